Source: an optimization exercise on an open RTL-to-GDS flow (aim: small area and a short achievable clock period). Production flows keep margins and buffers that such runs may drop.
Where RTL was checked, it was by simulation tests only, not by an equivalence proof against the original.
The runs stand in the order in which they began. Some may have run side by side, so a run need not build on the results above it, and the first need not be the original design.
Some runs may be left out. An edit can pass the tests and still lose a function that they never use.
For runs 2 to 12, 20, 22, 26, 28 and 30, only the layout was checked, not whether the RTL still works.
Power is estimated from default activity; no workload was simulated.

[design/flow/design.v]
module moving_avg_filter #(
	parameter WIDTH = 16,
	parameter N     = 16
)(
	input                         clk,
	input                         rst_n,
	input                         in_valid,
	input      signed [WIDTH-1:0] in_sample,
	output reg                    out_valid,
	output reg signed [WIDTH-1:0] out_sample
);
	localparam SHIFT = 4;
	localparam SUM_WIDTH = WIDTH + SHIFT;
	reg signed [WIDTH-1:0] window [0:N-1];
	reg [SHIFT-1:0] ptr;
	reg [SHIFT:0]   count;  
	reg signed [SUM_WIDTH-1:0] sum;
	wire signed [WIDTH-1:0]     old_sample = window[ptr];
	wire signed [SUM_WIDTH-1:0] next_sum   = sum + $signed({{(SUM_WIDTH-WIDTH){in_sample[WIDTH-1]}}, in_sample})
		                                         - $signed({{(SUM_WIDTH-WIDTH){old_sample[WIDTH-1]}}, old_sample});
	integer i;
	always @(posedge clk or negedge rst_n) begin
		if (!rst_n) begin
			for (i = 0; i < N; i = i + 1) begin
				window[i] <= {WIDTH{1'b0}};
			end
			ptr        <= {SHIFT{1'b0}};
			count      <= {(SHIFT+1){1'b0}};
			sum        <= {SUM_WIDTH{1'b0}};
			out_valid  <= 1'b0;
			out_sample <= {WIDTH{1'b0}};
		end else begin
			out_valid <= 1'b0;  
			if (in_valid) begin
				sum <= next_sum;
				window[ptr] <= in_sample;
				ptr <= ptr == N-1 ? {SHIFT{1'b0}} : ptr + 1'b1;
				count <= count < N ? count + 1'b1 : count;
				out_sample <= $signed(next_sum >>> SHIFT);
				out_valid <= count >= (N-1);
			end
		end
	end
endmodule
module moving_avg_top #(
    parameter FILTER_TYPE =  0,     
    parameter WIDTH       = 16,
    parameter N           = 16,
    parameter SHIFT       =  4,
    parameter DO_ROUND    =  0,
    parameter K           =  3
)(
    input                     clk,
    input                     rst_n,
    input                     in_valid,
    input  signed [WIDTH-1:0] in_sample,
    output                    out_valid,
    output signed [WIDTH-1:0] out_sample
);
    wire                     out_valid_w;
    wire signed [WIDTH-1:0]  out_sample_w;
    generate
        if (FILTER_TYPE == 0) begin : gen_win_buffer
            moving_avg_filter #(
                .WIDTH (WIDTH),
                .N     (N)
            ) u_filter (
                .clk        (clk),
                .rst_n      (rst_n),
                .in_valid   (in_valid),
                .in_sample  (in_sample),
                .out_valid  (out_valid_w),
                .out_sample (out_sample_w)
            );
        end else begin : gen_default
            moving_avg_filter #(
                .WIDTH (WIDTH),
                .N     (N)
            ) u_filter (
                .clk        (clk),
                .rst_n      (rst_n),
                .in_valid   (in_valid),
                .in_sample  (in_sample),
                .out_valid  (out_valid_w),
                .out_sample (out_sample_w)
            );
        end
    endgenerate
    assign out_valid  = out_valid_w;
    assign out_sample = out_sample_w;
endmodule
[design/flow/run.sh]
#!/bin/bash
# synth_recipe.tcl (not shown) runs the flow's synth.tcl, then flattens the netlist and writes it again
# the make line also repeats each setting of config.mk as NAME=value (left out here)
make -C /OpenROAD-flow-scripts/flow DESIGN_CONFIG=/design/flow/config.mk WORK_HOME=/design/flow/orfs CLKGATE_MAP_FILE= SYNTH_SCRIPT=/design/flow/synth_recipe.tcl finish
[design/flow/config.mk]
export PLATFORM = sky130hd
export DESIGN_NAME = moving_avg_top
export DESIGN_NICKNAME = moving_avg_top
export VERILOG_FILES = /design/flow/design.v
export SDC_FILE = /design/flow/constraint.sdc
export NUM_CORES = 4
export LEC_CHECK = 0
export CAP_MARGIN = 20
export CORE_MARGIN = 2
export CORE_UTILIZATION = 40
export SLEW_MARGIN = 20
[design/flow/constraint.sdc]
create_clock -name core_clock -period 4.8 [get_ports {clk}]
set_input_delay 0.9600 -clock core_clock [delete_from_list [all_inputs] [get_ports {clk}]]
set_output_delay 0.9600 -clock core_clock [all_outputs]
set_load 0.01 [all_outputs]
==> out/metrics.sh, run 1 <==
RUN_STATUS='no timing/DRC/antenna violations'
INITIAL_UTILIZATION=0.403
SYNTH_ENABLE_FLOP_CELLS=0
DRT_PASS1_ITERATIONS=5
MET2_LENGTH_MM=19.2
PERIOD_SHARE=0.956
VIAS=9956
ASYNC_FLOP_SHARE=1.00
DRIVE_ABOVE_1_SHARE=0.349
HOLD_SLACK_NS=0.383
ANTENNA_VIOLATING_NETS_LEFT=0
DRT-INITIAL-DRC-COUNT=733
CTS.SINK_COUNT=286
NUMCTSBUFFERS=31
LAYOUTNONFILLERINSTCOUNT=1709
DP.FINAL_HPWL_MM=27.1
CORE-AREA_UM2=35300
SYNTHESIS.AREA_UM2=14200
GRT_OVERFLOW_TOTAL=0
CLOCK_LATENCY_NS=0.57
ROUTE.DETAILED.VIAS_PER_INST=5.83
GRT_ANTENNA_BEFORE_REPAIR=0
NUM_ANTENNA_CELLS=0
TIMING.FINAL.HOLD_VIOLATIONS=0
FINALCOREUTILIZATION=0.469
FIRST_GLOBAL_VIAS=10200
TRACK_USAGE=0.228
NUMBER_OF_FILL_CELLS_IN_THE_LAYOUT=3170
FINAL_SETUP_VIOLATIONS=0
POSTSYNTHREGISTERBITS=286
DIEAREA_UM2=37100
CRITICAL_PATH.MAX_FANOUT=9
YOSYS_MOST_USED_DFF='sky130_fd_sc_hd__dfrtp_1'
ROOT_BUFFER='sky130_fd_sc_hd__clkbuf_16'
PERIOD_MINUS_SLACK_NS=4.59
SKEW_NS=0.0103
GRT_START_MAX_NET_PINS=100
MAX_SLEW_MARGIN=0.229
CTS.CLK_SLEW.WORST_PATHS_NS=0.06
SYNTH_ADDER_AREA_SHARE=0.0505
MOST_AREA_HUNGRY_CELL_TYPE_IN_THE_YOSYS_NETLIST='sky130_fd_sc_hd__dfrtp_1'
CP-START-KIND='flop'
SYNTHDISTINCTLIBCELLS=70
IOPINCOUNT=36
NUMPORTBUFFERS=35
WORSTHOLDPATHTYPE='input pin to asynchronous set/reset pin'
ROUTEDLENGTHMET1_MM=18.1
MAX_FREQ_MHz=218
DP.CELLS=1649
YOSYS_WARNINGS=2
SYN_NETS=1233
NUMBER_OF_NETS_AT_THE_END_OF_THE_FLOW=1288
SYNTHTOPCELLSBYAREA='sky130_fd_sc_hd__dfrtp_1, sky130_fd_sc_hd__mux2_2, sky130_fd_sc_hd__fa_1'
ARRIVAL_TIME_REPORTED_FOR_THE_CRITICAL_PATH_ENDPOINT_NS=5.05
GRT_PASS1_WL_MM=63.4
DRT-TOTAL-WL_MM=41.1
WORST_SLEW_PIN_SLEW_NS=1.15
MAX-CLOCK-PATH-BUFFERS=3
ROUTABILITY_CONGESTION_ESTIMATE=0.835
ROUTE.TOP_LAYER_USED='met4'
DIE_W_UM=193
CRITICAL_PATH_CLASS='flop to flop'
FLOORPLAN.ROWS=69
CRIT_REQUIRED_NS=5.26
DRC=0
DOMINANT_COMBINATIONAL_CELL_FAMILY_BY_AREA_AFTER_SYNTHESIS='multiplexers'
SYNTH_SEQUENTIAL_AREA_RATIO=0.503
SYNTHXORXNORAREAFRAC=0.0117
SYNTH_COMPOUND_GATE_AREA_SHARE=0.117
TRITONCTS='yes'
POST-SYNTH-TOP-AREA-FRACTION=0.503
WL_PER_CELL_UM=24.1
DRV.MAX_CAP_VIOLATION_COUNT=0
MET3ROUTEDLENGTH_MM=2.80
SYNTH_SIMPLE_GATE_AREA_FRAC=0.0622
POST_SYNTH.CELL_AREA_AVG_UM2=12.2
CLOCK_TREE.HTREE_LEVEL_COUNT=1
CELL_COUNT_AFTER_SYNTHESIS=1168
POST_SYNTH_MUX_AREA_SHARE=0.215
CP-END-KIND='flop'
SYN_TO_FINAL_GROWTH_PCT=16.4
FF_LATCH_AREA_UM2=7160
TIMING_MAX_TRANSITION_VIOLATIONS_FINAL=0
DIE_Y_UM=193
MULTI_INPUT_COMB_AREA_UM2=6570
## metrics by stage
stage / cell area (µm²) / setup TNS, ns / setup WS [ns]
after floorplan: 14200 / 0 / 0.382
after CTS: 16500 / 0 / 0.120
after global placement: 15400 / 0 / 0.223
after global routing: 16500 / -0.0688 / -0.0452
final: 16500 / 0 / 0.212
after detailed placement: 15400 / 0 / 0.132
## final timing paths
kind                                                        start                                endpoint  slack (ns)  cells past startpoint
max                                gen_win_buffer.u_filter.ptr[0]         gen_win_buffer.u_filter.sum[16]        0.21                     17
min                                                         rst_n   gen_win_buffer.u_filter.window[15][0]        0.38                      1
max reg2reg                        gen_win_buffer.u_filter.ptr[0]         gen_win_buffer.u_filter.sum[16]        0.21                     17
min reg2reg                gen_win_buffer.u_filter.window[13][15]  gen_win_buffer.u_filter.window[13][15]        0.48                      2
max in group asynchronous                                   rst_n   gen_win_buffer.u_filter.window[2][10]        3.32                      2
min in group core_clock    gen_win_buffer.u_filter.window[13][15]  gen_win_buffer.u_filter.window[13][15]        0.48                      2
## Yosys cell counts, types with 3 or more instances
cell type	number
sky130_fd_sc_hd__nor2_1	26
sky130_fd_sc_hd__mux2_2	254
sky130_fd_sc_hd__and3_1	14
sky130_fd_sc_hd__inv_1	28
sky130_fd_sc_hd__o31ai_1	3
sky130_fd_sc_hd__dfrtp_1	286
sky130_fd_sc_hd__a32oi_1	15
sky130_fd_sc_hd__a22o_1	8
sky130_fd_sc_hd__a21o_1	6
sky130_fd_sc_hd__o21a_1	3
sky130_fd_sc_hd__xor2_1	5
sky130_fd_sc_hd__ha_1	27
sky130_fd_sc_hd__fa_1	19
sky130_fd_sc_hd__nand2_1	76
sky130_fd_sc_hd__xnor2_1	14
sky130_fd_sc_hd__nand3_2	4
sky130_fd_sc_hd__nand4_1	13
sky130_fd_sc_hd__a32o_1	4
sky130_fd_sc_hd__a21oi_1	39
sky130_fd_sc_hd__a22oi_1	30
sky130_fd_sc_hd__a222oi_1	16
sky130_fd_sc_hd__and2_1	3
sky130_fd_sc_hd__nand3_1	18
sky130_fd_sc_hd__nor3_2	3
sky130_fd_sc_hd__o21ai_0	68
sky130_fd_sc_hd__a221oi_1	11
sky130_fd_sc_hd__nor2b_1	7
sky130_fd_sc_hd__clkbuf_1	54
sky130_fd_sc_hd__a211oi_1	3
sky130_fd_sc_hd__mux2i_1	15
sky130_fd_sc_hd__buf_2	26
sky130_fd_sc_hd__buf_4	17
## metal layers
layer,up-vias,track usage
met5,-,0
met4,0,0.0643
met3,65,0.0336
met2,339,0.367
met1,5163,0.321
li1,4389,-
## final cells by class
type / instances / area share
tap: 461 / 0.0349
multi-input combinational: 753 / 0.397
timing repair buffer: 121 / 0.0625
inverter: 30 / 0.00680
clock buffer: 43 / 0.0544
sequential: 286 / 0.433
clock inverter: 15 / 0.0116
## sequential cells by signal (all words and copies together) (netlist names)
| signal | count |
|---|---|
| gen_win_buffer.u_filter.ptr | 4 |
| gen_win_buffer.u_filter.sum | 20 |
| gen_win_buffer.u_filter.out_valid | 1 |
| gen_win_buffer.u_filter.count | 5 |
| gen_win_buffer.u_filter.window | 256 |
## layout by cell type, fill, tap and decap left out, types with 4 or more instances in the layout
| cell | Yosys | routed |
|---|---|---|
| sky130_fd_sc_hd__dfrtp_1 | 286 | 284 |
| sky130_fd_sc_hd__mux2_2 | 254 | 254 |
| sky130_fd_sc_hd__nor2b_1 | 7 | 7 |
| sky130_fd_sc_hd__ha_2 | 0 | 4 |
| sky130_fd_sc_hd__ha_1 | 27 | 23 |
| sky130_fd_sc_hd__nand4_1 | 13 | 13 |
| sky130_fd_sc_hd__nand3_2 | 4 | 4 |
| sky130_fd_sc_hd__nand2_1 | 76 | 76 |
| sky130_fd_sc_hd__a21o_1 | 6 | 6 |
| sky130_fd_sc_hd__a32o_1 | 4 | 4 |
| sky130_fd_sc_hd__and3_1 | 14 | 12 |
| sky130_fd_sc_hd__a22o_1 | 8 | 8 |
| sky130_fd_sc_hd__nand3_1 | 18 | 18 |
| sky130_fd_sc_hd__xnor2_1 | 14 | 14 |
| sky130_fd_sc_hd__clkbuf_1 | 54 | 4 |
| sky130_fd_sc_hd__o21ai_0 | 68 | 68 |
| sky130_fd_sc_hd__xor2_1 | 5 | 5 |
| sky130_fd_sc_hd__a22oi_1 | 30 | 30 |
| sky130_fd_sc_hd__a21oi_1 | 39 | 38 |
| sky130_fd_sc_hd__clkbuf_16 | 0 | 31 |
| sky130_fd_sc_hd__a221oi_1 | 11 | 10 |
| sky130_fd_sc_hd__clkinvlp_4 | 0 | 4 |
| sky130_fd_sc_hd__a222oi_1 | 16 | 16 |
| sky130_fd_sc_hd__inv_1 | 28 | 27 |
| sky130_fd_sc_hd__mux2i_1 | 15 | 14 |
| sky130_fd_sc_hd__buf_4 | 17 | 83 |
| sky130_fd_sc_hd__clkbuf_8 | 0 | 8 |
| sky130_fd_sc_hd__nor2_2 | 2 | 4 |
| sky130_fd_sc_hd__a32oi_1 | 15 | 15 |
| sky130_fd_sc_hd__clkdlybuf4s50_1 | 0 | 33 |
| sky130_fd_sc_hd__clkinv_2 | 0 | 5 |
| sky130_fd_sc_hd__fa_1 | 19 | 19 |
| sky130_fd_sc_hd__nor2_1 | 26 | 24 |
| sky130_fd_sc_hd__bufinv_16 | 0 | 4 |
## critical path: stages (launching register included)
cell and delay (ns):
sky130_fd_sc_hd__dfrtp_1 0.41, sky130_fd_sc_hd__inv_1 0.12, sky130_fd_sc_hd__ha_2 0.25, sky130_fd_sc_hd__buf_4 0.22
sky130_fd_sc_hd__a22oi_1 0.24, sky130_fd_sc_hd__a21oi_1 0.10, sky130_fd_sc_hd__a221o_1 0.27, sky130_fd_sc_hd__a221oi_1 0.24
sky130_fd_sc_hd__nand4_1 0.19, sky130_fd_sc_hd__o21ai_0 0.18, sky130_fd_sc_hd__fa_1 0.48, sky130_fd_sc_hd__ha_1 0.39
sky130_fd_sc_hd__o21a_1 0.19, sky130_fd_sc_hd__nand4_1 0.10, sky130_fd_sc_hd__o221a_2 0.32, sky130_fd_sc_hd__o21a_4 0.22
sky130_fd_sc_hd__or4_1 0.47, sky130_fd_sc_hd__o311ai_1 0.09
## logic make-up after synthesis
family,count (synthesis)
simple gates,180
flops,286
xor+xnor,19
mux,271
buf+inv,129
fa+ha+maj,46
compound gates,237
## timing repair
item,CTS,global route
endpoints found under the setup margin,0,9
hold buffers,0,0
setup buffers,0,2
resized for setup,0,20
Power of run 1 is not shown: the default activity estimate is doubtful for this run.
==> run 2: changes to the inputs <==
--- a/design/flow/design.v
+++ b/design/flow/design.v
@@ -9,3 +9,3 @@
 	output reg                    out_valid,
-	output reg signed [WIDTH-1:0] out_sample
+	output     signed [WIDTH-1:0] out_sample
 );
@@ -14,28 +14,28 @@
 	reg signed [WIDTH-1:0] window [0:N-1];
-	reg [SHIFT-1:0] ptr;
-	reg [SHIFT:0]   count;  
+	reg [SHIFT-1:0] count;    
+	reg             full;     
 	reg signed [SUM_WIDTH-1:0] sum;
-	wire signed [WIDTH-1:0]     old_sample = window[ptr];
-	wire signed [SUM_WIDTH-1:0] next_sum   = sum + $signed({{(SUM_WIDTH-WIDTH){in_sample[WIDTH-1]}}, in_sample})
-		                                         - $signed({{(SUM_WIDTH-WIDTH){old_sample[WIDTH-1]}}, old_sample});
+	wire signed [WIDTH-1:0] old_sample = full ? window[N-1] : {WIDTH{1'b0}};
+	wire signed [SUM_WIDTH-1:0] next_sum = sum + in_sample - old_sample;
 	integer i;
+	always @(posedge clk) begin
+		if (in_valid) begin
+			window[0] <= in_sample;
+			for (i = 1; i < N; i = i + 1)
+				window[i] <= window[i-1];
+		end
+	end
 	always @(posedge clk or negedge rst_n) begin
 		if (!rst_n) begin
-			for (i = 0; i < N; i = i + 1) begin
-				window[i] <= {WIDTH{1'b0}};
-			end
-			ptr        <= {SHIFT{1'b0}};
-			count      <= {(SHIFT+1){1'b0}};
-			sum        <= {SUM_WIDTH{1'b0}};
-			out_valid  <= 1'b0;
-			out_sample <= {WIDTH{1'b0}};
+			count     <= {SHIFT{1'b0}};
+			full      <= 1'b0;
+			sum       <= {SUM_WIDTH{1'b0}};
+			out_valid <= 1'b0;
 		end else begin
-			out_valid <= 1'b0;  
+			out_valid <= 1'b0;
 			if (in_valid) begin
-				sum <= next_sum;
-				window[ptr] <= in_sample;
-				ptr <= ptr == N-1 ? {SHIFT{1'b0}} : ptr + 1'b1;
-				count <= count < N ? count + 1'b1 : count;
-				out_sample <= $signed(next_sum >>> SHIFT);
-				out_valid <= count >= (N-1);
+				sum       <= next_sum;
+				count     <= count + 1'b1;
+				if (&count) full <= 1'b1;
+				out_valid <= full | (&count);
 			end
@@ -43,2 +43,3 @@
 	end
+	assign out_sample = sum[SUM_WIDTH-1:SHIFT];
 endmodule
==> run 2 against run 1 <==
- still clean on timing, DRC and antenna
- utilization grew 0.068 points
- sequential cell count fell by 4
- synthesized cell count decreased by 48%
- die area decreased by 25%
- sequential share of layout area up 25 points
- via count shrank 52%
- critical path depth decreased by 6
- fmax up 27%
- final area shrank 26%
- clock skew increased by 0.0053 ns
- cell count down 41%
- setup slack better by 0.97 ns
==> out/metrics.sh, run 2 <==
GRT_ANTENNA_BEFORE_REPAIR=0  # unchanged
MAX_FREQ_MHz=276  # +27%
WORST_SLEW_PIN_SLEW_NS=0.838  # -0.316 ns
FINAL_SETUP_VIOLATIONS=0  # unchanged
R2R.WORST_PATH.CELLS=10  # -7
CRITICAL_PATH.MAX_FANOUT=4  # -5
SYNTHTOPCELLSBYAREA='sky130_fd_sc_hd__edfxtp_1, sky130_fd_sc_hd__dfrtp_1, sky130_fd_sc_hd__fa_1'
WORST-PATH-STAGES=11  # -6
PRE_CTS_SLACK_NS=0.598  # +0.466 ns
CTS.CLK_SLEW.WORST_PATHS_NS=0.07  # about the same
NUM_ANTENNA_CELLS=0  # unchanged
YOSYS_WARNINGS=2  # unchanged
CLOCK_TREE.HTREE_LEVEL_COUNT=1  # unchanged
LARGEST_REGISTERS='gen_win_buffer.u_filter.window x256, gen_win_buffer.u_filter.sum x20, gen_win_buffer.u_filter.count x4'
DRT-INITIAL-DRC-COUNT=334  # -54%
DIE_W_UM=167  # -13%
ROUTABILITY_CONGESTION_ESTIMATE=0.777  # -6.9%
SYNTHDISTINCTLIBCELLS=48  # -31%
GRT_START_MAX_NET_PINS=123  # +23%
DRIVE_ABOVE_1_SHARE=0.0910  # -0.258
MAX_FLOP_REGISTER='gen_win_buffer.u_filter.window'
TRITONCTS='yes'
SYN_TO_FINAL_GROWTH_PCT=15.4
RUN_STATUS='no timing/DRC/antenna violations'
CRITICAL_PATH_TOP_DELAY_CELL='sky130_fd_sc_hd__fa_1'
NUMCTSBUFFERS=29  # -6.5%
FIRST_GLOBAL_VIAS=4944  # -51%
SYNTH_SEQUENTIAL_AREA_RATIO=0.787  # +0.284
SYNTHMOSTINSTANTIATEDCELL='sky130_fd_sc_hd__edfxtp_1'
CORE-AREA_UM2=26100  # -26%
CLOCK_LATENCY_NS=0.54  # -0.03 ns
DRT-TOTAL-WL_MM=16.0  # -61%
INITIAL_UTILIZATION=0.407  # +0.00387
ANTENNA_VIOLATING_NETS_LEFT=0  # unchanged
FLOORPLAN.ROWS=59  # -14%
TIMING.FINAL.HOLD_VIOLATIONS=0  # unchanged
NUMPORTBUFFERS=35  # unchanged
VIAS=4821  # -52%
SYNTHESIS.AREA_UM2=10600  # -25%
ROUTE.DETAILED.VIAS_PER_INST=4.80  # -18%
DIE_Y_UM=167  # -13%
SYN_NETS=662  # -46%
NUMBER_OF_NETS_AT_THE_END_OF_THE_FLOW=707  # -45%
CP-START-KIND='input pin'
R2R-START='gen_win_buffer.u_filter.full'
POST-SYNTH-TOP-AREA-FRACTION=0.726  # +0.222
FINAL_CRITICAL_PATH_SETUP_SLACK_NS=1.18  # +0.971 ns
MAX-CLOCK-PATH-BUFFERS=3  # unchanged
WORST_PATH_LARGEST_CELL_DELAY_NS=0.53  # +0.05 ns
YS_TOP_CELLS_BY_COUNT='sky130_fd_sc_hd__edfxtp_1, sky130_fd_sc_hd__inv_1, sky130_fd_sc_hd__dfrtp_1'
DRT_PASS1_ITERATIONS=4  # -1
DRV.MAX_CAP_VIOLATION_COUNT=0  # unchanged
PERIOD_SHARE=0.754  # -0.202
POSTCTSSETUPBUFFERS=0  # unchanged
MOST_AREA_HUNGRY_CELL_TYPE_IN_THE_YOSYS_NETLIST='sky130_fd_sc_hd__edfxtp_1'
FLIP_FLOP_COUNT_OF_THE_LARGEST_REGISTER_ALL_COPIES_AND_WORDS_ADDED=256  # unchanged
ARRIVAL_TIME_REPORTED_FOR_THE_CRITICAL_PATH_ENDPOINT_NS=4.08  # -0.97 ns
MULTI_INPUT_COMB_AREA_UM2=1810  # -72%
TIMING.CRITICAL_PATH.FROM='in_sample[1]'
LAYOUT_COMMONEST_CELL='sky130_fd_sc_hd__edfxtp_1'
ASYNC_FLOP_SHARE=0.0922  # -0.908
LAYOUT.CELLS.MOST_COMMON_LIST='sky130_fd_sc_hd__edfxtp_1, sky130_fd_sc_hd__inv_1, sky130_fd_sc_hd__clkdlybuf4s50_1'
TIMING_MAX_TRANSITION_VIOLATIONS_FINAL=0  # unchanged
GRT_OVERFLOW_TOTAL=0  # unchanged
MAX_SLEW_MARGIN=0.441  # +0.212
DIEAREA_UM2=27800  # -25%
CTS_RESIZED=0  # unchanged
POST_CTS_HOLD_BUFFER_COUNT=0  # unchanged
TIMING.CRITICAL_PATH.MAX_DELAY_FAMILY='compound AO/OA/AOI/OAI gates'
SKEW_NS=0.0156  # +0.00531 ns
NUMBER_OF_FILL_CELLS_IN_THE_LAYOUT=2200  # -31%
run 2: changes by cell type after synthesis, moves of 51 or more:
cell                       delta
sky130_fd_sc_hd__nand2_1     -56
sky130_fd_sc_hd__o21ai_0     -51
sky130_fd_sc_hd__dfrtp_1    -260
sky130_fd_sc_hd__inv_1       +51
sky130_fd_sc_hd__mux2_2     -251
sky130_fd_sc_hd__edfxtp_1   +256
run 2: power by group through the flow:
| stage | registers (mW) | logic [mW] | clock network [mW] |
|---|---|---|---|
| after floorplan | 3.08 | 2.03 | 0 |
| after global placement | 3.15 | 2.59 | 0 |
| after detailed placement | 3.15 | 2.64 | 0 |
| after CTS | 3.11 | 2.66 | 2.33 |
| after global routing | 3.13 | 2.99 | 2.42 |
| final | 3.10 | 2.63 | 2.25 |
run 2: stage by stage:
stage,cell area [µm²],hold WS (ns),cells,total power [mW],util
after floorplan,10600,0.400,602,5.11,-
final,12200,0.413,1005,7.98,0.469
after global placement,11300,0.404,951,5.74,0.432
after detailed placement,11300,0.405,951,5.79,0.432
after CTS,12200,0.415,1005,8.10,0.469
after global routing,12200,0.424,1005,8.54,0.469
run 2: path summary, 6_finish.rpt:
path                                                          end
setup / recovery                  gen_win_buffer.u_filter.sum[18]
hold / removal             gen_win_buffer.u_filter.window[10][12]
setup reg to reg                  gen_win_buffer.u_filter.sum[18]
hold reg to reg            gen_win_buffer.u_filter.window[10][12]
max in group asynchronous          gen_win_buffer.u_filter.sum[4]
min in group asynchronous        gen_win_buffer.u_filter.count[1]
run 2: per-layer routing:
layer / GRT usage / share of wire / wire length (µm) / vias up
met5: 0 / 0 / 0 / -
met4: 0.0307 / 0.024 / 389 / 0
met3: 0.0299 / 0.047 / 753 / 31
met2: 0.181 / 0.45 / 7250 / 86
met1: 0.162 / 0.48 / 7610 / 2440
li1: - / - / - / 2264
run 2: layout make-up:
type,instances,area share
clock buffer,33,0.0614
clock inverter,21,0.0185
inverter,79,0.0242
multi-input combinational,217,0.148
sequential,282,0.682
tap,335,0.0343
timing repair buffer,38,0.0319
run 2: kinds of logic (layout without fill, tap and decap cells):
family,count (synthesis),after routing,synth area share
AOI/OAI and AO/OA,78,78,0.0501
xor gates and xnor gates,15,15,0.0124
adders and majority gates,41,41,0.0619
buffers and inverters,103,171,0.0423
DFF,282,282,0.787
muxes,11,11,0.0107
and+or+nand+nor,72,72,0.0357
==> run 3: changes to the inputs <==
--- a/design/flow/config.mk
+++ b/design/flow/config.mk
@@ -10,2 +10,3 @@
 export CORE_UTILIZATION = 40
+export SETUP_SLACK_MARGIN = 2.8
 export SLEW_MARGIN = 20
==> run 3 against run 2 <==
- sequential cell count unchanged
- still clean on timing, DRC and antenna
- register-to-register slack better by 0.48 ns
- global-route usage up 0.88 points
- critical path depth up 1
- cell count up 4.3%
==> out/metrics.sh, run 3 <==
DIE_Y_UM=167  # unchanged
YS_TOP_CELLS_BY_COUNT='sky130_fd_sc_hd__edfxtp_1, sky130_fd_sc_hd__inv_1, sky130_fd_sc_hd__dfrtp_1'
GRT_OVERFLOW_TOTAL=0  # unchanged
CP-START-KIND='input pin'
TIMING.CRITICAL_PATH.MAX_DELAY_FAMILY='adder cells'
POST-SYNTH-TOP-AREA-FRACTION=0.726  # unchanged
SYNTH_SEQUENTIAL_AREA_RATIO=0.787  # unchanged
CORE-AREA_UM2=26100  # unchanged
SYN_TO_FINAL_GROWTH_PCT=23.2
ARRIVAL_TIME_REPORTED_FOR_THE_CRITICAL_PATH_ENDPOINT_NS=3.40  # -0.68 ns
CRITICAL_PATH_TOP_DELAY_CELL='sky130_fd_sc_hd__fa_1'
INITIAL_UTILIZATION=0.407  # unchanged
SYN_NETS=662  # unchanged
GR-MAX-USAGE-LAYER='met2'
LAYOUT_COMMONEST_CELL='sky130_fd_sc_hd__edfxtp_1'
LAYOUT.CELLS.MOST_COMMON_LIST='sky130_fd_sc_hd__edfxtp_1, sky130_fd_sc_hd__inv_1, sky130_fd_sc_hd__buf_4'
DRT-TOTAL-WL_MM=17.0  # +6.5%
GLOBAL_ROUTE.USAGE.MET2=0.198  # +0.0163
WORST_SLEW_PIN_SLEW_NS=0.599  # -0.240 ns
ROUTABILITY_CONGESTION_ESTIMATE=0.830  # +6.8%
CLOCK_LATENCY_NS=0.53  # about the same
DRV.MAX_CAP_VIOLATION_COUNT=0  # unchanged
GRT_ANTENNA_BEFORE_REPAIR=0  # unchanged
FLOORPLAN.ROWS=59  # unchanged
FLIP_FLOP_COUNT_OF_THE_LARGEST_REGISTER_ALL_COPIES_AND_WORDS_ADDED=256  # unchanged
POSTSYNTHREGISTERBITS=282
MAX_FREQ_MHz=335  # +21%
WORSTHOLDPATHTYPE='flop to flop'
RUN_STATUS='no timing/DRC/antenna violations'
TIMING.FINAL.HOLD_VIOLATIONS=0  # unchanged
NUM_ANTENNA_CELLS=0  # unchanged
NUMBER_OF_FILL_CELLS_IN_THE_LAYOUT=2123  # -3.5%
GRT.MET1_USAGE=0.174  # +0.0119
GRT_UTIL_MET3=0.0264  # -0.00356
HOLD_SLACK_NS=0.415  # +0.00164 ns
CRITICAL_PATH.MAX_FANOUT=4  # unchanged
PERIOD_SHARE=0.621  # -0.132
MAX_SLEW_MARGIN=0.601  # +0.160
WORST_PATH_LARGEST_CELL_DELAY_NS=0.56  # +0.03 ns
DRT_PASS1_ITERATIONS=4  # unchanged
ANTENNA_VIOLATING_NETS_LEFT=0  # unchanged
DIE_W_UM=167  # unchanged
FINAL_SETUP_VIOLATIONS=0  # unchanged
MAX-CLOCK-PATH-BUFFERS=3  # unchanged
MAX_FLOP_REGISTER='gen_win_buffer.u_filter.window'
NUMCTSBUFFERS=28  # -3.4%
CTS.CLK_SLEW.WORST_PATHS_NS=0.06  # about the same
VIAS=5026  # +4.3%
ASYNC_FLOP_SHARE=0.0922  # unchanged
ROUTEDLENGTHMET1_MM=7.84  # +3.1%
NUMPORTBUFFERS=35  # unchanged
ROUTE.DETAILED.VIAS_PER_INST=4.80  # about the same
FIRST_GLOBAL_VIAS=5270  # +6.6%
POSTCTSSETUPBUFFERS=39  # +39
MOST_AREA_HUNGRY_CELL_TYPE_IN_THE_YOSYS_NETLIST='sky130_fd_sc_hd__edfxtp_1'
POST_CTS_HOLD_BUFFER_COUNT=0  # unchanged
TIMING_MAX_TRANSITION_VIOLATIONS_FINAL=0  # unchanged
ROUTE.TOP_LAYER_USED='met4'
NUMBER_OF_NETS_AT_THE_END_OF_THE_FLOW=751  # +6.2%
MET2_LENGTH_MM=8.02  # +11%
TRITONCTS='yes'
GRT_PASS1_WL_MM=27.9
SYNTHDISTINCTLIBCELLS=48  # unchanged
GRT_START_MAX_NET_PINS=118  # -4.1%
CLOCK_TREE.HTREE_LEVEL_COUNT=1  # unchanged
MET3ROUTEDLENGTH_UM=659  # -12%
SKEW_NS=0.00875  # -0.00688 ns
SYNTHESIS.AREA_UM2=10600  # unchanged
DIEAREA_UM2=27800  # unchanged
DRT-INITIAL-DRC-COUNT=357  # +6.9%
LARGEST_REGISTERS='gen_win_buffer.u_filter.window x256, gen_win_buffer.u_filter.sum x20, gen_win_buffer.u_filter.count x4'
run 3: cell count changes in the layout (fill, tap and decap cells not counted), sizes merged:
cell,previous run,this run
dlygate4sd2,0,12
clkinvlp,6,1
inv,81,78
buf,4,67
clkinv,9,8
bufinv,4,3
clkdlybuf4s15,0,1
clkdlybuf4s50,34,2
clkbuf,33,42
run 3: worst paths after layout:
| kind | cells after the start | from | slack (ns) | endpoint |
|---|---|---|---|---|
| setup / recovery | 12 | in_sample[15] | 1.82 | gen_win_buffer.u_filter.sum[19] |
| min in group asynchronous | 2 | rst_n | 0.82 | gen_win_buffer.u_filter.out_valid |
| setup reg to reg | 12 | gen_win_buffer.u_filter.full | 1.83 | gen_win_buffer.u_filter.sum[19] |
| hold reg to reg | 0 | gen_win_buffer.u_filter.window[0][2] | 0.42 | gen_win_buffer.u_filter.window[1][2] |
| max in group asynchronous | 2 | rst_n | 3.68 | gen_win_buffer.u_filter.full |
| hold / removal | 0 | gen_win_buffer.u_filter.window[0][2] | 0.42 | gen_win_buffer.u_filter.window[1][2] |
run 3: layout make-up:
type	count	area, µm²	share of cell area
multi-input combinational	217	2270	0.174
inverter	79	315	0.0242
clock inverter	11	128	0.00978
sequential	282	8340	0.639
timing repair buffer	83	795	0.0609
clock buffer	41	781	0.0598
tap	335	419	0.0321
run 3: stage by stage:
step	utilization	instances	instance area (µm²)	setup WS [ns]
2_1_floorplan	-	602	10900	1.68
3_3_place_gp	0.444	951	11600	0.953
3_5_place_dp	0.444	951	11600	0.880
4_1_cts	0.496	1042	12900	1.84
5_1_grt	0.501	1048	13000	1.72
6_report	0.501	1048	13000	1.82
run 3: logic make-up (layout without fill, tap and decap cells):
kind of cell    after synthesis  count (layout)  synth area share
buf+inv                     103             214            0.0423
fa+ha+maj                    41              41            0.0619
simple gates                 72              72            0.0357
flops                       282             282             0.787
xor+xnor                     15              15            0.0124
compound gates               78              78            0.0501
mux                          11              11            0.0107
run 3: worst reg2reg max path, cell delays in order, from the launching register on:
cell and delay (ns):
sky130_fd_sc_hd__dfrtp_4 0.53, sky130_fd_sc_hd__buf_12 0.16, sky130_fd_sc_hd__and2_1 0.14, sky130_fd_sc_hd__fa_1 0.49, sky130_fd_sc_hd__inv_2 0.05, sky130_fd_sc_hd__ha_4 0.29, sky130_fd_sc_hd__and3_4 0.22, sky130_fd_sc_hd__nand3_4 0.10
sky130_fd_sc_hd__buf_4 0.15, sky130_fd_sc_hd__nor2_1 0.13, sky130_fd_sc_hd__nor3_2 0.07, sky130_fd_sc_hd__mux2i_1 0.13, sky130_fd_sc_hd__a2111o_1 0.39
Power of run 3 is not shown: the default activity estimate is doubtful for this run.
==> run 4: changes to the inputs <==
--- a/design/flow/config.mk
+++ b/design/flow/config.mk
@@ -10,3 +10,3 @@
 export CORE_UTILIZATION = 40
-export SETUP_SLACK_MARGIN = 2.8
+export SETUP_SLACK_MARGIN = 2.5
 export SLEW_MARGIN = 20
==> run 4 against run 3 <==
- setup slack worse by 0.067 ns
- sequential share of layout area is 0.60 points lower
- sequential cell count stayed put
- utilization is 0.47 points higher
- wire length is 2.8% higher
- final area is 0.94% higher
- register-to-register slack worse by 0.08 ns
- cell count stayed put
- highest routed layer unchanged
==> out/metrics.sh, run 4 <==
CLOCK_LATENCY_NS=0.54  # about the same
SYN_TO_FINAL_GROWTH_PCT=24.3
MOST_AREA_HUNGRY_CELL_TYPE_IN_THE_YOSYS_NETLIST='sky130_fd_sc_hd__edfxtp_1'
RUN_STATUS='no timing/DRC/antenna violations'
SYNTHESIS.AREA_UM2=10600  # unchanged
FIRST_GLOBAL_VIAS=5287  # +0.32%
NUMBER_OF_FILL_CELLS_IN_THE_LAYOUT=2118  # -0.24%
RSZ0062_AT_GRT='true'
SYNTHDISTINCTLIBCELLS=48  # unchanged
YOSYS_WARNINGS=2
CRITICAL_PATH.MAX_FANOUT=7  # +3
PRE_CTS_SLACK_NS=0.851  # -0.0293 ns
ROUTE.DETAILED.VIAS_PER_INST=4.85  # +1.1%
FLOORPLAN.ROWS=59  # unchanged
LAYOUT_COMMONEST_CELL='sky130_fd_sc_hd__edfxtp_1'
TIMING.HOLD.WORST_PATH_DEPTH=0  # unchanged
ARRIVAL_TIME_REPORTED_FOR_THE_CRITICAL_PATH_ENDPOINT_NS=3.46  # +0.06 ns
VIAS=5081  # +1.1%
DRT-TOTAL-WL_MM=17.5  # +2.8%
DRT_PASS1_ITERATIONS=5  # +1
ROOT_BUFFER='sky130_fd_sc_hd__clkbuf_16'
R2R.WORST_PATH.CELLS=12  # unchanged
DIEAREA_UM2=27800  # unchanged
NUM_ANTENNA_CELLS=0  # unchanged
CLOCK_TREE.HTREE_LEVEL_COUNT=1  # unchanged
ASYNC_FLOP_SHARE=0.0922  # unchanged
FINAL_SETUP_VIOLATIONS=0  # unchanged
DIE_Y_UM=167  # unchanged
POST-SYNTH-TOP-AREA-FRACTION=0.726  # unchanged
CTS.CLK_SLEW.WORST_PATHS_NS=0.06  # about the same
SYN_NETS=662  # unchanged
MAX_FREQ_MHz=328  # -2.2%
GRT_PASS1_WL_MM=28.1  # +0.64%
MULTI_INPUT_COMB_AREA_UM2=2380  # +5.0%
DRV.MAX_CAP_VIOLATION_COUNT=0  # unchanged
MAX-CLOCK-PATH-BUFFERS=3  # unchanged
ROUTABILITY_CONGESTION_ESTIMATE=0.786  # -5.3%
NUMPORTBUFFERS=35  # unchanged
PERIOD_SHARE=0.635  # +0.0140
NUMCTSBUFFERS=28  # unchanged
SKEW_NS=0.0193  # +0.0106 ns
LAYOUT.CELLS.MOST_COMMON_LIST='sky130_fd_sc_hd__edfxtp_1, sky130_fd_sc_hd__inv_1, sky130_fd_sc_hd__buf_4'
DP.FINAL_HPWL_MM=9.94
FINAL_CRITICAL_PATH_SETUP_SLACK_NS=1.75  # -0.0674 ns
DIE_W_UM=167  # unchanged
DRT-INITIAL-DRC-COUNT=390  # +9.2%
PLACE_AREA_UM2=11600  # about the same
NUMBER_OF_NETS_AT_THE_END_OF_THE_FLOW=755  # +0.53%
GRT_ANTENNA_BEFORE_REPAIR=0  # unchanged
ANTENNA_VIOLATING_NETS_LEFT=0  # unchanged
POST_CTS_HOLD_BUFFER_COUNT=0  # unchanged
CORE-AREA_UM2=26100  # unchanged
WORSTHOLDPATHTYPE='flop to flop'
FF_LATCH_AREA_UM2=8340  # unchanged
MAX_SLEW_MARGIN=0.494  # -0.107
FLIP_FLOP_COUNT_OF_THE_LARGEST_REGISTER_ALL_COPIES_AND_WORDS_ADDED=256  # unchanged
TRITONCTS='yes'
DESIGN_AREA_UM2=13200  # +0.94%
MAX_FLOP_REGISTER='gen_win_buffer.u_filter.window'
YS_TOP_CELLS_BY_COUNT='sky130_fd_sc_hd__edfxtp_1, sky130_fd_sc_hd__inv_1, sky130_fd_sc_hd__dfrtp_1'
CP-START-KIND='flop'
SYNTH_SEQUENTIAL_AREA_RATIO=0.787  # unchanged
GRT_OVERFLOW_TOTAL=0  # unchanged
DRIVE_ABOVE_1_SHARE=0.285
LARGEST_REGISTERS='gen_win_buffer.u_filter.window x256, gen_win_buffer.u_filter.sum x20, gen_win_buffer.u_filter.count x4'
GRT_START_MAX_NET_PINS=113  # -4.2%
TIMING_MAX_TRANSITION_VIOLATIONS_FINAL=0  # unchanged
WORST_SLEW_PIN_SLEW_NS=0.759  # +0.161 ns
INITIAL_UTILIZATION=0.407  # unchanged
POSTSYNTHREGISTERBITS=282  # unchanged
TIMING.FINAL.HOLD_VIOLATIONS=0  # unchanged
## run 4: area by class of cell
cell class,count,area share
flip-flops and latches,282,0.633
clock inverters,15,0.0180
clock buffers,33,0.0546
well taps,335,0.0318
multi-input cells,217,0.181
inverters,79,0.0239
repair buffers,87,0.0574
## run 4: worst paths after layout
path                            slack (ns)                               endpoint                                   from
worst max register to register        1.75        gen_win_buffer.u_filter.sum[19]           gen_win_buffer.u_filter.full
max in group asynchronous             3.64           gen_win_buffer.u_filter.full                                  rst_n
min in group asynchronous             0.84        gen_win_buffer.u_filter.sum[12]                                  rst_n
worst min-delay path                  0.41  gen_win_buffer.u_filter.window[3][10]  gen_win_buffer.u_filter.window[2][10]
worst min register to register        0.41  gen_win_buffer.u_filter.window[3][10]  gen_win_buffer.u_filter.window[2][10]
worst max-delay path                  1.75        gen_win_buffer.u_filter.sum[19]           gen_win_buffer.u_filter.full
## run 4: per-layer routing
metal  vias to the layer above  wire length (µm)  track usage  share of wire
li1                       2348                 -            -              -
met1                      2575              7900        0.175           0.45
met2                       113              8220        0.198           0.47
met3                        45               839       0.0297          0.048
met4                         0               554       0.0412          0.032
met5                         -                 0            0              0
## run 4: through the flow
step,instances,util,hold slack [ns]
floorplan,602,-,0.400
global placement,953,0.444,0.402
detailed placement,953,0.444,0.405
CTS,1034,0.495,0.417
global route,1048,0.505,0.417
finish,1048,0.505,0.412
## run 4: logic make-up (layout without fill, tap and decap cells)
kind of cell	Yosys count	in the layout	synth area share
muxes	11	11	0.0107
and+or+nand+nor	72	72	0.0357
AOI/OAI and AO/OA	78	78	0.0501
xor gates and xnor gates	15	15	0.0124
buffers and inverters	103	214	0.0423
adders and majority gates	41	41	0.0619
DFF	282	282	0.787
## run 4: worst max-delay path: stages (launching register included)
cell,delay [ns]
sky130_fd_sc_hd__dfrtp_4,0.54
sky130_fd_sc_hd__buf_6,0.17
sky130_fd_sc_hd__buf_6,0.11
sky130_fd_sc_hd__and2_4,0.14
sky130_fd_sc_hd__fa_1,0.51
sky130_fd_sc_hd__inv_2,0.05
sky130_fd_sc_hd__ha_4,0.30
sky130_fd_sc_hd__and2_4,0.18
sky130_fd_sc_hd__nand2_2,0.07
sky130_fd_sc_hd__nor4_4,0.23
sky130_fd_sc_hd__nor3_2,0.10
sky130_fd_sc_hd__mux2i_1,0.13
sky130_fd_sc_hd__a2111o_1,0.40
## run 4: timing repair
item	in CTS	in global routing
resized for setup	91	35
pin swaps	52	40
setup buffers	33	14
cloned	0	0
setup endpoints to repair	36	20
Power of run 4 is not shown: the default activity estimate is doubtful for this run.
==> run 5: changes to the inputs <==
--- a/design/flow/design.v
+++ b/design/flow/design.v
@@ -17,4 +17,6 @@
 	reg signed [SUM_WIDTH-1:0] sum;
-	wire signed [WIDTH-1:0] old_sample = full ? window[N-1] : {WIDTH{1'b0}};
-	wire signed [SUM_WIDTH-1:0] next_sum = sum + in_sample - old_sample;
+	wire empty = ~full & (count == {SHIFT{1'b0}});
+	wire signed [SUM_WIDTH-1:0] base       = empty ? {SUM_WIDTH{1'b0}} : sum;
+	wire signed [WIDTH-1:0]     old_sample = full ? window[N-1] : {WIDTH{1'b0}};
+	wire signed [SUM_WIDTH-1:0] next_sum   = base + in_sample - old_sample;
 	integer i;
@@ -22,2 +24,3 @@
 		if (in_valid) begin
+			sum       <= next_sum;
 			window[0] <= in_sample;
@@ -31,3 +34,2 @@
 			full      <= 1'b0;
-			sum       <= {SUM_WIDTH{1'b0}};
 			out_valid <= 1'b0;
@@ -36,3 +38,2 @@
 			if (in_valid) begin
-				sum       <= next_sum;
 				count     <= count + 1'b1;
--- a/design/flow/config.mk
+++ b/design/flow/config.mk
@@ -10,3 +10,3 @@
 export CORE_UTILIZATION = 40
-export SETUP_SLACK_MARGIN = 2.5
+export SETUP_SLACK_MARGIN = 2.8
 export SLEW_MARGIN = 20
==> run 5 against run 4 <==
- via count decreased by 3.5%
- clock-buffer cell count did not move
- wire length down 1.8%
- first-iteration DRC count fell by 7.4%
- register-to-register slack barely moved
- non-clock buffer count is 6 higher
- sequential cell count stayed put
- synthesized area fell by 0.59%
- cell count down 1.8%
- sequential share of layout area about the same
- largest cell class unchanged
- highest routed layer unchanged
==> out/metrics.sh, run 5 <==
POSTSYNTHREGISTERBITS=282  # unchanged
RRSETUPSLACK_NS=1.76  # about the same
LAYOUT_COMMONEST_CELL='sky130_fd_sc_hd__edfxtp_1'
DIE_W_UM=166  # -0.29%
ROOT_BUFFER='sky130_fd_sc_hd__clkbuf_16'
CLOCK_LATENCY_NS=0.55  # about the same
SKEW_NS=0.00908  # -0.0102 ns
DIEAREA_UM2=27600  # -0.58%
YOSYS_WARNINGS=2  # unchanged
ARRIVAL_TIME_REPORTED_FOR_THE_CRITICAL_PATH_ENDPOINT_NS=3.33  # -0.13 ns
ANTENNA_VIOLATING_NETS_LEFT=0  # unchanged
MAX_FREQ_MHz=329  # +0.38%
LARGEST_REGISTERS='gen_win_buffer.u_filter.window x256, gen_win_buffer.u_filter.sum x20, gen_win_buffer.u_filter.count x4'
LAYOUTNONFILLERINSTCOUNT=1029  # -1.8%
NUMPORTBUFFERS=35  # unchanged
SYNTH_SEQUENTIAL_AREA_RATIO=0.801  # +0.0142
ASYNC_FLOP_SHARE=0.0213  # -0.0709
RUN_STATUS='no timing/DRC/antenna violations'
RSZ0062_AT_GRT='true'
INITIAL_UTILIZATION=0.405  # -0.00125
DP.FINAL_HPWL_MM=9.18  # -7.7%
CLOCK_TREE.HTREE_LEVEL_COUNT=1  # unchanged
PERIOD_SHARE=0.633  # -0.00243
FLIP_FLOP_COUNT_OF_THE_LARGEST_REGISTER_ALL_COPIES_AND_WORDS_ADDED=256  # unchanged
WORST_PATH_LARGEST_CELL_DELAY_NS=0.50  # -0.04 ns
TIMING_MAX_TRANSITION_VIOLATIONS_FINAL=0  # unchanged
GRT_START_MAX_NET_PINS=153  # +35%
YS_TOP_CELLS_BY_COUNT='sky130_fd_sc_hd__edfxtp_1, sky130_fd_sc_hd__inv_1, sky130_fd_sc_hd__nand2_1'
CORE-AREA_UM2=26000  # -0.28%
WHS_ENDPOINT='gen_win_buffer.u_filter.window[9][8]'
HOLD_PATH_STARTPOINT='gen_win_buffer.u_filter.window[8][8]'
DESIGN_AREA_UM2=13300  # +1.2%
ROUTABILITY_CONGESTION_ESTIMATE=0.869  # +10%
R2R.WORST_PATH.CELLS=13  # +1
WORST-PATH-BUF-INV=2  # -1
TIMING.FINAL.HOLD_VIOLATIONS=0  # unchanged
FIRST_GLOBAL_VIAS=5024  # -5.0%
DRT_PASS1_ITERATIONS=4  # -1
GRT_PASS1_WL_MM=27.4  # -2.4%
WORSTREG2REGEND='gen_win_buffer.u_filter.sum[14]'
TRITONCTS='yes'
PRE_CTS_SLACK_NS=0.922  # +0.0716 ns
NUMBER_OF_NETS_AT_THE_END_OF_THE_FLOW=732  # -3.0%
DRT-TOTAL-WL_MM=17.2  # -1.8%
FINAL_CRITICAL_PATH_SETUP_SLACK_NS=1.76  # +0.0116 ns
WORSTHOLDPATHTYPE='flop to flop'
SYN_NETS=631  # -4.7%
DRIVE_ABOVE_1_SHARE=0.339  # +0.0539
WORST_SLEW_PIN_SLEW_NS=0.866  # +0.106 ns
SYN_TO_FINAL_GROWTH_PCT=26.5
CRITICAL_PATH.MAX_FANOUT=5  # -2
POST-SYNTH-TOP-AREA-FRACTION=0.787  # +0.0613
TIMING.CRITICAL_PATH.MAX_DELAY_FAMILY='simple AND/OR/NAND/NOR gates'
DIE_Y_UM=166  # -0.29%
SYNTHESIS.AREA_UM2=10500  # -0.59%
CTS.CLK_SLEW.WORST_PATHS_NS=0.06  # about the same
CP-START-KIND='flop'
PLACE_AREA_UM2=11500  # -0.94%
NUM_ANTENNA_CELLS=0  # unchanged
LAYOUT.CELLS.MOST_COMMON_LIST='sky130_fd_sc_hd__edfxtp_1, sky130_fd_sc_hd__buf_4, sky130_fd_sc_hd__inv_1'
GRT_OVERFLOW_TOTAL=0  # unchanged
MAX_FLOP_REGISTER='gen_win_buffer.u_filter.window'
CRITICAL_PATH_TOP_DELAY_CELL='sky130_fd_sc_hd__dfrtp_4'
MAX_SLEW_MARGIN=0.423  # -0.0709
VIAS=4901  # -3.5%
PATH_CELLS='nor2_4 > buf_4 > nand3_4 > nand2_2 > fa_1 > inv_2 > ha_4 > a21o_1 > nand4_1 > a211oi_4 > nor2_2 > o21bai_1 > xnor2_1'
DRT-INITIAL-DRC-COUNT=361  # -7.4%
SYNTHDISTINCTLIBCELLS=48  # unchanged
POST_CTS_HOLD_BUFFER_COUNT=0  # unchanged
TIMING.HOLD.WORST_PATH_DEPTH=0  # unchanged
FLOORPLAN.ROWS=59  # unchanged
run 5: cell types whose count changed after synthesis, sizes merged, moves of 4 or more:
cell,previous run,this run
mux2i,8,0
o21ai,18,10
nand2,20,33
dfrtp,26,6
nand3,3,10
a21oi,12,17
xnor2,8,15
clkbuf,7,3
inv,79,59
buf,17,23
edfxtp,256,276
a21o,11,7
nor2,11,5
run 5: logic make-up after synthesis:
kind of cell    Yosys count  share of synthesized area
simple gates             84                     0.0413
compound gates           56                     0.0386
fa+ha+maj                42                     0.0634
xor+xnor                 21                     0.0175
flops                   282                      0.801
buf+inv                  85                     0.0380
run 5: stage by stage:
step | util | hold slack [ns]
2_1_floorplan | - | 0.400
3_3_place_gp | 0.441 | 0.403
3_5_place_dp | 0.441 | 0.405
4_1_cts | 0.506 | 0.409
5_1_grt | 0.513 | 0.422
6_report | 0.513 | 0.413
run 5: final cells by class:
cell class / instances / area (µm²)
clock buffer: 33 / 783
clock inverter: 22 / 244
fill: 2072 / 12700
inverter: 59 / 240
multi-input combinational: 205 / 2300
sequential: 282 / 8440
tap: 335 / 419
timing repair buffer: 93 / 898
run 5: how the worst max path moves through the flow:
stage | startpoint | to | slack, ns | cells after the start
after global placement | in_sample[6] | gen_win_buffer.u_filter.sum[11] | 1.03 | 11
after detailed placement | in_sample[10] | gen_win_buffer.u_filter.sum[19] | 0.92 | 11
after global routing | gen_win_buffer.u_filter.full | gen_win_buffer.u_filter.sum[11] | 1.66 | 14
final | gen_win_buffer.u_filter.full | gen_win_buffer.u_filter.sum[14] | 1.76 | 13
after floorplan | in_sample[6] | gen_win_buffer.u_filter.sum[11] | 1.74 | 11
after CTS | gen_win_buffer.u_filter.full | gen_win_buffer.u_filter.sum[16] | 1.81 | 15
run 5: metal layers:
layer | wire, µm | share of wire | vias to the layer above | global-route usage
li1 | - | - | 2283 | -
met1 | 8060 | 0.47 | 2487 | 0.176
met2 | 7920 | 0.46 | 89 | 0.192
met3 | 730 | 0.042 | 42 | 0.0248
met4 | 485 | 0.028 | 0 | 0.0454
met5 | 0 | 0 | - | 0
run 5: timing repair:
| action | CTS | global route |
|---|---|---|
| pin swaps | 43 | 15 |
| gates cloned | 2 | 0 |
| resized for setup | 166 | 24 |
| buffers inserted | 42 | 13 |
| setup endpoints to repair | 58 | 36 |
Power of run 5 is not shown: the default activity estimate is doubtful for this run.
==> run 6: changes to the inputs <==
--- a/design/flow/design.v
+++ b/design/flow/design.v
@@ -17,6 +17,4 @@
 	reg signed [SUM_WIDTH-1:0] sum;
-	wire empty = ~full & (count == {SHIFT{1'b0}});
-	wire signed [SUM_WIDTH-1:0] base       = empty ? {SUM_WIDTH{1'b0}} : sum;
-	wire signed [WIDTH-1:0]     old_sample = full ? window[N-1] : {WIDTH{1'b0}};
-	wire signed [SUM_WIDTH-1:0] next_sum   = base + in_sample - old_sample;
+	wire signed [WIDTH-1:0] old_sample = full ? window[N-1] : {WIDTH{1'b0}};
+	wire signed [SUM_WIDTH-1:0] next_sum = sum + in_sample - old_sample;
 	integer i;
@@ -24,3 +22,2 @@
 		if (in_valid) begin
-			sum       <= next_sum;
 			window[0] <= in_sample;
@@ -34,2 +31,3 @@
 			full      <= 1'b0;
+			sum       <= {SUM_WIDTH{1'b0}};
 			out_valid <= 1'b0;
@@ -38,2 +36,3 @@
 			if (in_valid) begin
+				sum       <= next_sum;
 				count     <= count + 1'b1;
--- a/design/flow/config.mk
+++ b/design/flow/config.mk
@@ -7,2 +7,3 @@
 export LEC_CHECK = 0
+export ABC_CLOCK_PERIOD_IN_PS = 1500
 export CAP_MARGIN = 20
==> run 6 against run 5 <==
- still clean on timing, DRC and antenna
- clock skew about the same
- sequential cell count unchanged
- global-route usage increased by 0.052 points
- worst hold slack improved by 0.0025 ns
- critical endpoint is now gen_win_buffer.u_filter.sum[19]
- highest routed layer unchanged
==> out/metrics.sh, run 6 <==
CRITICAL_PATH_TOP_DELAY_CELL='sky130_fd_sc_hd__fa_1'
NUM_ANTENNA_CELLS=0  # unchanged
SYNTH_SEQUENTIAL_AREA_RATIO=0.787  # -0.0142
CRITICAL_PATH.MAX_FANOUT=4  # -1
NUMBER_OF_NETS_AT_THE_END_OF_THE_FLOW=751  # +2.6%
CP-END-KIND='flop'
PERIOD_SHARE=0.621  # -0.0116
DP.FINAL_HPWL_MM=9.82  # +7.0%
FLIP_FLOP_COUNT_OF_THE_LARGEST_REGISTER_ALL_COPIES_AND_WORDS_ADDED=256  # unchanged
CRIT_REQUIRED_NS=5.22
DRT-TOTAL-WL_MM=17.0  # -0.96%
DRT-INITIAL-DRC-COUNT=357  # -1.1%
ARRIVAL_TIME_REPORTED_FOR_THE_CRITICAL_PATH_ENDPOINT_NS=3.40  # +0.07 ns
NUMPORTBUFFERS=35  # unchanged
CLOCK_TREE.HTREE_LEVEL_COUNT=1  # unchanged
CP-START-KIND='input pin'
WORST_SLEW_PIN_SLEW_NS=0.599  # -0.267 ns
WHS_ENDPOINT='gen_win_buffer.u_filter.window[1][2]'
SYN_TO_FINAL_GROWTH_PCT=23.2
GRT_PASS1_WL_MM=27.9  # +1.8%
GRT_START_MAX_NET_PINS=118  # -23%
TIMING_MAX_TRANSITION_VIOLATIONS_FINAL=0  # unchanged
ROUTABILITY_CONGESTION_ESTIMATE=0.830  # -4.4%
PATH_CELLS='buf_2 > clkinvlp_4 > fa_1 > inv_1 > ha_4 > and4_4 > nand3_4 > buf_4 > nor2_1 > nor3_2 > mux2i_1 > a2111o_1'
DIE_W_UM=167  # +0.29%
POSTSYNTHREGISTERBITS=282  # unchanged
TIMING.FINAL.HOLD_VIOLATIONS=0  # unchanged
WORST-PATH-BUF-INV=4  # +2
WORSTREG2REGEND='gen_win_buffer.u_filter.sum[19]'
RSZ0062_AT_GRT='true'
CELL_COUNT_AFTER_SYNTHESIS=602
FINAL.SETUP.TNS_NS=0
WORSTHOLDPATHTYPE='flop to flop'
SKEW_NS=0.00875  # -0.000334 ns
DRIVE_ABOVE_1_SHARE=0.275  # -0.0637
LAYOUT.CELLS.MOST_COMMON_LIST='sky130_fd_sc_hd__edfxtp_1, sky130_fd_sc_hd__inv_1, sky130_fd_sc_hd__buf_4'
FIRST_GLOBAL_VIAS=5270  # +4.9%
MAX_SLEW_MARGIN=0.601  # +0.178
MAX_FREQ_MHz=335  # +1.9%
YOSYS_WARNINGS=2  # unchanged
TIMING.HOLD.WORST_PATH_DEPTH=0  # unchanged
DIE_Y_UM=167  # +0.29%
ASYNC_FLOP_SHARE=0.0922  # +0.0709
DIEAREA_UM2=27800  # +0.58%
ROOT_BUFFER='sky130_fd_sc_hd__clkbuf_16'
HOLD_PATH_STARTPOINT='gen_win_buffer.u_filter.window[0][2]'
VIAS=5026  # +2.6%
INITIAL_UTILIZATION=0.407  # +0.00125
MAX_FLOP_REGISTER='gen_win_buffer.u_filter.window'
WORST_PATH_LARGEST_CELL_DELAY_NS=0.56  # +0.06 ns
POST-SYNTH-TOP-AREA-FRACTION=0.726  # -0.0613
DRT_PASS1_ITERATIONS=4  # unchanged
SYNTHDISTINCTLIBCELLS=48  # unchanged
LARGEST_REGISTERS='gen_win_buffer.u_filter.window x256, gen_win_buffer.u_filter.sum x20, gen_win_buffer.u_filter.count x4'
TIMING.CRITICAL_PATH.MAX_DELAY_FAMILY='adder cells'
CTS.CLK_SLEW.WORST_PATHS_NS=0.06  # about the same
CTS.SINK_COUNT=282
RRSETUPSLACK_NS=1.83  # +0.07 ns
LAYOUT_COMMONEST_CELL='sky130_fd_sc_hd__edfxtp_1'
CORE-AREA_UM2=26100  # +0.28%
TRITONCTS='yes'
FLOORPLAN.ROWS=59  # unchanged
R2R.WORST_PATH.CELLS=12  # -1
YS_TOP_CELLS_BY_COUNT='sky130_fd_sc_hd__edfxtp_1, sky130_fd_sc_hd__inv_1, sky130_fd_sc_hd__dfrtp_1'
RUN_STATUS='no timing/DRC/antenna violations'
CLOCK_LATENCY_NS=0.53  # -0.02 ns
NUMCTSBUFFERS=28
ANTENNA_VIOLATING_NETS_LEFT=0  # unchanged
SYN_NETS=662  # +4.9%
GRT_OVERFLOW_TOTAL=0  # unchanged
SYNTHESIS.AREA_UM2=10600  # +0.59%
run 6: kinds of logic (layout without fill, tap and decap cells):
kind of cell,after synthesis,in the layout,share of synthesized area
xor gates and xnor gates,15,15,0.0124
buffers and inverters,103,214,0.0423
AOI/OAI and AO/OA,78,78,0.0501
muxes,11,11,0.0107
adders and majority gates,41,41,0.0619
DFF,282,282,0.787
and+or+nand+nor,72,72,0.0357
run 6: worst reg2reg max path: cells and delay by family (launching register included):
| kind | cells | cell delay (ns) |
|---|---|---|
| flops | 1 | 0.53 |
| simple gates | 5 | 0.66 |
| mux | 1 | 0.13 |
| compound gates | 1 | 0.39 |
| fa+ha+maj | 2 | 0.78 |
| buf+inv | 3 | 0.36 |
run 6: worst max-delay path by stage:
stage,slack [ns],start,to,cells past startpoint
after floorplan,1.68,in_sample[15],gen_win_buffer.u_filter.sum[19],10
after global placement,0.95,in_sample[1],gen_win_buffer.u_filter.sum[18],11
after detailed placement,0.88,in_sample[15],gen_win_buffer.u_filter.sum[19],11
after CTS,1.84,gen_win_buffer.u_filter.full,gen_win_buffer.u_filter.sum[19],11
after global routing,1.72,gen_win_buffer.u_filter.full,gen_win_buffer.u_filter.sum[19],12
final,1.82,in_sample[15],gen_win_buffer.u_filter.sum[19],12
run 6: routing by layer:
| metal | vias up | GRT usage | part of all wire |
|---|---|---|---|
| met3 | 44 | 0.0264 | 0.039 |
| met5 | - | 0 | 0 |
| met4 | 0 | 0.0386 | 0.030 |
| met2 | 90 | 0.198 | 0.47 |
| li1 | 2355 | - | - |
| met1 | 2537 | 0.174 | 0.46 |
run 6: timing repair:
action                     CTS  global route
hold buffers                 0             0
gates resized for setup    150            17
buffers inserted            39             6
setup endpoints to repair   36           147
gates cloned                 0             0
pin swaps                   39            20
run 6: area by class of cell:
class                      count  area (µm²)
inverter                      79         315
tap                          335         419
timing repair buffer          83         795
sequential                   282        8340
clock buffer                  41         781
fill                        2123       13000
multi-input combinational    217        2270
clock inverter                11         128
run 6: per-stage QoR:
step / hold slack, ns / utilization / setup slack, ns / instance area (µm²) / cells
final: 0.415 / 0.501 / 1.82 / 13000 / 1048
after global routing: 0.422 / 0.501 / 1.72 / 13000 / 1048
after CTS: 0.415 / 0.496 / 1.84 / 12900 / 1042
after detailed placement: 0.405 / 0.444 / 0.880 / 11600 / 951
after global placement: 0.401 / 0.444 / 0.953 / 11600 / 951
after floorplan: 0.400 / - / 1.68 / 10900 / 602
Power of run 6 is not shown: the default activity estimate is doubtful for this run.
==> run 7: changes to the inputs <==
==> design/flow/flow/run.sh (new file) <==
#!/bin/bash
# Standard ORFS layout, with Yosys's full/half-adder cell extraction turned
# off (ADDER_MAP_FILE empty) so ABC maps the adders for speed itself.
set -euo pipefail
export ADDER_MAP_FILE=
bash standard.sh > flow_make.log 2>&1
==> design/flow/standard.sh (new file) <==
#!/bin/bash
# synth_recipe.tcl (not shown) runs the flow's synth.tcl, then flattens the netlist and writes it again
# the make line also repeats each setting of config.mk as NAME=value (left out here)
make -C /OpenROAD-flow-scripts/flow DESIGN_CONFIG=/design/flow/config.mk WORK_HOME=/design/flow/orfs CLKGATE_MAP_FILE= SYNTH_SCRIPT=/design/flow/synth_recipe.tcl "${@:-finish}"
--- a/design/flow/config.mk
+++ b/design/flow/config.mk
@@ -7,3 +7,2 @@
 export LEC_CHECK = 0
-export ABC_CLOCK_PERIOD_IN_PS = 1500
 export CAP_MARGIN = 20
removed: design/flow/run.sh
==> run 7 against run 6 <==
- synthesized area about the same
- cell count rose by 3.1%
- final area up 1.2%
- non-clock buffer count grew 30
- die area about the same
- global-route usage increased by 0.56 points
- critical endpoint is now gen_win_buffer.u_filter.sum[9]
- fmax fell by 7.0%
- utilization grew 0.61 points
- worst hold slack worse by 0.0097 ns
- register-to-register slack got worse by 0.23 ns
- clock-buffer cell count decreased by 3
==> out/metrics.sh, run 7 <==
CORE-AREA_UM2=26100  # unchanged
CELL_COUNT_AFTER_SYNTHESIS=613  # +1.8%
ANTENNA_VIOLATING_NETS_LEFT=0  # unchanged
SYNTH_SEQUENTIAL_AREA_RATIO=0.786  # about the same
CRITICAL_PATH_TOP_DELAY_CELL='sky130_fd_sc_hd__maj3_2'
CRIT_REQUIRED_NS=5.23  # about the same
WORST_SLEW_PIN_SLEW_NS=0.648  # +0.0498 ns
SKEW_NS=0.0187  # +0.00991 ns
CLOCK_TREE.HTREE_LEVEL_COUNT=1  # unchanged
WHS_ENDPOINT='gen_win_buffer.u_filter.window[10][11]'
DIE_W_UM=167  # about the same
WORSTREG2REGEND='gen_win_buffer.u_filter.sum[9]'
FLOORPLAN.ROWS=59  # unchanged
YS_TOP_CELLS_BY_COUNT='sky130_fd_sc_hd__edfxtp_1, sky130_fd_sc_hd__nand2_1, sky130_fd_sc_hd__xnor2_1'
RUN_STATUS='no timing/DRC/antenna violations'
DRIVE_ABOVE_1_SHARE=0.340  # +0.0656
POST-SYNTH-TOP-AREA-FRACTION=0.725  # about the same
ROOT_BUFFER='sky130_fd_sc_hd__clkbuf_16'
WORST_PATH_LARGEST_CELL_DELAY_NS=0.34  # -0.22 ns
NUM_ANTENNA_CELLS=0  # unchanged
NUMBER_OF_FILL_CELLS_IN_THE_LAYOUT=2090  # -1.6%
VIAS=5534  # +10%
TRITONCTS='yes'
MAX_SLEW_MARGIN=0.568  # -0.0332
MAX_FLOP_REGISTER='gen_win_buffer.u_filter.window'
RRSETUPSLACK_NS=1.60  # -0.23 ns
SYN_TO_FINAL_GROWTH_PCT=24.6
CP-START-KIND='input pin'
DRT-INITIAL-DRC-COUNT=663  # +86%
LAYOUT.CELLS.MOST_COMMON_LIST='sky130_fd_sc_hd__edfxtp_1, sky130_fd_sc_hd__buf_4, sky130_fd_sc_hd__nand2_1'
FIRST_GLOBAL_VIAS=5334  # +1.2%
POSTSYNTHREGISTERBITS=282  # unchanged
GRT_PASS1_WL_MM=28.9  # +3.7%
GLOBAL_ROUTE.USAGE.MET2=0.198  # +0.000539
DIE_Y_UM=167  # about the same
ASYNC_FLOP_SHARE=0.0922  # unchanged
SYN_NETS=632  # -4.5%
SYNTHESIS.AREA_UM2=10600  # about the same
ROUTABILITY_CONGESTION_ESTIMATE=0.848  # +2.1%
POST_CTS_HOLD_BUFFER_COUNT=0  # unchanged
GR-MAX-USAGE-LAYER='met2'
NUMBER_OF_NETS_AT_THE_END_OF_THE_FLOW=745  # -0.80%
CLOCK_LATENCY_NS=0.54  # about the same
DRT_PASS1_ITERATIONS=6  # +2
RSZ0062_AT_GRT='true'
LAYOUT_COMMONEST_CELL='sky130_fd_sc_hd__edfxtp_1'
DRT-TOTAL-WL_MM=19.3  # +13%
PERIOD_SHARE=0.668  # +0.0467
CTS.SINK_COUNT=282  # unchanged
NUMPORTBUFFERS=35  # unchanged
ARRIVAL_TIME_REPORTED_FOR_THE_CRITICAL_PATH_ENDPOINT_NS=3.63  # +0.23 ns
CP-END-KIND='flop'
MAX_FREQ_MHz=312  # -7.0%
CRITICAL_PATH.MAX_FANOUT=5  # +1
GRT_UTIL_MET3=0.0266  # +0.000238
HOLD_PATH_STARTPOINT='gen_win_buffer.u_filter.window[9][11]'
DP.FINAL_HPWL_MM=9.67  # -1.6%
TIMING_MAX_TRANSITION_VIOLATIONS_FINAL=0  # unchanged
NUMCTSBUFFERS=27  # -3.6%
GRT.MET1_USAGE=0.190  # +0.0157
FLIP_FLOP_COUNT_OF_THE_LARGEST_REGISTER_ALL_COPIES_AND_WORDS_ADDED=256  # unchanged
DIEAREA_UM2=27800  # about the same
PATH_CELLS='buf_2 > xnor2_2 > xnor2_2 > buf_4 > a21oi_1 > a211oi_2 > buf_4 > o2111ai_2 > nand4b_1 > buf_4 > o31ai_4 > maj3_2 > xor2_1 > mux2_2'
WORSTHOLDPATHTYPE='flop to flop'
LARGEST_REGISTERS='gen_win_buffer.u_filter.window x256, gen_win_buffer.u_filter.sum x20, gen_win_buffer.u_filter.count x4'
GRT_OVERFLOW_TOTAL=0  # unchanged
GRT_START_MAX_NET_PINS=119  # +0.85%
YOSYS_WARNINGS=2  # unchanged
TIMING.FINAL.HOLD_VIOLATIONS=0  # unchanged
TRACK_USAGE=0.130
CTS.CLK_SLEW.WORST_PATHS_NS=0.06  # about the same
run 7: cell types whose count changed after synthesis, sizes merged, moves of 17 or more:
cell	change
fa	-19
ha	-22
inv	-73
maj3	+18
nand2	+30
nor2	+17
xnor2	+47
run 7: worst max path at each step:
stage / startpoint / end / slack (ns) / depth (start not counted)
5_1_grt: gen_win_buffer.u_filter.full / gen_win_buffer.u_filter.sum[16] / 1.52 / 14
4_1_cts: gen_win_buffer.u_filter.full / gen_win_buffer.u_filter.sum[12] / 1.71 / 13
2_1_floorplan: in_sample[1] / gen_win_buffer.u_filter.sum[12] / 1.45 / 11
3_5_place_dp: in_sample[1] / gen_win_buffer.u_filter.sum[12] / 0.62 / 12
6_report: in_sample[6] / gen_win_buffer.u_filter.sum[9] / 1.59 / 14
3_3_place_gp: in_sample[1] / gen_win_buffer.u_filter.sum[12] / 0.68 / 12
run 7: metrics by stage:
| stage | area, µm² | hold WS (ns) | utilization | instances | setup slack, ns |
|---|---|---|---|---|---|
| after floorplan | 10600 | 0.400 | - | 613 | 1.45 |
| after global placement | 11300 | 0.403 | 0.433 | 958 | 0.678 |
| after detailed placement | 11300 | 0.405 | 0.433 | 958 | 0.624 |
| after CTS | 12800 | 0.408 | 0.493 | 1058 | 1.71 |
| after global routing | 13200 | 0.415 | 0.507 | 1081 | 1.52 |
| final | 13200 | 0.405 | 0.507 | 1081 | 1.59 |
run 7: worst max-delay path, delay by kind of cell:
kind	cells	cell delay, ns
xor gates and xnor gates	3	0.50
and+or+nand+nor	1	0.24
buffers and inverters	4	0.70
muxes	1	0.27
adders and majority gates	1	0.34
AOI/OAI and AO/OA	4	0.62
run 7: kinds of logic after synthesis:
kind of cell	after synthesis	synth area share
simple gates	110	0.0477
mux	7	0.00732
xor+xnor	69	0.0620
buf+inv	35	0.0195
flops	282	0.786
compound gates	92	0.0596
fa+ha+maj	18	0.0176
run 7: final cells by class:
class / instances / area (µm²) / area share
timing repair buffer: 113 / 1000 / 0.0757
clock buffer: 38 / 767 / 0.0581
multi-input combinational: 296 / 2480 / 0.188
tap: 335 / 419 / 0.0317
clock inverter: 11 / 163 / 0.0123
inverter: 6 / 22.5 / 0.00171
sequential: 282 / 8360 / 0.633
run 7: what timing repair did:
item,CTS,global route
pin swaps,39,43
setup buffers,51,23
resized for setup,180,57
hold endpoints to repair,0,0
endpoints found under the setup margin,38,34
run 7: metal layers:
layer  vias to the layer above  wire length, µm  part of all wire
li1                       2528                -                 -
met1                      2782             8590              0.44
met2                       175             9120              0.47
met3                        49             1040             0.054
met4                         0              565             0.029
met5                         -                0                 0
Power of run 7 is not shown: the default activity estimate is doubtful for this run.
==> run 8: changes to the inputs <==
--- a/design/flow/design.v
+++ b/design/flow/design.v
@@ -17,4 +17,6 @@
 	reg signed [SUM_WIDTH-1:0] sum;
-	wire signed [WIDTH-1:0] old_sample = full ? window[N-1] : {WIDTH{1'b0}};
-	wire signed [SUM_WIDTH-1:0] next_sum = sum + in_sample - old_sample;
+	wire empty = ~full & (count == {SHIFT{1'b0}});
+	wire signed [SUM_WIDTH-1:0] base       = empty ? {SUM_WIDTH{1'b0}} : sum;
+	wire signed [WIDTH-1:0]     old_sample = full ? window[N-1] : {WIDTH{1'b0}};
+	wire signed [SUM_WIDTH-1:0] next_sum   = base + in_sample - old_sample;
 	integer i;
@@ -22,2 +24,3 @@
 		if (in_valid) begin
+			sum       <= next_sum;
 			window[0] <= in_sample;
@@ -31,3 +34,2 @@
 			full      <= 1'b0;
-			sum       <= {SUM_WIDTH{1'b0}};
 			out_valid <= 1'b0;
@@ -36,3 +38,2 @@
 			if (in_valid) begin
-				sum       <= next_sum;
 				count     <= count + 1'b1;
--- a/design/flow/config.mk
+++ b/design/flow/config.mk
@@ -7,2 +7,3 @@
 export LEC_CHECK = 0
+export ABC_CLOCK_PERIOD_IN_PS = 1000
 export CAP_MARGIN = 20
==> run 8 against run 7 <==
- cell count rose by 15%
- fmax rose by 3.7%
- first-iteration DRC count fell by 23%
- critical path depth fell by 1
- still clean on timing, DRC and antenna
- non-clock buffer count rose by 11
- wire length rose by 13%
- clock-buffer cell count fell by 7
- setup slack improved by 0.11 ns
- clock skew fell by 0.0074 ns
- synthesized area rose by 7.9%
- final area rose by 7.7%
- synthesized cell count rose by 19%
==> out/metrics.sh, run 8 <==
SYNTHESIS.AREA_UM2=11400  # +7.9%
MAX_SLEW_MARGIN=0.526  # -0.0414
GRT_PASS1_WL_MM=34.5  # +19%
TRACK_USAGE=0.144  # +0.0136
DIE_W_UM=173  # +3.8%
ROOT_BUFFER='sky130_fd_sc_hd__clkbuf_16'
CORE-AREA_UM2=28000  # +7.5%
FINAL.SETUP.TNS_NS=0
HOLD_PATH_STARTPOINT='gen_win_buffer.u_filter.window[7][3]'
FLOORPLAN.ROWS=61  # +3.4%
CP-END-KIND='flop'
TIMING.CRITICAL_PATH.FROM='gen_win_buffer.u_filter.full'
DRT-TOTAL-WL_MM=21.8  # +13%
SYN_NETS=750  # +19%
DIE_Y_UM=173  # +3.8%
ASYNC_FLOP_SHARE=0.0213  # -0.0709
GRT_START_MAX_NET_PINS=94  # -21%
ARRIVAL_TIME_REPORTED_FOR_THE_CRITICAL_PATH_ENDPOINT_NS=3.40  # -0.23 ns
CRITICAL_PATH.MAX_FANOUT=6  # +1
SYN_TO_FINAL_GROWTH_PCT=24.3
LARGEST_REGISTERS='gen_win_buffer.u_filter.window x256, gen_win_buffer.u_filter.sum x20, gen_win_buffer.u_filter.count x4'
PATH_CELLS='or3_4 > buf_6 > nor2_4 > buf_6 > o32ai_4 > xnor2_2 > nand2_2 > buf_4 > a21oi_1 > o211a_1 > nor2_1 > o31ai_2 > xnor2_1'
WORST_PATH_LARGEST_CELL_DELAY_NS=0.48  # +0.14 ns
FLIP_FLOP_COUNT_OF_THE_LARGEST_REGISTER_ALL_COPIES_AND_WORDS_ADDED=256  # unchanged
YS_TOP_CELLS_BY_COUNT='sky130_fd_sc_hd__edfxtp_1, sky130_fd_sc_hd__nand2_1, sky130_fd_sc_hd__xnor2_1'
GRT_OVERFLOW_TOTAL=0  # unchanged
NUM_ANTENNA_CELLS=0  # unchanged
GRT_ANTENNA_BEFORE_REPAIR=0
POST-SYNTH-TOP-AREA-FRACTION=0.724  # about the same
CTS.CLK_SLEW.WORST_PATHS_NS=0.06  # about the same
LAYOUT.CELLS.MOST_COMMON_LIST='sky130_fd_sc_hd__edfxtp_1, sky130_fd_sc_hd__buf_4, sky130_fd_sc_hd__nand2_1'
CLOCK_TREE.HTREE_LEVEL_COUNT=1  # unchanged
ANTENNA_VIOLATING_NETS_LEFT=0  # unchanged
POST_CTS_HOLD_BUFFER_COUNT=0  # unchanged
TIMING_MAX_TRANSITION_VIOLATIONS_FINAL=0  # unchanged
FINAL_CRITICAL_PATH_SETUP_SLACK_NS=1.71  # +0.114 ns
DRT_PASS1_ITERATIONS=5  # -1
CRIT_REQUIRED_NS=5.11  # -0.12 ns
CLOCK_LATENCY_NS=0.55  # about the same
CELL_COUNT_AFTER_SYNTHESIS=731  # +19%
ROUTABILITY_CONGESTION_ESTIMATE=0.794  # -6.3%
NUMCTSBUFFERS=29  # +7.4%
DP.CELLS=1118  # +17%
FIRST_GLOBAL_VIAS=6259  # +17%
CRITICAL_PATH_TOP_DELAY_CELL='sky130_fd_sc_hd__or3_4'
MAX_FLOP_REGISTER='gen_win_buffer.u_filter.window'
SKEW_NS=0.0112  # -0.00741 ns
DP.FINAL_HPWL_MM=11.7  # +21%
RSZ0062_AT_GRT='true'
DRT-INITIAL-DRC-COUNT=508  # -23%
PRE_CTS_SLACK_NS=0.577  # -0.0467 ns
WORST_SLEW_PIN_SLEW_NS=0.693  # +0.0442 ns
GR-MAX-USAGE-LAYER='met1'
GRT.MET1_USAGE=0.212  # +0.0228
GLOBAL_ROUTE.USAGE.MET2=0.210  # +0.0118
RUN_STATUS='no timing/DRC/antenna violations'
TIMING.FINAL.HOLD_VIOLATIONS=0  # unchanged
TRITONCTS='yes'
GRT_UTIL_MET3=0.0301  # +0.00351
R2R-START='gen_win_buffer.u_filter.full'
DRIVE_ABOVE_1_SHARE=0.274  # -0.0669
PERIOD_SHARE=0.644  # -0.0238
CP-START-KIND='flop'
WORSTHOLDPATHTYPE='flop to flop'
CTS.SINK_COUNT=282  # unchanged
NUMPORTBUFFERS=35  # unchanged
PERIOD_MINUS_SLACK_NS=3.09
NUMBER_OF_NETS_AT_THE_END_OF_THE_FLOW=869  # +17%
TIMING.CRITICAL_PATH.MAX_DELAY_FAMILY='simple AND/OR/NAND/NOR gates'
DIEAREA_UM2=30000  # +7.7%
LAYOUT_COMMONEST_CELL='sky130_fd_sc_hd__edfxtp_1'
[run 8: cell types whose count changed in the layout (fill, tap and decap cells not counted), sizes merged, moves of 10 or more]
| cell | change |
|---|---|
| o21ai | +17 |
| nand3b | +15 |
| xnor2 | -11 |
| edfxtp | +20 |
| o211ai | +12 |
| dfrtp | -20 |
| nand2 | +12 |
| a21boi | +13 |
| and2 | +10 |
[run 8: per-layer routing]
metal	up-vias	share of wire	wire (µm)
li1	3023	-	-
met3	61	0.059	1290
met1	3168	0.46	10100
met4	0	0.037	810
met5	-	0	0
met2	184	0.44	9610
[run 8: path summary, 6_finish.rpt]
| path | end | slack, ns | depth (start not counted) |
|---|---|---|---|
| min in group asynchronous | gen_win_buffer.u_filter.count[2] | 0.65 | 1 |
| max | gen_win_buffer.u_filter.sum[12] | 1.71 | 13 |
| min | gen_win_buffer.u_filter.window[8][3] | 0.41 | 0 |
| min reg2reg | gen_win_buffer.u_filter.window[8][3] | 0.41 | 0 |
| max in group asynchronous | gen_win_buffer.u_filter.full | 3.92 | 1 |
| max reg2reg | gen_win_buffer.u_filter.sum[12] | 1.71 | 13 |
[run 8: final cells by class]
type                       instances  area [µm²]
tap                              378         473
fill                            2340       13800
multi-input combinational        399        3150
clock inverter                    20         171
clock buffer                      31         733
sequential                       282        8440
timing repair buffer             124        1210
inverter                          14        52.6
[run 8: through the flow]
stage	area (µm²)	util	hold slack, ns
4_1_cts	14100	0.502	0.405
2_1_floorplan	11600	-	0.400
3_5_place_dp	12200	0.436	0.405
6_report	14200	0.508	0.412
3_3_place_gp	12200	0.436	0.401
5_1_grt	14200	0.508	0.418
[run 8: kinds of logic after synthesis]
logic type / count (synthesis) / synth area share
flops: 282 / 0.737
mux: 1 / 0.000875
compound gates: 161 / 0.102
fa+ha+maj: 10 / 0.00897
buf+inv: 50 / 0.0255
simple gates: 160 / 0.0721
xor+xnor: 67 / 0.0536
[run 8: timing repair]
item                       CTS  global route
cloned                       3             0
resized for setup          190            19
setup endpoints to repair   36            87
pin swaps                   42            16
setup buffers               64            12
Power of run 8 is not shown: the default activity estimate is doubtful for this run.
==> run 9: changes to the inputs <==
--- a/design/flow/design.v
+++ b/design/flow/design.v
@@ -17,6 +17,4 @@
 	reg signed [SUM_WIDTH-1:0] sum;
-	wire empty = ~full & (count == {SHIFT{1'b0}});
-	wire signed [SUM_WIDTH-1:0] base       = empty ? {SUM_WIDTH{1'b0}} : sum;
-	wire signed [WIDTH-1:0]     old_sample = full ? window[N-1] : {WIDTH{1'b0}};
-	wire signed [SUM_WIDTH-1:0] next_sum   = base + in_sample - old_sample;
+	wire signed [WIDTH-1:0] old_sample = full ? window[N-1] : {WIDTH{1'b0}};
+	wire signed [SUM_WIDTH-1:0] next_sum = sum + in_sample - old_sample;
 	integer i;
@@ -24,3 +22,2 @@
 		if (in_valid) begin
-			sum       <= next_sum;
 			window[0] <= in_sample;
@@ -34,2 +31,3 @@
 			full      <= 1'b0;
+			sum       <= {SUM_WIDTH{1'b0}};
 			out_valid <= 1'b0;
@@ -38,2 +36,3 @@
 			if (in_valid) begin
+				sum       <= next_sum;
 				count     <= count + 1'b1;
==> run 9 against run 8 <==
- global-route usage shrank 1.4 points
- die area shrank 7.2%
- wire length shrank 12%
- worst hold slack lost 0.0070 ns
- final area shrank 7.2%
- still clean
- register-to-register slack lost 0.11 ns
- synthesized area shrank 7.3%
- sequential share of layout area grew 3.9 points
==> out/metrics.sh, run 9 <==
WORST_PATH_LARGEST_CELL_DELAY_NS=0.34  # -0.14 ns
CP-END-KIND='flop'
NUMCTSBUFFERS=27  # -6.9%
DRT-INITIAL-DRC-COUNT=663  # +31%
PERIOD_SHARE=0.668  # +0.0238
CLOCK_TREE.HTREE_LEVEL_COUNT=1  # unchanged
TIMING.CRITICAL_PATH.MAX_DELAY_FAMILY='buffers and inverters'
LARGEST_REGISTERS='gen_win_buffer.u_filter.window x256, gen_win_buffer.u_filter.sum x20, gen_win_buffer.u_filter.count x4'
TRITONCTS='yes'
PLACE_AREA_UM2=11300  # -7.5%
RUN_STATUS='no timing/DRC/antenna violations'
NUMPORTBUFFERS=35  # unchanged
TIMING_MAX_TRANSITION_VIOLATIONS_FINAL=0  # unchanged
GRT_OVERFLOW_TOTAL=0  # unchanged
DIE_W_UM=167  # -3.7%
YS_TOP_CELLS_BY_COUNT='sky130_fd_sc_hd__edfxtp_1, sky130_fd_sc_hd__nand2_1, sky130_fd_sc_hd__xnor2_1'
FIRST_GLOBAL_VIAS=5334  # -15%
SYNTH_ENABLE_FLOP_CELLS=256
SYN_TO_FINAL_GROWTH_PCT=24.6
CTS.SINK_COUNT=282  # unchanged
DIEAREA_UM2=27800  # -7.2%
POST_CTS_HOLD_BUFFER_COUNT=0  # unchanged
DRT_PASS1_ITERATIONS=6  # +1
SKEW_NS=0.0187  # +0.00741 ns
MAX_SLEW_MARGIN=0.568  # +0.0414
CLOCK_LATENCY_NS=0.54  # about the same
TIMING.FINAL.HOLD_VIOLATIONS=0  # unchanged
POST-SYNTH-TOP-AREA-FRACTION=0.725  # about the same
RSZ0062_AT_GRT='true'
SYNTHESIS.AREA_UM2=10600  # -7.3%
ANTENNA_VIOLATING_NETS_LEFT=0  # unchanged
POSTCTSSETUPBUFFERS=51  # -20%
SYN_NETS=632  # -16%
DP.FINAL_HPWL_MM=9.67  # -17%
CP-START-KIND='input pin'
ROOT_BUFFER='sky130_fd_sc_hd__clkbuf_16'
FLOORPLAN.ROWS=59  # -3.3%
FLIP_FLOP_COUNT_OF_THE_LARGEST_REGISTER_ALL_COPIES_AND_WORDS_ADDED=256  # unchanged
CRITICAL_PATH.MAX_FANOUT=5  # -1
CTS_RESIZED=180  # -5.3%
NUMBER_OF_FILL_CELLS_IN_THE_LAYOUT=2090  # -11%
LAYOUT.CELLS.MOST_COMMON_LIST='sky130_fd_sc_hd__edfxtp_1, sky130_fd_sc_hd__buf_4, sky130_fd_sc_hd__nand2_1'
PATH_CELLS='buf_2 > xnor2_2 > xnor2_2 > buf_4 > a21oi_1 > a211oi_2 > buf_4 > o2111ai_2 > nand4b_1 > buf_4 > o31ai_4 > maj3_2 > xor2_1 > mux2_2'
DRIVE_ABOVE_1_SHARE=0.340  # +0.0669
MULTI_INPUT_COMB_AREA_UM2=2480  # -21%
CELL_COUNT_AFTER_SYNTHESIS=613  # -16%
WORSTHOLDPATHTYPE='flop to flop'
GRT_PASS1_WL_MM=28.9  # -16%
MAX_FLOP_REGISTER='gen_win_buffer.u_filter.window'
ROUTABILITY_CONGESTION_ESTIMATE=0.848  # +6.8%
DESIGN_AREA_UM2=13200  # -7.2%
CRITICAL_PATH_TOP_DELAY_CELL='sky130_fd_sc_hd__maj3_2'
IOPINCOUNT=36
CORE-AREA_UM2=26100  # -7.0%
CTS.CLK_SLEW.WORST_PATHS_NS=0.06  # about the same
LAYOUT_COMMONEST_CELL='sky130_fd_sc_hd__edfxtp_1'
TRACK_USAGE=0.130  # -0.0136
FF_LATCH_AREA_UM2=8360  # -1.0%
DRT-TOTAL-WL_MM=19.3  # -12%
ARRIVAL_TIME_REPORTED_FOR_THE_CRITICAL_PATH_ENDPOINT_NS=3.63  # +0.23 ns
DIE_Y_UM=167  # -3.7%
CRIT_REQUIRED_NS=5.23  # +0.12 ns
NUMBER_OF_NETS_AT_THE_END_OF_THE_FLOW=745  # -14%
FINAL.SETUP.TNS_NS=0  # unchanged
GRT_ANTENNA_BEFORE_REPAIR=0  # unchanged
ASYNC_FLOP_SHARE=0.0922  # +0.0709
GRT_START_MAX_NET_PINS=119  # +27%
NUM_ANTENNA_CELLS=0  # unchanged
WORST_SLEW_PIN_SLEW_NS=0.648  # -0.0442 ns
FINALCOREUTILIZATION=0.507  # -0.00104
PERIOD_MINUS_SLACK_NS=3.21  # +0.114 ns
run 9: final cells by class:
class | instances | area share
sequential | 282 | 0.633
multi-input combinational | 296 | 0.188
timing repair buffer | 113 | 0.0757
clock buffer | 38 | 0.0581
tap | 335 | 0.0317
clock inverter | 11 | 0.0123
inverter | 6 | 0.00171
run 9: metrics by stage:
stage	std cells	setup slack, ns	hold slack (ns)
floorplan	613	1.45	0.400
global placement	958	0.678	0.403
detailed placement	958	0.624	0.405
CTS	1058	1.71	0.408
global route	1081	1.52	0.415
finish	1081	1.59	0.405
run 9: logic make-up (layout without fill, tap and decap cells):
kind of cell             count (synthesis)  after routing  synth area share
AND/OR/NAND/NOR                        110            110            0.0477
XOR/XNOR                                69             69            0.0620
buffers and inverters                   35            168            0.0195
flip-flops                             282            282             0.786
adder cells (fa/ha/maj)                 18             18            0.0176
AO/OA/AOI/OAI                           92             92            0.0596
multiplexers                             7              7           0.00732
run 9: path summary, 6_finish.rpt:
path,endpoint,cells past startpoint,from,slack (ns)
hold / removal,gen_win_buffer.u_filter.window[10][11],0,gen_win_buffer.u_filter.window[9][11],0.41
max in group asynchronous,gen_win_buffer.u_filter.full,2,rst_n,3.60
min in group asynchronous,gen_win_buffer.u_filter.sum[18],2,rst_n,0.85
setup / recovery,gen_win_buffer.u_filter.sum[9],14,in_sample[6],1.59
hold reg to reg,gen_win_buffer.u_filter.window[10][11],0,gen_win_buffer.u_filter.window[9][11],0.41
setup reg to reg,gen_win_buffer.u_filter.sum[9],13,gen_win_buffer.u_filter.full,1.60
run 9: worst register-to-register path, stage by stage (launching register included):
cell and delay, ns:
sky130_fd_sc_hd__dfrtp_4 0.54, sky130_fd_sc_hd__buf_8 0.17, sky130_fd_sc_hd__nand2_2 0.09, sky130_fd_sc_hd__maj3_2 0.29, sky130_fd_sc_hd__o21ai_1 0.11, sky130_fd_sc_hd__a211oi_2 0.28, sky130_fd_sc_hd__buf_4 0.21, sky130_fd_sc_hd__o2111ai_2 0.12
sky130_fd_sc_hd__nand4b_1 0.24, sky130_fd_sc_hd__buf_4 0.17, sky130_fd_sc_hd__o31ai_4 0.07, sky130_fd_sc_hd__maj3_2 0.34, sky130_fd_sc_hd__xor2_1 0.17, sky130_fd_sc_hd__mux2_2 0.27
run 9: per-layer routing:
metal,track usage,part of all wire
met1,0.190,0.44
met2,0.198,0.47
met3,0.0266,0.054
met4,0.0401,0.029
met5,0,0
Power of run 9 is not shown: the default activity estimate is doubtful for this run.
==> run 10: changes to the inputs <==
--- a/design/flow/design.v
+++ b/design/flow/design.v
@@ -1 +1,32 @@
+module mavg_csa #(parameter W = 20) (
+	input  [W-1:0] a,
+	input  [W-1:0] b,
+	input  [W-1:0] c,
+	input          cin,
+	output [W-1:0] g,
+	output [W-1:0] p
+);
+	wire [W-1:0] u = a ^ b;
+	wire [W-1:0] v = a & b;
+	wire [W-1:0] s = u ^ c;
+	wire [W-1:0] k = {(v[W-2:0] | (u[W-2:0] & c[W-2:0])), cin};
+	assign g = s & k;
+	assign p = s ^ k;
+endmodule
+module mavg_ks_level #(parameter W = 20, parameter D = 1) (
+	input  [W-1:0] gi,
+	input  [W-1:0] pi,
+	output [W-1:0] go,
+	output [W-1:0] po
+);
+	assign go = gi | (pi & {gi[W-1-D:0], {D{1'b0}}});
+	assign po = pi & {pi[W-1-D:0], {D{1'b1}}};
+endmodule
+module mavg_sum #(parameter W = 20) (
+	input  [W-1:0] p,
+	input  [W-1:0] g,
+	output [W-1:0] s
+);
+	assign s = p ^ {g[W-2:0], 1'b0};
+endmodule
 module moving_avg_filter #(
@@ -12,9 +43,20 @@
 	localparam SHIFT = 4;
-	localparam SUM_WIDTH = WIDTH + SHIFT;
-	reg signed [WIDTH-1:0] window [0:N-1];
+	localparam W = WIDTH + SHIFT;
+	reg [WIDTH-1:0] window [0:N-1];
 	reg [SHIFT-1:0] count;    
 	reg             full;     
-	reg signed [SUM_WIDTH-1:0] sum;
-	wire signed [WIDTH-1:0] old_sample = full ? window[N-1] : {WIDTH{1'b0}};
-	wire signed [SUM_WIDTH-1:0] next_sum = sum + in_sample - old_sample;
+	reg [W-1:0]     sum;
+	wire empty = ~full & (count == {SHIFT{1'b0}});
+	wire [W-1:0] a = empty ? {W{1'b0}} : sum;
+	wire [WIDTH-1:0] old = full ? window[N-1] : {WIDTH{1'b0}};
+	wire [W-1:0] b = ~{{SHIFT{old[WIDTH-1]}}, old};
+	wire [W-1:0] c = {{SHIFT{in_sample[WIDTH-1]}}, in_sample};
+	wire [W-1:0] g0, p0, g1, p1, g2, p2, g3, p3, g4, p4, g5, p5, next_sum;
+	mavg_csa      #(.W(W))         u_csa (.a(a), .b(b), .c(c), .cin(1'b1), .g(g0), .p(p0));
+	mavg_ks_level #(.W(W), .D(1))  u_ks1 (.gi(g0), .pi(p0), .go(g1), .po(p1));
+	mavg_ks_level #(.W(W), .D(2))  u_ks2 (.gi(g1), .pi(p1), .go(g2), .po(p2));
+	mavg_ks_level #(.W(W), .D(4))  u_ks3 (.gi(g2), .pi(p2), .go(g3), .po(p3));
+	mavg_ks_level #(.W(W), .D(8))  u_ks4 (.gi(g3), .pi(p3), .go(g4), .po(p4));
+	mavg_ks_level #(.W(W), .D(16)) u_ks5 (.gi(g4), .pi(p4), .go(g5), .po(p5));
+	mavg_sum      #(.W(W))         u_sum (.p(p0), .g(g5), .s(next_sum));
 	integer i;
@@ -22,2 +64,3 @@
 		if (in_valid) begin
+			sum       <= next_sum;
 			window[0] <= in_sample;
@@ -31,3 +74,2 @@
 			full      <= 1'b0;
-			sum       <= {SUM_WIDTH{1'b0}};
 			out_valid <= 1'b0;
@@ -36,3 +78,2 @@
 			if (in_valid) begin
-				sum       <= next_sum;
 				count     <= count + 1'b1;
@@ -43,3 +84,3 @@
 	end
-	assign out_sample = sum[SUM_WIDTH-1:SHIFT];
+	assign out_sample = sum[W-1:SHIFT];
 endmodule
==> design/flow/run.sh (new file) <==
#!/bin/bash
# synth_recipe.tcl (not shown) runs the flow's synth.tcl, then flattens the netlist and writes it again
# the make line also repeats each setting of config.mk as NAME=value (left out here)
make -C /OpenROAD-flow-scripts/flow DESIGN_CONFIG=/design/flow/config.mk WORK_HOME=/design/flow/orfs CLKGATE_MAP_FILE= SYNTH_SCRIPT=/design/flow/synth_recipe.tcl finish
--- a/design/flow/config.mk
+++ b/design/flow/config.mk
@@ -7,3 +7,2 @@
 export LEC_CHECK = 0
-export ABC_CLOCK_PERIOD_IN_PS = 1000
 export CAP_MARGIN = 20
@@ -13 +12,2 @@
 export SLEW_MARGIN = 20
+export SYNTH_HIERARCHICAL = 1
removed: design/flow/flow/run.sh
removed: design/flow/standard.sh
==> run 10 against run 9 <==
- cell count grew 1.2%
- critical path depth grew 1
- final area grew 0.68%
==> out/metrics.sh, run 10 <==
RUN_STATUS='no timing/DRC/antenna violations'
WORST_SLEW_PIN_SLEW_NS=0.594  # -0.0542 ns
WORSTHOLDPATHTYPE='flop to flop'
FLIP_FLOP_COUNT_OF_THE_LARGEST_REGISTER_ALL_COPIES_AND_WORDS_ADDED=256  # unchanged
IOPINCOUNT=36  # unchanged
ROUTE.DETAILED.VIAS_PER_INST=4.46
CP-END-KIND='flop'
TRITONCTS='yes'
DIE_W_UM=171  # +2.2%
MAX_SLEW_MARGIN=0.604  # +0.0361
NUMBER_OF_FILL_CELLS_IN_THE_LAYOUT=2264  # +8.3%
YOSYS_WARNINGS=8
MET3ROUTEDLENGTH_UM=659  # -36%
GRT_OVERFLOW_TOTAL=0  # unchanged
HOLD_SLACK_NS=0.412  # +0.00614 ns
DIEAREA_UM2=29100  # +4.5%
CP-START-KIND='flop'
DP.FINAL_HPWL_MM=10.2  # +5.1%
VIAS=4882
MULTI_INPUT_COMB_AREA_UM2=2220  # -10%
DIE_Y_UM=171  # +2.2%
SYNTHESIS.AREA_UM2=11100  # +4.6%
CRITICAL_PATH.MAX_FANOUT=19  # +14
DRT-INITIAL-DRC-COUNT=383  # -42%
FINAL.SETUP.TNS_NS=0  # unchanged
NUMCTSBUFFERS=30  # +11%
DRT_PASS1_ITERATIONS=8  # +2
TRACK_USAGE=0.122  # -0.00826
LAYOUT_COMMONEST_CELL='sky130_fd_sc_hd__edfxtp_1'
NUMBER_OF_NETS_AT_THE_END_OF_THE_FLOW=760  # +2.0%
WORST_PATH_LARGEST_CELL_DELAY_NS=0.42  # +0.08 ns
NUM_ANTENNA_CELLS=0  # unchanged
PATH_CELLS='buf_12 > nor4b_4 > buf_6 > clkbuf_16 > nor2b_1 > inv_1 > fa_1 > inv_2 > ha_4 > a21o_1 > a21o_1 > a21o_1 > a21o_1 > a21o_1 > xor2_1'
ROUTABILITY_CONGESTION_ESTIMATE=0.816  # -3.8%
MET2_LENGTH_MM=7.63  # -16%
SKEW_NS=0.0130  # -0.00561 ns
DRV.MAX_CAP_VIOLATION_COUNT=0
POST_SYNTH.CELL_AREA_AVG_UM2=17.2
MAX_FREQ_MHz=309
WL_PER_CELL_UM=15.7
NUMPORTBUFFERS=35  # unchanged
PERIOD_SHARE=0.674  # +0.00648
LARGEST_REGISTERS='gen_win_buffer.u_filter.window x256, gen_win_buffer.u_filter.sum x20, gen_win_buffer.u_filter.count x4'
CRITICAL_PATH_CLASS='flop to flop'
ANTENNA_VIOLATING_NETS_LEFT=0  # unchanged
ARRIVAL_TIME_REPORTED_FOR_THE_CRITICAL_PATH_ENDPOINT_NS=3.53  # -0.10 ns
CLOCK_LATENCY_NS=0.54  # about the same
INITIAL_UTILIZATION=0.409
CTS.SINK_COUNT=282  # unchanged
MAX-CLOCK-PATH-BUFFERS=3
CELL_COUNT_AFTER_SYNTHESIS=646  # +5.4%
FF_LATCH_AREA_UM2=8440  # +0.97%
TIMING.FINAL.HOLD_VIOLATIONS=0  # unchanged
FINAL_SETUP_VIOLATIONS=0
CORE-AREA_UM2=27100  # +4.0%
DRC=0
GRT_START_MAX_NET_PINS=112  # -5.9%
RSZ0062_AT_GRT='true'
CLOCK_TREE.HTREE_LEVEL_COUNT=1  # unchanged
ROOT_BUFFER='sky130_fd_sc_hd__clkbuf_16'
GRT_PASS1_WL_MM=27.7  # -4.1%
DRIVE_ABOVE_1_SHARE=0.245  # -0.0953
SYN_NETS=706  # +12%
CRITICAL_PATH_TOP_DELAY_CELL='sky130_fd_sc_hd__fa_1'
FIRST_GLOBAL_VIAS=5107  # -4.3%
LAYOUT.CELLS.MOST_COMMON_LIST='sky130_fd_sc_hd__edfxtp_1, sky130_fd_sc_hd__inv_1, sky130_fd_sc_hd__a21o_1'
CRITICAL_PATH.MOST_COMMON_CELL='sky130_fd_sc_hd__a21o_1'
ROUTEDLENGTHMET1_MM=8.49  # -1.1%
GRT_ANTENNA_BEFORE_REPAIR=0  # unchanged
CTS.CLK_SLEW.WORST_PATHS_NS=0.06  # about the same
TIMING_MAX_TRANSITION_VIOLATIONS_FINAL=0  # unchanged
ROUTE.TOP_LAYER_USED='met4'
FLOORPLAN.ROWS=60  # +1.7%
SYN_TO_FINAL_GROWTH_PCT=19.8
CRIT_REQUIRED_NS=5.09  # -0.14 ns
MAX_FLOP_REGISTER='gen_win_buffer.u_filter.window'
PERIOD_MINUS_SLACK_NS=3.24  # +0.0311 ns
DRT-TOTAL-WL_MM=17.2  # -11%
## run 10: cell count changes in the layout (fill, tap and decap cells not counted), sizes merged, moves of 32 or more
| cell | previous run | this run |
|---|---|---|
| and2 | 3 | 46 |
| nand2 | 50 | 18 |
| xnor2 | 55 | 2 |
| inv | 8 | 93 |
| buf | 99 | 55 |
| a21o | 4 | 64 |
## run 10: through the flow
stage	util	cell area, µm²	setup WS, ns	instances
finish	0.491	13300	1.56	1094
detailed placement	0.438	11900	1.01	1006
CTS	0.483	13100	1.53	1079
global route	0.491	13300	1.41	1094
global placement	0.438	11900	1.01	1006
floorplan	-	11400	1.83	646
## run 10: metal layers
metal,vias to the layer above,GRT usage
met5,-,0
met4,0,0.0323
met3,33,0.0254
met2,66,0.179
met1,2470,0.185
li1,2313,-
## run 10: final timing paths
kind | start | endpoint | slack, ns | cells past startpoint
max | gen_win_buffer.u_filter.full | gen_win_buffer.u_filter.sum[17] | 1.56 | 15
min | gen_win_buffer.u_filter.window[10][1] | gen_win_buffer.u_filter.window[11][1] | 0.41 | 0
max reg2reg | gen_win_buffer.u_filter.full | gen_win_buffer.u_filter.sum[17] | 1.56 | 15
min reg2reg | gen_win_buffer.u_filter.window[10][1] | gen_win_buffer.u_filter.window[11][1] | 0.41 | 0
max in group asynchronous | rst_n | gen_win_buffer.u_filter.count[3] | 3.93 | 1
min in group asynchronous | rst_n | gen_win_buffer.u_filter.count[1] | 0.66 | 1
## run 10: what timing repair did
action,CTS,global route
pin swaps,3,10
cloned,1,2
resized for setup,96,20
setup buffers,18,13
hold buffers,0,0
hold endpoints to repair,0,0
setup endpoints to repair,40,38
## run 10: area by class of cell
cell class	instances	share of cell area
repair buffers	74	0.0613
well taps	372	0.0350
clock buffers	38	0.0603
multi-input cells	220	0.167
flip-flops and latches	282	0.635
inverters	92	0.0275
clock inverters	16	0.0144
## run 10: worst max-delay path, delay by kind of cell (launching register included)
| kind | cells | cell delay (ns) |
|---|---|---|
| xor gates and xnor gates | 1 | 0.17 |
| adders and majority gates | 2 | 0.62 |
| AOI/OAI and AO/OA | 5 | 0.85 |
| and+or+nand+nor | 2 | 0.27 |
| buffers and inverters | 5 | 0.67 |
| DFF | 1 | 0.40 |
Power of run 10 is not shown: the default activity estimate is doubtful for this run.
==> run 11: changes to the inputs <==
--- a/design/flow/design.v
+++ b/design/flow/design.v
@@ -1,4 +1,13 @@
-module mavg_csa #(parameter W = 20) (
+module mavg_pre #(parameter W = 20) (
 	input  [W-1:0] a,
 	input  [W-1:0] b,
+	output [W-1:0] u,
+	output [W-1:0] v
+);
+	assign u = a ^ b;
+	assign v = a & b;
+endmodule
+module mavg_merge #(parameter W = 20) (
+	input  [W-1:0] u,
+	input  [W-1:0] v,
 	input  [W-1:0] c,
@@ -8,4 +17,2 @@
 );
-	wire [W-1:0] u = a ^ b;
-	wire [W-1:0] v = a & b;
 	wire [W-1:0] s = u ^ c;
@@ -44,3 +51,4 @@
 	localparam W = WIDTH + SHIFT;
-	reg [WIDTH-1:0] window [0:N-1];
+	reg [WIDTH-1:0] window [0:N-2];
+	reg [WIDTH-1:0] oldest;   
 	reg [SHIFT-1:0] count;    
@@ -48,9 +56,8 @@
 	reg [W-1:0]     sum;
-	wire empty = ~full & (count == {SHIFT{1'b0}});
-	wire [W-1:0] a = empty ? {W{1'b0}} : sum;
-	wire [WIDTH-1:0] old = full ? window[N-1] : {WIDTH{1'b0}};
-	wire [W-1:0] b = ~{{SHIFT{old[WIDTH-1]}}, old};
+	wire fills = full | (&count);   
+	wire [W-1:0] b = ~{{SHIFT{oldest[WIDTH-1]}}, oldest};
 	wire [W-1:0] c = {{SHIFT{in_sample[WIDTH-1]}}, in_sample};
-	wire [W-1:0] g0, p0, g1, p1, g2, p2, g3, p3, g4, p4, g5, p5, next_sum;
-	mavg_csa      #(.W(W))         u_csa (.a(a), .b(b), .c(c), .cin(1'b1), .g(g0), .p(p0));
+	wire [W-1:0] u, v, g0, p0, g1, p1, g2, p2, g3, p3, g4, p4, g5, p5, next_sum;
+	mavg_pre      #(.W(W))         u_pre (.a(sum), .b(b), .u(u), .v(v));
+	mavg_merge    #(.W(W))         u_mrg (.u(u), .v(v), .c(c), .cin(1'b1), .g(g0), .p(p0));
 	mavg_ks_level #(.W(W), .D(1))  u_ks1 (.gi(g0), .pi(p0), .go(g1), .po(p1));
@@ -64,5 +71,4 @@
 		if (in_valid) begin
-			sum       <= next_sum;
 			window[0] <= in_sample;
-			for (i = 1; i < N; i = i + 1)
+			for (i = 1; i < N-1; i = i + 1)
 				window[i] <= window[i-1];
@@ -72,2 +78,4 @@
 		if (!rst_n) begin
+			oldest    <= {WIDTH{1'b0}};
+			sum       <= {W{1'b0}};
 			count     <= {SHIFT{1'b0}};
@@ -78,5 +86,7 @@
 			if (in_valid) begin
+				oldest    <= fills ? window[N-2] : {WIDTH{1'b0}};
+				sum       <= next_sum;
 				count     <= count + 1'b1;
 				if (&count) full <= 1'b1;
-				out_valid <= full | (&count);
+				out_valid <= fills;
 			end
--- a/design/flow/config.mk
+++ b/design/flow/config.mk
@@ -10,3 +10,3 @@
 export CORE_UTILIZATION = 40
-export SETUP_SLACK_MARGIN = 2.8
+export SETUP_SLACK_MARGIN = 2.6
 export SLEW_MARGIN = 20
==> run 11 against run 10 <==
- first-iteration DRC count decreased by 40%
- final area increased by 3.6%
- critical path type unchanged
- sequential share of layout area shrank 3.5 points
- wire length grew 3.7%
- cell count fell by 1.7%
- synthesized cell count down 3.3%
- clock-buffer cell count rose by 2
==> out/metrics.sh, run 11 <==
FINAL.SETUP.TNS_NS=0  # unchanged
MAX_FREQ_MHz=365  # +18%
SKEW_NS=0.00879  # -0.00425 ns
PRE_CTS_SLACK_NS=1.15  # +0.141 ns
DIE_W_UM=171  # about the same
GRT_ANTENNA_BEFORE_REPAIR=0  # unchanged
CELL_COUNT_AFTER_SYNTHESIS=625  # -3.3%
CTS.CLK_SLEW.WORST_PATHS_NS=0.06  # about the same
DRT_PASS1_ITERATIONS=4  # -4
ROUTE.DETAILED.VIAS_PER_INST=4.67  # +4.7%
CRITICAL_PATH.MAX_FANOUT=4  # -15
DRT-INITIAL-DRC-COUNT=229  # -40%
TRACK_USAGE=0.125  # +0.00332
CLOCK_TREE.HTREE_LEVEL_COUNT=1  # unchanged
INITIAL_UTILIZATION=0.410  # about the same
WORST_SLEW_PIN_SLEW_NS=0.721  # +0.127 ns
MAX_SLEW_MARGIN=0.519  # -0.0845
CP-START-KIND='flop'
ROOT_BUFFER='sky130_fd_sc_hd__clkbuf_16'
PLACE_AREA_UM2=12000  # +1.3%
POST_CTS_HOLD_BUFFER_COUNT=0  # unchanged
PATH_CELLS='inv_4 > ha_4 > ha_1 > or2_4 > ha_4 > and2_4 > and2_1 > and2_1 > and2_1 > a21o_1 > xor2_1 > mux2_4'
VIAS=5021  # +2.8%
CRITICAL_PATH_CLASS='flop to flop'
GRT_START_MAX_NET_PINS=135  # +21%
DRIVE_ABOVE_1_SHARE=0.353  # +0.108
WORSTHOLDPATHTYPE='flop to flop'
MAX_FLOP_REGISTER='gen_win_buffer.u_filter.window'
ROUTABILITY_CONGESTION_ESTIMATE=0.799  # -2.1%
SYN_NETS=704  # -0.28%
FINAL_SETUP_VIOLATIONS=0  # unchanged
TRITONCTS='yes'
DRV.MAX_CAP_VIOLATION_COUNT=0  # unchanged
DRC=0  # unchanged
PERIOD_SHARE=0.571  # -0.103
WL_PER_CELL_UM=16.6  # +5.5%
LARGEST_REGISTERS='gen_win_buffer.u_filter.window x240, gen_win_buffer.u_filter.sum x20, gen_win_buffer.u_filter.oldest x16'
NUMPORTBUFFERS=35  # unchanged
FLIP_FLOP_COUNT_OF_THE_LARGEST_REGISTER_ALL_COPIES_AND_WORDS_ADDED=240  # -6.3%
WORST-PATH-BUF-INV=1  # -4
POST_SYNTH.CELL_AREA_AVG_UM2=17.8  # +3.4%
DP.FINAL_HPWL_MM=10.2  # +0.72%
CRITICAL_PATH_TOP_DELAY_CELL='sky130_fd_sc_hd__dfrtp_1'
TIMING.FINAL.HOLD_VIOLATIONS=0  # unchanged
LAYOUT.CELLS.MOST_COMMON_LIST='sky130_fd_sc_hd__edfxtp_1, sky130_fd_sc_hd__a21o_1, sky130_fd_sc_hd__ha_4'
DIE_Y_UM=171  # about the same
CLOCK_LATENCY_NS=0.54  # about the same
YOSYS_WARNINGS=8  # unchanged
CORE-AREA_UM2=27100  # unchanged
DP.CELLS=980  # -2.6%
LAYOUT_COMMONEST_CELL='sky130_fd_sc_hd__edfxtp_1'
FLOORPLAN.ROWS=60  # unchanged
MULTI_INPUT_COMB_AREA_UM2=3140  # +41%
MAX-CLOCK-PATH-BUFFERS=3  # unchanged
DIEAREA_UM2=29100  # about the same
SYN_TO_FINAL_GROWTH_PCT=24.1
DESIGN_AREA_UM2=13800  # +3.6%
ANTENNA_VIOLATING_NETS_LEFT=0  # unchanged
SYNTHESIS.AREA_UM2=11100  # about the same
RSZ0062_AT_GRT='true'
NUMBER_OF_FILL_CELLS_IN_THE_LAYOUT=2204  # -2.7%
TIMING_MAX_TRANSITION_VIOLATIONS_FINAL=0  # unchanged
IOPINCOUNT=36  # unchanged
TIMING.CRITICAL_PATH.MAX_DELAY_FAMILY='simple AND/OR/NAND/NOR gates'
RUN_STATUS='no timing/DRC/antenna violations'
NUMCTSBUFFERS=30  # unchanged
NUM_ANTENNA_CELLS=0  # unchanged
DRT-TOTAL-WL_MM=17.8  # +3.7%
CTS.SINK_COUNT=282  # unchanged
GRT_PASS1_WL_MM=28.8  # +3.7%
FINAL_CRITICAL_PATH_SETUP_SLACK_NS=2.06  # +0.495 ns
TIMING.CRITICAL_PATH.FROM='gen_win_buffer.u_filter.oldest[15]'
PERIOD_MINUS_SLACK_NS=2.74  # -0.495 ns
HOLD_PATH_STARTPOINT='gen_win_buffer.u_filter.window[5][1]'
NUMBER_OF_NETS_AT_THE_END_OF_THE_FLOW=758  # -0.26%
ARRIVAL_TIME_REPORTED_FOR_THE_CRITICAL_PATH_ENDPOINT_NS=3.16  # -0.37 ns
CP-END-KIND='flop'
FIRST_GLOBAL_VIAS=5357  # +4.9%
GRT_OVERFLOW_TOTAL=0  # unchanged
LAYOUTNONFILLERINSTCOUNT=1075  # -1.7%
CRITICAL_PATH.MOST_COMMON_CELL='sky130_fd_sc_hd__and2_1'
FF_LATCH_AREA_UM2=8260  # -2.1%
WORST_PATH_LARGEST_CELL_DELAY_NS=0.41  # about the same
CRIT_REQUIRED_NS=5.22  # +0.13 ns
R2R-START='gen_win_buffer.u_filter.oldest[15]'
## run 11: cell types whose count changed in the layout (fill, tap and decap cells not counted), moves of 13 or more
cell / delta
sky130_fd_sc_hd__nor2b_1: -13
sky130_fd_sc_hd__nand2_1: -17
sky130_fd_sc_hd__fa_1: -19
sky130_fd_sc_hd__clkdlybuf4s50_1: -17
sky130_fd_sc_hd__mux2i_1: +16
sky130_fd_sc_hd__dfrtp_1: +34
sky130_fd_sc_hd__edfxtp_1: -36
sky130_fd_sc_hd__or2_4: +16
sky130_fd_sc_hd__a21oi_1: +16
sky130_fd_sc_hd__ha_4: +27
sky130_fd_sc_hd__mux2_4: +17
sky130_fd_sc_hd__inv_1: -60
## run 11: routing by layer
| layer | track usage | vias up | share of wire |
|---|---|---|---|
| li1 | - | 2369 | - |
| met1 | 0.176 | 2549 | 0.48 |
| met2 | 0.198 | 77 | 0.47 |
| met3 | 0.0278 | 26 | 0.042 |
| met4 | 0.0323 | 0 | 0.017 |
| met5 | 0 | - | 0 |
## run 11: through the flow
step / utilization / hold slack (ns)
floorplan: - / 0.400
global placement: 0.443 / 0.405
detailed placement: 0.443 / 0.405
CTS: 0.501 / 0.409
global route: 0.508 / 0.418
finish: 0.508 / 0.409
## run 11: what timing repair did
item / 4_1_cts / 5_1_grt
resized for setup: 170 / 35
pin swaps: 32 / 19
hold endpoints to repair: 0 / 0
endpoints found under the setup margin: 35 / 32
buffers inserted: 28 / 11
## run 11: cell type report
class | instances | area share
clock inverter | 16 | 0.0180
clock buffer | 40 | 0.0617
tap | 372 | 0.0338
timing repair buffer | 77 | 0.0546
multi-input combinational | 272 | 0.228
inverter | 16 | 0.00454
sequential | 282 | 0.600
## run 11: path summary, 6_finish.rpt
check	endpoint	cells past startpoint	slack (ns)
min in group asynchronous	gen_win_buffer.u_filter.full	1	0.42
hold / removal	gen_win_buffer.u_filter.window[6][1]	0	0.41
max in group asynchronous	gen_win_buffer.u_filter.sum[6]	1	3.92
hold reg to reg	gen_win_buffer.u_filter.window[6][1]	0	0.41
setup / recovery	gen_win_buffer.u_filter.sum[19]	12	2.06
setup reg to reg	gen_win_buffer.u_filter.sum[19]	12	2.06
Power of run 11 is not shown: the default activity estimate is doubtful for this run.
==> run 12: changes to the inputs <==
==> design/flow/design.v: back to that of run 2 <==
--- a/design/flow/config.mk
+++ b/design/flow/config.mk
@@ -10,4 +10,6 @@
 export CORE_UTILIZATION = 40
-export SETUP_SLACK_MARGIN = 2.6
+export CTS_BUF_LIST = sky130_fd_sc_hd__clkbuf_16
+export CTS_CLUSTER_DIAMETER = 100
+export CTS_CLUSTER_SIZE = 24
+export SETUP_SLACK_MARGIN = 2.8
 export SLEW_MARGIN = 20
-export SYNTH_HIERARCHICAL = 1
==> run 12 against run 11 <==
- synthesized cell count decreased by 3.7%
- via count decreased by 1.6%
- utilization decreased by 2.4 points
- still clean on timing, DRC and antenna
- worst hold slack improved by 0.013 ns
- die area decreased by 4.5%
- clock skew increased by 0.0043 ns
- sequential cell count unchanged
- critical path depth unchanged
- fmax decreased by 8.6%
- clock-buffer cell count decreased by 25
==> out/metrics.sh, run 12 <==
PERIOD_SHARE=0.625  # +0.0540
YOSYS_WARNINGS=2  # -6
MAX_FLOP_REGISTER='gen_win_buffer.u_filter.window'
GRT_OVERFLOW_TOTAL=0  # unchanged
FINAL_SETUP_VIOLATIONS=0  # unchanged
CELL_COUNT_AFTER_SYNTHESIS=602  # -3.7%
RSZ0062_AT_GRT='true'
DRIVE_ABOVE_1_SHARE=0.265  # -0.0875
CLOCK_LATENCY_NS=0.50  # -0.04 ns
LAYOUT_COMMONEST_CELL='sky130_fd_sc_hd__edfxtp_1'
ANTENNA_VIOLATING_NETS_LEFT=0  # unchanged
POST_CTS_HOLD_BUFFER_COUNT=0  # unchanged
WL_PER_CELL_UM=16.5  # -0.53%
DRT-INITIAL-DRC-COUNT=463  # +100%
WORST_SLEW_PIN_SLEW_NS=0.590  # -0.131 ns
DRT_PASS1_ITERATIONS=4  # unchanged
CTS.SINK_COUNT=282  # unchanged
ROUTE.DETAILED.VIAS_PER_INST=4.84  # +3.7%
NUMCTSBUFFERS=15  # -50%
LARGEST_REGISTERS='gen_win_buffer.u_filter.window x256, gen_win_buffer.u_filter.sum x20, gen_win_buffer.u_filter.count x4'
DRT-TOTAL-WL_MM=16.8  # -5.5%
FINAL_CRITICAL_PATH_SETUP_SLACK_NS=1.80  # -0.259 ns
TRACK_USAGE=0.122  # -0.00311
RRSETUPSLACK_NS=1.80  # -0.26 ns
MAX_SLEW_MARGIN=0.607  # +0.0874
ROUTE.TOP_LAYER_USED='met4'
ROOT_BUFFER='sky130_fd_sc_hd__clkbuf_16'
POST_SYNTH.CELL_AREA_AVG_UM2=17.6  # -0.91%
ARRIVAL_TIME_REPORTED_FOR_THE_CRITICAL_PATH_ENDPOINT_NS=3.38  # +0.22 ns
CP-END-KIND='flop'
LAYOUTNONFILLERINSTCOUNT=1021  # -5.0%
INITIAL_UTILIZATION=0.407  # -0.00302
NUMBER_OF_NETS_AT_THE_END_OF_THE_FLOW=738  # -2.6%
MAX_FREQ_MHz=333  # -8.6%
NUMBER_OF_FILL_CELLS_IN_THE_LAYOUT=2159  # -2.0%
MET2_LENGTH_MM=8.07  # -2.6%
TIMING_MAX_TRANSITION_VIOLATIONS_FINAL=0  # unchanged
MET3ROUTEDLENGTH_UM=597  # -20%
NUMPORTBUFFERS=35  # unchanged
FLIP_FLOP_COUNT_OF_THE_LARGEST_REGISTER_ALL_COPIES_AND_WORDS_ADDED=256  # +6.7%
MAX-CLOCK-PATH-BUFFERS=3  # unchanged
DRC=0  # unchanged
RUN_STATUS='no timing/DRC/antenna violations'
PERIOD_MINUS_SLACK_NS=3.00  # +0.259 ns
CLOCK_TREE.HTREE_LEVEL_COUNT=1  # unchanged
DIE_Y_UM=167  # -2.3%
DRV.MAX_CAP_VIOLATION_COUNT=0  # unchanged
SYNTHESIS.AREA_UM2=10600  # -4.6%
IOPINCOUNT=36  # unchanged
VIAS=4943  # -1.6%
CP-START-KIND='input pin'
CTS.CLK_SLEW.WORST_PATHS_NS=0.09  # +0.03 ns
SYN_TO_FINAL_GROWTH_PCT=19.0
CRITICAL_PATH_CLASS='input pin to flop'
SYNTHDISTINCTLIBCELLS=48
DP.FINAL_HPWL_MM=9.82  # -4.0%
FLOORPLAN.ROWS=59  # -1.7%
WORSTHOLDPATHTYPE='flop to flop'
CRIT_REQUIRED_NS=5.18  # -0.04 ns
LAYOUT.CELLS.MOST_COMMON_LIST='sky130_fd_sc_hd__edfxtp_1, sky130_fd_sc_hd__inv_1, sky130_fd_sc_hd__buf_6'
CRITICAL_PATH.MAX_FANOUT=4  # unchanged
GRT_START_MAX_NET_PINS=118  # -13%
DIEAREA_UM2=27800  # -4.5%
ROUTABILITY_CONGESTION_ESTIMATE=0.830  # +3.9%
TRITONCTS='yes'
PRE_CTS_SLACK_NS=0.880  # -0.267 ns
FINALCOREUTILIZATION=0.484  # -0.0245
GRT_PASS1_WL_MM=27.3  # -5.0%
GRT_ANTENNA_BEFORE_REPAIR=0  # unchanged
FIRST_GLOBAL_VIAS=5100  # -4.8%
CORE-AREA_UM2=26100  # -3.8%
-- run 12: what timing repair did --
item / CTS / global route
setup buffers: 39 / 6
endpoints found under the setup margin: 36 / 153
resized for setup: 156 / 24
hold endpoints to repair: 0 / 0
pin swaps: 38 / 25
gates cloned: 0 / 0
-- run 12: final timing paths --
kind | to | depth (start not counted) | from
min in group asynchronous | gen_win_buffer.u_filter.out_valid | 2 | rst_n
worst min register to register | gen_win_buffer.u_filter.window[12][9] | 0 | gen_win_buffer.u_filter.window[11][9]
worst max register to register | gen_win_buffer.u_filter.sum[14] | 12 | gen_win_buffer.u_filter.full
worst min-delay path | gen_win_buffer.u_filter.window[12][9] | 0 | gen_win_buffer.u_filter.window[11][9]
worst max-delay path | gen_win_buffer.u_filter.sum[19] | 12 | in_sample[15]
max in group asynchronous | gen_win_buffer.u_filter.full | 2 | rst_n
-- run 12: cell type report --
class	instances	area (µm²)	area share
Tap cell	335	419	0.0332
Clock inverter	10	47.5	0.00377
Inverter	79	315	0.0250
Clock buffer	15	375	0.0298
Timing Repair Buffer	83	821	0.0651
Multi-Input combinational cell	217	2290	0.182
Sequential cell	282	8340	0.662
-- run 12: logic make-up after synthesis --
family	after synthesis	synth area share
flops	282	0.787
buf+inv	103	0.0423
compound gates	78	0.0501
simple gates	72	0.0357
fa+ha+maj	41	0.0619
xor+xnor	15	0.0124
mux	11	0.0107
-- run 12: stage by stage --
stage	cell area (µm²)	hold WS [ns]
detailed placement	11600	0.405
global route	12600	0.425
global placement	11600	0.401
CTS	12500	0.423
floorplan	10900	0.400
finish	12600	0.421
-- run 12: per-layer routing --
layer | track usage | up-vias
met5 | 0 | -
met4 | 0.0300 | 0
met3 | 0.0247 | 27
met2 | 0.196 | 75
met1 | 0.173 | 2529
li1 | - | 2312
-- run 12: critical path: stages --
cell and delay [ns]:
sky130_fd_sc_hd__buf_2 0.13, sky130_fd_sc_hd__clkinvlp_4 0.16, sky130_fd_sc_hd__fa_1 0.56, sky130_fd_sc_hd__inv_1 0.08
sky130_fd_sc_hd__ha_4 0.29, sky130_fd_sc_hd__and4_4 0.25, sky130_fd_sc_hd__nand3_4 0.10, sky130_fd_sc_hd__buf_4 0.16
sky130_fd_sc_hd__nor2_2 0.10, sky130_fd_sc_hd__nor3_2 0.07, sky130_fd_sc_hd__mux2i_1 0.12, sky130_fd_sc_hd__a2111o_1 0.39
Power of run 12 is not shown: the default activity estimate is doubtful for this run.
==> run 13: changes to the inputs <==
--- a/design/flow/design.v
+++ b/design/flow/design.v
@@ -1 +1,69 @@
+module mavg_pre #(parameter W = 20) (
+	input  [W-1:0] a,
+	input  [W-1:0] b,
+	output [W-1:0] u,
+	output [W-1:0] v
+);
+	assign u = ~(a ^ b);
+	assign v = a & ~b;
+endmodule
+module mavg_merge #(parameter W = 20) (
+	input  [W-1:0] u,
+	input  [W-1:0] v,
+	input  [W-1:0] c,
+	output [W-1:0] g,
+	output [W-1:0] p
+);
+	wire [W-1:0] s = u ^ c;
+	wire [W-1:0] k = {(v[W-2:0] | (u[W-2:0] & c[W-2:0])), 1'b1};
+	assign g = s & k;
+	assign p = s ^ k;
+endmodule
+module mavg_ks_inv #(parameter W = 20, parameter D = 1) (
+	input  [W-1:0] g,
+	input  [W-1:0] p,
+	output [W-1:0] gn,
+	output [W-1:0] pn
+);
+	genvar j;
+	generate
+		for (j = 0; j < W; j = j + 1) begin : b
+			if (j >= D) begin : op
+				assign gn[j] = ~(g[j] | (p[j] & g[j-D]));
+				assign pn[j] = ~(p[j] & p[j-D]);
+			end else begin : pass
+				assign gn[j] = ~g[j];
+				assign pn[j] = 1'b1;
+			end
+		end
+	endgenerate
+endmodule
+module mavg_ks_true #(parameter W = 20, parameter D = 1) (
+	input  [W-1:0] gn,
+	input  [W-1:0] pn,
+	output [W-1:0] g,
+	output [W-1:0] p
+);
+	genvar j;
+	generate
+		for (j = 0; j < W; j = j + 1) begin : b
+			if (j >= D) begin : op
+				assign g[j] = ~(gn[j] & (pn[j] | gn[j-D]));
+				assign p[j] = ~(pn[j] | pn[j-D]);
+			end else begin : pass
+				assign g[j] = ~gn[j];
+				assign p[j] = 1'b0;
+			end
+		end
+	endgenerate
+endmodule
+module mavg_sum #(parameter W = 20) (
+	input  [W-1:0] p,
+	input  [W-1:0] cn,
+	input  [W-1:0] hold,
+	input          en,
+	output [W-1:0] s
+);
+	assign s = en ? (p ^ ~{cn[W-2:0], 1'b1}) : hold;
+endmodule
 module moving_avg_filter #(
@@ -12,9 +80,20 @@
 	localparam SHIFT = 4;
-	localparam SUM_WIDTH = WIDTH + SHIFT;
-	reg signed [WIDTH-1:0] window [0:N-1];
+	localparam W = WIDTH + SHIFT;
+	reg [WIDTH-1:0] window [0:N-2];
+	reg [WIDTH-1:0] oldest;   
 	reg [SHIFT-1:0] count;    
 	reg             full;     
-	reg signed [SUM_WIDTH-1:0] sum;
-	wire signed [WIDTH-1:0] old_sample = full ? window[N-1] : {WIDTH{1'b0}};
-	wire signed [SUM_WIDTH-1:0] next_sum = sum + in_sample - old_sample;
+	reg [W-1:0]     sum;
+	wire fills = full | (&count);   
+	wire [W-1:0] b = {{SHIFT{oldest[WIDTH-1]}}, oldest};
+	wire [W-1:0] c = {{SHIFT{in_sample[WIDTH-1]}}, in_sample};
+	wire [W-1:0] u, v, g0, p0, gn1, pn1, g2, p2, gn3, pn3, g4, p4, gn5, pn5, next_sum;
+	mavg_pre               u_pre (.a(sum), .b(b), .u(u), .v(v));
+	mavg_merge             u_mrg (.u(u), .v(v), .c(c), .g(g0), .p(p0));
+	mavg_ks_inv  #(.D(1))  u_ks1 (.g(g0),   .p(p0),   .gn(gn1), .pn(pn1));
+	mavg_ks_true #(.D(2))  u_ks2 (.gn(gn1), .pn(pn1), .g(g2),   .p(p2));
+	mavg_ks_inv  #(.D(4))  u_ks3 (.g(g2),   .p(p2),   .gn(gn3), .pn(pn3));
+	mavg_ks_true #(.D(8))  u_ks4 (.gn(gn3), .pn(pn3), .g(g4),   .p(p4));
+	mavg_ks_inv  #(.D(16)) u_ks5 (.g(g4),   .p(p4),   .gn(gn5), .pn(pn5));
+	mavg_sum               u_sum (.p(p0), .cn(gn5), .hold(sum), .en(in_valid), .s(next_sum));
 	integer i;
@@ -23,3 +102,3 @@
 			window[0] <= in_sample;
-			for (i = 1; i < N; i = i + 1)
+			for (i = 1; i < N-1; i = i + 1)
 				window[i] <= window[i-1];
@@ -29,13 +108,15 @@
 		if (!rst_n) begin
+			oldest    <= {WIDTH{1'b0}};
+			sum       <= {W{1'b0}};
 			count     <= {SHIFT{1'b0}};
 			full      <= 1'b0;
-			sum       <= {SUM_WIDTH{1'b0}};
 			out_valid <= 1'b0;
 		end else begin
+			sum       <= next_sum;
 			out_valid <= 1'b0;
 			if (in_valid) begin
-				sum       <= next_sum;
+				oldest    <= fills ? window[N-2] : {WIDTH{1'b0}};
 				count     <= count + 1'b1;
 				if (&count) full <= 1'b1;
-				out_valid <= full | (&count);
+				out_valid <= fills;
 			end
@@ -43,3 +124,3 @@
 	end
-	assign out_sample = sum[SUM_WIDTH-1:SHIFT];
+	assign out_sample = sum[W-1:SHIFT];
 endmodule
--- a/design/flow/config.mk
+++ b/design/flow/config.mk
@@ -10,6 +10,4 @@
 export CORE_UTILIZATION = 40
-export CTS_BUF_LIST = sky130_fd_sc_hd__clkbuf_16
-export CTS_CLUSTER_DIAMETER = 100
-export CTS_CLUSTER_SIZE = 24
 export SETUP_SLACK_MARGIN = 2.8
 export SLEW_MARGIN = 20
+export SYNTH_HIERARCHICAL = 1
==> run 13 against run 12 <==
- still clean on timing, DRC and antenna
- clock-buffer cell count up 28
- setup slack better by 0.49 ns
- via count grew 4.6%
- clock skew shrank 0.0030 ns
- wire length is 8.6% higher
- synthesized cell count grew 4.2%
- fmax rose by 20%
- global-route usage rose by 0.78 points
==> out/metrics.sh, run 13 <==
RUN_STATUS='no timing/DRC/antenna violations'
CRITICAL_PATH_TOP_DELAY_CELL='sky130_fd_sc_hd__ha_4'
INITIAL_UTILIZATION=0.405  # -0.00191
LAYOUT.CELLS.MOST_COMMON_LIST='sky130_fd_sc_hd__edfxtp_1, sky130_fd_sc_hd__ha_4, sky130_fd_sc_hd__dfrtp_1'
ARRIVAL_TIME_REPORTED_FOR_THE_CRITICAL_PATH_ENDPOINT_NS=2.93  # -0.45 ns
PERIOD_SHARE=0.523  # -0.102
TIMING.FINAL.HOLD_VIOLATIONS=0
TIMING_MAX_TRANSITION_VIOLATIONS_FINAL=0  # unchanged
CTS.CLK_SLEW.WORST_PATHS_NS=0.06  # -0.03 ns
YOSYS_WARNINGS=8  # +6
CTS.SINK_COUNT=282  # unchanged
FLOORPLAN.ROWS=60  # +1.7%
GRT_START_MAX_NET_PINS=116  # -1.7%
POST_CTS_HOLD_BUFFER_COUNT=0  # unchanged
CRIT_REQUIRED_NS=5.22  # +0.04 ns
ROUTE.DETAILED.VIAS_PER_INST=4.80  # -0.77%
DIEAREA_UM2=28400  # +2.0%
MAX_FLOP_REGISTER='gen_win_buffer.u_filter.window'
CLOCK_LATENCY_NS=0.54  # +0.04 ns
DRT-TOTAL-WL_MM=18.3  # +8.6%
WORSTREG2REGEND='gen_win_buffer.u_filter.sum[18]'
CORE-AREA_UM2=26700  # +2.6%
SYNTHESIS.AREA_UM2=10800  # +2.1%
CELL_COUNT_AFTER_SYNTHESIS=627  # +4.2%
DIE_W_UM=168
DRC=0  # unchanged
DRV.MAX_CAP_VIOLATION_COUNT=0  # unchanged
NUMPORTBUFFERS=35  # unchanged
NUMBER_OF_NETS_AT_THE_END_OF_THE_FLOW=791  # +7.2%
POST_SYNTH.CELL_AREA_AVG_UM2=17.2  # -2.0%
FLIP_FLOP_COUNT_OF_THE_LARGEST_REGISTER_ALL_COPIES_AND_WORDS_ADDED=240  # -6.3%
ANTENNA_VIOLATING_NETS_LEFT=0  # unchanged
MAX_FREQ_MHz=398  # +20%
GRT_ANTENNA_BEFORE_REPAIR=0  # unchanged
PATH_CELLS='dlygate4sd2_1 > ha_1 > or2_4 > ha_4 > nand2_2 > nor2_4 > nand2_2 > o21ai_2 > a21oi_2 > xnor2_1 > mux2_4'
DIE_Y_UM=168  # +1.0%
CP-END-KIND='flop'
CP-ENDPOINT='gen_win_buffer.u_filter.sum[18]'
ROUTABILITY_CONGESTION_ESTIMATE=0.867  # +4.5%
SKEW_NS=0.0101
IOPINCOUNT=36  # unchanged
SYN_NETS=705
DRT-INITIAL-DRC-COUNT=329  # -29%
TIMING.CRITICAL_PATH.FROM='in_sample[14]'
CRITICAL_PATH.MAX_FANOUT=4  # unchanged
CRITICAL_PATH_CLASS='input pin to flop'
R2R-START='gen_win_buffer.u_filter.sum[4]'
WORST_PATH_LARGEST_CELL_DELAY_NS=0.31  # -0.25 ns
LARGEST_REGISTERS='gen_win_buffer.u_filter.window x240, gen_win_buffer.u_filter.sum x20, gen_win_buffer.u_filter.oldest x16'
DRT_PASS1_ITERATIONS=4  # unchanged
PERIOD_MINUS_SLACK_NS=2.51  # -0.491 ns
CP-START-KIND='input pin'
ROOT_BUFFER='sky130_fd_sc_hd__clkbuf_16'
DRIVE_ABOVE_1_SHARE=0.456  # +0.190
MAX-CLOCK-PATH-BUFFERS=3  # unchanged
RSZ0062_AT_GRT='true'
FINAL_SETUP_VIOLATIONS=0  # unchanged
NUM_ANTENNA_CELLS=0
VIAS=5169  # +4.6%
SYN_TO_FINAL_GROWTH_PCT=30.0
FINAL.SETUP.TNS_NS=0
GRT_PASS1_WL_MM=29.4  # +7.7%
CLOCK_TREE.HTREE_LEVEL_COUNT=1  # unchanged
LAYOUT_COMMONEST_CELL='sky130_fd_sc_hd__edfxtp_1'
NUMCTSBUFFERS=30  # +15
TRACK_USAGE=0.130  # +0.00783
R2R.WORST_PATH.CELLS=11  # -1
MAX_SLEW_MARGIN=0.509  # -0.0981
GRT_OVERFLOW_TOTAL=0  # unchanged
TIMING.HOLD.WORST_PATH_DEPTH=0  # unchanged
RRSETUPSLACK_NS=2.31  # +0.51 ns
CRITICAL_PATH.MOST_COMMON_CELL='sky130_fd_sc_hd__nand2_2'
TRITONCTS='yes'
WORST_SLEW_PIN_SLEW_NS=0.737  # +0.147 ns
DP.FINAL_HPWL_MM=10.5  # +6.8%
FIRST_GLOBAL_VIAS=5402  # +5.9%
WORSTHOLDPATHTYPE='flop to flop'
WL_PER_CELL_UM=17.0  # +3.1%
run 13: worst max-delay path, delay by kind of cell:
kind / cells / cell delay [ns]
AOI/OAI and AO/OA: 2 / 0.21
xor gates and xnor gates: 1 / 0.13
adders and majority gates: 2 / 0.52
buffers and inverters: 1 / 0.28
muxes: 1 / 0.26
and+or+nand+nor: 4 / 0.58
run 13: how the worst min path moves through the flow:
stage                                            end  slack (ns)                                  start
2_1_floorplan  gen_win_buffer.u_filter.window[10][0]        0.40   gen_win_buffer.u_filter.window[9][0]
3_3_place_gp   gen_win_buffer.u_filter.window[4][11]        0.41  gen_win_buffer.u_filter.window[3][11]
3_5_place_dp    gen_win_buffer.u_filter.window[3][6]        0.40   gen_win_buffer.u_filter.window[2][6]
4_1_cts        gen_win_buffer.u_filter.window[11][0]        0.42  gen_win_buffer.u_filter.window[10][0]
5_1_grt        gen_win_buffer.u_filter.window[3][13]        0.42  gen_win_buffer.u_filter.window[2][13]
6_report        gen_win_buffer.u_filter.window[7][2]        0.41   gen_win_buffer.u_filter.window[6][2]
run 13: cell type report:
cell class	count	area (µm²)
clock inverters	11	109
multi-input cells	270	3390
clock buffers	43	892
fillers	2116	12700
inverters	52	195
well taps	341	427
flip-flops and latches	282	8260
repair buffers	77	783
run 13: per-layer routing:
metal,up-vias,track usage,share of wire
met5,-,0,0
met4,0,0.0345,0.030
met3,42,0.0242,0.032
met2,79,0.207,0.47
met1,2603,0.185,0.47
li1,2445,-,-
run 13: metrics by stage:
stage	setup WS [ns]	hold slack, ns	util	cell area, µm²	cells
2_1_floorplan	2.20	0.400	-	11500	627
3_3_place_gp	1.42	0.405	0.453	12100	984
3_5_place_dp	1.37	0.405	0.453	12100	984
4_1_cts	2.32	0.418	0.517	13800	1067
5_1_grt	2.21	0.418	0.526	14100	1076
6_report	2.29	0.414	0.526	14100	1076
run 13: repair_timing:
item                       4_1_cts  5_1_grt
setup endpoints to repair       42       36
cloned                           0        0
gates resized for setup        233       55
buffers inserted                29        9
pin swaps                       58       51
Power of run 13 is not shown: the default activity estimate is doubtful for this run.
==> run 14: changes to the inputs <==
--- a/design/flow/config.mk
+++ b/design/flow/config.mk
@@ -10,2 +10,5 @@
 export CORE_UTILIZATION = 40
+export CTS_BUF_LIST = sky130_fd_sc_hd__clkbuf_16
+export CTS_CLUSTER_DIAMETER = 100
+export CTS_CLUSTER_SIZE = 24
 export SETUP_SLACK_MARGIN = 2.8
==> run 14 against run 13 <==
- still clean
- synthesized area unchanged
- utilization down 2.3 points
- critical path depth up 1
- critical path type is now flop to flop
- largest cell class unchanged
==> out/metrics.sh, run 14 <==
MULTI_INPUT_COMB_AREA_UM2=3380  # -0.41%
LAYOUT.CELLS.MOST_COMMON_LIST='sky130_fd_sc_hd__edfxtp_1, sky130_fd_sc_hd__ha_4, sky130_fd_sc_hd__dfrtp_1'
SYN_NETS=705  # unchanged
R2R-START='gen_win_buffer.u_filter.oldest[7]'
CTS.SINK_COUNT=282  # unchanged
GLOBAL_ROUTE.USAGE.MET2=0.200  # -0.00698
TRITONCTS='yes'
DRT-TOTAL-WL_MM=17.6  # -3.5%
CP-END-KIND='flop'
GRT_ANTENNA_BEFORE_REPAIR=0  # unchanged
RRSETUPSLACK_NS=2.31  # about the same
MAX-CLOCK-PATH-BUFFERS=3  # unchanged
IOPINCOUNT=36  # unchanged
DIE_W_UM=168  # unchanged
FLIP_FLOP_COUNT_OF_THE_LARGEST_REGISTER_ALL_COPIES_AND_WORDS_ADDED=240  # unchanged
WORSTREG2REGEND='gen_win_buffer.u_filter.sum[13]'
LAYOUT_COMMONEST_CELL='sky130_fd_sc_hd__edfxtp_1'
FIRST_GLOBAL_VIAS=5239  # -3.0%
R2R.WORST_PATH.CELLS=12  # +1
FF_LATCH_AREA_UM2=8260  # about the same
GRT_OVERFLOW_TOTAL=0  # unchanged
ARRIVAL_TIME_REPORTED_FOR_THE_CRITICAL_PATH_ENDPOINT_NS=2.87  # -0.06 ns
CELL_COUNT_AFTER_SYNTHESIS=627  # unchanged
CP-ENDPOINT='gen_win_buffer.u_filter.sum[13]'
GRT_PASS1_WL_MM=28.5  # -3.0%
INITIAL_UTILIZATION=0.405  # unchanged
TIMING_MAX_TRANSITION_VIOLATIONS_FINAL=0  # unchanged
MAX_FLOP_REGISTER='gen_win_buffer.u_filter.window'
FINAL.SETUP.TNS_NS=0  # unchanged
FLOORPLAN.ROWS=60  # unchanged
NUMCTSBUFFERS=15  # -50%
DRT-INITIAL-DRC-COUNT=312  # -5.2%
CRIT_REQUIRED_NS=5.18  # -0.04 ns
CORE-AREA_UM2=26700  # unchanged
TIMING.CRITICAL_PATH.FROM='gen_win_buffer.u_filter.oldest[7]'
SKEW_NS=0.0232  # +0.0131 ns
ROUTABILITY_CONGESTION_ESTIMATE=0.867  # unchanged
CRITICAL_PATH_CLASS='flop to flop'
DRV.MAX_CAP_VIOLATION_COUNT=0  # unchanged
VIAS=5034  # -2.6%
RUN_STATUS='no timing/DRC/antenna violations'
DRC=0  # unchanged
FINAL_SETUP_VIOLATIONS=0  # unchanged
CLOCK_LATENCY_NS=0.51  # -0.03 ns
CRITICAL_PATH.MAX_FANOUT=4  # unchanged
TRACK_USAGE=0.126  # -0.00400
MAX_FREQ_MHz=401  # +0.74%
SYN_TO_FINAL_GROWTH_PCT=24.3
PERIOD_SHARE=0.519  # -0.00386
WORSTHOLDPATHTYPE='flop to flop'
POST_CTS_HOLD_BUFFER_COUNT=0  # unchanged
GRT.MET1_USAGE=0.182  # -0.00292
NUMBER_OF_FILL_CELLS_IN_THE_LAYOUT=2140  # +1.1%
ROOT_BUFFER='sky130_fd_sc_hd__clkbuf_16'
WL_PER_CELL_UM=16.8  # -1.0%
NUMBER_OF_NETS_AT_THE_END_OF_THE_FLOW=778  # -1.6%
LARGEST_REGISTERS='gen_win_buffer.u_filter.window x240, gen_win_buffer.u_filter.sum x20, gen_win_buffer.u_filter.oldest x16'
MAX_SLEW_MARGIN=0.517  # +0.00857
TIMING.FINAL.HOLD_VIOLATIONS=0  # unchanged
NUMPORTBUFFERS=35  # unchanged
DRIVE_ABOVE_1_SHARE=0.425  # -0.0306
CP-START-KIND='flop'
POST_SYNTH.CELL_AREA_AVG_UM2=17.2  # unchanged
NUM_ANTENNA_CELLS=0  # unchanged
YOSYS_WARNINGS=8  # unchanged
GR-MAX-USAGE-LAYER='met2'
DIEAREA_UM2=28400  # unchanged
SYNTHESIS.AREA_UM2=10800  # unchanged
PERIOD_MINUS_SLACK_NS=2.49  # -0.0185 ns
DIE_Y_UM=168  # unchanged
GRT_UTIL_MET3=0.0233  # -0.000940
ROUTE.DETAILED.VIAS_PER_INST=4.80  # -0.11%
DRT_PASS1_ITERATIONS=4  # unchanged
DP.FINAL_HPWL_MM=10.5  # unchanged
ANTENNA_VIOLATING_NETS_LEFT=0  # unchanged
RSZ0062_AT_GRT='true'
CTS.CLK_SLEW.WORST_PATHS_NS=0.09  # +0.03 ns
GRT_START_MAX_NET_PINS=116  # unchanged
CLOCK_TREE.HTREE_LEVEL_COUNT=1  # unchanged
WORST_SLEW_PIN_SLEW_NS=0.724  # -0.0128 ns
[run 14: layout make-up]
cell class / instances / area share
clock buffers: 15 / 0.0279
clock inverters: 10 / 0.00335
inverters: 52 / 0.0145
multi-input cells: 270 / 0.252
flip-flops and latches: 282 / 0.615
well taps: 341 / 0.0317
repair buffers: 79 / 0.0563
[run 14: worst max-delay path: stages (launching register included)]
cell                      delay (ns)
sky130_fd_sc_hd__dfrtp_1        0.42
sky130_fd_sc_hd__inv_2          0.08
sky130_fd_sc_hd__ha_4           0.20
sky130_fd_sc_hd__ha_4           0.15
sky130_fd_sc_hd__or2_4          0.23
sky130_fd_sc_hd__ha_4           0.26
sky130_fd_sc_hd__a21oi_4        0.22
sky130_fd_sc_hd__o21ai_4        0.09
sky130_fd_sc_hd__a21oi_1        0.21
sky130_fd_sc_hd__o21ai_2        0.11
sky130_fd_sc_hd__inv_2          0.08
sky130_fd_sc_hd__xnor2_2        0.06
sky130_fd_sc_hd__mux2_4         0.25
[run 14: stage by stage]
step                area (µm²)  worst slack, ns  hold WS [ns]  utilization  cells
finish                   13400             2.31         0.415        0.503   1049
global route             13400             2.19         0.427        0.503   1049
detailed placement       12100             1.37         0.405        0.453    984
global placement         12100             1.42         0.405        0.453    984
floorplan                11500             2.20         0.400            -    627
CTS                      13200             2.32         0.421        0.495   1039
[run 14: metal layers]
layer	share of wire	wire length (µm)
met5	0	0
met4	0.015	265
met3	0.035	611
met2	0.47	8240
met1	0.48	8520
[run 14: worst min path at each step]
stage	start	endpoint	slack, ns	cells after the start
after global routing	gen_win_buffer.u_filter.window[5][6]	gen_win_buffer.u_filter.window[6][6]	0.43	0
after floorplan	gen_win_buffer.u_filter.window[9][0]	gen_win_buffer.u_filter.window[10][0]	0.40	0
after detailed placement	gen_win_buffer.u_filter.window[2][6]	gen_win_buffer.u_filter.window[3][6]	0.40	0
final	gen_win_buffer.u_filter.window[12][1]	gen_win_buffer.u_filter.window[13][1]	0.41	0
after global placement	gen_win_buffer.u_filter.window[3][11]	gen_win_buffer.u_filter.window[4][11]	0.41	0
after CTS	gen_win_buffer.u_filter.window[6][2]	gen_win_buffer.u_filter.window[7][2]	0.42	0
[run 14: repair_timing]
action                                 4_1_cts  5_1_grt
gates cloned                                 0        0
pin swaps                                   70       53
buffers inserted                            30       10
setup endpoints to repair                   59       37
resized for setup                          240       47
endpoints found under the hold margin        0        0
Power of run 14 is not shown: the default activity estimate is doubtful for this run.
==> run 15: changes to the inputs <==
--- a/design/flow/design.v
+++ b/design/flow/design.v
@@ -1,11 +1,23 @@
-module mavg_pre #(parameter W = 20) (
+module mavg_pre_u #(parameter W = 20) (
 	input  [W-1:0] a,
 	input  [W-1:0] b,
-	output [W-1:0] u,
+	output [W-1:0] u
+);
+	assign u = ~(a ^ b);
+endmodule
+module mavg_pre_v #(parameter W = 20) (
+	input  [W-1:0] a,
+	input  [W-1:0] b,
 	output [W-1:0] v
 );
-	assign u = ~(a ^ b);
 	assign v = a & ~b;
 endmodule
-module mavg_merge #(parameter W = 20) (
+module mavg_merge_s #(parameter W = 20) (
+	input  [W-1:0] u,
+	input  [W-1:0] c,
+	output [W-1:0] sn
+);
+	assign sn = ~(u ^ c);
+endmodule
+module mavg_merge_k #(parameter W = 20) (
 	input  [W-1:0] u,
@@ -13,9 +25,19 @@
 	input  [W-1:0] c,
-	output [W-1:0] g,
+	output [W-1:0] kn
+);
+	assign kn = {~(v[W-2:0] | (u[W-2:0] & c[W-2:0])), 1'b0};
+endmodule
+module mavg_prop #(parameter W = 20) (
+	input  [W-1:0] sn,
+	input  [W-1:0] kn,
 	output [W-1:0] p
 );
-	wire [W-1:0] s = u ^ c;
-	wire [W-1:0] k = {(v[W-2:0] | (u[W-2:0] & c[W-2:0])), 1'b1};
-	assign g = s & k;
-	assign p = s ^ k;
+	assign p = sn ^ kn;
+endmodule
+module mavg_gen #(parameter W = 20) (
+	input  [W-1:0] sn,
+	input  [W-1:0] kn,
+	output [W-1:0] g
+);
+	assign g = ~(sn | kn);
 endmodule
@@ -89,5 +111,9 @@
 	wire [W-1:0] c = {{SHIFT{in_sample[WIDTH-1]}}, in_sample};
-	wire [W-1:0] u, v, g0, p0, gn1, pn1, g2, p2, gn3, pn3, g4, p4, gn5, pn5, next_sum;
-	mavg_pre               u_pre (.a(sum), .b(b), .u(u), .v(v));
-	mavg_merge             u_mrg (.u(u), .v(v), .c(c), .g(g0), .p(p0));
+	wire [W-1:0] u, v, sn, kn, g0, p0, gn1, pn1, g2, p2, gn3, pn3, g4, p4, gn5, pn5, next_sum;
+	mavg_pre_u             u_pru (.a(sum), .b(b), .u(u));
+	mavg_pre_v             u_prv (.a(sum), .b(b), .v(v));
+	mavg_merge_s           u_mgs (.u(u), .c(c), .sn(sn));
+	mavg_merge_k           u_mgk (.u(u), .v(v), .c(c), .kn(kn));
+	mavg_prop              u_prp (.sn(sn), .kn(kn), .p(p0));
+	mavg_gen               u_gen (.sn(sn), .kn(kn), .g(g0));
 	mavg_ks_inv  #(.D(1))  u_ks1 (.g(g0),   .p(p0),   .gn(gn1), .pn(pn1));
==> run 15 against run 14 <==
- sequential cell count is the same
- first-iteration DRC count grew 24%
- register-to-register slack gained 0.08 ns
- setup slack improved by 0.060 ns
- cell count rose by 2.0%
- wire length up 3.8%
- clock-buffer cell count unchanged
==> out/metrics.sh, run 15 <==
FLOORPLAN.ROWS=60  # unchanged
VIAS=5244  # +4.2%
POST_CTS_HOLD_BUFFER_COUNT=0  # unchanged
DRV.MAX_CAP_VIOLATION_COUNT=0  # unchanged
WORST_PATH_LARGEST_CELL_DELAY_NS=0.28  # -0.14 ns
FINAL.SETUP.TNS_NS=0  # unchanged
CRITICAL_PATH_TOP_DELAY_CELL='sky130_fd_sc_hd__clkdlybuf4s15_2'
TIMING.CRITICAL_PATH.FROM='in_sample[5]'
NUMCTSBUFFERS=15  # unchanged
DP.FINAL_HPWL_MM=10.6  # +1.1%
GRT_PASS1_WL_MM=29.3  # +2.7%
WL_PER_CELL_UM=17.1  # +1.7%
POST_SYNTH.CELL_AREA_AVG_UM2=16.9  # -2.2%
DIE_W_UM=169  # +0.47%
DESIGN_AREA_UM2=13600  # +1.1%
WHS_ENDPOINT='gen_win_buffer.u_filter.window[2][7]'
CRITICAL_PATH_CLASS='input pin to flop'
ROUTE.DETAILED.VIAS_PER_INST=4.90  # +2.1%
WORST-PATH-BUF-INV=2  # unchanged
INITIAL_UTILIZATION=0.406  # +0.00160
RSZ0062_AT_GRT='true'
RUN_STATUS='no timing/DRC/antenna violations'
FLIP_FLOP_COUNT_OF_THE_LARGEST_REGISTER_ALL_COPIES_AND_WORDS_ADDED=240  # unchanged
DIEAREA_UM2=28600  # +0.93%
DRT-INITIAL-DRC-COUNT=386  # +24%
DRIVE_ABOVE_1_SHARE=0.443  # +0.0179
CLOCK_TREE.HTREE_LEVEL_COUNT=1  # unchanged
DP.CELLS=1003  # +1.9%
WORST_SLEW_PIN_SLEW_NS=0.748  # +0.0238 ns
SKEW_NS=0.0238  # +0.000567 ns
GRT_OVERFLOW_TOTAL=0  # unchanged
TIMING.CRITICAL_PATH.MAX_DELAY_FAMILY='XOR/XNOR gates'
ROOT_BUFFER='sky130_fd_sc_hd__clkbuf_16'
CLOCK_LATENCY_NS=0.50  # about the same
CP-END-KIND='flop'
ANTENNA_VIOLATING_NETS_LEFT=0  # unchanged
SYN_NETS=667  # -5.4%
GRT_ANTENNA_BEFORE_REPAIR=0  # unchanged
MAX_FREQ_MHz=411  # +2.5%
CORE-AREA_UM2=26900  # +0.56%
ARRIVAL_TIME_REPORTED_FOR_THE_CRITICAL_PATH_ENDPOINT_NS=2.82  # -0.05 ns
TIMING.HOLD.WORST_PATH_DEPTH=0  # unchanged
PLACE_AREA_UM2=12100  # +0.34%
MAX_SLEW_MARGIN=0.501  # -0.0159
CP-START-KIND='input pin'
TRITONCTS='yes'
FIRST_GLOBAL_VIAS=5319  # +1.5%
GRT_START_MAX_NET_PINS=108  # -6.9%
LARGEST_REGISTERS='gen_win_buffer.u_filter.window x240, gen_win_buffer.u_filter.sum x20, gen_win_buffer.u_filter.oldest x16'
WORSTHOLDPATHTYPE='flop to flop'
YOSYS_WARNINGS=8  # unchanged
MAX_FLOP_REGISTER='gen_win_buffer.u_filter.window'
NUM_ANTENNA_CELLS=0  # unchanged
ROUTABILITY_CONGESTION_ESTIMATE=0.858  # -1.0%
CRITICAL_PATH.MAX_FANOUT=4  # unchanged
TIMING.FINAL.HOLD_VIOLATIONS=0  # unchanged
WORSTREG2REGEND='gen_win_buffer.u_filter.sum[16]'
PERIOD_MINUS_SLACK_NS=2.43  # -0.0605 ns
MAX-CLOCK-PATH-BUFFERS=3  # unchanged
IOPINCOUNT=36  # unchanged
PATH_CELLS='clkdlybuf4s15_2 > xnor2_4 > xor2_4 > nand2_4 > nor2_2 > a21oi_1 > o21ai_1 > inv_1 > xnor2_1 > mux2_4'
NUMBER_OF_NETS_AT_THE_END_OF_THE_FLOW=740  # -4.9%
TIMING_MAX_TRANSITION_VIOLATIONS_FINAL=0  # unchanged
CTS.CLK_SLEW.WORST_PATHS_NS=0.10  # about the same
R2R-START='gen_win_buffer.u_filter.sum[3]'
SYN_TO_FINAL_GROWTH_PCT=24.5
CTS.SINK_COUNT=282  # unchanged
TRACK_USAGE=0.128  # +0.00180
HOLD_PATH_STARTPOINT='gen_win_buffer.u_filter.window[1][7]'
NUMBER_OF_FILL_CELLS_IN_THE_LAYOUT=2190  # +2.3%
NUMPORTBUFFERS=35  # unchanged
FINAL_SETUP_VIOLATIONS=0  # unchanged
PERIOD_SHARE=0.507  # -0.0126
CRIT_REQUIRED_NS=5.19  # about the same
LAYOUT.CELLS.MOST_COMMON_LIST='sky130_fd_sc_hd__edfxtp_1, sky130_fd_sc_hd__buf_4, sky130_fd_sc_hd__xnor2_4'
SYNTHESIS.AREA_UM2=10900  # +0.96%
DRT-TOTAL-WL_MM=18.3  # +3.8%
RRSETUPSLACK_NS=2.39  # +0.08 ns
DIE_Y_UM=169  # +0.47%
DRT_PASS1_ITERATIONS=5  # +1
CELL_COUNT_AFTER_SYNTHESIS=647  # +3.2%
DRC=0  # unchanged
LAYOUT_COMMONEST_CELL='sky130_fd_sc_hd__edfxtp_1'
R2R.WORST_PATH.CELLS=10  # -2
LAYOUTNONFILLERINSTCOUNT=1070  # +2.0%
run 15: timing repair:
| item | in CTS | in global routing |
|---|---|---|
| gates cloned | 0 | 0 |
| buffers inserted | 29 | 12 |
| resized for setup | 246 | 55 |
| endpoints found under the hold margin | 0 | 0 |
| endpoints found under the setup margin | 78 | 35 |
| pin swaps | 46 | 25 |
run 15: layout make-up:
cell class / count / area (µm²) / share of cell area
clock inverters: 11 / 47.5 / 0.00350
multi-input cells: 310 / 3630 / 0.267
flip-flops and latches: 282 / 8300 / 0.610
clock buffers: 15 / 375 / 0.0276
repair buffers: 80 / 698 / 0.0514
well taps: 341 / 427 / 0.0314
inverters: 31 / 116 / 0.00856
run 15: how the worst max path moves through the flow:
stage	cells past startpoint	end	slack [ns]
6_report	10	gen_win_buffer.u_filter.sum[16]	2.37
5_1_grt	10	gen_win_buffer.u_filter.sum[18]	2.28
4_1_cts	11	gen_win_buffer.u_filter.sum[14]	2.43
3_5_place_dp	10	gen_win_buffer.u_filter.sum[19]	1.07
3_3_place_gp	10	gen_win_buffer.u_filter.sum[19]	1.25
2_1_floorplan	9	gen_win_buffer.u_filter.sum[17]	2.43
run 15: per-stage QoR:
stage	util	setup WS, ns	hold slack [ns]
3_5_place_dp	0.452	1.07	0.405
2_1_floorplan	-	2.43	0.400
4_1_cts	0.494	2.43	0.408
3_3_place_gp	0.452	1.25	0.404
5_1_grt	0.506	2.28	0.410
6_report	0.506	2.37	0.410
run 15: layer usage:
layer | GRT usage | vias to the layer above | wire length, µm
li1 | - | 2453 | -
met1 | 0.182 | 2649 | 8390
met4 | 0.0260 | 0 | 374
met2 | 0.206 | 105 | 8750
met5 | 0 | - | 0
met3 | 0.0259 | 37 | 788
Power of run 15 is not shown: the default activity estimate is doubtful for this run.
==> run 16: changes to the inputs <==
--- a/design/flow/config.mk
+++ b/design/flow/config.mk
@@ -13,3 +13,3 @@
 export CTS_CLUSTER_SIZE = 24
-export SETUP_SLACK_MARGIN = 2.8
+export SETUP_SLACK_MARGIN = 2.5
 export SLEW_MARGIN = 20
==> run 16 against run 15 <==
- clock-buffer cell count rose by 2
- synthesized area did not move
- wire length rose by 3.1%
- utilization rose by 0.54 points
- synthesized cell count did not move
- setup slack improved by 0.034 ns
- cell count did not move
- clock skew fell by 0.0039 ns
- worst hold slack improved by 0.0016 ns
- critical path depth did not move
- sequential share of layout area fell by 0.65 points
- final area rose by 1.1%
==> out/metrics.sh, run 16 <==
RUN_STATUS='no timing/DRC/antenna violations'
ANTENNA_VIOLATING_NETS_LEFT=0  # unchanged
GRT_START_MAX_NET_PINS=96  # -11%
CP-START-KIND='input pin'
MAX_FREQ_MHz=417  # +1.4%
CRITICAL_PATH_CLASS='input pin to flop'
ROUTABILITY_CONGESTION_ESTIMATE=0.773  # -9.9%
RSZ0062_AT_GRT='true'
GRT_ANTENNA_BEFORE_REPAIR=0  # unchanged
DRT-TOTAL-WL_MM=18.9  # +3.1%
DIE_Y_UM=169  # unchanged
CRITICAL_PATH_TOP_DELAY_CELL='sky130_fd_sc_hd__clkdlybuf4s15_2'
WL_PER_CELL_UM=17.6  # +3.1%
GRT_OVERFLOW_TOTAL=0  # unchanged
PLACE_AREA_UM2=12200  # +0.11%
LARGEST_REGISTERS='gen_win_buffer.u_filter.window x240, gen_win_buffer.u_filter.sum x20, gen_win_buffer.u_filter.oldest x16'
ROOT_BUFFER='sky130_fd_sc_hd__clkbuf_16'
YOSYS_WARNINGS=8  # unchanged
PERIOD_SHARE=0.499  # -0.00715
NUMBER_OF_FILL_CELLS_IN_THE_LAYOUT=2212  # +1.0%
PERIOD_MINUS_SLACK_NS=2.40  # -0.0343 ns
TRACK_USAGE=0.132  # +0.00434
NUMBER_OF_NETS_AT_THE_END_OF_THE_FLOW=739  # -0.14%
FINAL_SETUP_VIOLATIONS=0  # unchanged
CRIT_REQUIRED_NS=5.19  # about the same
LAYOUT_COMMONEST_CELL='sky130_fd_sc_hd__edfxtp_1'
TIMING.CRITICAL_PATH.MAX_DELAY_FAMILY='simple AND/OR/NAND/NOR gates'
MAX_FLOP_REGISTER='gen_win_buffer.u_filter.window'
IOPINCOUNT=36  # unchanged
ARRIVAL_TIME_REPORTED_FOR_THE_CRITICAL_PATH_ENDPOINT_NS=2.79  # -0.03 ns
TIMING.FINAL.HOLD_VIOLATIONS=0  # unchanged
WORSTHOLDPATHTYPE='flop to flop'
CLOCK_LATENCY_NS=0.51  # about the same
WORST_SLEW_PIN_SLEW_NS=0.767  # +0.0194 ns
LAYOUT.CELLS.MOST_COMMON_LIST='sky130_fd_sc_hd__edfxtp_1, sky130_fd_sc_hd__buf_4, sky130_fd_sc_hd__inv_1'
TIMING_MAX_TRANSITION_VIOLATIONS_FINAL=0  # unchanged
SKEW_NS=0.0199  # -0.00390 ns
CP-END-KIND='flop'
SYN_TO_FINAL_GROWTH_PCT=25.8
SYNTHESIS.AREA_UM2=10900  # unchanged
CTS.CLK_SLEW.WORST_PATHS_NS=0.09  # about the same
DRC=0  # unchanged
PATH_CELLS='clkdlybuf4s15_2 > a21oi_4 > xor2_4 > nand2_2 > nor2_4 > nand2_1 > o21ai_1 > inv_1 > xnor2_1 > mux2_4'
DIE_W_UM=169  # unchanged
CELL_COUNT_AFTER_SYNTHESIS=647  # unchanged
FLOORPLAN.ROWS=60  # unchanged
WORST_PATH_LARGEST_CELL_DELAY_NS=0.27  # about the same
NUMPORTBUFFERS=35  # unchanged
DP.FINAL_HPWL_MM=11.5  # +8.6%
DRT-INITIAL-DRC-COUNT=298  # -23%
SYN_NETS=667  # unchanged
DIEAREA_UM2=28600  # unchanged
DRT_PASS1_ITERATIONS=4  # -1
POST_SYNTH.CELL_AREA_AVG_UM2=16.9  # unchanged
FINAL.SETUP.TNS_NS=0  # unchanged
WORST-PATH-BUF-INV=2  # unchanged
MAX_SLEW_MARGIN=0.488  # -0.0129
INITIAL_UTILIZATION=0.406  # unchanged
MAX-CLOCK-PATH-BUFFERS=3  # unchanged
TRITONCTS='yes'
NUM_ANTENNA_CELLS=0  # unchanged
DRIVE_ABOVE_1_SHARE=0.420  # -0.0233
DRV.MAX_CAP_VIOLATION_COUNT=0  # unchanged
GRT_PASS1_WL_MM=29.6  # +1.2%
CTS.SINK_COUNT=282  # unchanged
CLOCK_TREE.HTREE_LEVEL_COUNT=1  # unchanged
DESIGN_AREA_UM2=13700  # +1.1%
CRITICAL_PATH.MAX_FANOUT=4  # unchanged
CORE-AREA_UM2=26900  # unchanged
ROUTE.DETAILED.VIAS_PER_INST=4.81  # -1.9%
VIAS=5143  # -1.9%
FLIP_FLOP_COUNT_OF_THE_LARGEST_REGISTER_ALL_COPIES_AND_WORDS_ADDED=240  # unchanged
NUMCTSBUFFERS=16  # +1
FIRST_GLOBAL_VIAS=5145  # -3.3%
[run 16: path summary, 6_finish.rpt]
kind | slack, ns | startpoint | to | cells after the start
min in group asynchronous | 0.42 | rst_n | gen_win_buffer.u_filter.sum[15] | 1
setup / recovery | 2.40 | in_sample[7] | gen_win_buffer.u_filter.sum[9] | 10
hold / removal | 0.41 | gen_win_buffer.u_filter.window[7][3] | gen_win_buffer.u_filter.window[8][3] | 0
max in group asynchronous | 3.81 | rst_n | gen_win_buffer.u_filter.oldest[1] | 2
setup reg to reg | 2.41 | gen_win_buffer.u_filter.sum[6] | gen_win_buffer.u_filter.sum[18] | 10
hold reg to reg | 0.41 | gen_win_buffer.u_filter.window[7][3] | gen_win_buffer.u_filter.window[8][3] | 0
[run 16: final cells by class]
| type | instances | area [µm²] | share of cell area |
|---|---|---|---|
| flip-flops and latches | 282 | 8300 | 0.604 |
| multi-input cells | 310 | 3750 | 0.273 |
| repair buffers | 78 | 659 | 0.0480 |
| well taps | 341 | 427 | 0.0311 |
| clock buffers | 17 | 425 | 0.0310 |
| inverters | 31 | 119 | 0.00865 |
| clock inverters | 11 | 66.3 | 0.00483 |
[run 16: routing by layer]
| metal | up-vias | wire, µm | GRT usage |
|---|---|---|---|
| li1 | 2440 | - | - |
| met1 | 2623 | 8930 | 0.197 |
| met2 | 55 | 8880 | 0.202 |
| met3 | 25 | 636 | 0.0236 |
| met4 | 0 | 434 | 0.0327 |
| met5 | - | 0 | 0 |
[run 16: through the flow]
step / setup slack (ns) / utilization / hold WS (ns) / std cells
after floorplan: 2.43 / - / 0.400 / 647
after global placement: 1.21 / 0.451 / 0.401 / 1003
after detailed placement: 1.17 / 0.452 / 0.405 / 1004
after CTS: 2.25 / 0.486 / 0.409 / 1046
after global routing: 2.31 / 0.511 / 0.414 / 1070
final: 2.40 / 0.511 / 0.412 / 1070
[run 16: what timing repair did]
item | in CTS | in global routing
pin swaps | 13 | 56
resized for setup | 120 | 133
endpoints found under the setup margin | 36 | 19
hold buffers | 0 | 0
setup buffers | 14 | 24
Power of run 16 is not shown: the default activity estimate is doubtful for this run.
==> run 17: changes to the inputs <==
--- a/design/flow/config.mk
+++ b/design/flow/config.mk
@@ -13,3 +13,3 @@
 export CTS_CLUSTER_SIZE = 24
-export SETUP_SLACK_MARGIN = 2.5
+export SETUP_SLACK_MARGIN = 2.2
 export SLEW_MARGIN = 20
==> run 17 against run 16 <==
- clock-buffer cell count fell by 2
- sequential cell count did not move
- first-iteration DRC count rose by 17%
- fmax fell by 6.4%
- die area did not move
- utilization fell by 4.8 points
- sequential share of layout area rose by 6.0 points
- worst hold slack got worse by 0.0061 ns
- synthesized cell count did not move
- via count fell by 0.29%
- largest cell class unchanged
==> out/metrics.sh, run 17 <==
LAYOUTNONFILLERINSTCOUNT=1049  # -2.0%
R2R-START='gen_win_buffer.u_filter.oldest[15]'
NUMCTSBUFFERS=15  # -1
ROUTE.DETAILED.VIAS_PER_INST=4.89  # +1.7%
CP-START-KIND='flop'
RRSETUPSLACK_NS=2.32  # -0.09 ns
CP-END-KIND='primary output'
DRV.MAX_CAP_VIOLATION_COUNT=0  # unchanged
CRITICAL_PATH.MAX_FANOUT=3  # -1
HOLD_PATH_STARTPOINT='gen_win_buffer.u_filter.window[11][10]'
CRITICAL_PATH_CLASS='flop to primary output'
WORST-PATH-STAGES=1  # -9
LAYOUT_COMMONEST_CELL='sky130_fd_sc_hd__edfxtp_1'
DRC=0  # unchanged
ROUTABILITY_CONGESTION_ESTIMATE=0.898  # +16%
MAX_SLEW_MARGIN=0.402  # -0.0862
GRT_START_MAX_NET_PINS=112  # +17%
FIRST_GLOBAL_VIAS=5214  # +1.3%
INITIAL_UTILIZATION=0.406  # unchanged
DESIGN_AREA_UM2=12500  # -9.4%
MAX-CLOCK-PATH-BUFFERS=3  # unchanged
TIMING.FINAL.HOLD_VIOLATIONS=0  # unchanged
MAX_FREQ_MHz=391  # -6.4%
IOPINCOUNT=36  # unchanged
PERIOD_MINUS_SLACK_NS=2.56  # +0.163 ns
CTS.CLK_SLEW.WORST_PATHS_NS=0.10  # about the same
WHS_ENDPOINT='gen_win_buffer.u_filter.window[12][10]'
CRIT_REQUIRED_NS=3.84  # -1.35 ns
TRACK_USAGE=0.118  # -0.0136
ANTENNA_VIOLATING_NETS_LEFT=0  # unchanged
DIE_Y_UM=169  # unchanged
TIMING_MAX_TRANSITION_VIOLATIONS_FINAL=0  # unchanged
CRITICAL_PATH_TOP_DELAY_CELL='sky130_fd_sc_hd__clkdlybuf4s50_1'
NUMPORTBUFFERS=35  # unchanged
TIMING.HOLD.WORST_PATH_DEPTH=0  # unchanged
YOSYS_WARNINGS=8  # unchanged
LAYOUT.CELLS.MOST_COMMON_LIST='sky130_fd_sc_hd__edfxtp_1, sky130_fd_sc_hd__a21oi_1, sky130_fd_sc_hd__dfrtp_1'
DIEAREA_UM2=28600  # unchanged
ROOT_BUFFER='sky130_fd_sc_hd__clkbuf_16'
MAX_FLOP_REGISTER='gen_win_buffer.u_filter.window'
SYN_NETS=667  # unchanged
POST_SYNTH.CELL_AREA_AVG_UM2=16.9  # unchanged
FINAL.SETUP.TNS_NS=0  # unchanged
PLACE_AREA_UM2=11500  # -5.0%
FLIP_FLOP_COUNT_OF_THE_LARGEST_REGISTER_ALL_COPIES_AND_WORDS_ADDED=240  # unchanged
RSZ0062_AT_GRT='true'
PERIOD_SHARE=0.533  # +0.0339
DRIVE_ABOVE_1_SHARE=0.225  # -0.195
GRT_OVERFLOW_TOTAL=0  # unchanged
CORE-AREA_UM2=26900  # unchanged
DRT-TOTAL-WL_MM=17.1  # -9.6%
FLOORPLAN.ROWS=60  # unchanged
NUMBER_OF_NETS_AT_THE_END_OF_THE_FLOW=719  # -2.7%
WORST-PATH-BUF-INV=1  # -1
CTS.SINK_COUNT=282  # unchanged
WL_PER_CELL_UM=16.3  # -7.8%
SKEW_NS=0.0262  # +0.00630 ns
SYN_TO_FINAL_GROWTH_PCT=14.1
DP.CELLS=1002  # -0.20%
DP.FINAL_HPWL_MM=9.88  # -14%
NUM_ANTENNA_CELLS=0  # unchanged
GRT_PASS1_WL_MM=27.3  # -7.9%
DRT_PASS1_ITERATIONS=5  # +1
GRT_ANTENNA_BEFORE_REPAIR=0  # unchanged
WORST_PATH_LARGEST_CELL_DELAY_NS=0.59  # +0.32 ns
LARGEST_REGISTERS='gen_win_buffer.u_filter.window x240, gen_win_buffer.u_filter.sum x20, gen_win_buffer.u_filter.oldest x16'
DIE_W_UM=169  # unchanged
FINAL_SETUP_VIOLATIONS=0  # unchanged
VIAS=5128  # -0.29%
WORSTHOLDPATHTYPE='flop to flop'
PATH_CELLS='clkdlybuf4s50_1'
TIMING.CRITICAL_PATH.MAX_DELAY_FAMILY='buffers and inverters'
R2R.WORST_PATH.CELLS=10  # unchanged
RUN_STATUS='no timing/DRC/antenna violations'
DRT-INITIAL-DRC-COUNT=350  # +17%
CLOCK_TREE.HTREE_LEVEL_COUNT=1  # unchanged
ARRIVAL_TIME_REPORTED_FOR_THE_CRITICAL_PATH_ENDPOINT_NS=1.60  # -1.19 ns
CLOCK_LATENCY_NS=0.51  # about the same
WORST_SLEW_PIN_SLEW_NS=0.897  # +0.129 ns
TRITONCTS='yes'
WORSTREG2REGEND='gen_win_buffer.u_filter.sum[19]'
SYNTHESIS.AREA_UM2=10900  # unchanged
CELL_COUNT_AFTER_SYNTHESIS=647  # unchanged
[run 17: area by class of cell]
| type | count | area (µm²) |
|---|---|---|
| clock buffer | 15 | 375 |
| clock inverter | 11 | 48.8 |
| sequential | 282 | 8260 |
| inverter | 31 | 116 |
| multi-input combinational | 310 | 2680 |
| fill | 2312 | 14400 |
| timing repair buffer | 59 | 548 |
| tap | 341 | 427 |
[run 17: how the worst max path moves through the flow]
stage / start / slack (ns) / to
floorplan: in_sample[7] / 2.28 / gen_win_buffer.u_filter.sum[18]
global placement: in_sample[15] / 1.41 / gen_win_buffer.u_filter.sum[18]
detailed placement: in_sample[15] / 1.27 / gen_win_buffer.u_filter.sum[19]
CTS: in_sample[14] / 2.20 / gen_win_buffer.u_filter.sum[19]
global route: in_sample[7] / 2.15 / gen_win_buffer.u_filter.sum[18]
finish: gen_win_buffer.u_filter.sum[19] / 2.24 / out_sample[15]
[run 17: per-stage QoR]
stage / hold WS (ns) / util / worst slack (ns)
floorplan: 0.400 / - / 2.28
global placement: 0.404 / 0.430 / 1.41
detailed placement: 0.405 / 0.430 / 1.27
CTS: 0.401 / 0.457 / 2.20
global route: 0.412 / 0.463 / 2.15
finish: 0.406 / 0.463 / 2.24
[run 17: layer usage]
metal | vias up | track usage | wire length, µm
li1 | 2397 | - | -
met1 | 2575 | 0.173 | 8330
met3 | 42 | 0.0229 | 634
met2 | 114 | 0.181 | 7570
met4 | 0 | 0.0364 | 529
met5 | - | 0 | 0
[run 17: timing repair]
action | CTS | global route
pin swaps | 18 | 8
setup endpoints to repair | 17 | 12
buffers inserted | 19 | 2
hold buffers | 0 | 0
resized for setup | 44 | 26
Power of run 17 is not shown: the default activity estimate is doubtful for this run.
==> run 18: changes to the inputs <==
--- a/design/flow/config.mk
+++ b/design/flow/config.mk
@@ -13,3 +13,3 @@
 export CTS_CLUSTER_SIZE = 24
-export SETUP_SLACK_MARGIN = 2.2
+export SETUP_SLACK_MARGIN = 2.0
 export SLEW_MARGIN = 20
==> run 18 against run 17 <==
- worst hold slack lost 0.0011 ns
- non-clock buffer count shrank 9
- wire length shrank 0.56%
- critical path type is now input pin to flop
- highest routed layer unchanged
==> out/metrics.sh, run 18 <==
RUN_STATUS='no timing/DRC/antenna violations'
ROUTE.DETAILED.VIAS_PER_INST=4.85  # -0.77%
DRT-INITIAL-DRC-COUNT=396  # +13%
NUMCTSBUFFERS=15  # unchanged
ROOT_BUFFER='sky130_fd_sc_hd__clkbuf_16'
NUM_ANTENNA_CELLS=0  # unchanged
CP-START-KIND='input pin'
CORE-AREA_UM2=26900  # unchanged
POST_CTS_HOLD_BUFFER_COUNT=0  # unchanged
LARGEST_REGISTERS='gen_win_buffer.u_filter.window x240, gen_win_buffer.u_filter.sum x20, gen_win_buffer.u_filter.oldest x16'
PLACE_AREA_UM2=11500  # unchanged
FLOORPLAN.ROWS=60  # unchanged
YOSYS_WARNINGS=8  # unchanged
TRACK_USAGE=0.117  # -0.00165
WORSTHOLDPATHTYPE='flop to flop'
FIRST_GLOBAL_VIAS=5121  # -1.8%
DRT_PASS1_ITERATIONS=5  # unchanged
WORST_SLEW_PIN_SLEW_NS=0.901  # +0.00456 ns
SYN_NETS=667  # unchanged
PERIOD_SHARE=0.577  # +0.0433
HOLD_SLACK_NS=0.405  # -0.00110 ns
SYN_TO_FINAL_GROWTH_PCT=12.8
FLIP_FLOP_COUNT_OF_THE_LARGEST_REGISTER_ALL_COPIES_AND_WORDS_ADDED=240  # unchanged
DRC=0  # unchanged
DRV.MAX_CAP_VIOLATION_COUNT=0  # unchanged
TRITONCTS='yes'
MAX-CLOCK-PATH-BUFFERS=3  # unchanged
DESIGN_AREA_UM2=12300  # -1.1%
ROUTABILITY_CONGESTION_ESTIMATE=0.898  # unchanged
MAX_SLEW_MARGIN=0.399  # -0.00304
FF_LATCH_AREA_UM2=8260  # about the same
MAX_FLOP_REGISTER='gen_win_buffer.u_filter.window'
CRIT_REQUIRED_NS=5.20  # +1.36 ns
DIE_Y_UM=169  # unchanged
PERIOD_MINUS_SLACK_NS=2.77  # +0.208 ns
R2R.WORST_PATH.CELLS=10  # unchanged
LAYOUT.CELLS.MOST_COMMON_LIST='sky130_fd_sc_hd__edfxtp_1, sky130_fd_sc_hd__xnor2_1, sky130_fd_sc_hd__a21oi_1'
GRT_PASS1_WL_MM=26.9  # -1.4%
INITIAL_UTILIZATION=0.406  # unchanged
CTS.CLK_SLEW.WORST_PATHS_NS=0.10  # about the same
PATH_CELLS='clkdlybuf4s50_1 > xnor2_2 > xor2_1 > buf_4 > nand2_1 > nor2_2 > nand2_1 > o21ai_1 > inv_1 > xnor2_1 > mux2_4'
CELL_COUNT_AFTER_SYNTHESIS=647  # unchanged
DP.FINAL_HPWL_MM=9.88  # unchanged
CLOCK_TREE.HTREE_LEVEL_COUNT=1  # unchanged
NUMBER_OF_FILL_CELLS_IN_THE_LAYOUT=2344  # +1.4%
DRIVE_ABOVE_1_SHARE=0.199  # -0.0257
DRT-TOTAL-WL_MM=17.0  # -0.56%
GRT_START_MAX_NET_PINS=112  # unchanged
CLOCK_LATENCY_NS=0.51  # about the same
NUMBER_OF_NETS_AT_THE_END_OF_THE_FLOW=710  # -1.3%
CTS.SINK_COUNT=282  # unchanged
FINAL.SETUP.TNS_NS=0  # unchanged
FINALCOREUTILIZATION=0.458  # -0.00526
CRITICAL_PATH_CLASS='input pin to flop'
ANTENNA_VIOLATING_NETS_LEFT=0  # unchanged
GRT_ANTENNA_BEFORE_REPAIR=0  # unchanged
WORST_PATH_LARGEST_CELL_DELAY_NS=0.53  # -0.06 ns
CP-END-KIND='flop'
MULTI_INPUT_COMB_AREA_UM2=2580  # -3.5%
WL_PER_CELL_UM=16.3  # +0.30%
TIMING.HOLD.WORST_PATH_DEPTH=0  # unchanged
DIEAREA_UM2=28600  # unchanged
GRT_OVERFLOW_TOTAL=0  # unchanged
LAYOUT_COMMONEST_CELL='sky130_fd_sc_hd__edfxtp_1'
CRITICAL_PATH.MOST_COMMON_CELL='sky130_fd_sc_hd__nand2_1'
RSZ0062_AT_GRT='false'
FINAL_SETUP_VIOLATIONS=0  # unchanged
DIE_W_UM=169  # unchanged
POST_SYNTH.CELL_AREA_AVG_UM2=16.9  # unchanged
CRITICAL_PATH_TOP_DELAY_CELL='sky130_fd_sc_hd__clkdlybuf4s50_1'
NUMPORTBUFFERS=35  # unchanged
CRITICAL_PATH.MAX_FANOUT=4  # +1
TIMING.FINAL.HOLD_VIOLATIONS=0  # unchanged
SKEW_NS=0.0263  # +0.000117 ns
IOPINCOUNT=36  # unchanged
TIMING_MAX_TRANSITION_VIOLATIONS_FINAL=0  # unchanged
VIAS=5045  # -1.6%
MAX_FREQ_MHz=361  # -7.5%
SYNTHESIS.AREA_UM2=10900  # unchanged
ARRIVAL_TIME_REPORTED_FOR_THE_CRITICAL_PATH_ENDPOINT_NS=3.16  # +1.56 ns
==> run 18: critical path: cells and delay by family <==
kind            cells  cell delay [ns]
compound gates      1             0.20
xor+xnor            3             0.54
buf+inv             3             0.76
mux                 1             0.26
simple gates        3             0.44
==> run 18: timing repair <==
action                                  CTS  global route
pin swaps                                 8             8
setup buffers                             9             3
gates resized for setup                   4            46
endpoints found under the setup margin    9            16
==> run 18: final cells by class <==
class                      instances  share of cell area
multi-input combinational        310               0.210
sequential                       282               0.671
inverter                          31             0.00945
timing repair buffer              50              0.0408
clock inverter                    11             0.00396
tap                              341              0.0347
clock buffer                      15              0.0305
==> run 18: stage by stage <==
stage,cells,worst slack [ns]
CTS,1037,2.00
global route,1040,1.96
floorplan,647,2.28
finish,1040,2.03
detailed placement,1002,1.27
global placement,1002,1.41
==> run 18: per-layer routing <==
layer  vias to the layer above  part of all wire  track usage
li1                       2382                 -            -
met1                      2498              0.49        0.172
met2                       124              0.44        0.176
met3                        41             0.039       0.0229
met4                         0             0.031       0.0368
met5                         -                 0            0
==> run 18: path summary, 6_finish.rpt <==
check | startpoint | to | slack (ns)
worst max-delay path | in_sample[10] | gen_win_buffer.u_filter.sum[13] | 2.03
worst min-delay path | gen_win_buffer.u_filter.window[11][10] | gen_win_buffer.u_filter.window[12][10] | 0.40
worst max register to register | gen_win_buffer.u_filter.oldest[15] | gen_win_buffer.u_filter.sum[19] | 2.23
worst min register to register | gen_win_buffer.u_filter.window[11][10] | gen_win_buffer.u_filter.window[12][10] | 0.40
max in group asynchronous | rst_n | gen_win_buffer.u_filter.oldest[5] | 3.90
min in group asynchronous | rst_n | gen_win_buffer.u_filter.oldest[1] | 0.43
Power of run 18 is not shown: the default activity estimate is doubtful for this run.
==> run 19: changes to the inputs <==
--- a/design/flow/config.mk
+++ b/design/flow/config.mk
@@ -13,3 +13,3 @@
 export CTS_CLUSTER_SIZE = 24
-export SETUP_SLACK_MARGIN = 2.0
+export SETUP_SLACK_MARGIN = 2.3
 export SLEW_MARGIN = 20
==> run 19 against run 18 <==
- die area is the same
- via count is 0.32% higher
- sequential cell count stayed put
- cell count is 2.5% higher
- clock skew fell by 0.0076 ns
- non-clock buffer count increased by 25
- synthesized cell count unchanged
- sequential share of layout area down 2.3 points
- global-route usage increased by 0.23 points
- final area is 3.7% higher
- utilization up 1.7 points
- first-iteration DRC count shrank 15%
==> out/metrics.sh, run 19 <==
RUN_STATUS='no timing/DRC/antenna violations'
CP-START-KIND='input pin'
DESIGN_AREA_UM2=12800  # +3.7%
ROUTE.DETAILED.VIAS_PER_INST=4.75  # -2.1%
CRITICAL_PATH.MOST_COMMON_CELL='sky130_fd_sc_hd__o21ai_1'
PERIOD_MINUS_SLACK_NS=2.50  # -0.266 ns
WORSTHOLDPATHTYPE='flop to flop'
NUMCTSBUFFERS=15  # unchanged
RRSETUPSLACK_NS=2.38  # +0.15 ns
CLOCK_LATENCY_NS=0.50  # about the same
YOSYS_WARNINGS=8  # unchanged
FLOORPLAN.ROWS=60  # unchanged
GRT_OVERFLOW_TOTAL=0  # unchanged
LAYOUT.CELLS.MOST_COMMON_LIST='sky130_fd_sc_hd__edfxtp_1, sky130_fd_sc_hd__a21oi_1, sky130_fd_sc_hd__inv_1'
LARGEST_REGISTERS='gen_win_buffer.u_filter.window x240, gen_win_buffer.u_filter.sum x20, gen_win_buffer.u_filter.oldest x16'
CTS.SINK_COUNT=282  # unchanged
TRITONCTS='yes'
DRT_PASS1_ITERATIONS=4  # -1
DIEAREA_UM2=28600  # unchanged
VIAS=5061  # +0.32%
ANTENNA_VIOLATING_NETS_LEFT=0  # unchanged
MAX_SLEW_MARGIN=0.326  # -0.0729
FINALCOREUTILIZATION=0.475  # +0.0171
DIE_Y_UM=169  # unchanged
CLOCK_TREE.HTREE_LEVEL_COUNT=1  # unchanged
SYN_TO_FINAL_GROWTH_PCT=17.0
FINAL_SETUP_VIOLATIONS=0  # unchanged
CELL_COUNT_AFTER_SYNTHESIS=647  # unchanged
ROOT_BUFFER='sky130_fd_sc_hd__clkbuf_16'
CTS.CLK_SLEW.WORST_PATHS_NS=0.09  # about the same
WORST_SLEW_PIN_SLEW_NS=1.01  # +0.109 ns
SYNTHESIS.AREA_UM2=10900  # unchanged
SKEW_NS=0.0187  # -0.00759 ns
NUMBER_OF_FILL_CELLS_IN_THE_LAYOUT=2284  # -2.6%
PERIOD_SHARE=0.521  # -0.0554
MAX_FLOP_REGISTER='gen_win_buffer.u_filter.window'
DRC=0  # unchanged
CP-END-KIND='flop'
TRACK_USAGE=0.119  # +0.00233
CRITICAL_PATH_CLASS='input pin to flop'
DRT-TOTAL-WL_MM=16.9  # -0.25%
FINAL.SETUP.TNS_NS=0  # unchanged
LAYOUT_COMMONEST_CELL='sky130_fd_sc_hd__edfxtp_1'
GRT_START_MAX_NET_PINS=133  # +19%
INITIAL_UTILIZATION=0.406  # unchanged
DRT-INITIAL-DRC-COUNT=336  # -15%
SYN_NETS=667  # unchanged
DIE_W_UM=169  # unchanged
WL_PER_CELL_UM=15.9  # -2.7%
PATH_CELLS='dlygate4sd2_1 > xnor2_2 > xor2_2 > nand2_1 > o21ai_1 > a21oi_1 > o21ai_1 > inv_1 > xnor2_1 > mux2_4'
GRT_PASS1_WL_MM=27.2  # +0.92%
PLACE_AREA_UM2=11600  # +0.69%
FLIP_FLOP_COUNT_OF_THE_LARGEST_REGISTER_ALL_COPIES_AND_WORDS_ADDED=240  # unchanged
CRIT_REQUIRED_NS=5.18  # -0.02 ns
TIMING.FINAL.HOLD_VIOLATIONS=0  # unchanged
TIMING.CRITICAL_PATH.MAX_DELAY_FAMILY='XOR/XNOR gates'
CRITICAL_PATH.MAX_FANOUT=4  # unchanged
MAX-CLOCK-PATH-BUFFERS=3  # unchanged
DRV.MAX_CAP_VIOLATION_COUNT=0  # unchanged
POST_SYNTH.CELL_AREA_AVG_UM2=16.9  # unchanged
GRT_ANTENNA_BEFORE_REPAIR=1  # +1
RSZ0062_AT_GRT='true'
IOPINCOUNT=36  # unchanged
FIRST_GLOBAL_VIAS=5050  # -1.4%
TIMING_MAX_TRANSITION_VIOLATIONS_FINAL=0  # unchanged
MAX_FREQ_MHz=400  # +11%
NUMBER_OF_NETS_AT_THE_END_OF_THE_FLOW=735  # +3.5%
ARRIVAL_TIME_REPORTED_FOR_THE_CRITICAL_PATH_ENDPOINT_NS=2.89  # -0.27 ns
DRIVE_ABOVE_1_SHARE=0.297  # +0.0981
CORE-AREA_UM2=26900  # unchanged
ROUTABILITY_CONGESTION_ESTIMATE=0.843  # -6.2%
DP.FINAL_HPWL_MM=9.94  # +0.61%
WORST_PATH_LARGEST_CELL_DELAY_NS=0.32  # -0.21 ns
CRITICAL_PATH_TOP_DELAY_CELL='sky130_fd_sc_hd__dlygate4sd2_1'
WORST-PATH-BUF-INV=2  # -1
NUMPORTBUFFERS=35  # unchanged
[run 19: changes by cell type in the layout (fill, tap and decap cells not counted), sizes merged]
| cell | change |
|---|---|
| buf | +26 |
| clkdlybuf4s50 | -19 |
| dlygate4sd2 | +19 |
| dlymetal6s2s | -4 |
| clkbuf | +3 |
| clkinv | -1 |
| diode | +1 |
| inv | +1 |
[run 19: metal layers]
| layer | part of all wire | wire [µm] | global-route usage |
|---|---|---|---|
| met5 | 0 | 0 | 0 |
| met4 | 0.019 | 316 | 0.0353 |
| met3 | 0.036 | 615 | 0.0217 |
| met2 | 0.45 | 7670 | 0.178 |
| met1 | 0.49 | 8330 | 0.179 |
[run 19: layout make-up]
type	instances	area, µm²	share of cell area
sequential	282	8270	0.648
multi-input combinational	310	2890	0.226
timing repair buffer	75	637	0.0499
tap	341	427	0.0334
clock buffer	15	375	0.0294
inverter	31	116	0.00911
clock inverter	11	51.3	0.00402
antenna	1	2.50	0.000196
[run 19: path summary, 6_finish.rpt]
kind,endpoint,depth (start not counted),startpoint
worst max-delay path,gen_win_buffer.u_filter.sum[13],10,in_sample[3]
worst max register to register,gen_win_buffer.u_filter.sum[13],10,gen_win_buffer.u_filter.oldest[4]
worst min register to register,gen_win_buffer.u_filter.window[1][14],0,gen_win_buffer.u_filter.window[0][14]
max in group asynchronous,gen_win_buffer.u_filter.oldest[9],1,rst_n
min in group asynchronous,gen_win_buffer.u_filter.sum[15],1,rst_n
worst min-delay path,gen_win_buffer.u_filter.window[1][14],0,gen_win_buffer.u_filter.window[0][14]
[run 19: through the flow]
| stage | setup WS, ns | cells | hold WS, ns |
|---|---|---|---|
| 4_1_cts | 2.30 | 1049 | 0.410 |
| 6_report | 2.30 | 1066 | 0.405 |
| 5_1_grt | 2.22 | 1065 | 0.429 |
| 2_1_floorplan | 2.31 | 647 | 0.400 |
| 3_5_place_dp | 1.29 | 1003 | 0.405 |
| 3_3_place_gp | 1.43 | 1003 | 0.405 |
[run 19: repair_timing]
action / 4_1_cts / 5_1_grt
endpoints found under the setup margin: 28 / 22
resized for setup: 57 / 67
pin swaps: 31 / 15
endpoints found under the hold margin: 0 / 0
hold buffers: 0 / 0
setup buffers: 20 / 16
Power of run 19 is not shown: the default activity estimate is doubtful for this run.
==> run 20: changes to the inputs <==
--- a/design/flow/design.v
+++ b/design/flow/design.v
@@ -84,7 +84,13 @@
 	input  [W-1:0] cn,
-	input  [W-1:0] hold,
+	output [W-1:0] s
+);
+	assign s = p ^ ~{cn[W-2:0], 1'b1};
+endmodule
+module mavg_addend #(parameter W = 16) (
+	input  [W-1:0] x,
+	input  [W-1:0] o,
 	input          en,
-	output [W-1:0] s
-);
-	assign s = en ? (p ^ ~{cn[W-2:0], 1'b1}) : hold;
+	output [W-1:0] c
+);
+	assign c = en ? x : o;
 endmodule
@@ -110,3 +116,4 @@
 	wire [W-1:0] b = {{SHIFT{oldest[WIDTH-1]}}, oldest};
-	wire [W-1:0] c = {{SHIFT{in_sample[WIDTH-1]}}, in_sample};
+	wire [WIDTH-1:0] addend;
+	wire [W-1:0] c = {{SHIFT{addend[WIDTH-1]}}, addend};
 	wire [W-1:0] u, v, sn, kn, g0, p0, gn1, pn1, g2, p2, gn3, pn3, g4, p4, gn5, pn5, next_sum;
@@ -123,3 +130,4 @@
 	mavg_ks_inv  #(.D(16)) u_ks5 (.g(g4),   .p(p4),   .gn(gn5), .pn(pn5));
-	mavg_sum               u_sum (.p(p0), .cn(gn5), .hold(sum), .en(in_valid), .s(next_sum));
+	mavg_sum               u_sum (.p(p0), .cn(gn5), .s(next_sum));
+	mavg_addend            u_add (.x(in_sample), .o(oldest), .en(in_valid), .c(addend));
 	integer i;
--- a/design/flow/config.mk
+++ b/design/flow/config.mk
@@ -13,3 +13,3 @@
 export CTS_CLUSTER_SIZE = 24
-export SETUP_SLACK_MARGIN = 2.3
+export SETUP_SLACK_MARGIN = 2.2
 export SLEW_MARGIN = 20
==> run 20 against run 19 <==
- clock-buffer cell count is the same
- largest cell class unchanged
- synthesized area shrank 0.61%
- still clean
- utilization grew 1.4 points
==> out/metrics.sh, run 20 <==
RUN_STATUS='no timing/DRC/antenna violations'
NUM_ANTENNA_CELLS=0  # -1
NUMBER_OF_NETS_AT_THE_END_OF_THE_FLOW=720  # -2.0%
CLOCK_LATENCY_NS=0.48  # -0.02 ns
WORST_SLEW_PIN_SLEW_NS=0.753  # -0.258 ns
FLIP_FLOP_COUNT_OF_THE_LARGEST_REGISTER_ALL_COPIES_AND_WORDS_ADDED=240  # unchanged
CTS.CLK_SLEW.WORST_PATHS_NS=0.10  # about the same
CLOCK_TREE.HTREE_LEVEL_COUNT=1  # unchanged
LAYOUT_COMMONEST_CELL='sky130_fd_sc_hd__edfxtp_1'
FINAL.SETUP.TNS_NS=0  # unchanged
SYN_NETS=664  # -0.45%
ROUTE.DETAILED.VIAS_PER_INST=4.87  # +2.5%
TIMING.FINAL.HOLD_VIOLATIONS=0  # unchanged
GRT_OVERFLOW_TOTAL=0  # unchanged
DP.FINAL_HPWL_MM=10.6  # +6.5%
ROOT_BUFFER='sky130_fd_sc_hd__clkbuf_16'
TIMING_MAX_TRANSITION_VIOLATIONS_FINAL=0  # unchanged
GRT_PASS1_WL_MM=28.2  # +3.9%
YOSYS_WARNINGS=8  # unchanged
DRT-INITIAL-DRC-COUNT=308  # -8.3%
TRITONCTS='yes'
CP-END-KIND='flop'
GRT_START_MAX_NET_PINS=63  # -53%
SYN_TO_FINAL_GROWTH_PCT=20.9
HOLD_PATH_STARTPOINT='gen_win_buffer.u_filter.window[12][1]'
DRT-TOTAL-WL_MM=18.4  # +8.6%
DRT_PASS1_ITERATIONS=4  # unchanged
FINAL_SETUP_VIOLATIONS=0  # unchanged
DRV.MAX_CAP_VIOLATION_COUNT=0  # unchanged
DIE_W_UM=169  # -0.30%
FIRST_GLOBAL_VIAS=5188  # +2.7%
RSZ0062_AT_GRT='true'
SKEW_NS=0.0150  # -0.00373 ns
POST_CTS_HOLD_BUFFER_COUNT=0  # unchanged
CP-START-KIND='input pin'
TIMING.CRITICAL_PATH.FROM='in_sample[10]'
R2R-START='gen_win_buffer.u_filter.oldest[5]'
CRITICAL_PATH.MAX_FANOUT=4  # unchanged
SYNTHESIS.AREA_UM2=10900  # -0.61%
PLACE_AREA_UM2=11600  # -0.46%
TRACK_USAGE=0.126  # +0.00731
DRIVE_ABOVE_1_SHARE=0.298  # +0.00106
NUMPORTBUFFERS=35  # unchanged
DESIGN_AREA_UM2=13100  # +2.7%
CRITICAL_PATH_CLASS='input pin to flop'
GRT_ANTENNA_BEFORE_REPAIR=0  # -1
PERIOD_MINUS_SLACK_NS=2.59  # +0.0918 ns
LARGEST_REGISTERS='gen_win_buffer.u_filter.window x240, gen_win_buffer.u_filter.sum x20, gen_win_buffer.u_filter.oldest x16'
FINALCOREUTILIZATION=0.489  # +0.0143
MAX_FREQ_MHz=386  # -3.5%
VIAS=5106  # +0.89%
DIE_Y_UM=169  # -0.30%
POST_SYNTH.CELL_AREA_AVG_UM2=16.9  # -0.14%
MAX_FLOP_REGISTER='gen_win_buffer.u_filter.window'
MAX-CLOCK-PATH-BUFFERS=3  # unchanged
CORE-AREA_UM2=26800  # -0.28%
ARRIVAL_TIME_REPORTED_FOR_THE_CRITICAL_PATH_ENDPOINT_NS=2.97  # +0.08 ns
FLOORPLAN.ROWS=60  # unchanged
INITIAL_UTILIZATION=0.405  # -0.00134
CTS.SINK_COUNT=282  # unchanged
IOPINCOUNT=36  # unchanged
ANTENNA_VIOLATING_NETS_LEFT=0  # unchanged
WL_PER_CELL_UM=17.5  # +10%
ROUTABILITY_CONGESTION_ESTIMATE=0.802  # -4.9%
CELL_COUNT_AFTER_SYNTHESIS=644  # -0.46%
CRIT_REQUIRED_NS=5.17  # about the same
MAX_SLEW_MARGIN=0.498  # +0.172
NUMCTSBUFFERS=15  # unchanged
PERIOD_SHARE=0.540  # +0.0191
DIEAREA_UM2=28500  # -0.59%
WORSTHOLDPATHTYPE='flop to flop'
DRC=0  # unchanged
LAYOUT.CELLS.MOST_COMMON_LIST='sky130_fd_sc_hd__edfxtp_1, sky130_fd_sc_hd__dfrtp_1, sky130_fd_sc_hd__inv_1'
HOLD_SLACK_NS=0.406  # +0.000672 ns
-- run 20: changes by cell type in the layout (fill, tap and decap cells not counted), sizes merged --
cell           delta
mux2              -4
diode             -1
dlymetal6s2s      +6
bufbuf            +1
buf              -14
inv               -1
clkdlybuf4s50    +12
dlygate4sd2      -13
clkbuf            -3
-- run 20: per-stage QoR --
step           std cells  setup WS (ns)
6_report            1049           2.21
5_1_grt             1049           2.15
4_1_cts             1045           2.19
3_5_place_dp        1001           1.26
3_3_place_gp        1001           1.21
2_1_floorplan        644           2.02
-- run 20: area by class of cell --
class | instances | area (µm²)
clock buffer | 15 | 375
clock inverter | 10 | 42.5
fill | 2209 | 13700
inverter | 31 | 116
multi-input combinational | 306 | 3260
sequential | 282 | 8260
tap | 341 | 427
timing repair buffer | 64 | 638
-- run 20: final timing paths --
| path | slack [ns] | depth (start not counted) | endpoint |
|---|---|---|---|
| min reg2reg | 0.41 | 0 | gen_win_buffer.u_filter.window[13][1] |
| min in group asynchronous | 0.55 | 2 | gen_win_buffer.u_filter.oldest[14] |
| max in group asynchronous | 3.81 | 2 | gen_win_buffer.u_filter.oldest[15] |
| max | 2.21 | 10 | gen_win_buffer.u_filter.sum[19] |
| max reg2reg | 2.34 | 10 | gen_win_buffer.u_filter.sum[19] |
| min | 0.41 | 0 | gen_win_buffer.u_filter.window[13][1] |
-- run 20: worst max-delay path: stages --
cell and delay, ns:
sky130_fd_sc_hd__clkdlybuf4s50_1 0.43, sky130_fd_sc_hd__mux2_4 0.32, sky130_fd_sc_hd__xnor2_4 0.23, sky130_fd_sc_hd__xor2_4 0.32, sky130_fd_sc_hd__nand2_4 0.13, sky130_fd_sc_hd__nor2_4 0.16
sky130_fd_sc_hd__a21oi_1 0.11, sky130_fd_sc_hd__o21ai_2 0.13, sky130_fd_sc_hd__a21oi_2 0.07, sky130_fd_sc_hd__xnor2_1 0.12
-- run 20: timing repair --
| action | 4_1_cts | 5_1_grt |
|---|---|---|
| gates cloned | 1 | 1 |
| gates resized for setup | 85 | 77 |
| hold endpoints to repair | 0 | 0 |
| setup buffers | 18 | 3 |
| setup endpoints to repair | 18 | 15 |
| pin swaps | 19 | 41 |
-- run 20: layer usage --
layer,global-route usage,share of wire,up-vias
li1,-,-,2386
met1,0.188,0.49,2619
met2,0.195,0.46,73
met3,0.0203,0.031,28
met4,0.0330,0.018,0
met5,0,0,-
Power of run 20 is not shown: the default activity estimate is doubtful for this run.
==> run 21: changes to the inputs <==
--- a/design/flow/design.v
+++ b/design/flow/design.v
@@ -84,13 +84,7 @@
 	input  [W-1:0] cn,
+	input  [W-1:0] hold,
+	input          en,
 	output [W-1:0] s
 );
-	assign s = p ^ ~{cn[W-2:0], 1'b1};
-endmodule
-module mavg_addend #(parameter W = 16) (
-	input  [W-1:0] x,
-	input  [W-1:0] o,
-	input          en,
-	output [W-1:0] c
-);
-	assign c = en ? x : o;
+	assign s = en ? (p ^ ~{cn[W-2:0], 1'b1}) : hold;
 endmodule
@@ -116,4 +110,3 @@
 	wire [W-1:0] b = {{SHIFT{oldest[WIDTH-1]}}, oldest};
-	wire [WIDTH-1:0] addend;
-	wire [W-1:0] c = {{SHIFT{addend[WIDTH-1]}}, addend};
+	wire [W-1:0] c = {{SHIFT{in_sample[WIDTH-1]}}, in_sample};
 	wire [W-1:0] u, v, sn, kn, g0, p0, gn1, pn1, g2, p2, gn3, pn3, g4, p4, gn5, pn5, next_sum;
@@ -130,4 +123,3 @@
 	mavg_ks_inv  #(.D(16)) u_ks5 (.g(g4),   .p(p4),   .gn(gn5), .pn(pn5));
-	mavg_sum               u_sum (.p(p0), .cn(gn5), .s(next_sum));
-	mavg_addend            u_add (.x(in_sample), .o(oldest), .en(in_valid), .c(addend));
+	mavg_sum               u_sum (.p(p0), .cn(gn5), .hold(sum), .en(in_valid), .s(next_sum));
 	integer i;
==> design/flow/flow/run.sh (new file) <==
#!/bin/bash
# The standard layout (standard.sh, unchanged synthesis), except that the
# port buffers that global placement inserts are plain buf_2 cells instead of
# the delay buffers buffer_ports picks by default.
set -euo pipefail
export BUFFER_PORTS_ARGS="-buffer_cell sky130_fd_sc_hd__buf_2"
bash standard.sh > flow_make.log 2>&1
==> design/flow/standard.sh (new file) <==
#!/bin/bash
# synth_recipe.tcl (not shown) runs the flow's synth.tcl, then flattens the netlist and writes it again
# the make line also repeats each setting of config.mk as NAME=value (left out here)
make -C /OpenROAD-flow-scripts/flow DESIGN_CONFIG=/design/flow/config.mk WORK_HOME=/design/flow/orfs CLKGATE_MAP_FILE= SYNTH_SCRIPT=/design/flow/synth_recipe.tcl "${@:-finish}"
--- a/design/flow/config.mk
+++ b/design/flow/config.mk
@@ -13,3 +13,3 @@
 export CTS_CLUSTER_SIZE = 24
-export SETUP_SLACK_MARGIN = 2.2
+export SETUP_SLACK_MARGIN = 2.4
 export SLEW_MARGIN = 20
removed: design/flow/run.sh
==> run 21 against run 20 <==
- clock-buffer cell count unchanged
- via count down 0.80%
- synthesized cell count up 0.47%
- wire length down 5.1%
- clock skew about the same
- die area up 0.59%
- worst hold slack better by 0.0042 ns
- largest cell class unchanged
- fmax up 8.9%
- utilization up 0.33 points
- critical endpoint unchanged
==> out/metrics.sh, run 21 <==
YOSYS_WARNINGS=8  # unchanged
RSZ0062_AT_GRT='true'
DRC=0  # unchanged
CP-START-KIND='flop'
CLOCK_LATENCY_NS=0.48  # about the same
HOLD_SLACK_NS=0.410  # +0.00425 ns
CLOCK_TREE.HTREE_LEVEL_COUNT=1  # unchanged
GRT_OVERFLOW_TOTAL=0  # unchanged
POST_SYNTH.CELL_AREA_AVG_UM2=16.9  # +0.14%
DESIGN_AREA_UM2=13200  # +0.95%
LAYOUT_COMMONEST_CELL='sky130_fd_sc_hd__edfxtp_1'
DRT-INITIAL-DRC-COUNT=265  # -14%
TIMING.FINAL.HOLD_VIOLATIONS=0  # unchanged
WL_PER_CELL_UM=16.6  # -5.3%
GR-MAX-USAGE-LAYER='met2'
RUN_STATUS='no timing/DRC/antenna violations'
CTS.SINK_COUNT=282  # unchanged
DIE_Y_UM=169  # +0.30%
LAYOUT.CELLS.MOST_COMMON_LIST='sky130_fd_sc_hd__edfxtp_1, sky130_fd_sc_hd__inv_1, sky130_fd_sc_hd__a21oi_1'
TIMING.HOLD.WORST_PATH_DEPTH=0  # unchanged
FIRST_GLOBAL_VIAS=5035  # -2.9%
DIE_W_UM=169  # +0.30%
ROOT_BUFFER='sky130_fd_sc_hd__clkbuf_16'
R2R.WORST_PATH.CELLS=10  # unchanged
VIAS=5065  # -0.80%
FINAL_SETUP_VIOLATIONS=0  # unchanged
CELL_COUNT_AFTER_SYNTHESIS=647  # +0.47%
IOPINCOUNT=36  # unchanged
NUMCTSBUFFERS=15  # unchanged
DRIVE_ABOVE_1_SHARE=0.394  # +0.0963
TIMING_MAX_TRANSITION_VIOLATIONS_FINAL=0  # unchanged
SYN_TO_FINAL_GROWTH_PCT=21.3
FINAL.SETUP.TNS_NS=0  # unchanged
ROUTABILITY_CONGESTION_ESTIMATE=0.838  # +4.6%
CORE-AREA_UM2=26900  # +0.28%
GRT_PASS1_WL_MM=27.4  # -3.1%
PERIOD_MINUS_SLACK_NS=2.38  # -0.212 ns
SYN_NETS=667  # +0.45%
HOLD_PATH_STARTPOINT='gen_win_buffer.u_filter.window[13][10]'
WORSTHOLDPATHTYPE='flop to flop'
WORST_SLEW_PIN_SLEW_NS=0.860  # +0.107 ns
PLACE_AREA_UM2=11800  # +2.0%
TRITONCTS='yes'
CRITICAL_PATH_CLASS='flop to flop'
DIEAREA_UM2=28600  # +0.59%
FLOORPLAN.ROWS=60  # unchanged
CRITICAL_PATH.MAX_FANOUT=7  # +3
DRV.MAX_CAP_VIOLATION_COUNT=0  # unchanged
TRACK_USAGE=0.120  # -0.00685
LARGEST_REGISTERS='gen_win_buffer.u_filter.window x240, gen_win_buffer.u_filter.sum x20, gen_win_buffer.u_filter.oldest x16'
INITIAL_UTILIZATION=0.406  # +0.00134
GRT_ANTENNA_BEFORE_REPAIR=0  # unchanged
DRT-TOTAL-WL_MM=17.4  # -5.1%
CRIT_REQUIRED_NS=5.17  # about the same
MAX_SLEW_MARGIN=0.427  # -0.0713
DRT_PASS1_ITERATIONS=4  # unchanged
NUMPORTBUFFERS=35  # unchanged
WHS_ENDPOINT='gen_win_buffer.u_filter.window[14][10]'
RRSETUPSLACK_NS=2.42  # +0.08 ns
NUMBER_OF_NETS_AT_THE_END_OF_THE_FLOW=722  # +0.28%
SKEW_NS=0.0147  # -0.000228 ns
DP.CELLS=1003  # +0.20%
CTS.CLK_SLEW.WORST_PATHS_NS=0.10  # about the same
GRT.MET1_USAGE=0.172  # -0.0157
ROUTE.DETAILED.VIAS_PER_INST=4.82  # -0.99%
NUM_ANTENNA_CELLS=0  # unchanged
R2R-START='gen_win_buffer.u_filter.oldest[15]'
MAX-CLOCK-PATH-BUFFERS=3  # unchanged
SYNTHESIS.AREA_UM2=10900  # +0.61%
DP.FINAL_HPWL_MM=10.4  # -2.0%
MAX_FLOP_REGISTER='gen_win_buffer.u_filter.window'
WORSTREG2REGEND='gen_win_buffer.u_filter.sum[19]'
ANTENNA_VIOLATING_NETS_LEFT=0  # unchanged
LAYOUTNONFILLERINSTCOUNT=1051  # +0.19%
CP-END-KIND='flop'
PERIOD_SHARE=0.496  # -0.0442
ARRIVAL_TIME_REPORTED_FOR_THE_CRITICAL_PATH_ENDPOINT_NS=2.76  # -0.21 ns
FLIP_FLOP_COUNT_OF_THE_LARGEST_REGISTER_ALL_COPIES_AND_WORDS_ADDED=240  # unchanged
GRT_START_MAX_NET_PINS=107  # +70%
MAX_FREQ_MHz=420  # +8.9%
GRT_UTIL_MET3=0.0238  # +0.00345
GLOBAL_ROUTE.USAGE.MET2=0.190  # -0.00541
[run 21: how the worst max path moves through the flow]
stage	start	to	slack, ns	cells after the start
after floorplan	in_sample[15]	gen_win_buffer.u_filter.sum[19]	2.40	9
final	gen_win_buffer.u_filter.oldest[15]	gen_win_buffer.u_filter.sum[19]	2.42	10
after global placement	in_sample[1]	gen_win_buffer.u_filter.sum[15]	1.91	10
after detailed placement	in_sample[15]	gen_win_buffer.u_filter.sum[19]	1.88	10
after global routing	gen_win_buffer.u_filter.oldest[15]	gen_win_buffer.u_filter.sum[17]	2.31	10
after CTS	gen_win_buffer.u_filter.oldest[1]	gen_win_buffer.u_filter.sum[15]	2.39	10
[run 21: per-layer routing]
metal	wire [µm]	part of all wire
met5	0	0
met4	229	0.013
met3	633	0.036
met2	8330	0.48
met1	8240	0.47
[run 21: cell type report]
class                      instances  area, µm²
tap                              341        427
multi-input combinational        310       3570
inverter                          31        116
timing repair buffer              62        422
fill                            2224      13600
sequential                       282       8290
clock buffer                      15        375
clock inverter                    10       42.5
[run 21: critical path: stages, from the launching register on]
cell                      delay, ns
sky130_fd_sc_hd__dfrtp_4       0.60
sky130_fd_sc_hd__xnor2_4       0.19
sky130_fd_sc_hd__xnor2_2       0.25
sky130_fd_sc_hd__xor2_2        0.28
sky130_fd_sc_hd__nand2_2       0.13
sky130_fd_sc_hd__nor2_4        0.15
sky130_fd_sc_hd__nand2_2       0.08
sky130_fd_sc_hd__o21ai_2       0.15
sky130_fd_sc_hd__a21oi_2       0.05
sky130_fd_sc_hd__xnor2_1       0.12
sky130_fd_sc_hd__mux2_4        0.26
[run 21: what timing repair did]
item	4_1_cts	5_1_grt
hold buffers	0	0
pin swaps	13	46
setup buffers	5	18
setup endpoints to repair	15	15
gates resized for setup	38	115
[run 21: per-stage QoR]
stage / utilization / setup WS (ns)
6_report: 0.493 / 2.42
5_1_grt: 0.493 / 2.31
4_1_cts: 0.466 / 2.39
3_5_place_dp: 0.439 / 1.88
3_3_place_gp: 0.439 / 1.91
2_1_floorplan: - / 2.40
Power of run 21 is not shown: the default activity estimate is doubtful for this run.
==> run 22: changes to the inputs <==
--- a/design/flow/design.v
+++ b/design/flow/design.v
@@ -84,7 +84,13 @@
 	input  [W-1:0] cn,
-	input  [W-1:0] hold,
+	output [W-1:0] s
+);
+	assign s = p ^ ~{cn[W-2:0], 1'b1};
+endmodule
+module mavg_addend #(parameter W = 16) (
+	input  [W-1:0] x,
+	input  [W-1:0] o,
 	input          en,
-	output [W-1:0] s
-);
-	assign s = en ? (p ^ ~{cn[W-2:0], 1'b1}) : hold;
+	output [W-1:0] c
+);
+	assign c = en ? x : o;
 endmodule
@@ -110,3 +116,4 @@
 	wire [W-1:0] b = {{SHIFT{oldest[WIDTH-1]}}, oldest};
-	wire [W-1:0] c = {{SHIFT{in_sample[WIDTH-1]}}, in_sample};
+	wire [WIDTH-1:0] addend;
+	wire [W-1:0] c = {{SHIFT{addend[WIDTH-1]}}, addend};
 	wire [W-1:0] u, v, sn, kn, g0, p0, gn1, pn1, g2, p2, gn3, pn3, g4, p4, gn5, pn5, next_sum;
@@ -123,3 +130,4 @@
 	mavg_ks_inv  #(.D(16)) u_ks5 (.g(g4),   .p(p4),   .gn(gn5), .pn(pn5));
-	mavg_sum               u_sum (.p(p0), .cn(gn5), .hold(sum), .en(in_valid), .s(next_sum));
+	mavg_sum               u_sum (.p(p0), .cn(gn5), .s(next_sum));
+	mavg_addend            u_add (.x(in_sample), .o(oldest), .en(in_valid), .c(addend));
 	integer i;
--- a/design/flow/config.mk
+++ b/design/flow/config.mk
@@ -13,3 +13,3 @@
 export CTS_CLUSTER_SIZE = 24
-export SETUP_SLACK_MARGIN = 2.4
+export SETUP_SLACK_MARGIN = 2.2
 export SLEW_MARGIN = 20
==> run 22 against run 21 <==
- sequential share of layout area is 5.2 points higher
- final area decreased by 8.0%
- sequential cell count unchanged
- cell count shrank 1.5%
==> out/metrics.sh, run 22 <==
FF_LATCH_AREA_UM2=8260  # -0.36%
SKEW_NS=0.0297  # +0.0149 ns
HOLD_PATH_STARTPOINT='gen_win_buffer.u_filter.window[10][10]'
WORSTHOLDPATHTYPE='flop to flop'
DIEAREA_UM2=28500  # -0.59%
LARGEST_REGISTERS='gen_win_buffer.u_filter.window x240, gen_win_buffer.u_filter.sum x20, gen_win_buffer.u_filter.oldest x16'
SYNTHESIS.AREA_UM2=10900  # -0.61%
IOPINCOUNT=36  # unchanged
NUMPORTBUFFERS=35  # unchanged
DRT_PASS1_ITERATIONS=4  # unchanged
TIMING.FINAL.HOLD_VIOLATIONS=0  # unchanged
CORE-AREA_UM2=26800  # -0.28%
RUN_STATUS='no timing/DRC/antenna violations'
ARRIVAL_TIME_REPORTED_FOR_THE_CRITICAL_PATH_ENDPOINT_NS=2.89  # +0.13 ns
VIAS=4978  # -1.7%
TIMING_MAX_TRANSITION_VIOLATIONS_FINAL=0  # unchanged
CRIT_REQUIRED_NS=5.19  # +0.02 ns
GRT_START_MAX_NET_PINS=61  # -43%
ROOT_BUFFER='sky130_fd_sc_hd__clkbuf_16'
MULTI_INPUT_COMB_AREA_UM2=2580  # -28%
LAYOUT_COMMONEST_CELL='sky130_fd_sc_hd__edfxtp_1'
CRITICAL_PATH_CLASS='input pin to flop'
TIMING.HOLD.WORST_PATH_DEPTH=0  # unchanged
CELL_COUNT_AFTER_SYNTHESIS=644  # -0.46%
FINALCOREUTILIZATION=0.455  # -0.0381
GRT_PASS1_WL_MM=28.2  # +2.9%
NUMBER_OF_NETS_AT_THE_END_OF_THE_FLOW=705  # -2.4%
MAX-CLOCK-PATH-BUFFERS=3  # unchanged
DRC=0  # unchanged
TRITONCTS='yes'
TRACK_USAGE=0.127  # +0.00719
DIE_W_UM=169  # -0.30%
RRSETUPSLACK_NS=2.44  # +0.02 ns
DIE_Y_UM=169  # -0.30%
DP.CELLS=1001  # -0.20%
CTS.CLK_SLEW.WORST_PATHS_NS=0.10  # about the same
WL_PER_CELL_UM=17.3  # +4.0%
CRITICAL_PATH_TOP_DELAY_CELL='sky130_fd_sc_hd__mux2_4'
MAX_FLOP_REGISTER='gen_win_buffer.u_filter.window'
POST_SYNTH.CELL_AREA_AVG_UM2=16.9  # -0.14%
DP.FINAL_HPWL_MM=10.8  # +3.7%
NUM_ANTENNA_CELLS=0  # unchanged
ROUTABILITY_CONGESTION_ESTIMATE=0.819  # -2.3%
NUMCTSBUFFERS=15  # unchanged
ROUTE.DETAILED.VIAS_PER_INST=4.81  # -0.20%
PATH_CELLS='buf_16 > mux2_4 > xnor2_2 > xor2_2 > nand2_1 > nor2_2 > nand2_1 > o21ai_1 > inv_1 > xnor2_1'
FIRST_GLOBAL_VIAS=4999  # -0.71%
MAX_SLEW_MARGIN=0.499  # +0.0724
CLOCK_LATENCY_NS=0.51  # +0.03 ns
SYN_TO_FINAL_GROWTH_PCT=12.3
ANTENNA_VIOLATING_NETS_LEFT=0  # unchanged
GRT_ANTENNA_BEFORE_REPAIR=0  # unchanged
SYN_NETS=664  # -0.45%
WHS_ENDPOINT='gen_win_buffer.u_filter.window[11][10]'
WORST_PATH_LARGEST_CELL_DELAY_NS=0.35  # -0.25 ns
CLOCK_TREE.HTREE_LEVEL_COUNT=1  # unchanged
LAYOUTNONFILLERINSTCOUNT=1035  # -1.5%
CP-END-KIND='flop'
FLOORPLAN.ROWS=60  # unchanged
PERIOD_MINUS_SLACK_NS=2.50  # +0.117 ns
DRT-TOTAL-WL_MM=17.9  # +2.4%
WORST_SLEW_PIN_SLEW_NS=0.751  # -0.109 ns
R2R-START='gen_win_buffer.u_filter.oldest[15]'
FINAL_SETUP_VIOLATIONS=0  # unchanged
CP-START-KIND='input pin'
R2R.WORST_PATH.CELLS=9  # -1
INITIAL_UTILIZATION=0.405  # -0.00134
DRV.MAX_CAP_VIOLATION_COUNT=0  # unchanged
FLIP_FLOP_COUNT_OF_THE_LARGEST_REGISTER_ALL_COPIES_AND_WORDS_ADDED=240  # unchanged
CRITICAL_PATH.MOST_COMMON_CELL='sky130_fd_sc_hd__nand2_1'
GRT_OVERFLOW_TOTAL=0  # unchanged
YOSYS_WARNINGS=8  # unchanged
PERIOD_SHARE=0.521  # +0.0244
LAYOUT.CELLS.MOST_COMMON_LIST='sky130_fd_sc_hd__edfxtp_1, sky130_fd_sc_hd__a21oi_1, sky130_fd_sc_hd__xnor2_1'
CTS.SINK_COUNT=282  # unchanged
DRIVE_ABOVE_1_SHARE=0.251  # -0.144
RSZ0062_AT_GRT='true'
CRITICAL_PATH.MAX_FANOUT=24  # +17
WORSTREG2REGEND='gen_win_buffer.u_filter.sum[18]'
MAX_FREQ_MHz=400  # -4.7%
FINAL.SETUP.TNS_NS=0  # unchanged
DRT-INITIAL-DRC-COUNT=428  # +62%
NUMBER_OF_FILL_CELLS_IN_THE_LAYOUT=2285  # +2.7%
run 22: how the worst max path moves through the flow:
stage / startpoint / to
finish: in_valid / gen_win_buffer.u_filter.sum[13]
global route: in_valid / gen_win_buffer.u_filter.sum[16]
CTS: in_valid / gen_win_buffer.u_filter.sum[16]
detailed placement: in_valid / gen_win_buffer.u_filter.sum[14]
global placement: in_valid / gen_win_buffer.u_filter.sum[19]
floorplan: in_valid / gen_win_buffer.u_filter.sum[19]
run 22: metrics by stage:
step                      area, µm²  hold slack (ns)  worst slack (ns)
after floorplan               11000            0.400              2.02
after global placement        11400            0.401              1.15
after detailed placement      11400            0.405              1.17
after CTS                     12000            0.414              2.20
after global routing          12200            0.417              2.19
final                         12200            0.401              2.30
run 22: metal layers:
layer / global-route usage / wire length (µm)
met3: 0.0206 / 588
met2: 0.190 / 7990
met4: 0.0326 / 384
met5: 0 / 0
met1: 0.193 / 8900
run 22: repair_timing:
action	CTS	global route
gates cloned	2	0
hold buffers	0	0
pin swaps	2	6
setup buffers	2	4
endpoints found under the setup margin	18	15
resized for setup	4	29
run 22: area by class of cell:
type,count,share of cell area
well taps,341,0.0350
repair buffers,49,0.0290
clock inverters,11,0.00595
multi-input cells,306,0.212
inverters,31,0.00955
clock buffers,15,0.0308
flip-flops and latches,282,0.678
run 22: worst max-delay path, delay by kind of cell:
kind,cells,cell delay (ns)
multiplexers,1,0.35
AND/OR/NAND/NOR,3,0.44
XOR/XNOR,3,0.67
AO/OA/AOI/OAI,1,0.18
buffers and inverters,2,0.25
Power of run 22 is not shown: the default activity estimate is doubtful for this run.
==> run 23: changes to the inputs <==
--- a/design/flow/design.v
+++ b/design/flow/design.v
@@ -84,13 +84,7 @@
 	input  [W-1:0] cn,
+	input  [W-1:0] hold,
+	input          en,
 	output [W-1:0] s
 );
-	assign s = p ^ ~{cn[W-2:0], 1'b1};
-endmodule
-module mavg_addend #(parameter W = 16) (
-	input  [W-1:0] x,
-	input  [W-1:0] o,
-	input          en,
-	output [W-1:0] c
-);
-	assign c = en ? x : o;
+	assign s = en ? (p ^ ~{cn[W-2:0], 1'b1}) : hold;
 endmodule
@@ -116,4 +110,3 @@
 	wire [W-1:0] b = {{SHIFT{oldest[WIDTH-1]}}, oldest};
-	wire [WIDTH-1:0] addend;
-	wire [W-1:0] c = {{SHIFT{addend[WIDTH-1]}}, addend};
+	wire [W-1:0] c = {{SHIFT{in_sample[WIDTH-1]}}, in_sample};
 	wire [W-1:0] u, v, sn, kn, g0, p0, gn1, pn1, g2, p2, gn3, pn3, g4, p4, gn5, pn5, next_sum;
@@ -130,4 +123,3 @@
 	mavg_ks_inv  #(.D(16)) u_ks5 (.g(g4),   .p(p4),   .gn(gn5), .pn(pn5));
-	mavg_sum               u_sum (.p(p0), .cn(gn5), .s(next_sum));
-	mavg_addend            u_add (.x(in_sample), .o(oldest), .en(in_valid), .c(addend));
+	mavg_sum               u_sum (.p(p0), .cn(gn5), .hold(sum), .en(in_valid), .s(next_sum));
 	integer i;
==> run 23 against run 22 <==
- die area increased by 0.59%
- synthesized area increased by 0.61%
- still clean
- highest routed layer unchanged
- sequential share of layout area increased by 0.11 points
- register-to-register slack got worse by 0.11 ns
- first-iteration DRC count shrank 13%
==> out/metrics.sh, run 23 <==
LAYOUT_COMMONEST_CELL='sky130_fd_sc_hd__edfxtp_1'
NUM_ANTENNA_CELLS=0  # unchanged
DRT-INITIAL-DRC-COUNT=373  # -13%
GRT_OVERFLOW_TOTAL=0  # unchanged
HOLD_SLACK_NS=0.415  # +0.0137 ns
FF_LATCH_AREA_UM2=8260  # about the same
ANTENNA_VIOLATING_NETS_LEFT=0  # unchanged
NUMBER_OF_NETS_AT_THE_END_OF_THE_FLOW=706  # +0.14%
DIE_Y_UM=169  # +0.30%
FLOORPLAN.ROWS=60  # unchanged
WORST_PATH_LARGEST_CELL_DELAY_NS=0.58  # +0.23 ns
DRT_PASS1_ITERATIONS=4  # unchanged
IOPINCOUNT=36  # unchanged
ROUTABILITY_CONGESTION_ESTIMATE=0.833  # +1.7%
CLOCK_LATENCY_NS=0.50  # about the same
TIMING_MAX_TRANSITION_VIOLATIONS_FINAL=0  # unchanged
RRSETUPSLACK_NS=2.33  # -0.11 ns
MAX-CLOCK-PATH-BUFFERS=3  # unchanged
FINAL.SETUP.TNS_NS=0  # unchanged
GRT_ANTENNA_BEFORE_REPAIR=0  # unchanged
DP.CELLS=1004  # +0.30%
SYNTHESIS.AREA_UM2=10900  # +0.61%
RUN_STATUS='no timing/DRC/antenna violations'
POST_SYNTH.CELL_AREA_AVG_UM2=16.9  # +0.14%
RSZ0062_AT_GRT='false'
WL_PER_CELL_UM=16.6  # -4.0%
LARGEST_REGISTERS='gen_win_buffer.u_filter.window x240, gen_win_buffer.u_filter.sum x20, gen_win_buffer.u_filter.oldest x16'
ROUTE.DETAILED.VIAS_PER_INST=4.79  # -0.50%
POST_CTS_HOLD_BUFFER_COUNT=0  # unchanged
DRC=0  # unchanged
TRITONCTS='yes'
CRIT_REQUIRED_NS=5.20  # about the same
ARRIVAL_TIME_REPORTED_FOR_THE_CRITICAL_PATH_ENDPOINT_NS=2.86  # -0.03 ns
VIAS=4958  # -0.40%
CTS.SINK_COUNT=282  # unchanged
YOSYS_WARNINGS=8  # unchanged
SKEW_NS=0.0237  # -0.00600 ns
NUMCTSBUFFERS=15  # unchanged
CLOCK_TREE.HTREE_LEVEL_COUNT=1  # unchanged
SYN_TO_FINAL_GROWTH_PCT=11.5
CELL_COUNT_AFTER_SYNTHESIS=647  # +0.47%
CRITICAL_PATH_CLASS='flop to flop'
DRT-TOTAL-WL_MM=17.2  # -3.9%
DP.FINAL_HPWL_MM=10.3  # -4.2%
PATH_CELLS='clkbuf_2 > buf_4 > nor2b_4 > a21oi_2 > xor2_1 > nand2_1 > nor2_1 > nand2_1 > nor2_1 > a21oi_2 > xnor2_1 > mux2_4'
MAX_FREQ_MHz=405  # +1.3%
CRITICAL_PATH.MAX_FANOUT=6  # -75%
WORST_SLEW_PIN_SLEW_NS=0.888  # +0.137 ns
FLIP_FLOP_COUNT_OF_THE_LARGEST_REGISTER_ALL_COPIES_AND_WORDS_ADDED=240  # unchanged
NUMBER_OF_FILL_CELLS_IN_THE_LAYOUT=2341  # +2.5%
PERIOD_SHARE=0.514  # -0.00670
MAX_FLOP_REGISTER='gen_win_buffer.u_filter.window'
CRITICAL_PATH_TOP_DELAY_CELL='sky130_fd_sc_hd__dfrtp_4'
NUMPORTBUFFERS=35  # unchanged
DIE_W_UM=169  # +0.30%
DRIVE_ABOVE_1_SHARE=0.246  # -0.00468
LAYOUT.CELLS.MOST_COMMON_LIST='sky130_fd_sc_hd__edfxtp_1, sky130_fd_sc_hd__a21oi_1, sky130_fd_sc_hd__dfrtp_1'
WORSTHOLDPATHTYPE='flop to flop'
CP-START-KIND='flop'
GRT_START_MAX_NET_PINS=117  # +92%
MULTI_INPUT_COMB_AREA_UM2=2660  # +3.0%
GRT_PASS1_WL_MM=27.4  # -2.7%
INITIAL_UTILIZATION=0.406  # +0.00134
SYN_NETS=667  # +0.45%
CP-END-KIND='flop'
PERIOD_MINUS_SLACK_NS=2.47  # -0.0322 ns
FIRST_GLOBAL_VIAS=5111  # +2.2%
CORE-AREA_UM2=26900  # +0.28%
TRACK_USAGE=0.119  # -0.00755
ROOT_BUFFER='sky130_fd_sc_hd__clkbuf_16'
LAYOUTNONFILLERINSTCOUNT=1036  # +0.097%
DIEAREA_UM2=28600  # +0.59%
CTS.CLK_SLEW.WORST_PATHS_NS=0.09  # about the same
MAX_SLEW_MARGIN=0.408  # -0.0914
DRV.MAX_CAP_VIOLATION_COUNT=0  # unchanged
TIMING.FINAL.HOLD_VIOLATIONS=0  # unchanged
FINAL_SETUP_VIOLATIONS=0  # unchanged
[run 23: worst paths after layout]
kind                                                          to  depth (start not counted)                                   from
setup / recovery                 gen_win_buffer.u_filter.sum[19]                         12     gen_win_buffer.u_filter.oldest[15]
hold reg to reg            gen_win_buffer.u_filter.window[14][1]                          0  gen_win_buffer.u_filter.window[13][1]
min in group asynchronous      gen_win_buffer.u_filter.oldest[1]                          1                                  rst_n
hold / removal             gen_win_buffer.u_filter.window[14][1]                          0  gen_win_buffer.u_filter.window[13][1]
setup reg to reg                 gen_win_buffer.u_filter.sum[19]                         12     gen_win_buffer.u_filter.oldest[15]
max in group asynchronous     gen_win_buffer.u_filter.oldest[15]                          1                                  rst_n
[run 23: metrics by stage]
stage                     area, µm²  utilization  setup slack, ns
final                         12200        0.453             2.33
after global routing          12200        0.453             2.18
after CTS                     11800        0.441             2.20
after detailed placement      11400        0.424             1.77
after global placement        11400        0.424             1.76
after floorplan               10900            -             2.28
[run 23: critical path: cells and delay by family (launching register included)]
| family | cells | cell delay [ns] |
|---|---|---|
| multiplexers | 1 | 0.25 |
| AND/OR/NAND/NOR | 5 | 0.60 |
| buffers and inverters | 2 | 0.35 |
| flip-flops | 1 | 0.58 |
| AO/OA/AOI/OAI | 2 | 0.15 |
| XOR/XNOR | 2 | 0.44 |
[run 23: final cells by class]
cell class                      count  share of cell area
Clock buffer                       15              0.0308
Clock inverter                     11             0.00401
Inverter                           31             0.00956
Multi-Input combinational cell    310               0.219
Sequential cell                   282               0.679
Tap cell                          341              0.0351
Timing Repair Buffer               46              0.0230
[run 23: per-layer routing]
metal | track usage | wire (µm) | vias up
met1 | 0.184 | 8740 | 2503
met4 | 0.0338 | 448 | 0
met3 | 0.0208 | 502 | 24
met2 | 0.174 | 7460 | 60
met5 | 0 | 0 | -
li1 | - | - | 2371
[run 23: timing repair]
item | in CTS | in global routing
pin swaps | 1 | 3
resized for setup | 4 | 40
endpoints found under the setup margin | 5 | 11
buffers inserted | 1 | 5
Power of run 23 is not shown: the default activity estimate is doubtful for this run.
==> run 24: changes to the inputs <==
--- a/design/flow/config.mk
+++ b/design/flow/config.mk
@@ -13,3 +13,3 @@
 export CTS_CLUSTER_SIZE = 24
-export SETUP_SLACK_MARGIN = 2.2
+export SETUP_SLACK_MARGIN = 2.0
 export SLEW_MARGIN = 20
==> run 24 against run 23 <==
- synthesized area is the same
- via count shrank 1.4%
- critical path depth shrank 2
==> out/metrics.sh, run 24 <==
CTS.SINK_COUNT=282  # unchanged
CRITICAL_PATH_CLASS='flop to flop'
NUM_ANTENNA_CELLS=0  # unchanged
HOLD_PATH_STARTPOINT='gen_win_buffer.u_filter.window[13][1]'
DRC=0  # unchanged
FIRST_GLOBAL_VIAS=5089  # -0.43%
CLOCK_LATENCY_NS=0.50  # about the same
MAX-CLOCK-PATH-BUFFERS=3  # unchanged
WL_PER_CELL_UM=16.3  # -1.6%
PATH_CELLS='xnor2_1 > xnor2_1 > xor2_1 > nand2_1 > nor2_1 > nand2_1 > o21ai_1 > inv_1 > xnor2_1 > mux2_4'
FLOORPLAN.ROWS=60  # unchanged
MAX_FREQ_MHz=383  # -5.6%
CLOCK_TREE.HTREE_LEVEL_COUNT=1  # unchanged
R2R-START='gen_win_buffer.u_filter.oldest[9]'
WHS_ENDPOINT='gen_win_buffer.u_filter.window[14][1]'
DRV.MAX_CAP_VIOLATION_COUNT=0  # unchanged
POST_SYNTH.CELL_AREA_AVG_UM2=16.9  # unchanged
POST_CTS_HOLD_BUFFER_COUNT=0  # unchanged
TIMING.CRITICAL_PATH.MAX_DELAY_FAMILY='XOR/XNOR gates'
NUMBER_OF_NETS_AT_THE_END_OF_THE_FLOW=700  # -0.85%
RUN_STATUS='no timing/DRC/antenna violations'
TIMING.FINAL.HOLD_VIOLATIONS=0  # unchanged
POSTCTSSETUPBUFFERS=0  # -1
ROOT_BUFFER='sky130_fd_sc_hd__clkbuf_16'
DIE_W_UM=169  # unchanged
NUMCTSBUFFERS=15  # unchanged
NUMBER_OF_FILL_CELLS_IN_THE_LAYOUT=2361  # +0.85%
ROUTE.DETAILED.VIAS_PER_INST=4.75  # -0.78%
CORE-AREA_UM2=26900  # unchanged
DIE_Y_UM=169  # unchanged
WORST_SLEW_PIN_SLEW_NS=0.889  # +0.000258 ns
LAYOUTNONFILLERINSTCOUNT=1030  # -0.58%
MET2_LENGTH_MM=7.20  # -3.5%
ROUTE.TOP_LAYER_USED='met4'
DP.CELLS=1004  # unchanged
CELL_COUNT_AFTER_SYNTHESIS=647  # unchanged
SYNTHESIS.AREA_UM2=10900  # unchanged
SKEW_NS=0.0227  # -0.000941 ns
SYN_TO_FINAL_GROWTH_PCT=8.51
GRT_OVERFLOW_TOTAL=0  # unchanged
WORST-PATH-BUF-INV=1  # -1
DRT_PASS1_ITERATIONS=4  # unchanged
GRT_START_MAX_NET_PINS=117  # unchanged
NUMPORTBUFFERS=35  # unchanged
CTS.CLK_SLEW.WORST_PATHS_NS=0.10  # about the same
ANTENNA_VIOLATING_NETS_LEFT=0  # unchanged
CP-START-KIND='flop'
FINAL.SETUP.TNS_NS=0  # unchanged
CRITICAL_PATH_TOP_DELAY_CELL='sky130_fd_sc_hd__dfrtp_1'
TIMING_MAX_TRANSITION_VIOLATIONS_FINAL=0  # unchanged
INITIAL_UTILIZATION=0.406  # unchanged
DIEAREA_UM2=28600  # unchanged
LAYOUT.CELLS.MOST_COMMON_LIST='sky130_fd_sc_hd__edfxtp_1, sky130_fd_sc_hd__xnor2_1, sky130_fd_sc_hd__a21oi_1'
GRT_ANTENNA_BEFORE_REPAIR=0  # unchanged
CTS_RESIZED=0  # -4
TRITONCTS='yes'
CRITICAL_PATH.MAX_FANOUT=4  # -2
WORSTHOLDPATHTYPE='flop to flop'
R2R.WORST_PATH.CELLS=10  # -2
TIMING.HOLD.WORST_PATH_DEPTH=0  # unchanged
TRACK_USAGE=0.119  # -0.000331
CP-END-KIND='flop'
IOPINCOUNT=36  # unchanged
MAX_SLEW_MARGIN=0.408  # about the same
RSZ0062_AT_GRT='true'
DP.FINAL_HPWL_MM=10.3  # unchanged
PERIOD_MINUS_SLACK_NS=2.61  # +0.146 ns
CRITICAL_PATH.MOST_COMMON_CELL='sky130_fd_sc_hd__xnor2_1'
FLIP_FLOP_COUNT_OF_THE_LARGEST_REGISTER_ALL_COPIES_AND_WORDS_ADDED=240  # unchanged
GRT_PASS1_WL_MM=27.3  # -0.25%
LAYOUT_COMMONEST_CELL='sky130_fd_sc_hd__edfxtp_1'
DRT-INITIAL-DRC-COUNT=325  # -13%
DRT-TOTAL-WL_MM=16.8  # -2.1%
YOSYS_WARNINGS=8  # unchanged
CRIT_REQUIRED_NS=5.20  # about the same
ROUTABILITY_CONGESTION_ESTIMATE=0.833  # unchanged
RRSETUPSLACK_NS=2.19  # -0.15 ns
ARRIVAL_TIME_REPORTED_FOR_THE_CRITICAL_PATH_ENDPOINT_NS=3.01  # +0.15 ns
MAX_FLOP_REGISTER='gen_win_buffer.u_filter.window'
TIMING.CRITICAL_PATH.FROM='gen_win_buffer.u_filter.oldest[9]'
LARGEST_REGISTERS='gen_win_buffer.u_filter.window x240, gen_win_buffer.u_filter.sum x20, gen_win_buffer.u_filter.oldest x16'
ROUTEDLENGTHMET1_MM=8.63  # -1.3%
WORSTREG2REGEND='gen_win_buffer.u_filter.sum[16]'
MET3ROUTEDLENGTH_UM=513  # +2.2%
FINAL_SETUP_VIOLATIONS=0  # unchanged
DRIVE_ABOVE_1_SHARE=0.187  # -0.0588
WORST_PATH_LARGEST_CELL_DELAY_NS=0.45  # -0.13 ns
PERIOD_SHARE=0.544  # +0.0304
VIAS=4891  # -1.4%
SYN_NETS=667  # unchanged
==> run 24: final cells by class <==
| type | instances | area (µm²) | area share |
|---|---|---|---|
| Multi-Input combinational cell | 310 | 2380 | 0.201 |
| Tap cell | 341 | 427 | 0.0360 |
| Sequential cell | 282 | 8260 | 0.697 |
| Inverter | 31 | 116 | 0.00982 |
| Clock buffer | 15 | 375 | 0.0317 |
| Timing Repair Buffer | 40 | 238 | 0.0201 |
| Clock inverter | 11 | 48.8 | 0.00412 |
==> run 24: layer usage <==
layer  global-route usage  up-vias
li1                     -     2364
met5                    0        -
met2                0.173       60
met4               0.0327        0
met3               0.0208       24
met1                0.183     2443
==> run 24: how the worst max path moves through the flow <==
stage | to | slack [ns] | cells past startpoint
floorplan | gen_win_buffer.u_filter.sum[18] | 2.28 | 9
global placement | gen_win_buffer.u_filter.sum[9] | 1.76 | 10
detailed placement | gen_win_buffer.u_filter.sum[9] | 1.77 | 10
CTS | gen_win_buffer.u_filter.sum[16] | 2.00 | 10
global route | gen_win_buffer.u_filter.sum[17] | 1.99 | 10
finish | gen_win_buffer.u_filter.sum[16] | 2.19 | 10
==> run 24: per-stage QoR <==
stage / area, µm² / util / setup WS (ns) / hold WS [ns]
final: 11800 / 0.441 / 2.19 / 0.412
after global routing: 11800 / 0.441 / 1.99 / 0.430
after CTS: 11800 / 0.439 / 2.00 / 0.416
after detailed placement: 11400 / 0.424 / 1.77 / 0.405
after global placement: 11400 / 0.424 / 1.76 / 0.403
after floorplan: 10900 / - / 2.28 / 0.400
Power of run 24 is not shown: the default activity estimate is doubtful for this run.
==> run 25: changes to the inputs <==
--- a/design/flow/config.mk
+++ b/design/flow/config.mk
@@ -9,3 +9,3 @@
 export CORE_MARGIN = 2
-export CORE_UTILIZATION = 40
+export CORE_UTILIZATION = 60
 export CTS_BUF_LIST = sky130_fd_sc_hd__clkbuf_16
@@ -13,3 +13,3 @@
 export CTS_CLUSTER_SIZE = 24
-export SETUP_SLACK_MARGIN = 2.0
+export SETUP_SLACK_MARGIN = 2.2
 export SLEW_MARGIN = 20
==> run 25 against run 24 <==
- still clean
- clock-buffer cell count stayed put
- worst hold slack better by 0.0010 ns
- clock skew is 0.0049 ns lower
- synthesized area stayed put
- sequential cell count stayed put
- highest routed layer unchanged
==> out/metrics.sh, run 25 <==
CP-ENDPOINT='gen_win_buffer.u_filter.sum[14]'
CORE-AREA_UM2=17900  # -33%
CRITICAL_PATH_TOP_DELAY_CELL='sky130_fd_sc_hd__dfrtp_1'
FIRST_GLOBAL_VIAS=4827  # -5.1%
TRITONCTS='yes'
DIE_Y_UM=139  # -18%
MAX_SLEW_MARGIN=0.320  # -0.0880
CTS.SINK_COUNT=282  # unchanged
CP-END-KIND='flop'
MAX_FREQ_MHz=408  # +6.7%
POST_SYNTH.CELL_AREA_AVG_UM2=16.9  # unchanged
NUMBER_OF_NETS_AT_THE_END_OF_THE_FLOW=705  # +0.71%
TIMING.FINAL.HOLD_VIOLATIONS=0  # unchanged
FLOORPLAN.ROWS=49  # -18%
ROOT_BUFFER='sky130_fd_sc_hd__clkbuf_16'
NUMCTSBUFFERS=15  # unchanged
TIMING.HOLD.WORST_PATH_DEPTH=0  # unchanged
IOPINCOUNT=36  # unchanged
CLOCK_LATENCY_NS=0.48  # -0.02 ns
SKEW_NS=0.0178  # -0.00487 ns
DP.CELLS=891  # -11%
CTS.CLK_SLEW.WORST_PATHS_NS=0.09  # about the same
LAYOUT_COMMONEST_CELL='sky130_fd_sc_hd__edfxtp_1'
MAX-CLOCK-PATH-BUFFERS=3  # unchanged
DRT-TOTAL-WL_MM=15.9  # -5.5%
PERIOD_SHARE=0.510  # -0.0341
WORSTREG2REGEND='gen_win_buffer.u_filter.sum[14]'
RUN_STATUS='no timing/DRC/antenna violations'
R2R.WORST_PATH.CELLS=10  # unchanged
LAYOUTNONFILLERINSTCOUNT=922  # -10%
DRIVE_ABOVE_1_SHARE=0.250  # +0.0624
DRT-INITIAL-DRC-COUNT=296  # -8.9%
RSZ0062_AT_GRT='true'
CELL_COUNT_AFTER_SYNTHESIS=647  # unchanged
SYNTHESIS.AREA_UM2=10900  # unchanged
INITIAL_UTILIZATION=0.610  # +0.204
TRACK_USAGE=0.164  # +0.0451
DRT_PASS1_ITERATIONS=4  # unchanged
NUMBER_OF_FILL_CELLS_IN_THE_LAYOUT=1234  # -48%
ROUTABILITY_CONGESTION_ESTIMATE=0.837  # +0.40%
GRT_OVERFLOW_TOTAL=0  # unchanged
DRC=0  # unchanged
DP.FINAL_HPWL_MM=9.91  # -3.9%
POST_CTS_HOLD_BUFFER_COUNT=0  # unchanged
YOSYS_WARNINGS=8  # unchanged
LARGEST_REGISTERS='gen_win_buffer.u_filter.window x240, gen_win_buffer.u_filter.sum x20, gen_win_buffer.u_filter.oldest x16'
ARRIVAL_TIME_REPORTED_FOR_THE_CRITICAL_PATH_ENDPOINT_NS=2.82  # -0.19 ns
CRITICAL_PATH.MAX_FANOUT=4  # unchanged
LAYOUT.CELLS.MOST_COMMON_LIST='sky130_fd_sc_hd__edfxtp_1, sky130_fd_sc_hd__a21oi_1, sky130_fd_sc_hd__dfrtp_1'
GRT_START_MAX_NET_PINS=130  # +11%
R2R-START='gen_win_buffer.u_filter.oldest[12]'
ROUTE.DETAILED.VIAS_PER_INST=5.30  # +12%
CP-START-KIND='flop'
MAX_FLOP_REGISTER='gen_win_buffer.u_filter.window'
WORST_SLEW_PIN_SLEW_NS=1.02  # +0.132 ns
CRITICAL_PATH_CLASS='flop to flop'
WORSTHOLDPATHTYPE='flop to flop'
WL_PER_CELL_UM=17.2  # +5.6%
HOLD_PATH_STARTPOINT='gen_win_buffer.u_filter.window[6][1]'
ANTENNA_VIOLATING_NETS_LEFT=0  # unchanged
PERIOD_MINUS_SLACK_NS=2.45  # -0.163 ns
SYN_TO_FINAL_GROWTH_PCT=10.2
DIE_W_UM=139  # -18%
SYN_NETS=667  # unchanged
GRT_PASS1_WL_MM=25.2  # -7.8%
FINAL.SETUP.TNS_NS=0  # unchanged
TIMING.CRITICAL_PATH.FROM='gen_win_buffer.u_filter.oldest[12]'
NUMPORTBUFFERS=35  # unchanged
NUM_ANTENNA_CELLS=0  # unchanged
VIAS=4887  # -0.082%
FINAL_SETUP_VIOLATIONS=0  # unchanged
TIMING_MAX_TRANSITION_VIOLATIONS_FINAL=0  # unchanged
RRSETUPSLACK_NS=2.35  # +0.16 ns
DRV.MAX_CAP_VIOLATION_COUNT=0  # unchanged
CRIT_REQUIRED_NS=5.17  # -0.03 ns
WORST_PATH_LARGEST_CELL_DELAY_NS=0.45  # about the same
FLIP_FLOP_COUNT_OF_THE_LARGEST_REGISTER_ALL_COPIES_AND_WORDS_ADDED=240  # unchanged
GRT_ANTENNA_BEFORE_REPAIR=0  # unchanged
PATH_CELLS='xnor2_2 > xnor2_1 > xor2_1 > nand2_1 > nor2_1 > nand2_1 > o21ai_2 > inv_1 > xnor2_1 > mux2_4'
CLOCK_TREE.HTREE_LEVEL_COUNT=1  # unchanged
DIEAREA_UM2=19300  # -33%
==> run 25: stage by stage <==
stage	instance area [µm²]	setup slack, ns	utilization	hold WS (ns)
6_report	12000	2.35	0.672	0.413
5_1_grt	12000	2.16	0.672	0.424
4_1_cts	11700	2.20	0.654	0.416
3_5_place_dp	11200	1.59	0.628	0.405
3_3_place_gp	11200	1.57	0.628	0.402
2_1_floorplan	10900	2.28	-	0.400
==> run 25: repair_timing <==
action / 4_1_cts / 5_1_grt
gates resized for setup: 4 / 45
pin swaps: 2 / 10
setup endpoints to repair: 9 / 13
buffers inserted: 2 / 4
==> run 25: area by class of cell <==
cell class	instances	area [µm²]	area share
multi-input combinational	310	2670	0.222
clock inverter	10	42.5	0.00353
tap	229	287	0.0238
inverter	31	116	0.00967
clock buffer	15	375	0.0312
sequential	282	8260	0.686
timing repair buffer	45	288	0.0239
==> run 25: worst min-delay path by stage <==
stage / to / slack, ns
after floorplan: gen_win_buffer.u_filter.window[10][0] / 0.40
after global placement: gen_win_buffer.u_filter.window[6][1] / 0.40
after detailed placement: gen_win_buffer.u_filter.window[11][9] / 0.40
after CTS: gen_win_buffer.u_filter.window[13][12] / 0.42
after global routing: gen_win_buffer.u_filter.window[13][12] / 0.42
final: gen_win_buffer.u_filter.window[7][1] / 0.41
==> run 25: critical path, delay by kind of cell (launching register included) <==
kind                   cells  cell delay (ns)
AND/OR/NAND/NOR            3             0.48
AO/OA/AOI/OAI              1             0.19
multiplexers               1             0.26
buffers and inverters      1             0.07
XOR/XNOR                   4             0.88
flip-flops                 1             0.45
==> run 25: routing by layer <==
layer / GRT usage / up-vias / wire (µm) / part of all wire
met4: 0.0351 / 0 / 235 / 0.015
met3: 0.0245 / 22 / 484 / 0.031
met5: 0 / - / 0 / 0
met1: 0.253 / 2444 / 7750 / 0.49
met2: 0.255 / 60 / 7400 / 0.47
li1: - / 2361 / - / -
Power of run 25 is not shown: the default activity estimate is doubtful for this run.
==> run 26: changes to the inputs <==
--- a/design/flow/design.v
+++ b/design/flow/design.v
@@ -1,14 +1,16 @@
-module mavg_pre_u #(parameter W = 20) (
+module mavg_pre_u #(parameter W = 20, parameter B = 16) (
 	input  [W-1:0] a,
-	input  [W-1:0] b,
+	input  [B-1:0] bn,
+	input          bs,
 	output [W-1:0] u
 );
-	assign u = ~(a ^ b);
-endmodule
-module mavg_pre_v #(parameter W = 20) (
+	assign u = {~(a[W-1:B] ^ {(W-B){bs}}), a[B-1:0] ^ bn};
+endmodule
+module mavg_pre_v #(parameter W = 20, parameter B = 16) (
 	input  [W-1:0] a,
-	input  [W-1:0] b,
+	input  [B-1:0] bn,
+	input          bs,
 	output [W-1:0] v
 );
-	assign v = a & ~b;
+	assign v = {a[W-1:B] & ~{(W-B){bs}}, a[B-1:0] & bn};
 endmodule
@@ -81,10 +83,16 @@
 endmodule
-module mavg_sum #(parameter W = 20) (
+module mavg_sum_n #(parameter W = 20) (
 	input  [W-1:0] p,
 	input  [W-1:0] cn,
-	input  [W-1:0] hold,
+	output [W-1:0] sn
+);
+	assign sn = p ^ {cn[W-2:0], 1'b1};
+endmodule
+module mavg_hold #(parameter W = 20) (
+	input  [W-1:0] an,
+	input  [W-1:0] bn,
 	input          en,
-	output [W-1:0] s
-);
-	assign s = en ? (p ^ ~{cn[W-2:0], 1'b1}) : hold;
+	output [W-1:0] y
+);
+	assign y = ~(en ? an : bn);
 endmodule
@@ -104,3 +112,4 @@
 	reg [WIDTH-1:0] window [0:N-2];
-	reg [WIDTH-1:0] oldest;   
+	reg [WIDTH-1:0] oldest_n;
+	reg             oldest_sign;
 	reg [SHIFT-1:0] count;    
@@ -109,7 +118,7 @@
 	wire fills = full | (&count);   
-	wire [W-1:0] b = {{SHIFT{oldest[WIDTH-1]}}, oldest};
 	wire [W-1:0] c = {{SHIFT{in_sample[WIDTH-1]}}, in_sample};
+	wire [W-1:0] next_sum_n, sum_n;
 	wire [W-1:0] u, v, sn, kn, g0, p0, gn1, pn1, g2, p2, gn3, pn3, g4, p4, gn5, pn5, next_sum;
-	mavg_pre_u             u_pru (.a(sum), .b(b), .u(u));
-	mavg_pre_v             u_prv (.a(sum), .b(b), .v(v));
+	mavg_pre_u             u_pru (.a(sum), .bn(oldest_n), .bs(oldest_sign), .u(u));
+	mavg_pre_v             u_prv (.a(sum), .bn(oldest_n), .bs(oldest_sign), .v(v));
 	mavg_merge_s           u_mgs (.u(u), .c(c), .sn(sn));
@@ -123,3 +132,5 @@
 	mavg_ks_inv  #(.D(16)) u_ks5 (.g(g4),   .p(p4),   .gn(gn5), .pn(pn5));
-	mavg_sum               u_sum (.p(p0), .cn(gn5), .hold(sum), .en(in_valid), .s(next_sum));
+	mavg_sum_n             u_sum (.p(p0), .cn(gn5), .sn(next_sum_n));
+	mavg_hold              u_hld (.an(next_sum_n), .bn(sum_n), .en(in_valid), .y(next_sum));
+	assign sum_n = ~sum;
 	integer i;
@@ -134,3 +145,4 @@
 		if (!rst_n) begin
-			oldest    <= {WIDTH{1'b0}};
+			oldest_n      <= {WIDTH{1'b1}};
+			oldest_sign   <= 1'b0;
 			sum       <= {W{1'b0}};
@@ -143,3 +155,4 @@
 			if (in_valid) begin
-				oldest    <= fills ? window[N-2] : {WIDTH{1'b0}};
+				oldest_n      <= ~(fills ? window[N-2] : {WIDTH{1'b0}});
+				oldest_sign   <= fills & window[N-2][WIDTH-1];
 				count     <= count + 1'b1;
--- a/design/flow/config.mk
+++ b/design/flow/config.mk
@@ -9,3 +9,3 @@
 export CORE_MARGIN = 2
-export CORE_UTILIZATION = 60
+export CORE_UTILIZATION = 40
 export CTS_BUF_LIST = sky130_fd_sc_hd__clkbuf_16
==> run 26 against run 25 <==
- still clean
- synthesized cell count rose by 6.8%
- critical endpoint is now gen_win_buffer.u_filter.sum[12]
- register-to-register slack better by 0.02 ns
- critical path depth is the same
- clock skew is 0.0024 ns higher
- first-iteration DRC count shrank 6.4%
- global-route usage down 4.1 points
- setup slack improved by 0.025 ns
- sequential cell count is 1 higher
==> out/metrics.sh, run 26 <==
DRV.MAX_CAP_VIOLATION_COUNT=0  # unchanged
ARRIVAL_TIME_REPORTED_FOR_THE_CRITICAL_PATH_ENDPOINT_NS=2.80  # -0.02 ns
DIE_Y_UM=169  # +22%
DESIGN_AREA_UM2=12100  # +0.27%
PERIOD_MINUS_SLACK_NS=2.42  # -0.0247 ns
TIMING_MAX_TRANSITION_VIOLATIONS_FINAL=0  # unchanged
TIMING.FINAL.HOLD_VIOLATIONS=0  # unchanged
FINAL_CRITICAL_PATH_SETUP_SLACK_NS=2.38  # +0.0247 ns
NUMBER_OF_NETS_AT_THE_END_OF_THE_FLOW=747  # +6.0%
MAX_FLOP_REGISTER='gen_win_buffer.u_filter.window'
TIMING.HOLD.WORST_PATH_DEPTH=0  # unchanged
FINAL_SETUP_VIOLATIONS=0  # unchanged
CRITICAL_PATH_CLASS='flop to flop'
IOPINCOUNT=36  # unchanged
SYN_TO_FINAL_GROWTH_PCT=10.6
TRITONCTS='yes'
VIAS=5111  # +4.6%
DIE_W_UM=169  # +22%
WORST_SLEW_PIN_SLEW_NS=0.700  # -0.321 ns
TRACK_USAGE=0.123  # -0.0407
FIRST_GLOBAL_VIAS=5135  # +6.4%
PERIOD_SHARE=0.505  # -0.00515
NUM_ANTENNA_CELLS=0  # unchanged
CLOCK_TREE.HTREE_LEVEL_COUNT=1  # unchanged
CLOCK_LATENCY_NS=0.50  # +0.02 ns
GRT_START_MAX_NET_PINS=98  # -25%
FLIP_FLOP_COUNT_OF_THE_LARGEST_REGISTER_ALL_COPIES_AND_WORDS_ADDED=240  # unchanged
RUN_STATUS='no timing/DRC/antenna violations'
CRITICAL_PATH.MAX_FANOUT=3  # -1
FINALCOREUTILIZATION=0.449  # -0.223
DRIVE_ABOVE_1_SHARE=0.208  # -0.0418
SYN_NETS=711  # +6.6%
SKEW_NS=0.0203  # +0.00244 ns
FINAL.SETUP.TNS_NS=0  # unchanged
INITIAL_UTILIZATION=0.406  # -0.204
CRIT_REQUIRED_NS=5.17  # about the same
GRT_ANTENNA_BEFORE_REPAIR=0  # unchanged
PLACE_AREA_UM2=11400  # +0.91%
ROUTE.DETAILED.VIAS_PER_INST=4.75  # -10%
YOSYS_WARNINGS=8  # unchanged
GRT_PASS1_WL_MM=27.8  # +10%
CP-START-KIND='flop'
CTS.SINK_COUNT=283  # +0.35%
ANTENNA_VIOLATING_NETS_LEFT=0  # unchanged
PRE_CTS_SLACK_NS=1.79  # +0.201 ns
CORE-AREA_UM2=26900  # +50%
MAX_SLEW_MARGIN=0.533  # +0.214
FLOORPLAN.ROWS=60  # +22%
R2R.WORST_PATH.CELLS=10  # unchanged
SYNTHESIS.AREA_UM2=10900  # about the same
WORSTHOLDPATHTYPE='flop to flop'
CP-END-KIND='flop'
CELL_COUNT_AFTER_SYNTHESIS=691  # +6.8%
DP.FINAL_HPWL_MM=10.9  # +9.7%
WL_PER_CELL_UM=16.4  # -4.7%
NUMPORTBUFFERS=35  # unchanged
NUMCTSBUFFERS=15  # unchanged
ROUTABILITY_CONGESTION_ESTIMATE=0.810  # -3.2%
MAX-CLOCK-PATH-BUFFERS=3  # unchanged
LAYOUT_COMMONEST_CELL='sky130_fd_sc_hd__edfxtp_1'
DRT-INITIAL-DRC-COUNT=277  # -6.4%
DRT_PASS1_ITERATIONS=4  # unchanged
LAYOUT.CELLS.MOST_COMMON_LIST='sky130_fd_sc_hd__edfxtp_1, sky130_fd_sc_hd__inv_1, sky130_fd_sc_hd__nor2_1'
POST_SYNTH.CELL_AREA_AVG_UM2=15.8  # -6.4%
GRT_OVERFLOW_TOTAL=0  # unchanged
DIEAREA_UM2=28600  # +48%
RSZ0062_AT_GRT='true'
CTS.CLK_SLEW.WORST_PATHS_NS=0.10  # about the same
LARGEST_REGISTERS='gen_win_buffer.u_filter.window x240, gen_win_buffer.u_filter.sum x20, gen_win_buffer.u_filter.oldest_n x16'
ROOT_BUFFER='sky130_fd_sc_hd__clkbuf_16'
DRC=0  # unchanged
MAX_FREQ_MHz=412  # +1.0%
DRT-TOTAL-WL_MM=17.7  # +11%
-- run 26: layer usage --
metal,GRT usage,vias to the layer above,share of wire
li1,-,2459,-
met1,0.186,2578,0.50
met2,0.188,51,0.45
met3,0.0233,23,0.033
met4,0.0253,0,0.014
met5,0,-,0
-- run 26: what timing repair did --
action                                  CTS  global route
pin swaps                                 0             9
endpoints found under the setup margin    4            11
endpoints found under the hold margin     0             0
buffers inserted                          0             6
gates resized for setup                   3            35
hold buffers                              0             0
-- run 26: layout make-up --
| cell class | count | area [µm²] |
|---|---|---|
| Clock buffer | 15 | 375 |
| Inverter | 53 | 199 |
| Multi-Input combinational cell | 328 | 2430 |
| Fill cell | 2392 | 14800 |
| Sequential cell | 283 | 8300 |
| Tap cell | 341 | 427 |
| Timing Repair Buffer | 46 | 283 |
| Clock inverter | 11 | 48.8 |
-- run 26: critical path, stage by stage, from the launching register on --
cell and delay [ns]:
sky130_fd_sc_hd__dfstp_2 0.56, sky130_fd_sc_hd__xor2_1 0.27, sky130_fd_sc_hd__xnor2_1 0.20, sky130_fd_sc_hd__xor2_1 0.28
sky130_fd_sc_hd__a21oi_1 0.15, sky130_fd_sc_hd__o21ai_1 0.20, sky130_fd_sc_hd__inv_1 0.10, sky130_fd_sc_hd__o21ai_1 0.17
sky130_fd_sc_hd__inv_1 0.08, sky130_fd_sc_hd__xor2_1 0.19, sky130_fd_sc_hd__mux2i_1 0.10
-- run 26: worst paths after layout --
path                                                            start                                     to  slack [ns]
worst max register to register    gen_win_buffer.u_filter.oldest_n[1]        gen_win_buffer.u_filter.sum[12]        2.38
worst max-delay path              gen_win_buffer.u_filter.oldest_n[1]        gen_win_buffer.u_filter.sum[12]        2.38
min in group asynchronous                                       rst_n        gen_win_buffer.u_filter.sum[18]        0.50
worst min-delay path            gen_win_buffer.u_filter.window[13][2]  gen_win_buffer.u_filter.window[14][2]        0.41
worst min register to register  gen_win_buffer.u_filter.window[13][2]  gen_win_buffer.u_filter.window[14][2]        0.41
max in group asynchronous                                       rst_n        gen_win_buffer.u_filter.sum[10]        3.87
-- run 26: metrics by stage --
stage	hold slack [ns]	cells
final	0.410	1077
after global routing	0.425	1077
after CTS	0.415	1071
after detailed placement	0.405	1045
after global placement	0.403	1045
after floorplan	0.400	691
Power of run 26 is not shown: the default activity estimate is doubtful for this run.
==> run 27: changes to the inputs <==
--- a/design/flow/design.v
+++ b/design/flow/design.v
@@ -1,16 +1,14 @@
-module mavg_pre_u #(parameter W = 20, parameter B = 16) (
+module mavg_pre_u #(parameter W = 20) (
 	input  [W-1:0] a,
-	input  [B-1:0] bn,
-	input          bs,
+	input  [W-1:0] b,
 	output [W-1:0] u
 );
-	assign u = {~(a[W-1:B] ^ {(W-B){bs}}), a[B-1:0] ^ bn};
-endmodule
-module mavg_pre_v #(parameter W = 20, parameter B = 16) (
+	assign u = ~(a ^ b);
+endmodule
+module mavg_pre_v #(parameter W = 20) (
 	input  [W-1:0] a,
-	input  [B-1:0] bn,
-	input          bs,
+	input  [W-1:0] b,
 	output [W-1:0] v
 );
-	assign v = {a[W-1:B] & ~{(W-B){bs}}, a[B-1:0] & bn};
+	assign v = a & ~b;
 endmodule
@@ -112,4 +110,3 @@
 	reg [WIDTH-1:0] window [0:N-2];
-	reg [WIDTH-1:0] oldest_n;
-	reg             oldest_sign;
+	reg [WIDTH-1:0] oldest;   
 	reg [SHIFT-1:0] count;    
@@ -118,2 +115,3 @@
 	wire fills = full | (&count);   
+	wire [W-1:0] b = {{SHIFT{oldest[WIDTH-1]}}, oldest};
 	wire [W-1:0] c = {{SHIFT{in_sample[WIDTH-1]}}, in_sample};
@@ -121,4 +119,4 @@
 	wire [W-1:0] u, v, sn, kn, g0, p0, gn1, pn1, g2, p2, gn3, pn3, g4, p4, gn5, pn5, next_sum;
-	mavg_pre_u             u_pru (.a(sum), .bn(oldest_n), .bs(oldest_sign), .u(u));
-	mavg_pre_v             u_prv (.a(sum), .bn(oldest_n), .bs(oldest_sign), .v(v));
+	mavg_pre_u             u_pru (.a(sum), .b(b), .u(u));
+	mavg_pre_v             u_prv (.a(sum), .b(b), .v(v));
 	mavg_merge_s           u_mgs (.u(u), .c(c), .sn(sn));
@@ -145,4 +143,3 @@
 		if (!rst_n) begin
-			oldest_n      <= {WIDTH{1'b1}};
-			oldest_sign   <= 1'b0;
+			oldest    <= {WIDTH{1'b0}};
 			sum       <= {W{1'b0}};
@@ -155,4 +152,3 @@
 			if (in_valid) begin
-				oldest_n      <= ~(fills ? window[N-2] : {WIDTH{1'b0}});
-				oldest_sign   <= fills & window[N-2][WIDTH-1];
+				oldest    <= fills ? window[N-2] : {WIDTH{1'b0}};
 				count     <= count + 1'b1;
--- a/design/flow/config.mk
+++ b/design/flow/config.mk
@@ -13,3 +13,3 @@
 export CTS_CLUSTER_SIZE = 24
-export SETUP_SLACK_MARGIN = 2.2
+export SETUP_SLACK_MARGIN = 2.4
 export SLEW_MARGIN = 20
==> run 27 against run 26 <==
- register-to-register slack better by 0.08 ns
- fmax grew 3.4%
- sequential share of layout area down 3.0 points
- utilization is 1.9 points higher
- first-iteration DRC count grew 12%
- final area up 4.3%
- clock skew is 0.0064 ns higher
- cell count shrank 0.19%
- synthesized area shrank 0.16%
- critical path depth stayed put
- global-route usage shrank 0.52 points
- largest cell class unchanged
==> out/metrics.sh, run 27 <==
MAX_SLEW_MARGIN=0.255  # -0.278
MAX_FLOP_REGISTER='gen_win_buffer.u_filter.window'
DRT-INITIAL-DRC-COUNT=310  # +12%
PERIOD_SHARE=0.489  # -0.0166
DESIGN_AREA_UM2=12600  # +4.3%
CLOCK_TREE.HTREE_LEVEL_COUNT=1  # unchanged
CORE-AREA_UM2=26900  # unchanged
NUMPORTBUFFERS=35  # unchanged
DRIVE_ABOVE_1_SHARE=0.304  # +0.0963
DRC=0  # unchanged
INITIAL_UTILIZATION=0.405  # -0.000652
CP-ENDPOINT='gen_win_buffer.u_filter.sum[18]'
VIAS=5057  # -1.1%
CP-START-KIND='flop'
CRITICAL_PATH_CLASS='flop to flop'
RUN_STATUS='no timing/DRC/antenna violations'
CELL_COUNT_AFTER_SYNTHESIS=668  # -3.3%
SYN_NETS=688  # -3.2%
WL_PER_CELL_UM=16.2  # -1.0%
NUMBER_OF_NETS_AT_THE_END_OF_THE_FLOW=744  # -0.40%
TRACK_USAGE=0.118  # -0.00525
CP-END-KIND='flop'
TRITONCTS='yes'
DIEAREA_UM2=28600  # -0.15%
FINAL.SETUP.TNS_NS=0  # unchanged
GRT_START_MAX_NET_PINS=137  # +40%
GRT_PASS1_WL_MM=27.0  # -3.2%
NUMCTSBUFFERS=15  # unchanged
CRITICAL_PATH.MAX_FANOUT=8  # +5
HOLD_SLACK_NS=0.397  # -0.0128 ns
CTS.CLK_SLEW.WORST_PATHS_NS=0.10  # about the same
TIMING.HOLD.WORST_PATH_DEPTH=0  # unchanged
LAYOUT_COMMONEST_CELL='sky130_fd_sc_hd__edfxtp_1'
LAYOUT.CELLS.MOST_COMMON_LIST='sky130_fd_sc_hd__edfxtp_1, sky130_fd_sc_hd__inv_1, sky130_fd_sc_hd__mux2i_1'
ARRIVAL_TIME_REPORTED_FOR_THE_CRITICAL_PATH_ENDPOINT_NS=2.69  # -0.11 ns
TIMING_MAX_TRANSITION_VIOLATIONS_FINAL=0  # unchanged
DRV.MAX_CAP_VIOLATION_COUNT=0  # unchanged
LARGEST_REGISTERS='gen_win_buffer.u_filter.window x240, gen_win_buffer.u_filter.sum x20, gen_win_buffer.u_filter.oldest x16'
FINAL_SETUP_VIOLATIONS=0  # unchanged
IOPINCOUNT=36  # unchanged
POST_SYNTH.CELL_AREA_AVG_UM2=16.3  # +3.3%
CTS.SINK_COUNT=282  # -0.35%
ROUTE.DETAILED.VIAS_PER_INST=4.70  # -0.87%
DP.CELLS=1023  # -2.1%
PLACE_AREA_UM2=11400  # +0.19%
CLOCK_LATENCY_NS=0.51  # about the same
DRT-TOTAL-WL_MM=17.4  # -1.2%
FLIP_FLOP_COUNT_OF_THE_LARGEST_REGISTER_ALL_COPIES_AND_WORDS_ADDED=240  # unchanged
ROOT_BUFFER='sky130_fd_sc_hd__clkbuf_16'
POST_CTS_HOLD_BUFFER_COUNT=0  # unchanged
LAYOUTNONFILLERINSTCOUNT=1075  # -0.19%
ROUTABILITY_CONGESTION_ESTIMATE=0.821  # +1.4%
CRIT_REQUIRED_NS=5.14  # -0.03 ns
R2R-START='gen_win_buffer.u_filter.oldest[15]'
DRT_PASS1_ITERATIONS=4  # unchanged
WORSTHOLDPATHTYPE='flop to flop'
MAX-CLOCK-PATH-BUFFERS=3  # unchanged
DIE_Y_UM=169  # about the same
YOSYS_WARNINGS=8  # unchanged
RRSETUPSLACK_NS=2.46  # +0.08 ns
ANTENNA_VIOLATING_NETS_LEFT=0  # unchanged
SYN_TO_FINAL_GROWTH_PCT=15.5
GRT_ANTENNA_BEFORE_REPAIR=0  # unchanged
TIMING.FINAL.HOLD_VIOLATIONS=0  # unchanged
WORST_SLEW_PIN_SLEW_NS=1.12  # +0.418 ns
FLOORPLAN.ROWS=60  # unchanged
PERIOD_MINUS_SLACK_NS=2.34  # -0.0795 ns
WORSTREG2REGEND='gen_win_buffer.u_filter.sum[18]'
MAX_FREQ_MHz=426  # +3.4%
RSZ0062_AT_GRT='true'
DP.FINAL_HPWL_MM=10.3  # -5.0%
GRT_OVERFLOW_TOTAL=0  # unchanged
FIRST_GLOBAL_VIAS=5030  # -2.0%
R2R.WORST_PATH.CELLS=10  # unchanged
TIMING.CRITICAL_PATH.FROM='gen_win_buffer.u_filter.oldest[15]'
SYNTHESIS.AREA_UM2=10900  # -0.16%
SKEW_NS=0.0267  # +0.00640 ns
DIE_W_UM=169  # about the same
[run 27: layout make-up]
cell class              instances  area (µm²)
diodes                          1        2.50
multi-input cells             310        2820
well taps                     341         427
flip-flops and latches        282        8280
clock inverters                11        51.3
inverters                      52         195
clock buffers                  15         375
fillers                      2335       14300
repair buffers                 63         435
[run 27: worst max-delay path: stages, from the launching register on]
cell and delay, ns:
sky130_fd_sc_hd__dfrtp_4 0.61, sky130_fd_sc_hd__xnor2_4 0.20, sky130_fd_sc_hd__xnor2_2 0.21, sky130_fd_sc_hd__xor2_2 0.27, sky130_fd_sc_hd__nand2_1 0.13, sky130_fd_sc_hd__nor2_1 0.14
sky130_fd_sc_hd__nand2_1 0.08, sky130_fd_sc_hd__nor2_1 0.14, sky130_fd_sc_hd__a21oi_2 0.09, sky130_fd_sc_hd__xor2_1 0.20, sky130_fd_sc_hd__mux2i_1 0.10
[run 27: timing repair]
item                                   in CTS  in global routing
setup buffers                              13                 12
setup endpoints to repair                  11                 14
endpoints found under the hold margin       0                  0
pin swaps                                  12                 32
gates resized for setup                    21                 90
cloned                                      0                  0
[run 27: per-layer routing]
| metal | up-vias | GRT usage | part of all wire |
|---|---|---|---|
| met5 | - | 0 | 0 |
| met4 | 0 | 0.0327 | 0.025 |
| met3 | 25 | 0.0245 | 0.040 |
| met2 | 59 | 0.175 | 0.45 |
| met1 | 2526 | 0.177 | 0.49 |
| li1 | 2447 | - | - |
[run 27: stage by stage]
step	util	setup WS, ns
final	0.468	2.46
after global routing	0.468	2.31
after CTS	0.448	2.40
after detailed placement	0.423	1.79
after global placement	0.423	1.77
after floorplan	-	2.43
[run 27: how the worst min path moves through the flow]
stage / end / slack (ns) / from
5_1_grt: gen_win_buffer.u_filter.window[13][5] / 0.42 / gen_win_buffer.u_filter.window[12][5]
3_3_place_gp: gen_win_buffer.u_filter.window[10][11] / 0.40 / gen_win_buffer.u_filter.window[9][11]
2_1_floorplan: gen_win_buffer.u_filter.window[10][0] / 0.40 / gen_win_buffer.u_filter.window[9][0]
6_report: gen_win_buffer.u_filter.window[13][5] / 0.40 / gen_win_buffer.u_filter.window[12][5]
4_1_cts: gen_win_buffer.u_filter.window[13][5] / 0.40 / gen_win_buffer.u_filter.window[12][5]
3_5_place_dp: gen_win_buffer.u_filter.window[10][9] / 0.40 / gen_win_buffer.u_filter.window[9][9]
Power of run 27 is not shown: the default activity estimate is doubtful for this run.
==> run 28: changes to the inputs <==
--- a/design/flow/design.v
+++ b/design/flow/design.v
@@ -43,8 +43,10 @@
 endmodule
-module mavg_ks_inv #(parameter W = 20, parameter D = 1) (
-	input  [W-1:0] g,
-	input  [W-1:0] p,
-	output [W-1:0] gn,
-	output [W-1:0] pn
-);
+module mavg_ks #(parameter W = 20, parameter L = 1) (
+	input  [W-1:0] gi,
+	input  [W-1:0] pi,
+	output [W-1:0] go,
+	output [W-1:0] po
+);
+	localparam D = 1 << (L - 1);
+	localparam IN_INV = ((L - 1) % 2) == 1;
 	genvar j;
@@ -52,8 +54,16 @@
 		for (j = 0; j < W; j = j + 1) begin : b
-			if (j >= D) begin : op
-				assign gn[j] = ~(g[j] | (p[j] & g[j-D]));
-				assign pn[j] = ~(p[j] & p[j-D]);
-			end else begin : pass
-				assign gn[j] = ~g[j];
-				assign pn[j] = 1'b1;
+			if (j < D) begin : pass
+				assign go[j] = gi[j];
+				assign po[j] = pi[j];
+			end else begin : op
+				localparam K = j - D;
+				localparam K_INV = (K < D) ? (K == 1 || (K >= 4 && K < 8) || K >= 16) : IN_INV;
+				wire gk_t = K_INV ? ~gi[K] : gi[K];
+				if (!IN_INV) begin : t2i
+					assign go[j] = ~(gi[j] | (pi[j] & gk_t));
+					assign po[j] = ~(pi[j] & pi[K]);
+				end else begin : i2t
+					assign go[j] = ~(gi[j] & (pi[j] | ~gk_t));
+					assign po[j] = ~(pi[j] | pi[K]);
+				end
 			end
@@ -62,17 +72,15 @@
 endmodule
-module mavg_ks_true #(parameter W = 20, parameter D = 1) (
-	input  [W-1:0] gn,
-	input  [W-1:0] pn,
-	output [W-1:0] g,
-	output [W-1:0] p
-);
+module mavg_sum_n #(parameter W = 20) (
+	input  [W-1:0] p,
+	input  [W-1:0] c,
+	output [W-1:0] sn
+);
+	assign sn[0] = ~p[0];
 	genvar j;
 	generate
-		for (j = 0; j < W; j = j + 1) begin : b
-			if (j >= D) begin : op
-				assign g[j] = ~(gn[j] & (pn[j] | gn[j-D]));
-				assign p[j] = ~(pn[j] | pn[j-D]);
-			end else begin : pass
-				assign g[j] = ~gn[j];
-				assign p[j] = 1'b0;
+		for (j = 1; j < W; j = j + 1) begin : b
+			if (j - 1 == 1 || (j - 1 >= 4 && j - 1 < 8) || j - 1 >= 16) begin : cinv
+				assign sn[j] = p[j] ^ c[j-1];
+			end else begin : ctrue
+				assign sn[j] = ~(p[j] ^ c[j-1]);
 			end
@@ -80,9 +88,2 @@
 	endgenerate
-endmodule
-module mavg_sum_n #(parameter W = 20) (
-	input  [W-1:0] p,
-	input  [W-1:0] cn,
-	output [W-1:0] sn
-);
-	assign sn = p ^ {cn[W-2:0], 1'b1};
 endmodule
@@ -125,8 +126,8 @@
 	mavg_gen               u_gen (.sn(sn), .kn(kn), .g(g0));
-	mavg_ks_inv  #(.D(1))  u_ks1 (.g(g0),   .p(p0),   .gn(gn1), .pn(pn1));
-	mavg_ks_true #(.D(2))  u_ks2 (.gn(gn1), .pn(pn1), .g(g2),   .p(p2));
-	mavg_ks_inv  #(.D(4))  u_ks3 (.g(g2),   .p(p2),   .gn(gn3), .pn(pn3));
-	mavg_ks_true #(.D(8))  u_ks4 (.gn(gn3), .pn(pn3), .g(g4),   .p(p4));
-	mavg_ks_inv  #(.D(16)) u_ks5 (.g(g4),   .p(p4),   .gn(gn5), .pn(pn5));
-	mavg_sum_n             u_sum (.p(p0), .cn(gn5), .sn(next_sum_n));
+	mavg_ks      #(.L(1))  u_ks1 (.gi(g0),  .pi(p0),  .go(gn1), .po(pn1));
+	mavg_ks      #(.L(2))  u_ks2 (.gi(gn1), .pi(pn1), .go(g2),  .po(p2));
+	mavg_ks      #(.L(3))  u_ks3 (.gi(g2),  .pi(p2),  .go(gn3), .po(pn3));
+	mavg_ks      #(.L(4))  u_ks4 (.gi(gn3), .pi(pn3), .go(g4),  .po(p4));
+	mavg_ks      #(.L(5))  u_ks5 (.gi(g4),  .pi(p4),  .go(gn5), .po(pn5));
+	mavg_sum_n             u_sum (.p(p0), .c(gn5), .sn(next_sum_n));
 	mavg_hold              u_hld (.an(next_sum_n), .bn(sum_n), .en(in_valid), .y(next_sum));
--- a/design/flow/config.mk
+++ b/design/flow/config.mk
@@ -13,3 +13,3 @@
 export CTS_CLUSTER_SIZE = 24
-export SETUP_SLACK_MARGIN = 2.4
+export SETUP_SLACK_MARGIN = 2.2
 export SLEW_MARGIN = 20
==> run 28 against run 27 <==
- clock-buffer cell count is the same
- global-route usage shrank 0.48 points
- die area grew 1.3%
- sequential share of layout area grew 3.7 points
- synthesized area grew 1.3%
- critical path depth is the same
- utilization shrank 2.8 points
- register-to-register slack lost 0.05 ns
- critical path type unchanged
==> out/metrics.sh, run 28 <==
RUN_STATUS='no timing/DRC/antenna violations'
SYN_NETS=694  # +0.87%
CRIT_REQUIRED_NS=5.15  # about the same
DRIVE_ABOVE_1_SHARE=0.190  # -0.115
DRT-INITIAL-DRC-COUNT=290  # -6.5%
FINAL.SETUP.TNS_NS=0  # unchanged
DRT-TOTAL-WL_MM=16.2  # -7.4%
DESIGN_AREA_UM2=11900  # -5.5%
DRC=0  # unchanged
LARGEST_REGISTERS='gen_win_buffer.u_filter.window x240, gen_win_buffer.u_filter.sum x20, gen_win_buffer.u_filter.oldest x16'
FLIP_FLOP_COUNT_OF_THE_LARGEST_REGISTER_ALL_COPIES_AND_WORDS_ADDED=240  # unchanged
IOPINCOUNT=36  # unchanged
DP.FINAL_HPWL_MM=9.92  # -4.0%
POST_SYNTH.CELL_AREA_AVG_UM2=16.4  # +0.41%
CLOCK_LATENCY_NS=0.49  # -0.02 ns
DIE_Y_UM=170  # +0.64%
MAX_FREQ_MHz=418  # -2.1%
CP-END-KIND='flop'
CTS.CLK_SLEW.WORST_PATHS_NS=0.09  # about the same
SYN_TO_FINAL_GROWTH_PCT=7.66
LAYOUT_COMMONEST_CELL='sky130_fd_sc_hd__edfxtp_1'
ROOT_BUFFER='sky130_fd_sc_hd__clkbuf_16'
CORE-AREA_UM2=27000  # +0.56%
TRITONCTS='yes'
DRT_PASS1_ITERATIONS=4  # unchanged
PLACE_AREA_UM2=11300  # -0.95%
CP-START-KIND='flop'
FINAL_SETUP_VIOLATIONS=0  # unchanged
RSZ0062_AT_GRT='true'
CTS.SINK_COUNT=282  # unchanged
ROUTABILITY_CONGESTION_ESTIMATE=0.835  # +1.7%
ARRIVAL_TIME_REPORTED_FOR_THE_CRITICAL_PATH_ENDPOINT_NS=2.75  # +0.06 ns
POST_CTS_HOLD_BUFFER_COUNT=0  # unchanged
CRITICAL_PATH_CLASS='flop to flop'
FIRST_GLOBAL_VIAS=4843  # -3.7%
WORSTHOLDPATHTYPE='flop to flop'
DIEAREA_UM2=28900  # +1.3%
DIE_W_UM=170  # +0.64%
ROUTE.DETAILED.VIAS_PER_INST=4.75  # +0.89%
NUMCTSBUFFERS=15  # unchanged
FLOORPLAN.ROWS=60  # unchanged
SKEW_NS=0.0203  # -0.00640 ns
SYNTHESIS.AREA_UM2=11000  # +1.3%
TIMING_MAX_TRANSITION_VIOLATIONS_FINAL=0  # unchanged
DRV.MAX_CAP_VIOLATION_COUNT=0  # unchanged
GRT_START_MAX_NET_PINS=101  # -26%
GRT_PASS1_WL_MM=26.1  # -3.4%
NUMBER_OF_NETS_AT_THE_END_OF_THE_FLOW=698  # -6.2%
TRACK_USAGE=0.113  # -0.00476
MAX-CLOCK-PATH-BUFFERS=3  # unchanged
WL_PER_CELL_UM=15.7  # -3.0%
GRT_OVERFLOW_TOTAL=0  # unchanged
ANTENNA_VIOLATING_NETS_LEFT=0  # unchanged
CLOCK_TREE.HTREE_LEVEL_COUNT=1  # unchanged
CRITICAL_PATH.MAX_FANOUT=4  # -4
INITIAL_UTILIZATION=0.409  # +0.00303
WORST_SLEW_PIN_SLEW_NS=0.763  # -0.355 ns
GRT_ANTENNA_BEFORE_REPAIR=0  # unchanged
PERIOD_MINUS_SLACK_NS=2.40  # +0.0502 ns
TIMING.FINAL.HOLD_VIOLATIONS=0  # unchanged
NUM_ANTENNA_CELLS=0  # -1
PERIOD_SHARE=0.499  # +0.0105
MAX_SLEW_MARGIN=0.492  # +0.237
LAYOUT.CELLS.MOST_COMMON_LIST='sky130_fd_sc_hd__edfxtp_1, sky130_fd_sc_hd__a21oi_1, sky130_fd_sc_hd__xnor2_1'
CELL_COUNT_AFTER_SYNTHESIS=674  # +0.90%
VIAS=4874  # -3.6%
YOSYS_WARNINGS=8  # unchanged
NUMPORTBUFFERS=35  # unchanged
MAX_FLOP_REGISTER='gen_win_buffer.u_filter.window'
==> run 28: cell count changes in the layout (fill, tap and decap cells not counted), sizes merged <==
cell and delta:
xor2 -11, diode -1, inv -26, buf -21, xnor2 +11
==> run 28: cell type report <==
class / count / area (µm²)
inverters: 27 / 101
fillers: 2399 / 15100
flip-flops and latches: 282 / 8260
multi-input cells: 310 / 2430
clock buffers: 15 / 375
clock inverters: 10 / 42.5
well taps: 341 / 427
repair buffers: 42 / 253
==> run 28: critical path, cell delays in order, from the launching register on <==
cell                      delay (ns)
sky130_fd_sc_hd__dfrtp_1        0.46
sky130_fd_sc_hd__xnor2_2        0.25
sky130_fd_sc_hd__xnor2_1        0.20
sky130_fd_sc_hd__xor2_1         0.35
sky130_fd_sc_hd__a21oi_1        0.16
sky130_fd_sc_hd__o21ai_1        0.21
sky130_fd_sc_hd__a21oi_1        0.11
sky130_fd_sc_hd__o21ai_1        0.16
sky130_fd_sc_hd__a21oi_2        0.06
sky130_fd_sc_hd__xor2_1         0.20
sky130_fd_sc_hd__mux2i_1        0.10
==> run 28: stage by stage <==
stage          cells   util  worst slack [ns]  hold slack (ns)
5_1_grt         1027  0.440              2.18            0.433
6_report        1027  0.440              2.40            0.414
3_3_place_gp     999  0.417              1.92            0.404
2_1_floorplan    674      -              2.41            0.400
4_1_cts         1024  0.432              2.26            0.421
3_5_place_dp     999  0.417              1.87            0.405
==> run 28: timing repair <==
action | 4_1_cts | 5_1_grt
endpoints found under the setup margin | 3 | 12
gates resized for setup | 1 | 26
setup buffers | 0 | 3
pin swaps | 0 | 2
==> run 28: final timing paths <==
kind                                                 startpoint  cells past startpoint                                   end  slack (ns)
setup reg to reg              gen_win_buffer.u_filter.oldest[4]                     10       gen_win_buffer.u_filter.sum[19]        2.40
min in group asynchronous                                 rst_n                      1     gen_win_buffer.u_filter.out_valid        0.46
hold / removal             gen_win_buffer.u_filter.window[7][6]                      0  gen_win_buffer.u_filter.window[8][6]        0.41
setup / recovery              gen_win_buffer.u_filter.oldest[4]                     10       gen_win_buffer.u_filter.sum[19]        2.40
hold reg to reg            gen_win_buffer.u_filter.window[7][6]                      0  gen_win_buffer.u_filter.window[8][6]        0.41
max in group asynchronous                                 rst_n                      1    gen_win_buffer.u_filter.oldest[15]        3.87
==> run 28: routing by layer <==
metal | vias to the layer above | global-route usage | wire (µm)
met3 | 16 | 0.0235 | 572
met4 | 0 | 0.0279 | 243
met5 | - | 0 | 0
met1 | 2436 | 0.171 | 8220
met2 | 66 | 0.167 | 7120
li1 | 2356 | - | -
Power of run 28 is not shown: the default activity estimate is doubtful for this run.
==> run 29: changes to the inputs <==
==> design/flow/design.v: back to that of run 27 <==
==> run 29 against run 28 <==
- setup slack got worse by 0.037 ns
- worst hold slack got worse by 0.017 ns
- synthesized area decreased by 1.3%
- fmax decreased by 1.5%
- utilization increased by 0.73 points
- final area increased by 1.1%
- synthesized cell count decreased by 0.89%
- critical path type unchanged
==> out/metrics.sh, run 29 <==
CORE-AREA_UM2=26900  # -0.56%
TIMING_MAX_TRANSITION_VIOLATIONS_FINAL=0  # unchanged
MAX_FREQ_MHz=411  # -1.5%
TRACK_USAGE=0.116  # +0.00327
YOSYS_WARNINGS=8  # unchanged
NUMBER_OF_NETS_AT_THE_END_OF_THE_FLOW=721  # +3.3%
POST_SYNTH.CELL_AREA_AVG_UM2=16.3  # -0.41%
RUN_STATUS='no timing/DRC/antenna violations'
FINAL.SETUP.TNS_NS=0  # unchanged
ROUTE.DETAILED.VIAS_PER_INST=4.71  # -0.67%
GRT_PASS1_WL_MM=26.6  # +2.2%
WORST_SLEW_PIN_SLEW_NS=1.13  # +0.368 ns
IOPINCOUNT=36  # unchanged
TIMING.CRITICAL_PATH.FROM='gen_win_buffer.u_filter.oldest[10]'
TIMING.FINAL.HOLD_VIOLATIONS=0  # unchanged
ANTENNA_VIOLATING_NETS_LEFT=0  # unchanged
TRITONCTS='yes'
RSZ0062_AT_GRT='false'
PLACE_AREA_UM2=11400  # +0.96%
MAX_FLOP_REGISTER='gen_win_buffer.u_filter.window'
DIEAREA_UM2=28600  # -1.3%
CTS.CLK_SLEW.WORST_PATHS_NS=0.10  # about the same
MULTI_INPUT_COMB_AREA_UM2=2440  # +0.67%
FF_LATCH_AREA_UM2=8260  # unchanged
WL_PER_CELL_UM=16.1  # +2.1%
SYNTHESIS.AREA_UM2=10900  # -1.3%
LAYOUT_COMMONEST_CELL='sky130_fd_sc_hd__edfxtp_1'
VIAS=4959  # +1.7%
ROUTEDLENGTHMET1_MM=8.42  # +2.5%
PERIOD_MINUS_SLACK_NS=2.43  # +0.0371 ns
CP-END-KIND='flop'
CTS.SINK_COUNT=282  # unchanged
WORSTHOLDPATHTYPE='flop to flop'
GRT_OVERFLOW_TOTAL=0  # unchanged
FLOORPLAN.ROWS=60  # unchanged
MAX-CLOCK-PATH-BUFFERS=3  # unchanged
POST_CTS_HOLD_BUFFER_COUNT=0  # unchanged
NUMPORTBUFFERS=35  # unchanged
DRT_PASS1_ITERATIONS=4  # unchanged
DRC=0  # unchanged
CRITICAL_PATH_CLASS='flop to flop'
CRIT_REQUIRED_NS=5.15  # about the same
CRITICAL_PATH.MAX_FANOUT=4  # unchanged
SYN_TO_FINAL_GROWTH_PCT=10.3
FIRST_GLOBAL_VIAS=4973  # +2.7%
ROUTABILITY_CONGESTION_ESTIMATE=0.821  # -1.7%
INITIAL_UTILIZATION=0.405  # -0.00303
CLOCK_LATENCY_NS=0.51  # +0.02 ns
DRV.MAX_CAP_VIOLATION_COUNT=0  # unchanged
DIE_W_UM=169  # -0.63%
MAX_SLEW_MARGIN=0.246  # -0.246
LARGEST_REGISTERS='gen_win_buffer.u_filter.window x240, gen_win_buffer.u_filter.sum x20, gen_win_buffer.u_filter.oldest x16'
ROOT_BUFFER='sky130_fd_sc_hd__clkbuf_16'
DRT-INITIAL-DRC-COUNT=347  # +20%
DRIVE_ABOVE_1_SHARE=0.183  # -0.00641
FLIP_FLOP_COUNT_OF_THE_LARGEST_REGISTER_ALL_COPIES_AND_WORDS_ADDED=240  # unchanged
FINAL_CRITICAL_PATH_SETUP_SLACK_NS=2.37  # -0.0371 ns
SKEW_NS=0.0282  # +0.00793 ns
ARRIVAL_TIME_REPORTED_FOR_THE_CRITICAL_PATH_ENDPOINT_NS=2.78  # +0.03 ns
NUMCTSBUFFERS=15  # unchanged
ROUTE.TOP_LAYER_USED='met4'
MET2_LENGTH_MM=7.33  # +3.0%
MET3ROUTEDLENGTH_UM=720  # +26%
DIE_Y_UM=169  # -0.63%
DRT-TOTAL-WL_MM=16.9  # +4.6%
FINAL_SETUP_VIOLATIONS=0  # unchanged
CP-START-KIND='flop'
PRE_CTS_SLACK_NS=1.79  # -0.0800 ns
CELL_COUNT_AFTER_SYNTHESIS=668  # -0.89%
R2R-START='gen_win_buffer.u_filter.oldest[10]'
GRT_START_MAX_NET_PINS=137  # +36%
CLOCK_TREE.HTREE_LEVEL_COUNT=1  # unchanged
GRT_ANTENNA_BEFORE_REPAIR=0  # unchanged
DESIGN_AREA_UM2=12000  # +1.1%
DP.FINAL_HPWL_MM=10.3  # +4.2%
PERIOD_SHARE=0.507  # +0.00772
LAYOUT.CELLS.MOST_COMMON_LIST='sky130_fd_sc_hd__edfxtp_1, sky130_fd_sc_hd__inv_1, sky130_fd_sc_hd__a21oi_1'
SYN_NETS=688  # -0.86%
HOLD_PATH_STARTPOINT='gen_win_buffer.u_filter.window[12][5]'
NUMBER_OF_FILL_CELLS_IN_THE_LAYOUT=2380  # -0.79%
-- run 29: timing repair --
action	4_1_cts	5_1_grt
gates resized for setup	2	28
setup buffers	1	1
endpoints found under the setup margin	4	11
pin swaps	1	1
-- run 29: per-stage QoR --
stage          hold WS, ns  utilization  instances
2_1_floorplan        0.400            -        668
3_3_place_gp         0.403        0.423       1023
3_5_place_dp         0.405        0.423       1023
4_1_cts              0.402        0.440       1050
5_1_grt              0.422        0.447       1051
6_report             0.397        0.447       1052
-- run 29: final cells by class --
class / instances / area share
antenna: 1 / 0.000208
clock buffer: 15 / 0.0312
clock inverter: 11 / 0.00427
inverter: 52 / 0.0162
multi-input combinational: 310 / 0.203
sequential: 282 / 0.687
tap: 341 / 0.0355
timing repair buffer: 40 / 0.0219
-- run 29: worst max-delay path, stage by stage (launching register included) --
cell and delay [ns]:
sky130_fd_sc_hd__dfrtp_1 0.47, sky130_fd_sc_hd__xnor2_2 0.25, sky130_fd_sc_hd__xnor2_1 0.19, sky130_fd_sc_hd__xor2_1 0.32
sky130_fd_sc_hd__buf_4 0.17, sky130_fd_sc_hd__nand2_1 0.08, sky130_fd_sc_hd__nor2_1 0.19, sky130_fd_sc_hd__nand2_1 0.09
sky130_fd_sc_hd__o21ai_1 0.16, sky130_fd_sc_hd__a21oi_2 0.06, sky130_fd_sc_hd__xor2_1 0.20, sky130_fd_sc_hd__mux2i_1 0.10
-- run 29: metal layers --
| metal | vias to the layer above | global-route usage |
|---|---|---|
| met5 | - | 0 |
| met4 | 0 | 0.0327 |
| met3 | 24 | 0.0245 |
| met2 | 65 | 0.172 |
| met1 | 2467 | 0.176 |
| li1 | 2403 | - |
-- run 29: final timing paths --
check | to | slack (ns) | depth (start not counted)
worst max-delay path | gen_win_buffer.u_filter.sum[18] | 2.37 | 11
worst min-delay path | gen_win_buffer.u_filter.window[13][5] | 0.40 | 0
worst max register to register | gen_win_buffer.u_filter.sum[18] | 2.37 | 11
worst min register to register | gen_win_buffer.u_filter.window[13][5] | 0.40 | 0
max in group asynchronous | gen_win_buffer.u_filter.oldest[15] | 3.87 | 1
min in group asynchronous | gen_win_buffer.u_filter.out_valid | 0.45 | 1
Power of run 29 is not shown: the default activity estimate is doubtful for this run.
==> run 30: changes to the inputs <==
==> design/flow/design.v: back to that of run 28 <==
--- a/design/flow/config.mk
+++ b/design/flow/config.mk
@@ -13,3 +13,3 @@
 export CTS_CLUSTER_SIZE = 24
-export SETUP_SLACK_MARGIN = 2.2
+export SETUP_SLACK_MARGIN = 2.3
 export SLEW_MARGIN = 20
==> run 30 against run 29 <==
- first-iteration DRC count decreased by 17%
- sequential share of layout area decreased by 0.34 points
- clock-buffer cell count unchanged
- setup slack improved by 0.080 ns
- global-route usage decreased by 0.32 points
- clock skew decreased by 0.0092 ns
- synthesized cell count increased by 0.90%
- synthesized area increased by 1.3%
- via count decreased by 1.2%
==> out/metrics.sh, run 30 <==
DIEAREA_UM2=28900  # +1.3%
POST_SYNTH.CELL_AREA_AVG_UM2=16.4  # +0.41%
WORSTHOLDPATHTYPE='flop to flop'
NUMCTSBUFFERS=15  # unchanged
CTS.CLK_SLEW.WORST_PATHS_NS=0.09  # about the same
NUMBER_OF_NETS_AT_THE_END_OF_THE_FLOW=702  # -2.6%
CORE-AREA_UM2=27000  # +0.56%
LARGEST_REGISTERS='gen_win_buffer.u_filter.window x240, gen_win_buffer.u_filter.sum x20, gen_win_buffer.u_filter.oldest x16'
DRC=0  # unchanged
CRIT_REQUIRED_NS=5.15  # about the same
INITIAL_UTILIZATION=0.409  # +0.00303
YOSYS_WARNINGS=8  # unchanged
TIMING_MAX_TRANSITION_VIOLATIONS_FINAL=0  # unchanged
DIE_Y_UM=170  # +0.64%
CELL_COUNT_AFTER_SYNTHESIS=674  # +0.90%
CTS.SINK_COUNT=282  # unchanged
LAYOUT.CELLS.MOST_COMMON_LIST='sky130_fd_sc_hd__edfxtp_1, sky130_fd_sc_hd__a21oi_1, sky130_fd_sc_hd__dfrtp_1'
HOLD_SLACK_NS=0.415  # +0.0180 ns
TIMING.FINAL.HOLD_VIOLATIONS=0  # unchanged
MAX_FLOP_REGISTER='gen_win_buffer.u_filter.window'
DRT-INITIAL-DRC-COUNT=288  # -17%
FINAL.SETUP.TNS_NS=0  # unchanged
DP.FINAL_HPWL_MM=9.92  # -4.0%
FLOORPLAN.ROWS=60  # unchanged
MAX_FREQ_MHz=425  # +3.4%
PERIOD_SHARE=0.490  # -0.0168
FINALCOREUTILIZATION=0.447  # about the same
GRT_START_MAX_NET_PINS=101  # -26%
DRV.MAX_CAP_VIOLATION_COUNT=0  # unchanged
ROUTE.DETAILED.VIAS_PER_INST=4.75  # +0.78%
WORST_SLEW_PIN_SLEW_NS=0.736  # -0.395 ns
SYNTHESIS.AREA_UM2=11000  # +1.3%
MULTI_INPUT_COMB_AREA_UM2=2590  # +6.0%
CLOCK_LATENCY_NS=0.49  # -0.02 ns
SKEW_NS=0.0191  # -0.00916 ns
GRT_OVERFLOW_TOTAL=0  # unchanged
WL_PER_CELL_UM=15.9  # -1.3%
LAYOUT_COMMONEST_CELL='sky130_fd_sc_hd__edfxtp_1'
RUN_STATUS='no timing/DRC/antenna violations'
RSZ0062_AT_GRT='true'
TRITONCTS='yes'
DIE_W_UM=170  # +0.64%
DP.CELLS=999  # -2.3%
DRT-TOTAL-WL_MM=16.3  # -3.2%
CP-START-KIND='flop'
FF_LATCH_AREA_UM2=8260  # unchanged
ARRIVAL_TIME_REPORTED_FOR_THE_CRITICAL_PATH_ENDPOINT_NS=2.70  # -0.08 ns
NUMBER_OF_FILL_CELLS_IN_THE_LAYOUT=2386  # +0.25%
LAYOUTNONFILLERINSTCOUNT=1031  # -2.0%
GRT_PASS1_WL_MM=26.1  # -2.0%
CRITICAL_PATH_CLASS='flop to flop'
FIRST_GLOBAL_VIAS=4852  # -2.4%
SYN_TO_FINAL_GROWTH_PCT=9.39
CRITICAL_PATH.MAX_FANOUT=4  # unchanged
MAX-CLOCK-PATH-BUFFERS=3  # unchanged
ROOT_BUFFER='sky130_fd_sc_hd__clkbuf_16'
ANTENNA_VIOLATING_NETS_LEFT=0  # unchanged
FLIP_FLOP_COUNT_OF_THE_LARGEST_REGISTER_ALL_COPIES_AND_WORDS_ADDED=240  # unchanged
TRACK_USAGE=0.113  # -0.00317
CP-END-KIND='flop'
GRT_ANTENNA_BEFORE_REPAIR=0  # unchanged
NUM_ANTENNA_CELLS=0  # -1
FINAL_SETUP_VIOLATIONS=0  # unchanged
MAX_SLEW_MARGIN=0.510  # +0.264
VIAS=4898  # -1.2%
DRIVE_ABOVE_1_SHARE=0.223  # +0.0401
CLOCK_TREE.HTREE_LEVEL_COUNT=1  # unchanged
ROUTABILITY_CONGESTION_ESTIMATE=0.835  # +1.7%
SYN_NETS=694  # +0.87%
DRT_PASS1_ITERATIONS=4  # unchanged
IOPINCOUNT=36  # unchanged
POST_CTS_HOLD_BUFFER_COUNT=0  # unchanged
PERIOD_MINUS_SLACK_NS=2.35  # -0.0804 ns
NUMPORTBUFFERS=35  # unchanged
## run 30: critical path: stages (launching register included)
cell and delay (ns):
sky130_fd_sc_hd__dfrtp_1 0.46, sky130_fd_sc_hd__xnor2_2 0.18, sky130_fd_sc_hd__xnor2_1 0.25, sky130_fd_sc_hd__xor2_1 0.11, sky130_fd_sc_hd__buf_4 0.16, sky130_fd_sc_hd__a21oi_1 0.21
sky130_fd_sc_hd__o21ai_1 0.13, sky130_fd_sc_hd__a21oi_1 0.18, sky130_fd_sc_hd__o21ai_1 0.10, sky130_fd_sc_hd__a21oi_2 0.16, sky130_fd_sc_hd__xor2_1 0.19, sky130_fd_sc_hd__mux2i_1 0.10
## run 30: final cells by class
cell class                      instances  area share
Sequential cell                       282       0.684
Multi-Input combinational cell        310       0.214
Tap cell                              341      0.0353
Clock buffer                           15      0.0311
Timing Repair Buffer                   46      0.0232
Inverter                               27     0.00839
Clock inverter                         10     0.00352
## run 30: final timing paths
| kind | from | to | slack (ns) | depth (start not counted) |
|---|---|---|---|---|
| setup / recovery | gen_win_buffer.u_filter.oldest[4] | gen_win_buffer.u_filter.sum[19] | 2.45 | 11 |
| hold / removal | gen_win_buffer.u_filter.window[7][6] | gen_win_buffer.u_filter.window[8][6] | 0.41 | 0 |
| setup reg to reg | gen_win_buffer.u_filter.oldest[4] | gen_win_buffer.u_filter.sum[19] | 2.45 | 11 |
| hold reg to reg | gen_win_buffer.u_filter.window[7][6] | gen_win_buffer.u_filter.window[8][6] | 0.41 | 0 |
| max in group asynchronous | rst_n | gen_win_buffer.u_filter.oldest[15] | 3.87 | 1 |
| min in group asynchronous | rst_n | gen_win_buffer.u_filter.out_valid | 0.46 | 1 |
## run 30: timing repair
action	CTS	global route
buffers inserted	0	7
gates cloned	0	0
pin swaps	0	6
endpoints found under the setup margin	6	13
gates resized for setup	4	47
## run 30: metrics by stage
stage	area (µm²)	worst slack, ns
floorplan	11000	2.41
global placement	11300	1.92
detailed placement	11300	1.87
CTS	11700	2.30
global route	12100	2.23
finish	12100	2.45
## run 30: routing by layer
metal | part of all wire | vias up | routed length (µm) | GRT usage
li1 | - | 2359 | - | -
met1 | 0.50 | 2461 | 8130 | 0.171
met2 | 0.45 | 62 | 7370 | 0.168
met3 | 0.037 | 16 | 602 | 0.0235
met4 | 0.015 | 0 | 243 | 0.0279
met5 | 0 | - | 0 | 0
Power of run 30 is not shown: the default activity estimate is doubtful for this run.
==> run 31: changes to the inputs <==
--- a/design/flow/design.v
+++ b/design/flow/design.v
@@ -35,2 +35,9 @@
 	assign p = sn ^ kn;
+endmodule
+module mavg_tprop #(parameter W = 20) (
+	input  [W-1:0] sn,
+	input  [W-1:0] kn,
+	output [W-1:0] t
+);
+	assign t = ~(sn & kn);
 endmodule
@@ -119,2 +126,3 @@
 	wire [W-1:0] next_sum_n, sum_n;
+	wire [W-1:0] t0;
 	wire [W-1:0] u, v, sn, kn, g0, p0, gn1, pn1, g2, p2, gn3, pn3, g4, p4, gn5, pn5, next_sum;
@@ -126,3 +134,4 @@
 	mavg_gen               u_gen (.sn(sn), .kn(kn), .g(g0));
-	mavg_ks      #(.L(1))  u_ks1 (.gi(g0),  .pi(p0),  .go(gn1), .po(pn1));
+	mavg_tprop             u_tpr (.sn(sn), .kn(kn), .t(t0));
+	mavg_ks      #(.L(1))  u_ks1 (.gi(g0),  .pi(t0),  .go(gn1), .po(pn1));
 	mavg_ks      #(.L(2))  u_ks2 (.gi(gn1), .pi(pn1), .go(g2),  .po(p2));
--- a/design/flow/config.mk
+++ b/design/flow/config.mk
@@ -9,3 +9,3 @@
 export CORE_MARGIN = 2
-export CORE_UTILIZATION = 40
+export CORE_UTILIZATION = 60
 export CTS_BUF_LIST = sky130_fd_sc_hd__clkbuf_16
@@ -13,3 +13,3 @@
 export CTS_CLUSTER_SIZE = 24
-export SETUP_SLACK_MARGIN = 2.3
+export SETUP_SLACK_MARGIN = 2.2
 export SLEW_MARGIN = 20
==> run 31 against run 30 <==
- worst hold slack worse by 0.0048 ns
- final area shrank 3.6%
- synthesized cell count up 2.7%
- cell count is 9.5% lower
- sequential share of layout area increased by 2.5 points
- clock-buffer cell count did not move
- via count grew 0.86%
- critical path type unchanged
- critical endpoint is now gen_win_buffer.u_filter.sum[15]
==> out/metrics.sh, run 31 <==
RUN_STATUS='no timing/DRC/antenna violations'
DRT_PASS1_ITERATIONS=16  # +12
FINAL_SETUP_VIOLATIONS=0  # unchanged
POST_SYNTH.CELL_AREA_AVG_UM2=16.1  # -2.0%
ROOT_BUFFER='sky130_fd_sc_hd__clkbuf_16'
CRITICAL_PATH_TOP_DELAY_CELL='sky130_fd_sc_hd__dfrtp_1'
CELL_COUNT_AFTER_SYNTHESIS=692  # +2.7%
ARRIVAL_TIME_REPORTED_FOR_THE_CRITICAL_PATH_ENDPOINT_NS=2.81  # +0.11 ns
WORST-PATH-BUF-INV=0  # -1
CP-START-KIND='flop'
DRV.MAX_CAP_VIOLATION_COUNT=0  # unchanged
FLOORPLAN.ROWS=49  # -18%
MAX_FLOP_REGISTER='gen_win_buffer.u_filter.window'
GRT_OVERFLOW_TOTAL=0  # unchanged
MAX_FREQ_MHz=402  # -5.4%
CLOCK_LATENCY_NS=0.50  # about the same
MAX-CLOCK-PATH-BUFFERS=3  # unchanged
WORST_SLEW_PIN_SLEW_NS=0.992  # +0.256 ns
GRT_ANTENNA_BEFORE_REPAIR=0  # unchanged
LARGEST_REGISTERS='gen_win_buffer.u_filter.window x240, gen_win_buffer.u_filter.sum x20, gen_win_buffer.u_filter.oldest x16'
DIEAREA_UM2=19600  # -32%
CORE-AREA_UM2=18100  # -33%
INITIAL_UTILIZATION=0.614  # +0.206
FLIP_FLOP_COUNT_OF_THE_LARGEST_REGISTER_ALL_COPIES_AND_WORDS_ADDED=240  # unchanged
CP-END-KIND='flop'
WORST_PATH_LARGEST_CELL_DELAY_NS=0.44  # -0.02 ns
LAYOUT.CELLS.MOST_COMMON_LIST='sky130_fd_sc_hd__edfxtp_1, sky130_fd_sc_hd__xnor2_1, sky130_fd_sc_hd__a21oi_1, sky130_fd_sc_hd__nand2_1, sky130_fd_sc_hd__dfrtp_1'
FIRST_GLOBAL_VIAS=4816  # -0.74%
SKEW_NS=0.0230  # +0.00396 ns
SYN_NETS=712  # +2.6%
ANTENNA_VIOLATING_NETS_LEFT=0  # unchanged
PATH_CELLS='xnor2_1 > xnor2_1 > nand2_1 > a21oi_1 > o21ai_1 > a21oi_1 > o21ai_1 > xnor2_1 > mux2i_1'
WORSTHOLDPATHTYPE='flop to flop'
SYN_TO_FINAL_GROWTH_PCT=4.87
CRITICAL_PATH.MOST_COMMON_CELL='sky130_fd_sc_hd__xnor2_1'
CRITICAL_PATH.MAX_FANOUT=4  # unchanged
PLACE_AREA_UM2=11200  # -0.51%
PERIOD_MINUS_SLACK_NS=2.49  # +0.134 ns
CLOCK_TREE.HTREE_LEVEL_COUNT=1  # unchanged
YOSYS_WARNINGS=8  # unchanged
FINAL_CRITICAL_PATH_SETUP_SLACK_NS=2.31  # -0.134 ns
TRITONCTS='yes'
NUMBER_OF_FILL_CELLS_IN_THE_LAYOUT=1261  # -47%
RRSETUPSLACK_NS=2.31  # -0.13 ns
TRACK_USAGE=0.162  # +0.0483
LAYOUTNONFILLERINSTCOUNT=933  # -9.5%
RSZ0062_AT_GRT='true'
ROUTE.DETAILED.VIAS_PER_INST=5.29  # +11%
FINAL.SETUP.TNS_NS=0  # unchanged
NUMCTSBUFFERS=15  # unchanged
DRIVE_ABOVE_1_SHARE=0.153  # -0.0698
TIMING.CRITICAL_PATH.MAX_DELAY_FAMILY='compound AO/OA/AOI/OAI gates'
MAX_SLEW_MARGIN=0.339  # -0.171
PERIOD_SHARE=0.518  # +0.0278
SYNTHESIS.AREA_UM2=11100  # +0.61%
GRT_START_MAX_NET_PINS=133  # +32%
PRE_CTS_SLACK_NS=1.87  # -0.00109 ns
POST_CTS_HOLD_BUFFER_COUNT=0  # unchanged
DRC=0  # unchanged
DRT-TOTAL-WL_MM=15.5  # -5.5%
CTS.CLK_SLEW.WORST_PATHS_NS=0.09  # about the same
LAYOUT_COMMONEST_CELL='sky130_fd_sc_hd__edfxtp_1'
TIMING.FINAL.HOLD_VIOLATIONS=0  # unchanged
DP.CELLS=907  # -9.2%
DESIGN_AREA_UM2=11600  # -3.6%
FF_LATCH_AREA_UM2=8260  # about the same
CRIT_REQUIRED_NS=5.13  # -0.02 ns
NUMBER_OF_NETS_AT_THE_END_OF_THE_FLOW=715  # +1.9%
DP.FINAL_HPWL_MM=9.62  # -3.0%
VIAS=4940  # +0.86%
ROUTABILITY_CONGESTION_ESTIMATE=0.845  # +1.2%
NUMPORTBUFFERS=35  # unchanged
DRT-INITIAL-DRC-COUNT=283  # -1.7%
NUM_ANTENNA_CELLS=0  # unchanged
DIE_Y_UM=140  # -18%
TIMING_MAX_TRANSITION_VIOLATIONS_FINAL=0  # unchanged
GRT_PASS1_WL_MM=25.1  # -3.9%
CTS.SINK_COUNT=282  # unchanged
DIE_W_UM=140  # -18%
MULTI_INPUT_COMB_AREA_UM2=2330  # -10%
CRITICAL_PATH_CLASS='flop to flop'
IOPINCOUNT=36  # unchanged
WL_PER_CELL_UM=16.6  # +4.5%
run 31: changes by cell type in the layout (fill, tap and decap cells not counted), sizes merged:
| cell | change |
|---|---|
| buf | -4 |
| clkbuf | -1 |
| inv | +1 |
| nand2 | +18 |
run 31: path summary, 6_finish.rpt:
kind	end	from	cells after the start
setup / recovery	gen_win_buffer.u_filter.sum[15]	gen_win_buffer.u_filter.oldest[2]	9
hold / removal	gen_win_buffer.u_filter.window[14][0]	gen_win_buffer.u_filter.window[13][0]	0
setup reg to reg	gen_win_buffer.u_filter.sum[15]	gen_win_buffer.u_filter.oldest[2]	9
hold reg to reg	gen_win_buffer.u_filter.window[14][0]	gen_win_buffer.u_filter.window[13][0]	0
max in group asynchronous	gen_win_buffer.u_filter.oldest[15]	rst_n	2
min in group asynchronous	gen_win_buffer.u_filter.sum[14]	rst_n	2
run 31: cell type report:
type / instances / share of cell area
Clock inverter: 11 / 0.00440
Tap cell: 229 / 0.0246
Clock buffer: 15 / 0.0322
Timing Repair Buffer: 41 / 0.0208
Sequential cell: 282 / 0.709
Multi-Input combinational cell: 328 / 0.200
Inverter: 27 / 0.00870
run 31: layer usage:
layer | GRT usage | up-vias | share of wire
met3 | 0.0250 | 18 | 0.032
li1 | - | 2417 | -
met2 | 0.248 | 63 | 0.45
met4 | 0.0441 | 0 | 0.020
met1 | 0.246 | 2442 | 0.50
met5 | 0 | - | 0
run 31: through the flow:
step | hold WS [ns] | util
detailed placement | 0.405 | 0.620
CTS | 0.405 | 0.643
global route | 0.416 | 0.644
floorplan | 0.400 | -
finish | 0.410 | 0.644
global placement | 0.402 | 0.620
run 31: what timing repair did:
| action | CTS | global route |
|---|---|---|
| endpoints found under the setup margin | 0 | 8 |
| setup buffers | 0 | 0 |
| endpoints found under the hold margin | 0 | 0 |
| gates resized for setup | 0 | 4 |
Power of run 31 is not shown: the default activity estimate is doubtful for this run.
==> run 32: changes to the inputs <==
--- a/design/flow/config.mk
+++ b/design/flow/config.mk
@@ -9,3 +9,3 @@
 export CORE_MARGIN = 2
-export CORE_UTILIZATION = 60
+export CORE_UTILIZATION = 40
 export CTS_BUF_LIST = sky130_fd_sc_hd__clkbuf_16
@@ -13,3 +13,3 @@
 export CTS_CLUSTER_SIZE = 24
-export SETUP_SLACK_MARGIN = 2.2
+export SETUP_SLACK_MARGIN = 2.3
 export SLEW_MARGIN = 20
==> run 32 against run 31 <==
- worst hold slack better by 0.00094 ns
- wire length is 5.9% higher
- synthesized area stayed put
- non-clock buffer count is 1 lower
- sequential cell count stayed put
- global-route usage is 4.7 points lower
- critical path depth is 1 higher
- register-to-register slack better by 0.15 ns
- final area is 3.5% higher
- fmax is 6.3% higher
==> out/metrics.sh, run 32 <==
ROUTEDLENGTHMET1_MM=8.02  # +4.4%
DP.FINAL_HPWL_MM=10.2  # +6.0%
LARGEST_REGISTERS='gen_win_buffer.u_filter.window x240, gen_win_buffer.u_filter.sum x20, gen_win_buffer.u_filter.oldest x16'
FINALCOREUTILIZATION=0.438  # -0.206
PLACE_AREA_UM2=11400  # +1.7%
LAYOUT_COMMONEST_CELL='sky130_fd_sc_hd__edfxtp_1'
CELL_COUNT_AFTER_SYNTHESIS=692  # unchanged
R2R.WORST_PATH.CELLS=10  # +1
GRT_OVERFLOW_TOTAL=0  # unchanged
MAX_FLOP_REGISTER='gen_win_buffer.u_filter.window'
MAX-CLOCK-PATH-BUFFERS=3  # unchanged
ROOT_BUFFER='sky130_fd_sc_hd__clkbuf_16'
GRT_START_MAX_NET_PINS=125  # -6.0%
SKEW_NS=0.0151  # -0.00791 ns
TRACK_USAGE=0.114  # -0.0475
DRIVE_ABOVE_1_SHARE=0.192  # +0.0389
GRT_PASS1_WL_MM=26.5  # +5.7%
TIMING.FINAL.HOLD_VIOLATIONS=0  # unchanged
SYN_NETS=712  # unchanged
NUMPORTBUFFERS=35  # unchanged
NUMBER_OF_NETS_AT_THE_END_OF_THE_FLOW=714  # -0.14%
DIE_Y_UM=171  # +22%
CLOCK_LATENCY_NS=0.49  # about the same
DRT-TOTAL-WL_MM=16.4  # +5.9%
FF_LATCH_AREA_UM2=8260  # about the same
YOSYS_WARNINGS=8  # unchanged
DRV.MAX_CAP_VIOLATION_COUNT=0  # unchanged
NUMBER_OF_FILL_CELLS_IN_THE_LAYOUT=2448  # +94%
FLIP_FLOP_COUNT_OF_THE_LARGEST_REGISTER_ALL_COPIES_AND_WORDS_ADDED=240  # unchanged
DRC=0  # unchanged
POST_CTS_HOLD_BUFFER_COUNT=0  # unchanged
ROUTE.TOP_LAYER_USED='met4'
CLOCK_TREE.HTREE_LEVEL_COUNT=1  # unchanged
FINAL_SETUP_VIOLATIONS=0  # unchanged
GRT_ANTENNA_BEFORE_REPAIR=0  # unchanged
WORSTHOLDPATHTYPE='flop to flop'
WL_PER_CELL_UM=15.1  # -8.6%
FINAL_CRITICAL_PATH_SETUP_SLACK_NS=2.46  # +0.148 ns
DRT_PASS1_ITERATIONS=4  # -12
DIE_W_UM=171  # +22%
VIAS=4924  # -0.32%
CP-START-KIND='flop'
TRITONCTS='yes'
CTS.CLK_SLEW.WORST_PATHS_NS=0.09  # about the same
DESIGN_AREA_UM2=12100  # +3.5%
PERIOD_SHARE=0.487  # -0.0308
TIMING.HOLD.WORST_PATH_DEPTH=0  # unchanged
CRITICAL_PATH.MAX_FANOUT=10  # +6
SYN_TO_FINAL_GROWTH_PCT=8.58
FLOORPLAN.ROWS=61  # +24%
CP-END-KIND='flop'
TIMING_MAX_TRANSITION_VIOLATIONS_FINAL=0  # unchanged
LAYOUT.CELLS.MOST_COMMON_LIST='sky130_fd_sc_hd__edfxtp_1, sky130_fd_sc_hd__nand2_1, sky130_fd_sc_hd__a21oi_1'
CTS.SINK_COUNT=282  # unchanged
PRE_CTS_SLACK_NS=1.86  # -0.00949 ns
ARRIVAL_TIME_REPORTED_FOR_THE_CRITICAL_PATH_ENDPOINT_NS=2.67  # -0.14 ns
FIRST_GLOBAL_VIAS=4949  # +2.8%
MET2_LENGTH_MM=7.48  # +7.5%
ROUTABILITY_CONGESTION_ESTIMATE=0.877  # +3.8%
MET3ROUTEDLENGTH_UM=632  # +28%
MULTI_INPUT_COMB_AREA_UM2=2540  # +8.9%
IOPINCOUNT=36  # unchanged
ANTENNA_VIOLATING_NETS_LEFT=0  # unchanged
CRIT_REQUIRED_NS=5.14  # about the same
NUMCTSBUFFERS=15  # unchanged
SYNTHESIS.AREA_UM2=11100  # unchanged
FINAL.SETUP.TNS_NS=0  # unchanged
POST_SYNTH.CELL_AREA_AVG_UM2=16.1  # unchanged
INITIAL_UTILIZATION=0.403  # -0.211
WORST_SLEW_PIN_SLEW_NS=0.920  # -0.0718 ns
RUN_STATUS='no timing/DRC/antenna violations'
CRITICAL_PATH_CLASS='flop to flop'
PERIOD_MINUS_SLACK_NS=2.34  # -0.148 ns
DRT-INITIAL-DRC-COUNT=236  # -17%
DIEAREA_UM2=29100  # +48%
MAX_FREQ_MHz=428  # +6.3%
RSZ0062_AT_GRT='false'
CORE-AREA_UM2=27600  # +52%
ROUTE.DETAILED.VIAS_PER_INST=4.56  # -14%
MAX_SLEW_MARGIN=0.387  # +0.0478
==> run 32: routing by layer <==
| metal | vias up | global-route usage |
|---|---|---|
| li1 | 2418 | - |
| met4 | 0 | 0.0238 |
| met3 | 19 | 0.0192 |
| met5 | - | 0 |
| met1 | 2441 | 0.172 |
| met2 | 46 | 0.174 |
==> run 32: through the flow <==
step                hold WS, ns  instances
finish                    0.411       1081
global route              0.425       1080
CTS                       0.411       1080
detailed placement        0.405       1055
global placement          0.404       1055
floorplan                 0.400        692
==> run 32: layout make-up <==
class,instances,share of cell area
Clock buffer,16,0.0332
Clock inverter,9,0.00280
Sequential cell,282,0.685
Timing Repair Buffer,40,0.0207
Inverter,27,0.00840
Multi-Input combinational cell,328,0.210
Antenna cell,1,0.000207
Tap cell,378,0.0392
==> run 32: critical path, cell delays in order, from the launching register on <==
cell                      delay, ns
sky130_fd_sc_hd__dfrtp_4       0.60
sky130_fd_sc_hd__xnor2_1       0.30
sky130_fd_sc_hd__xnor2_1       0.21
sky130_fd_sc_hd__nand2_1       0.14
sky130_fd_sc_hd__a21oi_1       0.21
sky130_fd_sc_hd__o21ai_1       0.09
sky130_fd_sc_hd__a21oi_1       0.12
sky130_fd_sc_hd__o21ai_1       0.09
sky130_fd_sc_hd__a21oi_2       0.15
sky130_fd_sc_hd__xor2_1        0.19
sky130_fd_sc_hd__mux2i_1       0.11
==> run 32: timing repair <==
item | in CTS | in global routing
gates resized for setup | 3 | 31
pin swaps | 0 | 3
buffers inserted | 0 | 0
setup endpoints to repair | 4 | 10
==> run 32: worst paths after layout <==
| path | startpoint | end | slack [ns] |
|---|---|---|---|
| max | gen_win_buffer.u_filter.oldest[15] | gen_win_buffer.u_filter.sum[19] | 2.46 |
| min in group asynchronous | rst_n | gen_win_buffer.u_filter.out_valid | 0.46 |
| min reg2reg | gen_win_buffer.u_filter.window[12][1] | gen_win_buffer.u_filter.window[13][1] | 0.41 |
| min | gen_win_buffer.u_filter.window[12][1] | gen_win_buffer.u_filter.window[13][1] | 0.41 |
| max reg2reg | gen_win_buffer.u_filter.oldest[15] | gen_win_buffer.u_filter.sum[19] | 2.46 |
| max in group asynchronous | rst_n | gen_win_buffer.u_filter.oldest[15] | 3.86 |
Power of run 32 is not shown: the default activity estimate is doubtful for this run.
==> run 33: changes to the inputs <==
--- a/design/flow/config.mk
+++ b/design/flow/config.mk
@@ -13,3 +13,3 @@
 export CTS_CLUSTER_SIZE = 24
-export SETUP_SLACK_MARGIN = 2.3
+export SETUP_SLACK_MARGIN = 2.1
 export SLEW_MARGIN = 20
==> run 33 against run 32 <==
- register-to-register slack got worse by 0.19 ns
- clock-buffer cell count did not move
- synthesized area did not move
- first-iteration DRC count rose by 2.5%
- cell count did not move
- critical path depth fell by 1
- die area did not move
- global-route usage barely moved
- utilization fell by 0.80 points
- still clean on timing, DRC and antenna
- final area fell by 1.8%
- worst hold slack got worse by 0.00073 ns
- sequential share of layout area rose by 1.3 points
- highest routed layer unchanged
==> out/metrics.sh, run 33 <==
RUN_STATUS='no timing/DRC/antenna violations'
POST_SYNTH.CELL_AREA_AVG_UM2=16.1  # unchanged
FINAL_SETUP_VIOLATIONS=0  # unchanged
TIMING.FINAL.HOLD_VIOLATIONS=0  # unchanged
MAX-CLOCK-PATH-BUFFERS=3  # unchanged
POST_CTS_HOLD_BUFFER_COUNT=0  # unchanged
HOLD_PATH_STARTPOINT='gen_win_buffer.u_filter.window[12][1]'
FINAL_CRITICAL_PATH_SETUP_SLACK_NS=2.27  # -0.190 ns
NUMCTSBUFFERS=15  # unchanged
WORST_SLEW_PIN_SLEW_NS=0.916  # -0.00435 ns
ARRIVAL_TIME_REPORTED_FOR_THE_CRITICAL_PATH_ENDPOINT_NS=2.90  # +0.23 ns
IOPINCOUNT=36  # unchanged
DIE_Y_UM=171  # unchanged
DRC=0  # unchanged
VIAS=4901  # -0.47%
CRITICAL_PATH_CLASS='flop to flop'
INITIAL_UTILIZATION=0.403  # unchanged
ROUTE.DETAILED.VIAS_PER_INST=4.53  # -0.47%
RRSETUPSLACK_NS=2.27  # -0.19 ns
NUMBER_OF_FILL_CELLS_IN_THE_LAYOUT=2463  # +0.61%
DRV.MAX_CAP_VIOLATION_COUNT=0  # unchanged
SYN_NETS=712  # unchanged
ANTENNA_VIOLATING_NETS_LEFT=0  # unchanged
WL_PER_CELL_UM=14.9  # -1.3%
CLOCK_TREE.HTREE_LEVEL_COUNT=1  # unchanged
FIRST_GLOBAL_VIAS=4938  # -0.22%
PRE_CTS_SLACK_NS=1.86  # unchanged
CLOCK_LATENCY_NS=0.49  # about the same
DIE_W_UM=171  # unchanged
DRT-INITIAL-DRC-COUNT=242  # +2.5%
GRT_ANTENNA_BEFORE_REPAIR=0  # unchanged
SYNTHESIS.AREA_UM2=11100  # unchanged
WORSTHOLDPATHTYPE='flop to flop'
NUMPORTBUFFERS=35  # unchanged
LARGEST_REGISTERS='gen_win_buffer.u_filter.window x240, gen_win_buffer.u_filter.sum x20, gen_win_buffer.u_filter.oldest x16'
WORSTREG2REGEND='gen_win_buffer.u_filter.sum[16]'
SKEW_NS=0.0149  # -0.000201 ns
CTS.SINK_COUNT=282  # unchanged
CRIT_REQUIRED_NS=5.17  # +0.03 ns
DRT-TOTAL-WL_MM=16.2  # -1.3%
PERIOD_MINUS_SLACK_NS=2.53  # +0.190 ns
CRITICAL_PATH.MAX_FANOUT=5  # -5
WHS_ENDPOINT='gen_win_buffer.u_filter.window[13][1]'
SYN_TO_FINAL_GROWTH_PCT=6.60
CORE-AREA_UM2=27600  # unchanged
FLOORPLAN.ROWS=61  # unchanged
LAYOUTNONFILLERINSTCOUNT=1081  # unchanged
DP.FINAL_HPWL_MM=10.2  # unchanged
TIMING_MAX_TRANSITION_VIOLATIONS_FINAL=0  # unchanged
MAX_FLOP_REGISTER='gen_win_buffer.u_filter.window'
CP-END-KIND='flop'
RSZ0062_AT_GRT='true'
CTS_RESIZED=0  # -3
LAYOUT_COMMONEST_CELL='sky130_fd_sc_hd__edfxtp_1'
GRT_OVERFLOW_TOTAL=0  # unchanged
ROOT_BUFFER='sky130_fd_sc_hd__clkbuf_16'
CELL_COUNT_AFTER_SYNTHESIS=692  # unchanged
TIMING.HOLD.WORST_PATH_DEPTH=0  # unchanged
YOSYS_WARNINGS=8  # unchanged
LAYOUT.CELLS.MOST_COMMON_LIST='sky130_fd_sc_hd__edfxtp_1, sky130_fd_sc_hd__xnor2_1, sky130_fd_sc_hd__a21oi_1'
MAX_FREQ_MHz=396  # -7.5%
ROUTABILITY_CONGESTION_ESTIMATE=0.877  # unchanged
DIEAREA_UM2=29100  # unchanged
FINAL.SETUP.TNS_NS=0  # unchanged
DRT_PASS1_ITERATIONS=5  # +1
R2R.WORST_PATH.CELLS=9  # -1
FLIP_FLOP_COUNT_OF_THE_LARGEST_REGISTER_ALL_COPIES_AND_WORDS_ADDED=240  # unchanged
PERIOD_SHARE=0.526  # +0.0395
POSTCTSSETUPBUFFERS=0  # unchanged
GRT_START_MAX_NET_PINS=125  # unchanged
NUMBER_OF_NETS_AT_THE_END_OF_THE_FLOW=714  # unchanged
GRT_PASS1_WL_MM=26.5  # -0.11%
TRITONCTS='yes'
R2R-START='gen_win_buffer.u_filter.oldest[1]'
DP.CELLS=1055  # unchanged
CTS.CLK_SLEW.WORST_PATHS_NS=0.09  # about the same
MAX_SLEW_MARGIN=0.390  # +0.00290
DRIVE_ABOVE_1_SHARE=0.150  # -0.0427
TRACK_USAGE=0.114  # about the same
CP-START-KIND='flop'
-- run 33: stage by stage --
stage,hold WS (ns),util,cell area (µm²)
final,0.410,0.430,11800
after global routing,0.425,0.430,11800
after CTS,0.411,0.429,11800
after detailed placement,0.405,0.414,11400
after global placement,0.404,0.414,11400
after floorplan,0.400,-,11100
-- run 33: worst max-delay path: stages, from the launching register on --
cell and delay, ns:
sky130_fd_sc_hd__dfrtp_1 0.44, sky130_fd_sc_hd__xnor2_1 0.30, sky130_fd_sc_hd__xnor2_1 0.22, sky130_fd_sc_hd__nand2_1 0.12, sky130_fd_sc_hd__a21oi_1 0.42, sky130_fd_sc_hd__o21ai_1 0.22
sky130_fd_sc_hd__a21oi_1 0.29, sky130_fd_sc_hd__o21ai_1 0.13, sky130_fd_sc_hd__xnor2_1 0.18, sky130_fd_sc_hd__mux2i_1 0.09
-- run 33: worst max-delay path by stage --
stage	to	startpoint	slack (ns)	cells past startpoint
after floorplan	gen_win_buffer.u_filter.sum[18]	in_sample[3]	2.49	9
after global placement	gen_win_buffer.u_filter.sum[15]	in_sample[0]	1.89	9
after detailed placement	gen_win_buffer.u_filter.sum[16]	in_sample[0]	1.86	9
after CTS	gen_win_buffer.u_filter.sum[15]	gen_win_buffer.u_filter.oldest[0]	2.22	9
after global routing	gen_win_buffer.u_filter.sum[16]	gen_win_buffer.u_filter.oldest[0]	1.99	9
final	gen_win_buffer.u_filter.sum[16]	gen_win_buffer.u_filter.oldest[1]	2.27	9
-- run 33: area by class of cell --
type | instances | area (µm²) | share of cell area
diodes | 1 | 2.50 | 0.000211
clock inverters | 9 | 33.8 | 0.00285
multi-input cells | 328 | 2320 | 0.196
clock buffers | 16 | 400 | 0.0338
repair buffers | 40 | 250 | 0.0211
well taps | 378 | 473 | 0.0399
inverters | 27 | 101 | 0.00856
flip-flops and latches | 282 | 8260 | 0.697
-- run 33: per-layer routing --
metal	up-vias	GRT usage	share of wire
met5	-	0	0
met4	0	0.0238	0.014
met3	19	0.0192	0.040
met2	55	0.174	0.45
met1	2413	0.172	0.49
li1	2414	-	-
Power of run 33 is not shown: the default activity estimate is doubtful for this run.
==> run 34: changes to the inputs <==
--- a/design/flow/config.mk
+++ b/design/flow/config.mk
@@ -13,3 +13,3 @@
 export CTS_CLUSTER_SIZE = 24
-export SETUP_SLACK_MARGIN = 2.1
+export SETUP_SLACK_MARGIN = 2.2
 export SLEW_MARGIN = 20
==> run 34 against run 33 <==
- final area up 0.54%
- global-route usage unchanged
- wire length is 0.39% higher
- fmax grew 7.1%
- die area unchanged
- sequential share of layout area down 0.37 points
- critical endpoint unchanged
- synthesized cell count is the same
- critical path depth is the same
- critical path type unchanged
- cell count did not move
- clock skew hardly changed
==> out/metrics.sh, run 34 <==
WL_PER_CELL_UM=15.0  # +0.39%
TIMING.HOLD.WORST_PATH_DEPTH=0  # unchanged
SYN_NETS=712  # unchanged
FLIP_FLOP_COUNT_OF_THE_LARGEST_REGISTER_ALL_COPIES_AND_WORDS_ADDED=240  # unchanged
CELL_COUNT_AFTER_SYNTHESIS=692  # unchanged
YOSYS_WARNINGS=8  # unchanged
POSTCTSSETUPBUFFERS=0  # unchanged
CRIT_REQUIRED_NS=5.17  # about the same
MAX_FLOP_REGISTER='gen_win_buffer.u_filter.window'
TRITONCTS='yes'
WORSTHOLDPATHTYPE='flop to flop'
CP-END-KIND='flop'
ROUTABILITY_CONGESTION_ESTIMATE=0.877  # unchanged
NUMBER_OF_FILL_CELLS_IN_THE_LAYOUT=2461  # -0.081%
DESIGN_AREA_UM2=11900  # +0.54%
PERIOD_MINUS_SLACK_NS=2.36  # -0.167 ns
SKEW_NS=0.0153  # +0.000394 ns
CRITICAL_PATH.MOST_COMMON_CELL='sky130_fd_sc_hd__xnor2_1'
WORSTREG2REGEND='gen_win_buffer.u_filter.sum[16]'
WORST_SLEW_PIN_SLEW_NS=0.918  # +0.00192 ns
DRT-INITIAL-DRC-COUNT=249  # +2.9%
ROUTE.DETAILED.VIAS_PER_INST=4.55  # +0.29%
NUMPORTBUFFERS=35  # unchanged
FIRST_GLOBAL_VIAS=4938  # unchanged
ANTENNA_VIOLATING_NETS_LEFT=0  # unchanged
DIE_W_UM=171  # unchanged
CRITICAL_PATH.MAX_FANOUT=5  # unchanged
FF_LATCH_AREA_UM2=8260  # unchanged
HOLD_PATH_STARTPOINT='gen_win_buffer.u_filter.window[12][1]'
DRIVE_ABOVE_1_SHARE=0.164  # +0.0142
FINAL_SETUP_VIOLATIONS=0  # unchanged
SYNTHESIS.AREA_UM2=11100  # unchanged
CRITICAL_PATH_TOP_DELAY_CELL='sky130_fd_sc_hd__dfrtp_1'
RRSETUPSLACK_NS=2.44  # +0.17 ns
DRC=0  # unchanged
TIMING.CRITICAL_PATH.MAX_DELAY_FAMILY='compound AO/OA/AOI/OAI gates'
GRT_ANTENNA_BEFORE_REPAIR=0  # unchanged
IOPINCOUNT=36  # unchanged
CP-START-KIND='flop'
POST_SYNTH.CELL_AREA_AVG_UM2=16.1  # unchanged
CLOCK_TREE.HTREE_LEVEL_COUNT=1  # unchanged
SYN_TO_FINAL_GROWTH_PCT=7.18
CTS.CLK_SLEW.WORST_PATHS_NS=0.09  # about the same
FINAL.SETUP.TNS_NS=0  # unchanged
CORE-AREA_UM2=27600  # unchanged
NUMCTSBUFFERS=15  # unchanged
LAYOUT.CELLS.MOST_COMMON_LIST='sky130_fd_sc_hd__edfxtp_1, sky130_fd_sc_hd__nand2_1, sky130_fd_sc_hd__a21oi_1, sky130_fd_sc_hd__xnor2_1, sky130_fd_sc_hd__dfrtp_1'
PERIOD_SHARE=0.492  # -0.0348
R2R-START='gen_win_buffer.u_filter.oldest[1]'
WORST-PATH-BUF-INV=0  # unchanged
NUMBER_OF_NETS_AT_THE_END_OF_THE_FLOW=714  # unchanged
DIE_Y_UM=171  # unchanged
DIEAREA_UM2=29100  # unchanged
TRACK_USAGE=0.114  # unchanged
PLACE_AREA_UM2=11400  # unchanged
DRT_PASS1_ITERATIONS=4  # -1
R2R.WORST_PATH.CELLS=9  # unchanged
RSZ0062_AT_GRT='false'
ROOT_BUFFER='sky130_fd_sc_hd__clkbuf_16'
RUN_STATUS='no timing/DRC/antenna violations'
VIAS=4915  # +0.29%
MULTI_INPUT_COMB_AREA_UM2=2380  # +2.7%
GRT_OVERFLOW_TOTAL=0  # unchanged
FLOORPLAN.ROWS=61  # unchanged
TIMING_MAX_TRANSITION_VIOLATIONS_FINAL=0  # unchanged
MAX_FREQ_MHz=424  # +7.1%
GRT_START_MAX_NET_PINS=125  # unchanged
MAX_SLEW_MARGIN=0.388  # -0.00128
CLOCK_LATENCY_NS=0.49  # about the same
CTS.SINK_COUNT=282  # unchanged
WORST_PATH_LARGEST_CELL_DELAY_NS=0.44  # about the same
run 34: cell types whose count changed in the layout (fill, tap and decap cells not counted):
cell	change
sky130_fd_sc_hd__xnor2_2	+7
sky130_fd_sc_hd__a21oi_2	+2
sky130_fd_sc_hd__a21oi_1	-2
sky130_fd_sc_hd__o21ai_2	+1
sky130_fd_sc_hd__xnor2_1	-7
sky130_fd_sc_hd__o21ai_1	-1
run 34: worst max path at each step:
stage	startpoint	to	cells after the start
5_1_grt	gen_win_buffer.u_filter.oldest[0]	gen_win_buffer.u_filter.sum[16]	9
2_1_floorplan	in_sample[3]	gen_win_buffer.u_filter.sum[18]	9
4_1_cts	gen_win_buffer.u_filter.oldest[0]	gen_win_buffer.u_filter.sum[15]	9
3_3_place_gp	in_sample[0]	gen_win_buffer.u_filter.sum[15]	9
3_5_place_dp	in_sample[0]	gen_win_buffer.u_filter.sum[16]	9
6_report	gen_win_buffer.u_filter.oldest[1]	gen_win_buffer.u_filter.sum[16]	9
run 34: cell type report:
cell class	count	share of cell area
repair buffers	40	0.0210
clock inverters	9	0.00284
well taps	378	0.0397
flip-flops and latches	282	0.694
inverters	27	0.00851
multi-input cells	328	0.200
diodes	1	0.000210
clock buffers	16	0.0336
run 34: worst register-to-register path: stages (launching register included):
cell	delay [ns]
sky130_fd_sc_hd__dfrtp_1	0.44
sky130_fd_sc_hd__xnor2_1	0.30
sky130_fd_sc_hd__xnor2_1	0.22
sky130_fd_sc_hd__nand2_1	0.14
sky130_fd_sc_hd__a21oi_2	0.29
sky130_fd_sc_hd__o21ai_1	0.18
sky130_fd_sc_hd__a21oi_1	0.27
sky130_fd_sc_hd__o21ai_1	0.13
sky130_fd_sc_hd__xnor2_1	0.18
sky130_fd_sc_hd__mux2i_1	0.09
run 34: metrics by stage:
step / utilization / hold WS, ns / worst slack [ns] / std cells
finish: 0.432 / 0.410 / 2.44 / 1081
global route: 0.432 / 0.425 / 2.19 / 1080
CTS: 0.429 / 0.411 / 2.22 / 1080
detailed placement: 0.414 / 0.405 / 1.86 / 1055
global placement: 0.414 / 0.404 / 1.89 / 1055
floorplan: - / 0.400 / 2.49 / 692
run 34: metal layers:
| layer | part of all wire | routed length [µm] | GRT usage | vias to the layer above |
|---|---|---|---|---|
| met5 | 0 | 0 | 0 | - |
| met4 | 0.014 | 226 | 0.0238 | 0 |
| met3 | 0.039 | 632 | 0.0192 | 19 |
| met2 | 0.45 | 7310 | 0.174 | 52 |
| met1 | 0.50 | 8040 | 0.172 | 2431 |
| li1 | - | - | - | 2413 |
Power of run 34 is not shown: the default activity estimate is doubtful for this run.
==> run 35: changes to the inputs <==
--- a/design/flow/config.mk
+++ b/design/flow/config.mk
@@ -12,3 +12,3 @@
 export CTS_CLUSTER_DIAMETER = 100
-export CTS_CLUSTER_SIZE = 24
+export CTS_CLUSTER_SIZE = 30
 export SETUP_SLACK_MARGIN = 2.2
==> run 35 against run 34 <==
- worst hold slack got worse by 0.0053 ns
- via count fell by 0.41%
- sequential cell count unchanged
- critical path depth stayed put
- global-route usage hardly changed
- fmax decreased by 0.52%
- critical endpoint unchanged
==> out/metrics.sh, run 35 <==
DRT-INITIAL-DRC-COUNT=291  # +17%
DRC=0  # unchanged
DIE_W_UM=171  # unchanged
POST_SYNTH.CELL_AREA_AVG_UM2=16.1  # unchanged
MAX_FLOP_REGISTER='gen_win_buffer.u_filter.window'
CLOCK_LATENCY_NS=0.49  # about the same
CTS.SINK_COUNT=282  # unchanged
YOSYS_WARNINGS=8  # unchanged
VIAS=4895  # -0.41%
PERIOD_MINUS_SLACK_NS=2.37  # +0.0124 ns
CRITICAL_PATH.MOST_COMMON_CELL='sky130_fd_sc_hd__xnor2_1'
MAX_FREQ_MHz=422  # -0.52%
ANTENNA_VIOLATING_NETS_LEFT=0  # unchanged
GRT_START_MAX_NET_PINS=125  # unchanged
TIMING.CRITICAL_PATH.MAX_DELAY_FAMILY='compound AO/OA/AOI/OAI gates'
SYN_NETS=712  # unchanged
CELL_COUNT_AFTER_SYNTHESIS=692  # unchanged
CORE-AREA_UM2=27600  # unchanged
DIE_Y_UM=171  # unchanged
GRT_PASS1_WL_MM=26.4
NUMBER_OF_FILL_CELLS_IN_THE_LAYOUT=2453  # -0.33%
FINAL_SETUP_VIOLATIONS=0  # unchanged
LAYOUT.CELLS.MOST_COMMON_LIST='sky130_fd_sc_hd__edfxtp_1, sky130_fd_sc_hd__nand2_1, sky130_fd_sc_hd__xnor2_1'
TIMING.HOLD.WORST_PATH_DEPTH=0  # unchanged
TIMING.FINAL.HOLD_VIOLATIONS=0
POST_CTS_HOLD_BUFFER_COUNT=0
CRIT_REQUIRED_NS=5.17  # about the same
DRT_PASS1_ITERATIONS=4  # unchanged
GRT_OVERFLOW_TOTAL=0  # unchanged
NUMPORTBUFFERS=35  # unchanged
DRV.MAX_CAP_VIOLATION_COUNT=0
TIMING_MAX_TRANSITION_VIOLATIONS_FINAL=0  # unchanged
DP.FINAL_HPWL_MM=10.2
IOPINCOUNT=36  # unchanged
CRITICAL_PATH.MAX_FANOUT=5  # unchanged
MAX_SLEW_MARGIN=0.388  # about the same
WHS_ENDPOINT='gen_win_buffer.u_filter.window[13][1]'
DIEAREA_UM2=29100  # unchanged
WORST_SLEW_PIN_SLEW_NS=0.918  # +0.000427 ns
WORST_PATH_LARGEST_CELL_DELAY_NS=0.45  # about the same
HOLD_SLACK_NS=0.405  # -0.00532 ns
ROUTE.DETAILED.VIAS_PER_INST=4.55  # about the same
SKEW_NS=0.0201  # +0.00476 ns
CRITICAL_PATH_TOP_DELAY_CELL='sky130_fd_sc_hd__dfrtp_1'
FLIP_FLOP_COUNT_OF_THE_LARGEST_REGISTER_ALL_COPIES_AND_WORDS_ADDED=240  # unchanged
SYNTHESIS.AREA_UM2=11100  # unchanged
DRIVE_ABOVE_1_SHARE=0.160  # -0.00336
TRITONCTS='yes'
FINAL.SETUP.TNS_NS=0  # unchanged
RUN_STATUS='no timing/DRC/antenna violations'
PATH_CELLS='xnor2_1 > xnor2_1 > nand2_1 > a21oi_2 > o21ai_1 > a21oi_1 > o21ai_1 > xnor2_1 > mux2i_1'
CRITICAL_PATH_CLASS='flop to flop'
R2R-START='gen_win_buffer.u_filter.oldest[1]'
CLOCK_TREE.HTREE_LEVEL_COUNT=1  # unchanged
FIRST_GLOBAL_VIAS=4898  # -0.81%
R2R.WORST_PATH.CELLS=9  # unchanged
LARGEST_REGISTERS='gen_win_buffer.u_filter.window x240, gen_win_buffer.u_filter.sum x20, gen_win_buffer.u_filter.oldest x16'
FLOORPLAN.ROWS=61  # unchanged
RRSETUPSLACK_NS=2.43  # about the same
NUMCTSBUFFERS=13  # -2
WORST-PATH-BUF-INV=0  # unchanged
CP-END-KIND='flop'
WL_PER_CELL_UM=15.0  # -0.17%
ROOT_BUFFER='sky130_fd_sc_hd__clkbuf_16'
CTS.CLK_SLEW.WORST_PATHS_NS=0.12  # +0.03 ns
DRT-TOTAL-WL_MM=16.1
PERIOD_SHARE=0.494  # +0.00258
TRACK_USAGE=0.114  # -0.000220
WORSTREG2REGEND='gen_win_buffer.u_filter.sum[16]'
SYN_TO_FINAL_GROWTH_PCT=6.51
ROUTABILITY_CONGESTION_ESTIMATE=0.877  # unchanged
HOLD_PATH_STARTPOINT='gen_win_buffer.u_filter.window[12][1]'
GRT_ANTENNA_BEFORE_REPAIR=0  # unchanged
INITIAL_UTILIZATION=0.403
NUM_ANTENNA_CELLS=0  # -1
MAX-CLOCK-PATH-BUFFERS=3
ARRIVAL_TIME_REPORTED_FOR_THE_CRITICAL_PATH_ENDPOINT_NS=2.74
POSTCTSSETUPBUFFERS=0  # unchanged
CP-START-KIND='flop'
LAYOUT_COMMONEST_CELL='sky130_fd_sc_hd__edfxtp_1'
WORSTHOLDPATHTYPE='flop to flop'
RSZ0062_AT_GRT='true'
NUMBER_OF_NETS_AT_THE_END_OF_THE_FLOW=712  # -0.28%
run 35: worst reg2reg max path, cell delays in order, from the launching register on:
cell	delay, ns
sky130_fd_sc_hd__dfrtp_1	0.45
sky130_fd_sc_hd__xnor2_1	0.30
sky130_fd_sc_hd__xnor2_1	0.22
sky130_fd_sc_hd__nand2_1	0.14
sky130_fd_sc_hd__a21oi_2	0.29
sky130_fd_sc_hd__o21ai_1	0.18
sky130_fd_sc_hd__a21oi_1	0.27
sky130_fd_sc_hd__o21ai_1	0.13
sky130_fd_sc_hd__xnor2_1	0.18
sky130_fd_sc_hd__mux2i_1	0.09
run 35: metrics by stage:
| step | cell area [µm²] | worst slack, ns | util | instances |
|---|---|---|---|---|
| detailed placement | 11400 | 1.86 | 0.414 | 1055 |
| finish | 11800 | 2.43 | 0.429 | 1076 |
| CTS | 11800 | 2.22 | 0.427 | 1076 |
| global placement | 11400 | 1.89 | 0.414 | 1055 |
| global route | 11800 | 2.18 | 0.429 | 1076 |
| floorplan | 11100 | 2.49 | - | 692 |
run 35: repair_timing:
action,CTS,global route
setup endpoints to repair,0,10
hold endpoints to repair,0,0
resized for setup,0,11
run 35: worst max path at each step:
stage	start	endpoint	slack (ns)	cells after the start
2_1_floorplan	in_sample[3]	gen_win_buffer.u_filter.sum[18]	2.49	9
3_3_place_gp	in_sample[0]	gen_win_buffer.u_filter.sum[15]	1.89	9
3_5_place_dp	in_sample[0]	gen_win_buffer.u_filter.sum[16]	1.86	9
4_1_cts	gen_win_buffer.u_filter.oldest[0]	gen_win_buffer.u_filter.sum[16]	2.22	9
5_1_grt	gen_win_buffer.u_filter.oldest[0]	gen_win_buffer.u_filter.sum[16]	2.18	9
6_report	gen_win_buffer.u_filter.oldest[1]	gen_win_buffer.u_filter.sum[16]	2.43	9
run 35: cell type report:
class,instances,area (µm²),share of cell area
tap,378,473,0.0400
clock inverter,8,45.0,0.00381
inverter,27,101,0.00857
sequential,282,8260,0.698
multi-input combinational,328,2380,0.201
timing repair buffer,40,250,0.0212
clock buffer,13,325,0.0275
run 35: layer usage:
layer | part of all wire | vias to the layer above | track usage
met5 | 0 | - | 0
met4 | 0.013 | 0 | 0.0223
met3 | 0.038 | 17 | 0.0201
met2 | 0.45 | 56 | 0.172
met1 | 0.50 | 2413 | 0.173
li1 | - | 2409 | -
Power of run 35 is not shown: the default activity estimate is doubtful for this run.
==> run 36: changes to the inputs <==
--- a/design/flow/design.v
+++ b/design/flow/design.v
@@ -141,6 +141,12 @@
 	mavg_sum_n             u_sum (.p(p0), .c(gn5), .sn(next_sum_n));
-	mavg_hold              u_hld (.an(next_sum_n), .bn(sum_n), .en(in_valid), .y(next_sum));
-	assign sum_n = ~sum;
+	mavg_hold              u_hld (.an(next_sum_n), .bn(sum_n), .en(sum_en), .y(next_sum));
+	assign sum_n = ~(sum & {W{rst_n}});
+	wire   sum_en = in_valid & rst_n;
 	integer i;
 	always @(posedge clk) begin
+		sum <= next_sum;
+		if (!rst_n)
+			oldest <= {WIDTH{1'b0}};
+		else if (in_valid)
+			oldest <= fills ? window[N-2] : {WIDTH{1'b0}};
 		if (in_valid) begin
@@ -153,4 +159,2 @@
 		if (!rst_n) begin
-			oldest    <= {WIDTH{1'b0}};
-			sum       <= {W{1'b0}};
 			count     <= {SHIFT{1'b0}};
@@ -159,6 +163,4 @@
 		end else begin
-			sum       <= next_sum;
 			out_valid <= 1'b0;
 			if (in_valid) begin
-				oldest    <= fills ? window[N-2] : {WIDTH{1'b0}};
 				count     <= count + 1'b1;
--- a/design/flow/config.mk
+++ b/design/flow/config.mk
@@ -12,3 +12,3 @@
 export CTS_CLUSTER_DIAMETER = 100
-export CTS_CLUSTER_SIZE = 30
+export CTS_CLUSTER_SIZE = 24
 export SETUP_SLACK_MARGIN = 2.2
==> run 36 against run 35 <==
- critical path type unchanged
- via count is 2.0% higher
- fmax rose by 1.6%
- sequential cell count stayed put
- die area decreased by 2.1%
- register-to-register slack better by 0.04 ns
==> out/metrics.sh, run 36 <==
SWITCHING_POWER_mW=2.02
NUMPORTBUFFERS=35  # unchanged
VDD_DROP_MAX_V=0.000251
PERIOD_MINUS_SLACK_NS=2.34  # -0.0367 ns
IOPINCOUNT=36  # unchanged
TIMING_MAX_TRANSITION_VIOLATIONS_FINAL=0  # unchanged
MAX_FLOP_REGISTER='gen_win_buffer.u_filter.window'
WORST_SLEW_PIN_SLEW_NS=0.916  # -0.00210 ns
CLOCK_TREE.HTREE_LEVEL_COUNT=1  # unchanged
TRACK_USAGE=0.117  # +0.00309
FINAL_SETUP_VIOLATIONS=0  # unchanged
ARRIVAL_TIME_REPORTED_FOR_THE_CRITICAL_PATH_ENDPOINT_NS=2.69  # -0.05 ns
POST_CTS_HOLD_BUFFER_COUNT=0  # unchanged
POWER-PER-CELL-AREA_nW_PER_UM2=548
SYN_TO_FINAL_GROWTH_PCT=5.64
LAYOUT_COMMONEST_CELL='sky130_fd_sc_hd__edfxtp_1'
DRV.MAX_CAP_VIOLATION_COUNT=0  # unchanged
DP.CELLS=1002  # -5.0%
GRT_PASS1_WL_MM=26.9  # +1.8%
POWER_FRAC_SEQ=0.486
WORSTHOLDPATHTYPE='flop to flop'
COMBPWRFRAC=0.312
CRIT_REQUIRED_NS=5.15  # -0.02 ns
FINAL.SETUP.TNS_NS=0  # unchanged
DESIGN_POWER_TOTAL_mW=6.30
DIE_W_UM=169  # -1.0%
CRITICAL_PATH.MOST_COMMON_CELL='sky130_fd_sc_hd__xnor2_1'
GRT.MET1_USAGE=0.170  # -0.00313
DRIVE_ABOVE_1_SHARE=0.149  # -0.0118
CTS_RESIZED=0  # unchanged
NUMBER_OF_NETS_AT_THE_END_OF_THE_FLOW=698  # -2.0%
CP-END-KIND='flop'
ANTENNA_VIOLATING_NETS_LEFT=0  # unchanged
RUN_STATUS='no timing/DRC/antenna violations'
FLIP_FLOP_COUNT_OF_THE_LARGEST_REGISTER_ALL_COPIES_AND_WORDS_ADDED=240  # unchanged
RSZ0062_AT_GRT='false'
NUM_ANTENNA_CELLS=0  # unchanged
WORST_PATH_LARGEST_CELL_DELAY_NS=0.37  # -0.08 ns
SYN_NETS=702  # -1.4%
CLOCK_LATENCY_NS=0.48  # about the same
PATH_CELLS='xnor2_1 > xnor2_1 > nor2_2 > inv_1 > o21ai_1 > a21oi_1 > o21ai_1 > xnor2_1 > mux2i_1'
TIMING.CRITICAL_PATH.MAX_DELAY_FAMILY='compound AO/OA/AOI/OAI gates'
MAX-CLOCK-PATH-BUFFERS=3  # unchanged
GRT_START_MAX_NET_PINS=120  # -4.0%
GLOBAL_ROUTE.USAGE.MET2=0.184  # +0.0116
MAX_FREQ_MHz=428  # +1.6%
INITIAL_UTILIZATION=0.406  # +0.00258
MAX_SLEW_MARGIN=0.389  # +0.00140
LAYOUT.CELLS.MOST_COMMON_LIST='sky130_fd_sc_hd__edfxtp_1, sky130_fd_sc_hd__nand2_1, sky130_fd_sc_hd__xnor2_1'
TIMING.FINAL.HOLD_VIOLATIONS=0  # unchanged
FLOORPLAN.ROWS=60  # -1.6%
GRT_ANTENNA_BEFORE_REPAIR=0  # unchanged
GRT_OVERFLOW_TOTAL=0  # unchanged
GRT_UTIL_MET3=0.0220  # +0.00185
GR-MAX-USAGE-LAYER='met2'
CTS.SINK_COUNT=282  # unchanged
CELL_INTERNAL_PWR_mW=4.28
FIRST_GLOBAL_VIAS=5108  # +4.3%
POST_SYNTH.CELL_AREA_AVG_UM2=15.9  # -0.67%
CELL_COUNT_AFTER_SYNTHESIS=682  # -1.4%
DP.FINAL_HPWL_MM=10.2  # +0.32%
DIE_Y_UM=169  # -1.0%
NETSWITCHINGFRACTION=0.321
WORST-PATH-BUF-INV=1  # +1
DRT-TOTAL-WL_MM=16.3  # +1.4%
CORE-AREA_UM2=26800  # -2.7%
TRITONCTS='yes'
DRT-INITIAL-DRC-COUNT=286  # -1.7%
CRITICAL_PATH_TOP_DELAY_CELL='sky130_fd_sc_hd__o21ai_1'
WL_PER_CELL_UM=15.9  # +6.2%
CLOCK_POWER_SHARE=0.203
FINALCOREUTILIZATION=0.429  # -0.000790
CP-START-KIND='flop'
SKEW_NS=0.00763  # -0.0124 ns
CRITICAL_PATH.MAX_FANOUT=6  # +1
POSTCTSSETUPBUFFERS=0  # unchanged
PLACE_AREA_UM2=11100  # -3.0%
ROUTABILITY_CONGESTION_ESTIMATE=0.846  # -3.5%
DRC=0  # unchanged
LAYOUTNONFILLERINSTCOUNT=1027  # -4.6%
PERIOD_SHARE=0.487  # -0.00764
ROUTE.DETAILED.VIAS_PER_INST=4.86  # +6.9%
DESIGN_AREA_UM2=11500  # -2.9%
POWER_LEAKAGE_nW=3.99
YOSYS_WARNINGS=8  # unchanged
CRITICAL_PATH_CLASS='flop to flop'
DRT_PASS1_ITERATIONS=4  # unchanged
LARGEST_REGISTERS='gen_win_buffer.u_filter.window x240, gen_win_buffer.u_filter.sum x20, gen_win_buffer.u_filter.oldest x16'
NUMCTSBUFFERS=15  # +2
DIEAREA_UM2=28500  # -2.1%
VIAS=4993  # +2.0%
ROOT_BUFFER='sky130_fd_sc_hd__clkbuf_16'
CTS.CLK_SLEW.WORST_PATHS_NS=0.09  # -0.03 ns
SYNTHESIS.AREA_UM2=10900  # -2.1%
run 36: area by class of cell:
cell class              count  area [µm²]
inverters                   7        26.3
clock buffers              15         375
multi-input cells         334        2320
clock inverters            10        42.5
well taps                 341         427
flip-flops and latches    282        8080
fillers                  2350       15300
repair buffers             38         220
run 36: metrics by stage:
step	worst slack [ns]	hold slack, ns
2_1_floorplan	2.49	0.400
3_3_place_gp	1.95	0.405
3_5_place_dp	1.90	0.405
4_1_cts	2.29	0.423
5_1_grt	2.25	0.433
6_report	2.46	0.418
run 36: final timing paths:
kind / from / endpoint / slack [ns] / cells after the start
max reg2reg: gen_win_buffer.u_filter.oldest[0] / gen_win_buffer.u_filter.sum[15] / 2.46 / 9
max in group asynchronous: rst_n / gen_win_buffer.u_filter.count[0] / 3.91 / 1
min reg2reg: gen_win_buffer.u_filter.window[7][4] / gen_win_buffer.u_filter.window[8][4] / 0.42 / 0
max: gen_win_buffer.u_filter.oldest[0] / gen_win_buffer.u_filter.sum[15] / 2.46 / 9
min: gen_win_buffer.u_filter.window[7][4] / gen_win_buffer.u_filter.window[8][4] / 0.42 / 0
min in group asynchronous: rst_n / gen_win_buffer.u_filter.out_valid / 0.49 / 1
run 36: layer usage:
metal | part of all wire | up-vias | wire length, µm
met5 | 0 | - | 0
met4 | 0.016 | 0 | 255
met3 | 0.040 | 21 | 651
met2 | 0.44 | 65 | 7270
met1 | 0.50 | 2508 | 8160
li1 | - | 2399 | -
run 36: power by group through the flow:
stage	registers (mW)	clock network [mW]	logic, mW
floorplan	3.07	0	1.92
global placement	3.09	0	1.94
detailed placement	3.11	0	1.96
CTS	3.06	1.34	1.97
global route	3.09	1.42	2.20
finish	3.06	1.28	1.96
==> run 37: changes to the inputs <==
--- a/design/flow/config.mk
+++ b/design/flow/config.mk
@@ -13,3 +13,3 @@
 export CTS_CLUSTER_SIZE = 24
-export SETUP_SLACK_MARGIN = 2.2
+export SETUP_SLACK_MARGIN = 2.3
 export SLEW_MARGIN = 20
==> run 37 against run 36 <==
- largest power group unchanged
- critical endpoint unchanged
- first-iteration DRC count fell by 2.1%
- register-to-register slack barely moved
- synthesized cell count did not move
- synthesized area did not move
==> out/metrics.sh, run 37 <==
LARGEST_REGISTERS='gen_win_buffer.u_filter.window x240, gen_win_buffer.u_filter.sum x20, gen_win_buffer.u_filter.oldest x16'
GR-MAX-USAGE-LAYER='met2'
CRITICAL_PATH.MAX_FANOUT=6  # unchanged
FINAL_SETUP_VIOLATIONS=0  # unchanged
LAYOUTNONFILLERINSTCOUNT=1027  # unchanged
DRC=0  # unchanged
SYN_NETS=702  # unchanged
PLACE_AREA_UM2=11100  # unchanged
WORST-PATH-BUF-INV=1  # unchanged
NUMPORTBUFFERS=35  # unchanged
ARRIVAL_TIME_REPORTED_FOR_THE_CRITICAL_PATH_ENDPOINT_NS=2.68  # about the same
CRITICAL_PATH_CLASS='flop to flop'
SYN_TO_FINAL_GROWTH_PCT=5.85
CLOCK_TREE.HTREE_LEVEL_COUNT=1  # unchanged
TIMING_MAX_TRANSITION_VIOLATIONS_FINAL=0  # unchanged
CP-START-KIND='flop'
ROOT_BUFFER='sky130_fd_sc_hd__clkbuf_16'
HOLD_SLACK_NS=0.418  # -0.000896 ns
FLOORPLAN.ROWS=60  # unchanged
ROUTE.DETAILED.VIAS_PER_INST=4.88  # +0.32%
TIMING.CRITICAL_PATH.MAX_DELAY_FAMILY='compound AO/OA/AOI/OAI gates'
VDD_DROP_MAX_V=0.000251  # +0.15%
CRIT_REQUIRED_NS=5.15  # about the same
GRT_START_MAX_NET_PINS=120  # unchanged
SYNTHESIS.AREA_UM2=10900  # unchanged
PERIOD_MINUS_SLACK_NS=2.33  # -0.00328 ns
LAYOUT.CELLS.MOST_COMMON_LIST='sky130_fd_sc_hd__edfxtp_1, sky130_fd_sc_hd__nand2_1, sky130_fd_sc_hd__xnor2_1'
CP-END-KIND='flop'
CORE-AREA_UM2=26800  # unchanged
CTS.SINK_COUNT=282  # unchanged
DIEAREA_UM2=28500  # unchanged
GRT.MET1_USAGE=0.170  # unchanged
YOSYS_WARNINGS=8  # unchanged
MAX_FLOP_REGISTER='gen_win_buffer.u_filter.window'
DP.FINAL_HPWL_MM=10.2  # unchanged
VIAS=5009  # +0.32%
GRT_PASS1_WL_MM=26.9  # unchanged
CRITICAL_PATH.MOST_COMMON_CELL='sky130_fd_sc_hd__xnor2_1'
FIRST_GLOBAL_VIAS=5108  # unchanged
GLOBAL_ROUTE.USAGE.MET2=0.184  # unchanged
POWER_LEAKAGE_nW=4.00  # +0.30%
FLIP_FLOP_COUNT_OF_THE_LARGEST_REGISTER_ALL_COPIES_AND_WORDS_ADDED=240  # unchanged
CRITICAL_PATH_TOP_DELAY_CELL='sky130_fd_sc_hd__o21ai_1'
TIMING.FINAL.HOLD_VIOLATIONS=0  # unchanged
LAYOUT_COMMONEST_CELL='sky130_fd_sc_hd__edfxtp_1'
GRT_UTIL_MET3=0.0220  # unchanged
INITIAL_UTILIZATION=0.406  # unchanged
RUN_STATUS='no timing/DRC/antenna violations'
SKEW_NS=0.00846  # +0.000829 ns
DRV.MAX_CAP_VIOLATION_COUNT=0  # unchanged
NUMBER_OF_NETS_AT_THE_END_OF_THE_FLOW=698  # unchanged
WORSTHOLDPATHTYPE='flop to flop'
ANTENNA_VIOLATING_NETS_LEFT=0  # unchanged
DRT-INITIAL-DRC-COUNT=280  # -2.1%
DRT-TOTAL-WL_MM=16.4  # +0.25%
NUM_ANTENNA_CELLS=0  # unchanged
TRACK_USAGE=0.117  # unchanged
NUMBER_OF_FILL_CELLS_IN_THE_LAYOUT=2347  # -0.13%
RSZ0062_AT_GRT='true'
PERIOD_SHARE=0.486  # -0.000683
POSTCTSSETUPBUFFERS=0  # unchanged
POWER-PER-CELL-AREA_nW_PER_UM2=548  # about the same
DESIGN_AREA_UM2=11500  # +0.20%
NUMCTSBUFFERS=15  # unchanged
CLOCK_LATENCY_NS=0.49  # about the same
CELL_COUNT_AFTER_SYNTHESIS=682  # unchanged
TRITONCTS='yes'
CTS.CLK_SLEW.WORST_PATHS_NS=0.09  # about the same
MAX-CLOCK-PATH-BUFFERS=3  # unchanged
POST_CTS_HOLD_BUFFER_COUNT=0  # unchanged
MAX_SLEW_MARGIN=0.373  # -0.0160
POST_SYNTH.CELL_AREA_AVG_UM2=15.9  # unchanged
MAX_FREQ_MHz=429  # +0.14%
PATH_CELLS='xnor2_1 > xnor2_1 > nor2_2 > inv_1 > o21ai_1 > a21oi_1 > o21ai_1 > xnor2_1 > mux2i_1'
WL_PER_CELL_UM=15.9  # +0.25%
WORST_SLEW_PIN_SLEW_NS=0.940  # +0.0240 ns
FINAL.SETUP.TNS_NS=0  # unchanged
DRT_PASS1_ITERATIONS=4  # unchanged
WORST_PATH_LARGEST_CELL_DELAY_NS=0.37  # about the same
ROUTABILITY_CONGESTION_ESTIMATE=0.846  # unchanged
GRT_ANTENNA_BEFORE_REPAIR=0  # unchanged
DRIVE_ABOVE_1_SHARE=0.153  # +0.00437
DIE_W_UM=169  # unchanged
GRT_OVERFLOW_TOTAL=0  # unchanged
DIE_Y_UM=169  # unchanged
IOPINCOUNT=36  # unchanged
DP.CELLS=1002  # unchanged
## run 37: cell count changes in the layout (fill, tap and decap cells not counted)
cell	before	now
sky130_fd_sc_hd__xnor2_1	53	50
sky130_fd_sc_hd__xnor2_2	0	3
## run 37: cell type report
type | count | area [µm²] | area share
clock buffer | 15 | 375 | 0.0326
clock inverter | 10 | 42.5 | 0.00370
inverter | 7 | 26.3 | 0.00228
multi-input combinational | 334 | 2340 | 0.203
sequential | 282 | 8080 | 0.702
tap | 341 | 427 | 0.0371
timing repair buffer | 38 | 220 | 0.0191
## run 37: where the power goes
part           switching (mW)  internal [mW]  total (mW)
combinational            1.16          0.809        1.97
clock                   0.702          0.575        1.28
sequential              0.159           2.90        3.06
total                    2.03           4.28        6.31
## run 37: repair_timing
item                       in CTS  in global routing
hold endpoints to repair        0                  0
setup endpoints to repair       2                  7
gates resized for setup         1                  5
cloned                          0                  0
## run 37: worst paths after layout
| path | startpoint | endpoint | slack, ns | cells past startpoint |
|---|---|---|---|---|
| worst min register to register | gen_win_buffer.u_filter.window[7][4] | gen_win_buffer.u_filter.window[8][4] | 0.42 | 0 |
| min in group asynchronous | rst_n | gen_win_buffer.u_filter.out_valid | 0.49 | 1 |
| worst max-delay path | gen_win_buffer.u_filter.oldest[0] | gen_win_buffer.u_filter.sum[15] | 2.47 | 9 |
| worst min-delay path | gen_win_buffer.u_filter.window[7][4] | gen_win_buffer.u_filter.window[8][4] | 0.42 | 0 |
| max in group asynchronous | rst_n | gen_win_buffer.u_filter.count[0] | 3.91 | 1 |
| worst max register to register | gen_win_buffer.u_filter.oldest[0] | gen_win_buffer.u_filter.sum[15] | 2.47 | 9 |
## run 37: stage by stage
stage,worst slack [ns],utilization,power [mW]
floorplan,2.49,-,4.99
global placement,1.95,0.413,5.04
detailed placement,1.90,0.413,5.07
CTS,2.38,0.428,6.38
global route,2.29,0.429,6.72
finish,2.47,0.429,6.31
## run 37: metal layers
| metal | share of wire | vias to the layer above |
|---|---|---|
| met5 | 0 | - |
| met4 | 0.016 | 0 |
| met3 | 0.038 | 21 |
| met2 | 0.45 | 64 |
| met1 | 0.50 | 2526 |
| li1 | - | 2398 |
==> run 38: changes to the inputs <==
--- a/design/flow/config.mk
+++ b/design/flow/config.mk
@@ -13,3 +13,3 @@
 export CTS_CLUSTER_SIZE = 24
-export SETUP_SLACK_MARGIN = 2.3
+export SETUP_SLACK_MARGIN = 2.4
 export SLEW_MARGIN = 20
==> run 38 against run 37 <==
- largest power group unchanged
- wire length up 0.13%
- cell count unchanged
- sequential cell count unchanged
- sequential share of layout area down 0.58 points
- sequential power about the same
- register-to-register slack better by 0.04 ns
- critical path depth unchanged
- synthesized area unchanged
- combinational power up 3%
- highest routed layer unchanged
- non-clock buffer count unchanged
- power up 0.81%
- via count up 0.44%
==> out/metrics.sh, run 38 <==
RUN_STATUS='no timing/DRC/antenna violations'
FINAL_CRITICAL_PATH_SETUP_SLACK_NS=2.51  # +0.0378 ns
FINAL.SETUP.TNS_NS=0  # unchanged
DRC=0  # unchanged
GRT_START_MAX_NET_PINS=120  # unchanged
VIAS=5031  # +0.44%
MAX_SLEW_MARGIN=0.389  # +0.0154
MAX_FLOP_REGISTER='gen_win_buffer.u_filter.window'
MAX_FREQ_MHz=436  # +1.6%
TIMING.HOLD.WORST_PATH_DEPTH=0  # unchanged
TRACK_USAGE=0.117  # unchanged
FINALCOREUTILIZATION=0.433  # +0.00373
INITIAL_UTILIZATION=0.406  # unchanged
NUMBER_OF_NETS_AT_THE_END_OF_THE_FLOW=698  # unchanged
DRIVE_ABOVE_1_SHARE=0.172  # +0.0190
TIMING.CRITICAL_PATH.MAX_DELAY_FAMILY='compound AO/OA/AOI/OAI gates'
GRT_PASS1_WL_MM=26.9  # unchanged
GRT_OVERFLOW_TOTAL=0  # unchanged
TIMING.FINAL.HOLD_VIOLATIONS=0  # unchanged
GRT_ANTENNA_BEFORE_REPAIR=0  # unchanged
SKEW_NS=0.00922  # +0.000760 ns
CLOCK_LATENCY_NS=0.49  # about the same
DRT-TOTAL-WL_MM=16.4  # +0.13%
R2R.WORST_PATH.CELLS=9  # unchanged
ROUTE.DETAILED.VIAS_PER_INST=4.90  # +0.44%
FLIP_FLOP_COUNT_OF_THE_LARGEST_REGISTER_ALL_COPIES_AND_WORDS_ADDED=240  # unchanged
TRITONCTS='yes'
CP-START-KIND='flop'
ROOT_BUFFER='sky130_fd_sc_hd__clkbuf_16'
CTS.SINK_COUNT=282  # unchanged
SYN_TO_FINAL_GROWTH_PCT=6.77
WORST_SLEW_PIN_SLEW_NS=0.917  # -0.0230 ns
POWER_LEAKAGE_nW=4.06  # +1.4%
WORST_PATH_LARGEST_CELL_DELAY_NS=0.39  # +0.02 ns
WL_PER_CELL_UM=16.0  # +0.13%
CTS.CLK_SLEW.WORST_PATHS_NS=0.09  # about the same
WORST-PATH-STAGES=9  # unchanged
CRITICAL_PATH_CLASS='flop to flop'
FLOORPLAN.ROWS=60  # unchanged
NUMCTSBUFFERS=15  # unchanged
DRT-INITIAL-DRC-COUNT=264  # -5.7%
DIE_W_UM=169  # unchanged
ANTENNA_VIOLATING_NETS_LEFT=0  # unchanged
CRIT_REQUIRED_NS=5.15  # about the same
ARRIVAL_TIME_REPORTED_FOR_THE_CRITICAL_PATH_ENDPOINT_NS=2.65  # -0.03 ns
PRE_CTS_SLACK_NS=1.90  # unchanged
LAYOUT.CELLS.MOST_COMMON_LIST='sky130_fd_sc_hd__edfxtp_1, sky130_fd_sc_hd__nand2_1, sky130_fd_sc_hd__xnor2_1'
PERIOD_MINUS_SLACK_NS=2.29  # -0.0378 ns
ROUTABILITY_CONGESTION_ESTIMATE=0.846  # unchanged
YOSYS_WARNINGS=8  # unchanged
HOLD_SLACK_NS=0.418  # +0.000346 ns
WORSTHOLDPATHTYPE='flop to flop'
FIRST_GLOBAL_VIAS=5108  # unchanged
WORST-PATH-BUF-INV=1  # unchanged
CRITICAL_PATH.MOST_COMMON_CELL='sky130_fd_sc_hd__xnor2_1'
POST_SYNTH.CELL_AREA_AVG_UM2=15.9  # unchanged
PATH_CELLS='xnor2_1 > xnor2_1 > nor2_2 > inv_1 > o21ai_1 > a21oi_2 > o21ai_1 > xnor2_1 > mux2i_1'
MAX-CLOCK-PATH-BUFFERS=3  # unchanged
CLOCK_TREE.HTREE_LEVEL_COUNT=1  # unchanged
CRITICAL_PATH.MAX_FANOUT=6  # unchanged
DIEAREA_UM2=28500  # unchanged
LARGEST_REGISTERS='gen_win_buffer.u_filter.window x240, gen_win_buffer.u_filter.sum x20, gen_win_buffer.u_filter.oldest x16'
VDD_DROP_MAX_V=0.000249  # -0.90%
RSZ0062_AT_GRT='true'
CP-END-KIND='flop'
POST_CTS_HOLD_BUFFER_COUNT=0  # unchanged
PERIOD_SHARE=0.478  # -0.00788
CRITICAL_PATH_TOP_DELAY_CELL='sky130_fd_sc_hd__o21ai_1'
DP.FINAL_HPWL_MM=10.2  # unchanged
FF_LATCH_AREA_UM2=8080  # about the same
POWER-PER-CELL-AREA_nW_PER_UM2=548  # about the same
LAYOUT_COMMONEST_CELL='sky130_fd_sc_hd__edfxtp_1'
NUM_ANTENNA_CELLS=0  # unchanged
NUMPORTBUFFERS=35  # unchanged
NUMBER_OF_FILL_CELLS_IN_THE_LAYOUT=2329  # -0.77%
TIMING_MAX_TRANSITION_VIOLATIONS_FINAL=0  # unchanged
FINAL_SETUP_VIOLATIONS=0  # unchanged
SYN_NETS=702  # unchanged
CELL_COUNT_AFTER_SYNTHESIS=682  # unchanged
SYNTHESIS.AREA_UM2=10900  # unchanged
CORE-AREA_UM2=26800  # unchanged
DIE_Y_UM=169  # unchanged
DRT_PASS1_ITERATIONS=4  # unchanged
DRV.MAX_CAP_VIOLATION_COUNT=0  # unchanged
IOPINCOUNT=36  # unchanged
MULTI_INPUT_COMB_AREA_UM2=2440  # +4.2%
## run 38: cell type report
class	count	area share
Sequential cell	282	0.696
Multi-Input combinational cell	334	0.210
Tap cell	341	0.0367
Clock buffer	15	0.0323
Timing Repair Buffer	38	0.0190
Clock inverter	10	0.00366
Inverter	7	0.00226
## run 38: final timing paths
| check | end | slack (ns) | startpoint |
|---|---|---|---|
| max | gen_win_buffer.u_filter.sum[15] | 2.51 | gen_win_buffer.u_filter.oldest[0] |
| max in group asynchronous | gen_win_buffer.u_filter.count[0] | 3.91 | rst_n |
| max reg2reg | gen_win_buffer.u_filter.sum[15] | 2.51 | gen_win_buffer.u_filter.oldest[0] |
| min in group asynchronous | gen_win_buffer.u_filter.out_valid | 0.48 | rst_n |
| min reg2reg | gen_win_buffer.u_filter.window[8][4] | 0.42 | gen_win_buffer.u_filter.window[7][4] |
| min | gen_win_buffer.u_filter.window[8][4] | 0.42 | gen_win_buffer.u_filter.window[7][4] |
## run 38: per-stage QoR
step                      total power, mW  instance area [µm²]  std cells
final                                6.36                11600       1027
after global routing                 6.77                11600       1027
after CTS                            6.38                11500       1027
after detailed placement             5.07                11100       1002
after global placement               5.04                11100       1002
after floorplan                      4.99                10900        682
## run 38: what timing repair did
action	4_1_cts	5_1_grt
setup buffers	0	0
cloned	0	0
resized for setup	2	19
endpoints found under the setup margin	5	11
pin swaps	0	1
## run 38: layer usage
metal,wire length (µm),part of all wire,vias to the layer above,GRT usage
met2,7340,0.45,73,0.184
met3,705,0.043,23,0.0220
li1,-,-,2400,-
met5,0,0,-,0
met4,269,0.016,0,0.0259
met1,8090,0.49,2535,0.170
## run 38: report_power, final
group	switching [mW]	internal (mW)	total, mW
Combinational	1.18	0.841	2.02
Clock	0.701	0.575	1.28
Sequential	0.165	2.90	3.07
Total	2.04	4.32	6.36
==> run 39: changes to the inputs <==
--- a/design/flow/config.mk
+++ b/design/flow/config.mk
@@ -13,3 +13,4 @@
 export CTS_CLUSTER_SIZE = 24
-export SETUP_SLACK_MARGIN = 2.4
+export PLACE_DENSITY = 0.8
+export SETUP_SLACK_MARGIN = 2.2
 export SLEW_MARGIN = 20
==> run 39 against run 38 <==
- global-route usage decreased by 0.21 points
- first-iteration DRC count is 30% higher
- clock skew rose by 0.0048 ns
- critical path depth is the same
- power down 0.92%
- wire length grew 0.16%
- highest routed layer unchanged
- setup slack got worse by 0.11 ns
- synthesized area unchanged
- sequential power barely moved
- die area stayed put
- worst hold slack worse by 0.0098 ns
==> out/metrics.sh, run 39 <==
RUN_STATUS='no timing/DRC/antenna violations'
FINAL_CRITICAL_PATH_SETUP_SLACK_NS=2.40  # -0.105 ns
CTS_RESIZED=1  # -1
PATH_CELLS='xnor2_1 > xnor2_1 > nand2_1 > a21oi_2 > o21ai_1 > a21oi_1 > o21ai_1 > xnor2_1 > mux2i_1'
DRT_PASS1_ITERATIONS=4  # unchanged
CRITICAL_PATH_CLASS='flop to flop'
POST_CTS_HOLD_BUFFER_COUNT=0  # unchanged
VIAS=4969  # -1.2%
WORST_PATH_LARGEST_CELL_DELAY_NS=0.51  # +0.12 ns
ROUTE.DETAILED.VIAS_PER_INST=4.83  # -1.3%
DRIVE_ABOVE_1_SHARE=0.151  # -0.0206
MAX_FREQ_MHz=417  # -4.4%
LAYOUT.CELLS.MOST_COMMON_LIST='sky130_fd_sc_hd__edfxtp_1, sky130_fd_sc_hd__nand2_1, sky130_fd_sc_hd__xnor2_1'
CTS.SINK_COUNT=282  # unchanged
WORST-PATH-BUF-INV=0  # -1
IOPINCOUNT=36  # unchanged
NUMBER_OF_NETS_AT_THE_END_OF_THE_FLOW=700  # +0.29%
MULTI_INPUT_COMB_AREA_UM2=2320  # -4.9%
DIEAREA_UM2=28500  # unchanged
DRT-TOTAL-WL_MM=16.4  # +0.16%
TIMING.CRITICAL_PATH.MAX_DELAY_FAMILY='compound AO/OA/AOI/OAI gates'
POST_SYNTH.CELL_AREA_AVG_UM2=15.9  # unchanged
GRT_START_MAX_NET_PINS=108  # -10%
CORE-AREA_UM2=26800  # unchanged
SYN_TO_FINAL_GROWTH_PCT=5.65
TRITONCTS='yes'
SKEW_NS=0.0140  # +0.00482 ns
PERIOD_SHARE=0.500  # +0.0219
PRE_CTS_SLACK_NS=1.85  # -0.0457 ns
FINAL_SETUP_VIOLATIONS=0  # unchanged
NUMPORTBUFFERS=35  # unchanged
NUMCTSBUFFERS=15  # unchanged
YOSYS_WARNINGS=8  # unchanged
CELL_COUNT_AFTER_SYNTHESIS=682  # unchanged
TIMING.FINAL.HOLD_VIOLATIONS=0  # unchanged
CP-END-KIND='flop'
NUM_ANTENNA_CELLS=0  # unchanged
POWER-PER-CELL-AREA_nW_PER_UM2=549  # +0.13%
MAX_FLOP_REGISTER='gen_win_buffer.u_filter.window'
RSZ0062_AT_GRT='true'
VDD_DROP_MAX_V=0.000302  # +21%
DESIGN_AREA_UM2=11500  # -1.0%
ANTENNA_VIOLATING_NETS_LEFT=0  # unchanged
POWER_LEAKAGE_nW=3.99  # -1.7%
FLIP_FLOP_COUNT_OF_THE_LARGEST_REGISTER_ALL_COPIES_AND_WORDS_ADDED=240  # unchanged
INITIAL_UTILIZATION=0.406  # unchanged
FF_LATCH_AREA_UM2=8080  # unchanged
CP-START-KIND='flop'
TIMING_MAX_TRANSITION_VIOLATIONS_FINAL=0  # unchanged
SYNTHESIS.AREA_UM2=10900  # unchanged
MAX_SLEW_MARGIN=0.452  # +0.0632
DRC=0  # unchanged
NUMBER_OF_FILL_CELLS_IN_THE_LAYOUT=2320  # -0.39%
PLACE_AREA_UM2=11100  # about the same
GRT_ANTENNA_BEFORE_REPAIR=0  # unchanged
DIE_Y_UM=169  # unchanged
DRV.MAX_CAP_VIOLATION_COUNT=0  # unchanged
LARGEST_REGISTERS='gen_win_buffer.u_filter.window x240, gen_win_buffer.u_filter.sum x20, gen_win_buffer.u_filter.oldest x16'
GRT_PASS1_WL_MM=25.7  # -4.2%
MAX-CLOCK-PATH-BUFFERS=3  # unchanged
FLOORPLAN.ROWS=60  # unchanged
GRT_OVERFLOW_TOTAL=0  # unchanged
ARRIVAL_TIME_REPORTED_FOR_THE_CRITICAL_PATH_ENDPOINT_NS=2.76  # +0.11 ns
DRT-INITIAL-DRC-COUNT=344  # +30%
CTS.CLK_SLEW.WORST_PATHS_NS=0.09  # about the same
ROUTABILITY_CONGESTION_ESTIMATE=0.841  # -0.64%
WORST_SLEW_PIN_SLEW_NS=0.822  # -0.0948 ns
HOLD_SLACK_NS=0.408  # -0.00980 ns
CRITICAL_PATH.MOST_COMMON_CELL='sky130_fd_sc_hd__xnor2_1'
DIE_W_UM=169  # unchanged
CRIT_REQUIRED_NS=5.16  # about the same
POSTCTSSETUPBUFFERS=0  # unchanged
TRACK_USAGE=0.115  # -0.00208
DP.FINAL_HPWL_MM=10.5  # +3.1%
RRSETUPSLACK_NS=2.40  # -0.11 ns
FINAL.SETUP.TNS_NS=0  # unchanged
ROOT_BUFFER='sky130_fd_sc_hd__clkbuf_16'
CRITICAL_PATH.MAX_FANOUT=5  # -1
CLOCK_TREE.HTREE_LEVEL_COUNT=1  # unchanged
CRITICAL_PATH_TOP_DELAY_CELL='sky130_fd_sc_hd__dfxtp_1'
LAYOUT_COMMONEST_CELL='sky130_fd_sc_hd__edfxtp_1'
CLOCK_LATENCY_NS=0.49  # about the same
WORSTHOLDPATHTYPE='flop to flop'
FIRST_GLOBAL_VIAS=4817  # -5.7%
PERIOD_MINUS_SLACK_NS=2.40  # +0.105 ns
WL_PER_CELL_UM=16.0  # about the same
SYN_NETS=702  # unchanged
run 39: through the flow:
stage	utilization	instances	total power, mW
floorplan	-	682	4.99
global placement	0.413	1004	5.06
global route	0.429	1028	6.68
CTS	0.428	1028	6.37
finish	0.429	1028	6.30
detailed placement	0.413	1004	5.08
run 39: where the power goes:
part	leakage, nW	total (mW)	switching (mW)	internal [mW]
Sequential	2.72	3.06	0.157	2.90
Combinational	1.04	1.97	1.17	0.801
Clock	0.232	1.28	0.703	0.574
run 39: layout make-up:
class | count | area share
Sequential cell | 282 | 0.703
Clock inverter | 9 | 0.00338
Inverter | 7 | 0.00229
Multi-Input combinational cell | 334 | 0.202
Timing Repair Buffer | 40 | 0.0194
Tap cell | 341 | 0.0371
Clock buffer | 15 | 0.0327
run 39: path summary, 6_finish.rpt:
path                                                       from                              endpoint  depth (start not counted)
max                           gen_win_buffer.u_filter.oldest[1]       gen_win_buffer.u_filter.sum[16]                          9
min                        gen_win_buffer.u_filter.window[2][3]  gen_win_buffer.u_filter.window[3][3]                          0
max reg2reg                   gen_win_buffer.u_filter.oldest[1]       gen_win_buffer.u_filter.sum[16]                          9
min reg2reg                gen_win_buffer.u_filter.window[2][3]  gen_win_buffer.u_filter.window[3][3]                          0
max in group asynchronous                                 rst_n      gen_win_buffer.u_filter.count[0]                          1
min in group asynchronous                                 rst_n     gen_win_buffer.u_filter.out_valid                          1
run 39: metal layers:
metal	up-vias	GRT usage	share of wire
met2	74	0.171	0.43
met5	-	0	0
li1	2400	-	-
met1	2474	0.174	0.51
met3	21	0.0231	0.036
met4	0	0.0270	0.023
==> run 40: changes to the inputs <==
--- a/design/flow/config.mk
+++ b/design/flow/config.mk
@@ -13,4 +13,3 @@
 export CTS_CLUSTER_SIZE = 24
-export PLACE_DENSITY = 0.8
-export SETUP_SLACK_MARGIN = 2.2
+export SETUP_SLACK_MARGIN = 2.6
 export SLEW_MARGIN = 20
==> run 40 against run 39 <==
- still clean
- fmax increased by 11%
- sequential share of layout area decreased by 3.6 points
- wire length increased by 6.1%
- cell count is 0.29% higher
- final area up 5.7%
- largest cell class unchanged
- largest power group unchanged
==> out/metrics.sh, run 40 <==
LARGEST_REGISTERS='gen_win_buffer.u_filter.window x240, gen_win_buffer.u_filter.sum x20, gen_win_buffer.u_filter.oldest x16'
MAX_FREQ_MHz=461  # +11%
ANTENNA_VIOLATING_NETS_LEFT=0  # unchanged
ROUTABILITY_CONGESTION_ESTIMATE=0.862  # +2.5%
ROOT_BUFFER='sky130_fd_sc_hd__clkbuf_16'
VIAS=5033  # +1.3%
POWER_LEAKAGE_nW=4.24  # +6.4%
YOSYS_WARNINGS=8  # unchanged
POST_CTS_HOLD_BUFFER_COUNT=0  # unchanged
PATH_CELLS='buf_2 > xnor2_2 > nand2_1 > a21oi_2 > o21ai_1 > a21oi_1 > o21ai_1 > xnor2_1 > mux2i_1'
CTS.SINK_COUNT=282  # unchanged
SYN_TO_FINAL_GROWTH_PCT=11.7
IOPINCOUNT=36  # unchanged
LAYOUT.CELLS.MOST_COMMON_LIST='sky130_fd_sc_hd__edfxtp_1, sky130_fd_sc_hd__nand2_1, sky130_fd_sc_hd__nor2_1, sky130_fd_sc_hd__a21oi_2, sky130_fd_sc_hd__buf_2'
PERIOD_SHARE=0.452  # -0.0482
MAX-CLOCK-PATH-BUFFERS=3  # unchanged
TIMING.CRITICAL_PATH.FROM='in_sample[2]'
GRT_START_MAX_NET_PINS=139  # +29%
CP-START-KIND='input pin'
SYNTHESIS.AREA_UM2=10900  # unchanged
CRITICAL_PATH_TOP_DELAY_CELL='sky130_fd_sc_hd__a21oi_1'
SKEW_NS=0.00819  # -0.00584 ns
LAYOUT_COMMONEST_CELL='sky130_fd_sc_hd__edfxtp_1'
DESIGN_POWER_TOTAL_mW=6.76  # +7.2%
DRC=0  # unchanged
CRITICAL_PATH_CLASS='input pin to flop'
MAX_SLEW_MARGIN=0.439  # -0.0126
FINAL_SETUP_VIOLATIONS=0  # unchanged
WORST_SLEW_PIN_SLEW_NS=0.841  # +0.0189 ns
DRV.MAX_CAP_VIOLATION_COUNT=0  # unchanged
FINAL.SETUP.TNS_NS=0  # unchanged
DRIVE_ABOVE_1_SHARE=0.270  # +0.118
ARRIVAL_TIME_REPORTED_FOR_THE_CRITICAL_PATH_ENDPOINT_NS=2.54  # -0.22 ns
CRITICAL_PATH.MOST_COMMON_CELL='sky130_fd_sc_hd__o21ai_1'
DRT_PASS1_ITERATIONS=4  # unchanged
VDD_DROP_MAX_V=0.000248  # -18%
TRITONCTS='yes'
RUN_STATUS='no timing/DRC/antenna violations'
GRT_OVERFLOW_TOTAL=0  # unchanged
CLOCK_TREE.HTREE_LEVEL_COUNT=1  # unchanged
DP.FINAL_HPWL_MM=10.6  # +0.47%
POWER-PER-CELL-AREA_nW_PER_UM2=556  # +1.4%
TIMING_MAX_TRANSITION_VIOLATIONS_FINAL=0  # unchanged
FIRST_GLOBAL_VIAS=4874  # +1.2%
CRITICAL_PATH.MAX_FANOUT=3  # -2
INITIAL_UTILIZATION=0.406  # unchanged
FINALCOREUTILIZATION=0.453  # +0.0246
GRT_ANTENNA_BEFORE_REPAIR=0  # unchanged
NUMPORTBUFFERS=35  # unchanged
ROUTE.DETAILED.VIAS_PER_INST=4.88  # +0.99%
NUMCTSBUFFERS=15  # unchanged
TIMING.FINAL.HOLD_VIOLATIONS=0  # unchanged
DIEAREA_UM2=28500  # unchanged
WORSTHOLDPATHTYPE='flop to flop'
HOLD_PATH_STARTPOINT='gen_win_buffer.u_filter.window[10][13]'
CELL_COUNT_AFTER_SYNTHESIS=682  # unchanged
WL_PER_CELL_UM=16.9  # +5.8%
TRACK_USAGE=0.117  # +0.00252
SYN_NETS=702  # unchanged
R2R-START='gen_win_buffer.u_filter.oldest[2]'
FLIP_FLOP_COUNT_OF_THE_LARGEST_REGISTER_ALL_COPIES_AND_WORDS_ADDED=240  # unchanged
GRT_PASS1_WL_MM=26.5  # +3.1%
RSZ0062_AT_GRT='true'
CLOCK_LATENCY_NS=0.48  # about the same
DIE_Y_UM=169  # unchanged
MAX_FLOP_REGISTER='gen_win_buffer.u_filter.window'
FLOORPLAN.ROWS=60  # unchanged
DRT-TOTAL-WL_MM=17.4  # +6.1%
WORST_PATH_LARGEST_CELL_DELAY_NS=0.30  # -0.21 ns
NUMBER_OF_NETS_AT_THE_END_OF_THE_FLOW=702  # +0.29%
CP-END-KIND='flop'
CRIT_REQUIRED_NS=5.17  # about the same
PERIOD_MINUS_SLACK_NS=2.17  # -0.231 ns
NUM_ANTENNA_CELLS=0  # unchanged
DIE_W_UM=169  # unchanged
DRT-INITIAL-DRC-COUNT=343  # -0.29%
POST_SYNTH.CELL_AREA_AVG_UM2=15.9  # unchanged
CTS.CLK_SLEW.WORST_PATHS_NS=0.10  # about the same
CORE-AREA_UM2=26800  # unchanged
run 40: final cells by class:
cell class | instances | area, µm²
Clock inverter | 9 | 33.8
Inverter | 7 | 26.3
Timing Repair Buffer | 41 | 256
Fill cell | 2291 | 14700
Multi-Input combinational cell | 335 | 2890
Tap cell | 341 | 427
Sequential cell | 282 | 8110
Clock buffer | 16 | 400
run 40: worst max-delay path: cells and delay by family:
family	cells	cell delay, ns
XOR/XNOR	2	0.40
AND/OR/NAND/NOR	1	0.15
AO/OA/AOI/OAI	4	0.77
buffers and inverters	1	0.15
multiplexers	1	0.09
run 40: metrics by stage:
stage | hold slack (ns) | setup slack, ns | cells | cell area [µm²]
2_1_floorplan | 0.400 | 2.59 | 682 | 11000
3_3_place_gp | 0.401 | 2.02 | 1000 | 11200
3_5_place_dp | 0.405 | 1.98 | 1000 | 11200
4_1_cts | 0.423 | 2.54 | 1025 | 11700
5_1_grt | 0.429 | 2.52 | 1031 | 12100
6_report | 0.416 | 2.63 | 1031 | 12100
run 40: repair_timing:
item,4_1_cts,5_1_grt
buffers inserted,0,5
hold endpoints to repair,0,0
gates resized for setup,14,79
pin swaps,0,5
endpoints found under the setup margin,28,88
cloned,0,1
run 40: path summary, 6_finish.rpt:
check,to,slack (ns),cells past startpoint
setup / recovery,gen_win_buffer.u_filter.sum[13],2.63,9
hold reg to reg,gen_win_buffer.u_filter.window[11][13],0.42,0
max in group asynchronous,gen_win_buffer.u_filter.count[0],3.89,1
setup reg to reg,gen_win_buffer.u_filter.sum[13],2.68,9
hold / removal,gen_win_buffer.u_filter.window[11][13],0.42,0
min in group asynchronous,gen_win_buffer.u_filter.full,0.49,1
run 40: where the power goes:
part	switching (mW)	internal (mW)	leakage (nW)
Sequential	0.202	2.91	2.73
Combinational	1.32	1.01	1.27
Clock	0.711	0.607	0.245
run 40: layer usage:
layer  up-vias  part of all wire  track usage
li1       2408                 -            -
met1      2528              0.49        0.183
met2        75              0.45        0.174
met3        22             0.042       0.0157
met4         0             0.015       0.0289
met5         -                 0            0
==> run 41: changes to the inputs <==
--- a/design/flow/design.v
+++ b/design/flow/design.v
@@ -79,8 +79,19 @@
 endmodule
-module mavg_sum_n #(parameter W = 20) (
+module mavg_presel #(parameter W = 20) (
 	input  [W-1:0] p,
+	input  [W-1:0] hn,
+	input          en,
+	output [W-1:0] a1,
+	output [W-1:0] a0
+);
+	assign a1 = en ? p : hn;
+	assign a0 = en ? ~p : hn;
+endmodule
+module mavg_final #(parameter W = 20) (
+	input  [W-1:0] a1,
+	input  [W-1:0] a0,
 	input  [W-1:0] c,
-	output [W-1:0] sn
-);
-	assign sn[0] = ~p[0];
+	output [W-1:0] y
+);
+	assign y[0] = ~a0[0];
 	genvar j;
@@ -89,5 +100,5 @@
 			if (j - 1 == 1 || (j - 1 >= 4 && j - 1 < 8) || j - 1 >= 16) begin : cinv
-				assign sn[j] = p[j] ^ c[j-1];
+				assign y[j] = ~(c[j-1] ? a0[j] : a1[j]);
 			end else begin : ctrue
-				assign sn[j] = ~(p[j] ^ c[j-1]);
+				assign y[j] = ~(c[j-1] ? a1[j] : a0[j]);
 			end
@@ -95,10 +106,2 @@
 	endgenerate
-endmodule
-module mavg_hold #(parameter W = 20) (
-	input  [W-1:0] an,
-	input  [W-1:0] bn,
-	input          en,
-	output [W-1:0] y
-);
-	assign y = ~(en ? an : bn);
 endmodule
@@ -125,3 +128,3 @@
 	wire [W-1:0] c = {{SHIFT{in_sample[WIDTH-1]}}, in_sample};
-	wire [W-1:0] next_sum_n, sum_n;
+	wire [W-1:0] sel1, sel0, sum_n;
 	wire [W-1:0] t0;
@@ -140,4 +143,4 @@
 	mavg_ks      #(.L(5))  u_ks5 (.gi(g4),  .pi(p4),  .go(gn5), .po(pn5));
-	mavg_sum_n             u_sum (.p(p0), .c(gn5), .sn(next_sum_n));
-	mavg_hold              u_hld (.an(next_sum_n), .bn(sum_n), .en(sum_en), .y(next_sum));
+	mavg_presel            u_psl (.p(p0), .hn(sum_n), .en(sum_en), .a1(sel1), .a0(sel0));
+	mavg_final             u_fin (.a1(sel1), .a0(sel0), .c(gn5), .y(next_sum));
 	assign sum_n = ~(sum & {W{rst_n}});
--- a/design/flow/config.mk
+++ b/design/flow/config.mk
@@ -13,3 +13,3 @@
 export CTS_CLUSTER_SIZE = 24
-export SETUP_SLACK_MARGIN = 2.6
+export SETUP_SLACK_MARGIN = 2.2
 export SLEW_MARGIN = 20
==> run 41 against run 40 <==
- wire length down 4.0%
- synthesized area up 2.0%
- critical endpoint is now gen_win_buffer.u_filter.oldest[0]
- power down 2.7%
- final area down 3.4%
- still clean
==> out/metrics.sh, run 41 <==
RUN_STATUS='no timing/DRC/antenna violations'
DRT-INITIAL-DRC-COUNT=430  # +25%
DP.FINAL_HPWL_MM=10.4  # -1.6%
CRITICAL_PATH.MAX_FANOUT=157  # +154
WORST_PATH_LARGEST_CELL_DELAY_NS=0.61  # +0.31 ns
DRT_PASS1_ITERATIONS=5  # +1
NETSWITCHINGFRACTION=0.337  # +0.00685
INITIAL_UTILIZATION=0.409  # +0.00340
FINAL_CRITICAL_PATH_SETUP_SLACK_NS=2.52  # -0.114 ns
LAYOUT.CELLS.MOST_COMMON_LIST='sky130_fd_sc_hd__edfxtp_1, sky130_fd_sc_hd__nand2_1, sky130_fd_sc_hd__xnor2_1'
POST_CTS_HOLD_BUFFER_COUNT=0  # unchanged
PERIOD_MINUS_SLACK_NS=2.28  # +0.114 ns
DESIGN_POWER_TOTAL_mW=6.58  # -2.7%
ROUTABILITY_CONGESTION_ESTIMATE=0.870  # +0.92%
VIAS=5225  # +3.8%
WL_PER_CELL_UM=15.0  # -11%
DIEAREA_UM2=29100  # +1.9%
DRT-TOTAL-WL_MM=16.7  # -4.0%
WORSTHOLDPATHTYPE='flop to flop'
CRIT_REQUIRED_NS=5.18  # about the same
TRACK_USAGE=0.117  # -0.000685
NUMBER_OF_FILL_CELLS_IN_THE_LAYOUT=2433  # +6.2%
ROUTE.DETAILED.VIAS_PER_INST=4.67  # -4.3%
POWER_FRAC_SEQ=0.471  # +0.010
WORST_SLEW_PIN_SLEW_NS=0.836  # -0.00484 ns
MULTI_INPUT_COMB_AREA_UM2=2510  # -13%
CELL_INTERNAL_PWR_mW=4.36  # -3.7%
CLOCK_LATENCY_NS=0.49  # about the same
FLOORPLAN.ROWS=60  # unchanged
CLOCK_POWER_SHARE=0.197  # +0.002
ARRIVAL_TIME_REPORTED_FOR_THE_CRITICAL_PATH_ENDPOINT_NS=2.66  # +0.12 ns
CTS.CLK_SLEW.WORST_PATHS_NS=0.10  # about the same
DIE_Y_UM=170  # +0.96%
CORE-AREA_UM2=27100  # +1.1%
CTS.SINK_COUNT=282  # unchanged
GRT_START_MAX_NET_PINS=158  # +14%
LARGEST_REGISTERS='gen_win_buffer.u_filter.window x240, gen_win_buffer.u_filter.sum x20, gen_win_buffer.u_filter.oldest x16'
SYN_TO_FINAL_GROWTH_PCT=5.87
PERIOD_SHARE=0.475  # +0.0237
DRIVE_ABOVE_1_SHARE=0.141  # -0.129
COMBPWRFRAC=0.332  # -0.012
CLOCK_TREE.HTREE_LEVEL_COUNT=1  # unchanged
CELL_COUNT_AFTER_SYNTHESIS=743  # +8.9%
NUMCTSBUFFERS=15  # unchanged
PATH_CELLS='buf_8 > buf_12 > nor2b_1 > buf_4 > a32o_1'
CRITICAL_PATH_TOP_DELAY_CELL='sky130_fd_sc_hd__buf_12'
DRV.MAX_CAP_VIOLATION_COUNT=0  # unchanged
RSZ0062_AT_GRT='false'
CP-START-KIND='input pin'
SKEW_NS=0.0163  # +0.00811 ns
POSTCTSSETUPBUFFERS=0  # unchanged
NUM_ANTENNA_CELLS=0  # unchanged
MAX_SLEW_MARGIN=0.442  # +0.00322
NUMBER_OF_NETS_AT_THE_END_OF_THE_FLOW=757  # +7.8%
YOSYS_WARNINGS=8  # unchanged
ROOT_BUFFER='sky130_fd_sc_hd__clkbuf_16'
ANTENNA_VIOLATING_NETS_LEFT=0  # unchanged
DIE_W_UM=170  # +0.96%
DRC=0  # unchanged
FINAL_SETUP_VIOLATIONS=0  # unchanged
SYN_NETS=763  # +8.7%
TIMING.FINAL.HOLD_VIOLATIONS=0  # unchanged
GRT_OVERFLOW_TOTAL=0  # unchanged
CP-END-KIND='flop'
SYNTHESIS.AREA_UM2=11100  # +2.0%
NUMPORTBUFFERS=35  # unchanged
POWER-PER-CELL-AREA_nW_PER_UM2=560  # +0.73%
POWER_LEAKAGE_nW=4.18  # -1.4%
MAX_FLOP_REGISTER='gen_win_buffer.u_filter.window'
VDD_DROP_MAX_V=0.000259  # +4.4%
FLIP_FLOP_COUNT_OF_THE_LARGEST_REGISTER_ALL_COPIES_AND_WORDS_ADDED=240  # unchanged
IOPINCOUNT=36  # unchanged
SWITCHING_POWER_mW=2.22  # -0.65%
LAYOUT_COMMONEST_CELL='sky130_fd_sc_hd__edfxtp_1'
FINAL.SETUP.TNS_NS=0  # unchanged
FIRST_GLOBAL_VIAS=5020  # +3.0%
POST_SYNTH.CELL_AREA_AVG_UM2=14.9  # -6.4%
PRE_CTS_SLACK_NS=1.97  # -0.00952 ns
MAX_FREQ_MHz=438  # -5.0%
GRT_ANTENNA_BEFORE_REPAIR=0  # unchanged
CRITICAL_PATH_CLASS='input pin to flop'
TIMING_MAX_TRANSITION_VIOLATIONS_FINAL=0  # unchanged
FF_LATCH_AREA_UM2=8080  # -0.39%
TRITONCTS='yes'
GRT_PASS1_WL_MM=26.7  # +0.73%
MAX-CLOCK-PATH-BUFFERS=3  # unchanged
==> run 41: layer usage <==
layer	global-route usage	up-vias	share of wire
li1	-	2589	-
met2	0.177	65	0.44
met4	0.0275	0	0.020
met5	0	-	0
met3	0.0248	21	0.040
met1	0.173	2550	0.50
==> run 41: layout make-up <==
class / count / share of cell area
clock buffer: 15 / 0.0320
timing repair buffer: 39 / 0.0194
inverter: 8 / 0.00256
clock inverter: 11 / 0.00437
multi-input combinational: 391 / 0.214
sequential: 282 / 0.688
tap: 372 / 0.0397
==> run 41: per-stage QoR <==
step                utilization  hold slack (ns)  cells  instance area (µm²)
finish                    0.433            0.415   1118                11700
floorplan                     -            0.400    743                11100
detailed placement        0.417            0.405   1092                11300
global route              0.433            0.418   1118                11700
CTS                       0.433            0.416   1118                11700
global placement          0.417            0.401   1092                11300
==> run 41: final timing paths <==
| path | from | to | slack (ns) | depth (start not counted) |
|---|---|---|---|---|
| setup / recovery | in_valid | gen_win_buffer.u_filter.oldest[0] | 2.52 | 5 |
| hold / removal | gen_win_buffer.u_filter.window[6][13] | gen_win_buffer.u_filter.window[7][13] | 0.41 | 0 |
| setup reg to reg | gen_win_buffer.u_filter.oldest[0] | gen_win_buffer.u_filter.sum[15] | 2.61 | 8 |
| hold reg to reg | gen_win_buffer.u_filter.window[6][13] | gen_win_buffer.u_filter.window[7][13] | 0.41 | 0 |
| max in group asynchronous | rst_n | gen_win_buffer.u_filter.count[1] | 4.10 | 2 |
| min in group asynchronous | rst_n | gen_win_buffer.u_filter.out_valid | 0.45 | 2 |
==> run 41: what timing repair did <==
item                                    CTS  global route
endpoints found under the hold margin     0             0
gates resized for setup                   0             3
endpoints found under the setup margin    0             5
==> run 41: critical path, delay by kind of cell <==
kind            cells  cell delay (ns)
compound gates      1             0.22
buf+inv             3             1.20
simple gates        1             0.10
==> run 41: power groups by stage <==
stage	Clock (mW)	Combinational [mW]	Sequential, mW
finish	1.30	2.18	3.10
global route	1.44	2.45	3.13
floorplan	0	2.13	3.10
CTS	1.36	2.20	3.10
detailed placement	0	2.19	3.15
global placement	0	2.17	3.15
==> run 42: changes to the inputs <==
--- a/design/flow/design.v
+++ b/design/flow/design.v
@@ -79,19 +79,8 @@
 endmodule
-module mavg_presel #(parameter W = 20) (
+module mavg_sum_n #(parameter W = 20) (
 	input  [W-1:0] p,
-	input  [W-1:0] hn,
-	input          en,
-	output [W-1:0] a1,
-	output [W-1:0] a0
-);
-	assign a1 = en ? p : hn;
-	assign a0 = en ? ~p : hn;
-endmodule
-module mavg_final #(parameter W = 20) (
-	input  [W-1:0] a1,
-	input  [W-1:0] a0,
 	input  [W-1:0] c,
-	output [W-1:0] y
-);
-	assign y[0] = ~a0[0];
+	output [W-1:0] sn
+);
+	assign sn[0] = ~p[0];
 	genvar j;
@@ -100,5 +89,5 @@
 			if (j - 1 == 1 || (j - 1 >= 4 && j - 1 < 8) || j - 1 >= 16) begin : cinv
-				assign y[j] = ~(c[j-1] ? a0[j] : a1[j]);
+				assign sn[j] = p[j] ^ c[j-1];
 			end else begin : ctrue
-				assign y[j] = ~(c[j-1] ? a1[j] : a0[j]);
+				assign sn[j] = ~(p[j] ^ c[j-1]);
 			end
@@ -106,2 +95,10 @@
 	endgenerate
+endmodule
+module mavg_hold #(parameter W = 20) (
+	input  [W-1:0] an,
+	input  [W-1:0] bn,
+	input          en,
+	output [W-1:0] y
+);
+	assign y = ~(en ? an : bn);
 endmodule
@@ -128,3 +125,3 @@
 	wire [W-1:0] c = {{SHIFT{in_sample[WIDTH-1]}}, in_sample};
-	wire [W-1:0] sel1, sel0, sum_n;
+	wire [W-1:0] next_sum_n, sum_n;
 	wire [W-1:0] t0;
@@ -143,4 +140,4 @@
 	mavg_ks      #(.L(5))  u_ks5 (.gi(g4),  .pi(p4),  .go(gn5), .po(pn5));
-	mavg_presel            u_psl (.p(p0), .hn(sum_n), .en(sum_en), .a1(sel1), .a0(sel0));
-	mavg_final             u_fin (.a1(sel1), .a0(sel0), .c(gn5), .y(next_sum));
+	mavg_sum_n             u_sum (.p(p0), .c(gn5), .sn(next_sum_n));
+	mavg_hold              u_hld (.an(next_sum_n), .bn(sum_n), .en(sum_en), .y(next_sum));
 	assign sum_n = ~(sum & {W{rst_n}});
--- a/design/flow/config.mk
+++ b/design/flow/config.mk
@@ -13,3 +13,3 @@
 export CTS_CLUSTER_SIZE = 24
-export SETUP_SLACK_MARGIN = 2.2
+export SETUP_SLACK_MARGIN = 2.8
 export SLEW_MARGIN = 20
==> run 42 against run 41 <==
- still clean on timing, DRC and antenna
- fmax increased by 10%
- sequential cell count unchanged
- wire length increased by 7.7%
- utilization grew 5.0 points
- register-to-register slack better by 0.18 ns
- synthesized area is 1.9% lower
- sequential power is 2% higher
- global-route usage increased by 1.2 points
- setup slack gained 0.21 ns
- clock power about the same
- power is 13% higher
- first-iteration DRC count shrank 28%
- highest routed layer unchanged
==> out/metrics.sh, run 42 <==
RUN_STATUS='no timing/DRC/antenna violations'
CRITICAL_PATH.MAX_FANOUT=4  # -97%
ANTENNA_VIOLATING_NETS_LEFT=0  # unchanged
POWER_FRAC_SEQ=0.423  # -0.048
COMBPWRFRAC=0.402  # +0.070
TIMING.CRITICAL_PATH.FROM='gen_win_buffer.u_filter.sum[8]'
GRT_OVERFLOW_TOTAL=0  # unchanged
WORSTREG2REGEND='gen_win_buffer.u_filter.sum[13]'
RRSETUPSLACK_NS=2.79  # +0.18 ns
GRT_START_MAX_NET_PINS=106  # -33%
IOPINCOUNT=36  # unchanged
DRT-TOTAL-WL_MM=18.0  # +7.7%
RSZ0062_AT_GRT='true'
MAX_FLOP_REGISTER='gen_win_buffer.u_filter.window'
TIMING.FINAL.HOLD_VIOLATIONS=0  # unchanged
PERIOD_MINUS_SLACK_NS=2.07  # -0.213 ns
DRV.MAX_CAP_VIOLATION_COUNT=0  # unchanged
GRT_PASS1_WL_MM=28.9  # +8.3%
INITIAL_UTILIZATION=0.406  # -0.00340
MAX-CLOCK-PATH-BUFFERS=3  # unchanged
DIE_W_UM=169  # -0.95%
DESIGN_POWER_TOTAL_mW=7.44  # +13%
VIAS=5133  # -1.8%
NUMCTSBUFFERS=15  # unchanged
CORE-AREA_UM2=26800  # -1.1%
CTS.CLK_SLEW.WORST_PATHS_NS=0.09  # about the same
ROUTABILITY_CONGESTION_ESTIMATE=0.886  # +1.9%
NUM_ANTENNA_CELLS=0  # unchanged
CP-END-KIND='primary output'
CLOCK_TREE.HTREE_LEVEL_COUNT=1  # unchanged
TIMING_MAX_TRANSITION_VIOLATIONS_FINAL=0  # unchanged
POST_SYNTH.CELL_AREA_AVG_UM2=15.9  # +6.8%
WORSTHOLDPATHTYPE='input pin to asynchronous set/reset pin'
YOSYS_WARNINGS=8  # unchanged
DRIVE_ABOVE_1_SHARE=0.381  # +0.240
POWER-PER-CELL-AREA_nW_PER_UM2=574  # +2.4%
SWITCHING_POWER_mW=2.54  # +14%
CRITICAL_PATH_CLASS='flop to primary output'
POST_CTS_HOLD_BUFFER_COUNT=0  # unchanged
CLOCK_POWER_SHARE=0.175  # -0.022
WORST-PATH-STAGES=2  # -3
TIMING.CRITICAL_PATH.MAX_DELAY_FAMILY='flip-flops'
CELL_INTERNAL_PWR_mW=4.90  # +12%
ARRIVAL_TIME_REPORTED_FOR_THE_CRITICAL_PATH_ENDPOINT_NS=1.11  # -1.55 ns
LAYOUT_COMMONEST_CELL='sky130_fd_sc_hd__edfxtp_1'
CTS.SINK_COUNT=282  # unchanged
DRC=0  # unchanged
DRT-INITIAL-DRC-COUNT=310  # -28%
MAX_FREQ_MHz=483  # +10%
PRE_CTS_SLACK_NS=1.91  # -0.0601 ns
R2R.WORST_PATH.CELLS=11  # +3
FINAL_CRITICAL_PATH_SETUP_SLACK_NS=2.73  # +0.213 ns
FLOORPLAN.ROWS=60  # unchanged
WORST_SLEW_PIN_SLEW_NS=0.928  # +0.0917 ns
CLOCK_LATENCY_NS=0.50  # about the same
DRT_PASS1_ITERATIONS=4  # -1
LAYOUT.CELLS.MOST_COMMON_LIST='sky130_fd_sc_hd__edfxtp_1, sky130_fd_sc_hd__nand2_1, sky130_fd_sc_hd__xor2_1, sky130_fd_sc_hd__xnor2_4, sky130_fd_sc_hd__buf_4'
POWER_LEAKAGE_nW=4.45  # +6.5%
CRITICAL_PATH_TOP_DELAY_CELL='sky130_fd_sc_hd__dfxtp_4'
WORST_PATH_LARGEST_CELL_DELAY_NS=0.38  # -0.23 ns
ROOT_BUFFER='sky130_fd_sc_hd__clkbuf_16'
NUMBER_OF_NETS_AT_THE_END_OF_THE_FLOW=722  # -4.6%
PERIOD_SHARE=0.431  # -0.0444
SYN_TO_FINAL_GROWTH_PCT=19.2
SYN_NETS=702  # -8.0%
PATH_CELLS='buf_6 > buf_6'
NUMBER_OF_FILL_CELLS_IN_THE_LAYOUT=2217  # -8.9%
FLIP_FLOP_COUNT_OF_THE_LARGEST_REGISTER_ALL_COPIES_AND_WORDS_ADDED=240  # unchanged
CP-ENDPOINT='out_sample[4]'
CP-START-KIND='flop'
GRT_ANTENNA_BEFORE_REPAIR=0  # unchanged
run 42: worst min-delay path by stage:
stage	from	to	slack, ns
final	rst_n	gen_win_buffer.u_filter.out_valid	0.39
after global routing	rst_n	gen_win_buffer.u_filter.count[2]	0.39
after CTS	rst_n	gen_win_buffer.u_filter.count[2]	0.38
after detailed placement	gen_win_buffer.u_filter.window[9][6]	gen_win_buffer.u_filter.window[10][6]	0.40
after global placement	gen_win_buffer.u_filter.window[8][15]	gen_win_buffer.u_filter.window[9][15]	0.40
after floorplan	gen_win_buffer.u_filter.window[9][0]	gen_win_buffer.u_filter.window[10][0]	0.40
run 42: cell type report:
| type | count | area (µm²) | share of cell area |
|---|---|---|---|
| Tap cell | 341 | 427 | 0.0329 |
| Inverter | 7 | 26.3 | 0.00203 |
| Timing Repair Buffer | 61 | 534 | 0.0412 |
| Sequential cell | 282 | 8170 | 0.631 |
| Multi-Input combinational cell | 335 | 3370 | 0.260 |
| Clock inverter | 11 | 51.3 | 0.00396 |
| Clock buffer | 15 | 375 | 0.0290 |
run 42: through the flow:
stage / utilization / cells / hold WS [ns] / area (µm²)
final: 0.484 / 1052 / 0.394 / 13000
after global routing: 0.484 / 1052 / 0.388 / 13000
after CTS: 0.473 / 1043 / 0.379 / 12700
after detailed placement: 0.428 / 1002 / 0.405 / 11500
after global placement: 0.428 / 1002 / 0.403 / 11500
after floorplan: - / 682 / 0.400 / 11300
run 42: per-layer routing:
metal / GRT usage / vias up / routed length, µm
met5: 0 / - / 0
met4: 0.0341 / 0 / 448
met3: 0.0274 / 29 / 672
met2: 0.204 / 57 / 8360
met1: 0.181 / 2587 / 8530
li1: - / 2460 / -
run 42: repair_timing:
action,CTS,global route
pin swaps,32,28
cloned,1,0
endpoints found under the setup margin,56,129
buffers inserted,14,9
gates resized for setup,154,46
run 42: power by group through the flow:
stage               clock network (mW)  logic [mW]  registers [mW]
detailed placement                   0        2.30            3.11
finish                            1.30        2.99            3.15
global placement                     0        2.30            3.09
CTS                               1.37        2.77            3.14
global route                      1.44        3.26            3.18
floorplan                            0        2.25            3.07
==> run 43: changes to the inputs <==
--- a/design/flow/config.mk
+++ b/design/flow/config.mk
@@ -13,3 +13,3 @@
 export CTS_CLUSTER_SIZE = 24
-export SETUP_SLACK_MARGIN = 2.8
+export SETUP_SLACK_MARGIN = 3.0
 export SLEW_MARGIN = 20
==> run 43 against run 42 <==
- critical path depth up 7
- power up 5.0%
- combinational power up 12%
- critical path type is now flop to flop
- sequential share of layout area down 1.8 points
- setup slack better by 0.035 ns
- cell count up 1.6%
- sequential cell count unchanged
- first-iteration DRC count up 5.8%
- synthesized cell count unchanged
- utilization up 1.5 points
==> out/metrics.sh, run 43 <==
CP-START-KIND='flop'
MAX_SLEW_MARGIN=0.437
SKEW_NS=0.00894
LAYOUT.CELLS.MOST_COMMON_LIST='sky130_fd_sc_hd__edfxtp_1, sky130_fd_sc_hd__nand2_1, sky130_fd_sc_hd__buf_4'
CTS.CLK_SLEW.WORST_PATHS_NS=0.10  # about the same
MET2_LENGTH_MM=9.12  # +9.0%
SYN_TO_FINAL_GROWTH_PCT=22.9
CLOCK_TREE.HTREE_LEVEL_COUNT=1  # unchanged
CLOCK_LATENCY_NS=0.49  # about the same
DRIVE_ABOVE_1_SHARE=0.422  # +0.0405
MAX-CLOCK-PATH-BUFFERS=3  # unchanged
MAX_FREQ_MHz=492  # +1.7%
POST_SYNTH.CELL_AREA_AVG_UM2=15.9  # unchanged
GRT_START_MAX_NET_PINS=119  # +12%
TRACK_USAGE=0.132
GR-MAX-USAGE-LAYER='met2'
PERIOD_SHARE=0.424  # -0.00724
NUMBER_OF_FILL_CELLS_IN_THE_LAYOUT=2134  # -3.7%
LARGEST_REGISTERS='gen_win_buffer.u_filter.window x240, gen_win_buffer.u_filter.sum x20, gen_win_buffer.u_filter.oldest x16'
GRT_PASS1_WL_MM=29.6  # +2.5%
ROUTEDLENGTHMET1_MM=8.36  # -2.0%
VDD_DROP_MAX_V=0.000269
ROUTABILITY_CONGESTION_ESTIMATE=0.835  # -5.7%
NUMPORTBUFFERS=35
FLIP_FLOP_COUNT_OF_THE_LARGEST_REGISTER_ALL_COPIES_AND_WORDS_ADDED=240  # unchanged
DIE_W_UM=169  # unchanged
DRT_PASS1_ITERATIONS=4  # unchanged
DP.FINAL_HPWL_MM=10.5
CTS.SINK_COUNT=282  # unchanged
CELL_INTERNAL_PWR_mW=5.10  # +4.1%
WORSTHOLDPATHTYPE='input pin to asynchronous set/reset pin'
NUMCTSBUFFERS=15  # unchanged
LAYOUT_COMMONEST_CELL='sky130_fd_sc_hd__edfxtp_1'
ARRIVAL_TIME_REPORTED_FOR_THE_CRITICAL_PATH_ENDPOINT_NS=2.41  # +1.30 ns
FLOORPLAN.ROWS=60  # unchanged
SYN_NETS=702  # unchanged
ROOT_BUFFER='sky130_fd_sc_hd__clkbuf_16'
GRT_UTIL_MET3=0.0346  # +0.00725
GRT.MET1_USAGE=0.177  # -0.00384
DRT-INITIAL-DRC-COUNT=328  # +5.8%
POWER_FRAC_SEQ=0.403  # -0.020
SYNTHESIS.AREA_UM2=10900
DESIGN_POWER_TOTAL_mW=7.80  # +5.0%
FINAL.SETUP.TNS_NS=0
YOSYS_WARNINGS=8  # unchanged
DRT-TOTAL-WL_MM=18.8  # +4.3%
TRITONCTS='yes'
CRITICAL_PATH_CLASS='flop to flop'
VIAS=5261  # +2.5%
TIMING.FINAL.HOLD_VIOLATIONS=0  # unchanged
WORST_SLEW_PIN_SLEW_NS=0.845  # -0.0834 ns
CP-END-KIND='flop'
IOPINCOUNT=36  # unchanged
NUMBER_OF_NETS_AT_THE_END_OF_THE_FLOW=740  # +2.5%
CLOCK_POWER_SHARE=0.166  # -0.009
TIMING_MAX_TRANSITION_VIOLATIONS_FINAL=0  # unchanged
DIEAREA_UM2=28500
MET3ROUTEDLENGTH_UM=898  # +34%
ROUTE.DETAILED.VIAS_PER_INST=4.92
ANTENNA_VIOLATING_NETS_LEFT=0  # unchanged
GLOBAL_ROUTE.USAGE.MET2=0.214  # +0.0103
CELL_COUNT_AFTER_SYNTHESIS=682
COMBPWRFRAC=0.431  # +0.029
FINAL_SETUP_VIOLATIONS=0
DRC=0  # unchanged
NUM_ANTENNA_CELLS=0  # unchanged
CORE-AREA_UM2=26800  # unchanged
RUN_STATUS='no timing/DRC/antenna violations'
ROUTE.TOP_LAYER_USED='met4'
FIRST_GLOBAL_VIAS=5463
POWER_LEAKAGE_nW=4.64  # +4.1%
WL_PER_CELL_UM=17.6
NETSWITCHINGFRACTION=0.347
GRT_OVERFLOW_TOTAL=0  # unchanged
DIE_Y_UM=169
CRITICAL_PATH.MAX_FANOUT=4  # unchanged
POWER-PER-CELL-AREA_nW_PER_UM2=584  # +1.8%
CRIT_REQUIRED_NS=5.17
GRT_ANTENNA_BEFORE_REPAIR=0  # unchanged
PERIOD_MINUS_SLACK_NS=2.03  # -0.0347 ns
INITIAL_UTILIZATION=0.406  # unchanged
MAX_FLOP_REGISTER='gen_win_buffer.u_filter.window'
DRV.MAX_CAP_VIOLATION_COUNT=0  # unchanged
RSZ0062_AT_GRT='true'
SWITCHING_POWER_mW=2.71  # +6.7%
==> run 43: area by class of cell <==
cell class	count	area, µm²	area share
flip-flops and latches	282	8190	0.613
multi-input cells	335	3540	0.265
repair buffers	79	758	0.0568
well taps	341	427	0.0319
clock buffers	15	375	0.0281
clock inverters	10	45.0	0.00337
inverters	7	26.3	0.00197
==> run 43: power by group through the flow <==
stage          Combinational [mW]  Sequential [mW]  Clock, mW
6_report                     3.36             3.14       1.30
5_1_grt                      3.61             3.18       1.44
4_1_cts                      3.00             3.14       1.35
3_5_place_dp                 2.27             3.11          0
3_3_place_gp                 2.26             3.10          0
2_1_floorplan                2.25             3.07          0
==> run 43: critical path: stages, from the launching register on <==
cell and delay (ns):
sky130_fd_sc_hd__dfxtp_4 0.38, sky130_fd_sc_hd__xnor2_4 0.28, sky130_fd_sc_hd__xnor2_4 0.19, sky130_fd_sc_hd__nand2_4 0.11, sky130_fd_sc_hd__a21oi_4 0.17, sky130_fd_sc_hd__buf_6 0.12
sky130_fd_sc_hd__o21ai_4 0.08, sky130_fd_sc_hd__a21oi_2 0.20, sky130_fd_sc_hd__xor2_1 0.26, sky130_fd_sc_hd__mux2i_1 0.12
==> run 43: repair_timing <==
item	4_1_cts	5_1_grt
hold buffers	0	0
setup endpoints to repair	186	85
gates resized for setup	189	61
buffers inserted	30	12
pin swaps	54	39
cloned	2	0
==> run 43: through the flow <==
step	cells	area (µm²)	util	worst slack (ns)	hold slack, ns
after detailed placement	1000	11500	0.427	1.91	0.405
final	1069	13400	0.498	2.77	0.386
after floorplan	682	11300	-	2.65	0.400
after global routing	1069	13400	0.498	2.67	0.372
after global placement	1000	11500	0.427	1.97	0.404
after CTS	1057	13000	0.484	2.79	0.377
==> run 43: final timing paths <==
path | to | slack [ns] | startpoint | cells after the start
setup / recovery | gen_win_buffer.u_filter.sum[7] | 2.77 | gen_win_buffer.u_filter.oldest[2] | 9
hold / removal | gen_win_buffer.u_filter.out_valid | 0.39 | rst_n | 1
max in group asynchronous | gen_win_buffer.u_filter.full | 4.11 | rst_n | 1
hold reg to reg | gen_win_buffer.u_filter.window[8][7] | 0.42 | gen_win_buffer.u_filter.window[7][7] | 0
min in group core_clock | gen_win_buffer.u_filter.window[8][7] | 0.42 | gen_win_buffer.u_filter.window[7][7] | 0
setup reg to reg | gen_win_buffer.u_filter.sum[7] | 2.77 | gen_win_buffer.u_filter.oldest[2] | 9
==> run 44: changes to the inputs <==
--- a/design/flow/design.v
+++ b/design/flow/design.v
@@ -79,8 +79,19 @@
 endmodule
-module mavg_sum_n #(parameter W = 20) (
+module mavg_presel #(parameter W = 20) (
 	input  [W-1:0] p,
+	input  [W-1:0] hn,
+	input          en,
+	output [W-1:0] a1,
+	output [W-1:0] a0
+);
+	assign a1 = en ? p : hn;
+	assign a0 = en ? ~p : hn;
+endmodule
+module mavg_final #(parameter W = 20) (
+	input  [W-1:0] a1,
+	input  [W-1:0] a0,
 	input  [W-1:0] c,
-	output [W-1:0] sn
-);
-	assign sn[0] = ~p[0];
+	output [W-1:0] y
+);
+	assign y[0] = ~a0[0];
 	genvar j;
@@ -89,5 +100,5 @@
 			if (j - 1 == 1 || (j - 1 >= 4 && j - 1 < 8) || j - 1 >= 16) begin : cinv
-				assign sn[j] = p[j] ^ c[j-1];
+				assign y[j] = ~(c[j-1] ? a0[j] : a1[j]);
 			end else begin : ctrue
-				assign sn[j] = ~(p[j] ^ c[j-1]);
+				assign y[j] = ~(c[j-1] ? a1[j] : a0[j]);
 			end
@@ -95,10 +106,2 @@
 	endgenerate
-endmodule
-module mavg_hold #(parameter W = 20) (
-	input  [W-1:0] an,
-	input  [W-1:0] bn,
-	input          en,
-	output [W-1:0] y
-);
-	assign y = ~(en ? an : bn);
 endmodule
@@ -125,3 +128,3 @@
 	wire [W-1:0] c = {{SHIFT{in_sample[WIDTH-1]}}, in_sample};
-	wire [W-1:0] next_sum_n, sum_n;
+	wire [W-1:0] sel1, sel0, sum_n;
 	wire [W-1:0] t0;
@@ -140,4 +143,4 @@
 	mavg_ks      #(.L(5))  u_ks5 (.gi(g4),  .pi(p4),  .go(gn5), .po(pn5));
-	mavg_sum_n             u_sum (.p(p0), .c(gn5), .sn(next_sum_n));
-	mavg_hold              u_hld (.an(next_sum_n), .bn(sum_n), .en(sum_en), .y(next_sum));
+	mavg_presel            u_psl (.p(p0), .hn(sum_n), .en(sum_en), .a1(sel1), .a0(sel0));
+	mavg_final             u_fin (.a1(sel1), .a0(sel0), .c(gn5), .y(next_sum));
 	assign sum_n = ~(sum & {W{rst_n}});
--- a/design/flow/config.mk
+++ b/design/flow/config.mk
@@ -13,3 +13,3 @@
 export CTS_CLUSTER_SIZE = 24
-export SETUP_SLACK_MARGIN = 3.0
+export SETUP_SLACK_MARGIN = 2.8
 export SLEW_MARGIN = 20
==> run 44 against run 43 <==
- sequential power increased by 2%
- final area decreased by 2.4%
- critical path depth decreased by 8
- setup slack improved by 0.012 ns
- critical path type is now flop to primary output
- largest cell class unchanged
- highest routed layer unchanged
==> out/metrics.sh, run 44 <==
DIEAREA_UM2=29100  # +1.9%
LARGEST_REGISTERS='gen_win_buffer.u_filter.window x240, gen_win_buffer.u_filter.sum x20, gen_win_buffer.u_filter.oldest x16'
CRITICAL_PATH_CLASS='flop to primary output'
DRIVE_ABOVE_1_SHARE=0.320  # -0.101
NUMBER_OF_FILL_CELLS_IN_THE_LAYOUT=2271  # +6.4%
NETSWITCHINGFRACTION=0.353  # +0.00565
NUMCTSBUFFERS=15  # unchanged
GRT_START_MAX_NET_PINS=85  # -29%
DIE_W_UM=170  # +0.96%
SWITCHING_POWER_mW=2.69  # -0.72%
CLOCK_POWER_SHARE=0.170  # +0.004
WORST_SLEW_PIN_SLEW_NS=0.797  # -0.0474 ns
POST_CTS_HOLD_BUFFER_COUNT=0  # unchanged
ARRIVAL_TIME_REPORTED_FOR_THE_CRITICAL_PATH_ENDPOINT_NS=1.06  # -1.35 ns
RUN_STATUS='no timing/DRC/antenna violations'
ROOT_BUFFER='sky130_fd_sc_hd__clkbuf_16'
POWER_LEAKAGE_nW=4.60  # -0.71%
HOLD_SLACK_NS=0.378  # -0.00840 ns
POST_SYNTH.CELL_AREA_AVG_UM2=14.9  # -6.4%
PATH_CELLS='buf_2'
SYN_NETS=763  # +8.7%
VIAS=5440  # +3.4%
WL_PER_CELL_UM=16.5  # -6.1%
DRC=0  # unchanged
WORST_PATH_LARGEST_CELL_DELAY_NS=0.40  # +0.02 ns
MAX_SLEW_MARGIN=0.469  # +0.0316
DRT-TOTAL-WL_MM=18.8  # about the same
DP.FINAL_HPWL_MM=10.7  # +1.7%
LAYOUT_COMMONEST_CELL='sky130_fd_sc_hd__edfxtp_1'
FLIP_FLOP_COUNT_OF_THE_LARGEST_REGISTER_ALL_COPIES_AND_WORDS_ADDED=240  # unchanged
CRIT_REQUIRED_NS=3.84  # -1.33 ns
COMBPWRFRAC=0.408  # -0.023
DRV.MAX_CAP_VIOLATION_COUNT=0  # unchanged
PERIOD_SHARE=0.421  # -0.00247
SYN_TO_FINAL_GROWTH_PCT=17.6
TRITONCTS='yes'
CRITICAL_PATH.MAX_FANOUT=3  # -1
FINAL.SETUP.TNS_NS=0  # unchanged
NUMBER_OF_NETS_AT_THE_END_OF_THE_FLOW=777  # +5.0%
ROUTABILITY_CONGESTION_ESTIMATE=0.839  # +0.47%
TIMING_MAX_TRANSITION_VIOLATIONS_FINAL=0  # unchanged
FIRST_GLOBAL_VIAS=5223  # -4.4%
POWER_FRAC_SEQ=0.422  # +0.019
INITIAL_UTILIZATION=0.409  # +0.00340
LAYOUT.CELLS.MOST_COMMON_LIST='sky130_fd_sc_hd__edfxtp_1, sky130_fd_sc_hd__nand2_1, sky130_fd_sc_hd__xnor2_4'
VDD_DROP_MAX_V=0.000358  # +33%
CTS.CLK_SLEW.WORST_PATHS_NS=0.10  # about the same
TIMING.CRITICAL_PATH.MAX_DELAY_FAMILY='flip-flops'
CLOCK_TREE.HTREE_LEVEL_COUNT=1  # unchanged
MAX_FREQ_MHz=494  # +0.58%
CELL_COUNT_AFTER_SYNTHESIS=743  # +8.9%
ROUTE.DETAILED.VIAS_PER_INST=4.78  # -2.8%
PERIOD_MINUS_SLACK_NS=2.02  # -0.0118 ns
GRT_ANTENNA_BEFORE_REPAIR=0  # unchanged
TIMING.FINAL.HOLD_VIOLATIONS=0  # unchanged
DIE_Y_UM=170  # +0.96%
CTS.SINK_COUNT=282  # unchanged
CLOCK_LATENCY_NS=0.50  # about the same
CP-END-KIND='primary output'
NUMPORTBUFFERS=35  # unchanged
CP-START-KIND='flop'
WORSTHOLDPATHTYPE='input pin to asynchronous set/reset pin'
SYNTHESIS.AREA_UM2=11100  # +2.0%
DRT-INITIAL-DRC-COUNT=327  # -0.30%
RSZ0062_AT_GRT='true'
MAX-CLOCK-PATH-BUFFERS=3  # unchanged
IOPINCOUNT=36  # unchanged
GRT_OVERFLOW_TOTAL=0  # unchanged
MAX_FLOP_REGISTER='gen_win_buffer.u_filter.window'
SKEW_NS=0.0210  # +0.0121 ns
NUM_ANTENNA_CELLS=0  # unchanged
FINAL_SETUP_VIOLATIONS=0  # unchanged
GRT_PASS1_WL_MM=28.6  # -3.5%
DRT_PASS1_ITERATIONS=5  # +1
WORST-PATH-BUF-INV=1  # unchanged
FLOORPLAN.ROWS=60  # unchanged
TRACK_USAGE=0.127  # -0.00487
POWER-PER-CELL-AREA_nW_PER_UM2=585  # about the same
ANTENNA_VIOLATING_NETS_LEFT=0  # unchanged
YOSYS_WARNINGS=8  # unchanged
CELL_INTERNAL_PWR_mW=4.93  # -3.2%
CRITICAL_PATH_TOP_DELAY_CELL='sky130_fd_sc_hd__dfxtp_2'
CORE-AREA_UM2=27100  # +1.1%
## run 44: cell type report
cell class	count	area, µm²	area share
Tap cell	372	465	0.0357
Inverter	8	30.0	0.00230
Clock buffer	15	375	0.0288
Multi-Input combinational cell	393	3470	0.266
Timing Repair Buffer	57	493	0.0378
Sequential cell	282	8160	0.626
Clock inverter	10	41.3	0.00317
## run 44: timing repair
action | 4_1_cts | 5_1_grt
gates resized for setup | 52 | 119
endpoints found under the setup margin | 210 | 35
buffers inserted | 7 | 12
cloned | 2 | 1
pin swaps | 2 | 35
## run 44: power by group through the flow
stage               combinational, mW  clock (mW)  sequential (mW)
finish                           3.11        1.30             3.21
global route                     3.39        1.44             3.25
CTS                              2.61        1.36             3.14
detailed placement               2.47           0             3.15
global placement                 2.44           0             3.15
floorplan                        2.39           0             3.10
## run 44: metrics by stage
step           setup WS (ns)  instance area, µm²  power (mW)  instances  utilization
2_1_floorplan           2.73               11400        5.48        743            -
3_3_place_gp            1.94               11600        5.59       1090        0.430
3_5_place_dp            1.87               11600        5.62       1090        0.430
4_1_cts                 2.68               12400        7.12       1124        0.456
5_1_grt                 2.70               13000        8.08       1137        0.481
6_report                2.78               13000        7.62       1137        0.481
## run 44: path summary, 6_finish.rpt
kind	cells past startpoint	endpoint	from	slack [ns]
worst max-delay path	1	out_sample[11]	gen_win_buffer.u_filter.sum[15]	2.78
worst min-delay path	1	gen_win_buffer.u_filter.out_valid	rst_n	0.38
worst max register to register	8	gen_win_buffer.u_filter.sum[11]	gen_win_buffer.u_filter.sum[9]	2.82
worst min register to register	0	gen_win_buffer.u_filter.window[7][5]	gen_win_buffer.u_filter.window[6][5]	0.42
max in group asynchronous	1	gen_win_buffer.u_filter.count[0]	rst_n	4.14
min in group core_clock	0	gen_win_buffer.u_filter.window[7][5]	gen_win_buffer.u_filter.window[6][5]	0.42
## run 44: per-layer routing
layer  vias to the layer above  routed length [µm]  track usage
li1                       2646                   -            -
met5                         -                   0            0
met1                      2697                9180        0.188
met3                        17                 668       0.0215
met2                        80                8530        0.196
met4                         0                 400       0.0312
==> run 45: changes to the inputs <==
--- a/design/flow/config.mk
+++ b/design/flow/config.mk
@@ -13,3 +13,3 @@
 export CTS_CLUSTER_SIZE = 24
-export SETUP_SLACK_MARGIN = 2.8
+export SETUP_SLACK_MARGIN = 2.6
 export SLEW_MARGIN = 20
==> run 45 against run 44 <==
- via count shrank 3.8%
- sequential share of layout area grew 4.8 points
- first-iteration DRC count grew 19%
- sequential power shrank 3%
- largest power group unchanged
- sequential cell count is the same
- register-to-register slack lost 0.11 ns
- synthesized area is the same
==> out/metrics.sh, run 45 <==
CTS.CLK_SLEW.WORST_PATHS_NS=0.10  # about the same
PLACE_AREA_UM2=11300  # -2.8%
WORSTHOLDPATHTYPE='input pin to asynchronous set/reset pin'
SYNTHESIS.AREA_UM2=11100  # unchanged
ROUTE.DETAILED.VIAS_PER_INST=4.68  # -2.2%
DIE_Y_UM=170  # unchanged
DRT-INITIAL-DRC-COUNT=388  # +19%
CTS.SINK_COUNT=282  # unchanged
VIAS=5235  # -3.8%
DP.CELLS=1090  # unchanged
R2R.WORST_PATH.CELLS=9  # +1
MAX_FREQ_MHz=470  # -4.9%
WL_PER_CELL_UM=15.6  # -5.7%
ROUTABILITY_CONGESTION_ESTIMATE=0.838  # -0.14%
YOSYS_WARNINGS=8  # unchanged
GRT_PASS1_WL_MM=27.1  # -5.2%
TIMING_MAX_TRANSITION_VIOLATIONS_FINAL=0  # unchanged
POWER_FRAC_SEQ=0.460  # +0.038
TIMING.FINAL.HOLD_VIOLATIONS=0  # unchanged
CRITICAL_PATH.MAX_FANOUT=10  # +7
LAYOUT_COMMONEST_CELL='sky130_fd_sc_hd__edfxtp_1'
DIEAREA_UM2=29100  # unchanged
NUMCTSBUFFERS=15  # unchanged
CLOCK_TREE.HTREE_LEVEL_COUNT=1  # unchanged
DRV.MAX_CAP_VIOLATION_COUNT=0  # unchanged
WORST-PATH-STAGES=9  # +8
MAX_SLEW_MARGIN=0.447  # -0.0217
WORST_PATH_LARGEST_CELL_DELAY_NS=0.33  # -0.07 ns
DRC=0  # unchanged
NUMBER_OF_NETS_AT_THE_END_OF_THE_FLOW=758  # -2.4%
CELL_COUNT_AFTER_SYNTHESIS=743  # unchanged
GRT_OVERFLOW_TOTAL=0  # unchanged
WORST_SLEW_PIN_SLEW_NS=0.830  # +0.0326 ns
FINAL.SETUP.TNS_NS=0  # unchanged
LAYOUTNONFILLERINSTCOUNT=1119  # -1.6%
PERIOD_SHARE=0.443  # +0.0219
ROOT_BUFFER='sky130_fd_sc_hd__clkbuf_16'
NUMPORTBUFFERS=35  # unchanged
CLOCK_POWER_SHARE=0.196  # +0.026
R2R-START='gen_win_buffer.u_filter.oldest[15]'
CORE-AREA_UM2=27100  # unchanged
CLOCK_LATENCY_NS=0.50  # about the same
COMBPWRFRAC=0.344  # -0.064
DRT_PASS1_ITERATIONS=5  # unchanged
DESIGN_AREA_UM2=12000  # -8.0%
FINAL_SETUP_VIOLATIONS=0  # unchanged
DIE_W_UM=170  # unchanged
TRACK_USAGE=0.119  # -0.00725
DP.FINAL_HPWL_MM=10.4  # -2.2%
CELL_INTERNAL_PWR_mW=4.46  # -9.7%
RSZ0062_AT_GRT='true'
FIRST_GLOBAL_VIAS=5049  # -3.3%
MAX-CLOCK-PATH-BUFFERS=3  # unchanged
IOPINCOUNT=36  # unchanged
VDD_DROP_MAX_V=0.000284  # -21%
FLIP_FLOP_COUNT_OF_THE_LARGEST_REGISTER_ALL_COPIES_AND_WORDS_ADDED=240  # unchanged
PERIOD_MINUS_SLACK_NS=2.13  # +0.105 ns
SKEW_NS=0.0135  # -0.00747 ns
WORSTREG2REGEND='gen_win_buffer.u_filter.sum[18]'
DRT-TOTAL-WL_MM=17.4  # -7.2%
SYN_NETS=763  # unchanged
PATH_CELLS='buf_2 > xnor2_1 > nand2_1 > a21oi_1 > o21ai_1 > a21oi_1 > o21ai_1 > a21oi_2 > mux2i_1'
LARGEST_REGISTERS='gen_win_buffer.u_filter.window x240, gen_win_buffer.u_filter.sum x20, gen_win_buffer.u_filter.oldest x16'
INITIAL_UTILIZATION=0.409  # unchanged
FLOORPLAN.ROWS=60  # unchanged
TRITONCTS='yes'
CP-END-KIND='flop'
RUN_STATUS='no timing/DRC/antenna violations'
POWER_LEAKAGE_nW=4.33  # -5.9%
SYN_TO_FINAL_GROWTH_PCT=8.20
POWER-PER-CELL-AREA_nW_PER_UM2=565  # -3.4%
-- run 45: cell types whose count changed in the layout (fill, tap and decap cells not counted), moves of 14 or more --
cell,change
sky130_fd_sc_hd__a21oi_1,+18
sky130_fd_sc_hd__buf_2,+15
sky130_fd_sc_hd__xnor2_2,+21
sky130_fd_sc_hd__dfxtp_4,-16
sky130_fd_sc_hd__xnor2_4,-31
sky130_fd_sc_hd__buf_4,-19
sky130_fd_sc_hd__buf_6,-14
sky130_fd_sc_hd__a21oi_4,-16
sky130_fd_sc_hd__dfxtp_1,+28
-- run 45: metal layers --
layer | track usage | part of all wire
met4 | 0.0260 | 0.019
met3 | 0.0254 | 0.036
met1 | 0.178 | 0.51
met5 | 0 | 0
met2 | 0.181 | 0.43
-- run 45: power by group through the flow --
stage / sequential, mW / combinational [mW] / clock [mW]
global placement: 3.15 / 2.19 / 0
detailed placement: 3.15 / 2.21 / 0
CTS: 3.10 / 2.24 / 1.38
global route: 3.15 / 2.62 / 1.46
floorplan: 3.10 / 2.15 / 0
finish: 3.11 / 2.33 / 1.33
-- run 45: worst max-delay path by stage --
stage                                                  start                         endpoint  slack (ns)
final                                          in_sample[15]  gen_win_buffer.u_filter.sum[18]        2.67
after global routing      gen_win_buffer.u_filter.oldest[15]  gen_win_buffer.u_filter.sum[18]        2.50
after CTS                 gen_win_buffer.u_filter.oldest[15]  gen_win_buffer.u_filter.sum[18]        2.57
after detailed placement                            in_valid   gen_win_buffer.u_filter.sum[2]        1.77
after global placement                              in_valid   gen_win_buffer.u_filter.sum[2]        1.87
after floorplan                                 in_sample[2]  gen_win_buffer.u_filter.sum[19]        2.61
-- run 45: cell type report --
type / instances / area, µm²
clock inverter: 11 / 51.3
fill: 2413 / 15100
sequential: 282 / 8090
inverter: 8 / 30.0
timing repair buffer: 39 / 235
multi-input combinational: 392 / 2750
clock buffer: 15 / 375
tap: 372 / 465
-- run 45: stage by stage --
stage | hold slack [ns] | power [mW] | util | worst slack [ns]
3_3_place_gp | 0.400 | 5.34 | 0.418 | 1.87
5_1_grt | 0.394 | 7.23 | 0.443 | 2.50
3_5_place_dp | 0.405 | 5.36 | 0.418 | 1.77
6_report | 0.392 | 6.77 | 0.443 | 2.67
4_1_cts | 0.414 | 6.72 | 0.434 | 2.57
2_1_floorplan | 0.400 | 5.25 | - | 2.61
-- run 45: repair_timing --
action                     CTS  global route
setup buffers                0             2
cloned                       1             0
setup endpoints to repair   20           102
resized for setup            5            37
hold buffers                 0             0
pin swaps                    1             2
==> run 46: changes to the inputs <==
--- a/design/flow/design.v
+++ b/design/flow/design.v
@@ -1,14 +1,16 @@
-module mavg_pre_u #(parameter W = 20) (
+module mavg_pre_u #(parameter W = 20, parameter B = 16) (
 	input  [W-1:0] a,
-	input  [W-1:0] b,
+	input  [B-1:0] b,
+	input          bsn,
 	output [W-1:0] u
 );
-	assign u = ~(a ^ b);
-endmodule
-module mavg_pre_v #(parameter W = 20) (
+	assign u = {a[W-1:B] ^ {(W-B){bsn}}, ~(a[B-1:0] ^ b)};
+endmodule
+module mavg_pre_v #(parameter W = 20, parameter B = 16) (
 	input  [W-1:0] a,
-	input  [W-1:0] b,
+	input  [B-1:0] b,
+	input          bsn,
 	output [W-1:0] v
 );
-	assign v = a & ~b;
+	assign v = {a[W-1:B] & {(W-B){bsn}}, a[B-1:0] & ~b};
 endmodule
@@ -122,2 +124,3 @@
 	reg [WIDTH-1:0] oldest;   
+	reg             oldest_sign_n;   
 	reg [SHIFT-1:0] count;    
@@ -126,3 +129,2 @@
 	wire fills = full | (&count);   
-	wire [W-1:0] b = {{SHIFT{oldest[WIDTH-1]}}, oldest};
 	wire [W-1:0] c = {{SHIFT{in_sample[WIDTH-1]}}, in_sample};
@@ -131,4 +133,4 @@
 	wire [W-1:0] u, v, sn, kn, g0, p0, gn1, pn1, g2, p2, gn3, pn3, g4, p4, gn5, pn5, next_sum;
-	mavg_pre_u             u_pru (.a(sum), .b(b), .u(u));
-	mavg_pre_v             u_prv (.a(sum), .b(b), .v(v));
+	mavg_pre_u             u_pru (.a(sum), .b(oldest), .bsn(oldest_sign_n), .u(u));
+	mavg_pre_v             u_prv (.a(sum), .b(oldest), .bsn(oldest_sign_n), .v(v));
 	mavg_merge_s           u_mgs (.u(u), .c(c), .sn(sn));
@@ -150,6 +152,9 @@
 		sum <= next_sum;
-		if (!rst_n)
-			oldest <= {WIDTH{1'b0}};
-		else if (in_valid)
-			oldest <= fills ? window[N-2] : {WIDTH{1'b0}};
+		if (!rst_n) begin
+			oldest        <= {WIDTH{1'b0}};
+			oldest_sign_n <= 1'b1;
+		end else if (in_valid) begin
+			oldest        <= fills ? window[N-2] : {WIDTH{1'b0}};
+			oldest_sign_n <= ~(fills & window[N-2][WIDTH-1]);
+		end
 		if (in_valid) begin
==> run 46 against run 45 <==
- still clean
- synthesized cell count grew 0.40%
- wire length grew 4.2%
- synthesized area shrank 0.99%
- global-route usage grew 0.61 points
- non-clock buffer count is the same
- register-to-register slack lost 0.02 ns
- fmax shrank 3.0%
- setup slack lost 0.066 ns
- critical endpoint unchanged
- largest cell class unchanged
- highest routed layer unchanged
==> out/metrics.sh, run 46 <==
RUN_STATUS='no timing/DRC/antenna violations'
MAX-CLOCK-PATH-BUFFERS=3  # unchanged
VIAS=5374  # +2.7%
IOPINCOUNT=36  # unchanged
TIMING_MAX_TRANSITION_VIOLATIONS_FINAL=0  # unchanged
WORST-PATH-STAGES=9  # unchanged
DRC=0  # unchanged
DIE_W_UM=170  # -0.49%
ROOT_BUFFER='sky130_fd_sc_hd__clkbuf_16'
YOSYS_WARNINGS=8  # unchanged
POSTCTSSETUPBUFFERS=0  # unchanged
WORST_PATH_LARGEST_CELL_DELAY_NS=0.26  # -0.07 ns
POST_CTS_HOLD_BUFFER_COUNT=0  # unchanged
DIE_Y_UM=170  # -0.49%
INITIAL_UTILIZATION=0.407  # -0.00181
DRT_PASS1_ITERATIONS=5  # unchanged
SKEW_NS=0.0203  # +0.00683 ns
DRT-INITIAL-DRC-COUNT=393  # +1.3%
CTS.SINK_COUNT=283  # +0.35%
NUMPORTBUFFERS=35  # unchanged
FINAL.SETUP.TNS_NS=0  # unchanged
SYN_TO_FINAL_GROWTH_PCT=7.65
GRT_ANTENNA_BEFORE_REPAIR=0
DRT-TOTAL-WL_MM=18.2  # +4.2%
GRT_OVERFLOW_TOTAL=0  # unchanged
CELL_COUNT_AFTER_SYNTHESIS=746  # +0.40%
WORST_SLEW_PIN_SLEW_NS=0.916  # +0.0864 ns
CORE-AREA_UM2=27000  # -0.55%
TRACK_USAGE=0.126  # +0.00611
MAX_FREQ_MHz=456  # -3.0%
POWER_LEAKAGE_nW=4.27  # -1.4%
R2R-START='gen_win_buffer.u_filter.oldest[9]'
CRITICAL_PATH.MAX_FANOUT=3  # -7
LARGEST_REGISTERS='gen_win_buffer.u_filter.window x240, gen_win_buffer.u_filter.sum x20, gen_win_buffer.u_filter.oldest x16'
CRITICAL_PATH_CLASS='input pin to flop'
FINAL_SETUP_VIOLATIONS=0  # unchanged
DP.FINAL_HPWL_MM=10.9  # +3.9%
FLOORPLAN.ROWS=60  # unchanged
PERIOD_MINUS_SLACK_NS=2.19  # +0.0662 ns
WORSTHOLDPATHTYPE='flop to flop'
DRV.MAX_CAP_VIOLATION_COUNT=0  # unchanged
WORSTREG2REGEND='gen_win_buffer.u_filter.sum[18]'
DESIGN_POWER_TOTAL_mW=6.69  # -1.3%
FIRST_GLOBAL_VIAS=5145  # +1.9%
PERIOD_SHARE=0.457  # +0.0138
ROUTABILITY_CONGESTION_ESTIMATE=0.902  # +7.7%
MAX_SLEW_MARGIN=0.389  # -0.0576
PRE_CTS_SLACK_NS=1.60  # -0.167 ns
LAYOUT_COMMONEST_CELL='sky130_fd_sc_hd__edfxtp_1'
NUMCTSBUFFERS=15  # unchanged
WHS_ENDPOINT='gen_win_buffer.u_filter.window[5][2]'
FINAL_CRITICAL_PATH_SETUP_SLACK_NS=2.61  # -0.0662 ns
TIMING.FINAL.HOLD_VIOLATIONS=0  # unchanged
R2R.WORST_PATH.CELLS=9  # unchanged
POWER-PER-CELL-AREA_nW_PER_UM2=566  # +0.22%
CLOCK_TREE.HTREE_LEVEL_COUNT=1  # unchanged
PATH_CELLS='buf_2 > xnor2_2 > nand2_1 > a21oi_1 > o21ai_1 > a21oi_1 > o21ai_1 > a21oi_2 > mux2i_1'
VDD_DROP_MAX_V=0.000275  # -3.2%
CTS.CLK_SLEW.WORST_PATHS_NS=0.10  # about the same
CLOCK_LATENCY_NS=0.49  # about the same
NUMBER_OF_NETS_AT_THE_END_OF_THE_FLOW=761  # +0.40%
TRITONCTS='yes'
RSZ0062_AT_GRT='true'
GRT_PASS1_WL_MM=28.3  # +4.3%
SYNTHESIS.AREA_UM2=11000  # -0.99%
ROUTE.DETAILED.VIAS_PER_INST=4.93  # +5.4%
CP-END-KIND='flop'
DIEAREA_UM2=28800  # -0.97%
FLIP_FLOP_COUNT_OF_THE_LARGEST_REGISTER_ALL_COPIES_AND_WORDS_ADDED=240  # unchanged
SYN_NETS=766  # +0.39%
LAYOUT.CELLS.MOST_COMMON_LIST='sky130_fd_sc_hd__edfxtp_1, sky130_fd_sc_hd__nand2_1, sky130_fd_sc_hd__nor2_1'
-- run 46: where the power goes --
| part | switching (mW) | total [mW] | internal (mW) |
|---|---|---|---|
| Combinational | 1.42 | 2.29 | 0.871 |
| Sequential | 0.174 | 3.10 | 2.93 |
| Clock | 0.719 | 1.29 | 0.575 |
-- run 46: worst max path at each step --
stage | start | end | slack, ns
finish | in_sample[9] | gen_win_buffer.u_filter.sum[18] | 2.61
global route | in_sample[9] | gen_win_buffer.u_filter.sum[18] | 2.49
CTS | gen_win_buffer.u_filter.oldest[9] | gen_win_buffer.u_filter.sum[18] | 2.63
detailed placement | in_valid | gen_win_buffer.u_filter.sum[1] | 1.60
global placement | in_valid | gen_win_buffer.u_filter.sum[2] | 1.67
floorplan | in_sample[2] | gen_win_buffer.u_filter.sum[19] | 2.61
-- run 46: worst register-to-register path: stages, from the launching register on --
cell,delay (ns)
sky130_fd_sc_hd__dfxtp_2,0.37
sky130_fd_sc_hd__xnor2_2,0.25
sky130_fd_sc_hd__xnor2_2,0.16
sky130_fd_sc_hd__nand2_1,0.15
sky130_fd_sc_hd__a21oi_1,0.27
sky130_fd_sc_hd__o21ai_1,0.15
sky130_fd_sc_hd__a21oi_1,0.23
sky130_fd_sc_hd__o21ai_1,0.12
sky130_fd_sc_hd__a21oi_2,0.16
sky130_fd_sc_hd__mux2i_1,0.19
-- run 46: layout make-up --
| class | count | area (µm²) |
|---|---|---|
| Sequential cell | 283 | 8100 |
| Inverter | 9 | 33.8 |
| Tap cell | 341 | 427 |
| Fill cell | 2407 | 15100 |
| Clock buffer | 15 | 375 |
| Clock inverter | 10 | 40.0 |
| Multi-Input combinational cell | 393 | 2590 |
| Timing Repair Buffer | 39 | 251 |
-- run 46: metal layers --
metal  up-vias  wire (µm)  GRT usage
met5         -          0          0
met4         0        356     0.0279
met3        24        846     0.0264
met2        79       7630      0.185
met1      2657       9330      0.192
li1       2614          -          -
-- run 46: what timing repair did --
action,4_1_cts,5_1_grt
pin swaps,1,0
resized for setup,11,23
cloned,1,1
endpoints found under the setup margin,110,18
-- run 46: through the flow --
step | util | cells | area, µm² | hold slack, ns
detailed placement | 0.414 | 1063 | 11200 | 0.405
floorplan | - | 746 | 11000 | 0.400
CTS | 0.432 | 1089 | 11600 | 0.419
global route | 0.438 | 1090 | 11800 | 0.405
global placement | 0.414 | 1063 | 11200 | 0.401
finish | 0.438 | 1090 | 11800 | 0.411
==> run 47: changes to the inputs <==
--- a/design/flow/design.v
+++ b/design/flow/design.v
@@ -1,16 +1,14 @@
-module mavg_pre_u #(parameter W = 20, parameter B = 16) (
+module mavg_pre_u #(parameter W = 20) (
 	input  [W-1:0] a,
-	input  [B-1:0] b,
-	input          bsn,
+	input  [W-1:0] b,
 	output [W-1:0] u
 );
-	assign u = {a[W-1:B] ^ {(W-B){bsn}}, ~(a[B-1:0] ^ b)};
-endmodule
-module mavg_pre_v #(parameter W = 20, parameter B = 16) (
+	assign u = ~(a ^ b);
+endmodule
+module mavg_pre_v #(parameter W = 20) (
 	input  [W-1:0] a,
-	input  [B-1:0] b,
-	input          bsn,
+	input  [W-1:0] b,
 	output [W-1:0] v
 );
-	assign v = {a[W-1:B] & {(W-B){bsn}}, a[B-1:0] & ~b};
+	assign v = a & ~b;
 endmodule
@@ -124,3 +122,2 @@
 	reg [WIDTH-1:0] oldest;   
-	reg             oldest_sign_n;   
 	reg [SHIFT-1:0] count;    
@@ -129,2 +126,3 @@
 	wire fills = full | (&count);   
+	wire [W-1:0] b = {{SHIFT{oldest[WIDTH-1]}}, oldest};
 	wire [W-1:0] c = {{SHIFT{in_sample[WIDTH-1]}}, in_sample};
@@ -133,4 +131,4 @@
 	wire [W-1:0] u, v, sn, kn, g0, p0, gn1, pn1, g2, p2, gn3, pn3, g4, p4, gn5, pn5, next_sum;
-	mavg_pre_u             u_pru (.a(sum), .b(oldest), .bsn(oldest_sign_n), .u(u));
-	mavg_pre_v             u_prv (.a(sum), .b(oldest), .bsn(oldest_sign_n), .v(v));
+	mavg_pre_u             u_pru (.a(sum), .b(b), .u(u));
+	mavg_pre_v             u_prv (.a(sum), .b(b), .v(v));
 	mavg_merge_s           u_mgs (.u(u), .c(c), .sn(sn));
@@ -152,9 +150,6 @@
 		sum <= next_sum;
-		if (!rst_n) begin
-			oldest        <= {WIDTH{1'b0}};
-			oldest_sign_n <= 1'b1;
-		end else if (in_valid) begin
-			oldest        <= fills ? window[N-2] : {WIDTH{1'b0}};
-			oldest_sign_n <= ~(fills & window[N-2][WIDTH-1]);
-		end
+		if (!rst_n)
+			oldest <= {WIDTH{1'b0}};
+		else if (in_valid)
+			oldest <= fills ? window[N-2] : {WIDTH{1'b0}};
 		if (in_valid) begin
--- a/design/flow/config.mk
+++ b/design/flow/config.mk
@@ -13,3 +13,3 @@
 export CTS_CLUSTER_SIZE = 24
-export SETUP_SLACK_MARGIN = 2.6
+export SETUP_SLACK_MARGIN = 2.7
 export SLEW_MARGIN = 20
==> run 47 against run 46 <==
- clock-buffer cell count did not move
- combinational power rose by 7%
- utilization rose by 1.0 points
- via count rose by 0.11%
- setup slack improved by 0.13 ns
- clock power barely moved
- clock skew fell by 0.0092 ns
- synthesized cell count fell by 0.40%
- fmax rose by 6.1%
- synthesized area rose by 1.0%
- sequential power rose by 1%
- critical path type unchanged
- largest cell class unchanged
==> out/metrics.sh, run 47 <==
GRT_START_MAX_NET_PINS=185
TIMING.FINAL.HOLD_VIOLATIONS=0  # unchanged
GRT_PASS1_WL_MM=27.6  # -2.5%
FIRST_GLOBAL_VIAS=4987  # -3.1%
NUMBER_OF_NETS_AT_THE_END_OF_THE_FLOW=758  # -0.39%
DRV.MAX_CAP_VIOLATION_COUNT=0  # unchanged
HOLD_SLACK_NS=0.399  # -0.0123 ns
CP-END-KIND='flop'
RUN_STATUS='no timing/DRC/antenna violations'
POST_CTS_HOLD_BUFFER_COUNT=0  # unchanged
CRIT_REQUIRED_NS=5.22
FINAL.SETUP.TNS_NS=0  # unchanged
DRT-TOTAL-WL_MM=17.9  # -1.2%
DESIGN_POWER_TOTAL_mW=6.88  # +2.9%
LAYOUT.CELLS.MOST_COMMON_LIST='sky130_fd_sc_hd__edfxtp_1, sky130_fd_sc_hd__nand2_1, sky130_fd_sc_hd__nor2_1'
CTS.SINK_COUNT=282  # -0.35%
SKEW_NS=0.0111  # -0.00925 ns
NUMBER_OF_FILL_CELLS_IN_THE_LAYOUT=2397  # -0.42%
DRT_PASS1_ITERATIONS=5  # unchanged
TIMING.CRITICAL_PATH.MAX_DELAY_FAMILY='compound AO/OA/AOI/OAI gates'
GRT_OVERFLOW_TOTAL=0  # unchanged
WORST-PATH-BUF-INV=1
FF_LATCH_AREA_UM2=8110  # +0.12%
VDD_DROP_MAX_V=0.000329  # +20%
DIE_Y_UM=170  # +0.49%
FLOORPLAN.ROWS=60  # unchanged
LARGEST_REGISTERS='gen_win_buffer.u_filter.window x240, gen_win_buffer.u_filter.sum x20, gen_win_buffer.u_filter.oldest x16'
INITIAL_UTILIZATION=0.409  # +0.00181
PATH_CELLS='clkbuf_4 > xnor2_2 > nand2_1 > a21oi_2 > o21ai_1 > a21oi_1 > o21ai_1 > a21oi_2 > mux2i_1'
ANTENNA_VIOLATING_NETS_LEFT=0
WL_PER_CELL_UM=16.0
LAYOUTNONFILLERINSTCOUNT=1119  # +2.7%
CRITICAL_PATH.MAX_FANOUT=10  # +7
VIAS=5380  # +0.11%
CLOCK_TREE.HTREE_LEVEL_COUNT=1  # unchanged
SYN_NETS=763  # -0.39%
RSZ0062_AT_GRT='true'
TRACK_USAGE=0.123  # -0.00287
DRC=0  # unchanged
NUMPORTBUFFERS=35  # unchanged
NUMCTSBUFFERS=15  # unchanged
POST_SYNTH.CELL_AREA_AVG_UM2=14.9
PERIOD_MINUS_SLACK_NS=2.07  # -0.126 ns
MAX_FREQ_MHz=484  # +6.1%
PERIOD_SHARE=0.431  # -0.0263
POSTCTSSETUPBUFFERS=0  # unchanged
TRITONCTS='yes'
MULTI_INPUT_COMB_AREA_UM2=2880  # +11%
FLIP_FLOP_COUNT_OF_THE_LARGEST_REGISTER_ALL_COPIES_AND_WORDS_ADDED=240  # unchanged
SYNTHESIS.AREA_UM2=11100  # +1.0%
DIE_W_UM=170  # +0.49%
IOPINCOUNT=36  # unchanged
CRITICAL_PATH_TOP_DELAY_CELL='sky130_fd_sc_hd__xnor2_2'
DP.FINAL_HPWL_MM=10.8  # -0.25%
MAX_FLOP_REGISTER='gen_win_buffer.u_filter.window'
SYN_TO_FINAL_GROWTH_PCT=9.67
FINAL_SETUP_VIOLATIONS=0  # unchanged
YOSYS_WARNINGS=8  # unchanged
CLOCK_LATENCY_NS=0.49  # about the same
ARRIVAL_TIME_REPORTED_FOR_THE_CRITICAL_PATH_ENDPOINT_NS=2.49
GRT_ANTENNA_BEFORE_REPAIR=0  # unchanged
DIEAREA_UM2=29100  # +0.98%
DRIVE_ABOVE_1_SHARE=0.237
MAX-CLOCK-PATH-BUFFERS=3  # unchanged
DP.CELLS=1090  # +2.5%
CP-START-KIND='input pin'
CELL_COUNT_AFTER_SYNTHESIS=743  # -0.40%
WORST_PATH_LARGEST_CELL_DELAY_NS=0.25  # about the same
ROUTE.DETAILED.VIAS_PER_INST=4.81  # -2.5%
NUM_ANTENNA_CELLS=0
POWER-PER-CELL-AREA_nW_PER_UM2=566  # about the same
ROOT_BUFFER='sky130_fd_sc_hd__clkbuf_16'
ROUTABILITY_CONGESTION_ESTIMATE=0.846  # -6.3%
WORSTHOLDPATHTYPE='input pin to asynchronous set/reset pin'
MAX_SLEW_MARGIN=0.437  # +0.0480
CRITICAL_PATH_CLASS='input pin to flop'
DRT-INITIAL-DRC-COUNT=385  # -2.0%
POWER_LEAKAGE_nW=4.38  # +2.5%
FINALCOREUTILIZATION=0.449  # +0.0102
TIMING_MAX_TRANSITION_VIOLATIONS_FINAL=0  # unchanged
LAYOUT_COMMONEST_CELL='sky130_fd_sc_hd__edfxtp_1'
WORST_SLEW_PIN_SLEW_NS=0.844  # -0.0720 ns
CTS.CLK_SLEW.WORST_PATHS_NS=0.10  # about the same
CORE-AREA_UM2=27100  # +0.56%
==> run 47: worst reg2reg max path: stages, from the launching register on <==
cell                      delay (ns)
sky130_fd_sc_hd__dfxtp_2        0.37
sky130_fd_sc_hd__xnor2_4        0.25
sky130_fd_sc_hd__xnor2_4        0.12
sky130_fd_sc_hd__nor2_4         0.25
sky130_fd_sc_hd__inv_1          0.09
sky130_fd_sc_hd__o21ai_2        0.29
sky130_fd_sc_hd__a21oi_1        0.18
sky130_fd_sc_hd__o21ai_1        0.23
sky130_fd_sc_hd__mux2i_1        0.19
==> run 47: path summary, 6_finish.rpt <==
kind	start	endpoint	slack, ns	cells past startpoint
worst max-delay path	in_sample[15]	gen_win_buffer.u_filter.sum[17]	2.73	9
worst min-delay path	rst_n	gen_win_buffer.u_filter.out_valid	0.40	1
worst max register to register	gen_win_buffer.u_filter.sum[0]	gen_win_buffer.u_filter.sum[15]	2.77	8
worst min register to register	gen_win_buffer.u_filter.window[12][10]	gen_win_buffer.u_filter.window[13][10]	0.41	0
max in group asynchronous	rst_n	gen_win_buffer.u_filter.count[0]	4.12	1
min in group core_clock	gen_win_buffer.u_filter.window[12][10]	gen_win_buffer.u_filter.window[13][10]	0.41	0
==> run 47: area by class of cell <==
class,instances,share of cell area
clock buffers,15,0.0309
clock inverters,11,0.00401
inverters,8,0.00247
multi-input cells,393,0.237
flip-flops and latches,282,0.667
well taps,372,0.0383
repair buffers,38,0.0206
==> run 47: repair_timing <==
item	4_1_cts	5_1_grt
resized for setup	19	45
setup endpoints to repair	33	161
pin swaps	2	4
cloned	1	2
hold endpoints to repair	0	0
==> run 47: where the power goes <==
part / switching (mW) / internal [mW]
Sequential: 0.204 / 2.93
Clock: 0.728 / 0.579
Combinational: 1.44 / 0.999
==> run 47: per-layer routing <==
metal  vias to the layer above  GRT usage  wire length, µm
met4                         0     0.0327              393
met3                        21     0.0236              677
met2                        80      0.186             7990
met5                         -          0                0
met1                      2674      0.182             8880
li1                       2605          -                -
==> run 47: per-stage QoR <==
step           setup slack, ns  cell area, µm²
3_3_place_gp              2.01           11400
3_5_place_dp              1.96           11400
6_report                  2.73           12200
2_1_floorplan             2.68           11200
4_1_cts                   2.68           11900
5_1_grt                   2.64           12200
==> run 48: changes to the inputs <==
--- a/design/flow/design.v
+++ b/design/flow/design.v
@@ -1,14 +1,16 @@
-module mavg_pre_u #(parameter W = 20) (
+module mavg_pre_u #(parameter W = 20, parameter B = 16) (
 	input  [W-1:0] a,
-	input  [W-1:0] b,
+	input  [B-1:0] b,
+	input          bsn,
 	output [W-1:0] u
 );
-	assign u = ~(a ^ b);
-endmodule
-module mavg_pre_v #(parameter W = 20) (
+	assign u = {a[W-1:B] ^ {(W-B){bsn}}, ~(a[B-1:0] ^ b)};
+endmodule
+module mavg_pre_v #(parameter W = 20, parameter B = 16) (
 	input  [W-1:0] a,
-	input  [W-1:0] b,
+	input  [B-1:0] b,
+	input          bsn,
 	output [W-1:0] v
 );
-	assign v = a & ~b;
+	assign v = {a[W-1:B] & {(W-B){bsn}}, a[B-1:0] & ~b};
 endmodule
@@ -122,2 +124,3 @@
 	reg [WIDTH-1:0] oldest;   
+	reg             oldest_sign_n;   
 	reg [SHIFT-1:0] count;    
@@ -126,3 +129,2 @@
 	wire fills = full | (&count);   
-	wire [W-1:0] b = {{SHIFT{oldest[WIDTH-1]}}, oldest};
 	wire [W-1:0] c = {{SHIFT{in_sample[WIDTH-1]}}, in_sample};
@@ -131,4 +133,4 @@
 	wire [W-1:0] u, v, sn, kn, g0, p0, gn1, pn1, g2, p2, gn3, pn3, g4, p4, gn5, pn5, next_sum;
-	mavg_pre_u             u_pru (.a(sum), .b(b), .u(u));
-	mavg_pre_v             u_prv (.a(sum), .b(b), .v(v));
+	mavg_pre_u             u_pru (.a(sum), .b(oldest), .bsn(oldest_sign_n), .u(u));
+	mavg_pre_v             u_prv (.a(sum), .b(oldest), .bsn(oldest_sign_n), .v(v));
 	mavg_merge_s           u_mgs (.u(u), .c(c), .sn(sn));
@@ -150,6 +152,9 @@
 		sum <= next_sum;
-		if (!rst_n)
-			oldest <= {WIDTH{1'b0}};
-		else if (in_valid)
-			oldest <= fills ? window[N-2] : {WIDTH{1'b0}};
+		if (!rst_n) begin
+			oldest        <= {WIDTH{1'b0}};
+			oldest_sign_n <= 1'b1;
+		end else if (in_valid) begin
+			oldest        <= fills ? window[N-2] : {WIDTH{1'b0}};
+			oldest_sign_n <= ~(fills & window[N-2][WIDTH-1]);
+		end
 		if (in_valid) begin
--- a/design/flow/config.mk
+++ b/design/flow/config.mk
@@ -13,3 +13,3 @@
 export CTS_CLUSTER_SIZE = 24
-export SETUP_SLACK_MARGIN = 2.7
+export SETUP_SLACK_MARGIN = 2.5
 export SLEW_MARGIN = 20
==> run 48 against run 47 <==
- fmax fell by 6.4%
- combinational power fell by 9.4%
- cell count fell by 2.4%
- synthesized cell count rose by 0.40%
- worst hold slack improved by 0.0077 ns
- sequential share of layout area rose by 2.4 points
- sequential power fell by 2%
- critical endpoint unchanged
- highest routed layer unchanged
==> out/metrics.sh, run 48 <==
ROUTABILITY_CONGESTION_ESTIMATE=0.868  # +2.6%
GRT_ANTENNA_BEFORE_REPAIR=0  # unchanged
DIE_Y_UM=170  # -0.49%
DRT_PASS1_ITERATIONS=5  # unchanged
FIRST_GLOBAL_VIAS=5099  # +2.2%
CRITICAL_PATH.MAX_FANOUT=3  # -7
TRITONCTS='yes'
POWER_LEAKAGE_nW=4.21  # -3.8%
SKEW_NS=0.0174  # +0.00634 ns
NUMBER_OF_FILL_CELLS_IN_THE_LAYOUT=2379  # -0.75%
DRT-INITIAL-DRC-COUNT=384  # -0.26%
INITIAL_UTILIZATION=0.407  # -0.00181
MAX_SLEW_MARGIN=0.433  # -0.00438
MAX_FLOP_REGISTER='gen_win_buffer.u_filter.window'
YOSYS_WARNINGS=8  # unchanged
FINALCOREUTILIZATION=0.435  # -0.0140
FLIP_FLOP_COUNT_OF_THE_LARGEST_REGISTER_ALL_COPIES_AND_WORDS_ADDED=240  # unchanged
GRT_START_MAX_NET_PINS=149  # -19%
NUMPORTBUFFERS=35  # unchanged
TIMING.FINAL.HOLD_VIOLATIONS=0  # unchanged
CRITICAL_PATH_TOP_DELAY_CELL='sky130_fd_sc_hd__xnor2_1'
FINAL.SETUP.TNS_NS=0  # unchanged
DP.CELLS=1063  # -2.5%
VDD_DROP_MAX_V=0.000254  # -23%
LAYOUTNONFILLERINSTCOUNT=1092  # -2.4%
DRC=0  # unchanged
WORSTHOLDPATHTYPE='flop to flop'
POST_SYNTH.CELL_AREA_AVG_UM2=14.7  # -1.4%
PLACE_AREA_UM2=11100  # -2.4%
WORST_PATH_LARGEST_CELL_DELAY_NS=0.33  # +0.08 ns
POWER-PER-CELL-AREA_nW_PER_UM2=562  # -0.60%
CLOCK_TREE.HTREE_LEVEL_COUNT=1  # unchanged
TIMING_MAX_TRANSITION_VIOLATIONS_FINAL=0  # unchanged
NUMCTSBUFFERS=15  # unchanged
LAYOUT_COMMONEST_CELL='sky130_fd_sc_hd__edfxtp_1'
RUN_STATUS='no timing/DRC/antenna violations'
DRV.MAX_CAP_VIOLATION_COUNT=0  # unchanged
PERIOD_SHARE=0.460  # +0.0294
ANTENNA_VIOLATING_NETS_LEFT=0  # unchanged
GRT_OVERFLOW_TOTAL=0  # unchanged
CORE-AREA_UM2=27000  # -0.55%
IOPINCOUNT=36  # unchanged
DESIGN_AREA_UM2=11700  # -3.7%
CTS.SINK_COUNT=283  # +0.35%
PATH_CELLS='buf_2 > xnor2_1 > nand2_1 > a21oi_1 > o21ai_1 > a21oi_1 > o21ai_1 > a21oi_2 > mux2i_1'
CLOCK_LATENCY_NS=0.49  # about the same
DRIVE_ABOVE_1_SHARE=0.134  # -0.102
FINAL_SETUP_VIOLATIONS=0  # unchanged
RSZ0062_AT_GRT='false'
ARRIVAL_TIME_REPORTED_FOR_THE_CRITICAL_PATH_ENDPOINT_NS=2.62  # +0.13 ns
PRE_CTS_SLACK_NS=1.86  # -0.0990 ns
FLOORPLAN.ROWS=60  # unchanged
CP-START-KIND='input pin'
DIEAREA_UM2=28800  # -0.97%
MAX_FREQ_MHz=453  # -6.4%
GRT_PASS1_WL_MM=27.5  # -0.37%
FINAL_CRITICAL_PATH_SETUP_SLACK_NS=2.59  # -0.141 ns
NUMBER_OF_NETS_AT_THE_END_OF_THE_FLOW=763  # +0.66%
SYNTHESIS.AREA_UM2=11000  # -0.99%
TRACK_USAGE=0.121  # -0.00172
ROUTE.DETAILED.VIAS_PER_INST=4.87  # +1.3%
DP.FINAL_HPWL_MM=10.5  # -3.3%
NUM_ANTENNA_CELLS=0  # unchanged
LAYOUT.CELLS.MOST_COMMON_LIST='sky130_fd_sc_hd__edfxtp_1, sky130_fd_sc_hd__nand2_1, sky130_fd_sc_hd__nor2_1'
CTS.CLK_SLEW.WORST_PATHS_NS=0.09  # about the same
DIE_W_UM=170  # -0.49%
ROOT_BUFFER='sky130_fd_sc_hd__clkbuf_16'
MAX-CLOCK-PATH-BUFFERS=3  # unchanged
WL_PER_CELL_UM=15.8  # -1.5%
VIAS=5317  # -1.2%
PERIOD_MINUS_SLACK_NS=2.21  # +0.141 ns
CRITICAL_PATH_CLASS='input pin to flop'
CP-END-KIND='flop'
CELL_COUNT_AFTER_SYNTHESIS=746  # +0.40%
WORST_SLEW_PIN_SLEW_NS=0.851  # +0.00656 ns
LARGEST_REGISTERS='gen_win_buffer.u_filter.window x240, gen_win_buffer.u_filter.sum x20, gen_win_buffer.u_filter.oldest x16'
CRIT_REQUIRED_NS=5.21  # about the same
SYN_TO_FINAL_GROWTH_PCT=6.72
DRT-TOTAL-WL_MM=17.2  # -3.9%
SYN_NETS=766  # +0.39%
-- run 48: repair_timing --
item / in CTS / in global routing
hold buffers: 0 / 0
setup buffers: 0 / 2
cloned: 1 / 1
gates resized for setup: 2 / 15
pin swaps: 1 / 1
endpoints found under the setup margin: 12 / 24
-- run 48: worst max-delay path: cells and delay by family --
family                    cells  cell delay [ns]
xor gates and xnor gates      1             0.33
muxes                         1             0.21
and+or+nand+nor               1             0.15
AOI/OAI and AO/OA             5             0.83
buffers and inverters         1             0.15
-- run 48: per-stage QoR --
stage	power [mW]	hold WS [ns]
after CTS	6.62	0.410
after floorplan	5.16	0.400
final	6.59	0.407
after global routing	7.04	0.419
after detailed placement	5.29	0.405
after global placement	5.26	0.401
-- run 48: layer usage --
metal  track usage  wire length, µm  up-vias
met5             0                0        -
li1              -                -     2614
met2         0.175             7300       86
met1         0.187             8790     2596
met3        0.0250              798       21
met4        0.0294              344        0
-- run 48: where the power goes --
part / switching (mW) / total [mW] / internal [mW]
logic: 1.38 / 2.21 / 0.835
clock network: 0.712 / 1.29 / 0.575
registers: 0.163 / 3.09 / 2.93
total: 2.25 / 6.59 / 4.34
-- run 48: worst paths after layout --
| check | slack, ns | end | cells past startpoint | start |
|---|---|---|---|---|
| worst max-delay path | 2.59 | gen_win_buffer.u_filter.sum[17] | 9 | in_sample[2] |
| worst min-delay path | 0.41 | gen_win_buffer.u_filter.window[12][3] | 0 | gen_win_buffer.u_filter.window[11][3] |
| worst max register to register | 2.66 | gen_win_buffer.u_filter.sum[17] | 9 | gen_win_buffer.u_filter.oldest[6] |
| worst min register to register | 0.41 | gen_win_buffer.u_filter.window[12][3] | 0 | gen_win_buffer.u_filter.window[11][3] |
| max in group asynchronous | 3.90 | gen_win_buffer.u_filter.count[0] | 1 | rst_n |
| min in group asynchronous | 0.49 | gen_win_buffer.u_filter.out_valid | 1 | rst_n |
-- run 48: cell type report --
class,count,area (µm²),area share
sequential,283,8100,0.691
clock inverter,10,40.0,0.00342
clock buffer,15,375,0.0320
inverter,9,33.8,0.00288
multi-input combinational,393,2470,0.211
tap,341,427,0.0364
timing repair buffer,41,268,0.0229
==> run 49: changes to the inputs <==
--- a/design/flow/config.mk
+++ b/design/flow/config.mk
@@ -13,3 +13,3 @@
 export CTS_CLUSTER_SIZE = 24
-export SETUP_SLACK_MARGIN = 2.5
+export SETUP_SLACK_MARGIN = 2.8
 export SLEW_MARGIN = 20
==> run 49 against run 48 <==
- still clean on timing, DRC and antenna
- fmax up 9.3%
- power up 13%
- clock power about the same
- via count up 1.4%
- first-iteration DRC count up 11%
- worst hold slack better by 0.010 ns
- non-clock buffer count up 10
- critical path depth down 8
- sequential share of layout area down 5.1 points
- die area unchanged
- sequential cell count unchanged
- critical path type is now flop to primary output
- largest power group unchanged
==> out/metrics.sh, run 49 <==
ARRIVAL_TIME_REPORTED_FOR_THE_CRITICAL_PATH_ENDPOINT_NS=1.06  # -1.56 ns
PATH_CELLS='buf_4'
LARGEST_REGISTERS='gen_win_buffer.u_filter.window x240, gen_win_buffer.u_filter.sum x20, gen_win_buffer.u_filter.oldest x16'
CRITICAL_PATH_TOP_DELAY_CELL='sky130_fd_sc_hd__dfxtp_2'
ANTENNA_VIOLATING_NETS_LEFT=0  # unchanged
TIMING.FINAL.HOLD_VIOLATIONS=0  # unchanged
DP.CELLS=1064  # +0.094%
TIMING_MAX_TRANSITION_VIOLATIONS_FINAL=0  # unchanged
LAYOUT.CELLS.MOST_COMMON_LIST='sky130_fd_sc_hd__edfxtp_1, sky130_fd_sc_hd__nand2_1, sky130_fd_sc_hd__o21ai_1'
PERIOD_SHARE=0.421  # -0.0392
TRITONCTS='yes'
DIE_W_UM=170  # unchanged
CELL_COUNT_AFTER_SYNTHESIS=746  # unchanged
GRT_ANTENNA_BEFORE_REPAIR=0  # unchanged
DRT-TOTAL-WL_MM=17.9  # +4.0%
FINAL_SETUP_VIOLATIONS=0  # unchanged
FINAL.SETUP.TNS_NS=0  # unchanged
INITIAL_UTILIZATION=0.407  # unchanged
LAYOUT_COMMONEST_CELL='sky130_fd_sc_hd__edfxtp_1'
GR-MAX-USAGE-LAYER='met1'
CORE-AREA_UM2=27000  # unchanged
DESIGN_POWER_TOTAL_mW=7.44  # +13%
CRITICAL_PATH.MAX_FANOUT=4  # +1
WORST_SLEW_PIN_SLEW_NS=0.924  # +0.0737 ns
MAX_FREQ_MHz=495  # +9.3%
GLOBAL_ROUTE.USAGE.MET2=0.178  # +0.00373
DP.FINAL_HPWL_MM=10.4  # -0.69%
NUM_ANTENNA_CELLS=0  # unchanged
GRT_UTIL_MET3=0.0250  # unchanged
GRT_OVERFLOW_TOTAL=0  # unchanged
CLOCK_LATENCY_NS=0.49  # about the same
FIRST_GLOBAL_VIAS=5024  # -1.5%
CTS.SINK_COUNT=283  # unchanged
SYN_NETS=766  # unchanged
RUN_STATUS='no timing/DRC/antenna violations'
VIAS=5391  # +1.4%
WORST_PATH_LARGEST_CELL_DELAY_NS=0.42  # +0.09 ns
ROOT_BUFFER='sky130_fd_sc_hd__clkbuf_16'
POWER_LEAKAGE_nW=4.51  # +7.1%
FLOORPLAN.ROWS=60  # unchanged
WL_PER_CELL_UM=16.3  # +3.0%
TIMING.CRITICAL_PATH.MAX_DELAY_FAMILY='flip-flops'
FINALCOREUTILIZATION=0.474  # +0.0389
WORSTHOLDPATHTYPE='flop to flop'
CTS.CLK_SLEW.WORST_PATHS_NS=0.10  # about the same
SKEW_NS=0.0140  # -0.00349 ns
NUMPORTBUFFERS=35  # unchanged
TRACK_USAGE=0.122  # +0.00112
IOPINCOUNT=36  # unchanged
DRT-INITIAL-DRC-COUNT=427  # +11%
RRSETUPSLACK_NS=2.86  # +0.20 ns
DIE_Y_UM=170  # unchanged
MAX-CLOCK-PATH-BUFFERS=3  # unchanged
NUMBER_OF_FILL_CELLS_IN_THE_LAYOUT=2276  # -4.3%
CRITICAL_PATH_CLASS='flop to primary output'
PERIOD_MINUS_SLACK_NS=2.02  # -0.188 ns
GRT_START_MAX_NET_PINS=100  # -33%
ROUTE.DETAILED.VIAS_PER_INST=4.89  # +0.38%
SYN_TO_FINAL_GROWTH_PCT=16.3
POST_SYNTH.CELL_AREA_AVG_UM2=14.7  # unchanged
CP-END-KIND='primary output'
SYNTHESIS.AREA_UM2=11000  # unchanged
NUMBER_OF_NETS_AT_THE_END_OF_THE_FLOW=774  # +1.4%
LAYOUTNONFILLERINSTCOUNT=1103  # +1.0%
WORST-PATH-BUF-INV=1  # unchanged
POWER-PER-CELL-AREA_nW_PER_UM2=583  # +3.6%
DIEAREA_UM2=28800  # unchanged
NUMCTSBUFFERS=15  # unchanged
FLIP_FLOP_COUNT_OF_THE_LARGEST_REGISTER_ALL_COPIES_AND_WORDS_ADDED=240  # unchanged
CLOCK_TREE.HTREE_LEVEL_COUNT=1  # unchanged
POST_CTS_HOLD_BUFFER_COUNT=0  # unchanged
DRV.MAX_CAP_VIOLATION_COUNT=0  # unchanged
DRIVE_ABOVE_1_SHARE=0.283  # +0.149
RSZ0062_AT_GRT='true'
ROUTABILITY_CONGESTION_ESTIMATE=0.841  # -3.1%
HOLD_SLACK_NS=0.417  # +0.0101 ns
DRT_PASS1_ITERATIONS=5  # unchanged
MAX_FLOP_REGISTER='gen_win_buffer.u_filter.window'
CP-START-KIND='flop'
DRC=0  # unchanged
GRT_PASS1_WL_MM=27.7  # +0.70%
CRIT_REQUIRED_NS=3.84  # -1.37 ns
VDD_DROP_MAX_V=0.000251  # -1.3%
MAX_SLEW_MARGIN=0.384  # -0.0491
YOSYS_WARNINGS=8  # unchanged
GRT.MET1_USAGE=0.187  # unchanged
-- run 49: timing repair --
| action | 4_1_cts | 5_1_grt |
|---|---|---|
| cloned | 1 | 1 |
| endpoints found under the setup margin | 190 | 143 |
| buffers inserted | 1 | 11 |
| pin swaps | 3 | 21 |
| resized for setup | 59 | 107 |
-- run 49: final cells by class --
type                       instances  area (µm²)  area share
clock buffer                      15         375      0.0294
clock inverter                    10        40.0     0.00314
inverter                           9        33.8     0.00265
multi-input combinational        394        3290       0.258
sequential                       283        8170       0.640
tap                              341         427      0.0334
timing repair buffer              51         425      0.0333
-- run 49: final timing paths --
kind / from / end / depth (start not counted)
max: gen_win_buffer.u_filter.sum[18] / out_sample[14] / 1
min reg2reg: gen_win_buffer.u_filter.window[8][15] / gen_win_buffer.u_filter.window[9][15] / 0
min in group asynchronous: rst_n / gen_win_buffer.u_filter.out_valid / 2
min: gen_win_buffer.u_filter.window[8][15] / gen_win_buffer.u_filter.window[9][15] / 0
max reg2reg: gen_win_buffer.u_filter.sum[2] / gen_win_buffer.u_filter.sum[17] / 9
max in group asynchronous: rst_n / gen_win_buffer.u_filter.count[3] / 2
-- run 49: layer usage --
layer | share of wire | vias to the layer above
met5 | 0 | -
met4 | 0.019 | 0
met3 | 0.044 | 17
met2 | 0.44 | 81
met1 | 0.50 | 2642
li1 | - | 2651
-- run 49: power by group --
group,internal [mW],switching (mW)
Sequential,2.97,0.236
Combinational,1.29,1.66
Clock,0.575,0.708
Total,4.83,2.61
-- run 49: metrics by stage --
step	instance area (µm²)	setup slack (ns)
finish	12800	2.78
global route	12800	2.72
CTS	12200	2.76
detailed placement	11500	1.82
global placement	11500	1.87
floorplan	11300	2.73
==> run 50: changes to the inputs <==
--- a/design/flow/config.mk
+++ b/design/flow/config.mk
@@ -13,3 +13,3 @@
 export CTS_CLUSTER_SIZE = 24
-export SETUP_SLACK_MARGIN = 2.8
+export SETUP_SLACK_MARGIN = 2.7
 export SLEW_MARGIN = 20
==> run 50 against run 49 <==
- sequential power shrank 2%
- synthesized cell count is the same
- utilization shrank 2.6 points
- highest routed layer unchanged
- largest power group unchanged
- sequential share of layout area grew 3.2 points
- wire length shrank 1.3%
- sequential cell count is the same
==> out/metrics.sh, run 50 <==
TRACK_USAGE=0.124  # +0.00177
WORSTHOLDPATHTYPE='input pin to asynchronous set/reset pin'
MAX_SLEW_MARGIN=0.388  # +0.00373
CRITICAL_PATH.MAX_FANOUT=4  # unchanged
CP-START-KIND='flop'
TIMING.FINAL.HOLD_VIOLATIONS=0  # unchanged
FINAL.SETUP.TNS_NS=0  # unchanged
COMBINATIONALPOWER_mW=2.45  # -17%
RUN_STATUS='no timing/DRC/antenna violations'
LARGEST_REGISTERS='gen_win_buffer.u_filter.window x240, gen_win_buffer.u_filter.sum x20, gen_win_buffer.u_filter.oldest x16'
DRC=0  # unchanged
ROUTE.DETAILED.VIAS_PER_INST=4.87  # -0.41%
NETSWITCHINGFRACTION=0.347  # -0.00333
NUMBER_OF_FILL_CELLS_IN_THE_LAYOUT=2354  # +3.4%
ARRIVAL_TIME_REPORTED_FOR_THE_CRITICAL_PATH_ENDPOINT_NS=1.10  # +0.04 ns
GRT_ANTENNA_BEFORE_REPAIR=0  # unchanged
NUMBER_OF_NETS_AT_THE_END_OF_THE_FLOW=766  # -1.0%
TRITONCTS='yes'
DP.CELLS=1062  # -0.19%
WORST-PATH-BUF-INV=1  # unchanged
ANTENNA_VIOLATING_NETS_LEFT=0  # unchanged
GRT_START_MAX_NET_PINS=161  # +61%
DRT_PASS1_ITERATIONS=5  # unchanged
CELL_INTERNAL_PWR_mW=4.48  # -7.2%
COMBPWRFRAC=0.356  # -0.041
GRT_OVERFLOW_TOTAL=0  # unchanged
INITIAL_UTILIZATION=0.407  # unchanged
VDD_DROP_MAX_V=0.000281  # +12%
POST_CTS_HOLD_BUFFER_COUNT=0  # unchanged
PATH_CELLS='buf_2'
DIE_Y_UM=170  # unchanged
NUM_ANTENNA_CELLS=0  # unchanged
IOPINCOUNT=36  # unchanged
NUMPORTBUFFERS=35  # unchanged
DRV.MAX_CAP_VIOLATION_COUNT=0  # unchanged
MAX_FREQ_MHz=485  # -2.1%
SYN_TO_FINAL_GROWTH_PCT=9.95
TIMING_MAX_TRANSITION_VIOLATIONS_FINAL=0  # unchanged
P_CLK_mW=1.29  # about the same
DRT-TOTAL-WL_MM=17.7  # -1.3%
VIAS=5330  # -1.1%
CLOCK_POWER_SHARE=0.188  # +0.015
GRT_PASS1_WL_MM=28.0  # +0.97%
CRITICAL_PATH_CLASS='flop to primary output'
SKEW_NS=0.0171  # +0.00316 ns
SWITCHING_POWER_mW=2.38  # -8.6%
POWER-PER-CELL-AREA_nW_PER_UM2=569  # -2.4%
CRITICAL_PATH_TOP_DELAY_CELL='sky130_fd_sc_hd__dfxtp_1'
CLOCK_TREE.HTREE_LEVEL_COUNT=1  # unchanged
CLOCK_LATENCY_NS=0.49  # about the same
PERIOD_MINUS_SLACK_NS=2.06  # +0.0425 ns
LAYOUT.CELLS.MOST_COMMON_LIST='sky130_fd_sc_hd__edfxtp_1, sky130_fd_sc_hd__nand2_1, sky130_fd_sc_hd__nor2_1'
DIEAREA_UM2=28800  # unchanged
CRIT_REQUIRED_NS=3.84  # about the same
SYN_NETS=766  # unchanged
POWER_FRAC_SEQ=0.455  # +0.024
POST_SYNTH.CELL_AREA_AVG_UM2=14.7  # unchanged
CELL_COUNT_AFTER_SYNTHESIS=746  # unchanged
ROOT_BUFFER='sky130_fd_sc_hd__clkbuf_16'
CTS.SINK_COUNT=283  # unchanged
WORST_SLEW_PIN_SLEW_NS=0.919  # -0.00560 ns
FLOORPLAN.ROWS=60  # unchanged
DRT-INITIAL-DRC-COUNT=437  # +2.3%
YOSYS_WARNINGS=8  # unchanged
POWER_LEAKAGE_nW=4.35  # -3.5%
CTS.CLK_SLEW.WORST_PATHS_NS=0.09  # about the same
NUMCTSBUFFERS=15  # unchanged
ROUTABILITY_CONGESTION_ESTIMATE=0.860  # +2.2%
MAX_FLOP_REGISTER='gen_win_buffer.u_filter.window'
PERIOD_SHARE=0.430  # +0.00886
DP.FINAL_HPWL_MM=10.7  # +2.8%
RSZ0062_AT_GRT='true'
CP-END-KIND='primary output'
WL_PER_CELL_UM=16.2  # -0.54%
SYNTHESIS.AREA_UM2=11000  # unchanged
FINAL_SETUP_VIOLATIONS=0  # unchanged
CORE-AREA_UM2=27000  # unchanged
MAX-CLOCK-PATH-BUFFERS=3  # unchanged
WORST_PATH_LARGEST_CELL_DELAY_NS=0.43  # about the same
LAYOUT_COMMONEST_CELL='sky130_fd_sc_hd__edfxtp_1'
TOP_POWER_GROUP='registers'
LAYOUTNONFILLERINSTCOUNT=1095  # -0.73%
DRIVE_ABOVE_1_SHARE=0.200  # -0.0832
TIMING.CRITICAL_PATH.MAX_DELAY_FAMILY='flip-flops'
FLIP_FLOP_COUNT_OF_THE_LARGEST_REGISTER_ALL_COPIES_AND_WORDS_ADDED=240  # unchanged
FINALCOREUTILIZATION=0.448  # -0.0258
SEQUENTIAL_CELL_POWER_mW=3.13  # -2%
FIRST_GLOBAL_VIAS=4999  # -0.50%
DIE_W_UM=170  # unchanged
==> run 50: stage by stage <==
stage	setup WS, ns	total power, mW	cell area (µm²)	hold slack, ns
3_5_place_dp	1.83	5.37	11300	0.405
4_1_cts	2.69	6.75	11800	0.416
2_1_floorplan	2.68	5.24	11100	0.400
3_3_place_gp	1.92	5.35	11300	0.400
5_1_grt	2.65	7.33	12100	0.398
6_report	2.74	6.86	12100	0.415
==> run 50: area by class of cell <==
class | instances | area (µm²) | share of cell area
sequential | 283 | 8110 | 0.672
multi-input combinational | 394 | 2810 | 0.233
tap | 341 | 427 | 0.0353
clock buffer | 15 | 375 | 0.0311
timing repair buffer | 43 | 275 | 0.0228
clock inverter | 10 | 41.3 | 0.00342
inverter | 9 | 33.8 | 0.00280
==> run 50: routing by layer <==
metal,GRT usage,share of wire
met4,0.0327,0.021
met1,0.196,0.51
met2,0.178,0.43
met5,0,0
met3,0.0182,0.037
==> run 50: final timing paths <==
kind | start | to | slack (ns) | cells past startpoint
worst max-delay path | gen_win_buffer.u_filter.sum[6] | out_sample[2] | 2.74 | 1
worst min-delay path | rst_n | gen_win_buffer.u_filter.count[2] | 0.42 | 1
worst max register to register | gen_win_buffer.u_filter.oldest[7] | gen_win_buffer.u_filter.sum[11] | 2.79 | 8
worst min register to register | gen_win_buffer.u_filter.window[6][2] | gen_win_buffer.u_filter.window[7][2] | 0.42 | 0
max in group asynchronous | rst_n | gen_win_buffer.u_filter.count[3] | 4.11 | 1
min in group core_clock | gen_win_buffer.u_filter.window[6][2] | gen_win_buffer.u_filter.window[7][2] | 0.42 | 0
==> run 50: timing repair <==
item / in CTS / in global routing
endpoints found under the setup margin: 140 / 28
pin swaps: 2 / 7
endpoints found under the hold margin: 0 / 0
cloned: 1 / 1
resized for setup: 13 / 46
buffers inserted: 2 / 4
==> run 50: worst reg2reg max path, stage by stage, from the launching register on <==
cell and delay (ns):
sky130_fd_sc_hd__dfxtp_1 0.36, sky130_fd_sc_hd__xnor2_2 0.32, sky130_fd_sc_hd__a21oi_2 0.13, sky130_fd_sc_hd__nand2_1 0.18, sky130_fd_sc_hd__nand2_1 0.13, sky130_fd_sc_hd__nor2_1 0.24, sky130_fd_sc_hd__nand2_1 0.12, sky130_fd_sc_hd__o21ai_1 0.27
sky130_fd_sc_hd__mux2i_1 0.21
==> run 51: changes to the inputs <==
==> design/flow/flow/run.sh (replaced) <==
#!/bin/bash
# The standard layout (standard.sh, unchanged synthesis), except that the
# port buffers that global placement inserts are plain buf_4 cells instead of
# the delay buffers buffer_ports picks by default.
set -euo pipefail
export BUFFER_PORTS_ARGS="-buffer_cell sky130_fd_sc_hd__buf_4"
bash standard.sh > flow_make.log 2>&1
==> run 51 against run 50 <==
- still clean
- critical path depth did not move
- sequential share of layout area decreased by 0.23 points
- clock skew decreased by 0.0010 ns
- clock-buffer cell count is the same
- sequential cell count did not move
- combinational power increased by 2%
- fmax increased by 0.18%
- final area increased by 0.26%
- utilization rose by 0.12 points
==> out/metrics.sh, run 51 <==
CORE-AREA_UM2=27000  # unchanged
WORST_SLEW_PIN_SLEW_NS=0.933  # +0.0146 ns
WORST-PATH-STAGES=1  # unchanged
CLOCK_TREE.HTREE_LEVEL_COUNT=1  # unchanged
NUM_ANTENNA_CELLS=0  # unchanged
TIMING_MAX_TRANSITION_VIOLATIONS_FINAL=0  # unchanged
POWER_LEAKAGE_nW=4.36  # +0.23%
WORST_PATH_LARGEST_CELL_DELAY_NS=0.45  # +0.02 ns
CELL_INTERNAL_PWR_mW=4.52  # +0.75%
SWITCHING_POWER_mW=2.38  # about the same
POWER-PER-CELL-AREA_nW_PER_UM2=570  # +0.23%
PLACE_AREA_UM2=11400  # +0.75%
FLOORPLAN.ROWS=60  # unchanged
POWER_FRAC_SEQ=0.452  # -0.003
PERIOD_SHARE=0.429  # -0.000777
WORSTHOLDPATHTYPE='input pin to asynchronous set/reset pin'
SYNTHESIS.AREA_UM2=11000  # unchanged
TIMING.CRITICAL_PATH.FROM='gen_win_buffer.u_filter.sum[8]'
MAX_FREQ_MHz=485  # +0.18%
NUMBER_OF_FILL_CELLS_IN_THE_LAYOUT=2362  # +0.34%
DIE_W_UM=170  # unchanged
NUMPORTBUFFERS=35  # unchanged
RRSETUPSLACK_NS=2.79  # about the same
CRITICAL_PATH.MAX_FANOUT=4  # unchanged
TIMING.FINAL.HOLD_VIOLATIONS=0  # unchanged
IOPINCOUNT=36  # unchanged
DIE_Y_UM=170  # unchanged
DIEAREA_UM2=28800  # unchanged
NUMBER_OF_NETS_AT_THE_END_OF_THE_FLOW=766  # unchanged
RUN_STATUS='no timing/DRC/antenna violations'
LAYOUT.CELLS.MOST_COMMON_LIST='sky130_fd_sc_hd__edfxtp_1, sky130_fd_sc_hd__nand2_1, sky130_fd_sc_hd__buf_4'
ROUTE.DETAILED.VIAS_PER_INST=4.88  # +0.36%
GRT_PASS1_WL_MM=28.1  # +0.47%
DRT-TOTAL-WL_MM=17.8  # +0.39%
TRITONCTS='yes'
MAX_FLOP_REGISTER='gen_win_buffer.u_filter.window'
WORST-PATH-BUF-INV=1  # unchanged
SYN_TO_FINAL_GROWTH_PCT=10.2
DRT-INITIAL-DRC-COUNT=404  # -7.6%
GRT_OVERFLOW_TOTAL=0  # unchanged
CRITICAL_PATH_CLASS='flop to primary output'
RSZ0062_AT_GRT='true'
LARGEST_REGISTERS='gen_win_buffer.u_filter.window x240, gen_win_buffer.u_filter.sum x20, gen_win_buffer.u_filter.oldest x16'
ROOT_BUFFER='sky130_fd_sc_hd__clkbuf_16'
FINAL.SETUP.TNS_NS=0  # unchanged
CRITICAL_PATH_TOP_DELAY_CELL='sky130_fd_sc_hd__dfxtp_1'
MAX_SLEW_MARGIN=0.378  # -0.00976
ANTENNA_VIOLATING_NETS_LEFT=0  # unchanged
CRIT_REQUIRED_NS=3.84  # about the same
ARRIVAL_TIME_REPORTED_FOR_THE_CRITICAL_PATH_ENDPOINT_NS=1.10  # about the same
WORSTREG2REGEND='gen_win_buffer.u_filter.sum[14]'
R2R-START='gen_win_buffer.u_filter.oldest[2]'
ROUTABILITY_CONGESTION_ESTIMATE=0.800  # -7.0%
INITIAL_UTILIZATION=0.407  # unchanged
NUMCTSBUFFERS=15  # unchanged
FINAL_SETUP_VIOLATIONS=0  # unchanged
DRC=0  # unchanged
DRIVE_ABOVE_1_SHARE=0.192  # -0.00796
GRT_START_MAX_NET_PINS=159  # -1.2%
CTS.SINK_COUNT=283  # unchanged
DESIGN_AREA_UM2=12100  # +0.26%
CLOCK_POWER_SHARE=0.187  # about the same
DP.FINAL_HPWL_MM=10.5  # -1.5%
PERIOD_MINUS_SLACK_NS=2.06  # -0.00373 ns
CELL_COUNT_AFTER_SYNTHESIS=746  # unchanged
PATH_CELLS='buf_4'
CLOCK_LATENCY_NS=0.49  # about the same
CP-END-KIND='primary output'
POST_SYNTH.CELL_AREA_AVG_UM2=14.7  # unchanged
WL_PER_CELL_UM=16.2  # +0.39%
DRT_PASS1_ITERATIONS=4  # -1
COMBPWRFRAC=0.361  # +0.005
DRV.MAX_CAP_VIOLATION_COUNT=0  # unchanged
SKEW_NS=0.0161  # -0.00102 ns
R2R.WORST_PATH.CELLS=8  # unchanged
TIMING.CRITICAL_PATH.MAX_DELAY_FAMILY='flip-flops'
FIRST_GLOBAL_VIAS=5165  # +3.3%
LAYOUT_COMMONEST_CELL='sky130_fd_sc_hd__edfxtp_1'
VDD_DROP_MAX_V=0.000268  # -4.7%
FLIP_FLOP_COUNT_OF_THE_LARGEST_REGISTER_ALL_COPIES_AND_WORDS_ADDED=240  # unchanged
CP-START-KIND='flop'
TRACK_USAGE=0.124  # -0.000288
NETSWITCHINGFRACTION=0.345  # -0.00173
VIAS=5349  # +0.36%
GRT_ANTENNA_BEFORE_REPAIR=0  # unchanged
CTS.CLK_SLEW.WORST_PATHS_NS=0.09  # about the same
SYN_NETS=766  # unchanged
YOSYS_WARNINGS=8  # unchanged
MAX-CLOCK-PATH-BUFFERS=3  # unchanged
[run 51: repair_timing]
action                                  4_1_cts  5_1_grt
pin swaps                                     2        9
gates cloned                                  1        1
resized for setup                            11       39
buffers inserted                              0        6
hold buffers                                  0        0
endpoints found under the setup margin      160       21
[run 51: worst max-delay path by stage]
stage / end / slack [ns]
2_1_floorplan: gen_win_buffer.u_filter.sum[18] / 2.68
3_3_place_gp: gen_win_buffer.u_filter.sum[8] / 1.87
3_5_place_dp: gen_win_buffer.u_filter.sum[6] / 1.83
4_1_cts: gen_win_buffer.u_filter.sum[15] / 2.69
5_1_grt: gen_win_buffer.u_filter.sum[17] / 2.66
6_report: out_sample[4] / 2.74
[run 51: through the flow]
step                total power [mW]  instances  setup slack [ns]   util  hold slack [ns]
floorplan                       5.24        746              2.68      -            0.400
global placement                5.40       1062              1.87  0.421            0.400
detailed placement              5.41       1062              1.83  0.421            0.405
CTS                             6.77       1088              2.69  0.440            0.375
global route                    7.35       1095              2.66  0.449            0.376
finish                          6.90       1095              2.74  0.449            0.383
[run 51: power groups by stage]
stage               clock [mW]  sequential (mW)  combinational (mW)
floorplan                    0             3.09                2.15
global placement             0             3.14                2.26
detailed placement           0             3.14                2.27
CTS                       1.35             3.10                2.32
global route              1.43             3.15                2.77
finish                    1.29             3.12                2.49
[run 51: cell type report]
cell class,count,area (µm²),area share
timing repair buffer,43,355,0.0294
tap,341,427,0.0353
sequential,283,8100,0.670
clock inverter,10,40.0,0.00331
inverter,9,33.8,0.00279
clock buffer,15,375,0.0310
multi-input combinational,394,2770,0.229
[run 51: routing by layer]
metal | routed length (µm) | up-vias | part of all wire | global-route usage
li1 | - | 2620 | - | -
met1 | 9110 | 2624 | 0.51 | 0.193
met2 | 7640 | 83 | 0.43 | 0.179
met3 | 681 | 22 | 0.038 | 0.0219
met4 | 334 | 0 | 0.019 | 0.0297
met5 | 0 | - | 0 | 0

==> static timing again, ports no longer ideal <==
In the flow no input, the clock included, has a driving cell. The finished layouts below were timed again as built, in two steps. Step 1, drivers: a clkbuf_16 drives clk and a buf_2 each remaining input, both assumed. Step 2 also shifts input and output timing later by t, the mid clock arrival at the registers, as if the neighbouring blocks saw the same clock. Three values: ideal, step 1, step 2; two values: the first two.
run | t (ns) | setup WS [ns] | worst setup path at the end
run 1 | 0.617 | 0.212 / 0.212 / 0.212 | register to register
run 2 | 0.577 | 1.183 / 1.203 / 0.626 | input to register
run 3 | 0.574 | 1.818 / 1.829 / 1.261 | input to register
run 4 | 0.577 | 1.750 / 1.750 / 1.213 | input to register
run 5 | 0.593 | 1.762 / 1.762 / 1.235 | input to register
run 6 | 0.574 | 1.818 / 1.829 / 1.261 | input to register
run 7 | 0.575 | 1.594 / 1.599 / 1.039 | input to register
run 8 | 0.591 | 1.708 / 1.708 / 1.223 | input to register
run 9 | 0.575 | 1.594 / 1.599 / 1.039 | input to register
run 10 | 0.577 | 1.562 / 1.562 / 1.055 | input to register
run 11 | 0.578 | 2.057 / 2.057 / 1.506 | input to register
run 12 | 0.535 | 1.798 / 1.804 / 1.283 | input to register
run 13 | 0.577 | 2.289 / 2.313 / 1.740 | input to register
run 14 | 0.545 | 2.308 / 2.308 / 1.787 | input to register
run 15 | 0.538 | 2.368 / 2.387 / 1.855 | input to register
run 16 | 0.545 | 2.403 / 2.399 / 1.868 | input to register
run 17 | 0.538 | 2.240 / 2.196 / 1.740 | input to register
run 18 | 0.537 | 2.032 / 2.052 / 1.515 | input to register
run 19 | 0.536 | 2.298 / 2.315 / 1.793 | input to register
run 20 | 0.526 | 2.206 / 2.091 / 1.565 | input to register
run 21 | 0.520 | 2.418 / 2.418 / 1.959 | input to register
run 22 | 0.546 | 2.301 / 2.163 / 1.617 | input to register
run 23 | 0.534 | 2.333 / 2.333 / 1.898 | input to register
run 24 | 0.534 | 2.187 / 2.187 / 1.784 | input to register
run 25 | 0.515 | 2.351 / 2.351 / 1.893 | input to register
run 26 | 0.532 | 2.376 / 2.376 / 1.983 | input to register
run 27 | 0.538 | 2.455 / 2.455 / 1.965 | input to register
run 28 | 0.523 | 2.405 / 2.405 / 1.953 | input to register
run 29 | 0.540 | 2.368 / 2.368 / 1.919 | input to register
run 30 | 0.522 | 2.448 / 2.448 / 1.968 | input to register
run 31 | 0.526 | 2.315 / 2.315 / 1.880 | input to register
run 32 | 0.522 | 2.463 / 2.463 / 2.036 | input to register
run 33 | 0.520 | 2.273 / 2.273 / 1.851 | input to register
run 34 | 0.520 | 2.440 / 2.440 / 1.959 | input to register
run 35 | 0.520 | 2.428 / 2.428 / 1.957 | input to register
run 36 | 0.520 | 2.464 / 2.464 / 1.972 | input to register
run 37 | 0.522 | 2.468 / 2.468 / 1.973 | input to register
run 38 | 0.522 | 2.505 / 2.505 / 2.031 | input to register
run 39 | 0.520 | 2.400 / 2.400 / 1.959 | input to register
run 40 | 0.519 | 2.632 / 2.623 / 2.140 | input to register
run 41 | 0.530 | 2.518 / 2.515 / 1.984 | input to register
run 42 | 0.538 | 2.731 / 2.686 / 2.239 | input to register
run 43 | 0.530 | 2.766 / 2.766 / 2.259 | input to register
run 44 | 0.530 | 2.777 / 2.730 / 2.291 | input to register
run 45 | 0.538 | 2.672 / 2.661 / 2.152 | input to register
run 46 | 0.528 | 2.606 / 2.627 / 2.099 | input to register
run 47 | 0.532 | 2.732 / 2.687 / 2.226 | input to register
run 48 | 0.522 | 2.591 / 2.614 / 2.092 | input to register
run 49 | 0.528 | 2.779 / 2.732 / 2.326 | input to register
run 50 | 0.523 | 2.736 / 2.693 / 2.215 | input to register
run 51 | 0.526 | 2.740 / 2.695 / 2.249 | input to register
After both steps setup and hold are still met in every run listed. For run 22, which loses most, drivers alone change the setup slack by -0.138 ns; drivers and shift together by -0.684 ns.
